This design comes from an exercise in tuning for small area, a short achievable clock period and few clock cycles on the open sky130 flow, not from production work.
Function was checked by simulation only, so behaviour that the tests miss may differ from the original.
The runs stand in the order in which they began. Some may have run side by side, so a run need not build on the results above it, and the first need not be the original design.
Not every run is shown, and edits may drop behaviour that the tests do not exercise.

`config.mk`:
```
export PLATFORM = sky130hd
export DESIGN_NAME = JAM
export DESIGN_NICKNAME = JAM
export VERILOG_FILES = /design/flow/design.v
export SDC_FILE = /design/flow/constraint.sdc
export NUM_CORES = 4
export LEC_CHECK = 0
export CAP_MARGIN = 20
export CORE_MARGIN = 2
export CORE_UTILIZATION = 40
export SLEW_MARGIN = 20
```
`run.sh`:
```
#!/bin/bash
# synth_recipe.tcl (not shown) runs the flow's synth.tcl, then flattens the netlist and writes it again
# the make line also repeats each setting of config.mk as NAME=value (left out here)
make -C /OpenROAD-flow-scripts/flow DESIGN_CONFIG=/design/flow/config.mk WORK_HOME=/design/flow/orfs CLKGATE_MAP_FILE= SYNTH_SCRIPT=/design/flow/synth_recipe.tcl finish
```
`constraint.sdc`:
```
create_clock -name core_clock -period 8.0 [get_ports {CLK}]
set_input_delay 1.6000 -clock core_clock [delete_from_list [all_inputs] [get_ports {CLK}]]
set_output_delay 1.6000 -clock core_clock [all_outputs]
set_load 0.01 [all_outputs]
```
`design.v`:
```
module JAM (
input CLK,
input RST,
output reg [2:0] W,
output reg [2:0] J,
input [6:0] Cost,
output reg [3:0] MatchCount,
output reg [9:0] MinCost,
output reg Valid );
reg [2:0] array [7:0]; 
reg [2:0] ChangingPoint;  
reg [2:0] minNumPosition;  
reg [9:0] tempMinCost;  
reg [2:0] CostCount;  
wire S2_cmp0 = (array[6] < array[7]);
wire S2_cmp1 = (array[5] < array[6]);
wire S2_cmp2 = (array[4] < array[5]);
wire S2_cmp3 = (array[3] < array[4]);
wire S2_cmp4 = (array[2] < array[3]);
wire S2_cmp5 = (array[1] < array[2]);
wire S2_cmp6 = (array[0] < array[1]);
wire S3_cmp0 = (array[7] > array[ChangingPoint]);
wire S3_cmp1 = (array[6] > array[ChangingPoint]);
wire S3_cmp2 = (array[5] > array[ChangingPoint]);
wire S3_cmp3 = (array[4] > array[ChangingPoint]);
wire S3_cmp4 = (array[3] > array[ChangingPoint]);
wire S3_cmp5 = (array[2] > array[ChangingPoint]);
reg [2:0] state;
parameter S0 = 3'd0,  
          S1 = 3'd1,  
          S2 = 3'd2,  
          S3 = 3'd3,  
          S4 = 3'd4;  
always @(*) begin
    case (state)
        S0: begin
            W = CostCount;
            J = array[CostCount];
        end
        default: begin
            W = 3'd0;
            J = 3'd0;
        end
    endcase
end
always @(posedge CLK or posedge RST) begin
    if (RST) begin
        state <= S0;
        MatchCount <= 0;
        MinCost <= 10'd1023;
        Valid <= 0;
        tempMinCost <= 0;
        CostCount <= 0;
        array[0] <= 3'd0;
        array[1] <= 3'd1;
        array[2] <= 3'd2;
        array[3] <= 3'd3;
        array[4] <= 3'd4;
        array[5] <= 3'd5;
        array[6] <= 3'd6;
        array[7] <= 3'd7;
    end else begin
        case (state)
            S0: begin
                tempMinCost <= tempMinCost + Cost;
                if (CostCount == 3'd7) begin
                    state <= S1;
                    CostCount <= 0;
                end else begin
                    CostCount <= CostCount + 3'd1;
                end
            end 
            S1: begin
                if (tempMinCost < MinCost) begin
                    MinCost <= tempMinCost;
                    MatchCount <= 4'd1;
                end else if (tempMinCost == MinCost) begin
                    MatchCount <= MatchCount + 4'd1;
                end else begin
                    MinCost <= MinCost;
                    MatchCount <= MatchCount;
                end 
                tempMinCost <= 0;
                state <= S2;
            end
            S2: begin  
                if (S2_cmp0) begin
                    ChangingPoint <= 3'd6;
                    state <= S3;
                end else if (S2_cmp1) begin
                    ChangingPoint <= 3'd5;
                    state <= S3;
                end else if (S2_cmp2) begin
                    ChangingPoint <= 3'd4;
                    state <= S3;
                end else if (S2_cmp3) begin
                    ChangingPoint <= 3'd3;
                    state <= S3;
                end else if (S2_cmp4) begin
                    ChangingPoint <= 3'd2;
                    state <= S3;
                end else if (S2_cmp5) begin
                    ChangingPoint <= 3'd1;
                    state <= S3;
                end else if (S2_cmp6) begin
                    ChangingPoint <= 3'd0;
                    state <= S3;
                end else begin
                    Valid <= 1'd1;
                end
            end
            S3: begin
                if (S3_cmp0) begin
                    array[7] <= array[ChangingPoint];
                    array[ChangingPoint] <= array[7];
                end else if (S3_cmp1) begin
                    array[6] <= array[ChangingPoint];
                    array[ChangingPoint] <= array[6];
                end else if (S3_cmp2) begin
                    array[5] <= array[ChangingPoint];
                    array[ChangingPoint] <= array[5];
                end else if (S3_cmp3) begin
                    array[4] <= array[ChangingPoint];
                    array[ChangingPoint] <= array[4];
                end else if (S3_cmp4) begin
                    array[3] <= array[ChangingPoint];
                    array[ChangingPoint] <= array[3];
                end else if (S3_cmp5) begin
                    array[2] <= array[ChangingPoint];
                    array[ChangingPoint] <= array[2];
                end else begin
                    array[1] <= array[ChangingPoint];
                    array[ChangingPoint] <= array[1];
                end
                state <= S4;
            end
            S4: begin
                case (ChangingPoint)
                    3'd0: begin  
                        array[1] <= array[7]; array[7] <= array[1];
                        array[2] <= array[6]; array[6] <= array[2];
                        array[3] <= array[5]; array[5] <= array[3];
                    end
                    3'd1: begin  
                        array[2] <= array[7]; array[7] <= array[2];
                        array[3] <= array[6]; array[6] <= array[3];
                        array[4] <= array[5]; array[5] <= array[4];
                    end
                    3'd2: begin
                        array[3] <= array[7]; array[7] <= array[3];
                        array[4] <= array[6]; array[6] <= array[4];
                    end
                    3'd3: begin
                        array[4] <= array[7]; array[7] <= array[4];
                        array[5] <= array[6]; array[6] <= array[5];
                    end
                    3'd4: begin
                        array[5] <= array[7]; array[7] <= array[5];
                    end
                    3'd5: begin
                        array[6] <= array[7]; array[7] <= array[6];
                    end
                    default: ;
                endcase
                    tempMinCost <= 0;
                    CostCount <= 0;
                    state <= S0;
            end
            default: state <= state;
        endcase
    end
end
endmodule
```
==> results.cfg, run 1 <==
[clock_network]
clk_pin_slew_ns = 0.06
cts_setup_buffers = 0
postCtsHoldBufs = 0
clockBufferDepth = 2
clock-sinks = 58
htree_num_levels = 3
cts_tree = yes
cts_resized = 0
numCtsBuffers = 9
cts_root_buffer = clkbuf_16
worst_skew_pair.late_latency_ns = 0.34

[placement]
routabilityCongestion = 1.005
numPortBuffers = 29
pre_cts_ws_ns = 2.026
dp.final_hpwl_um = 19160

[synth]
synth_area_mm2 = 0.006903
ys.flop_type = dfrtp_1
ys_types = 92
synth-seq-area-share_pct = 21.64
synth-seq-cells = 58
synth_cells = 863
yosysWarnings = 2
synth_top_area_cell = dfrtp_1
ys_async_sr_fraction_pct = 94.83
syn_nets = 927
synth_edf_count = 3
syn_avg_cell_area_um2 = 7.999
netlist_top_cells_area = dfrtp_1 12%, ha_1 9.8%, dfstp_2 8.4%
synth_top_cell_area_share_pct = 11.96

[detailed_routing]
drc = 0
wire_per_inst_um = 25.15
wl_um = 27010
drt_iter0_drc = 1047
drtAntennaViolNets = 0
vias = 7252
first_pass_iters = 9
routed_via_density = 6.752

[outcome]
status = no timing/DRC/antenna violations

[sta]
timing.setup.tns_ns = 0
finalWorstSetupSlack_ns = 1.738
maxSlewHeadroom_pct = 38.80
fin_crit_ns = 6.262
fin_crit_sh_pct = 78.28
setup_viol = 0
rsz0062_at_grt = false
max_freq_mhz = 159.7
fin_skew_ns = 0.01207
slew_viol_final = 0
tightest_slew_ns = 0.9180
final-hold-violation-count = 0

[floorplan]
rows = 48
die_h_um = 135.4
start_util_pct = 40.47
die_w_um = 135.4
core_area_mm2 = 0.01706
io_pins = 30
dieArea_mm2 = 0.01832

[finish]
multi_input_area_mm2 = 0.004907
area_growth_pct = 9.643
register_area_mm2 = 0.001494
n_fill_cell = 1756
drive_gt1_share_pct = 11.78
insertedDiodeCount = 0
nets = 908

[hold_path]
min_from = Valid
hold_path.class = reg2reg

[setup_path]
r2r-end = array[1][1]
cp-end-kind = flip-flop
cp_max_fo = 37
required_ns = 8.21
regToRegStartpoint = ChangingPoint[2]
crit_path_end = array[1][1]
setup.worst_path.start = ChangingPoint[2]
r2r_setup_slack_ns = 1.74
r2r_cells = 16
cp.arrival_ns = 6.48
critical_path_class = reg2reg
crit_path_start_kind = flip-flop

[global_route]
grt_pass1_vias = 6616
grt_use_total_pct = 29.70
grt_pass1_wl_um = 40770
antenna_found_initial = 0
grt-ovfl-total = 0
grt_max_degree = 46

[flow_run]
drv_cap = 0
flip-flops by register name, summed over array words and instances (netlist names):
name	count
ChangingPoint	3
CostCount	3
MatchCount	4
MinCost	10
Valid	1
array	24
state	3
tempMinCost	10
Yosys cell counts (13+ instances only):
cell type  count
a211oi_1      13
a21o_1        19
a21oi_1       50
a221oi_1      16
a22oi_1       13
a31oi_1       14
clkbuf_1      45
dfrtp_1       33
dfstp_2       22
ha_1          54
inv_1         45
mux2_2        17
mux2i_1       28
nand2_1       83
nand2b_1      14
nand3_1       16
nor2_1        60
nor3_1        13
o21ai_0       55
through the flow:
step | hold WS [ns] | util (%) | instance area (µm²) | instances
global route | 0.5103 | 44.37 | 7569 | 1074
floorplan | 0.4915 | - | 6903 | 863
detailed placement | 0.4545 | 42.46 | 7242 | 1058
CTS | 0.4799 | 44.37 | 7567 | 1074
global placement | 0.4646 | 42.46 | 7242 | 1058
finish | 0.4770 | 44.37 | 7569 | 1074
critical path, stage by stage, from the launching register on:
cell and delay (ns):
edfxtp_1 0.32, buf_4 0.34, inv_1 0.32, ha_1 0.38, or3_1 0.36, nor2_1 0.67
a21oi_1 0.07, a21oi_1 0.53, ha_1 0.37, or3b_2 0.22, a211o_1 0.11, o31a_1 0.18
nand4_1 0.61, nor3_2 0.65, nand4_1 0.26, a31oi_2 0.34, mux2_1 0.36
final cells by class:
cell class / instances / share of cell area (%)
inverters: 46 / 2.281
well taps: 225 / 3.720
multi-input cells: 687 / 64.84
repair buffers: 42 / 5.125
flip-flops and latches: 58 / 19.74
clock buffers: 13 / 3.720
clock inverters: 3 / 0.5786
cell families (layout without fill, tap and decap cells):
family	count (synthesis)	count (layout)	synth area share, %
adder cells (fa/ha/maj)	55	55	10.08
AND/OR/NAND/NOR	263	263	19.54
buffers and inverters	118	104	7.286
AO/OA/AOI/OAI	307	307	31.92
flip-flops	58	58	21.64
multiplexers	52	52	8.265
XOR/XNOR	10	10	1.269
placed cells by master, fill, tap and decap left out, types with 22 or more instances in the layout:
cell / netlist / final
nand2_1: 83 / 83
nor2_1: 60 / 60
o21ai_0: 55 / 55
ha_1: 54 / 54
a21oi_1: 50 / 50
inv_1: 45 / 44
dfrtp_1: 33 / 33
clkdlybuf4s50_1: 0 / 29
mux2i_1: 28 / 28
dfstp_2: 22 / 22
layer usage:
metal	share of wire (%)	routed length [µm]	GRT usage, %	vias up
met5	0	0	0	-
li1	-	-	-	3239
met3	13	3475	9.128	116
met2	40	10750	40.30	530
met4	5.3	1419	15.22	0
met1	42	11370	41.99	3367
worst min path at each step:
stage / end / slack, ns / depth (start not counted)
after global routing: Valid / 0.51 / 1
after global placement: Valid / 0.46 / 1
after floorplan: tempMinCost[0] / 0.49 / 1
after detailed placement: Valid / 0.45 / 1
after CTS: Valid / 0.48 / 1
final: Valid / 0.48 / 1
Testbench counts, summed over its fixed seeds: cycles 5,806,056.
Power of run 1 is not shown: the default activity estimate is doubtful for this run.
==> inputs of run 2 (changes only) <==
==> design.v (replaced) <==
module JAM (
input CLK,
input RST,
output reg [2:0] W,
output reg [2:0] J,
input [6:0] Cost,
output reg [3:0] MatchCount,
output reg [9:0] MinCost,
output reg Valid );
localparam P_COL = 2'd0, P_ROW = 2'd1, P_DFS = 2'd2, P_DONE = 2'd3;
reg [1:0] phase;
reg [6:0] colm [0:7];    
reg [6:0] rowm [0:7];    
reg [9:0] LB0;            
reg [9:0] LB [1:7];      
reg [2:0] job [0:6];     
reg [7:0] U;             
reg       adv;           
integer k;
wire [6:0] cm  = colm[J];
wire [6:0] d2  = Cost - cm;
wire [6:0] rm  = rowm[W];
wire [6:0] nc  = (W == 3'd0 || Cost < cm) ? Cost : cm;
wire [6:0] nr  = (J == 3'd0 || d2 < rm) ? d2 : rm;
wire [9:0]  curLB = (W == 3'd0) ? LB0 : LB[W];
wire [7:0]  off   = {1'b0, rm} + {1'b0, cm};
wire [12:0] thr = {3'b000, MinCost} + 13'd1024 - {3'b000, curLB} + {5'b00000, off};
wire [12:0] cs  = {6'b000000, Cost} + 13'd1024;
wire ok   = !adv && (cs <= thr);
wire push = (phase == P_DFS) && ok && (W != 3'd7);
wire less = (cs < thr);
wire [9:0] childLB = curLB + {3'b000, Cost} - {2'b00, off};
wire [7:0] freeU = ~U;
reg  [2:0] nxt; reg has_nxt;
always @(*) begin
    has_nxt = 1'b0; nxt = 3'd0;
    for (k = 7; k >= 0; k = k - 1)
        if (freeU[k] && k > J) begin has_nxt = 1'b1; nxt = k; end
end
wire [7:0] freeP = ~(U | (8'd1 << J));
reg  [2:0] first;
always @(*) begin
    first = 3'd0;
    for (k = 7; k >= 0; k = k - 1)
        if (freeP[k]) first = k;
end
wire [2:0] pj = job[W - 3'd1];
wire [7:0] Up = U & ~(8'd1 << pj);
reg  [2:0] pnxt; reg has_pnxt;
always @(*) begin
    has_pnxt = 1'b0; pnxt = 3'd0;
    for (k = 7; k >= 0; k = k - 1)
        if (!Up[k] && k > pj) begin has_pnxt = 1'b1; pnxt = k; end
end
always @(posedge CLK) begin
    if (phase == P_COL) colm[J] <= nc;
    if (phase == P_ROW) rowm[W] <= nr;
    if (push) begin
        job[W] <= J;
        LB[W + 3'd1] <= childLB;
    end
end
always @(posedge CLK or posedge RST) begin
    if (RST) begin
        phase <= P_COL;
        W <= 3'd0;
        J <= 3'd0;
        U <= 8'd0;
        adv <= 1'b0;
        MinCost <= 10'd1023;
        MatchCount <= 4'd0;
        Valid <= 1'b0;
        LB0 <= 10'd0;
    end else begin
        case (phase)
        P_COL: begin
            if (W == 3'd7) LB0 <= LB0 + {3'b000, nc};
            {J, W} <= {J, W} + 6'd1;
            if (W == 3'd7 && J == 3'd7) phase <= P_ROW;
        end
        P_ROW: begin
            if (J == 3'd7) LB0 <= LB0 + {3'b000, nr};
            {W, J} <= {W, J} + 6'd1;
            if (W == 3'd7 && J == 3'd7) phase <= P_DFS;
        end
        P_DFS: begin
            adv <= 1'b0;
            if (W == 3'd7) begin
                if (ok) begin
                    if (less) begin
                        MinCost <= childLB;
                        MatchCount <= 4'd1;
                    end else
                        MatchCount <= MatchCount + 4'd1;
                end
            end
            if (push) begin
                U <= U | (8'd1 << J);
                W <= W + 3'd1;
                J <= first;
            end else if (has_nxt && W != 3'd7) begin
                J <= nxt;
            end else if (W == 3'd0) begin
                phase <= P_DONE;
                Valid <= 1'b1;
            end else begin
                W <= W - 3'd1;
                U <= Up;
                if (has_pnxt) J <= pnxt;
                else begin
                    J <= pj;
                    adv <= 1'b1;
                end
            end
        end
        default: ;
        endcase
    end
end
endmodule
==> run 2 against run 1 <==
Synthesized cell count increased by 32%. Final area increased by 100%. Fmax decreased by 9.7%. Hold slack improved by 0.0026 ns. Largest cell class is now flip-flops and latches. Highest routed layer unchanged.
==> results.cfg, run 2 <==
[outcome]
status = no timing/DRC/antenna violations

[sta]
tightest_slew_ns = 1.078
final-hold-violation-count = 0
fin_crit_sh_pct = 86.70
slew_viol_final = 0
setup_viol = 0
max_freq_mhz = 144.2
rsz0062_at_grt = false
timing.setup.tns_ns = 0
fin_skew_ns = 0.01250
maxSlewHeadroom_pct = 27.86
fin_crit_ns = 6.936

[clock_network]
cts_resized = 0
htree_num_levels = 1
clock-sinks = 245
clk_pin_slew_ns = 0.06
cts_tree = yes
clockBufferDepth = 3
worst_skew_pair.late_latency_ns = 0.53
numCtsBuffers = 27
cts_setup_buffers = 0
postCtsHoldBufs = 0
cts_root_buffer = clkbuf_16

[global_route]
grt_pass1_vias = 9027
grt_use_total_pct = 19.09
grt_max_degree = 41
grt_pass1_wl_um = 52230
grt-ovfl-total = 0
antenna_found_initial = 0

[finish]
insertedDiodeCount = 0
final_common_cell = edfxtp_1
largest_register_ffs = 70
largestRegisters = LB: 70 flops, colm: 56 flops, rowm: 56 flops
area_growth_pct = 13.55
nets = 1276
final_cell_mix = 203 x edfxtp_1, 92 x inv_1, 77 x nor2_1, 74 x ha_1, 72 x a21oi_1
drive_gt1_share_pct = 13.82
largest_register = LB

[hold_path]
hold_path.class = reg2reg
holdPathStages = 1
min_from = LB0[9]
min_to = LB0[9]

[placement]
dp.final_hpwl_um = 23830
routabilityCongestion = 0.8495
numPortBuffers = 29

[setup_path]
r2r_cells = 23
path_buf_inv = 3
r2r_setup_slack_ns = 1.06
cp.arrival_ns = 7.17
cp_max_fo = 19
crit_chain = clkinv_1, nor2_1, a221o_1, ha_1, a21o_1, a21oi_1, o21bai_1, a21oi_1, o21bai_1, a21oi_1, fa_1, inv_1, ha_1, a211oi_1, nor2_1, a21o_1, o32ai_4, nand2_1, nor3_1, o21a_4, nand2_1, nor3b_1, buf_4
critical_path_class = reg2reg
setup.worst_path.start = W[1]
crit_family = compound AO/OA/AOI/OAI gates
cpMostUsedCell = a21oi_1
regToRegStartpoint = W[1]
max_stage_delay_ns = 0.61
required_ns = 8.24
crit_path_start_kind = flip-flop
slowest_stage = clkinv_1
r2r-end = LB[2][0]
cp-end-kind = flip-flop

[synth]
synth_edf_count = 203
synth_cells = 1137
synth_xor_area_share_pct = 2.288
synth_common_cells = 203 x edfxtp_1, 93 x inv_1, 77 x nor2_1
synthMuxAreaShare_pct = 7.639
syn_nets = 1238
synth-adder-area-share_pct = 9.600
yosysWarnings = 1
ys_types = 64
synth_area_mm2 = 0.01340
synth_top_area_cell = edfxtp_1
synth-seq-cells = 245
synth_compound_gate_area_share_pct = 14.35
synth_simple_gate_area_share_pct = 8.442
yosysMostFrequentCell = edfxtp_1
netlist_top_cells_area = edfxtp_1 45%, ha_1 6.9%, dfrtp_1 6.0%
synth-seq-area-share_pct = 53.44
synth_top_cell_area_share_pct = 45.50
synth_top_family_by_area = compound AO/OA/AOI/OAI gates
ys_async_sr_fraction_pct = 17.14
syn_avg_cell_area_um2 = 11.78
ys.flop_type = edfxtp_1

[detailed_routing]
wl_um = 33540
first_pass_iters = 5
drt_iter0_drc = 834
routed_via_density = 5.608
vias = 9209
wire_per_inst_um = 20.42
drc = 0
drtAntennaViolNets = 0

[floorplan]
die_h_um = 187.0
die_w_um = 187.0
start_util_pct = 40.26
rows = 67
dieArea_mm2 = 0.03497
io_pins = 30
core_area_mm2 = 0.03328

[flow_run]
drv_cap = 0
-- run 2: worst max-delay path by stage --
stage | to | slack, ns | depth (start not counted)
finish | LB[2][0] | 1.06 | 23
global placement | LB0[8] | 0.95 | 26
floorplan | LB[3][0] | 0.70 | 27
global route | W[2] | 0.47 | 26
detailed placement | LB0[8] | 0.87 | 26
CTS | LB[2][0] | 1.04 | 23
-- run 2: cells by family after synthesis --
| family | Yosys count |
|---|---|
| AO/OA/AOI/OAI | 289 |
| flip-flops | 245 |
| buffers and inverters | 149 |
| XOR/XNOR | 35 |
| AND/OR/NAND/NOR | 243 |
| adder cells (fa/ha/maj) | 92 |
| multiplexers | 84 |
-- run 2: cell type report --
| class | instances | area [µm²] |
|---|---|---|
| flip-flops and latches | 245 | 7164 |
| clock inverters | 13 | 156.4 |
| inverters | 95 | 356.6 |
| clock buffers | 35 | 725.7 |
| fillers | 3058 | 18070 |
| repair buffers | 63 | 545.5 |
| multi-input cells | 743 | 5704 |
| well taps | 448 | 560.5 |
-- run 2: metal layers --
metal,share of wire [%],GRT usage [%],vias to the layer above
met1,46,27.15,4563
li1,-,-,4292
met4,3.1,6.502,0
met3,5.5,2.758,59
met5,0,0,-
met2,46,30.04,295
-- run 2: metrics by stage --
| step | hold slack, ns | cells | worst slack, ns | cell area (µm²) | util [%] |
|---|---|---|---|---|---|
| global placement | 0.4539 | 1594 | 0.9540 | 14330 | 43.05 |
| floorplan | 0.4405 | 1137 | 0.6978 | 13400 | - |
| global route | 0.5237 | 1642 | 0.4703 | 15210 | 45.71 |
| finish | 0.4795 | 1642 | 1.064 | 15210 | 45.71 |
| detailed placement | 0.4817 | 1594 | 0.8741 | 14330 | 43.05 |
| CTS | 0.4903 | 1642 | 1.039 | 15210 | 45.70 |
Testbench counts for the RTL of run 2, summed over its fixed seeds: cycles 17,790.
Power of run 2 is not shown: the default activity estimate is doubtful for this run.
==> inputs of run 3 (changes only) <==
--- a/design.v
+++ b/design.v
@@ -11,6 +11,7 @@
 reg [1:0] phase;
 reg [6:0] colm [0:7];    
 reg [6:0] rowm [0:7];    
+reg [2:0] am [0:7];      
 reg [9:0] LB0;            
 reg [9:0] LB [1:7];      
 reg [2:0] job [0:6];     
@@ -21,7 +22,8 @@
 wire [6:0] d2  = Cost - cm;
 wire [6:0] rm  = rowm[W];
 wire [6:0] nc  = (W == 3'd0 || Cost < cm) ? Cost : cm;
-wire [6:0] nr  = (J == 3'd0 || d2 < rm) ? d2 : rm;
+wire       tr  = (J == 3'd0 || d2 <= rm);
+wire [6:0] nr  = tr ? d2 : rm;
 wire [9:0]  curLB = (W == 3'd0) ? LB0 : LB[W];
 wire [7:0]  off   = {1'b0, rm} + {1'b0, cm};
 wire [12:0] thr = {3'b000, MinCost} + 13'd1024 - {3'b000, curLB} + {5'b00000, off};
@@ -30,31 +32,42 @@
 wire push = (phase == P_DFS) && ok && (W != 3'd7);
 wire less = (cs < thr);
 wire [9:0] childLB = curLB + {3'b000, Cost} - {2'b00, off};
-wire [7:0] freeU = ~U;
+wire [2:0] ca   = am[W];
+wire [7:0] freeU = ~U & ~(8'd1 << ca);
+wire [7:0] aboveJ = (J == ca) ? 8'hff : (8'hfe << J);
+wire [7:0] candN = freeU & aboveJ;
 reg  [2:0] nxt; reg has_nxt;
 always @(*) begin
     has_nxt = 1'b0; nxt = 3'd0;
     for (k = 7; k >= 0; k = k - 1)
-        if (freeU[k] && k > J) begin has_nxt = 1'b1; nxt = k; end
+        if (candN[k]) begin has_nxt = 1'b1; nxt = k; end
 end
-wire [7:0] freeP = ~(U | (8'd1 << J));
+wire [7:0] Uc  = U | (8'd1 << J);
+wire [2:0] na  = am[W + 3'd1];
+wire [7:0] freeP = ~Uc;
 reg  [2:0] first;
 always @(*) begin
     first = 3'd0;
     for (k = 7; k >= 0; k = k - 1)
         if (freeP[k]) first = k;
+    if (freeP[na]) first = na;
 end
 wire [2:0] pj = job[W - 3'd1];
+wire [2:0] pa = am[W - 3'd1];
 wire [7:0] Up = U & ~(8'd1 << pj);
+wire [7:0] candP = ~Up & ~(8'd1 << pa) & ((pj == pa) ? 8'hff : (8'hfe << pj));
 reg  [2:0] pnxt; reg has_pnxt;
 always @(*) begin
     has_pnxt = 1'b0; pnxt = 3'd0;
     for (k = 7; k >= 0; k = k - 1)
-        if (!Up[k] && k > pj) begin has_pnxt = 1'b1; pnxt = k; end
+        if (candP[k]) begin has_pnxt = 1'b1; pnxt = k; end
 end
 always @(posedge CLK) begin
     if (phase == P_COL) colm[J] <= nc;
-    if (phase == P_ROW) rowm[W] <= nr;
+    if (phase == P_ROW) begin
+        rowm[W] <= nr;
+        if (tr) am[W] <= J;
+    end
     if (push) begin
         job[W] <= J;
         LB[W + 3'd1] <= childLB;
@@ -81,7 +94,10 @@
         P_ROW: begin
             if (J == 3'd7) LB0 <= LB0 + {3'b000, nr};
             {W, J} <= {W, J} + 6'd1;
-            if (W == 3'd7 && J == 3'd7) phase <= P_DFS;
+            if (W == 3'd7 && J == 3'd7) begin
+                phase <= P_DFS;
+                J <= am[0];
+            end
         end
         P_DFS: begin
             adv <= 1'b0;
==> run 3 against run 2 <==
Global-route usage up 1.3 points. Hold slack better by 0.039 ns. Final cell count up 14%. Count of clock-buffer cells in the layout up 1. Register-to-register slack worse by 0.02 ns. Non-clock buffer count up 2. Area after synthesis up 17%. First-iteration DRC count up 14%. Via count up 16%. Wire length up 23%. Final area up 16%. Critical endpoint is now LB[7][6].
==> results.cfg, run 3 <==
[detailed_routing]
vias = 10724
drc = 0
routed_via_density = 5.723
first_pass_iters = 5
drtAntennaViolNets = 0
drt_iter0_drc = 954
wire_per_inst_um = 22.06
wl_um = 41340

[clock_network]
cts_root_buffer = clkbuf_16
cts_setup_buffers = 0
clockBufferDepth = 3
numCtsBuffers = 30
cts_tree = yes
clock-sinks = 269
worst_skew_pair.late_latency_ns = 0.56
htree_num_levels = 1
clk_pin_slew_ns = 0.06
cts_resized = 0
postCtsHoldBufs = 0

[floorplan]
dieArea_mm2 = 0.04076
die_h_um = 201.9
start_util_pct = 40.53
core_area_mm2 = 0.03865
rows = 72
io_pins = 30
die_w_um = 201.9

[sta]
fin_crit_sh_pct = 86.94
timing.setup.tns_ns = 0
slew_viol_final = 0
maxSlewHeadroom_pct = 27.37
final-hold-violation-count = 0
setup_viol = 0
max_freq_mhz = 143.8
tightest_slew_ns = 1.078
rsz0062_at_grt = false
fin_crit_ns = 6.955
fin_skew_ns = 0.01767

[setup_path]
r2r-end = LB[7][6]
cp.arrival_ns = 7.22
critical_path_class = reg2reg
max_stage_delay_ns = 0.71
r2r_setup_slack_ns = 1.04
cp_max_fo = 25
crit_chain = and2_1, a221oi_1, a21oi_1, a221o_1, ha_1, a21o_1, a21oi_1, o21bai_1, a21oi_1, xnor2_1, fa_1, inv_1, ha_1, o211ai_1, nand2_1, ha_1, nand3_1, o21bai_1, a21oi_1, a2bb2oi_1, o211ai_1, buf_4, nor3_1, buf_4
regToRegStartpoint = W[2]
crit_family = compound AO/OA/AOI/OAI gates
required_ns = 8.26
cpMostUsedCell = a21oi_1
cp-end-kind = flip-flop
path_buf_inv = 3
crit_path_start_kind = flip-flop
slowest_stage = nor3_1
r2r_cells = 24

[synth]
ys.flop_type = edfxtp_1
synth-seq-cells = 269
synth_top_cell_area_share_pct = 43.52
synth_top_area_cell = edfxtp_1
yosysMostFrequentCell = edfxtp_1
synth-seq-area-share_pct = 50.31
synth_common_cells = 227 x edfxtp_1, 88 x inv_1, 88 x nand2_1
synth_cells = 1291
ys_types = 100
netlist_top_cells_area = edfxtp_1 44%, ha_1 6.1%, dfrtp_1 5.1%
syn_nets = 1394
synth_area_mm2 = 0.01566
syn_avg_cell_area_um2 = 12.13
yosysWarnings = 1
ys_async_sr_fraction_pct = 15.61
synth_edf_count = 227

[finish]
final_common_cell = edfxtp_1
design_area_mm2 = 0.01771
drive_gt1_share_pct = 15.78
insertedDiodeCount = 0
largest_register_ffs = 70
area_growth_pct = 13.04
nets = 1436
largestRegisters = LB: 70 flops, colm: 56 flops, rowm: 56 flops
post-route-util_pct = 45.81
n_fill_cell = 3442
largest_register = LB
final_cell_mix = 227 x edfxtp_1, 88 x nand2_1, 87 x inv_1, 76 x ha_1, 73 x nor2_1

[global_route]
grt_pass1_wl_um = 63780
grt-ovfl-total = 0
grt_pass1_vias = 10643
grt_use_total_pct = 20.35
grt_max_degree = 43
antenna_found_initial = 2

[outcome]
status = no timing/DRC/antenna violations

[hold_path]
hold_path.class = reg2reg
min_from = LB0[9]
min_to = LB0[9]
holdPathStages = 1

[placement]
placed_area_mm2 = 0.01662
numPortBuffers = 29
routabilityCongestion = 0.9104
dp.final_hpwl_um = 30150

[flow_run]
drv_cap = 0
==> run 3: cell count changes after synthesis, sizes merged, moves of 7 or more <==
cell	previous run	this run
edfxtp	203	227
mux4	9	30
nand2	71	89
mux2i	29	46
o31ai	2	14
a21oi	72	61
and2	7	17
nand2b	6	16
nor3	20	30
or3	0	10
a22o	11	2
a211o	0	7
nand3	12	19
==> run 3: how the worst max path moves through the flow <==
stage	from	cells after the start	to	slack, ns
after global routing	W[2]	23	LB[7][6]	0.46
after global placement	Cost[0]	28	LB0[9]	0.72
after detailed placement	Cost[0]	28	LB0[9]	0.70
after CTS	W[2]	24	LB[7][0]	1.02
final	W[2]	24	LB[7][6]	1.04
after floorplan	W[2]	27	LB[1][0]	0.52
==> run 3: final cells by class <==
class	instances	area, µm²	share of cell area [%]
sequential	269	7885	44.53
multi-input combinational	874	7182	40.56
clock buffer	36	794.5	4.487
tap	518	648.1	3.661
timing repair buffer	65	560.5	3.166
inverter	93	349.1	1.972
clock inverter	19	286.5	1.618
==> run 3: kinds of logic (layout without fill, tap and decap cells) <==
family                     after synthesis  in the layout  synth area share [%]
AOI/OAI and AO/OA                      314            314                 14.35
buffers and inverters                  148            213                 4.050
DFF                                    269            269                 50.31
and+or+nand+nor                        308            308                 9.793
muxes                                  120            120                 10.62
adders and majority gates               94             94                 8.371
xor gates and xnor gates                38             38                 2.508
==> run 3: routing by layer <==
layer  global-route usage, %  routed length (µm)  vias up  part of all wire [%]
met2                   33.91               19860      330                    48
li1                        -                   -     4972                     -
met3                   2.564                2172       60                   5.3
met5                       0                   8        -                 0.019
met4                   5.751                1004        2                   2.4
met1                   28.01               18290     5360                    44
==> run 3: worst reg2reg max path: cells and delay by family (launching register included) <==
family                   cells  cell delay (ns)
flip-flops                   1             0.64
buffers and inverters        3             0.60
XOR/XNOR                     1             0.15
AND/OR/NAND/NOR              4             1.28
AO/OA/AOI/OAI               12             2.49
adder cells (fa/ha/maj)      4             1.48
==> run 3: metrics by stage <==
stage,setup slack [ns],hold WS [ns],instances
after floorplan,0.5162,0.4448,1291
after global placement,0.7191,0.5207,1819
after detailed placement,0.6989,0.5214,1819
after CTS,1.017,0.5322,1874
after global routing,0.4581,0.5484,1874
final,1.045,0.5181,1874
Testbench counts for the RTL of run 3, summed over its fixed seeds: cycles 8,896.
Power of run 3 is not shown: the default activity estimate is doubtful for this run.
==> inputs of run 4 (changes only) <==
==> design.v (replaced) <==
module JAM (
input CLK,
input RST,
output reg [2:0] W,
output reg [2:0] J,
input [6:0] Cost,
output reg [3:0] MatchCount,
output reg [9:0] MinCost,
output reg Valid );
localparam P_COL = 2'd0, P_ROW = 2'd1, P_INIT = 2'd2, P_DFS = 2'd3;
reg [1:0]  phase;
reg        done;
reg [6:0]  colm [0:7];    
reg [6:0]  rowm [0:7];    
reg [2:0]  am [0:7];      
reg [10:0] P0;            
reg [10:0] P [1:6];       
reg [2:0]  job [0:6];     
reg [7:0]  U;             
reg        adv;           
reg [11:0] thr;           
integer k;
wire [6:0] cm  = colm[J];
wire [6:0] d2  = Cost - cm;
wire [6:0] rm  = rowm[W];
wire [6:0] nc  = (W == 3'd0 || Cost < cm) ? Cost : cm;
wire       tr  = (J == 3'd0 || d2 <= rm);
wire [6:0] nr  = tr ? d2 : rm;
wire thr_neg = thr[11];
wire thr_big = |thr[10:7];
wire ok   = !adv && !thr_neg && (thr_big || Cost <= thr[6:0]);
wire less = !thr_neg && (thr_big || Cost < thr[6:0]);
wire leaf = (W == 3'd7);
wire push = ok && !leaf;
wire better = leaf && ok && less;
wire [2:0] ca     = am[W];
wire [7:0] candN  = ~U & ~(8'd1 << ca) & ((J == ca) ? 8'hff : (8'hfe << J));
reg  [2:0] nxt; reg has_nxt;
always @(*) begin
    has_nxt = 1'b0; nxt = 3'd0;
    for (k = 7; k >= 0; k = k - 1)
        if (candN[k]) begin has_nxt = 1'b1; nxt = k; end
end
wire [2:0] W1    = W + 3'd1;
wire [7:0] freeP = ~(U | (8'd1 << J));
wire [2:0] na    = am[W1];
reg  [2:0] first;
always @(*) begin
    first = 3'd0;
    for (k = 7; k >= 0; k = k - 1)
        if (freeP[k]) first = k;
    if (freeP[na]) first = na;
end
wire [2:0] Wm    = W - 3'd1;
wire [2:0] pj    = job[Wm];
wire [2:0] pa    = am[Wm];
wire [7:0] Up    = U & ~(8'd1 << pj);
wire [7:0] candP = ~Up & ~(8'd1 << pa) & ((pj == pa) ? 8'hff : (8'hfe << pj));
reg  [2:0] pnxt; reg has_pnxt;
always @(*) begin
    has_pnxt = 1'b0; pnxt = 3'd0;
    for (k = 7; k >= 0; k = k - 1)
        if (candP[k]) begin has_pnxt = 1'b1; pnxt = k; end
end
wire [2:0] pc = has_pnxt ? pnxt : pj;
wire [11:0] costx   = {5'd0, Cost};
wire [11:0] rm1     = {5'd0, rowm[W1]};
wire [11:0] a_push  = thr + rm1 + {5'd0, colm[first]};
wire [11:0] thr_push = a_push - costx;
wire [11:0] p_push  = thr + rm1 - {2'd0, MinCost} - costx;
wire [11:0] thr_next = thr - {5'd0, cm} + {5'd0, colm[nxt]};
wire [10:0] Pm      = (Wm == 3'd0) ? P0 : P[Wm];
wire [11:0] b_pop   = {Pm[10], Pm} + {5'd0, colm[pc]};
wire [11:0] thr_pop_same = b_pop + {2'd0, MinCost};
wire [11:0] thr_pop_better = b_pop + {2'd0, MinCost} - thr + costx;
wire [9:0]  leafcost = MinCost - thr[9:0] + {3'd0, Cost};
always @(posedge CLK) begin
    if (phase == P_COL) colm[J] <= nc;
    if (phase == P_ROW) begin
        rowm[W] <= nr;
        if (tr) am[W] <= J;
    end
    if (phase == P_DFS && push) begin
        job[W] <= J;
        if (W1 != 3'd7) P[W1] <= p_push[10:0];
    end
end
always @(posedge CLK or posedge RST) begin
    if (RST) begin
        phase <= P_COL;
        done <= 1'b0;
        W <= 3'd0;
        J <= 3'd0;
        U <= 8'd0;
        adv <= 1'b0;
        thr <= 12'd0;
        P0 <= 11'd0;
        MinCost <= 10'd1023;
        MatchCount <= 4'd0;
        Valid <= 1'b0;
    end else begin
        case (phase)
        P_COL: begin
            if (W == 3'd7) P0 <= P0 - {4'd0, nc};
            {J, W} <= {J, W} + 6'd1;
            if (W == 3'd7 && J == 3'd7) phase <= P_ROW;
        end
        P_ROW: begin
            if (J == 3'd7 && W != 3'd0) P0 <= P0 - {4'd0, nr};
            {W, J} <= {W, J} + 6'd1;
            if (W == 3'd7 && J == 3'd7) phase <= P_INIT;
        end
        P_INIT: begin
            thr <= 12'd1023 + {P0[10], P0} + {5'd0, colm[am[0]]};
            J <= am[0];
            phase <= P_DFS;
        end
        P_DFS: if (!done) begin
            adv <= 1'b0;
            if (better) begin
                MinCost <= leafcost;
                MatchCount <= 4'd1;
            end else if (leaf && ok)
                MatchCount <= MatchCount + 4'd1;
            if (push) begin
                U <= U | (8'd1 << J);
                W <= W1;
                J <= first;
                thr <= thr_push;
            end else if (has_nxt && !leaf) begin
                J <= nxt;
                thr <= thr_next;
            end else if (W == 3'd0) begin
                done <= 1'b1;
                Valid <= 1'b1;
            end else begin
                W <= Wm;
                U <= Up;
                J <= pc;
                adv <= !has_pnxt;
                thr <= better ? thr_pop_better : thr_pop_same;
            end
        end
        endcase
    end
end
endmodule
--- a/config.mk
+++ b/config.mk
@@ -5,7 +5,9 @@
 export SDC_FILE = /design/flow/constraint.sdc
 export NUM_CORES = 4
 export LEC_CHECK = 0
+export ABC_CLOCK_PERIOD_IN_PS = 3500
 export CAP_MARGIN = 20
 export CORE_MARGIN = 2
 export CORE_UTILIZATION = 40
+export SETUP_SLACK_MARGIN = 4.5
 export SLEW_MARGIN = 20
==> run 4 against run 3 <==
Fmax is 10% lower. Critical path depth is 5 higher. Sequential cell count is 10 higher. Non-clock buffer count is 146 higher. Highest routed layer unchanged.
==> results.cfg, run 4 <==
[outcome]
status = no timing/DRC/antenna violations

[setup_path]
cp.arrival_ns = 8.17
crit_path_start_kind = flip-flop
path_buf_inv = 3
r2r_cells = 29
cp_max_fo = 4
critical_path_class = reg2reg
crit_family = compound AO/OA/AOI/OAI gates
cpMostUsedCell = ha_4
cp-end-kind = flip-flop
required_ns = 8.41
slowest_stage = mux4_2
max_stage_delay_ns = 0.61
path_depth = 29

[sta]
finalWorstSetupSlack_ns = 0.2362
maxSlewHeadroom_pct = 22.56
fin_crit_sh_pct = 97.05
slew_viol_final = 0
fin_crit_ns = 7.764
max_freq_mhz = 128.8
final-hold-violation-count = 0
fin_skew_ns = 0.04723
rsz0062_at_grt = true
setup_viol = 0
tightest_slew_ns = 1.157

[global_route]
grt_pass1_vias = 17378
antenna_found_initial = 1
grt_pass1_wl_um = 104800
grt_use_total_pct = 24.47
grt-ovfl-total = 0
grt_max_degree = 66

[detailed_routing]
wl_um = 69260
routed_via_density = 5.939
drtAntennaViolNets = 0
first_pass_iters = 6
drc = 0
wire_per_inst_um = 23.74
vias = 17323
drt_iter0_drc = 1496

[finish]
design_area_mm2 = 0.02637
n_fill_cell = 4841
drive_gt1_share_pct = 24.00
final_cell_mix = 223 x edfxtp_1, 170 x inv_1, 161 x nor2_1, 146 x buf_4, 138 x mux2i_1
largest_register = P
nets = 2409
insertedDiodeCount = 0
area_growth_pct = 22.21
final_cells = 2917
final_common_cell = edfxtp_1
largest_register_ffs = 66
largestRegisters = P: 66 flops, colm: 56 flops, rowm: 56 flops

[synth]
ys_async_sr_fraction_pct = 20.07
ys.flop_type = edfxtp_1
netlist_top_cells_area = edfxtp_1 31%, ha_1 9.1%, mux4_2 6.8%
synth_area_mm2 = 0.02158
synth_top_cell_area_share_pct = 31.04
syn_nets = 2257
ys_types = 92
synth_cells = 2044
yosysMostFrequentCell = edfxtp_1
syn_avg_cell_area_um2 = 10.56
synth-seq-cells = 279
synth-seq-area-share_pct = 37.59
synth_edf_count = 223
synth_top_area_cell = edfxtp_1
yosysWarnings = 1
synth_common_cells = 223 x edfxtp_1, 177 x inv_1, 171 x nor2_1

[floorplan]
rows = 85
die_h_um = 236.3
dieArea_mm2 = 0.05582
io_pins = 30
core_area_mm2 = 0.05360
start_util_pct = 40.25
die_w_um = 236.3

[clock_network]
clk_pin_slew_ns = 0.07
htree_num_levels = 2
clock-sinks = 279
cts_root_buffer = clkbuf_16
numCtsBuffers = 34
worst_skew_pair.late_latency_ns = 0.58
clockBufferDepth = 3
cts_tree = yes

[placement]
pre_cts_ws_ns = 0.008151
routabilityCongestion = 0.9228
place_inst = 2774
dp.final_hpwl_um = 49800
numPortBuffers = 29
placed_area_mm2 = 0.02339

[hold_path]
hold_path.class = reg2reg
holdPathStages = 1

[flow_run]
drv_cap = 0
==> run 4: cell types whose count changed in the layout (fill, tap and decap cells not counted), sizes merged, moves of 20 or more <==
cell / previous run / this run
mux4: 30 / 65
buf: 36 / 176
fa: 18 / 47
xnor2: 26 / 65
inv: 90 / 183
nand2: 89 / 129
mux2i: 46 / 144
nor2: 73 / 172
ha: 76 / 157
xor2: 11 / 31
o21ai: 71 / 122
a21oi: 61 / 125
==> run 4: metrics by stage <==
| step | util (%) | hold slack [ns] | TNS, ns |
|---|---|---|---|
| global route | 49.19 | 0.5631 | -0.07295 |
| CTS | 47.36 | 0.5315 | 0 |
| floorplan | - | 0.4737 | 0 |
| global placement | 43.64 | 0.5014 | 0 |
| finish | 49.19 | 0.5157 | 0 |
| detailed placement | 43.64 | 0.5182 | 0 |
==> run 4: final cells by class <==
type                            count  area, µm²  share of cell area (%)
Timing Repair Buffer              211       2021                   7.663
Tap cell                          696      870.8                   3.302
Sequential cell                   279       8122                   30.80
Inverter                          180      704.4                   2.671
Multi-Input combinational cell   1490      13570                   51.46
Clock buffer                       42      890.9                   3.378
Clock inverter                     19      190.2                  0.7212
==> run 4: final timing paths <==
| check | start | end | slack [ns] |
|---|---|---|---|
| worst max-delay path | W[0] | thr[6] | 0.24 |
| worst min-delay path | MatchCount[2] | MatchCount[2] | 0.52 |
| worst max register to register | W[0] | thr[6] | 0.24 |
| worst min register to register | MatchCount[2] | MatchCount[2] | 0.52 |
| max in group asynchronous | RST | W[0] | 5.67 |
| min in group asynchronous | RST | adv | 1.66 |
==> run 4: routing by layer <==
layer,global-route usage (%),up-vias,routed length (µm)
met5,0,-,11
met4,7.384,2,2279
met3,4.693,138,4887
met2,41.05,696,33080
met1,32.10,8646,29000
li1,-,7841,-
==> run 4: timing repair <==
item | in CTS | in global routing
endpoints found under the setup margin | 348 | 343
pin swaps | 40 | 60
setup buffers | 38 | 37
hold buffers | 0 | 0
resized for setup | 100 | 116
gates cloned | 5 | 2
==> run 4: cell families after synthesis <==
family | synth area share (%)
AOI/OAI and AO/OA | 14.91
xor gates and xnor gates | 4.019
adders and majority gates | 13.46
buffers and inverters | 5.230
DFF | 37.59
muxes | 15.09
and+or+nand+nor | 9.701
Testbench counts for the RTL of run 4, summed over its fixed seeds: cycles 8,908.
Power of run 4 is not shown: the default activity estimate is doubtful for this run.
==> inputs of run 5 (changes only) <==
==> config.mk (replaced) <==
export PLATFORM = sky130hd
export DESIGN_NAME = JAM
export DESIGN_NICKNAME = JAM
export VERILOG_FILES = /design/flow/design.v
export SDC_FILE = /design/flow/constraint.sdc
export NUM_CORES = 4
export LEC_CHECK = 0
export CAP_MARGIN = 20
export CORE_MARGIN = 2
export CORE_UTILIZATION = 40
export SLEW_MARGIN = 20
==> run 5 against run 4 <==
Clock skew down 0.013 ns. Synthesized cell count unchanged. Via count down 1.8%. Critical path type unchanged. Critical endpoint is now thr[11]. Largest cell class unchanged.
==> results.cfg, run 5 <==
[finish]
area_growth_pct = 14.65
design_area_mm2 = 0.02474
drive_gt1_share_pct = 16.99
nets = 2359
largest_register_ffs = 66
largestRegisters = P: 66 flops, colm: 56 flops, rowm: 56 flops
n_fill_cell = 4999
final_common_cell = edfxtp_1
insertedDiodeCount = 0
largest_register = P
final_cell_mix = 223 x edfxtp_1, 174 x inv_1, 167 x nor2_1, 150 x ha_1, 143 x mux2i_1

[synth]
synth_top_area_cell = edfxtp_1
synth-seq-area-share_pct = 37.59
synth_common_cells = 223 x edfxtp_1, 177 x inv_1, 171 x nor2_1
synth_cells = 2044
ys_types = 92
netlist_top_cells_area = edfxtp_1 31%, ha_1 9.1%, mux4_2 6.8%
synth-seq-cells = 279
syn_nets = 2257
synth_area_mm2 = 0.02158
yosysWarnings = 1
synth_top_cell_area_share_pct = 31.04
ys_async_sr_fraction_pct = 20.07
yosysMostFrequentCell = edfxtp_1
synth_edf_count = 223
syn_avg_cell_area_um2 = 10.56
ys.flop_type = edfxtp_1

[global_route]
grt_busiest_layer = met2
grt_use_met3_pct = 4.143
grt-ovfl-total = 0
use_met1_pct = 32.44
grt_pass1_vias = 16893
grt_max_degree = 64
antenna_found_initial = 2
use_met2_pct = 37.95
grt_use_total_pct = 24.05
grt_pass1_wl_um = 102400

[placement]
placed_area_mm2 = 0.02330
numPortBuffers = 29
dp.final_hpwl_um = 50530
routabilityCongestion = 0.9476

[sta]
maxSlewHeadroom_pct = 23.19
fin_crit_ns = 7.690
rsz0062_at_grt = true
slew_viol_final = 0
final-hold-violation-count = 0
max_freq_mhz = 130.0
fin_crit_sh_pct = 96.13
fin_skew_ns = 0.03461
tightest_slew_ns = 1.148
setup_viol = 0

[flow_run]
drv_cap = 0

[setup_path]
slowest_stage = mux4_2
cp_max_fo = 5
max_stage_delay_ns = 0.62
cp-end-kind = flip-flop
cpMostUsedCell = a21oi_2
r2r_setup_slack_ns = 0.31
cp.arrival_ns = 8.11
crit_path_start_kind = flip-flop
required_ns = 8.41
critical_path_class = reg2reg

[detailed_routing]
first_pass_iters = 7
routed_via_density = 5.933
wl_um = 67000
wire_per_inst_um = 23.36
drtAntennaViolNets = 0
drc = 0
drt_iter0_drc = 1543
vias = 17017

[hold_path]
hold_path.class = reg2reg

[floorplan]
die_h_um = 236.3
die_w_um = 236.3
start_util_pct = 40.25
io_pins = 30
core_area_mm2 = 0.05360
rows = 85
dieArea_mm2 = 0.05582

[clock_network]
htree_num_levels = 2
clock-sinks = 279
numCtsBuffers = 34
cts_tree = yes
clk_pin_slew_ns = 0.07
clockBufferDepth = 3
worst_skew_pair.late_latency_ns = 0.56
cts_root_buffer = clkbuf_16

[outcome]
status = no timing/DRC/antenna violations
==> run 5: cell count changes in the layout (fill, tap and decap cells not counted), sizes merged, moves of 2 or more <==
| cell | previous run | this run |
|---|---|---|
| buf | 176 | 132 |
| bufbuf | 4 | 0 |
| clkbuf | 45 | 41 |
| bufinv | 2 | 4 |
| clkdlybuf4s50 | 27 | 29 |
| clkinvlp | 4 | 2 |
==> run 5: metal layers <==
layer / vias up / share of wire, %
li1: 7741 / -
met1: 8364 / 43
met2: 749 / 44
met3: 161 / 7.4
met4: 2 / 5.1
met5: - / 0.018
==> run 5: cell type report <==
class                           instances  area (µm²)  share of cell area (%)
Clock buffer                           41       917.1                   3.707
Clock inverter                         21       236.5                  0.9559
Inverter                              180       675.6                   2.731
Multi-Input combinational cell       1490       12620                   51.03
Sequential cell                       279        8117                   32.81
Tap cell                              696       870.8                   3.520
Timing Repair Buffer                  161        1296                   5.240
==> run 5: stage by stage <==
step / setup TNS (ns) / hold slack (ns) / cells / utilization (%) / setup slack [ns]
2_1_floorplan: 0 / 0.4737 / 2044 / - / 0.03007
3_3_place_gp: -0.2739 / 0.4479 / 2805 / 43.48 / -0.1521
3_5_place_dp: -0.8612 / 0.4670 / 2805 / 43.48 / -0.2739
4_1_cts: 0 / 0.4917 / 2868 / 45.75 / 0.02155
5_1_grt: -0.07498 / 0.5323 / 2868 / 46.15 / -0.06639
6_report: 0 / 0.4933 / 2868 / 46.15 / 0.3096
==> run 5: path summary, 6_finish.rpt <==
check,depth (start not counted),start,to
max in group asynchronous,3,RST,W[0]
max,34,W[0],thr[11]
min,1,Valid,Valid
max reg2reg,34,W[0],thr[11]
min reg2reg,1,Valid,Valid
min in group asynchronous,2,RST,MatchCount[0]
==> run 5: logic make-up (layout without fill, tap and decap cells) <==
kind of cell / Yosys count / after routing / share of synthesized area, %
compound gates: 492 / 492 / 14.91
simple gates: 459 / 459 / 9.701
flops: 279 / 279 / 37.59
buf+inv: 275 / 403 / 5.230
mux: 239 / 239 / 15.09
fa+ha+maj: 204 / 204 / 13.46
xor+xnor: 96 / 96 / 4.019
==> run 5: repair_timing <==
action	in CTS	in global routing
hold buffers	0	0
pin swaps	1	21
endpoints found under the setup margin	6	7
setup buffers	1	0
gates resized for setup	11	51
==> run 5: critical path: cells and delay by family (launching register included) <==
kind	cells	cell delay [ns]
adder cells (fa/ha/maj)	5	1.71
AO/OA/AOI/OAI	13	2.11
XOR/XNOR	5	0.88
buffers and inverters	4	0.45
multiplexers	1	0.62
AND/OR/NAND/NOR	6	1.28
flip-flops	1	0.48
Power of run 5 is not shown: the default activity estimate is doubtful for this run.
==> inputs of run 6 (changes only) <==
==> design.v (replaced) <==
module JAM (
input CLK,
input RST,
output reg [2:0] W,
output reg [2:0] J,
input [6:0] Cost,
output reg [3:0] MatchCount,
output reg [9:0] MinCost,
output reg Valid );
localparam P_COL = 3'd0, P_ROW = 3'd1, P_INS = 3'd2, P_INIT = 3'd3, P_DFS = 3'd4, P_DONE = 3'd5;
reg [2:0]  phase;
reg [6:0]  colm [0:7];    
reg [2:0]  lid  [0:7];    
reg [6:0]  lrm  [0:7];    
reg [2:0]  lam  [0:7];    
reg [2:0]  lkey [0:7];    
reg [6:0]  crm;
reg [2:0]  cam;
reg [2:0]  ckey;
reg [2:0]  L;             
reg [10:0] P0;            
reg [10:0] P [1:6];       
reg [2:0]  job [0:6];     
reg [7:0]  U;             
reg        adv;           
reg [11:0] G;             
reg [6:0]  cmJ;           
integer k;
wire [6:0] cm  = colm[J];
wire [6:0] d2  = Cost - cm;
wire [6:0] nc  = (W == 3'd0 || Cost < cm) ? Cost : cm;
wire       lt2 = (J == 3'd0 || d2 < crm);
wire       eq2 = (d2 == crm);
wire [2:0] ins_id = W - 3'd1;
wire [2:0] ins_n  = W - 3'd1;
reg  [7:0] gt;
always @(*) begin
    for (k = 0; k < 8; k = k + 1)
        gt[k] = (k >= ins_n) || (lkey[k] > ckey);
end
wire do_ins = (phase == P_ROW && J == 3'd0 && W != 3'd0) || (phase == P_INS);
wire [11:0] thr = G + {5'd0, cmJ};
wire thr_neg = thr[11];
wire thr_big = |thr[10:7];
wire ok   = !adv && !thr_neg && (thr_big || Cost <= thr[6:0]);
wire less = !thr_neg && (thr_big || Cost < thr[6:0]);
wire leaf = (L == 3'd7);
wire push = ok && !leaf;
wire better = leaf && ok && less;
wire [2:0] ca     = lam[L];
wire [7:0] candN  = ~U & ~(8'd1 << ca) & ((J == ca) ? 8'hff : (8'hfe << J));
reg  [2:0] nxt; reg has_nxt;
always @(*) begin
    has_nxt = 1'b0; nxt = 3'd0;
    for (k = 7; k >= 0; k = k - 1)
        if (candN[k]) begin has_nxt = 1'b1; nxt = k; end
end
wire [2:0] L1    = L + 3'd1;
wire [7:0] freeP = ~(U | (8'd1 << J));
wire [2:0] na    = lam[L1];
reg  [2:0] first;
always @(*) begin
    first = 3'd0;
    for (k = 7; k >= 0; k = k - 1)
        if (freeP[k]) first = k;
    if (freeP[na]) first = na;
end
wire [2:0] Lm    = L - 3'd1;
wire [2:0] pj    = job[Lm];
wire [2:0] pa    = lam[Lm];
wire [7:0] Up    = U & ~(8'd1 << pj);
wire [7:0] candP = ~Up & ~(8'd1 << pa) & ((pj == pa) ? 8'hff : (8'hfe << pj));
reg  [2:0] pnxt; reg has_pnxt;
always @(*) begin
    has_pnxt = 1'b0; pnxt = 3'd0;
    for (k = 7; k >= 0; k = k - 1)
        if (candP[k]) begin has_pnxt = 1'b1; pnxt = k; end
end
wire [2:0] pc = has_pnxt ? pnxt : pj;
wire [11:0] costx   = {5'd0, Cost};
wire [11:0] rm1     = {5'd0, lrm[L1]};
wire [11:0] a_push  = thr + rm1;
wire [11:0] g_push  = a_push - costx;
wire [11:0] p_push  = a_push - {2'd0, MinCost} - costx;
wire [10:0] Pm      = (Lm == 3'd0) ? P0 : P[Lm];
wire [11:0] g_pop_same = {Pm[10], Pm} + {2'd0, MinCost};
wire [11:0] g_pop_better = {Pm[10], Pm} + {2'd0, MinCost} - thr + costx;
wire [9:0]  leafcost = MinCost - thr[9:0] + {3'd0, Cost};
always @(posedge CLK) begin
    if (phase == P_COL) colm[J] <= nc;
    if (phase == P_ROW) begin
        if (lt2) begin
            crm <= d2;
            cam <= J;
            ckey <= 3'd0;
        end else if (eq2) begin
            cam <= J;
            ckey <= ckey + 3'd1;
        end
    end
    if (do_ins) begin
        for (k = 0; k < 8; k = k + 1)
            if (gt[k]) begin
                if (k > 0 && gt[k - 1]) begin
                    lid[k]  <= lid[k - 1];
                    lrm[k]  <= lrm[k - 1];
                    lam[k]  <= lam[k - 1];
                    lkey[k] <= lkey[k - 1];
                end else begin
                    lid[k]  <= ins_id;
                    lrm[k]  <= crm;
                    lam[k]  <= cam;
                    lkey[k] <= ckey;
                end
            end
    end
    if (phase == P_DFS && push) begin
        job[L] <= J;
        if (L1 != 3'd7) P[L1] <= p_push[10:0];
    end
end
always @(posedge CLK or posedge RST) begin
    if (RST) begin
        phase <= P_COL;
        W <= 3'd0;
        J <= 3'd0;
        L <= 3'd0;
        U <= 8'd0;
        adv <= 1'b0;
        G <= 12'd0;
        cmJ <= 7'd0;
        P0 <= 11'd0;
        MinCost <= 10'd1023;
        MatchCount <= 4'd0;
        Valid <= 1'b0;
    end else begin
        case (phase)
        P_COL: begin
            if (W == 3'd7) P0 <= P0 - {4'd0, nc};
            {J, W} <= {J, W} + 6'd1;
            if (W == 3'd7 && J == 3'd7) phase <= P_ROW;
        end
        P_ROW: begin
            if (J == 3'd0 && W != 3'd0) P0 <= P0 - {4'd0, crm};
            {W, J} <= {W, J} + 6'd1;
            if (W == 3'd7 && J == 3'd7) phase <= P_INS;
        end
        P_INS: begin
            P0 <= P0 - {4'd0, crm};
            phase <= P_INIT;
        end
        P_INIT: begin
            P0 <= P0 + {4'd0, lrm[0]};
            G <= 12'd1023 + {P0[10], P0} + {5'd0, lrm[0]};
            cmJ <= colm[lam[0]];
            W <= lid[0];
            J <= lam[0];
            phase <= P_DFS;
        end
        P_DFS: begin
            adv <= 1'b0;
            if (better) begin
                MinCost <= leafcost;
                MatchCount <= 4'd1;
            end else if (leaf && ok)
                MatchCount <= MatchCount + 4'd1;
            if (push) begin
                U <= U | (8'd1 << J);
                L <= L1;
                W <= lid[L1];
                J <= first;
                G <= g_push;
                cmJ <= colm[first];
            end else if (has_nxt && !leaf) begin
                J <= nxt;
                cmJ <= colm[nxt];
            end else if (L == 3'd0) begin
                phase <= P_DONE;
                Valid <= 1'b1;
            end else begin
                L <= Lm;
                W <= lid[Lm];
                U <= Up;
                J <= pc;
                adv <= !has_pnxt;
                G <= better ? g_pop_better : g_pop_same;
                cmJ <= colm[pc];
            end
        end
        default: ;
        endcase
    end
end
endmodule
==> run 6 against run 5 <==
Synthesized cell count is 21% higher. Sequential cell count is 71 higher. Die area is 16% higher. Final cell count is 17% higher. Worst setup slack better by 0.45 ns. Final area is 13% higher. Via count is 19% higher. Critical path depth is 3 lower. Global-route usage is 0.54 points higher.
==> results.cfg, run 6 <==
[detailed_routing]
first_pass_iters = 9
wl_um = 79680
drt-met1-wl_um = 34350
drt_iter0_drc = 2254
wire_per_inst_um = 23.82
wl_met2_um = 36520
vias = 20227
top_layer = met4
met3_length_um = 5768
routed_via_density = 6.047
drc = 0
drtAntennaViolNets = 0

[synth]
ys.flop_type = edfxtp_1
yosysMostFrequentCell = edfxtp_1
synth-seq-area-share_pct = 40.36
synth-seq-cells = 350
synth_cells = 2464
syn_avg_cell_area_um2 = 10.22
syn_nets = 2667
synth_area_mm2 = 0.02518
synth_edf_count = 281
ys_async_sr_fraction_pct = 18.86
synth_common_cells = 281 x edfxtp_1, 194 x inv_1, 190 x nand2_1
synth_top_area_cell = edfxtp_1
yosysWarnings = 6
netlist_top_cells_area = edfxtp_1 34%, ha_1 8.2%, mux2i_1 6.1%
synth_top_cell_area_share_pct = 33.52
ys_types = 107

[setup_path]
cp_max_fo = 16
cp-end-kind = flip-flop
max_stage_delay_ns = 0.73
r2r_setup_slack_ns = 0.76
slowest_stage = dfrtp_1
cp.arrival_ns = 7.73
crit_family = compound AO/OA/AOI/OAI gates
path_buf_inv = 3
crit_path_start_kind = flip-flop
required_ns = 8.49
cpMostUsedCell = a21oi_1
critical_path_class = reg2reg

[sta]
setup_viol = 0
tightest_slew_ns = 1.181
fin_crit_sh_pct = 90.46
fin_skew_ns = 0.02585
max_freq_mhz = 138.2
final-hold-violation-count = 0
timing.setup.tns_ns = 0
slew_viol_final = 0
fin_crit_ns = 7.237
maxSlewHeadroom_pct = 20.94
rsz0062_at_grt = false

[finish]
largest_register = P
register_area_mm2 = 0.01016
multi_input_area_mm2 = 0.01379
largestRegisters = P: 66 flops, colm: 56 flops, lrm: 56 flops
insertedDiodeCount = 0
design_area_mm2 = 0.02796
area_growth_pct = 11.07
drive_gt1_share_pct = 12.00
final_common_cell = edfxtp_1
post-route-util_pct = 45.15
nets = 2679
n_fill_cell = 5872
final_cell_mix = 281 x edfxtp_1, 193 x inv_1, 190 x nand2_1, 180 x a21oi_1, 169 x nor2_1
largest_register_ffs = 66

[clock_network]
postCtsHoldBufs = 0
cts_tree = yes
numCtsBuffers = 40
clockBufferDepth = 3
worst_skew_pair.late_latency_ns = 0.59
clock-sinks = 350
cts_resized = 0
cts_root_buffer = clkbuf_16
clk_pin_slew_ns = 0.06
htree_num_levels = 2
cts_setup_buffers = 0

[floorplan]
rows = 91
start_util_pct = 40.65
io_pins = 30
dieArea_mm2 = 0.06496
core_area_mm2 = 0.06194
die_w_um = 254.9
die_h_um = 254.9

[hold_path]
hold_path.class = reg2reg

[global_route]
grt_use_total_pct = 24.59
antenna_found_initial = 0
grt_pass1_vias = 19819
grt_pass1_wl_um = 121100
grt-ovfl-total = 0
grt_max_degree = 67

[placement]
routabilityCongestion = 0.9359
placed_area_mm2 = 0.02655
dp.final_hpwl_um = 57630
numPortBuffers = 29

[flow_run]
drv_cap = 0

[outcome]
status = no timing/DRC/antenna violations
## run 6: routing by layer
| layer | track usage, % | vias to the layer above |
|---|---|---|
| met4 | 9.357 | 0 |
| met5 | 0 | - |
| li1 | - | 9155 |
| met3 | 3.865 | 185 |
| met2 | 39.47 | 863 |
| met1 | 33.45 | 10024 |
## run 6: logic make-up (layout without fill, tap and decap cells)
group,count (synthesis),count (layout),share of synthesized area [%]
AND/OR/NAND/NOR,556,556,10.22
multiplexers,260,260,11.76
XOR/XNOR,110,110,4.065
adder cells (fa/ha/maj),194,194,10.48
buffers and inverters,325,369,5.293
flip-flops,350,350,40.36
AO/OA/AOI/OAI,669,669,17.82
## run 6: path summary, 6_finish.rpt
check,startpoint,to,cells past startpoint
max,J[2],P0[10],31
min,Valid,Valid,1
max reg2reg,J[2],P0[10],31
min reg2reg,Valid,Valid,1
max in group asynchronous,RST,L[0],4
min in group asynchronous,RST,MatchCount[2],3
## run 6: stage by stage
stage | hold slack [ns] | setup WS [ns] | std cells
2_1_floorplan | 0.4244 | 1.316 | 2464
3_3_place_gp | 0.4644 | 0.6770 | 3270
3_5_place_dp | 0.4664 | 0.6178 | 3270
4_1_cts | 0.4915 | 0.9513 | 3344
5_1_grt | 0.5182 | 0.0006466 | 3345
6_report | 0.4786 | 0.7634 | 3345
## run 6: final cells by class
| class | count | area share, % |
|---|---|---|
| flip-flops and latches | 350 | 36.35 |
| clock inverters | 19 | 1.025 |
| repair buffers | 99 | 2.989 |
| inverters | 196 | 2.635 |
| clock buffers | 55 | 3.928 |
| well taps | 837 | 3.745 |
| multi-input cells | 1789 | 49.33 |
## run 6: worst register-to-register path: cells and delay by family (launching register included)
family	cells	cell delay (ns)
muxes	1	0.36
adders and majority gates	3	0.93
buffers and inverters	3	0.59
and+or+nand+nor	6	0.85
AOI/OAI and AO/OA	17	3.52
DFF	1	0.73
xor gates and xnor gates	1	0.16
Testbench counts for the RTL of run 6, summed over its fixed seeds: cycles 5,256.
Power of run 6 is not shown: default switching activity piles up to over one toggle a cycle in this logic, so the estimate is an artifact.
==> inputs of run 7 (changes only) <==
--- a/design.v
+++ b/design.v
@@ -17,7 +17,7 @@
 reg [6:0]  crm;
 reg [2:0]  cam;
 reg [2:0]  ckey;
-reg [2:0]  L;             
+reg [7:0]  Lh;            
 reg [10:0] P0;            
 reg [10:0] P [1:6];       
 reg [2:0]  job [0:6];     
@@ -32,22 +32,41 @@
 wire       lt2 = (J == 3'd0 || d2 < crm);
 wire       eq2 = (d2 == crm);
 wire [2:0] ins_id = W - 3'd1;
-wire [2:0] ins_n  = W - 3'd1;
 reg  [7:0] gt;
 always @(*) begin
     for (k = 0; k < 8; k = k + 1)
-        gt[k] = (k >= ins_n) || (lkey[k] > ckey);
+        gt[k] = (k >= ins_id) || (lkey[k] > ckey);
 end
 wire do_ins = (phase == P_ROW && J == 3'd0 && W != 3'd0) || (phase == P_INS);
+wire [7:0] Lup = {Lh[6:0], 1'b0};      
+wire [7:0] Ldn = {1'b0, Lh[7:1]};      
+reg  [6:0] rm1;                        
+reg  [2:0] na, ca, pa, pj, wup, wdn;   
+reg  [10:0] Pm;                        
+always @(*) begin
+    rm1 = 7'd0; na = 3'd0; ca = 3'd0; pa = 3'd0; pj = 3'd0; wup = 3'd0; wdn = 3'd0; Pm = 11'd0;
+    for (k = 0; k < 8; k = k + 1) begin
+        rm1 = rm1 | ({7{Lup[k]}} & lrm[k]);
+        na  = na  | ({3{Lup[k]}} & lam[k]);
+        wup = wup | ({3{Lup[k]}} & lid[k]);
+        ca  = ca  | ({3{Lh[k]}}  & lam[k]);
+        pa  = pa  | ({3{Ldn[k]}} & lam[k]);
+        wdn = wdn | ({3{Ldn[k]}} & lid[k]);
+    end
+    for (k = 0; k < 7; k = k + 1)
+        pj = pj | ({3{Ldn[k]}} & job[k]);
+    Pm = {11{Ldn[0]}} & P0;
+    for (k = 1; k < 7; k = k + 1)
+        Pm = Pm | ({11{Ldn[k]}} & P[k]);
+end
 wire [11:0] thr = G + {5'd0, cmJ};
 wire thr_neg = thr[11];
 wire thr_big = |thr[10:7];
 wire ok   = !adv && !thr_neg && (thr_big || Cost <= thr[6:0]);
 wire less = !thr_neg && (thr_big || Cost < thr[6:0]);
-wire leaf = (L == 3'd7);
+wire leaf = Lh[7];
 wire push = ok && !leaf;
 wire better = leaf && ok && less;
-wire [2:0] ca     = lam[L];
 wire [7:0] candN  = ~U & ~(8'd1 << ca) & ((J == ca) ? 8'hff : (8'hfe << J));
 reg  [2:0] nxt; reg has_nxt;
 always @(*) begin
@@ -55,9 +74,7 @@
     for (k = 7; k >= 0; k = k - 1)
         if (candN[k]) begin has_nxt = 1'b1; nxt = k; end
 end
-wire [2:0] L1    = L + 3'd1;
 wire [7:0] freeP = ~(U | (8'd1 << J));
-wire [2:0] na    = lam[L1];
 reg  [2:0] first;
 always @(*) begin
     first = 3'd0;
@@ -65,9 +82,6 @@
         if (freeP[k]) first = k;
     if (freeP[na]) first = na;
 end
-wire [2:0] Lm    = L - 3'd1;
-wire [2:0] pj    = job[Lm];
-wire [2:0] pa    = lam[Lm];
 wire [7:0] Up    = U & ~(8'd1 << pj);
 wire [7:0] candP = ~Up & ~(8'd1 << pa) & ((pj == pa) ? 8'hff : (8'hfe << pj));
 reg  [2:0] pnxt; reg has_pnxt;
@@ -76,15 +90,10 @@
     for (k = 7; k >= 0; k = k - 1)
         if (candP[k]) begin has_pnxt = 1'b1; pnxt = k; end
 end
-wire [2:0] pc = has_pnxt ? pnxt : pj;
-wire [11:0] costx   = {5'd0, Cost};
-wire [11:0] rm1     = {5'd0, lrm[L1]};
-wire [11:0] a_push  = thr + rm1;
-wire [11:0] g_push  = a_push - costx;
-wire [11:0] p_push  = a_push - {2'd0, MinCost} - costx;
-wire [10:0] Pm      = (Lm == 3'd0) ? P0 : P[Lm];
-wire [11:0] g_pop_same = {Pm[10], Pm} + {2'd0, MinCost};
-wire [11:0] g_pop_better = {Pm[10], Pm} + {2'd0, MinCost} - thr + costx;
+wire [11:0] g_push  = thr + {5'd0, rm1} - {5'd0, Cost};
+wire [11:0] p_push  = thr + {5'd0, rm1} - {2'd0, MinCost} - {5'd0, Cost};
+wire [11:0] g_pop   = {Pm[10], Pm} + {2'd0, MinCost};
+wire [11:0] g_better = {Pm[10], Pm} + {2'd0, MinCost} - thr + {5'd0, Cost};
 wire [9:0]  leafcost = MinCost - thr[9:0] + {3'd0, Cost};
 always @(posedge CLK) begin
     if (phase == P_COL) colm[J] <= nc;
@@ -115,8 +124,10 @@
             end
     end
     if (phase == P_DFS && push) begin
-        job[L] <= J;
-        if (L1 != 3'd7) P[L1] <= p_push[10:0];
+        for (k = 0; k < 7; k = k + 1)
+            if (Lh[k]) job[k] <= J;
+        for (k = 1; k < 7; k = k + 1)
+            if (Lup[k]) P[k] <= p_push[10:0];
     end
 end
 always @(posedge CLK or posedge RST) begin
@@ -124,7 +135,7 @@
         phase <= P_COL;
         W <= 3'd0;
         J <= 3'd0;
-        L <= 3'd0;
+        Lh <= 8'd1;
         U <= 8'd0;
         adv <= 1'b0;
         G <= 12'd0;
@@ -136,12 +147,12 @@
     end else begin
         case (phase)
         P_COL: begin
-            if (W == 3'd7) P0 <= P0 - {4'd0, nc};
             {J, W} <= {J, W} + 6'd1;
             if (W == 3'd7 && J == 3'd7) phase <= P_ROW;
         end
         P_ROW: begin
-            if (J == 3'd0 && W != 3'd0) P0 <= P0 - {4'd0, crm};
+            if (W == 3'd0) P0 <= P0 - {4'd0, cm};
+            else if (J == 3'd0) P0 <= P0 - {4'd0, crm};
             {W, J} <= {W, J} + 6'd1;
             if (W == 3'd7 && J == 3'd7) phase <= P_INS;
         end
@@ -166,25 +177,31 @@
                 MatchCount <= MatchCount + 4'd1;
             if (push) begin
                 U <= U | (8'd1 << J);
-                L <= L1;
-                W <= lid[L1];
+                Lh <= Lup;
+                W <= wup;
                 J <= first;
                 G <= g_push;
                 cmJ <= colm[first];
             end else if (has_nxt && !leaf) begin
                 J <= nxt;
                 cmJ <= colm[nxt];
-            end else if (L == 3'd0) begin
+            end else if (Lh[0]) begin
                 phase <= P_DONE;
                 Valid <= 1'b1;
             end else begin
-                L <= Lm;
-                W <= lid[Lm];
+                Lh <= Ldn;
+                W <= wdn;
                 U <= Up;
-                J <= pc;
-                adv <= !has_pnxt;
-                G <= better ? g_pop_better : g_pop_same;
-                cmJ <= colm[pc];
+                if (better) begin
+                    J <= pj;
+                    adv <= 1'b1;
+                    G <= g_better;
+                end else begin
+                    J <= has_pnxt ? pnxt : pj;
+                    adv <= !has_pnxt;
+                    G <= g_pop;
+                    cmJ <= colm[has_pnxt ? pnxt : pj];
+                end
             end
         end
         default: ;
--- a/config.mk
+++ b/config.mk
@@ -8,4 +8,5 @@
 export CAP_MARGIN = 20
 export CORE_MARGIN = 2
 export CORE_UTILIZATION = 40
+export SETUP_SLACK_MARGIN = 3
 export SLEW_MARGIN = 20
==> run 7 against run 6 <==
Wire length up 2.8%. Fmax increased by 48%. Sequential share of layout area hardly changed. Non-clock buffer count grew 37. Clock skew down 0.0047 ns. First-iteration DRC count increased by 0.18%. Worst setup slack improved by 2.3 ns. Final cell count fell by 4.1%. Global-route usage increased by 0.39 points. Register-to-register slack gained 2.3 ns.
==> results.cfg, run 7 <==
[setup_path]
cp_max_fo = 6
required_ns = 8.50
r2r_cells = 23
cp.arrival_ns = 5.40
crit_path_start_kind = flip-flop
critical_path_class = reg2reg
cp-end-kind = flip-flop
r2r_setup_slack_ns = 3.10

[global_route]
grt_busiest_layer = met2
grt_pass1_wl_um = 120900
use_met2_pct = 40.30
grt_pass1_vias = 19466
grt-ovfl-total = 0
grt_use_total_pct = 24.98
grt_max_degree = 50
grt_use_met3_pct = 3.223
use_met1_pct = 33.98
antenna_found_initial = 0

[sta]
fin_crit_sh_pct = 61.29
timing.setup.tns_ns = 0
max_freq_mhz = 204.0
fin_crit_ns = 4.903
maxSlewHeadroom_pct = 23.22
rsz0062_at_grt = true
setup_viol = 0
finalWorstSetupSlack_ns = 3.097
slew_viol_final = 0
fin_skew_ns = 0.02119
final-hold-violation-count = 0
tightest_slew_ns = 1.145

[floorplan]
start_util_pct = 40.21
die_h_um = 252.4
die_w_um = 252.4
dieArea_mm2 = 0.06369
core_area_mm2 = 0.06137
io_pins = 30
rows = 91

[hold_path]
hold_path.class = reg2reg
holdPathStages = 1

[detailed_routing]
wire_per_inst_um = 25.52
vias = 20068
routed_via_density = 6.256
first_pass_iters = 8
wl_um = 81880
drtAntennaViolNets = 0
drc = 0
drt_iter0_drc = 2258

[synth]
ys_types = 85
synth_top_area_cell = edfxtp_1
ys.flop_type = edfxtp_1
synth_top_cell_area_share_pct = 34.20
synth_cells = 2336
ys_async_sr_fraction_pct = 20.00
syn_avg_cell_area_um2 = 10.56
syn_nets = 2548
netlist_top_cells_area = edfxtp_1 34%, ha_1 8.8%, dfrtp_1 6.1%
synth-seq-area-share_pct = 41.70
synth-seq-cells = 355
synth_common_cells = 281 x edfxtp_1, 195 x inv_1, 173 x ha_1
synth_area_mm2 = 0.02467
synth_edf_count = 281
yosysWarnings = 8
yosysMostFrequentCell = edfxtp_1

[clock_network]
htree_num_levels = 2
worst_skew_pair.late_latency_ns = 0.58
cts_tree = yes
clockBufferDepth = 3
clock-sinks = 355
clk_pin_slew_ns = 0.06
cts_root_buffer = clkbuf_16
postCtsHoldBufs = 0
numCtsBuffers = 39

[placement]
dp.final_hpwl_um = 57020
routabilityCongestion = 0.9088
numPortBuffers = 29
placed_area_mm2 = 0.02576
pre_cts_ws_ns = 2.090

[finish]
register_area_mm2 = 0.01031
n_fill_cell = 5568
largestRegisters = P: 66 flops, colm: 56 flops, lrm: 56 flops
insertedDiodeCount = 0
drive_gt1_share_pct = 19.60
nets = 2601
multi_input_area_mm2 = 0.01377
area_growth_pct = 15.07
largest_register = P
design_area_mm2 = 0.02839
largest_register_ffs = 66
final_common_cell = edfxtp_1
final_cell_mix = 281 x edfxtp_1, 185 x inv_1, 159 x ha_1, 153 x nand2_1, 121 x o21ai_0

[outcome]
status = no timing/DRC/antenna violations

[flow_run]
drv_cap = 0
-- run 7: cell families after synthesis --
logic type	count (synthesis)	share of synthesized area, %
AO/OA/AOI/OAI	647	17.51
AND/OR/NAND/NOR	525	10.21
flip-flops	355	41.70
buffers and inverters	319	5.340
adder cells (fa/ha/maj)	203	11.21
multiplexers	188	10.52
XOR/XNOR	99	3.514
-- run 7: layout make-up --
cell class	instances	area share (%)
Clock buffer	58	4.160
Clock inverter	12	0.2997
Inverter	195	2.609
Multi-Input combinational cell	1662	48.48
Sequential cell	355	36.31
Tap cell	790	3.481
Timing Repair Buffer	136	4.658
-- run 7: what timing repair did --
action / CTS / global route
gates cloned: 0 / 6
endpoints found under the hold margin: 0 / 0
gates resized for setup: 98 / 90
endpoints found under the setup margin: 173 / 145
buffers inserted: 12 / 43
pin swaps: 22 / 57
-- run 7: final timing paths --
path | from | to
min in group asynchronous | RST | P0[0]
max in group asynchronous | RST | J[2]
setup / recovery | Lh[3] | G[11]
setup reg to reg | Lh[3] | G[11]
hold / removal | MatchCount[3] | MatchCount[3]
hold reg to reg | MatchCount[3] | MatchCount[3]
-- run 7: per-layer routing --
metal / share of wire [%] / routed length (µm) / vias to the layer above
met5: 0 / 0 / -
met3: 7.5 / 6119 / 187
met2: 47 / 38220 / 985
li1: - / - / 8880
met4: 4.2 / 3407 / 0
met1: 42 / 34140 / 10016
-- run 7: worst max-delay path, stage by stage (launching register included) --
cell      delay [ns]
dfrtp_2         0.46
buf_12          0.16
buf_4           0.13
buf_4           0.12
a222oi_1        0.36
nand3_1         0.21
ha_1            0.35
inv_1           0.11
o21ai_2         0.07
a21o_1          0.18
a21o_1          0.23
xnor2_2         0.19
fa_2            0.58
inv_2           0.04
ha_4            0.15
and2_4          0.14
o21ai_2         0.15
o21ai_2         0.09
o41ai_2         0.31
xor2_1          0.26
a211oi_2        0.11
nor3b_2         0.19
o31ai_1         0.09
a21oi_1         0.14
-- run 7: metrics by stage --
stage                     cells  util (%)  hold WS (ns)
final                      3208     46.26        0.5363
after global routing       3208     46.26        0.5424
after CTS                  3159     44.81        0.5347
after detailed placement   3077     41.98        0.5261
after global placement     3077     41.97        0.5227
after floorplan            2336         -        0.5015
Testbench counts for the RTL of run 7, summed over its fixed seeds: cycles 5,296.
Power of run 7 is left out for the same reason.
==> inputs of run 8 (changes only) <==
--- a/config.mk
+++ b/config.mk
@@ -8,5 +8,4 @@
 export CAP_MARGIN = 20
 export CORE_MARGIN = 2
 export CORE_UTILIZATION = 40
-export SETUP_SLACK_MARGIN = 3
 export SLEW_MARGIN = 20
==> run 8 against run 7 <==
Still clean on timing, DRC and antenna. Wire length down 4.0%. Fmax down 15%. Worst setup slack worse by 0.85 ns. Register-to-register slack worse by 0.85 ns. Critical path depth down 2. Critical endpoint is now P[3][10].
==> results.cfg, run 8 <==
[outcome]
status = no timing/DRC/antenna violations

[global_route]
grt_max_degree = 43
grt_pass1_vias = 19538
grt_pass1_wl_um = 119600
antenna_found_initial = 1
grt_use_total_pct = 24.61
grt-ovfl-total = 0

[sta]
fin_crit_sh_pct = 71.93
setup_viol = 0
fin_crit_ns = 5.755
max_freq_mhz = 173.8
final-hold-violation-count = 0
rsz0062_at_grt = false
fin_skew_ns = 0.01337
tightest_slew_ns = 1.211
timing.setup.tns_ns = 0
slew_viol_final = 0
maxSlewHeadroom_pct = 16.94

[detailed_routing]
drc = 0
routed_via_density = 6.204
vias = 19554
wire_per_inst_um = 24.93
drt_iter0_drc = 2126
drtAntennaViolNets = 0
wl_um = 78570
first_pass_iters = 6

[synth]
synth_top_family_by_area = compound AO/OA/AOI/OAI gates
yosysWarnings = 8
ys.flop_type = edfxtp_1
synth-seq-area-share_pct = 41.70
synth_cells = 2336
ys_async_sr_fraction_pct = 20.00
synth_compound_gate_area_share_pct = 17.51
syn_nets = 2548
yosysMostFrequentCell = edfxtp_1
synthMuxAreaShare_pct = 10.52
synth_top_cell_area_share_pct = 34.20
netlist_top_cells_area = edfxtp_1 34%, ha_1 8.8%, dfrtp_1 6.1%
synth_area_mm2 = 0.02467
synth_common_cells = 281 x edfxtp_1, 195 x inv_1, 173 x ha_1
synth_xor_area_share_pct = 3.514
synth_top_area_cell = edfxtp_1
synth_edf_count = 281
syn_avg_cell_area_um2 = 10.56
synth-seq-cells = 355
synth-adder-area-share_pct = 11.21
synth_simple_gate_area_share_pct = 10.21
ys_types = 85

[finish]
area_growth_pct = 10.24
multi_input_area_mm2 = 0.01312
insertedDiodeCount = 0
largestRegisters = P: 66 flops, colm: 56 flops, lrm: 56 flops
post-route-util_pct = 44.32
register_area_mm2 = 0.01029
design_area_mm2 = 0.02720
n_fill_cell = 5661
nets = 2541
final_common_cell = edfxtp_1
largest_register = P
drive_gt1_share_pct = 12.40
largest_register_ffs = 66
final_cell_mix = 281 x edfxtp_1, 194 x inv_1, 173 x ha_1, 157 x nand2_1, 137 x o21ai_0

[clock_network]
postCtsHoldBufs = 0
cts_resized = 0
htree_num_levels = 2
clk_pin_slew_ns = 0.06
worst_skew_pair.late_latency_ns = 0.57
cts_root_buffer = clkbuf_16
cts_tree = yes
clockBufferDepth = 3
numCtsBuffers = 41
clock-sinks = 355
cts_setup_buffers = 0

[hold_path]
hold_path.class = reg2reg
min_from = MinCost[7]
holdPathStages = 2
min_to = MinCost[7]

[setup_path]
cp_max_fo = 25
crit_family = compound AO/OA/AOI/OAI gates
r2r-end = P[3][10]
critical_path_class = reg2reg
path_buf_inv = 3
cp-end-kind = flip-flop
cp.arrival_ns = 6.04
regToRegStartpoint = Lh[0]
r2r_cells = 21
crit_chain = a22oi_1, nand3_1, ha_1, inv_1, fa_1, xnor2_1, inv_1, fa_1, inv_1, ha_1, a21o_1, a21oi_1, o21bai_1, a21oi_1, nor2b_1, o21a_1, o21ai_0, nand2b_1, a21oi_1, xnor2_1, xnor2_1
r2r_setup_slack_ns = 2.25
required_ns = 8.29
crit_path_start_kind = flip-flop
path_depth = 21
max_stage_delay_ns = 0.97
slowest_stage = dfstp_2

[flow_run]
drv_cap = 0

[floorplan]
core_area_mm2 = 0.06137
rows = 91
start_util_pct = 40.21
die_h_um = 252.4
die_w_um = 252.4
io_pins = 30
dieArea_mm2 = 0.06369

[placement]
dp.final_hpwl_um = 56920
routabilityCongestion = 0.9253
numPortBuffers = 29
placed_area_mm2 = 0.02575
[run 8: worst max-delay path by stage]
stage                           to     from  slack (ns)
final                     P[3][10]    Lh[0]        2.25
after global routing      P[6][10]   cmJ[0]        1.88
after CTS                   crm[2]     J[2]        2.26
after detailed placement     G[11]  Cost[1]        2.07
after global placement       G[11]  Cost[1]        2.19
after floorplan           P[1][10]    Lh[0]        2.99
[run 8: cells by family after synthesis]
kind of cell,Yosys count
AOI/OAI and AO/OA,647
DFF,355
xor gates and xnor gates,99
and+or+nand+nor,525
adders and majority gates,203
muxes,188
buffers and inverters,319
[run 8: metrics by stage]
stage | setup slack (ns) | instances | hold WS, ns
floorplan | 2.993 | 2336 | 0.5015
global placement | 2.187 | 3075 | 0.5165
detailed placement | 2.074 | 3076 | 0.5149
CTS | 2.261 | 3152 | 0.5249
global route | 1.876 | 3152 | 0.5555
finish | 2.245 | 3152 | 0.5262
[run 8: final cells by class]
cell class / count / share of cell area, %
repair buffers: 74 / 2.300
well taps: 790 / 3.634
multi-input cells: 1662 / 48.22
clock inverters: 22 / 1.164
inverters: 195 / 2.695
flip-flops and latches: 355 / 37.84
clock buffers: 54 / 4.144
[run 8: layer usage]
layer  part of all wire [%]  GRT usage, %  vias to the layer above
met5                      0             0                        -
met4                    4.2         10.16                        0
met3                    7.3         3.409                      184
met2                     47         40.33                      945
met1                     42         32.81                     9658
li1                       -             -                     8767
[run 8: worst reg2reg max path, cell delays in order, from the launching register on]
cell and delay [ns]:
dfstp_2 0.97, a22oi_1 0.22, nand3_1 0.28, ha_1 0.23
inv_1 0.06, fa_1 0.42, xnor2_1 0.31, inv_1 0.09
fa_1 0.48, inv_1 0.04, ha_1 0.32, a21o_1 0.19
a21oi_1 0.22, o21bai_1 0.10, a21oi_1 0.23, nor2b_1 0.08
o21a_1 0.19, o21ai_0 0.15, nand2b_1 0.09, a21oi_1 0.19
xnor2_1 0.10, xnor2_1 0.49
Power of run 8 is left out for the same reason.
==> inputs of run 9 (changes only) <==
--- a/design.v
+++ b/design.v
@@ -22,6 +22,7 @@
 reg [10:0] P [1:6];       
 reg [2:0]  job [0:6];     
 reg [7:0]  U;             
+reg [6:0]  hm;            
 reg        adv;           
 reg [11:0] G;             
 reg [6:0]  cmJ;           
@@ -39,25 +40,16 @@
 end
 wire do_ins = (phase == P_ROW && J == 3'd0 && W != 3'd0) || (phase == P_INS);
 wire [7:0] Lup = {Lh[6:0], 1'b0};      
-wire [7:0] Ldn = {1'b0, Lh[7:1]};      
 reg  [6:0] rm1;                        
-reg  [2:0] na, ca, pa, pj, wup, wdn;   
-reg  [10:0] Pm;                        
-always @(*) begin
-    rm1 = 7'd0; na = 3'd0; ca = 3'd0; pa = 3'd0; pj = 3'd0; wup = 3'd0; wdn = 3'd0; Pm = 11'd0;
+reg  [2:0] na, ca, wup;                
+always @(*) begin
+    rm1 = 7'd0; na = 3'd0; ca = 3'd0; wup = 3'd0;
     for (k = 0; k < 8; k = k + 1) begin
         rm1 = rm1 | ({7{Lup[k]}} & lrm[k]);
         na  = na  | ({3{Lup[k]}} & lam[k]);
         wup = wup | ({3{Lup[k]}} & lid[k]);
         ca  = ca  | ({3{Lh[k]}}  & lam[k]);
-        pa  = pa  | ({3{Ldn[k]}} & lam[k]);
-        wdn = wdn | ({3{Ldn[k]}} & lid[k]);
-    end
-    for (k = 0; k < 7; k = k + 1)
-        pj = pj | ({3{Ldn[k]}} & job[k]);
-    Pm = {11{Ldn[0]}} & P0;
-    for (k = 1; k < 7; k = k + 1)
-        Pm = Pm | ({11{Ldn[k]}} & P[k]);
+    end
 end
 wire [11:0] thr = G + {5'd0, cmJ};
 wire thr_neg = thr[11];
@@ -82,18 +74,47 @@
         if (freeP[k]) first = k;
     if (freeP[na]) first = na;
 end
-wire [7:0] Up    = U & ~(8'd1 << pj);
-wire [7:0] candP = ~Up & ~(8'd1 << pa) & ((pj == pa) ? 8'hff : (8'hfe << pj));
-reg  [2:0] pnxt; reg has_pnxt;
-always @(*) begin
-    has_pnxt = 1'b0; pnxt = 3'd0;
+reg  [7:0] below;      
+reg  [6:0] T;          
+reg  [6:0] lowerT;     
+reg        any;
+always @(*) begin
+    for (k = 0; k < 8; k = k + 1) begin
+        below[k] = 1'b0;
+        if (k < 7) below[k] = |(Lh >> (k + 1));
+    end
+    T = 7'd0; any = 1'b0;
+    for (k = 0; k < 7; k = k + 1)
+        if (hm[k] && below[k]) begin T = 7'd1 << k; any = 1'b1; end
+    for (k = 0; k < 7; k = k + 1)
+        lowerT[k] = (k < 6) ? |(T >> (k + 1)) : 1'b0;
+end
+reg  [2:0] tj, ta, tw;    
+reg  [10:0] Pt;           
+reg  [7:0] Ut;            
+always @(*) begin
+    tj = 3'd0; ta = 3'd0; tw = 3'd0; Ut = 8'd0;
+    for (k = 0; k < 7; k = k + 1) begin
+        tj = tj | ({3{T[k]}} & job[k]);
+        ta = ta | ({3{T[k]}} & lam[k]);
+        tw = tw | ({3{T[k]}} & lid[k]);
+        Ut = Ut | ({8{lowerT[k]}} & (8'd1 << job[k]));
+    end
+    Pt = {11{T[0]}} & P0;
+    for (k = 1; k < 7; k = k + 1)
+        Pt = Pt | ({11{T[k]}} & P[k]);
+end
+wire [7:0] candP = ~Ut & ~(8'd1 << ta) & ((tj == ta) ? 8'hff : (8'hfe << tj));
+reg  [2:0] pnxt;
+always @(*) begin
+    pnxt = 3'd0;
     for (k = 7; k >= 0; k = k - 1)
-        if (candP[k]) begin has_pnxt = 1'b1; pnxt = k; end
+        if (candP[k]) pnxt = k;
 end
 wire [11:0] g_push  = thr + {5'd0, rm1} - {5'd0, Cost};
 wire [11:0] p_push  = thr + {5'd0, rm1} - {2'd0, MinCost} - {5'd0, Cost};
-wire [11:0] g_pop   = {Pm[10], Pm} + {2'd0, MinCost};
-wire [11:0] g_better = {Pm[10], Pm} + {2'd0, MinCost} - thr + {5'd0, Cost};
+wire [11:0] g_pop   = {Pt[10], Pt} + {2'd0, MinCost};
+wire [11:0] g_better = {Pt[10], Pt} + {2'd0, MinCost} - thr + {5'd0, Cost};
 wire [9:0]  leafcost = MinCost - thr[9:0] + {3'd0, Cost};
 always @(posedge CLK) begin
     if (phase == P_COL) colm[J] <= nc;
@@ -125,7 +146,10 @@
     end
     if (phase == P_DFS && push) begin
         for (k = 0; k < 7; k = k + 1)
-            if (Lh[k]) job[k] <= J;
+            if (Lh[k]) begin
+                job[k] <= J;
+                hm[k] <= has_nxt;
+            end
         for (k = 1; k < 7; k = k + 1)
             if (Lup[k]) P[k] <= p_push[10:0];
     end
@@ -185,22 +209,21 @@
             end else if (has_nxt && !leaf) begin
                 J <= nxt;
                 cmJ <= colm[nxt];
-            end else if (Lh[0]) begin
+            end else if (!any) begin
                 phase <= P_DONE;
                 Valid <= 1'b1;
             end else begin
-                Lh <= Ldn;
-                W <= wdn;
-                U <= Up;
+                Lh <= {1'b0, T};
+                W <= tw;
+                U <= Ut;
                 if (better) begin
-                    J <= pj;
+                    J <= tj;
                     adv <= 1'b1;
                     G <= g_better;
                 end else begin
-                    J <= has_pnxt ? pnxt : pj;
-                    adv <= !has_pnxt;
+                    J <= pnxt;
                     G <= g_pop;
-                    cmJ <= colm[has_pnxt ? pnxt : pj];
+                    cmJ <= colm[pnxt];
                 end
             end
         end
--- a/config.mk
+++ b/config.mk
@@ -8,4 +8,5 @@
 export CAP_MARGIN = 20
 export CORE_MARGIN = 2
 export CORE_UTILIZATION = 40
+export SETUP_SLACK_MARGIN = 3.5
 export SLEW_MARGIN = 20
==> run 9 against run 8 <==
Count of clock-buffer cells in the layout is 1 lower. Final area is 17% higher. First-iteration DRC count is 24% higher. Still clean. Fmax is 1.7% higher. Wire length is 18% higher. Sequential share of layout area is 4.8 points lower. Via count is 15% higher. Final cell count is 13% higher. Register-to-register slack better by 0.096 ns. Critical path depth is 1 higher. Worst setup slack better by 0.096 ns.
==> results.cfg, run 9 <==
[outcome]
status = no timing/DRC/antenna violations

[setup_path]
crit_path_start_kind = flip-flop
required_ns = 8.48
slowest_stage = or4_4
critical_path_class = reg2reg
cp.arrival_ns = 6.14
cp-end-kind = flip-flop
crit_chain = or4_4, o21a_4, or4_4, o21ai_2, buf_4, inv_1, fa_2, fa_1, inv_1, ha_1, a21o_1, a21oi_4, o21ai_2, a21o_1, a21oi_2, o21ai_2, o41ai_2, xnor2_1, buf_4, a311oi_2, a211oi_1, o22a_1
cp_max_fo = 5
crit_family = compound AO/OA/AOI/OAI gates
max_stage_delay_ns = 0.59
cpMostUsedCell = o21ai_2
path_buf_inv = 4

[finish]
largestRegisters = P: 66 flops, colm: 56 flops, lrm: 56 flops
largest_register = P
insertedDiodeCount = 0
final_common_cell = edfxtp_1
nets = 2881
area_growth_pct = 23.02
final_cell_mix = 288 x edfxtp_1, 214 x nand2_1, 190 x inv_1, 155 x buf_4, 153 x ha_1
drive_gt1_share_pct = 26.06
largest_register_ffs = 66

[synth]
synth-seq-cells = 362
ys_types = 99
ys_async_sr_fraction_pct = 19.61
synth_edf_count = 288
synth_top_area_cell = edfxtp_1
yosysMostFrequentCell = edfxtp_1
synth-seq-area-share_pct = 40.62
yosysWarnings = 8
synth_area_mm2 = 0.02584
synth_cells = 2499
netlist_top_cells_area = edfxtp_1 33%, ha_1 8.3%, dfrtp_1 5.8%
syn_nets = 2709
synth_common_cells = 288 x edfxtp_1, 221 x nand2_1, 196 x inv_1
syn_avg_cell_area_um2 = 10.34
synth_top_cell_area_share_pct = 33.46
ys.flop_type = edfxtp_1

[clock_network]
cts_root_buffer = clkbuf_16
cts_tree = yes
numCtsBuffers = 43
clock-sinks = 362
worst_skew_pair.late_latency_ns = 0.62
htree_num_levels = 2
clockBufferDepth = 3
clk_pin_slew_ns = 0.06

[global_route]
grt-ovfl-total = 0
grt_max_degree = 60
grt_pass1_vias = 21971
antenna_found_initial = 2
grt_use_met3_pct = 5.477
use_met2_pct = 43.82
grt_busiest_layer = met2
use_met1_pct = 33.66
grt_use_total_pct = 26.65
grt_pass1_wl_um = 135400

[floorplan]
dieArea_mm2 = 0.06666
start_util_pct = 40.31
die_h_um = 258.2
core_area_mm2 = 0.06412
rows = 93
die_w_um = 258.2
io_pins = 30

[detailed_routing]
vias = 22424
wire_per_inst_um = 26.03
drc = 0
first_pass_iters = 7
routed_via_density = 6.299
wl_um = 92680
drtAntennaViolNets = 0
drt_iter0_drc = 2636

[sta]
slew_viol_final = 0
timing.setup.tns_ns = 0
fin_crit_ns = 5.658
holdWs_ns = 0.4834
rsz0062_at_grt = true
max_freq_mhz = 176.7
fin_skew_ns = 0.03819
tightest_slew_ns = 1.144
maxSlewHeadroom_pct = 23.43
fin_crit_sh_pct = 70.73
setup_viol = 0
final-hold-violation-count = 0

[hold_path]
hold_path.class = reg2reg

[flow_run]
drv_cap = 0

[placement]
routabilityCongestion = 0.9356
numPortBuffers = 29
dp.final_hpwl_um = 62370
run 9: cell count changes after synthesis, sizes merged, moves of 12 or more:
cell	change
nand2	+64
a22oi	-33
a221oi	+23
o21ai	+22
o211ai	+21
a31o	+13
a21oi	+12
run 9: worst paths after layout:
| path | startpoint | to | slack (ns) | depth (start not counted) |
|---|---|---|---|---|
| min reg2reg | Valid | Valid | 0.48 | 1 |
| min | Valid | Valid | 0.48 | 1 |
| max in group asynchronous | RST | J[1] | 5.40 | 3 |
| min in group asynchronous | RST | G[9] | 1.26 | 2 |
| max | Lh[7] | G[11] | 2.34 | 22 |
| max reg2reg | Lh[7] | G[11] | 2.34 | 22 |
run 9: repair_timing:
item | 4_1_cts | 5_1_grt
endpoints found under the setup margin | 259 | 256
pin swaps | 73 | 101
buffers inserted | 72 | 85
gates resized for setup | 179 | 168
cloned | 3 | 7
hold buffers | 0 | 0
run 9: per-stage QoR:
step	util, %	setup WS [ns]	area, µm²	std cells
global route	49.59	2.173	31790	3560
floorplan	-	2.359	25960	2499
detailed placement	42.43	1.484	27200	3314
CTS	47.04	2.364	30160	3468
finish	49.59	2.342	31790	3560
global placement	42.43	1.591	27200	3314
run 9: logic make-up (layout without fill, tap and decap cells):
kind of cell / Yosys count / count (layout) / share of synthesized area (%)
AO/OA/AOI/OAI: 730 / 733 / 20.02
multiplexers: 168 / 168 / 8.893
buffers and inverters: 318 / 518 / 4.977
flip-flops: 362 / 362 / 40.62
XOR/XNOR: 96 / 96 / 3.253
adder cells (fa/ha/maj): 201 / 201 / 10.60
AND/OR/NAND/NOR: 624 / 627 / 11.63
run 9: routing by layer:
metal	part of all wire [%]	wire length, µm	up-vias
li1	-	-	9817
met1	38	35300	11005
met2	46	42880	1297
met3	10	9375	303
met4	5.5	5107	2
met5	0.014	13	-
run 9: area by class of cell:
class | count | area, µm²
Fill cell | 5602 | 32320
Clock inverter | 26 | 319.1
Multi-Input combinational cell | 1825 | 15620
Tap cell | 855 | 1070
Timing Repair Buffer | 240 | 2377
Inverter | 199 | 764.5
Clock buffer | 53 | 1134
Sequential cell | 362 | 10520
run 9: worst reg2reg max path: stages, from the launching register on:
cell,delay [ns]
dfrtp_2,0.45
or4_4,0.59
o21a_4,0.26
or4_4,0.59
o21ai_2,0.21
buf_4,0.13
inv_1,0.05
fa_2,0.47
fa_1,0.54
inv_1,0.05
ha_1,0.26
a21o_1,0.20
a21oi_4,0.17
o21ai_2,0.08
a21o_1,0.19
a21oi_2,0.19
o21ai_2,0.09
o41ai_2,0.24
xnor2_1,0.14
buf_4,0.15
a311oi_2,0.22
a211oi_1,0.07
o22a_1,0.19
Testbench counts for the RTL of run 9, summed over its fixed seeds: cycles 4,969.
Power of run 9 is left out for the same reason.
==> inputs of run 10 (changes only) <==
--- a/config.mk
+++ b/config.mk
@@ -8,5 +8,5 @@
 export CAP_MARGIN = 20
 export CORE_MARGIN = 2
 export CORE_UTILIZATION = 40
-export SETUP_SLACK_MARGIN = 3.5
+export SETUP_SLACK_MARGIN = 4.0
 export SLEW_MARGIN = 20
==> run 10 against run 9 <==
Critical path depth increased by 4. Core utilization increased by 0.93 points. Sequential cell count unchanged. Worst setup slack got worse by 0.19 ns. Critical path type unchanged. Largest cell class unchanged.
==> results.cfg, run 10 <==
[outcome]
status = no timing/DRC/antenna violations

[synth]
synth_top_family_by_area = compound AO/OA/AOI/OAI gates
ys_async_sr_fraction_pct = 19.61
ys_types = 99
synthMuxAreaShare_pct = 8.893
synth_common_cells = 288 x edfxtp_1, 221 x nand2_1, 196 x inv_1
syn_nets = 2709
synth_compound_gate_area_share_pct = 20.02
yosysMostFrequentCell = edfxtp_1
ys.flop_type = edfxtp_1
netlist_top_cells_area = edfxtp_1 33%, ha_1 8.3%, dfrtp_1 5.8%
synth-seq-cells = 362
synth_top_cell_area_share_pct = 33.46
synth_area_mm2 = 0.02584
syn_avg_cell_area_um2 = 10.34
synth-adder-area-share_pct = 10.60
synth_edf_count = 288
synth_cells = 2499
synth-seq-area-share_pct = 40.62
yosysWarnings = 8
synth_simple_gate_area_share_pct = 11.63
synth_top_area_cell = edfxtp_1
synth_xor_area_share_pct = 3.253

[sta]
fin_crit_sh_pct = 73.11
slew_viol_final = 0
maxSlewHeadroom_pct = 24.48
timing.setup.tns_ns = 0
fin_skew_ns = 0.03217
tightest_slew_ns = 1.123
final-hold-violation-count = 0
max_freq_mhz = 171.0
setup_viol = 0
fin_crit_ns = 5.849
rsz0062_at_grt = true

[clock_network]
cts_root_buffer = clkbuf_16
postCtsHoldBufs = 0
htree_num_levels = 2
clock-sinks = 362
clockBufferDepth = 3
cts_tree = yes
worst_skew_pair.late_latency_ns = 0.61
numCtsBuffers = 42
clk_pin_slew_ns = 0.06

[floorplan]
core_area_mm2 = 0.06412
dieArea_mm2 = 0.06666
io_pins = 30
die_h_um = 258.2
start_util_pct = 40.31
die_w_um = 258.2
rows = 93

[setup_path]
required_ns = 8.48
path_buf_inv = 3
crit_family = compound AO/OA/AOI/OAI gates
cp.arrival_ns = 6.33
cp-end-kind = flip-flop
critical_path_class = reg2reg
r2r_cells = 26
cp_max_fo = 5
slowest_stage = or4_4
cpMostUsedCell = a21oi_2
max_stage_delay_ns = 0.61
path_depth = 26
r2r_setup_slack_ns = 2.15
crit_path_start_kind = flip-flop

[placement]
numPortBuffers = 29
routabilityCongestion = 0.9605
dp.final_hpwl_um = 62410

[global_route]
grt-ovfl-total = 0
antenna_found_initial = 0
grt_max_degree = 63
grt_use_total_pct = 27.46
grt_pass1_vias = 22583
grt_pass1_wl_um = 139300

[detailed_routing]
wl_um = 93880
drc = 0
first_pass_iters = 8
drt_iter0_drc = 3009
drtAntennaViolNets = 0
vias = 22697
wire_per_inst_um = 26.16
routed_via_density = 6.326

[flow_run]
drv_cap = 0

[finish]
drive_gt1_share_pct = 29.17
largestRegisters = P: 66 flops, colm: 56 flops, lrm: 56 flops
area_growth_pct = 25.33
largest_register = P
largest_register_ffs = 66
final_common_cell = edfxtp_1
nets = 2908
final_cell_mix = 288 x edfxtp_1, 209 x nand2_1, 184 x inv_1, 170 x buf_4, 150 x ha_1

[hold_path]
hold_path.class = reg2reg
holdPathStages = 2
run 10: cell counts after synthesis:
Identical to the previous run, type by type.
run 10: metal layers:
metal / track usage [%] / part of all wire [%] / vias up
met2: 45.06 / 47 / 1348
met1: 35.04 / 39 / 11166
met3: 5.026 / 9.3 / 304
met4: 13.21 / 5.1 / 0
met5: 0 / 0 / -
li1: - / - / 9879
run 10: what timing repair did:
| action | in CTS | in global routing |
|---|---|---|
| buffers inserted | 128 | 52 |
| endpoints found under the setup margin | 284 | 303 |
| cloned | 15 | 2 |
| gates resized for setup | 315 | 123 |
| pin swaps | 122 | 95 |
run 10: path summary, 6_finish.rpt:
check,from,end
max in group asynchronous,RST,J[1]
worst min-delay path,MinCost[7],MinCost[7]
worst max register to register,Lh[7],G[11]
worst max-delay path,Lh[7],G[11]
worst min register to register,MinCost[7],MinCost[7]
min in group asynchronous,RST,MinCost[8]
run 10: area by class of cell:
cell class,instances,area [µm²]
Antenna cell,1,2.502
Tap cell,855,1070
Clock buffer,48,1105
Timing Repair Buffer,261,2489
Multi-Input combinational cell,1832,16090
Sequential cell,362,10520
Inverter,199,774.5
Clock inverter,30,339.1
Fill cell,5575,31720
run 10: through the flow:
step | hold slack, ns | cell area [µm²] | instances | utilization [%] | worst slack [ns]
after detailed placement | 0.5084 | 27290 | 3312 | 42.57 | 1.624
after global placement | 0.4989 | 27290 | 3312 | 42.57 | 1.741
after floorplan | 0.4492 | 26100 | 2499 | - | 2.359
final | 0.5223 | 32390 | 3588 | 50.52 | 2.151
after CTS | 0.5217 | 31400 | 3533 | 48.97 | 2.287
after global routing | 0.5430 | 32390 | 3587 | 50.52 | 1.877
run 10: cells by family (layout without fill, tap and decap cells):
group / count (synthesis) / count (layout)
other cells: 0 / 1
fa+ha+maj: 201 / 201
xor+xnor: 96 / 96
simple gates: 624 / 637
compound gates: 730 / 730
buf+inv: 318 / 538
mux: 168 / 168
flops: 362 / 362
run 10: worst reg2reg max path, stage by stage, from the launching register on:
cell and delay (ns):
dfrtp_1 0.42, or4_4 0.61, o31a_4 0.30, or4_4 0.58, o21ai_2 0.19, ha_2 0.21, inv_2 0.04, fa_2 0.35
inv_2 0.07, a21oi_2 0.05, o21ai_2 0.23, a21oi_2 0.10, o21bai_2 0.22, a21oi_2 0.08, o21bai_1 0.20, a31o_2 0.22
xnor2_2 0.08, ha_1 0.36, ha_4 0.28, nor2_1 0.04, nor2_1 0.17, o41ai_2 0.12, xnor2_1 0.16, buf_4 0.15
a311oi_2 0.24, a211oi_2 0.07, o22a_1 0.17
Power of run 10 is left out for the same reason.
==> inputs of run 11 (changes only) <==
--- a/design.v
+++ b/design.v
@@ -23,6 +23,7 @@
 reg [2:0]  job [0:6];     
 reg [7:0]  U;             
 reg [6:0]  hm;            
+reg [6:0]  T;             
 reg        adv;           
 reg [11:0] G;             
 reg [6:0]  cmJ;           
@@ -74,21 +75,16 @@
         if (freeP[k]) first = k;
     if (freeP[na]) first = na;
 end
-reg  [7:0] below;      
-reg  [6:0] T;          
 reg  [6:0] lowerT;     
-reg        any;
-always @(*) begin
-    for (k = 0; k < 8; k = k + 1) begin
-        below[k] = 1'b0;
-        if (k < 7) below[k] = |(Lh >> (k + 1));
-    end
-    T = 7'd0; any = 1'b0;
-    for (k = 0; k < 7; k = k + 1)
-        if (hm[k] && below[k]) begin T = 7'd1 << k; any = 1'b1; end
+reg  [6:0] Tn;         
+always @(*) begin
     for (k = 0; k < 7; k = k + 1)
         lowerT[k] = (k < 6) ? |(T >> (k + 1)) : 1'b0;
-end
+    Tn = 7'd0;
+    for (k = 0; k < 7; k = k + 1)
+        if (hm[k] && lowerT[k]) Tn = 7'd1 << k;
+end
+wire any = |T;
 reg  [2:0] tj, ta, tw;    
 reg  [10:0] Pt;           
 reg  [7:0] Ut;            
@@ -111,11 +107,34 @@
     for (k = 7; k >= 0; k = k - 1)
         if (candP[k]) pnxt = k;
 end
-wire [11:0] g_push  = thr + {5'd0, rm1} - {5'd0, Cost};
-wire [11:0] p_push  = thr + {5'd0, rm1} - {2'd0, MinCost} - {5'd0, Cost};
+function [23:0] csa;    
+    input [11:0] x, y, z;
+    begin
+        csa[11:0]  = x ^ y ^ z;
+        csa[23:12] = {(x[10:0] & y[10:0]) | (x[10:0] & z[10:0]) | (y[10:0] & z[10:0]), 1'b0};
+    end
+endfunction
+wire [11:0] e_cm   = {5'd0, cmJ};
+wire [11:0] e_rm1  = {5'd0, rm1};
+wire [11:0] n_cost = ~{5'd0, Cost};
+wire [11:0] n_min  = ~{2'd0, MinCost};
+wire [23:0] gp1 = csa(G, e_cm, e_rm1);
+wire [23:0] gp2 = csa(gp1[11:0], gp1[23:12], n_cost);
+wire [11:0] g_push = gp2[11:0] + gp2[23:12] + 12'd1;
+wire [23:0] pp3 = csa(gp2[11:0], gp2[23:12], n_min);
+wire [11:0] p_push = pp3[11:0] + pp3[23:12] + 12'd2;
+wire [23:0] lc1 = csa({2'd0, MinCost}, ~G, ~e_cm);
+wire [23:0] lc2 = csa(lc1[11:0], lc1[23:12], {5'd0, Cost});
+wire [11:0] leafsum = lc2[11:0] + lc2[23:12] + 12'd2;
+wire [9:0]  leafcost = leafsum[9:0];
 wire [11:0] g_pop   = {Pt[10], Pt} + {2'd0, MinCost};
-wire [11:0] g_better = {Pt[10], Pt} + {2'd0, MinCost} - thr + {5'd0, Cost};
-wire [9:0]  leafcost = MinCost - thr[9:0] + {3'd0, Cost};
+reg  [10:0] Pc;
+always @(*) begin
+    Pc = {11{Lh[0]}} & P0;
+    for (k = 1; k < 7; k = k + 1)
+        Pc = Pc | ({11{Lh[k]}} & P[k]);
+end
+wire [11:0] g_adv   = {Pc[10], Pc} + {2'd0, MinCost};
 always @(posedge CLK) begin
     if (phase == P_COL) colm[J] <= nc;
     if (phase == P_ROW) begin
@@ -160,6 +179,7 @@
         W <= 3'd0;
         J <= 3'd0;
         Lh <= 8'd1;
+        T <= 7'd0;
         U <= 8'd0;
         adv <= 1'b0;
         G <= 12'd0;
@@ -202,6 +222,7 @@
             if (push) begin
                 U <= U | (8'd1 << J);
                 Lh <= Lup;
+                if (has_nxt) T <= Lh[6:0];
                 W <= wup;
                 J <= first;
                 G <= g_push;
@@ -209,17 +230,18 @@
             end else if (has_nxt && !leaf) begin
                 J <= nxt;
                 cmJ <= colm[nxt];
+                if (adv) G <= g_adv;
             end else if (!any) begin
                 phase <= P_DONE;
                 Valid <= 1'b1;
             end else begin
                 Lh <= {1'b0, T};
+                T <= Tn;
                 W <= tw;
                 U <= Ut;
                 if (better) begin
                     J <= tj;
                     adv <= 1'b1;
-                    G <= g_better;
                 end else begin
                     J <= pnxt;
                     G <= g_pop;
--- a/config.mk
+++ b/config.mk
@@ -8,5 +8,5 @@
 export CAP_MARGIN = 20
 export CORE_MARGIN = 2
 export CORE_UTILIZATION = 40
-export SETUP_SLACK_MARGIN = 4.0
+export SETUP_SLACK_MARGIN = 3.0
 export SLEW_MARGIN = 20
==> run 11 against run 10 <==
Still clean on timing, DRC and antenna. Die area is 0.60% higher. First-iteration DRC count is 8.0% lower. Sequential share of layout area is 3.0 points higher. Area after synthesis is 0.61% higher. Fmax is 13% higher. Critical path depth is 1 higher. Sequential cell count is 6 higher. Count of clock-buffer cells in the layout is 1 higher. Clock skew is 0.0044 ns higher. Largest cell class unchanged. Highest routed layer unchanged.
==> results.cfg, run 11 <==
[finish]
final_common_cell = edfxtp_1
drive_gt1_share_pct = 18.49
area_growth_pct = 15.64
largest_register = P
nets = 2817
final_cell_mix = 287 x edfxtp_1, 182 x inv_1, 178 x nand2_1, 174 x ha_1, 147 x nor2_1
insertedDiodeCount = 0
largest_register_ffs = 66
largestRegisters = P: 66 flops, colm: 56 flops, lrm: 56 flops
post-route-util_pct = 46.73

[synth]
synthMuxAreaShare_pct = 8.483
syn_avg_cell_area_um2 = 10.33
synth_xor_area_share_pct = 2.627
synth_area_mm2 = 0.02600
synth_simple_gate_area_share_pct = 11.10
synth_edf_count = 287
synth-adder-area-share_pct = 12.13
netlist_top_cells_area = edfxtp_1 33%, ha_1 8.7%, dfrtp_1 6.4%
yosysWarnings = 8
synth_top_cell_area_share_pct = 33.14
synth_cells = 2516
ys_async_sr_fraction_pct = 21.20
synth_top_family_by_area = compound AO/OA/AOI/OAI gates
synth_compound_gate_area_share_pct = 19.69
synth_common_cells = 287 x edfxtp_1, 186 x inv_1, 180 x ha_1
yosysMostFrequentCell = edfxtp_1
syn_nets = 2750
ys_types = 96
synth-seq-cells = 368
synth-seq-area-share_pct = 40.93
synth_top_area_cell = edfxtp_1
ys.flop_type = edfxtp_1

[detailed_routing]
drt_iter0_drc = 2767
routed_via_density = 6.415
wl_um = 91750
wire_per_inst_um = 26.42
first_pass_iters = 10
drc = 0
vias = 22281
drtAntennaViolNets = 0

[clock_network]
cts_tree = yes
cts_root_buffer = clkbuf_16
worst_skew_pair.late_latency_ns = 0.62
numCtsBuffers = 44
postCtsHoldBufs = 0
htree_num_levels = 2
clockBufferDepth = 3
clk_pin_slew_ns = 0.07
clock-sinks = 368

[setup_path]
regToRegStartpoint = Lh[3]
cp.arrival_ns = 5.68
r2r_setup_slack_ns = 2.83
cp_max_fo = 5
r2r-end = G[10]
required_ns = 8.51
r2r_cells = 27
critical_path_class = reg2reg
cp-end-kind = flip-flop
crit_path_start_kind = flip-flop

[global_route]
grt_use_total_pct = 26.76
grt_max_degree = 51
antenna_found_initial = 1
grt_pass1_vias = 21897
grt-ovfl-total = 0
grt_pass1_wl_um = 136300

[sta]
rsz0062_at_grt = true
timing.setup.tns_ns = 0
fin_skew_ns = 0.03655
maxSlewHeadroom_pct = 24.56
slew_viol_final = 0
fin_crit_sh_pct = 64.59
setup_viol = 0
finalWorstSetupSlack_ns = 2.833
max_freq_mhz = 193.5
final-hold-violation-count = 0
fin_crit_ns = 5.167
tightest_slew_ns = 1.126

[floorplan]
dieArea_mm2 = 0.06706
die_h_um = 259.0
die_w_um = 259.0
start_util_pct = 40.41
core_area_mm2 = 0.06435
io_pins = 30
rows = 93

[hold_path]
hold_path.class = reg2reg
min_from = Valid
holdPathStages = 1
min_to = Valid

[placement]
dp.final_hpwl_um = 63080
routabilityCongestion = 0.9311
pre_cts_ws_ns = 1.559
numPortBuffers = 29

[flow_run]
drv_cap = 0

[outcome]
status = no timing/DRC/antenna violations
[run 11: cell count changes after synthesis, sizes merged, moves of 15 or more]
| cell | previous run | this run |
|---|---|---|
| nand2 | 221 | 179 |
| fa | 30 | 45 |
| nor2 | 121 | 159 |
| o211ai | 35 | 17 |
| a31o | 17 | 2 |
| a22oi | 47 | 77 |
| mux4 | 40 | 20 |
| a21oi | 146 | 128 |
| mux2i | 35 | 64 |
| a222oi | 30 | 47 |
[run 11: area by class of cell]
type                            instances  area, µm²
Clock buffer                           49       1140
Clock inverter                         32      397.9
Fill cell                            5853      34280
Inverter                              188      708.2
Multi-Input combinational cell       1820      14620
Sequential cell                       368      10670
Tap cell                              855       1070
Timing Repair Buffer                  161       1464
[run 11: stage by stage]
stage	std cells	hold slack [ns]	instance area, µm²
5_1_grt	3473	0.4960	30070
6_report	3473	0.4768	30070
4_1_cts	3442	0.4861	29470
2_1_floorplan	2516	0.4747	26080
3_3_place_gp	3319	0.4525	27320
3_5_place_dp	3319	0.4755	27320
[run 11: cells by family (layout without fill, tap and decap cells)]
kind of cell             Yosys count  after routing
AO/OA/AOI/OAI                    733            733
XOR/XNOR                          78             78
adder cells (fa/ha/maj)          225            225
buffers and inverters            329            430
flip-flops                       368            368
multiplexers                     183            183
AND/OR/NAND/NOR                  600            601
[run 11: worst max path at each step]
stage | start | to | slack, ns | depth (start not counted)
CTS | Lh[3] | G[11] | 2.95 | 23
global placement | Lh[6] | G[11] | 1.67 | 22
floorplan | Lh[0] | G[11] | 3.01 | 27
global route | Lh[3] | G[10] | 2.67 | 27
finish | Lh[3] | G[10] | 2.83 | 27
detailed placement | Lh[5] | G[11] | 1.56 | 22
[run 11: repair_timing]
| action | in CTS | in global routing |
|---|---|---|
| gates resized for setup | 83 | 67 |
| buffers inserted | 41 | 28 |
| endpoints found under the hold margin | 0 | 0 |
| endpoints found under the setup margin | 209 | 201 |
| cloned | 1 | 2 |
| pin swaps | 22 | 56 |
[run 11: critical path: stages (launching register included)]
cell      delay, ns
dfrtp_2        0.44
buf_6          0.13
a22oi_2        0.20
nand4_1        0.20
buf_4          0.20
buf_6          0.11
mux2i_2        0.15
nand3_2        0.12
a221oi_4       0.07
or3_4          0.42
or2_4          0.29
and2_4         0.19
buf_8          0.12
nor2_4         0.07
a31oi_2        0.05
ha_2           0.22
fa_2           0.40
a21o_1         0.18
a21oi_2        0.16
o21bai_1       0.12
a21oi_2        0.15
o21bai_1       0.11
a21oi_2        0.18
o21bai_1       0.10
a21oi_1        0.17
xor2_1         0.18
a211oi_1       0.09
a211oi_1       0.25
[run 11: routing by layer]
metal | wire [µm] | global-route usage [%] | part of all wire (%)
met1 | 37100 | 35.78 | 40
met2 | 41240 | 41.76 | 45
met3 | 8719 | 4.940 | 9.5
met4 | 4685 | 13.21 | 5.1
met5 | 0 | 0 | 0
Testbench counts for the RTL of run 11, summed over its fixed seeds: cycles 4,969.
Power of run 11 is left out for the same reason.
==> inputs of run 12 (changes only) <==
--- a/config.mk
+++ b/config.mk
@@ -8,5 +8,5 @@
 export CAP_MARGIN = 20
 export CORE_MARGIN = 2
 export CORE_UTILIZATION = 40
-export SETUP_SLACK_MARGIN = 3.0
+export SETUP_SLACK_MARGIN = 3.5
 export SLEW_MARGIN = 20
==> run 12 against run 11 <==
Die area unchanged. Sequential share of layout area decreased by 1.3 points. Critical path depth decreased by 2. Non-clock buffer count grew 58. Worst setup slack better by 0.12 ns. Final cell count increased by 1.7%. Wire length rose by 1.8%. Core utilization increased by 1.8 points. Critical endpoint unchanged. Highest routed layer is now met5.
==> results.cfg, run 12 <==
[flow_run]
drv_cap = 0

[setup_path]
cp.arrival_ns = 5.55
cp-end-kind = flip-flop
r2r_setup_slack_ns = 2.95
critical_path_class = reg2reg
regToRegStartpoint = Lh[1]
r2r_cells = 25
r2r-end = G[10]
setup.worst_path.start = Lh[1]
crit_path_start_kind = flip-flop
required_ns = 8.50
crit_path_end = G[10]
cp_max_fo = 7

[finish]
post-route-util_pct = 48.54
drive_gt1_share_pct = 22.65
nets = 2875
design_area_mm2 = 0.03124
n_fill_cell = 5735
largestRegisters = P: 66 flops, colm: 56 flops, lrm: 56 flops
largest_register_ffs = 66
final_common_cell = edfxtp_1
largest_register = P
final_cell_mix = 287 x edfxtp_1, 178 x inv_1, 178 x nand2_1, 166 x ha_1, 144 x buf_4
area_growth_pct = 20.13

[synth]
synth_edf_count = 287
netlist_top_cells_area = edfxtp_1 33%, ha_1 8.7%, dfrtp_1 6.4%
synthMuxAreaShare_pct = 8.483
synth-seq-cells = 368
synth_xor_area_share_pct = 2.627
yosysMostFrequentCell = edfxtp_1
ys_async_sr_fraction_pct = 21.20
synth_common_cells = 287 x edfxtp_1, 186 x inv_1, 180 x ha_1
synth_cells = 2516
ys.flop_type = edfxtp_1
synth_top_cell_area_share_pct = 33.14
synth_simple_gate_area_share_pct = 11.10
synth_top_area_cell = edfxtp_1
synth-seq-area-share_pct = 40.93
synth_compound_gate_area_share_pct = 19.69
synth_top_family_by_area = compound AO/OA/AOI/OAI gates
ys_types = 96
yosysWarnings = 8
synth_area_mm2 = 0.02600
syn_nets = 2750
syn_avg_cell_area_um2 = 10.33
synth-adder-area-share_pct = 12.13

[sta]
maxSlewHeadroom_pct = 15.69
final-hold-violation-count = 0
setup_viol = 0
fin_skew_ns = 0.04044
holdWs_ns = 0.5298
timing.setup.tns_ns = 0
fin_crit_ns = 5.050
rsz0062_at_grt = true
max_freq_mhz = 198.0
fin_crit_sh_pct = 63.12
tightest_slew_ns = 1.259
slew_viol_final = 0

[clock_network]
postCtsHoldBufs = 0
htree_num_levels = 2
worst_skew_pair.late_latency_ns = 0.61
cts_root_buffer = clkbuf_16
clockBufferDepth = 3
clock-sinks = 368
clk_pin_slew_ns = 0.06
numCtsBuffers = 43
cts_tree = yes

[hold_path]
min_from = MinCost[7]
hold_path.class = reg2reg

[detailed_routing]
wl_um = 93400
first_pass_iters = 8
wire_per_inst_um = 26.45
drc = 0
vias = 22570
drtAntennaViolNets = 0
routed_via_density = 6.392
drt_iter0_drc = 2859

[placement]
dp.final_hpwl_um = 63270
numPortBuffers = 29
placed_area_mm2 = 0.02734
routabilityCongestion = 0.9225

[global_route]
antenna_found_initial = 0
grt-ovfl-total = 0
grt_max_degree = 45
grt_pass1_vias = 22027
grt_pass1_wl_um = 137200
grt_use_total_pct = 26.84

[floorplan]
core_area_mm2 = 0.06435
start_util_pct = 40.41
die_h_um = 259.0
dieArea_mm2 = 0.06706
io_pins = 30
rows = 93
die_w_um = 259.0

[outcome]
status = no timing/DRC/antenna violations
==> run 12: layout make-up <==
| class | count | area (µm²) | share of cell area, % |
|---|---|---|---|
| Antenna cell | 1 | 2.502 | 0.008011 |
| Clock buffer | 47 | 1091 | 3.493 |
| Clock inverter | 32 | 330.3 | 1.057 |
| Inverter | 188 | 714.4 | 2.287 |
| Multi-Input combinational cell | 1821 | 15180 | 48.60 |
| Sequential cell | 368 | 10660 | 34.14 |
| Tap cell | 855 | 1070 | 3.425 |
| Timing Repair Buffer | 219 | 2185 | 6.994 |
==> run 12: worst min path at each step <==
stage	depth (start not counted)	to	slack [ns]
final	2	MinCost[7]	0.53
after global routing	2	MinCost[7]	0.56
after CTS	1	MatchCount[2]	0.54
after detailed placement	1	MatchCount[2]	0.53
after global placement	1	MatchCount[2]	0.52
after floorplan	2	cmJ[2]	0.47
==> run 12: worst max-delay path, stage by stage, from the launching register on <==
cell      delay [ns]
dfrtp_4         0.52
buf_12          0.16
a22oi_2         0.19
nand4_1         0.17
buf_4           0.19
o211ai_1        0.24
a21oi_2         0.11
a21o_1          0.17
or3_4           0.40
or2_4           0.28
and2_4          0.21
nor2_4          0.09
a31oi_2         0.05
ha_2            0.21
fa_2            0.34
a21o_1          0.17
a21oi_2         0.19
o21bai_1        0.11
a21oi_2         0.15
o21bai_1        0.09
a21oi_2         0.14
o21bai_1        0.09
a21oi_1         0.19
xor2_1          0.16
a211oi_1        0.09
a211oi_1        0.22
==> run 12: logic make-up (layout without fill, tap and decap cells) <==
kind of cell,after synthesis,in the layout
other,0,1
multiplexers,183,183
AO/OA/AOI/OAI,733,734
adder cells (fa/ha/maj),225,225
XOR/XNOR,78,78
buffers and inverters,329,486
AND/OR/NAND/NOR,600,601
flip-flops,368,368
==> run 12: layer usage <==
| layer | vias to the layer above | track usage (%) | routed length [µm] |
|---|---|---|---|
| met5 | - | 0 | 99 |
| met3 | 306 | 4.872 | 8700 |
| met4 | 2 | 11.45 | 4776 |
| li1 | 9811 | - | - |
| met2 | 1370 | 42.73 | 42480 |
| met1 | 11081 | 35.92 | 37350 |
==> run 12: stage by stage <==
stage               std cells  worst slack, ns
global route             3530            2.720
finish                   3531            2.950
global placement         3308            2.090
CTS                      3474            3.006
detailed placement       3308            1.973
floorplan                2516            3.189
==> run 12: timing repair <==
action	CTS	global route
gates resized for setup	148	104
gates cloned	4	5
pin swaps	88	52
setup endpoints to repair	278	251
buffers inserted	83	51
Power of run 12 is left out for the same reason.
==> inputs of run 13 (changes only) <==
==> design.v (replaced) <==
module JAM (
input CLK,
input RST,
output reg [2:0] W,
output reg [2:0] J,
input [6:0] Cost,
output reg [3:0] MatchCount,
output reg [9:0] MinCost,
output reg Valid );
localparam P_COL = 3'd0, P_ROW = 3'd1, P_INS = 3'd2, P_INIT = 3'd3, P_DFS = 3'd4, P_DONE = 3'd5, P_INIT2 = 3'd6;
reg [2:0]  phase;
reg [6:0]  colm [0:7];    
reg [2:0]  lid  [0:7];    
reg [6:0]  lrm  [0:7];    
reg [2:0]  lam  [0:7];    
reg [2:0]  lkey [0:7];    
reg [6:0]  crm;
reg [2:0]  cam;
reg [2:0]  ckey;
reg [7:0]  Lh;            
reg [10:0] P0;            
reg [10:0] P [1:6];       
reg [2:0]  job [0:6];     
reg [7:0]  U;             
reg        adv;           
reg [11:0] G;             
reg [6:0]  cmJ;           
integer k;
wire [6:0] cm  = colm[J];
wire [6:0] d2  = Cost - cm;
wire [6:0] nc  = (W == 3'd0 || Cost < cm) ? Cost : cm;
wire       lt2 = (J == 3'd0 || d2 < crm);
wire       eq2 = (d2 == crm);
wire [2:0] ins_id = W - 3'd1;
reg  [7:0] gt;
always @(*) begin
    for (k = 0; k < 8; k = k + 1)
        gt[k] = (k >= ins_id) || (lkey[k] > ckey);
end
wire do_ins = (phase == P_ROW && J == 3'd0 && W != 3'd0) || (phase == P_INS);
wire [7:0] Lup = {Lh[6:0], 1'b0};      
wire [7:0] Ldn = {1'b0, Lh[7:1]};      
reg  [6:0] rm1;                        
reg  [2:0] na, ca, pa, pj, wup, wdn;   
reg  [10:0] Pm;                        
always @(*) begin
    rm1 = 7'd0; na = 3'd0; ca = 3'd0; pa = 3'd0; pj = 3'd0; wup = 3'd0; wdn = 3'd0; Pm = 11'd0;
    for (k = 0; k < 8; k = k + 1) begin
        rm1 = rm1 | ({7{Lup[k]}} & lrm[k]);
        na  = na  | ({3{Lup[k]}} & lam[k]);
        wup = wup | ({3{Lup[k]}} & lid[k]);
        ca  = ca  | ({3{Lh[k]}}  & lam[k]);
        pa  = pa  | ({3{Ldn[k]}} & lam[k]);
        wdn = wdn | ({3{Ldn[k]}} & lid[k]);
    end
    for (k = 0; k < 7; k = k + 1)
        pj = pj | ({3{Ldn[k]}} & job[k]);
    Pm = {11{Ldn[0]}} & P0;
    for (k = 1; k < 7; k = k + 1)
        Pm = Pm | ({11{Ldn[k]}} & P[k]);
end
wire [11:0] thr = G + {5'd0, cmJ};
wire thr_neg = thr[11];
wire thr_big = |thr[10:7];
function [1:0] cmp7;
    input [6:0] a, b;
    reg [7:0] l, e;
    reg [3:0] l1, e1;
    reg [1:0] l2, e2;
    integer i;
    begin
        l = {1'b0, ~a & b};
        e = {1'b1, ~(a ^ b)};
        for (i = 0; i < 4; i = i + 1) begin
            l1[i] = l[2*i+1] | (e[2*i+1] & l[2*i]);
            e1[i] = e[2*i+1] & e[2*i];
        end
        for (i = 0; i < 2; i = i + 1) begin
            l2[i] = l1[2*i+1] | (e1[2*i+1] & l1[2*i]);
            e2[i] = e1[2*i+1] & e1[2*i];
        end
        cmp7 = {l2[1] | (e2[1] & l2[0]), e2[1] & e2[0]};
    end
endfunction
wire [1:0] c7 = cmp7(Cost, thr[6:0]);
wire ok   = !adv && !thr_neg && (thr_big || c7[1] || c7[0]);
wire less = !thr_neg && (thr_big || c7[1]);
wire leaf = Lh[7];
wire push = ok && !leaf;
wire better = leaf && ok && less;
wire [7:0] candN  = ~U & ~(8'd1 << ca) & ((J == ca) ? 8'hff : (8'hfe << J));
reg  [2:0] nxt; reg has_nxt;
always @(*) begin
    has_nxt = 1'b0; nxt = 3'd0;
    for (k = 7; k >= 0; k = k - 1)
        if (candN[k]) begin has_nxt = 1'b1; nxt = k; end
end
wire [7:0] freeP = ~(U | (8'd1 << J));
reg  [2:0] first;
always @(*) begin
    first = 3'd0;
    for (k = 7; k >= 0; k = k - 1)
        if (freeP[k]) first = k;
    if (freeP[na]) first = na;
end
wire [7:0] Up    = U & ~(8'd1 << pj);
wire [7:0] candP = ~Up & ~(8'd1 << pa) & ((pj == pa) ? 8'hff : (8'hfe << pj));
reg  [2:0] pnxt; reg has_pnxt;
always @(*) begin
    has_pnxt = 1'b0; pnxt = 3'd0;
    for (k = 7; k >= 0; k = k - 1)
        if (candP[k]) begin has_pnxt = 1'b1; pnxt = k; end
end
function [23:0] csa;    
    input [11:0] x, y, z;
    begin
        csa[11:0]  = x ^ y ^ z;
        csa[23:12] = {(x[10:0] & y[10:0]) | (x[10:0] & z[10:0]) | (y[10:0] & z[10:0]), 1'b0};
    end
endfunction
wire [11:0] e_cm   = {5'd0, cmJ};
wire [11:0] e_rm1  = {5'd0, rm1};
wire [11:0] n_cost = ~{5'd0, Cost};
wire [11:0] n_min  = ~{2'd0, MinCost};
wire [23:0] gp1 = csa(G, e_cm, e_rm1);
wire [23:0] gp2 = csa(gp1[11:0], gp1[23:12], n_cost);
wire [11:0] g_push = gp2[11:0] + gp2[23:12] + 12'd1;
wire [23:0] pp3 = csa(gp2[11:0], gp2[23:12], n_min);
wire [11:0] p_push = pp3[11:0] + pp3[23:12] + 12'd2;
wire [23:0] lc1 = csa({2'd0, MinCost}, ~G, ~e_cm);
wire [23:0] lc2 = csa(lc1[11:0], lc1[23:12], {5'd0, Cost});
wire [11:0] leafsum = lc2[11:0] + lc2[23:12] + 12'd2;
wire [9:0]  leafcost = leafsum[9:0];
wire [11:0] g_pop   = {Pm[10], Pm} + {2'd0, MinCost};
reg  [10:0] Pc;
always @(*) begin
    Pc = {11{Lh[0]}} & P0;
    for (k = 1; k < 7; k = k + 1)
        Pc = Pc | ({11{Lh[k]}} & P[k]);
end
wire [11:0] g_adv   = {Pc[10], Pc} + {2'd0, MinCost};
always @(posedge CLK) begin
    if (phase == P_COL) colm[J] <= nc;
    if (phase == P_ROW) begin
        if (lt2) begin
            crm <= d2;
            cam <= J;
            ckey <= 3'd0;
        end else if (eq2) begin
            cam <= J;
            ckey <= ckey + 3'd1;
        end
    end
    if (do_ins) begin
        for (k = 0; k < 8; k = k + 1)
            if (gt[k]) begin
                if (k > 0 && gt[k - 1]) begin
                    lid[k]  <= lid[k - 1];
                    lrm[k]  <= lrm[k - 1];
                    lam[k]  <= lam[k - 1];
                    lkey[k] <= lkey[k - 1];
                end else begin
                    lid[k]  <= ins_id;
                    lrm[k]  <= crm;
                    lam[k]  <= cam;
                    lkey[k] <= ckey;
                end
            end
    end
    if (phase == P_DFS) begin
        for (k = 0; k < 7; k = k + 1)
            if (Lh[k]) job[k] <= J;
        for (k = 1; k < 7; k = k + 1)
            if (Lup[k]) P[k] <= p_push[10:0];
    end
end
reg [2:0]  phase_n, W_n, J_n;
reg        Valid_n, adv_n;
reg [7:0]  Lh_n, U_n;
reg [11:0] G_n;
reg [6:0]  cmJ_n;
reg [10:0] P0_n;
reg [9:0]  MinCost_n;
reg [3:0]  MatchCount_n;
always @(*) begin
    phase_n = phase; W_n = W; J_n = J; Valid_n = Valid;
    Lh_n = Lh; U_n = U; adv_n = adv; G_n = G; cmJ_n = cmJ; P0_n = P0;
    MinCost_n = MinCost; MatchCount_n = MatchCount;
    case (phase)
    P_COL: begin
        {J_n, W_n} = {J, W} + 6'd1;
        if (W == 3'd7 && J == 3'd7) phase_n = P_ROW;
    end
    P_ROW: begin
        if (W == 3'd0) P0_n = ((J == 3'd0) ? 11'd0 : P0) - {4'd0, cm};
        else if (J == 3'd0) P0_n = P0 - {4'd0, crm};
        {W_n, J_n} = {W, J} + 6'd1;
        if (W == 3'd7 && J == 3'd7) phase_n = P_INS;
    end
    P_INS: begin
        P0_n = P0 - {4'd0, crm};
        phase_n = P_INIT;
    end
    P_INIT: begin
        P0_n = P0 + {4'd0, lrm[0]};
        G_n = 12'd1023 + {P0[10], P0} + {5'd0, lrm[0]};
        W_n = lid[0];
        J_n = lam[0];
        Lh_n = 8'd1;
        U_n = 8'd0;
        adv_n = 1'b0;
        MinCost_n = 10'd1023;
        MatchCount_n = 4'd0;
        phase_n = P_INIT2;
    end
    P_INIT2: begin
        cmJ_n = cm;
        phase_n = P_DFS;
    end
    P_DFS: begin
        adv_n = 1'b0;
        if (better) begin
            MinCost_n = leafcost;
            MatchCount_n = 4'd1;
        end else if (leaf && ok)
            MatchCount_n = MatchCount + 4'd1;
        if (push) begin
            U_n = U | (8'd1 << J);
            Lh_n = Lup;
            W_n = wup;
            J_n = first;
            G_n = g_push;
            cmJ_n = colm[first];
        end else if (has_nxt && !leaf) begin
            J_n = nxt;
            cmJ_n = colm[nxt];
            if (adv) G_n = g_adv;
        end else if (Lh[0]) begin
            phase_n = P_DONE;
            Valid_n = 1'b1;
        end else begin
            Lh_n = Ldn;
            W_n = wdn;
            U_n = Up;
            J_n = (has_pnxt && !better) ? pnxt : pj;
            adv_n = !has_pnxt || better;
            G_n = g_pop;
            cmJ_n = colm[pnxt];
        end
    end
    default: ;
    endcase
end
always @(posedge CLK or posedge RST) begin
    if (RST) begin
        phase <= P_COL;
        W <= 3'd0;
        J <= 3'd0;
        Valid <= 1'b0;
    end else begin
        phase <= phase_n;
        W <= W_n;
        J <= J_n;
        Valid <= Valid_n;
    end
end
always @(posedge CLK) begin
    Lh <= Lh_n;
    U <= U_n;
    adv <= adv_n;
    G <= G_n;
    cmJ <= cmJ_n;
    P0 <= P0_n;
    MinCost <= MinCost_n;
    MatchCount <= MatchCount_n;
end
endmodule
==> run 13 against run 12 <==
Critical path type unchanged. Non-clock buffer count grew 2. Worst setup slack gained 0.16 ns. Area after synthesis decreased by 5.8%. Final area down 6.2%. First-iteration DRC count decreased by 7.8%. Via count decreased by 11%. Wire length down 12%. Critical path depth decreased by 2. Sequential share of layout area is 1.8 points higher. Clock skew down 0.024 ns.
==> results.cfg, run 13 <==
[synth]
synth-seq-area-share_pct = 42.97
ys_async_sr_fraction_pct = 2.841
yosysWarnings = 8
syn_avg_cell_area_um2 = 10.64
yosysMostFrequentCell = edfxtp_1
synth_simple_gate_area_share_pct = 8.948
synth-adder-area-share_pct = 12.83
ys_types = 81
synth_top_family_by_area = compound AO/OA/AOI/OAI gates
syn_nets = 2533
synth_edf_count = 342
synth_xor_area_share_pct = 3.071
synth_top_area_cell = edfxtp_1
synth_cells = 2300
netlist_top_cells_area = edfxtp_1 42%, ha_1 9.1%, mux2i_1 4.6%
synth_area_mm2 = 0.02448
synth_compound_gate_area_share_pct = 18.21
ys.flop_type = edfxtp_1
synthMuxAreaShare_pct = 8.948
synth-seq-cells = 352
synth_top_cell_area_share_pct = 41.95
synth_common_cells = 342 x edfxtp_1, 186 x inv_1, 179 x ha_1

[sta]
fin_skew_ns = 0.01669
fin_crit_sh_pct = 61.08
rsz0062_at_grt = true
max_freq_mhz = 204.7
slew_viol_final = 0
setup_viol = 0
fin_crit_ns = 4.886
final-hold-violation-count = 0
holdWs_ns = 0.5587
tightest_slew_ns = 1.122
maxSlewHeadroom_pct = 25.23
timing.setup.tns_ns = 0

[detailed_routing]
routed_via_density = 6.178
drtAntennaViolNets = 0
drt_iter0_drc = 2637
drc = 0
first_pass_iters = 9
vias = 20129
wl_um = 82140
wire_per_inst_um = 25.21

[global_route]
grt-ovfl-total = 0
grt_max_degree = 41
grt_pass1_wl_um = 122500
antenna_found_initial = 0
grt_pass1_vias = 19971
grt_use_total_pct = 25.55

[flow_run]
drv_cap = 0

[finish]
nets = 2681
register_area_mm2 = 0.01053
n_fill_cell = 5327
largest_register_ffs = 66
final_common_cell = edfxtp_1
drive_gt1_share_pct = 20.88
insertedDiodeCount = 0
final_cell_mix = 342 x edfxtp_1, 176 x inv_1, 168 x ha_1, 154 x buf_4, 145 x nand2_1
area_growth_pct = 19.73
multi_input_area_mm2 = 0.01361
largest_register = P
largestRegisters = P: 66 flops, colm: 56 flops, lrm: 56 flops

[clock_network]
htree_num_levels = 2
cts_tree = yes
clk_pin_slew_ns = 0.07
worst_skew_pair.late_latency_ns = 0.58
clock-sinks = 352
cts_root_buffer = clkbuf_16
numCtsBuffers = 40
postCtsHoldBufs = 0
clockBufferDepth = 3

[floorplan]
rows = 90
core_area_mm2 = 0.06047
die_w_um = 251.4
io_pins = 30
start_util_pct = 40.49
dieArea_mm2 = 0.06320
die_h_um = 251.4

[setup_path]
crit_path_start_kind = flip-flop
cp_max_fo = 7
cp-end-kind = flip-flop
required_ns = 8.31
critical_path_class = reg2reg
r2r_setup_slack_ns = 3.11
setup.worst_path.start = Lh[3]
regToRegStartpoint = Lh[3]
cp.arrival_ns = 5.19

[placement]
numPortBuffers = 29
dp.final_hpwl_um = 53630
routabilityCongestion = 0.9581

[hold_path]
hold_path.class = reg2reg
min_from = lkey[5][2]

[outcome]
status = no timing/DRC/antenna violations
[run 13: changes by cell type after synthesis, moves of 19 or more]
cell	change
mux2i_1	+48
edfxtp_1	+55
mux2_2	-19
nand2_1	-31
clkbuf_1	-20
dfrtp_1	-57
[run 13: layout make-up]
cell class	count	area share, %
clock inverters	23	0.8579
inverters	189	2.446
multi-input cells	1644	46.44
repair buffers	221	7.295
clock buffers	47	3.718
well taps	782	3.338
flip-flops and latches	352	35.91
[run 13: per-layer routing]
layer / routed length [µm] / part of all wire (%) / up-vias / track usage [%]
met1: 34380 / 42 / 9924 / 34.38
li1: - / - / 8948 / -
met2: 37230 / 45 / 1062 / 40.89
met4: 3581 / 4.4 / 0 / 10.41
met3: 6955 / 8.5 / 195 / 4.421
met5: 0 / 0 / - / 0
[run 13: critical path, stage by stage, from the launching register on]
cell	delay (ns)
edfxtp_1	0.42
buf_6	0.16
buf_6	0.11
a22oi_2	0.23
nand4_4	0.21
xnor2_4	0.24
o211ai_1	0.18
a21oi_1	0.23
and4bb_4	0.24
a31oi_4	0.31
a31oi_1	0.14
ha_2	0.21
fa_2	0.34
a21o_1	0.21
a21oi_2	0.16
o21bai_1	0.11
a21oi_2	0.18
o21bai_1	0.10
a21oi_2	0.18
o21bai_1	0.08
a21oi_1	0.17
xnor2_1	0.10
a211oi_1	0.20
o21ai_1	0.09
[run 13: path summary, 6_finish.rpt]
check / to / cells after the start
worst max-delay path: G[10] / 23
worst min-delay path: lkey[6][2] / 2
worst max register to register: G[10] / 23
worst min register to register: lkey[6][2] / 2
max in group asynchronous: J[2] / 2
min in group asynchronous: W[0] / 2
[run 13: per-stage QoR]
step	cells	utilization [%]	cell area [µm²]	setup WS (ns)
6_report	3258	48.48	29310	3.114
5_1_grt	3258	48.48	29310	2.873
4_1_cts	3205	47.33	28620	3.146
3_5_place_dp	3036	42.65	25790	1.936
3_3_place_gp	3036	42.65	25790	1.980
2_1_floorplan	2300	-	24790	3.143
[run 13: kinds of logic (layout without fill, tap and decap cells)]
| logic type | after synthesis | after routing |
|---|---|---|
| flops | 352 | 352 |
| xor+xnor | 85 | 85 |
| simple gates | 476 | 479 |
| compound gates | 656 | 657 |
| buf+inv | 308 | 480 |
| fa+ha+maj | 224 | 224 |
| mux | 199 | 199 |
[run 13: what timing repair did]
| action | in CTS | in global routing |
|---|---|---|
| buffers inserted | 87 | 52 |
| endpoints found under the setup margin | 240 | 159 |
| resized for setup | 134 | 70 |
| pin swaps | 57 | 68 |
| gates cloned | 12 | 1 |
Testbench counts for the RTL of run 13, summed over its fixed seeds: cycles 5,308.
Power of run 13 is not shown: the default activity estimate is doubtful for this run.
==> inputs of run 14 (changes only) <==
--- a/config.mk
+++ b/config.mk
@@ -8,5 +8,5 @@
 export CAP_MARGIN = 20
 export CORE_MARGIN = 2
 export CORE_UTILIZATION = 40
-export SETUP_SLACK_MARGIN = 3.5
+export SETUP_SLACK_MARGIN = 3.0
 export SLEW_MARGIN = 20
==> run 14 against run 13 <==
Via count down 2.4%. Register-to-register slack worse by 0.25 ns. Critical endpoint is now P[3][10]. Synthesized cell count unchanged. Fmax is 4.9% lower. Largest cell class unchanged. Highest routed layer is now met5.
==> results.cfg, run 14 <==
[finish]
area_growth_pct = 15.18
final_cells = 3181
largestRegisters = P: 66 flops, colm: 56 flops, lrm: 56 flops
post-route-util_pct = 46.63
insertedDiodeCount = 0
final_common_cell = edfxtp_1
largest_register_ffs = 66
largest_register = P
final_cell_mix = 342 x edfxtp_1, 182 x inv_1, 173 x ha_1, 143 x nor2_1, 141 x nand2_1
drive_gt1_share_pct = 16.47
nets = 2600

[global_route]
antenna_found_initial = 1
grt_max_degree = 41
grt_use_total_pct = 24.48
grt_pass1_wl_um = 117600
grt_pass1_vias = 19123
grt-ovfl-total = 0

[sta]
rsz0062_at_grt = true
timing.setup.tns_ns = 0
tightest_slew_ns = 1.124
max_freq_mhz = 194.6
maxSlewHeadroom_pct = 24.82
fin_crit_ns = 5.138
slew_viol_final = 0
fin_crit_sh_pct = 64.22
setup_viol = 0
final-hold-violation-count = 0
fin_skew_ns = 0.03248

[setup_path]
r2r_cells = 19
path_depth = 19
cp.arrival_ns = 5.42
crit_family = adder cells
crit_chain = buf_6, buf_16, a222oi_1, and3_4, fa_1, fa_2, fa_1, inv_2, ha_4, ha_4, fa_2, a21oi_2, nor2_1, nor2_1, o21bai_1, a21oi_2, o21bai_1, a21oi_2, xnor2_2
critical_path_class = reg2reg
path_buf_inv = 3
r2r_setup_slack_ns = 2.86
required_ns = 8.28
max_stage_delay_ns = 0.60
r2r-end = P[3][10]
setup.worst_path.start = Lh[4]
cpMostUsedCell = a21oi_2
cp_max_fo = 6
regToRegStartpoint = Lh[4]
crit_path_start_kind = flip-flop
slowest_stage = fa_2
cp-end-kind = flip-flop
crit_path_end = P[3][10]

[flow_run]
drv_cap = 0

[synth]
synth_area_mm2 = 0.02448
synth-seq-cells = 352
yosysMostFrequentCell = edfxtp_1
yosysWarnings = 8
synth_cells = 2300
ys.flop_type = edfxtp_1
ys_async_sr_fraction_pct = 2.841
syn_avg_cell_area_um2 = 10.64
netlist_top_cells_area = edfxtp_1 42%, ha_1 9.1%, mux2i_1 4.6%
ys_types = 81
synth_edf_count = 342
synth_common_cells = 342 x edfxtp_1, 186 x inv_1, 179 x ha_1
synth_top_cell_area_share_pct = 41.95
synth_top_area_cell = edfxtp_1
syn_nets = 2533
synth-seq-area-share_pct = 42.97

[floorplan]
rows = 90
start_util_pct = 40.49
dieArea_mm2 = 0.06320
core_area_mm2 = 0.06047
io_pins = 30
die_w_um = 251.4
die_h_um = 251.4

[placement]
dp.final_hpwl_um = 53910
place_inst = 3037
routabilityCongestion = 0.9642
numPortBuffers = 29

[clock_network]
numCtsBuffers = 42
clock-sinks = 352
postCtsHoldBufs = 0
cts_root_buffer = clkbuf_16
clockBufferDepth = 3
worst_skew_pair.late_latency_ns = 0.58
cts_tree = yes
htree_num_levels = 2
clk_pin_slew_ns = 0.06

[detailed_routing]
met3_length_um = 6342
drt-met1-wl_um = 33730
wl_um = 79630
drc = 0
routed_via_density = 6.177
drtAntennaViolNets = 0
first_pass_iters = 9
wire_per_inst_um = 25.03
top_layer = met5
vias = 19648
drt_iter0_drc = 2400
wl_met2_um = 37310

[hold_path]
min_from = lkey[5][2]
hold_path.class = reg2reg

[outcome]
status = no timing/DRC/antenna violations
==> run 14: cell counts after synthesis <==
No cell type changed its count.
==> run 14: worst reg2reg max path, cell delays in order (launching register included) <==
cell and delay [ns]:
edfxtp_1 0.50, buf_6 0.18, buf_16 0.13, a222oi_1 0.31, and3_4 0.28, fa_1 0.47, fa_2 0.60, fa_1 0.43
inv_2 0.09, ha_4 0.20, ha_4 0.17, fa_2 0.45, a21oi_2 0.18, nor2_1 0.05, nor2_1 0.16, o21bai_1 0.10
a21oi_2 0.15, o21bai_1 0.09, a21oi_2 0.17, xnor2_2 0.11
==> run 14: what timing repair did <==
action | in CTS | in global routing
setup endpoints to repair | 132 | 117
gates resized for setup | 84 | 70
gates cloned | 3 | 3
buffers inserted | 35 | 27
endpoints found under the hold margin | 0 | 0
pin swaps | 25 | 56
==> run 14: metal layers <==
metal  global-route usage [%]  vias up
met4                    8.350        2
li1                         -     8793
met5                        0        -
met3                    4.162      149
met2                    40.13      933
met1                    32.84     9771
==> run 14: logic make-up (layout without fill, tap and decap cells) <==
logic type | after synthesis | in the layout | synth area share, %
multiplexers | 199 | 199 | 8.948
XOR/XNOR | 85 | 85 | 3.071
AO/OA/AOI/OAI | 656 | 657 | 18.21
buffers and inverters | 308 | 405 | 5.029
flip-flops | 352 | 352 | 42.97
AND/OR/NAND/NOR | 476 | 477 | 8.948
adder cells (fa/ha/maj) | 224 | 224 | 12.83
==> run 14: worst min path at each step <==
| stage | end | slack (ns) | cells past startpoint |
|---|---|---|---|
| after floorplan | Valid | 0.50 | 1 |
| after CTS | Valid | 0.57 | 1 |
| after global placement | lkey[2][1] | 0.54 | 2 |
| final | lkey[6][2] | 0.57 | 2 |
| after detailed placement | lkey[6][2] | 0.55 | 2 |
| after global routing | lrm[6][2] | 0.59 | 2 |
==> run 14: stage by stage <==
| stage | area (µm²) | hold slack, ns | setup slack [ns] |
|---|---|---|---|
| after floorplan | 24560 | 0.5041 | 3.011 |
| after global placement | 25660 | 0.5439 | 1.535 |
| after detailed placement | 25660 | 0.5540 | 1.497 |
| after CTS | 27640 | 0.5670 | 2.863 |
| after global routing | 28200 | 0.5911 | 2.652 |
| final | 28200 | 0.5662 | 2.862 |
==> run 14: cell type report <==
class | count | area (µm²)
Clock buffer | 56 | 1135
Clock inverter | 20 | 165.2
Fill cell | 5474 | 32270
Inverter | 189 | 718.2
Multi-Input combinational cell | 1642 | 13320
Sequential cell | 352 | 10530
Tap cell | 782 | 978.4
Timing Repair Buffer | 140 | 1356
Power of run 14 is not shown: the default activity estimate is doubtful for this run.
==> inputs of run 15 (changes only) <==
--- a/design.v
+++ b/design.v
@@ -18,8 +18,8 @@
 reg [2:0]  cam;
 reg [2:0]  ckey;
 reg [7:0]  Lh;            
-reg [10:0] P0;            
-reg [10:0] P [1:6];       
+reg [9:0]  LB0;           
+reg [9:0]  LB [1:6];      
 reg [2:0]  job [0:6];     
 reg [7:0]  U;             
 reg        adv;           
@@ -42,9 +42,10 @@
 wire [7:0] Ldn = {1'b0, Lh[7:1]};      
 reg  [6:0] rm1;                        
 reg  [2:0] na, ca, pa, pj, wup, wdn;   
-reg  [10:0] Pm;                        
-always @(*) begin
-    rm1 = 7'd0; na = 3'd0; ca = 3'd0; pa = 3'd0; pj = 3'd0; wup = 3'd0; wdn = 3'd0; Pm = 11'd0;
+reg  [9:0] LBm;                        
+reg  [6:0] rmm, rmc;                   
+always @(*) begin
+    rm1 = 7'd0; na = 3'd0; ca = 3'd0; pa = 3'd0; pj = 3'd0; wup = 3'd0; wdn = 3'd0; LBm = 10'd0; rmm = 7'd0; rmc = 7'd0;
     for (k = 0; k < 8; k = k + 1) begin
         rm1 = rm1 | ({7{Lup[k]}} & lrm[k]);
         na  = na  | ({3{Lup[k]}} & lam[k]);
@@ -55,9 +56,13 @@
     end
     for (k = 0; k < 7; k = k + 1)
         pj = pj | ({3{Ldn[k]}} & job[k]);
-    Pm = {11{Ldn[0]}} & P0;
+    LBm = {10{Ldn[0]}} & LB0;
     for (k = 1; k < 7; k = k + 1)
-        Pm = Pm | ({11{Ldn[k]}} & P[k]);
+        LBm = LBm | ({10{Ldn[k]}} & LB[k]);
+    for (k = 0; k < 8; k = k + 1) begin
+        rmm = rmm | ({7{Ldn[k]}} & lrm[k]);
+        rmc = rmc | ({7{Lh[k]}} & lrm[k]);
+    end
 end
 wire [11:0] thr = G + {5'd0, cmJ};
 wire thr_neg = thr[11];
@@ -121,24 +126,23 @@
 wire [11:0] e_cm   = {5'd0, cmJ};
 wire [11:0] e_rm1  = {5'd0, rm1};
 wire [11:0] n_cost = ~{5'd0, Cost};
-wire [11:0] n_min  = ~{2'd0, MinCost};
 wire [23:0] gp1 = csa(G, e_cm, e_rm1);
 wire [23:0] gp2 = csa(gp1[11:0], gp1[23:12], n_cost);
 wire [11:0] g_push = gp2[11:0] + gp2[23:12] + 12'd1;
-wire [23:0] pp3 = csa(gp2[11:0], gp2[23:12], n_min);
-wire [11:0] p_push = pp3[11:0] + pp3[23:12] + 12'd2;
 wire [23:0] lc1 = csa({2'd0, MinCost}, ~G, ~e_cm);
 wire [23:0] lc2 = csa(lc1[11:0], lc1[23:12], {5'd0, Cost});
 wire [11:0] leafsum = lc2[11:0] + lc2[23:12] + 12'd2;
 wire [9:0]  leafcost = leafsum[9:0];
-wire [11:0] g_pop   = {Pm[10], Pm} + {2'd0, MinCost};
-reg  [10:0] Pc;
-always @(*) begin
-    Pc = {11{Lh[0]}} & P0;
+wire [23:0] gb1     = csa({2'd0, MinCost}, ~{2'd0, LBm}, {5'd0, rmm});
+wire [11:0] g_pop   = gb1[11:0] + gb1[23:12] + 12'd1;
+reg  [9:0] LBc;
+always @(*) begin
+    LBc = {10{Lh[0]}} & LB0;
     for (k = 1; k < 7; k = k + 1)
-        Pc = Pc | ({11{Lh[k]}} & P[k]);
-end
-wire [11:0] g_adv   = {Pc[10], Pc} + {2'd0, MinCost};
+        LBc = LBc | ({10{Lh[k]}} & LB[k]);
+end
+wire [23:0] ga1     = csa({2'd0, MinCost}, ~{2'd0, LBc}, {5'd0, rmc});
+wire [11:0] g_adv   = ga1[11:0] + ga1[23:12] + 12'd1;
 always @(posedge CLK) begin
     if (phase == P_COL) colm[J] <= nc;
     if (phase == P_ROW) begin
@@ -171,7 +175,7 @@
         for (k = 0; k < 7; k = k + 1)
             if (Lh[k]) job[k] <= J;
         for (k = 1; k < 7; k = k + 1)
-            if (Lup[k]) P[k] <= p_push[10:0];
+            if (Lup[k]) LB[k] <= leafcost;
     end
 end
 reg [2:0]  phase_n, W_n, J_n;
@@ -179,12 +183,12 @@
 reg [7:0]  Lh_n, U_n;
 reg [11:0] G_n;
 reg [6:0]  cmJ_n;
-reg [10:0] P0_n;
+reg [9:0]  LB0_n;
 reg [9:0]  MinCost_n;
 reg [3:0]  MatchCount_n;
 always @(*) begin
     phase_n = phase; W_n = W; J_n = J; Valid_n = Valid;
-    Lh_n = Lh; U_n = U; adv_n = adv; G_n = G; cmJ_n = cmJ; P0_n = P0;
+    Lh_n = Lh; U_n = U; adv_n = adv; G_n = G; cmJ_n = cmJ; LB0_n = LB0;
     MinCost_n = MinCost; MatchCount_n = MatchCount;
     case (phase)
     P_COL: begin
@@ -192,18 +196,17 @@
         if (W == 3'd7 && J == 3'd7) phase_n = P_ROW;
     end
     P_ROW: begin
-        if (W == 3'd0) P0_n = ((J == 3'd0) ? 11'd0 : P0) - {4'd0, cm};
-        else if (J == 3'd0) P0_n = P0 - {4'd0, crm};
+        if (W == 3'd0) LB0_n = ((J == 3'd0) ? 10'd0 : LB0) + {3'd0, cm};
+        else if (J == 3'd0) LB0_n = LB0 + {3'd0, crm};
         {W_n, J_n} = {W, J} + 6'd1;
         if (W == 3'd7 && J == 3'd7) phase_n = P_INS;
     end
     P_INS: begin
-        P0_n = P0 - {4'd0, crm};
+        LB0_n = LB0 + {3'd0, crm};
         phase_n = P_INIT;
     end
     P_INIT: begin
-        P0_n = P0 + {4'd0, lrm[0]};
-        G_n = 12'd1023 + {P0[10], P0} + {5'd0, lrm[0]};
+        G_n = 12'd1023 - {2'd0, LB0} + {5'd0, lrm[0]};
         W_n = lid[0];
         J_n = lam[0];
         Lh_n = 8'd1;
@@ -270,7 +273,7 @@
     adv <= adv_n;
     G <= G_n;
     cmJ <= cmJ_n;
-    P0 <= P0_n;
+    LB0 <= LB0_n;
     MinCost <= MinCost_n;
     MatchCount <= MatchCount_n;
 end
--- a/config.mk
+++ b/config.mk
@@ -8,5 +8,5 @@
 export CAP_MARGIN = 20
 export CORE_MARGIN = 2
 export CORE_UTILIZATION = 40
-export SETUP_SLACK_MARGIN = 3.0
+export SETUP_SLACK_MARGIN = 4.0
 export SLEW_MARGIN = 20
==> run 15 against run 14 <==
Non-clock buffer count increased by 72. First-iteration DRC count increased by 6.7%. Critical path type unchanged. Final cell count decreased by 0.63%. Highest routed layer unchanged. Count of clock-buffer cells in the layout decreased by 10. Hold slack about the same. Worst setup slack improved by 0.82 ns. Via count increased by 1.8%. Clock skew decreased by 0.0086 ns.
==> results.cfg, run 15 <==
[clock_network]
worst_skew_pair.late_latency_ns = 0.59
postCtsHoldBufs = 0
htree_num_levels = 2
clockBufferDepth = 3
cts_tree = yes
clk_pin_slew_ns = 0.06
cts_root_buffer = clkbuf_16
clock-sinks = 345
numCtsBuffers = 41

[outcome]
status = no timing/DRC/antenna violations

[hold_path]
hold_path.class = reg2reg
min_from = lkey[5][2]

[global_route]
grt_max_degree = 60
grt_pass1_vias = 19647
grt_use_total_pct = 25.46
antenna_found_initial = 1
grt_pass1_wl_um = 121500
grt-ovfl-total = 0

[setup_path]
max_stage_delay_ns = 0.52
regToRegStartpoint = Lh[3]
cp_max_fo = 6
slowest_stage = fa_1
setup.worst_path.start = Lh[3]
crit_chain = buf_4, buf_6, a222oi_1, and3_4, fa_1, fa_1, inv_1, ha_4, nor2b_2, o21ai_2, a21boi_2, o21ai_2, a21boi_2, o21ai_2, a21boi_2, o21a_1, o21ai_0, nand3b_1, o211ai_1
crit_path_start_kind = flip-flop
cp-end-kind = flip-flop
critical_path_class = reg2reg
path_buf_inv = 3
cp.arrival_ns = 4.73
required_ns = 8.42
crit_family = compound AO/OA/AOI/OAI gates

[synth]
synth_cells = 2209
synth-seq-cells = 345
synth-seq-area-share_pct = 42.75
yosysMostFrequentCell = edfxtp_1
synth_top_area_cell = edfxtp_1
synth_edf_count = 335
synth_area_mm2 = 0.02412
syn_avg_cell_area_um2 = 10.92
netlist_top_cells_area = edfxtp_1 42%, ha_1 7.8%, mux2_2 4.3%
ys_async_sr_fraction_pct = 2.899
ys_types = 95
synth_top_cell_area_share_pct = 41.71
synth_common_cells = 335 x edfxtp_1, 174 x inv_1, 151 x ha_1
ys.flop_type = edfxtp_1
yosysWarnings = 8
syn_nets = 2420

[finish]
drive_gt1_share_pct = 24.51
insertedDiodeCount = 0
largest_register_ffs = 60
largest_register = LB
final_common_cell = edfxtp_1
n_fill_cell = 5336
final_cell_mix = 335 x edfxtp_1, 163 x inv_1, 142 x ha_1, 135 x a22oi_1, 128 x buf_4
nets = 2558
area_growth_pct = 20.73
largestRegisters = LB: 60 flops, colm: 56 flops, lrm: 56 flops

[sta]
slew_viol_final = 0
max_freq_mhz = 231.7
fin_crit_ns = 4.316
tightest_slew_ns = 1.191
final-hold-violation-count = 0
rsz0062_at_grt = true
maxSlewHeadroom_pct = 20.62
setup_viol = 0
fin_skew_ns = 0.02392
fin_crit_sh_pct = 53.95
timing.setup.tns_ns = 0

[floorplan]
core_area_mm2 = 0.06002
start_util_pct = 40.18
rows = 90
die_h_um = 249.5
io_pins = 30
die_w_um = 249.5
dieArea_mm2 = 0.06227

[detailed_routing]
drtAntennaViolNets = 0
drt_iter0_drc = 2561
routed_via_density = 6.327
wl_um = 82740
wire_per_inst_um = 26.17
drc = 0
vias = 19999
first_pass_iters = 8

[placement]
dp.final_hpwl_um = 55150
routabilityCongestion = 0.9238
numPortBuffers = 29

[flow_run]
drv_cap = 0
==> run 15: final timing paths <==
| check | end | slack (ns) | cells after the start |
|---|---|---|---|
| setup / recovery | G[10] | 3.68 | 19 |
| hold / removal | lkey[6][2] | 0.57 | 2 |
| setup reg to reg | G[10] | 3.68 | 19 |
| hold reg to reg | lkey[6][2] | 0.57 | 2 |
| max in group asynchronous | J[1] | 6.20 | 2 |
| min in group asynchronous | Valid | 1.44 | 2 |
==> run 15: worst reg2reg max path, stage by stage (launching register included) <==
cell and delay, ns:
edfxtp_1 0.36, buf_4 0.18, buf_6 0.15, a222oi_1 0.31
and3_4 0.29, fa_1 0.44, fa_1 0.52, inv_1 0.08
ha_4 0.23, nor2b_2 0.15, o21ai_2 0.18, a21boi_2 0.10
o21ai_2 0.16, a21boi_2 0.09, o21ai_2 0.15, a21boi_2 0.08
o21a_1 0.20, o21ai_0 0.20, nand3b_1 0.11, o211ai_1 0.19
==> run 15: kinds of logic (layout without fill, tap and decap cells) <==
group	after synthesis	in the layout	share of synthesized area (%)
DFF	345	345	42.75
AOI/OAI and AO/OA	611	611	17.87
buffers and inverters	294	462	5.204
muxes	178	178	9.032
and+or+nand+nor	508	510	10.43
adders and majority gates	202	202	12.07
xor gates and xnor gates	71	71	2.641
==> run 15: what timing repair did <==
item	CTS	global route
gates resized for setup	155	136
gates cloned	8	5
setup buffers	63	62
pin swaps	57	75
setup endpoints to repair	198	141
==> run 15: layer usage <==
metal / vias to the layer above / track usage (%) / share of wire, %
li1: 8707 / - / -
met2: 1150 / 41.34 / 47
met4: 2 / 13.13 / 5.5
met5: - / 0 / 0.0085
met1: 9888 / 32.98 / 39
met3: 252 / 3.963 / 8.5
==> run 15: layout make-up <==
cell class / count / area (µm²) / share of cell area, %
multi-input cells: 1572 / 13600 / 46.71
clock buffers: 46 / 1045 / 3.588
repair buffers: 212 / 2237 / 7.683
clock inverters: 29 / 256.5 / 0.8809
inverters: 175 / 685.7 / 2.355
flip-flops and latches: 345 / 10310 / 35.42
well taps: 782 / 978.4 / 3.360
==> run 15: through the flow <==
stage	std cells	util (%)	worst slack, ns	hold WS (ns)	instance area [µm²]
floorplan	2209	-	3.685	0.5122	24390
global placement	2947	42.31	2.431	0.5480	25390
detailed placement	2948	42.32	2.330	0.5499	25400
CTS	3094	46.70	3.651	0.5679	28030
global route	3161	48.51	3.468	0.6001	29120
finish	3161	48.51	3.684	0.5660	29120
Testbench counts for the RTL of run 15, summed over its fixed seeds: cycles 5,308.
Power of run 15 is not shown: the default activity estimate is doubtful for this run.
==> inputs of run 16 (changes only) <==
--- a/config.mk
+++ b/config.mk
@@ -8,5 +8,5 @@
 export CAP_MARGIN = 20
 export CORE_MARGIN = 2
 export CORE_UTILIZATION = 40
-export SETUP_SLACK_MARGIN = 4.0
+export SETUP_SLACK_MARGIN = 3.5
 export SLEW_MARGIN = 20
==> run 16 against run 15 <==
Still clean on timing, DRC and antenna. Final area fell by 5.3%. First-iteration DRC count fell by 4.8%. Hold slack improved by 0.010 ns. Final cell count fell by 2.8%. Via count fell by 3.5%. Global-route usage fell by 0.74 points. Count of clock-buffer cells in the layout rose by 6. Sequential cell count did not move. Die area did not move. Critical endpoint is now W[1]. Largest cell class unchanged. Highest routed layer is now met4.
==> results.cfg, run 16 <==
[outcome]
status = no timing/DRC/antenna violations

[finish]
largest_register = LB
final_common_cell = edfxtp_1
area_growth_pct = 14.37
design_area_mm2 = 0.02758
largestRegisters = LB: 60 flops, colm: 56 flops, lrm: 56 flops
largest_register_ffs = 60
insertedDiodeCount = 0
final_cell_mix = 335 x edfxtp_1, 170 x inv_1, 150 x ha_1, 135 x a22oi_1, 130 x nand2_1
post-route-util_pct = 45.96
drive_gt1_share_pct = 17.06
nets = 2471

[setup_path]
crit_family = compound AO/OA/AOI/OAI gates
r2r-end = W[1]
crit_path_start_kind = flip-flop
required_ns = 8.45
slowest_stage = edfxtp_1
setup.worst_path.start = cmJ[0]
r2r_cells = 19
crit_path_end = W[1]
crit_chain = ha_2, inv_1, fa_1, nor2b_2, o31a_1, o21a_1, nor2_1, xnor2_2, ha_1, nand2_1, nor3_4, a21oi_1, a311oi_2, buf_4, nand2_1, buf_4, a21oi_1, o211a_1, mux2_2
regToRegStartpoint = cmJ[0]
path_depth = 19
path_buf_inv = 3
max_stage_delay_ns = 0.43
cp_max_fo = 15
cp.arrival_ns = 4.93
cp-end-kind = flip-flop
r2r_setup_slack_ns = 3.53
critical_path_class = reg2reg

[sta]
rsz0062_at_grt = true
max_freq_mhz = 223.6
final-hold-violation-count = 0
fin_crit_ns = 4.473
tightest_slew_ns = 1.156
fin_crit_sh_pct = 55.92
slew_viol_final = 0
timing.setup.tns_ns = 0
setup_viol = 0
maxSlewHeadroom_pct = 22.94
finalWorstSetupSlack_ns = 3.527
fin_skew_ns = 0.03672

[hold_path]
hold_path.class = reg2reg
holdPathStages = 1

[floorplan]
die_h_um = 249.5
rows = 90
io_pins = 30
dieArea_mm2 = 0.06227
core_area_mm2 = 0.06002
start_util_pct = 40.18
die_w_um = 249.5

[global_route]
grt_pass1_wl_um = 117800
grt-ovfl-total = 0
grt_pass1_vias = 18959
grt_max_degree = 62
grt_use_total_pct = 24.71
antenna_found_initial = 0

[synth]
synth-seq-area-share_pct = 42.75
synth-seq-cells = 345
syn_avg_cell_area_um2 = 10.92
ys_types = 95
yosysWarnings = 8
syn_nets = 2420
ys.flop_type = edfxtp_1
synth_edf_count = 335
synth_cells = 2209
synth_common_cells = 335 x edfxtp_1, 174 x inv_1, 151 x ha_1
synth_top_area_cell = edfxtp_1
netlist_top_cells_area = edfxtp_1 42%, ha_1 7.8%, mux2_2 4.3%
synth_top_cell_area_share_pct = 41.71
yosysMostFrequentCell = edfxtp_1
synth_area_mm2 = 0.02412
ys_async_sr_fraction_pct = 2.899

[placement]
dp.final_hpwl_um = 54840
pre_cts_ws_ns = 2.299
numPortBuffers = 29
routabilityCongestion = 0.9146
placed_area_mm2 = 0.02525

[detailed_routing]
routed_via_density = 6.281
drtAntennaViolNets = 0
wl_um = 79240
wire_per_inst_um = 25.78
drc = 0
vias = 19309
drt_iter0_drc = 2437
first_pass_iters = 6

[clock_network]
worst_skew_pair.late_latency_ns = 0.60
clockBufferDepth = 3
clk_pin_slew_ns = 0.06
postCtsHoldBufs = 0
htree_num_levels = 2
cts_root_buffer = clkbuf_16
clock-sinks = 345
cts_tree = yes
numCtsBuffers = 41

[flow_run]
drv_cap = 0
[run 16: cell types whose count changed in the layout (fill, tap and decap cells not counted), sizes merged]
cell           delta
buf              -81
bufbuf            -6
clkinv            -6
dlymetal6s2s      +3
bufinv            +2
clkbuf            +2
inv               -2
clkdlybuf4s15     +1
clkdlybuf4s50     +1
nand2             -1
[run 16: worst min-delay path by stage]
stage	from	to	slack, ns
floorplan	Valid	Valid	0.51
global placement	lid[5][2]	lid[6][2]	0.54
detailed placement	lid[5][2]	lid[6][2]	0.55
CTS	lid[5][2]	lid[6][2]	0.57
global route	lid[5][2]	lid[6][2]	0.60
finish	lid[5][2]	lid[6][2]	0.58
[run 16: stage by stage]
step | cells | hold WS, ns
after floorplan | 2209 | 0.5122
after global placement | 2946 | 0.5447
after detailed placement | 2946 | 0.5550
after CTS | 3044 | 0.5698
after global routing | 3074 | 0.6025
final | 3074 | 0.5761
[run 16: timing repair]
action | in CTS | in global routing
pin swaps | 11 | 38
gates resized for setup | 64 | 66
cloned | 2 | 1
hold endpoints to repair | 0 | 0
endpoints found under the setup margin | 125 | 113
setup buffers | 21 | 28
[run 16: logic make-up after synthesis]
| kind of cell | after synthesis | synth area share (%) |
|---|---|---|
| mux | 178 | 9.032 |
| simple gates | 508 | 10.43 |
| fa+ha+maj | 202 | 12.07 |
| xor+xnor | 71 | 2.641 |
| compound gates | 611 | 17.87 |
| flops | 345 | 42.75 |
| buf+inv | 294 | 5.204 |
[run 16: per-layer routing]
layer / track usage, % / share of wire [%]
met1: 32.05 / 40
met2: 40.79 / 47
met3: 3.066 / 7.7
met4: 12.58 / 5.4
met5: 0 / 0
[run 16: area by class of cell]
class	count	area (µm²)
clock buffer	52	1110
clock inverter	23	255.2
fill	5449	32440
inverter	175	664.4
multi-input combinational	1571	12980
sequential	345	10320
tap	782	978.4
timing repair buffer	126	1274
Power of run 16 is not shown: the default activity estimate is doubtful for this run.
==> inputs of run 17 (changes only) <==
--- a/design.v
+++ b/design.v
@@ -19,7 +19,7 @@
 reg [2:0]  ckey;
 reg [7:0]  Lh;            
 reg [9:0]  LB0;           
-reg [9:0]  LB [1:6];      
+reg [6:0]  dcol [0:6];    
 reg [2:0]  job [0:6];     
 reg [7:0]  U;             
 reg        adv;           
@@ -42,10 +42,9 @@
 wire [7:0] Ldn = {1'b0, Lh[7:1]};      
 reg  [6:0] rm1;                        
 reg  [2:0] na, ca, pa, pj, wup, wdn;   
-reg  [9:0] LBm;                        
-reg  [6:0] rmm, rmc;                   
-always @(*) begin
-    rm1 = 7'd0; na = 3'd0; ca = 3'd0; pa = 3'd0; pj = 3'd0; wup = 3'd0; wdn = 3'd0; LBm = 10'd0; rmm = 7'd0; rmc = 7'd0;
+reg  [6:0] dm, rmc;                    
+always @(*) begin
+    rm1 = 7'd0; na = 3'd0; ca = 3'd0; pa = 3'd0; pj = 3'd0; wup = 3'd0; wdn = 3'd0; dm = 7'd0; rmc = 7'd0;
     for (k = 0; k < 8; k = k + 1) begin
         rm1 = rm1 | ({7{Lup[k]}} & lrm[k]);
         na  = na  | ({3{Lup[k]}} & lam[k]);
@@ -56,13 +55,10 @@
     end
     for (k = 0; k < 7; k = k + 1)
         pj = pj | ({3{Ldn[k]}} & job[k]);
-    LBm = {10{Ldn[0]}} & LB0;
-    for (k = 1; k < 7; k = k + 1)
-        LBm = LBm | ({10{Ldn[k]}} & LB[k]);
-    for (k = 0; k < 8; k = k + 1) begin
-        rmm = rmm | ({7{Ldn[k]}} & lrm[k]);
+    for (k = 0; k < 7; k = k + 1)
+        dm = dm | ({7{Ldn[k]}} & dcol[k]);
+    for (k = 0; k < 8; k = k + 1)
         rmc = rmc | ({7{Lh[k]}} & lrm[k]);
-    end
 end
 wire [11:0] thr = G + {5'd0, cmJ};
 wire thr_neg = thr[11];
@@ -133,16 +129,12 @@
 wire [23:0] lc2 = csa(lc1[11:0], lc1[23:12], {5'd0, Cost});
 wire [11:0] leafsum = lc2[11:0] + lc2[23:12] + 12'd2;
 wire [9:0]  leafcost = leafsum[9:0];
-wire [23:0] gb1     = csa({2'd0, MinCost}, ~{2'd0, LBm}, {5'd0, rmm});
+wire [23:0] gb1     = csa(G, ~{5'd0, rmc}, {5'd0, dm});
 wire [11:0] g_pop   = gb1[11:0] + gb1[23:12] + 12'd1;
-reg  [9:0] LBc;
-always @(*) begin
-    LBc = {10{Lh[0]}} & LB0;
-    for (k = 1; k < 7; k = k + 1)
-        LBc = LBc | ({10{Lh[k]}} & LB[k]);
-end
-wire [23:0] ga1     = csa({2'd0, MinCost}, ~{2'd0, LBc}, {5'd0, rmc});
-wire [11:0] g_adv   = ga1[11:0] + ga1[23:12] + 12'd1;
+wire [23:0] gq1     = csa({5'd0, dm}, ~{5'd0, rmc}, ~e_cm);
+wire [23:0] gq2     = csa(gq1[11:0], gq1[23:12], {5'd0, Cost});
+wire [11:0] g_popb  = gq2[11:0] + gq2[23:12] + 12'd2;
+wire [6:0]  dnow    = Cost - cmJ;
 always @(posedge CLK) begin
     if (phase == P_COL) colm[J] <= nc;
     if (phase == P_ROW) begin
@@ -174,8 +166,8 @@
     if (phase == P_DFS) begin
         for (k = 0; k < 7; k = k + 1)
             if (Lh[k]) job[k] <= J;
-        for (k = 1; k < 7; k = k + 1)
-            if (Lup[k]) LB[k] <= leafcost;
+        for (k = 0; k < 7; k = k + 1)
+            if (Lh[k]) dcol[k] <= dnow;
     end
 end
 reg [2:0]  phase_n, W_n, J_n;
@@ -237,7 +229,6 @@
         end else if (has_nxt && !leaf) begin
             J_n = nxt;
             cmJ_n = colm[nxt];
-            if (adv) G_n = g_adv;
         end else if (Lh[0]) begin
             phase_n = P_DONE;
             Valid_n = 1'b1;
@@ -245,9 +236,9 @@
             Lh_n = Ldn;
             W_n = wdn;
             U_n = Up;
-            J_n = (has_pnxt && !better) ? pnxt : pj;
-            adv_n = !has_pnxt || better;
-            G_n = g_pop;
+            J_n = has_pnxt ? pnxt : pj;
+            adv_n = !has_pnxt;
+            G_n = better ? g_popb : g_pop;
             cmJ_n = colm[pnxt];
         end
     end
--- a/config.mk
+++ b/config.mk
@@ -8,5 +8,5 @@
 export CAP_MARGIN = 20
 export CORE_MARGIN = 2
 export CORE_UTILIZATION = 40
-export SETUP_SLACK_MARGIN = 3.5
+export SETUP_SLACK_MARGIN = 3.0
 export SLEW_MARGIN = 20
==> run 17 against run 16 <==
Sequential share of layout area is 1.2 points higher. Fmax is 7.4% lower. Clock skew is 0.0096 ns lower. Core utilization is 0.99 points lower. Die area is 4.0% lower. First-iteration DRC count is 15% lower. Worst setup slack worse by 0.36 ns. Area after synthesis is 4.1% lower.
==> results.cfg, run 17 <==
[synth]
synth-seq-cells = 334
synthMuxAreaShare_pct = 9.252
synth_top_cell_area_share_pct = 42.07
ys_types = 80
synth_area_mm2 = 0.02312
synth-adder-area-share_pct = 13.38
synth_edf_count = 324
syn_nets = 2324
synth_xor_area_share_pct = 3.171
synth_simple_gate_area_share_pct = 8.895
synth_cells = 2102
synth-seq-area-share_pct = 43.16
syn_avg_cell_area_um2 = 11.00
synth_compound_gate_area_share_pct = 17.15
synth_common_cells = 324 x edfxtp_1, 182 x inv_1, 156 x ha_1
ys_async_sr_fraction_pct = 2.994
yosysMostFrequentCell = edfxtp_1
ys.flop_type = edfxtp_1
synth_top_family_by_area = compound AO/OA/AOI/OAI gates
synth_top_area_cell = edfxtp_1
yosysWarnings = 8
netlist_top_cells_area = edfxtp_1 42%, ha_1 8.4%, fa_1 4.9%

[floorplan]
dieArea_mm2 = 0.05975
io_pins = 30
rows = 88
core_area_mm2 = 0.05748
die_w_um = 244.4
die_h_um = 244.4
start_util_pct = 40.23

[clock_network]
htree_num_levels = 2
numCtsBuffers = 39
cts_tree = yes
clock-sinks = 334
clockBufferDepth = 3
postCtsHoldBufs = 0
cts_root_buffer = clkbuf_16
worst_skew_pair.late_latency_ns = 0.57
clk_pin_slew_ns = 0.06

[finish]
drive_gt1_share_pct = 13.33
n_fill_cell = 5314
final_cell_mix = 324 x edfxtp_1, 181 x inv_1, 156 x ha_1, 129 x a21oi_1, 118 x nor2_1
insertedDiodeCount = 0
nets = 2355
final_common_cell = edfxtp_1
area_growth_pct = 11.75
largestRegisters = colm: 56 flops, lrm: 56 flops, dcol: 49 flops

[outcome]
status = no timing/DRC/antenna violations

[setup_path]
r2r_setup_slack_ns = 3.17
cp-end-kind = flip-flop
cp.arrival_ns = 5.08
r2r_cells = 19
required_ns = 8.25
critical_path_class = reg2reg
crit_path_start_kind = flip-flop
r2r-end = ckey[2]
cp_max_fo = 21
regToRegStartpoint = J[2]

[detailed_routing]
wl_um = 72310
met3_length_um = 5627
first_pass_iters = 6
vias = 17847
wl_met2_um = 34260
drt-met1-wl_um = 29880
drc = 0
routed_via_density = 6.102
wire_per_inst_um = 24.72
drt_iter0_drc = 2074
drtAntennaViolNets = 0
top_layer = met4

[sta]
fin_skew_ns = 0.02713
fin_crit_sh_pct = 60.40
fin_crit_ns = 4.832
tightest_slew_ns = 1.125
setup_viol = 0
slew_viol_final = 0
maxSlewHeadroom_pct = 24.24
rsz0062_at_grt = true
final-hold-violation-count = 0
max_freq_mhz = 207.0
timing.setup.tns_ns = 0

[hold_path]
min_to = lkey[6][2]
hold_path.class = reg2reg
holdPathStages = 2
min_from = lkey[5][2]

[global_route]
grt_pass1_vias = 17856
grt_max_degree = 49
grt_use_total_pct = 23.93
antenna_found_initial = 0
grt-ovfl-total = 0
grt_pass1_wl_um = 109000

[flow_run]
drv_cap = 0

[placement]
dp.final_hpwl_um = 51200
numPortBuffers = 29
routabilityCongestion = 0.9401
run 17: cell count changes in the layout (fill, tap and decap cells not counted), sizes merged, moves of 12 or more:
cell    change
a21oi      +31
nand3      -20
buf        -34
inv        +12
nand2      -19
a222oi     -19
mux2       -13
o21ai      -13
and3       -18
a22oi      -31
run 17: layout make-up:
type                            instances  area [µm²]  area share (%)
Clock buffer                           48        1010           3.907
Multi-Input combinational cell       1485       12150           47.02
Sequential cell                       334        9983           38.63
Inverter                              183       690.7           2.673
Tap cell                              765       957.2           3.704
Clock inverter                         20       207.7          0.8037
Timing Repair Buffer                   90       843.3           3.263
run 17: cell families (layout without fill, tap and decap cells):
family                   Yosys count  in the layout
flip-flops                       334            334
AND/OR/NAND/NOR                  426            426
multiplexers                     176            176
XOR/XNOR                          82             82
adder cells (fa/ha/maj)          213            213
buffers and inverters            284            341
AO/OA/AOI/OAI                    587            588
run 17: through the flow:
| step | instance area, µm² | worst slack (ns) | util (%) | instances | hold slack (ns) |
|---|---|---|---|---|---|
| after floorplan | 23130 | 3.007 | - | 2102 | 0.4932 |
| after global placement | 24300 | 2.327 | 42.27 | 2838 | 0.5560 |
| after detailed placement | 24300 | 2.244 | 42.28 | 2838 | 0.5630 |
| after CTS | 25630 | 2.953 | 44.60 | 2915 | 0.5768 |
| after global routing | 25840 | 2.971 | 44.96 | 2925 | 0.5977 |
| final | 25840 | 3.168 | 44.96 | 2925 | 0.5747 |
run 17: worst max path at each step:
| stage | start | slack, ns | endpoint |
|---|---|---|---|
| 6_report | J[2] | 3.17 | ckey[2] |
| 5_1_grt | Lh[1] | 2.97 | G[8] |
| 4_1_cts | Lh[1] | 2.95 | cmJ[6] |
| 3_5_place_dp | Cost[1] | 2.24 | Lh[3] |
| 3_3_place_gp | Cost[1] | 2.33 | cmJ[2] |
| 2_1_floorplan | J[2] | 3.01 | crm[0] |
run 17: repair_timing:
item	in CTS	in global routing
gates cloned	1	1
pin swaps	2	5
buffers inserted	8	9
setup endpoints to repair	50	91
resized for setup	9	30
run 17: metal layers:
| metal | vias to the layer above | GRT usage [%] |
|---|---|---|
| met4 | 0 | 9.254 |
| met2 | 830 | 39.26 |
| li1 | 7995 | - |
| met3 | 153 | 3.622 |
| met1 | 8869 | 31.92 |
| met5 | - | 0 |
run 17: worst max-delay path, cell delays in order (launching register included):
cell,delay (ns)
dfrtp_4,0.60
buf_6,0.29
mux4_2,0.52
mux2i_1,0.16
buf_4,0.16
inv_1,0.10
ha_1,0.20
inv_1,0.09
fa_1,0.51
ha_1,0.33
nor2b_1,0.13
o21a_1,0.15
o21ai_0,0.15
nand2b_1,0.08
a21oi_1,0.15
nor2b_1,0.06
o21ai_0,0.22
a21oi_2,0.15
o21ai_0,0.11
and3_2,0.31
Testbench counts for the RTL of run 17, summed over its fixed seeds: cycles 5,268.
Power of run 17 is not shown: the default activity estimate is doubtful for this run.
==> inputs of run 18 (changes only) <==
--- a/config.mk
+++ b/config.mk
@@ -8,5 +8,5 @@
 export CAP_MARGIN = 20
 export CORE_MARGIN = 2
 export CORE_UTILIZATION = 40
-export SETUP_SLACK_MARGIN = 3.0
+export SETUP_SLACK_MARGIN = 3.5
 export SLEW_MARGIN = 20
==> run 18 against run 17 <==
Synthesized cell count unchanged. Highest routed layer is now met5. Critical path type unchanged. Global-route usage up 0.78 points. Register-to-register slack better by 0.28 ns. Die area did not move. First-iteration DRC count fell by 0.53%. Sequential share of layout area decreased by 1.9 points. Count of clock-buffer cells in the layout is 2 lower. Largest cell class unchanged. Final area is 5.1% higher. Clock skew shrank 0.011 ns. Hold slack worse by 0.015 ns. Sequential cell count did not move.
==> results.cfg, run 18 <==
[synth]
ys.flop_type = edfxtp_1
syn_nets = 2324
yosysWarnings = 8
synth_area_mm2 = 0.02312
synth_top_area_cell = edfxtp_1
yosysMostFrequentCell = edfxtp_1
ys_types = 80
synth_cells = 2102
synth_edf_count = 324
synth_top_cell_area_share_pct = 42.07
synth-seq-area-share_pct = 43.16
synth_common_cells = 324 x edfxtp_1, 182 x inv_1, 156 x ha_1
netlist_top_cells_area = edfxtp_1 42%, ha_1 8.4%, fa_1 4.9%
ys_async_sr_fraction_pct = 2.994
synth-seq-cells = 334
syn_avg_cell_area_um2 = 11.00

[setup_path]
crit_path_start_kind = flip-flop
r2r-end = G[8]
max_stage_delay_ns = 0.53
r2r_setup_slack_ns = 3.44
r2r_cells = 20
cp_max_fo = 12
crit_chain = buf_4, buf_4, bufbuf_16, a22oi_1, and4_4, inv_1, fa_1, fa_1, inv_1, ha_4, ha_4, a21oi_2, nor2_1, nor2_2, o21bai_1, a21oi_2, xnor2_1, a21oi_1, o211ai_1, o21ai_1
slowest_stage = fa_1
cp.arrival_ns = 4.85
cp-end-kind = flip-flop
critical_path_class = reg2reg
required_ns = 8.29
regToRegStartpoint = Lh[3]

[detailed_routing]
drtAntennaViolNets = 0
drt_iter0_drc = 2063
routed_via_density = 6.168
drc = 0
vias = 18499
wire_per_inst_um = 25.35
first_pass_iters = 6
wl_um = 76020

[clock_network]
worst_skew_pair.late_latency_ns = 0.57
clk_pin_slew_ns = 0.07
htree_num_levels = 2
cts_root_buffer = clkbuf_16
clock-sinks = 334
numCtsBuffers = 39
cts_tree = yes
clockBufferDepth = 3
postCtsHoldBufs = 0

[sta]
fin_crit_ns = 4.555
fin_crit_sh_pct = 56.94
maxSlewHeadroom_pct = 26.11
tightest_slew_ns = 1.108
setup_viol = 0
finalWorstSetupSlack_ns = 3.445
max_freq_mhz = 219.5
rsz0062_at_grt = true
slew_viol_final = 0
fin_skew_ns = 0.01628
final-hold-violation-count = 0
timing.setup.tns_ns = 0

[hold_path]
holdPathStages = 2
hold_path.class = reg2reg
min_from = lkey[5][2]
min_to = lkey[6][2]

[finish]
n_fill_cell = 5211
design_area_mm2 = 0.02717
post-route-util_pct = 47.27
nets = 2426
final_common_cell = edfxtp_1
area_growth_pct = 17.48
final_cell_mix = 324 x edfxtp_1, 167 x inv_1, 147 x ha_1, 118 x a21oi_1, 113 x nor2_1
insertedDiodeCount = 0
largestRegisters = colm: 56 flops, lrm: 56 flops, dcol: 49 flops
drive_gt1_share_pct = 20.10

[flow_run]
drv_cap = 0

[floorplan]
die_w_um = 244.4
rows = 88
dieArea_mm2 = 0.05975
die_h_um = 244.4
core_area_mm2 = 0.05748
io_pins = 30
start_util_pct = 40.23

[global_route]
grt_max_degree = 41
antenna_found_initial = 1
grt-ovfl-total = 0
grt_pass1_vias = 18228
grt_use_total_pct = 24.71
grt_pass1_wl_um = 111700

[placement]
routabilityCongestion = 0.9377
dp.final_hpwl_um = 51420
placed_area_mm2 = 0.02429
numPortBuffers = 29
pre_cts_ws_ns = 1.742

[outcome]
status = no timing/DRC/antenna violations
[run 18: cell counts after synthesis]
No cell type changed its count.
[run 18: cell type report]
cell class	count	area [µm²]	share of cell area [%]
clock inverters	25	362.8	1.336
inverters	183	699.4	2.575
multi-input cells	1488	12590	46.35
flip-flops and latches	334	9988	36.77
well taps	765	957.2	3.523
clock buffers	46	1023	3.767
repair buffers	158	1543	5.679
[run 18: worst max path at each step]
stage	cells after the start	start	slack, ns	end
after floorplan	21	Lh[6]	3.50	G[8]
after global placement	13	Cost[1]	1.92	cmJ[6]
after detailed placement	13	Cost[1]	1.74	cmJ[4]
after CTS	14	Lh[4]	3.34	cmJ[4]
after global routing	19	Lh[1]	3.28	G[9]
final	20	Lh[3]	3.44	G[8]
[run 18: kinds of logic (layout without fill, tap and decap cells)]
family                     after synthesis  after routing  synth area share [%]
AOI/OAI and AO/OA                      587            591                 17.15
and+or+nand+nor                        426            426                 8.895
DFF                                    334            334                 43.16
buffers and inverters                  284            412                 5.005
adders and majority gates              213            213                 13.38
muxes                                  176            176                 9.252
xor gates and xnor gates                82             82                 3.171
[run 18: layer usage]
| layer | part of all wire, % | wire length, µm | vias to the layer above | GRT usage, % |
|---|---|---|---|---|
| met2 | 46 | 34990 | 964 | 39.99 |
| li1 | - | - | 8134 | - |
| met4 | 4.3 | 3278 | 2 | 10.42 |
| met1 | 41 | 31220 | 9234 | 32.85 |
| met5 | 0.016 | 12 | - | 0 |
| met3 | 8.6 | 6507 | 165 | 4.083 |
[run 18: critical path: cells and delay by family, from the launching register on]
kind            cells  cell delay [ns]
fa+ha+maj           4             1.51
compound gates      7             0.94
buf+inv             5             0.75
simple gates        3             0.50
flops               1             0.45
xor+xnor            1             0.14
[run 18: timing repair]
action,in CTS,in global routing
endpoints found under the setup margin,160,135
buffers inserted,46,37
pin swaps,45,45
cloned,5,4
resized for setup,111,66
[run 18: stage by stage]
step	hold WS, ns	cells
4_1_cts	0.5615	2958
2_1_floorplan	0.4932	2102
5_1_grt	0.6050	2999
3_3_place_gp	0.5473	2836
6_report	0.5602	2999
3_5_place_dp	0.5498	2836
Power of run 18 is not shown: the default activity estimate is doubtful for this run.
==> inputs of run 19 (changes only) <==
==> design.v (replaced) <==
module JAM (
input CLK,
input RST,
output reg [2:0] W,
output reg [2:0] J,
input [6:0] Cost,
output reg [3:0] MatchCount,
output reg [9:0] MinCost,
output reg Valid );
localparam P_COL = 3'd0, P_FL = 3'd1, P_FL2 = 3'd2, P_INIT = 3'd3, P_DFS = 3'd4, P_DONE = 3'd5, P_INIT2 = 3'd6, P_INIT3 = 3'd7;
reg [2:0]  phase;
reg [6:0]  colm [0:7];    
reg [6:0]  cmprev;        
reg [6:0]  sr [0:7];      
reg [6:0]  rowm [0:7];
reg [2:0]  am   [0:7];
reg [2:0]  key  [0:7];
reg [2:0]  lid  [0:7];
reg [2:0]  lkey [0:7];
reg [2:0]  W1, Wm;        
reg [7:0]  Lh;            
reg [9:0]  LB0;           
reg [6:0]  dcol [0:6];    
reg [2:0]  job [0:6];     
reg [7:0]  U;             
reg        adv;           
reg [11:0] G;             
reg [6:0]  cmJ;           
integer k;
function [6:0] sel7;
    input [55:0] v;
    input [2:0] i;
    integer n;
    begin
        sel7 = 7'd0;
        for (n = 0; n < 8; n = n + 1)
            sel7 = sel7 | ({7{i == n}} & v[7*n +: 7]);
    end
endfunction
function [2:0] sel3;
    input [23:0] v;
    input [2:0] i;
    integer n;
    begin
        sel3 = 3'd0;
        for (n = 0; n < 8; n = n + 1)
            sel3 = sel3 | ({3{i == n}} & v[3*n +: 3]);
    end
endfunction
wire [55:0] colm_f = {colm[7], colm[6], colm[5], colm[4], colm[3], colm[2], colm[1], colm[0]};
wire [55:0] rowm_f = {rowm[7], rowm[6], rowm[5], rowm[4], rowm[3], rowm[2], rowm[1], rowm[0]};
wire [23:0] am_f   = {am[7], am[6], am[5], am[4], am[3], am[2], am[1], am[0]};
wire [23:0] key_f  = {key[7], key[6], key[5], key[4], key[3], key[2], key[1], key[0]};
wire [6:0] cm  = sel7(colm_f, J);
wire [6:0] nc  = (W == 3'd0 || Cost < cm) ? Cost : cm;
wire       pr  = (phase == P_COL && J != 3'd0) || (phase == P_FL);
wire [2:0] pc  = (phase == P_FL) ? 3'd7 : J - 3'd1;
wire [6:0] d   = sr[7] - cmprev;
wire [6:0] rw  = sel7(rowm_f, W);
wire       lt2 = (pc == 3'd0 || d < rw);
wire       eq2 = (d == rw);
wire       do_ins = (phase == P_FL && W != 3'd0) || (phase == P_FL2);
wire [2:0] ins_id = W - 3'd1;
wire [2:0] ins_key = sel3(key_f, ins_id);
wire [6:0] ins_rm  = sel7(rowm_f, ins_id);
reg  [7:0] gt;
always @(*) begin
    for (k = 0; k < 8; k = k + 1)
        gt[k] = (k >= ins_id) || (lkey[k] > ins_key);
end
wire [7:0] Lup = {Lh[6:0], 1'b0};      
wire [7:0] Ldn = {1'b0, Lh[7:1]};      
wire [6:0] rm1 = sel7(rowm_f, W1);
wire [2:0] na  = sel3(am_f, W1);
wire [6:0] rmc = sel7(rowm_f, W);
wire [2:0] ca  = sel3(am_f, W);
wire [2:0] pa  = sel3(am_f, Wm);
reg  [2:0] pj, lid2u, lid2d;           
reg  [6:0] dm;                         
always @(*) begin
    pj = 3'd0; dm = 7'd0; lid2u = 3'd0; lid2d = 3'd0;
    for (k = 0; k < 7; k = k + 1) begin
        pj = pj | ({3{Ldn[k]}} & job[k]);
        dm = dm | ({7{Ldn[k]}} & dcol[k]);
    end
    for (k = 0; k < 6; k = k + 1) begin
        lid2u = lid2u | ({3{Lh[k]}} & lid[k + 2]);
        lid2d = lid2d | ({3{Lh[k + 2]}} & lid[k]);
    end
end
wire [11:0] thr = G + {5'd0, cmJ};
wire thr_neg = thr[11];
wire thr_big = |thr[10:7];
function [1:0] cmp7;
    input [6:0] a, b;
    reg [7:0] l, e;
    reg [3:0] l1, e1;
    reg [1:0] l2, e2;
    integer i;
    begin
        l = {1'b0, ~a & b};
        e = {1'b1, ~(a ^ b)};
        for (i = 0; i < 4; i = i + 1) begin
            l1[i] = l[2*i+1] | (e[2*i+1] & l[2*i]);
            e1[i] = e[2*i+1] & e[2*i];
        end
        for (i = 0; i < 2; i = i + 1) begin
            l2[i] = l1[2*i+1] | (e1[2*i+1] & l1[2*i]);
            e2[i] = e1[2*i+1] & e1[2*i];
        end
        cmp7 = {l2[1] | (e2[1] & l2[0]), e2[1] & e2[0]};
    end
endfunction
wire [1:0] c7 = cmp7(Cost, thr[6:0]);
wire ok   = !adv && !thr_neg && (thr_big || c7[1] || c7[0]);
wire less = !thr_neg && (thr_big || c7[1]);
wire leaf = Lh[7];
wire push = ok && !leaf;
wire better = leaf && ok && less;
wire [7:0] candN  = ~U & ~(8'd1 << ca) & ((J == ca) ? 8'hff : (8'hfe << J));
reg  [2:0] nxt; reg has_nxt;
always @(*) begin
    has_nxt = 1'b0; nxt = 3'd0;
    for (k = 7; k >= 0; k = k - 1)
        if (candN[k]) begin has_nxt = 1'b1; nxt = k; end
end
wire [7:0] freeP = ~(U | (8'd1 << J));
reg  [2:0] first;
always @(*) begin
    first = 3'd0;
    for (k = 7; k >= 0; k = k - 1)
        if (freeP[k]) first = k;
    if (freeP[na]) first = na;
end
wire [7:0] Up    = U & ~(8'd1 << pj);
wire [7:0] candP = ~Up & ~(8'd1 << pa) & ((pj == pa) ? 8'hff : (8'hfe << pj));
reg  [2:0] pnxt; reg has_pnxt;
always @(*) begin
    has_pnxt = 1'b0; pnxt = 3'd0;
    for (k = 7; k >= 0; k = k - 1)
        if (candP[k]) begin has_pnxt = 1'b1; pnxt = k; end
end
wire [6:0] cm_first = sel7(colm_f, first);
wire [6:0] cm_nxt   = sel7(colm_f, nxt);
wire [6:0] cm_pop   = sel7(colm_f, pnxt);
function [23:0] csa;    
    input [11:0] x, y, z;
    begin
        csa[11:0]  = x ^ y ^ z;
        csa[23:12] = {(x[10:0] & y[10:0]) | (x[10:0] & z[10:0]) | (y[10:0] & z[10:0]), 1'b0};
    end
endfunction
function [11:0] padd;    
    input [11:0] a, b;
    input cin;
    reg [11:0] g, p, gg, pp, g2, p2;
    integer i, lev, blk;
    begin
        g = a & b; p = a ^ b;
        gg = g; pp = p;
        gg[0] = g[0] | (p[0] & cin);
        for (lev = 0; lev < 4; lev = lev + 1) begin
            g2 = gg; p2 = pp;
            for (i = 0; i < 12; i = i + 1)
                if ((i >> lev) & 1) begin
                    blk = ((i >> lev) << lev) - 1;
                    g2[i] = gg[i] | (pp[i] & gg[blk]);
                    p2[i] = pp[i] & pp[blk];
                end
            gg = g2; pp = p2;
        end
        padd = p ^ {gg[10:0], cin};
    end
endfunction
wire [11:0] e_cm   = {5'd0, cmJ};
wire [11:0] e_rm1  = {5'd0, rm1};
wire [11:0] n_cost = ~{5'd0, Cost};
wire [23:0] gp1 = csa(G, e_cm, e_rm1);
wire [23:0] gp2 = csa(gp1[11:0], gp1[23:12], n_cost);
wire [11:0] g_push = padd(gp2[11:0], gp2[23:12], 1'b1);
wire [23:0] lc1 = csa({2'd0, MinCost}, ~G, ~e_cm);
wire [23:0] lc2 = csa(lc1[11:0], lc1[23:12], {5'd0, Cost});
wire [11:0] leafsum = padd(lc2[11:0], {lc2[23:13], 1'b1}, 1'b1);
wire [9:0]  leafcost = leafsum[9:0];
wire [23:0] gb1     = csa(G, ~{5'd0, rmc}, {5'd0, dm});
wire [11:0] g_pop   = padd(gb1[11:0], gb1[23:12], 1'b1);
wire [23:0] gq1     = csa({5'd0, dm}, ~{5'd0, rmc}, ~e_cm);
wire [23:0] gq2     = csa(gq1[11:0], gq1[23:12], {5'd0, Cost});
wire [11:0] g_popb  = padd(gq2[11:0], {gq2[23:13], 1'b1}, 1'b1);
wire [6:0]  dnow    = Cost - cmJ;
always @(posedge CLK) begin
    if (phase == P_COL) begin
        for (k = 0; k < 8; k = k + 1)
            if (J == k) colm[k] <= nc;
        if (W == 3'd7) cmprev <= nc;
    end
    sr[0] <= Cost;
    for (k = 1; k < 8; k = k + 1)
        sr[k] <= sr[k - 1];
    if (pr) begin
        for (k = 0; k < 8; k = k + 1)
            if (W == k) begin
                if (lt2) begin
                    rowm[k] <= d;
                    am[k] <= pc;
                    key[k] <= 3'd0;
                end else if (eq2) begin
                    am[k] <= pc;
                    key[k] <= key[k] + 3'd1;
                end
            end
    end
    if (do_ins) begin
        for (k = 0; k < 8; k = k + 1)
            if (gt[k]) begin
                if (k > 0 && gt[k - 1]) begin
                    lid[k]  <= lid[k - 1];
                    lkey[k] <= lkey[k - 1];
                end else begin
                    lid[k]  <= ins_id;
                    lkey[k] <= ins_key;
                end
            end
    end
    if (phase == P_DFS) begin
        for (k = 0; k < 7; k = k + 1)
            if (Lh[k]) job[k] <= J;
        for (k = 0; k < 7; k = k + 1)
            if (Lh[k]) dcol[k] <= dnow;
    end
end
reg [2:0]  phase_n, W_n, J_n;
reg        Valid_n, adv_n;
reg [2:0]  W1_n, Wm_n;
reg [7:0]  Lh_n, U_n;
reg [11:0] G_n;
reg [6:0]  cmJ_n;
reg [9:0]  LB0_n;
reg [9:0]  MinCost_n;
reg [3:0]  MatchCount_n;
always @(*) begin
    phase_n = phase; W_n = W; J_n = J; Valid_n = Valid;
    W1_n = W1; Wm_n = Wm;
    Lh_n = Lh; U_n = U; adv_n = adv; G_n = G; cmJ_n = cmJ; LB0_n = LB0;
    MinCost_n = MinCost; MatchCount_n = MatchCount;
    case (phase)
    P_COL: begin
        if (W == 3'd0) LB0_n = (J == 3'd0) ? 10'd0 : LB0 + {3'd0, cmprev};
        {J_n, W_n} = {J, W} + 6'd1;
        if (W == 3'd7 && J == 3'd7) phase_n = P_FL;
    end
    P_FL: begin
        LB0_n = LB0 + {3'd0, (W == 3'd0) ? cmprev : ins_rm};
        W_n = W + 3'd1;
        if (W == 3'd7) phase_n = P_FL2;
    end
    P_FL2: begin
        LB0_n = LB0 + {3'd0, ins_rm};
        phase_n = P_INIT;
    end
    P_INIT: begin
        W_n = lid[0];
        W1_n = lid[1];
        Lh_n = 8'd1;
        U_n = 8'd0;
        adv_n = 1'b0;
        MinCost_n = 10'd1023;
        MatchCount_n = 4'd0;
        phase_n = P_INIT2;
    end
    P_INIT2: begin
        G_n = 12'd1023 - {2'd0, LB0} + {5'd0, rmc};
        J_n = ca;
        phase_n = P_INIT3;
    end
    P_INIT3: begin
        cmJ_n = cm;
        phase_n = P_DFS;
    end
    P_DFS: begin
        adv_n = 1'b0;
        if (better) begin
            MinCost_n = leafcost;
            MatchCount_n = 4'd1;
        end else if (leaf && ok)
            MatchCount_n = MatchCount + 4'd1;
        if (push) begin
            U_n = U | (8'd1 << J);
            Lh_n = Lup;
            W_n = W1;
            Wm_n = W;
            W1_n = lid2u;
            J_n = first;
            G_n = g_push;
            cmJ_n = cm_first;
        end else if (has_nxt && !leaf) begin
            J_n = nxt;
            cmJ_n = cm_nxt;
        end else if (Lh[0]) begin
            phase_n = P_DONE;
            Valid_n = 1'b1;
        end else begin
            Lh_n = Ldn;
            W_n = Wm;
            W1_n = W;
            Wm_n = lid2d;
            U_n = Up;
            J_n = has_pnxt ? pnxt : pj;
            adv_n = !has_pnxt;
            G_n = better ? g_popb : g_pop;
            cmJ_n = cm_pop;
        end
    end
    default: ;
    endcase
end
always @(posedge CLK or posedge RST) begin
    if (RST) begin
        phase <= P_COL;
        W <= 3'd0;
        J <= 3'd0;
        Valid <= 1'b0;
    end else begin
        phase <= phase_n;
        W <= W_n;
        J <= J_n;
        Valid <= Valid_n;
    end
end
always @(posedge CLK) begin
    Lh <= Lh_n;
    W1 <= W1_n;
    Wm <= Wm_n;
    U <= U_n;
    adv <= adv_n;
    G <= G_n;
    cmJ <= cmJ_n;
    LB0 <= LB0_n;
    MinCost <= MinCost_n;
    MatchCount <= MatchCount_n;
end
endmodule
==> run 19 against run 18 <==
Sequential share of layout area hardly changed. Hold slack got worse by 0.24 ns. Critical path type unchanged. Core utilization rose by 2.7 points. Still clean on timing, DRC and antenna. Clock skew up 0.012 ns. Worst setup slack worse by 0.57 ns. Synthesized cell count is 16% higher. Critical endpoint is now G[9].
==> results.cfg, run 19 <==
[outcome]
status = no timing/DRC/antenna violations

[clock_network]
clk_pin_slew_ns = 0.06
cts_tree = yes
htree_num_levels = 2
clockBufferDepth = 3
clock-sinks = 414
cts_root_buffer = clkbuf_16
worst_skew_pair.late_latency_ns = 0.61
numCtsBuffers = 49
postCtsHoldBufs = 0

[global_route]
grt_max_degree = 42
grt-ovfl-total = 0
antenna_found_initial = 2
grt_use_total_pct = 27.17
grt_pass1_wl_um = 137600
grt_pass1_vias = 21519

[sta]
holdWs_ns = 0.3220
fin_crit_sh_pct = 64.11
fin_crit_ns = 5.129
tightest_slew_ns = 1.082
maxSlewHeadroom_pct = 27.32
final-hold-violation-count = 0
max_freq_mhz = 195.0
setup_viol = 0
fin_skew_ns = 0.02844
rsz0062_at_grt = true
timing.setup.tns_ns = 0
slew_viol_final = 0

[floorplan]
die_w_um = 259.3
rows = 93
core_area_mm2 = 0.06446
start_util_pct = 40.46
die_h_um = 259.3
io_pins = 30
dieArea_mm2 = 0.06726

[setup_path]
required_ns = 8.45
max_stage_delay_ns = 0.47
slowest_stage = fa_1
path_buf_inv = 7
cp_max_fo = 7
crit_chain = buf_12, clkinvlp_4, buf_6, ha_4, buf_6, buf_6, a222oi_1, mux2i_1, a221o_2, inv_2, fa_1, fa_1, ha_1, a21boi_2, o21a_1, o21a_1, o21a_1, o31ai_4, buf_4, o211ai_1, o21ai_1, nand3_1, o21ai_1
cp-end-kind = flip-flop
crit_path_start_kind = flip-flop
critical_path_class = reg2reg
crit_family = compound AO/OA/AOI/OAI gates
cp.arrival_ns = 5.58

[synth]
synth_common_cells = 348 x edfxtp_1, 194 x nand2_1, 178 x inv_1
synth_edf_count = 348
synth_area_mm2 = 0.02608
yosysWarnings = 11
synth-seq-area-share_pct = 45.33
synth_cells = 2443
synth_top_cell_area_share_pct = 40.07
ys.flop_type = edfxtp_1
netlist_top_cells_area = edfxtp_1 40%, ha_1 7.2%, fa_1 5.0%
syn_avg_cell_area_um2 = 10.68
ys_async_sr_fraction_pct = 2.415
synth-seq-cells = 414
syn_nets = 2668
yosysMostFrequentCell = edfxtp_1
synth_top_area_cell = edfxtp_1
ys_types = 103

[placement]
dp.final_hpwl_um = 63820
routabilityCongestion = 0.9827
numPortBuffers = 29

[detailed_routing]
drc = 0
drtAntennaViolNets = 0
routed_via_density = 6.260
first_pass_iters = 9
drt_iter0_drc = 2662
vias = 22173
wire_per_inst_um = 26.56
wl_um = 94060

[finish]
largestRegisters = colm: 56 flops, rowm: 56 flops, sr: 56 flops
nets = 2873
area_growth_pct = 23.51
final_common_cell = edfxtp_1
drive_gt1_share_pct = 22.75
final_cell_mix = 348 x edfxtp_1, 190 x nand2_1, 187 x buf_4, 160 x inv_1, 137 x nor2_1
n_fill_cell = 5745

[hold_path]
hold_path.class = reg2reg

[flow_run]
drv_cap = 0
-- run 19: metrics by stage --
| stage | std cells | setup slack, ns | cell area [µm²] | util (%) |
|---|---|---|---|---|
| 2_1_floorplan | 2443 | 2.990 | 26210 | - |
| 3_3_place_gp | 3237 | 1.950 | 27300 | 42.34 |
| 3_5_place_dp | 3237 | 2.115 | 27300 | 42.35 |
| 4_1_cts | 3473 | 2.972 | 31050 | 48.17 |
| 5_1_grt | 3541 | 2.678 | 32210 | 49.97 |
| 6_report | 3542 | 2.871 | 32210 | 49.97 |
-- run 19: cell families after synthesis --
kind of cell	Yosys count	share of synthesized area [%]
xor gates and xnor gates	65	2.183
and+or+nand+nor	624	11.30
AOI/OAI and AO/OA	722	20.09
muxes	94	4.227
DFF	414	45.33
adders and majority gates	216	12.23
buffers and inverters	308	4.639
-- run 19: layer usage --
layer	global-route usage, %	up-vias	routed length [µm]
met3	4.589	287	8238
met4	13.83	0	5240
met2	43.49	1221	43080
met5	0	-	0
li1	-	9662	-
met1	35.52	11003	37500
-- run 19: path summary, 6_finish.rpt --
check	slack [ns]	endpoint	start	cells past startpoint
min reg2reg	0.32	sr[7][3]	sr[6][3]	0
max reg2reg	2.87	G[9]	W[0]	23
max in group asynchronous	6.17	J[1]	RST	2
max	2.87	G[9]	W[0]	23
min	0.32	sr[7][3]	sr[6][3]	0
min in group asynchronous	1.37	W[1]	RST	2
-- run 19: what timing repair did --
| item | 4_1_cts | 5_1_grt |
|---|---|---|
| endpoints found under the setup margin | 372 | 257 |
| gates resized for setup | 217 | 124 |
| buffers inserted | 144 | 63 |
| cloned | 3 | 4 |
| pin swaps | 76 | 109 |
-- run 19: final cells by class --
cell class,instances,area [µm²],share of cell area (%)
Multi-Input combinational cell,1722,14340,44.51
Clock inverter,28,205.2,0.6370
Antenna cell,1,2.502,0.007769
Timing Repair inverter,1,7.507,0.02331
Sequential cell,414,11830,36.72
Tap cell,855,1070,3.321
Inverter,178,694.4,2.156
Clock buffer,61,1343,4.168
Timing Repair Buffer,282,2724,8.456
Testbench counts for the RTL of run 19, summed over its fixed seeds: cycles 4,608.
Power of run 19 is not shown: the default activity estimate is doubtful for this run.
==> inputs of run 20 (changes only) <==
--- a/config.mk
+++ b/config.mk
@@ -8,5 +8,5 @@
 export CAP_MARGIN = 20
 export CORE_MARGIN = 2
 export CORE_UTILIZATION = 40
-export SETUP_SLACK_MARGIN = 3.5
+export SETUP_SLACK_MARGIN = 3.0
 export SLEW_MARGIN = 20
==> run 20 against run 19 <==
Still clean on timing, DRC and antenna. Non-clock buffer count down 134. Core utilization down 3.1 points. Final cell count down 3.9%. Critical path depth down 3. Critical path type unchanged. Critical endpoint is now G[10].
==> results.cfg, run 20 <==
[outcome]
status = no timing/DRC/antenna violations

[sta]
fin_crit_sh_pct = 64.68
timing.setup.tns_ns = 0
holdWs_ns = 0.3169
max_freq_mhz = 193.3
rsz0062_at_grt = true
fin_crit_ns = 5.174
slew_viol_final = 0
final-hold-violation-count = 0
maxSlewHeadroom_pct = 28.14
setup_viol = 0
tightest_slew_ns = 1.078
fin_skew_ns = 0.03491
finalWorstSetupSlack_ns = 2.826

[detailed_routing]
routed_via_density = 6.255
drt_iter0_drc = 2787
wl_um = 88930
drc = 0
wire_per_inst_um = 26.12
first_pass_iters = 11
vias = 21298
drtAntennaViolNets = 0

[setup_path]
cp_max_fo = 11
crit_chain = buf_12, clkinvlp_4, buf_6, ha_4, buf_4, buf_6, a222oi_1, mux2i_1, a221o_1, inv_1, fa_1, fa_1, ha_1, o21a_1, o21a_1, o21a_1, o31ai_4, or2_4, o21ai_1, o31ai_1
crit_family = compound AO/OA/AOI/OAI gates
cp.arrival_ns = 5.60
cp-end-kind = flip-flop
cpMostUsedCell = o21a_1
path_buf_inv = 6
max_stage_delay_ns = 0.45
slowest_stage = fa_1
critical_path_class = reg2reg
crit_path_start_kind = flip-flop
required_ns = 8.43

[floorplan]
core_area_mm2 = 0.06446
die_w_um = 259.3
rows = 93
die_h_um = 259.3
io_pins = 30
dieArea_mm2 = 0.06726
start_util_pct = 40.46

[global_route]
grt_pass1_vias = 20583
grt_pass1_wl_um = 131500
grt_max_degree = 38
grt-ovfl-total = 0
antenna_found_initial = 0
grt_use_total_pct = 25.94

[synth]
synth-seq-cells = 414
synth_edf_count = 348
synth_top_cell_area_share_pct = 40.07
yosysMostFrequentCell = edfxtp_1
synth_common_cells = 348 x edfxtp_1, 194 x nand2_1, 178 x inv_1
synth-seq-area-share_pct = 45.33
synth_top_area_cell = edfxtp_1
ys.flop_type = edfxtp_1
ys_async_sr_fraction_pct = 2.415
netlist_top_cells_area = edfxtp_1 40%, ha_1 7.2%, fa_1 5.0%
synth_area_mm2 = 0.02608
synth_cells = 2443
yosysWarnings = 11
ys_types = 103
syn_nets = 2668
syn_avg_cell_area_um2 = 10.68

[finish]
final_cells = 3405
multi_input_area_mm2 = 0.01359
final_cell_mix = 348 x edfxtp_1, 194 x nand2_1, 173 x inv_1, 144 x ha_1, 142 x nor2_1
area_growth_pct = 15.74
insertedDiodeCount = 0
nets = 2736
largestRegisters = colm: 56 flops, rowm: 56 flops, sr: 56 flops
final_common_cell = edfxtp_1
drive_gt1_share_pct = 14.59
n_fill_cell = 5905
register_area_mm2 = 0.01183

[placement]
place_inst = 3240
routabilityCongestion = 0.9549
dp.final_hpwl_um = 62460
numPortBuffers = 29
pre_cts_ws_ns = 2.038

[clock_network]
htree_num_levels = 2
cts_root_buffer = clkbuf_16
clockBufferDepth = 3
numCtsBuffers = 48
cts_tree = yes
worst_skew_pair.late_latency_ns = 0.61
clock-sinks = 414
clk_pin_slew_ns = 0.07
postCtsHoldBufs = 0

[flow_run]
drv_cap = 0

[hold_path]
hold_path.class = reg2reg
run 20: cell counts after synthesis:
No cell type changed its count.
run 20: logic make-up after synthesis:
logic type               count (synthesis)  share of synthesized area [%]
multiplexers                            94                          4.227
adder cells (fa/ha/maj)                216                          12.23
buffers and inverters                  308                          4.639
flip-flops                             414                          45.33
AND/OR/NAND/NOR                        624                          11.30
AO/OA/AOI/OAI                          722                          20.09
XOR/XNOR                                65                          2.183
run 20: what timing repair did:
item / 4_1_cts / 5_1_grt
setup buffers: 38 / 37
pin swaps: 21 / 48
cloned: 0 / 1
endpoints found under the setup margin: 315 / 253
resized for setup: 66 / 82
endpoints found under the hold margin: 0 / 0
run 20: final cells by class:
| class | count | area share, % |
|---|---|---|
| flip-flops and latches | 414 | 39.19 |
| clock buffers | 58 | 4.353 |
| clock inverters | 31 | 0.9824 |
| repair buffers | 148 | 4.684 |
| multi-input cells | 1721 | 45.01 |
| inverters | 178 | 2.238 |
| well taps | 855 | 3.544 |
run 20: through the flow:
step / utilization (%) / cell area, µm²
floorplan: - / 26120
global placement: 42.29 / 27260
detailed placement: 42.30 / 27270
CTS: 45.67 / 29440
global route: 46.82 / 30180
finish: 46.82 / 30180
run 20: final timing paths:
check	depth (start not counted)	slack, ns	to	startpoint
hold / removal	0	0.32	sr[4][5]	sr[3][5]
setup reg to reg	20	2.83	G[10]	W[0]
setup / recovery	20	2.83	G[10]	W[0]
min in group asynchronous	2	1.38	W[2]	RST
hold reg to reg	0	0.32	sr[4][5]	sr[3][5]
max in group asynchronous	2	6.18	J[1]	RST
run 20: per-layer routing:
| metal | part of all wire (%) | track usage, % | routed length, µm |
|---|---|---|---|
| met4 | 5.2 | 11.67 | 4604 |
| met3 | 8.9 | 4.911 | 7875 |
| met2 | 45 | 40.19 | 39730 |
| met5 | 0 | 0 | 0 |
| met1 | 41 | 35.29 | 36720 |
Power of run 20 is not shown: the default activity estimate is doubtful for this run.
==> inputs of run 21 (changes only) <==
==> design.v: back to that of run 17 <==
==> config.mk (replaced) <==
export PLATFORM = sky130hd
export DESIGN_NAME = JAM
export DESIGN_NICKNAME = JAM
export VERILOG_FILES = /design/flow/design.v
export SDC_FILE = /design/flow/constraint.sdc
export NUM_CORES = 4
export LEC_CHECK = 0
export CAP_MARGIN = 10
export CORE_MARGIN = 2
export CORE_UTILIZATION = 40
export SETUP_SLACK_MARGIN = 3.5
export SLEW_MARGIN = 10
==> run 21 against run 20 <==
Still clean on timing, DRC and antenna. Count of clock-buffer cells in the layout fell by 10. Wire length fell by 14%. Final area fell by 10%.
==> results.cfg, run 21 <==
[synth]
ys.flop_type = edfxtp_1
synth_area_mm2 = 0.02312
synth-seq-cells = 334
ys_types = 80
synth-seq-area-share_pct = 43.16
synth_top_area_cell = edfxtp_1
syn_nets = 2324
synth_edf_count = 324
synth_common_cells = 324 x edfxtp_1, 182 x inv_1, 156 x ha_1
yosysMostFrequentCell = edfxtp_1
syn_avg_cell_area_um2 = 11.00
ys_async_sr_fraction_pct = 2.994
synth_top_cell_area_share_pct = 42.07
synth_cells = 2102
yosysWarnings = 8
netlist_top_cells_area = edfxtp_1 42%, ha_1 8.4%, fa_1 4.9%

[sta]
timing.setup.tns_ns = 0
slew_viol_final = 0
tightest_slew_ns = 1.129
fin_crit_ns = 4.615
fin_crit_sh_pct = 57.69
fin_skew_ns = 0.01986
final-hold-violation-count = 0
max_freq_mhz = 216.7
rsz0062_at_grt = true
finalWorstSetupSlack_ns = 3.385
setup_viol = 0
maxSlewHeadroom_pct = 24.72

[floorplan]
io_pins = 30
dieArea_mm2 = 0.05975
die_w_um = 244.4
start_util_pct = 40.23
die_h_um = 244.4
core_area_mm2 = 0.05748
rows = 88

[setup_path]
r2r_cells = 12
cp.arrival_ns = 5.06
setup.worst_path.start = cmJ[3]
crit_path_end = W[1]
cp_max_fo = 9
r2r-end = W[1]
regToRegStartpoint = cmJ[3]
crit_path_start_kind = flip-flop
r2r_setup_slack_ns = 3.38
required_ns = 8.45
critical_path_class = reg2reg
cp-end-kind = flip-flop

[global_route]
grt_use_total_pct = 24.81
grt-ovfl-total = 0
use_met2_pct = 39.99
grt_pass1_vias = 18017
antenna_found_initial = 0
grt_use_met3_pct = 4.104
grt_busiest_layer = met2
use_met1_pct = 33.49
grt_max_degree = 41
grt_pass1_wl_um = 112100

[placement]
numPortBuffers = 29
place_inst = 2836
routabilityCongestion = 0.9377
dp.final_hpwl_um = 51420
placed_area_mm2 = 0.02429
pre_cts_ws_ns = 1.762

[detailed_routing]
drt_iter0_drc = 2357
routed_via_density = 6.175
drtAntennaViolNets = 0
wl_um = 76830
vias = 18531
drc = 0
first_pass_iters = 7
wire_per_inst_um = 25.60

[finish]
drive_gt1_share_pct = 20.18
area_growth_pct = 17.42
final_cells = 3001
largestRegisters = colm: 56 flops, lrm: 56 flops, dcol: 49 flops
final_cell_mix = 324 x edfxtp_1, 165 x inv_1, 148 x ha_1, 121 x a21oi_1, 112 x nor2_1
final_common_cell = edfxtp_1
design_area_mm2 = 0.02715
nets = 2427

[clock_network]
worst_skew_pair.late_latency_ns = 0.57
clockBufferDepth = 3
htree_num_levels = 2
cts_root_buffer = clkbuf_16
postCtsHoldBufs = 0
cts_tree = yes
clk_pin_slew_ns = 0.06
numCtsBuffers = 39
clock-sinks = 334

[hold_path]
hold_path.class = reg2reg

[outcome]
status = no timing/DRC/antenna violations

[flow_run]
drv_cap = 0
run 21: cell types whose count changed in the layout (fill, tap and decap cells not counted), sizes merged, moves of 25 or more:
cell / delta
nand2: -83
mux2: +63
dfxtp: -56
nor2: -47
a22oi: +44
nand3: -25
run 21: what timing repair did:
item	in CTS	in global routing
endpoints found under the setup margin	158	121
pin swaps	49	43
gates resized for setup	118	64
setup buffers	43	40
cloned	6	4
run 21: per-stage QoR:
step | hold slack, ns | util (%)
global route | 0.5993 | 47.24
global placement | 0.5473 | 42.26
CTS | 0.5598 | 46.11
detailed placement | 0.5498 | 42.26
floorplan | 0.4932 | -
finish | 0.5657 | 47.24
run 21: worst max-delay path, stage by stage, from the launching register on:
cell and delay (ns):
edfxtp_1 0.50, inv_1 0.20, ha_1 0.41, and2_1 0.22, a311oi_4 0.38, o211ai_1 0.15, o211ai_1 0.29, nor2b_1 0.88
o21ai_4 0.19, buf_4 0.27, a211o_1 0.30, a21boi_1 0.33, mux2_2 0.39
run 21: final cells by class:
cell class / instances / area, µm²
fill: 5226 / 30320
multi-input combinational: 1488 / 12600
sequential: 334 / 9988
timing repair buffer: 159 / 1572
clock buffer: 48 / 1031
tap: 765 / 957.2
inverter: 183 / 699.4
clock inverter: 23 / 297.8
antenna: 1 / 2.502
run 21: kinds of logic (layout without fill, tap and decap cells):
family,Yosys count,in the layout,share of synthesized area (%)
adders and majority gates,213,213,13.38
DFF,334,334,43.16
buffers and inverters,284,413,5.005
AOI/OAI and AO/OA,587,591,17.15
other,0,1,0
muxes,176,176,9.252
and+or+nand+nor,426,426,8.895
xor gates and xnor gates,82,82,3.171
run 21: how the worst min path moves through the flow:
stage	startpoint	depth (start not counted)	to
floorplan	Valid	1	Valid
global placement	lkey[1][2]	2	lkey[2][2]
detailed placement	lkey[5][2]	2	lkey[6][2]
CTS	lkey[5][2]	2	lkey[6][2]
global route	lrm[1][5]	2	lrm[2][5]
finish	lkey[1][2]	2	lkey[2][2]
run 21: routing by layer:
metal  vias to the layer above  part of all wire, %
li1                       8131                    -
met1                      9213                   41
met2                      1011                   46
met3                       176                  9.2
met4                         0                  3.9
met5                         -                    0
Testbench counts for the RTL of run 21, summed over its fixed seeds: cycles 5,268.
Power of run 21 is not shown: the default activity estimate is doubtful for this run.
==> inputs of run 22 (changes only) <==
==> config.mk (replaced) <==
export PLATFORM = sky130hd
export DESIGN_NAME = JAM
export DESIGN_NICKNAME = JAM
export VERILOG_FILES = /design/flow/design.v
export SDC_FILE = /design/flow/constraint.sdc
export NUM_CORES = 4
export LEC_CHECK = 0
export CAP_MARGIN = 20
export CORE_MARGIN = 2
export CORE_UTILIZATION = 60
export SETUP_SLACK_MARGIN = 3.5
export SLEW_MARGIN = 20
==> run 22 against run 21 <==
Die area down 33%. Highest routed layer unchanged. Worst setup slack gained 0.066 ns. Area after synthesis unchanged.
==> results.cfg, run 22 <==
[finish]
multi_input_area_mm2 = 0.01252
insertedDiodeCount = 0
drive_gt1_share_pct = 18.79
final_cell_mix = 324 x edfxtp_1, 171 x inv_1, 148 x ha_1, 119 x a21oi_1, 115 x nor2_1
largestRegisters = colm: 56 flops, lrm: 56 flops, dcol: 49 flops
n_fill_cell = 2840
nets = 2408
area_growth_pct = 14.49
final_common_cell = edfxtp_1
register_area_mm2 = 0.009982

[detailed_routing]
top_layer = met4
drc = 0
drt_iter0_drc = 2323
met3_length_um = 7972
drt-met1-wl_um = 28620
wl_um = 73530
wire_per_inst_um = 26.98
drtAntennaViolNets = 0
vias = 18458
wl_met2_um = 33200
routed_via_density = 6.774
first_pass_iters = 9

[setup_path]
max_stage_delay_ns = 0.52
r2r_setup_slack_ns = 3.45
critical_path_class = reg2reg
cp-end-kind = flip-flop
crit_chain = buf_12, buf_6, a222oi_1, nand3_1, buf_4, fa_1, ha_1, a21oi_1, o21bai_1, a21oi_1, o21bai_1, a21oi_2, o21ai_0, o41ai_2, xor2_1, o211a_1, a211oi_2
slowest_stage = edfxtp_1
required_ns = 8.39
crit_path_start_kind = flip-flop
regToRegStartpoint = Lh[1]
r2r-end = G[11]
crit_family = compound AO/OA/AOI/OAI gates
cp.arrival_ns = 4.94
path_buf_inv = 3
cp_max_fo = 5
r2r_cells = 17

[clock_network]
cts_root_buffer = clkbuf_16
cts_tree = yes
clockBufferDepth = 3
numCtsBuffers = 38
clock-sinks = 334
postCtsHoldBufs = 0
clk_pin_slew_ns = 0.06
worst_skew_pair.late_latency_ns = 0.58
htree_num_levels = 2

[global_route]
grt_pass1_wl_um = 109500
grt_pass1_vias = 18050
grt_max_degree = 34
antenna_found_initial = 0
grt_use_total_pct = 36.08
grt-ovfl-total = 0

[sta]
slew_viol_final = 0
fin_crit_ns = 4.549
tightest_slew_ns = 1.083
fin_crit_sh_pct = 56.87
rsz0062_at_grt = true
setup_viol = 0
maxSlewHeadroom_pct = 27.01
final-hold-violation-count = 0
timing.setup.tns_ns = 0
max_freq_mhz = 219.8
fin_skew_ns = 0.03203

[synth]
synth_edf_count = 324
synth_cells = 2102
ys_types = 80
ys_async_sr_fraction_pct = 2.994
synth-seq-area-share_pct = 43.16
synth-seq-cells = 334
netlist_top_cells_area = edfxtp_1 42%, ha_1 8.4%, fa_1 4.9%
yosysWarnings = 8
synth_top_area_cell = edfxtp_1
syn_nets = 2324
synth_common_cells = 324 x edfxtp_1, 182 x inv_1, 156 x ha_1
synth_area_mm2 = 0.02312
syn_avg_cell_area_um2 = 11.00
yosysMostFrequentCell = edfxtp_1
synth_top_cell_area_share_pct = 42.07
ys.flop_type = edfxtp_1

[floorplan]
die_w_um = 200.3
core_area_mm2 = 0.03784
io_pins = 30
start_util_pct = 61.11
die_h_um = 200.3
dieArea_mm2 = 0.04013
rows = 71

[hold_path]
hold_path.class = reg2reg
holdPathStages = 1
min_to = Valid
min_from = Valid

[placement]
routabilityCongestion = 0.9501
dp.final_hpwl_um = 50160
numPortBuffers = 29

[outcome]
status = no timing/DRC/antenna violations

[flow_run]
drv_cap = 0
[run 22: cell counts after synthesis]
No cell type changed its count.
[run 22: worst max path at each step]
stage                        from  endpoint  slack (ns)  cells past startpoint
after global routing        Lh[1]     G[11]        3.23                     17
after global placement    Cost[1]    cmJ[0]        2.43                     13
final                       Lh[1]     G[11]        3.45                     17
after detailed placement  Cost[1]    cmJ[0]        2.33                     13
after floorplan             Lh[6]      G[8]        3.50                     21
after CTS                   Lh[1]     G[11]        3.36                     16
[run 22: logic make-up after synthesis]
family                     share of synthesized area (%)
AOI/OAI and AO/OA                                  17.15
xor gates and xnor gates                           3.171
muxes                                              9.252
DFF                                                43.16
buffers and inverters                              5.005
and+or+nand+nor                                    8.895
adders and majority gates                          13.38
[run 22: per-layer routing]
layer  vias to the layer above  track usage, %
li1                       8111               -
met1                      9000           49.86
met2                      1136           55.63
met3                       211           6.378
met4                         0           17.20
met5                         -               0
[run 22: timing repair]
item                       in CTS  in global routing
cloned                          5                  2
gates resized for setup        79                 92
pin swaps                      29                 59
buffers inserted               26                 34
setup endpoints to repair     152                149
[run 22: layout make-up]
class,instances,area share [%]
Clock buffer,49,3.989
Clock inverter,19,0.6144
Inverter,183,2.637
Multi-Input combinational cell,1484,47.30
Sequential cell,334,37.70
Tap cell,511,2.415
Timing Repair Buffer,145,5.340
[run 22: per-stage QoR]
step                area [µm²]  hold WS, ns  cells  utilization, %  worst slack (ns)
floorplan                23200       0.4932   2102               -             3.503
global placement         24010       0.5441   2590           63.45             2.432
detailed placement       24010       0.5430   2590           63.45             2.334
CTS                      25830       0.5626   2689           68.25             3.356
global route             26480       0.5982   2725           69.96             3.232
finish                   26480       0.5683   2725           69.96             3.451
Power of run 22 is not shown: the default activity estimate is doubtful for this run.
==> inputs of run 23 (changes only) <==
--- a/design.v
+++ b/design.v
@@ -25,6 +25,7 @@
 reg        adv;           
 reg [11:0] G;             
 reg [6:0]  cmJ;           
+reg [6:0]  rmc, rm1, dm;  
 integer k;
 wire [6:0] cm  = colm[J];
 wire [6:0] d2  = Cost - cm;
@@ -40,13 +41,13 @@
 wire do_ins = (phase == P_ROW && J == 3'd0 && W != 3'd0) || (phase == P_INS);
 wire [7:0] Lup = {Lh[6:0], 1'b0};      
 wire [7:0] Ldn = {1'b0, Lh[7:1]};      
-reg  [6:0] rm1;                        
+reg  [6:0] rm2u, rm1d;                 
+reg  [6:0] dm2;                        
 reg  [2:0] na, ca, pa, pj, wup, wdn;   
-reg  [6:0] dm, rmc;                    
-always @(*) begin
-    rm1 = 7'd0; na = 3'd0; ca = 3'd0; pa = 3'd0; pj = 3'd0; wup = 3'd0; wdn = 3'd0; dm = 7'd0; rmc = 7'd0;
+always @(*) begin
+    rm2u = 7'd0; rm1d = 7'd0; dm2 = 7'd0; na = 3'd0; ca = 3'd0; pa = 3'd0; pj = 3'd0; wup = 3'd0; wdn = 3'd0;
     for (k = 0; k < 8; k = k + 1) begin
-        rm1 = rm1 | ({7{Lup[k]}} & lrm[k]);
+        rm1d = rm1d | ({7{Ldn[k]}} & lrm[k]);
         na  = na  | ({3{Lup[k]}} & lam[k]);
         wup = wup | ({3{Lup[k]}} & lid[k]);
         ca  = ca  | ({3{Lh[k]}}  & lam[k]);
@@ -55,10 +56,10 @@
     end
     for (k = 0; k < 7; k = k + 1)
         pj = pj | ({3{Ldn[k]}} & job[k]);
-    for (k = 0; k < 7; k = k + 1)
-        dm = dm | ({7{Ldn[k]}} & dcol[k]);
-    for (k = 0; k < 8; k = k + 1)
-        rmc = rmc | ({7{Lh[k]}} & lrm[k]);
+    for (k = 0; k < 6; k = k + 1) begin
+        rm2u = rm2u | ({7{Lh[k]}} & lrm[k + 2]);
+        dm2  = dm2  | ({7{Lh[k + 2]}} & dcol[k]);
+    end
 end
 wire [11:0] thr = G + {5'd0, cmJ};
 wire thr_neg = thr[11];
@@ -174,13 +175,13 @@
 reg        Valid_n, adv_n;
 reg [7:0]  Lh_n, U_n;
 reg [11:0] G_n;
-reg [6:0]  cmJ_n;
+reg [6:0]  cmJ_n, rmc_n, rm1_n, dm_n;
 reg [9:0]  LB0_n;
 reg [9:0]  MinCost_n;
 reg [3:0]  MatchCount_n;
 always @(*) begin
     phase_n = phase; W_n = W; J_n = J; Valid_n = Valid;
-    Lh_n = Lh; U_n = U; adv_n = adv; G_n = G; cmJ_n = cmJ; LB0_n = LB0;
+    Lh_n = Lh; U_n = U; adv_n = adv; G_n = G; cmJ_n = cmJ; rmc_n = rmc; rm1_n = rm1; dm_n = dm; LB0_n = LB0;
     MinCost_n = MinCost; MatchCount_n = MatchCount;
     case (phase)
     P_COL: begin
@@ -199,6 +200,8 @@
     end
     P_INIT: begin
         G_n = 12'd1023 - {2'd0, LB0} + {5'd0, lrm[0]};
+        rmc_n = lrm[0];
+        rm1_n = lrm[1];
         W_n = lid[0];
         J_n = lam[0];
         Lh_n = 8'd1;
@@ -225,6 +228,9 @@
             W_n = wup;
             J_n = first;
             G_n = g_push;
+            rmc_n = rm1;
+            rm1_n = rm2u;
+            dm_n = dnow;
             cmJ_n = colm[first];
         end else if (has_nxt && !leaf) begin
             J_n = nxt;
@@ -239,6 +245,9 @@
             J_n = has_pnxt ? pnxt : pj;
             adv_n = !has_pnxt;
             G_n = better ? g_popb : g_pop;
+            rmc_n = rm1d;
+            rm1_n = rmc;
+            dm_n = dm2;
             cmJ_n = colm[pnxt];
         end
     end
@@ -264,6 +273,9 @@
     adv <= adv_n;
     G <= G_n;
     cmJ <= cmJ_n;
+    rmc <= rmc_n;
+    rm1 <= rm1_n;
+    dm <= dm_n;
     LB0 <= LB0_n;
     MinCost <= MinCost_n;
     MatchCount <= MatchCount_n;
--- a/config.mk
+++ b/config.mk
@@ -7,6 +7,6 @@
 export LEC_CHECK = 0
 export CAP_MARGIN = 20
 export CORE_MARGIN = 2
-export CORE_UTILIZATION = 60
+export CORE_UTILIZATION = 40
 export SETUP_SLACK_MARGIN = 3.5
 export SLEW_MARGIN = 20
==> run 23 against run 22 <==
Non-clock buffer count decreased by 25. Die area increased by 55%. Register-to-register slack improved by 0.09 ns. Sequential share of layout area increased by 0.22 points. Global-route usage decreased by 12 points. Largest cell class unchanged. Highest routed layer unchanged. Still clean on timing, DRC and antenna. Final area increased by 3.7%. Final cell count increased by 13%. Worst setup slack improved by 0.067 ns. First-iteration DRC count decreased by 6.3%. Clock skew decreased by 0.012 ns. Wire length increased by 5.6%. Core utilization decreased by 24 points.
==> results.cfg, run 23 <==
[clock_network]
clock-sinks = 348
worst_skew_pair.late_latency_ns = 0.59
clk_pin_slew_ns = 0.06
cts_tree = yes
numCtsBuffers = 42
htree_num_levels = 2
cts_root_buffer = clkbuf_16
clockBufferDepth = 3

[setup_path]
setup.worst_path.start = Cost[2]
crit_chain = buf_2, fa_1, inv_1, ha_1, nor2b_1, o21ai_1, a21boi_0, o21ai_1, a21boi_0, o21ai_1, a21boi_0, o21a_1, or4_1, a31oi_1, a21oi_1
slowest_stage = fa_1
crit_path_start_kind = primary input
r2r-end = cmJ[2]
crit_path_end = G[10]
crit_family = compound AO/OA/AOI/OAI gates
max_stage_delay_ns = 0.56
path_buf_inv = 2
required_ns = 8.30
regToRegStartpoint = Lh[1]
r2r_setup_slack_ns = 3.54
r2r_cells = 12
cp_max_fo = 7
cp.arrival_ns = 4.79
critical_path_class = in2reg
path_depth = 15
cp-end-kind = flip-flop

[synth]
synth_compound_gate_area_share_pct = 17.55
ys_types = 86
synthMuxAreaShare_pct = 9.588
synth-adder-area-share_pct = 12.87
syn_nets = 2425
synth_top_family_by_area = compound AO/OA/AOI/OAI gates
synth_xor_area_share_pct = 2.943
synth_area_mm2 = 0.02402
yosysMostFrequentCell = edfxtp_1
netlist_top_cells_area = edfxtp_1 42%, ha_1 8.1%, fa_1 4.7%
synth_cells = 2203
synth_simple_gate_area_share_pct = 8.687
ys_async_sr_fraction_pct = 2.874
yosysWarnings = 8
synth_top_cell_area_share_pct = 42.25
synth_top_area_cell = edfxtp_1
synth-seq-cells = 348
synth_common_cells = 338 x edfxtp_1, 188 x inv_1, 156 x ha_1
synth-seq-area-share_pct = 43.29
ys.flop_type = edfxtp_1
syn_avg_cell_area_um2 = 10.91
synth_edf_count = 338

[placement]
pre_cts_ws_ns = 1.761
dp.final_hpwl_um = 53160
routabilityCongestion = 0.9286
placed_area_mm2 = 0.02526
numPortBuffers = 29

[finish]
area_growth_pct = 14.23
final_common_cell = edfxtp_1
design_area_mm2 = 0.02744
final_cell_mix = 338 x edfxtp_1, 183 x inv_1, 154 x ha_1, 137 x a21oi_1
drive_gt1_share_pct = 15.66
nets = 2482
insertedDiodeCount = 0
largestRegisters = colm: 56 flops, lrm: 56 flops, dcol: 42 flops

[sta]
timing.setup.tns_ns = 0
final-hold-violation-count = 0
tightest_slew_ns = 1.159
fin_crit_sh_pct = 56.03
max_freq_mhz = 223.1
fin_skew_ns = 0.01953
fin_crit_ns = 4.483
finalWorstSetupSlack_ns = 3.517
setup_viol = 0
slew_viol_final = 0
maxSlewHeadroom_pct = 22.43
rsz0062_at_grt = true

[global_route]
grt-ovfl-total = 0
grt_use_total_pct = 24.36
grt_pass1_vias = 18422
grt_max_degree = 45
antenna_found_initial = 1
grt_pass1_wl_um = 116000

[floorplan]
start_util_pct = 40.55
die_w_um = 249.1
core_area_mm2 = 0.05924
dieArea_mm2 = 0.06204
io_pins = 30
die_h_um = 249.1
rows = 89

[detailed_routing]
drc = 0
drt_iter0_drc = 2177
drtAntennaViolNets = 0
wl_um = 77630
routed_via_density = 6.119
wire_per_inst_um = 25.32
vias = 18761
first_pass_iters = 6

[outcome]
status = no timing/DRC/antenna violations

[hold_path]
hold_path.class = reg2reg

[flow_run]
drv_cap = 0
## run 23: cell count changes after synthesis, moves of 12 or more
cell      change
a22oi_1      -17
a31oi_1      +32
edfxtp_1     +14
mux2i_1      +37
nand2_1      +22
nor2_1       +12
## run 23: cell type report
class / instances / area, µm²
Clock buffer: 49 / 1129
Clock inverter: 28 / 391.6
Fill cell: 5400 / 31800
Inverter: 189 / 720.7
Multi-Input combinational cell: 1559 / 12700
Sequential cell: 348 / 10410
Tap cell: 773 / 967.2
Timing Repair Buffer: 120 / 1132
## run 23: worst min-delay path by stage
stage          depth (start not counted)    endpoint  startpoint
2_1_floorplan                          1       Valid       Valid
3_3_place_gp                           1   lid[6][2]   lid[5][2]
3_5_place_dp                           2  lkey[2][1]  lkey[1][1]
4_1_cts                                1   lid[6][2]   lid[5][2]
5_1_grt                                1   lid[6][2]   lid[5][2]
6_report                               2  lkey[6][2]  lkey[5][2]
## run 23: logic make-up after synthesis
group | count (synthesis)
AOI/OAI and AO/OA | 623
and+or+nand+nor | 442
DFF | 348
buffers and inverters | 297
adders and majority gates | 213
muxes | 201
xor gates and xnor gates | 79
## run 23: repair_timing
item,4_1_cts,5_1_grt
hold endpoints to repair,0,0
buffers inserted,18,18
gates cloned,1,3
pin swaps,4,18
hold buffers,0,0
resized for setup,45,34
setup endpoints to repair,192,136
## run 23: metrics by stage
stage               hold WS, ns  util, %  std cells
detailed placement       0.5521    42.64       2949
CTS                      0.5674    45.70       3045
finish                   0.5688    46.33       3066
global route             0.5815    46.33       3066
global placement         0.5454    42.64       2949
floorplan                0.5041        -       2203
## run 23: tightest hold or removal path, cell delays in order (launching register included)
cell and delay, ns:
edfxtp_1 0.35, nand2_1 0.05, o21ai_0 0.06
## run 23: routing by layer
metal  vias to the layer above  wire (µm)  global-route usage, %
met3                       150       6182                  3.814
met4                         0       2228                  7.022
met5                         -          0                      0
li1                       8403          -                      -
met1                      9308      33160                  33.85
met2                       900      36050                  39.43
Testbench counts for the RTL of run 23, summed over its fixed seeds: cycles 5,268.
Power of run 23 is not shown: the default activity estimate is doubtful for this run.
==> inputs of run 24 (changes only) <==
==> design.v: back to that of run 17 <==
--- a/config.mk
+++ b/config.mk
@@ -7,6 +7,6 @@
 export LEC_CHECK = 0
 export CAP_MARGIN = 20
 export CORE_MARGIN = 2
-export CORE_UTILIZATION = 40
+export CORE_UTILIZATION = 75
 export SETUP_SLACK_MARGIN = 3.5
 export SLEW_MARGIN = 20
==> run 24 against run 23 <==
Final area shrank 3.5%. Global-route usage increased by 20 points. Non-clock buffer count increased by 34. Sequential share of layout area is 0.22 points lower. Still clean on timing, DRC and antenna. Via count is 7.5% higher. Critical path type is now reg2reg. Clock skew up 0.015 ns. Critical path depth grew 1.
==> results.cfg, run 24 <==
[floorplan]
die_w_um = 179.6
core_area_mm2 = 0.03051
rows = 64
die_h_um = 179.6
start_util_pct = 75.80
dieArea_mm2 = 0.03225
io_pins = 30

[hold_path]
hold_path.class = reg2reg

[detailed_routing]
vias = 20174
wl_um = 80780
first_pass_iters = 10
drc = 0
routed_via_density = 7.700
met3_length_um = 13370
wire_per_inst_um = 30.83
top_layer = met4
drtAntennaViolNets = 0
drt-met1-wl_um = 25400
wl_met2_um = 35130
drt_iter0_drc = 3861

[outcome]
status = no timing/DRC/antenna violations

[synth]
syn_avg_cell_area_um2 = 11.00
syn_nets = 2324
synth_top_area_cell = edfxtp_1
ys_types = 80
synth_top_cell_area_share_pct = 42.07
yosysWarnings = 8
synth-seq-area-share_pct = 43.16
yosysMostFrequentCell = edfxtp_1
netlist_top_cells_area = edfxtp_1 42%, ha_1 8.4%, fa_1 4.9%
synth_cells = 2102
synth_edf_count = 324
synth-seq-cells = 334
synth_area_mm2 = 0.02312
ys.flop_type = edfxtp_1
synth_common_cells = 324 x edfxtp_1, 182 x inv_1, 156 x ha_1
ys_async_sr_fraction_pct = 2.994

[setup_path]
required_ns = 8.26
cp.arrival_ns = 4.96
crit_path_start_kind = flip-flop
critical_path_class = reg2reg
cp_max_fo = 20
cp-end-kind = flip-flop

[sta]
final-hold-violation-count = 0
rsz0062_at_grt = true
slew_viol_final = 0
setup_viol = 0
fin_crit_sh_pct = 58.68
tightest_slew_ns = 1.248
holdWs_ns = 0.5652
max_freq_mhz = 213.0
fin_crit_ns = 4.695
fin_skew_ns = 0.03482
timing.setup.tns_ns = 0
maxSlewHeadroom_pct = 16.81

[finish]
final_common_cell = edfxtp_1
final_cells = 2620
largestRegisters = colm: 56 flops, lrm: 56 flops, dcol: 49 flops
final_cell_mix = 324 x edfxtp_1, 168 x inv_1, 148 x ha_1, 119 x a21oi_1, 116 x nor2_1
drive_gt1_share_pct = 19.72
n_fill_cell = 1466
register_area_mm2 = 0.009982
area_growth_pct = 14.48
nets = 2416
multi_input_area_mm2 = 0.01250

[placement]
place_inst = 2473
numPortBuffers = 29
routabilityCongestion = 0.9789
dp.final_hpwl_um = 48700

[clock_network]
clockBufferDepth = 3
clock-sinks = 334
postCtsHoldBufs = 0
worst_skew_pair.late_latency_ns = 0.57
numCtsBuffers = 37
clk_pin_slew_ns = 0.07
cts_tree = yes
cts_root_buffer = clkbuf_16
htree_num_levels = 2

[global_route]
antenna_found_initial = 0
grt_pass1_wl_um = 110700
grt_pass1_vias = 19199
grt_use_total_pct = 44.63
grt_max_degree = 51
grt-ovfl-total = 0

[flow_run]
drv_cap = 0
==> run 24: cell types whose count changed after synthesis, sizes merged, moves of 11 or more <==
cell / delta
mux2i: -37
a31oi: -34
nand2: -24
a22oi: +18
edfxtp: -14
nor2: -14
and2: +11
o21ai: -11
==> run 24: worst paths after layout <==
path | end | slack [ns] | startpoint | cells after the start
worst min-delay path | lkey[2][2] | 0.57 | lkey[1][2] | 2
worst max-delay path | G[11] | 3.31 | Lh[6] | 16
worst max register to register | G[11] | 3.31 | Lh[6] | 16
min in group asynchronous | phase[2] | 1.44 | RST | 2
max in group asynchronous | J[0] | 6.18 | RST | 2
worst min register to register | lkey[2][2] | 0.57 | lkey[1][2] | 2
==> run 24: repair_timing <==
| action | CTS | global route |
|---|---|---|
| pin swaps | 27 | 68 |
| gates resized for setup | 84 | 104 |
| cloned | 3 | 10 |
| buffers inserted | 26 | 39 |
| endpoints found under the setup margin | 128 | 144 |
==> run 24: final cells by class <==
cell class              count  area share, %
clock buffers              43          3.582
multi-input cells        1484          47.20
well taps                 396          1.872
clock inverters            23         0.8460
diodes                      3        0.02836
flip-flops and latches    334          37.71
repair buffers            154          6.135
inverters                 183          2.628
==> run 24: kinds of logic after synthesis <==
kind of cell | count (synthesis) | synth area share (%)
buffers and inverters | 284 | 5.005
XOR/XNOR | 82 | 3.171
AND/OR/NAND/NOR | 426 | 8.895
adder cells (fa/ha/maj) | 213 | 13.38
flip-flops | 334 | 43.16
AO/OA/AOI/OAI | 587 | 17.15
multiplexers | 176 | 9.252
==> run 24: critical path: stages, from the launching register on <==
cell and delay [ns]:
edfxtp_1 0.49, buf_4 0.22, clkbuf_16 0.21, a222oi_1 0.35
and3_1 0.51, fa_1 0.53, fa_1 0.51, inv_1 0.05
ha_1 0.21, a21oi_1 0.27, o21ai_2 0.14, nand3_1 0.12
nand2_2 0.08, a21o_1 0.21, a21oi_2 0.19, xor2_1 0.21
a211oi_1 0.10
==> run 24: layer usage <==
| metal | vias up | GRT usage [%] |
|---|---|---|
| met5 | - | 0 |
| met4 | 0 | 26.47 |
| met3 | 559 | 12.84 |
| met2 | 2083 | 68.66 |
| met1 | 9446 | 56.69 |
| li1 | 8086 | - |
==> run 24: stage by stage <==
| stage | area, µm² | setup slack, ns | util [%] |
|---|---|---|---|
| final | 26470 | 3.305 | 86.77 |
| after global routing | 26470 | 3.188 | 86.75 |
| after CTS | 25570 | 3.493 | 83.81 |
| after detailed placement | 23860 | 2.333 | 78.20 |
| after global placement | 23850 | 2.238 | 78.16 |
| after floorplan | 23200 | 3.503 | - |
Testbench counts for the RTL of run 24, summed over its fixed seeds: cycles 5,268.
Power of run 24 is not shown: the default activity estimate is doubtful for this run.
==> inputs of run 25 (changes only) <==
--- a/config.mk
+++ b/config.mk
@@ -5,8 +5,9 @@
 export SDC_FILE = /design/flow/constraint.sdc
 export NUM_CORES = 4
 export LEC_CHECK = 0
+export ABC_AREA = 1
 export CAP_MARGIN = 20
 export CORE_MARGIN = 2
-export CORE_UTILIZATION = 75
+export CORE_UTILIZATION = 60
 export SETUP_SLACK_MARGIN = 3.5
 export SLEW_MARGIN = 20
==> run 25 against run 24 <==
Critical path depth increased by 2. Wire length shrank 4.0%. Worst setup slack improved by 0.18 ns. Sequential cell count is the same.
==> results.cfg, run 25 <==
[outcome]
status = no timing/DRC/antenna violations

[detailed_routing]
first_pass_iters = 9
drt_iter0_drc = 2642
drc = 0
routed_via_density = 6.143
drtAntennaViolNets = 0
wire_per_inst_um = 22.46
wl_um = 77590
vias = 21218

[setup_path]
crit_path_start_kind = primary input
cp-end-kind = flip-flop
required_ns = 8.45
critical_path_class = in2reg
cp.arrival_ns = 4.97
cp_max_fo = 6

[sta]
maxSlewHeadroom_pct = 25.26
fin_skew_ns = 0.02648
timing.setup.tns_ns = 0
slew_viol_final = 0
setup_viol = 0
fin_crit_sh_pct = 56.44
rsz0062_at_grt = true
fin_crit_ns = 4.515
final-hold-violation-count = 0
max_freq_mhz = 221.5
tightest_slew_ns = 1.118

[placement]
routabilityCongestion = 0.9718
dp.final_hpwl_um = 53780
numPortBuffers = 29

[synth]
netlist_top_cells_area = edfxtp_1 41%, nand2_1 12%, ha_1 8.2%
yosysMostFrequentCell = nand2_1
syn_nets = 3055
synth-seq-cells = 334
synth-seq-area-share_pct = 41.97
ys_async_sr_fraction_pct = 2.994
synth_top_area_cell = edfxtp_1
synth_cells = 2833
yosysWarnings = 8
syn_avg_cell_area_um2 = 8.394
ys.flop_type = edfxtp_1
ys_types = 57
synth_top_cell_area_share_pct = 40.91
synth_edf_count = 324
synth_common_cells = 776 x nand2_1, 372 x inv_1, 324 x edfxtp_1
synth_area_mm2 = 0.02378

[finish]
nets = 3132
multi_input_area_mm2 = 0.01245
register_area_mm2 = 0.009987
n_fill_cell = 3038
final_common_cell = nand2_1
insertedDiodeCount = 0
area_growth_pct = 14.34
final_cell_mix = 764 x nand2_1, 353 x inv_1, 324 x edfxtp_1, 261 x nand3_1, 169 x o21ai_0
largestRegisters = colm: 56 flops, lrm: 56 flops, dcol: 49 flops
drive_gt1_share_pct = 12.13

[global_route]
grt_pass1_wl_um = 117800
grt_max_degree = 33
grt-ovfl-total = 0
grt_pass1_vias = 20202
grt_use_total_pct = 37.67
antenna_found_initial = 0

[floorplan]
die_w_um = 203.1
dieArea_mm2 = 0.04124
io_pins = 30
core_area_mm2 = 0.03892
rows = 72
start_util_pct = 61.10
die_h_um = 203.1

[clock_network]
cts_root_buffer = clkbuf_16
numCtsBuffers = 38
worst_skew_pair.late_latency_ns = 0.60
htree_num_levels = 2
clock-sinks = 334
clockBufferDepth = 3
clk_pin_slew_ns = 0.06
postCtsHoldBufs = 0
cts_tree = yes

[hold_path]
hold_path.class = reg2reg

[flow_run]
drv_cap = 0
==> run 25: layout make-up <==
| class | count | area share, % |
|---|---|---|
| well taps | 518 | 2.384 |
| repair buffers | 138 | 4.878 |
| multi-input cells | 2007 | 45.79 |
| repair inverters | 1 | 0.02761 |
| clock buffers | 42 | 3.552 |
| clock inverters | 24 | 1.146 |
| inverters | 390 | 5.494 |
| flip-flops and latches | 334 | 36.73 |
==> run 25: path summary, 6_finish.rpt <==
path | startpoint | endpoint | slack [ns] | cells after the start
max in group asynchronous | RST | J[0] | 6.22 | 2
worst min-delay path | cam[2] | lam[0][2] | 0.45 | 0
min in group asynchronous | RST | W[1] | 1.40 | 2
worst min register to register | cam[2] | lam[0][2] | 0.45 | 0
worst max register to register | Lh[6] | G[8] | 3.50 | 24
worst max-delay path | Cost[5] | G[8] | 3.48 | 18
==> run 25: critical path, cell delays in order <==
cell	delay (ns)
clkdlybuf4s50_1	0.75
inv_1	0.16
fa_1	0.56
inv_1	0.05
ha_1	0.33
ha_4	0.28
a21oi_2	0.16
nand2_2	0.10
a21oi_2	0.12
nor2_1	0.06
nor2_1	0.11
inv_1	0.06
or2_4	0.24
nand2_2	0.07
nor2_2	0.04
o22ai_1	0.11
nand2_1	0.06
nand2_1	0.08
==> run 25: cell families (layout without fill, tap and decap cells) <==
group                    count (synthesis)  count (layout)  share of synthesized area, %
AO/OA/AOI/OAI                          460             460                         11.21
AND/OR/NAND/NOR                       1273            1274                         22.85
buffers and inverters                  493             595                         8.755
XOR/XNOR                                59              59                         2.173
multiplexers                             1               1                       0.04209
adder cells (fa/ha/maj)                213             213                         13.01
flip-flops                             334             334                         41.97
==> run 25: metal layers <==
layer | track usage, % | wire length (µm) | vias to the layer above
li1 | - | - | 9706
met1 | 50.54 | 29960 | 9981
met2 | 60.25 | 35450 | 1309
met3 | 7.207 | 8467 | 222
met4 | 15.69 | 3709 | 0
met5 | 0 | 0 | -
==> run 25: what timing repair did <==
item,in CTS,in global routing
pin swaps,25,37
cloned,6,0
resized for setup,126,79
buffers inserted,37,32
endpoints found under the setup margin,167,156
==> run 25: through the flow <==
step	utilization, %	cell area [µm²]	instances	setup WS (ns)	hold slack, ns
2_1_floorplan	-	23800	2833	3.508	0.4264
3_3_place_gp	62.69	24400	3312	1.935	0.4376
3_5_place_dp	62.72	24410	3313	1.768	0.4388
4_1_cts	68.53	26670	3422	3.363	0.4521
5_1_grt	69.87	27190	3454	3.291	0.4704
6_report	69.87	27190	3454	3.485	0.4517
Power of run 25 is not shown: the default activity estimate is doubtful for this run.
==> inputs of run 26 (changes only) <==
--- a/design.v
+++ b/design.v
@@ -125,16 +125,12 @@
 wire [23:0] gp1 = csa(G, e_cm, e_rm1);
 wire [23:0] gp2 = csa(gp1[11:0], gp1[23:12], n_cost);
 wire [11:0] g_push = gp2[11:0] + gp2[23:12] + 12'd1;
-wire [23:0] lc1 = csa({2'd0, MinCost}, ~G, ~e_cm);
-wire [23:0] lc2 = csa(lc1[11:0], lc1[23:12], {5'd0, Cost});
-wire [11:0] leafsum = lc2[11:0] + lc2[23:12] + 12'd2;
-wire [9:0]  leafcost = leafsum[9:0];
-wire [23:0] gb1     = csa(G, ~{5'd0, rmc}, {5'd0, dm});
-wire [11:0] g_pop   = gb1[11:0] + gb1[23:12] + 12'd1;
-wire [23:0] gq1     = csa({5'd0, dm}, ~{5'd0, rmc}, ~e_cm);
-wire [23:0] gq2     = csa(gq1[11:0], gq1[23:12], {5'd0, Cost});
-wire [11:0] g_popb  = gq2[11:0] + gq2[23:12] + 12'd2;
 wire [6:0]  dnow    = Cost - cmJ;
+wire [9:0]  leafcost = MinCost - G[9:0] + {3'd0, dnow};
+wire [7:0]  xpop    = {1'b0, dm} - {1'b0, rmc};
+wire [11:0] g_pop   = G + {{4{xpop[7]}}, xpop};
+wire [8:0]  gpb     = {xpop[7], xpop} + {2'd0, dnow};
+wire [11:0] g_popb  = {{3{gpb[8]}}, gpb};
 always @(posedge CLK) begin
     if (phase == P_COL) colm[J] <= nc;
     if (phase == P_ROW) begin
--- a/config.mk
+++ b/config.mk
@@ -5,7 +5,6 @@
 export SDC_FILE = /design/flow/constraint.sdc
 export NUM_CORES = 4
 export LEC_CHECK = 0
-export ABC_AREA = 1
 export CAP_MARGIN = 20
 export CORE_MARGIN = 2
 export CORE_UTILIZATION = 60
==> run 26 against run 25 <==
Still clean. Sequential cell count unchanged. Critical path depth down 1. Register-to-register slack worse by 0.06 ns. Die area down 3.9%. Hold slack better by 0.023 ns. Via count down 12%.
==> results.cfg, run 26 <==
[outcome]
status = no timing/DRC/antenna violations

[synth]
synth_cells = 2109
syn_avg_cell_area_um2 = 10.83
syn_nets = 2291
ys_types = 95
synth_area_mm2 = 0.02284
synth-seq-cells = 334
netlist_top_cells_area = edfxtp_1 43%, ha_1 7.8%, mux2_2 4.3%
synth-seq-area-share_pct = 43.68
synth_top_cell_area_share_pct = 42.59
synth_edf_count = 324
ys_async_sr_fraction_pct = 2.994
yosysMostFrequentCell = edfxtp_1
ys.flop_type = edfxtp_1
synth_top_area_cell = edfxtp_1
yosysWarnings = 8
synth_common_cells = 324 x edfxtp_1, 150 x inv_1, 143 x ha_1

[finish]
final_common_cell = edfxtp_1
largestRegisters = colm: 56 flops, lrm: 56 flops, dcol: 49 flops
n_fill_cell = 2867
nets = 2364
final_cell_mix = 324 x edfxtp_1, 148 x inv_1, 137 x ha_1, 120 x nand2_1, 114 x a21oi_1
multi_input_area_mm2 = 0.01230
drive_gt1_share_pct = 18.36
register_area_mm2 = 0.009986
area_growth_pct = 13.97
insertedDiodeCount = 0
design_area_mm2 = 0.02604

[clock_network]
clk_pin_slew_ns = 0.06
worst_skew_pair.late_latency_ns = 0.58
cts_tree = yes
postCtsHoldBufs = 0
cts_root_buffer = clkbuf_16
htree_num_levels = 2
clock-sinks = 334
numCtsBuffers = 38
clockBufferDepth = 3

[setup_path]
max_stage_delay_ns = 0.60
cp-end-kind = flip-flop
critical_path_class = reg2reg
regToRegStartpoint = Lh[4]
cpMostUsedCell = a21oi_2
cp.arrival_ns = 4.87
crit_path_start_kind = flip-flop
r2r_cells = 17
cp_max_fo = 3
required_ns = 8.31
r2r_setup_slack_ns = 3.44
slowest_stage = fa_1
crit_chain = a222oi_1, and3_4, fa_2, fa_1, inv_1, ha_1, a21o_1, a21oi_2, o21ai_1, a21oi_2, o21ai_2, a21oi_2, nand2b_4, a21boi_2, or3_1, a21oi_2, o31ai_1
r2r-end = G[9]

[detailed_routing]
vias = 18674
drc = 0
drt_iter0_drc = 2323
first_pass_iters = 9
wire_per_inst_um = 26.55
drtAntennaViolNets = 0
wl_um = 72280
routed_via_density = 6.860

[global_route]
grt_busiest_layer = met2
use_met1_pct = 48.34
grt-ovfl-total = 0
grt_use_total_pct = 36.43
grt_max_degree = 50
grt_use_met3_pct = 6.549
use_met2_pct = 57.74
grt_pass1_vias = 17998
grt_pass1_wl_um = 107600
antenna_found_initial = 0

[sta]
max_freq_mhz = 219.5
slew_viol_final = 0
final-hold-violation-count = 0
finalWorstSetupSlack_ns = 3.444
maxSlewHeadroom_pct = 23.41
fin_crit_sh_pct = 56.95
timing.setup.tns_ns = 0
setup_viol = 0
fin_skew_ns = 0.02679
fin_crit_ns = 4.556
rsz0062_at_grt = true
tightest_slew_ns = 1.149

[hold_path]
min_to = Valid
holdPathStages = 1
hold_path.class = reg2reg
min_from = Valid

[floorplan]
dieArea_mm2 = 0.03965
die_h_um = 199.1
start_util_pct = 60.79
core_area_mm2 = 0.03758
rows = 71
io_pins = 30
die_w_um = 199.1

[placement]
placed_area_mm2 = 0.02378
numPortBuffers = 29
routabilityCongestion = 0.9772
dp.final_hpwl_um = 49970
pre_cts_ws_ns = 1.997

[flow_run]
drv_cap = 0
## run 26: cell types whose count changed after synthesis, moves of 27 or more
cell      before  now
a21o_1         5   39
a22oi_1        4  103
nand3_1      265   59
a221oi_1      33    5
mux2_2         0   88
a222oi_1       0   29
inv_1        372  150
nand2_1      776  121
o21ai_0      190  118
mux2i_1        1   65
fa_1          57   30
## run 26: layout make-up
cell class                 instances  area share [%]
clock inverter                    26          0.9275
tap                              511           2.456
sequential                       334           38.36
clock buffer                      43           3.725
inverter                         152           2.292
multi-input combinational       1518           47.25
timing repair buffer             138           4.998
## run 26: worst max-delay path by stage
stage                     startpoint         end  depth (start not counted)
after floorplan              Cost[0]  MinCost[9]                         17
after global placement       Cost[1]  MinCost[9]                         17
after detailed placement     Cost[1]       G[10]                         14
after CTS                      Lh[4]       G[10]                         16
after global routing           Lh[4]        G[9]                         17
final                          Lh[4]        G[9]                         17
## run 26: cells by family (layout without fill, tap and decap cells)
logic type / Yosys count / in the layout / share of synthesized area (%)
AO/OA/AOI/OAI: 622 / 622 / 18.53
AND/OR/NAND/NOR: 469 / 469 / 10.22
flip-flops: 334 / 334 / 43.68
buffers and inverters: 257 / 359 / 4.710
multiplexers: 179 / 179 / 9.420
adder cells (fa/ha/maj): 173 / 173 / 10.46
XOR/XNOR: 75 / 75 / 2.974
## run 26: stage by stage
step                util, %  cells  hold WS (ns)
floorplan                 -   2109        0.4932
global placement      63.29   2595        0.4641
detailed placement    63.29   2595        0.4682
CTS                   68.07   2700        0.4804
global route          69.28   2722        0.4926
finish                69.28   2722        0.4750
## run 26: timing repair
action,4_1_cts,5_1_grt
gates resized for setup,86,72
gates cloned,2,1
setup endpoints to repair,168,135
buffers inserted,34,21
pin swaps,26,41
endpoints found under the hold margin,0,0
## run 26: layer usage
layer,wire [µm],vias to the layer above,share of wire (%)
met2,33090,1148,46
met4,3886,0,5.4
li1,-,8183,-
met5,0,-,0
met1,28080,9112,39
met3,7222,231,10
## run 26: worst max-delay path, delay by kind of cell, from the launching register on
family	cells	cell delay, ns
AO/OA/AOI/OAI	10	1.60
adder cells (fa/ha/maj)	3	1.34
buffers and inverters	1	0.06
flip-flops	1	0.52
AND/OR/NAND/NOR	3	0.79
Testbench counts for the RTL of run 26, summed over its fixed seeds: cycles 5,268.
Power of run 26 is not shown: the default activity estimate is doubtful for this run.
==> inputs of run 27 (changes only) <==
--- a/config.mk
+++ b/config.mk
@@ -7,6 +7,6 @@
 export LEC_CHECK = 0
 export CAP_MARGIN = 20
 export CORE_MARGIN = 2
-export CORE_UTILIZATION = 60
+export CORE_UTILIZATION = 50
 export SETUP_SLACK_MARGIN = 3.5
 export SLEW_MARGIN = 20
==> run 27 against run 26 <==
Hold slack gained 0.034 ns. Core utilization shrank 11 points. Worst setup slack lost 0.066 ns. Critical endpoint is now G[10]. Fmax shrank 1.4%. Register-to-register slack lost 0.07 ns. Sequential cell count is the same. Area after synthesis is the same. Still clean. Final area grew 1.6%. Global-route usage shrank 5.7 points. Count of clock-buffer cells in the layout grew 7. Final cell count grew 4.2%.
==> results.cfg, run 27 <==
[setup_path]
cp_max_fo = 10
crit_family = adder cells
r2r_cells = 18
required_ns = 8.43
regToRegStartpoint = Lh[6]
cp.arrival_ns = 5.05
slowest_stage = fa_2
max_stage_delay_ns = 0.50
cp-end-kind = flip-flop
critical_path_class = reg2reg
cpMostUsedCell = o21ai_2
crit_chain = buf_12, a222oi_1, and3_4, fa_1, fa_2, buf_4, fa_2, nor2b_4, o21ai_2, a21boi_2, o21ai_2, a21boi_2, o21ai_2, a21boi_2, o21ai_2, and4_1, or3_1, o22ai_1
path_buf_inv = 2
crit_path_start_kind = flip-flop
path_depth = 18
setup.worst_path.start = Lh[6]

[clock_network]
cts_root_buffer = clkbuf_16
numCtsBuffers = 41
clock-sinks = 334
postCtsHoldBufs = 0
cts_tree = yes
worst_skew_pair.late_latency_ns = 0.59
htree_num_levels = 2
clockBufferDepth = 3
clk_pin_slew_ns = 0.06

[outcome]
status = no timing/DRC/antenna violations

[finish]
register_area_mm2 = 0.009986
final_cell_mix = 324 x edfxtp_1, 146 x inv_1, 135 x ha_1, 120 x nand2_1, 109 x a21oi_1
final_common_cell = edfxtp_1
drive_gt1_share_pct = 19.60
nets = 2385
multi_input_area_mm2 = 0.01240
area_growth_pct = 15.79
largestRegisters = colm: 56 flops, lrm: 56 flops, dcol: 49 flops
post-route-util_pct = 58.41
n_fill_cell = 3832
insertedDiodeCount = 0

[floorplan]
io_pins = 30
start_util_pct = 50.45
core_area_mm2 = 0.04528
die_h_um = 217.8
dieArea_mm2 = 0.04742
die_w_um = 217.8
rows = 78

[synth]
synth_top_cell_area_share_pct = 42.59
synth_top_family_by_area = compound AO/OA/AOI/OAI gates
ys.flop_type = edfxtp_1
syn_avg_cell_area_um2 = 10.83
yosysMostFrequentCell = edfxtp_1
synth_xor_area_share_pct = 2.974
synth_cells = 2109
synth_compound_gate_area_share_pct = 18.53
synth-adder-area-share_pct = 10.46
ys_types = 95
synth_top_area_cell = edfxtp_1
yosysWarnings = 8
synth_simple_gate_area_share_pct = 10.22
ys_async_sr_fraction_pct = 2.994
syn_nets = 2291
netlist_top_cells_area = edfxtp_1 43%, ha_1 7.8%, mux2_2 4.3%
synth_common_cells = 324 x edfxtp_1, 150 x inv_1, 143 x ha_1
synth-seq-area-share_pct = 43.68
synth_edf_count = 324
synth-seq-cells = 334
synthMuxAreaShare_pct = 9.421
synth_area_mm2 = 0.02284

[placement]
dp.final_hpwl_um = 50820
pre_cts_ws_ns = 2.041
numPortBuffers = 29
routabilityCongestion = 0.9497

[detailed_routing]
vias = 18396
drc = 0
wire_per_inst_um = 25.95
first_pass_iters = 7
drt_iter0_drc = 2177
routed_via_density = 6.489
wl_um = 73570
drtAntennaViolNets = 0

[sta]
holdWs_ns = 0.5089
tightest_slew_ns = 1.090
finalWorstSetupSlack_ns = 3.378
max_freq_mhz = 216.4
timing.setup.tns_ns = 0
fin_crit_ns = 4.622
slew_viol_final = 0
fin_skew_ns = 0.03479
fin_crit_sh_pct = 57.77
maxSlewHeadroom_pct = 27.31
setup_viol = 0
final-hold-violation-count = 0
rsz0062_at_grt = true

[hold_path]
min_from = Valid
hold_path.class = reg2reg
holdPathStages = 1

[global_route]
grt_use_total_pct = 30.74
grt_max_degree = 50
grt-ovfl-total = 0
antenna_found_initial = 0
use_met2_pct = 50.36
grt_pass1_wl_um = 110000
grt_use_met3_pct = 4.310
grt_busiest_layer = met2
use_met1_pct = 41.22
grt_pass1_vias = 17894

[flow_run]
drv_cap = 0
## run 27: layer usage
metal | vias to the layer above | share of wire, %
li1 | 8236 | -
met1 | 9123 | 41
met2 | 874 | 47
met3 | 163 | 8.3
met4 | 0 | 4.2
met5 | - | 0
## run 27: per-stage QoR
| step | std cells | area [µm²] |
|---|---|---|
| 6_report | 2835 | 26450 |
| 5_1_grt | 2835 | 26450 |
| 4_1_cts | 2796 | 25810 |
| 3_5_place_dp | 2679 | 23880 |
| 3_3_place_gp | 2679 | 23880 |
| 2_1_floorplan | 2109 | 22990 |
## run 27: worst reg2reg max path, delay by kind of cell (launching register included)
family	cells	cell delay (ns)
buffers and inverters	2	0.36
DFF	1	0.47
adders and majority gates	3	1.37
AOI/OAI and AO/OA	9	1.33
and+or+nand+nor	4	0.93
## run 27: worst paths after layout
check / end / slack [ns]
setup / recovery: G[10] / 3.38
hold / removal: Valid / 0.51
setup reg to reg: G[10] / 3.38
hold reg to reg: Valid / 0.51
max in group asynchronous: J[0] / 6.27
min in group asynchronous: J[1] / 1.33
## run 27: repair_timing
action,CTS,global route
cloned,2,1
setup endpoints to repair,166,131
pin swaps,25,52
resized for setup,83,84
buffers inserted,40,38
## run 27: cell type report
class	instances	share of cell area (%)
multi-input combinational	1518	46.89
sequential	334	37.75
timing repair buffer	156	5.468
clock inverter	25	0.7190
inverter	152	2.242
tap	600	2.838
clock buffer	50	4.087
## run 27: cell families after synthesis
| logic type | Yosys count |
|---|---|
| AOI/OAI and AO/OA | 622 |
| xor gates and xnor gates | 75 |
| adders and majority gates | 173 |
| buffers and inverters | 257 |
| DFF | 334 |
| muxes | 179 |
| and+or+nand+nor | 469 |
Power of run 27 is not shown: the default activity estimate is doubtful for this run.
==> inputs of run 28 (changes only) <==
--- a/config.mk
+++ b/config.mk
@@ -7,6 +7,6 @@
 export LEC_CHECK = 0
 export CAP_MARGIN = 20
 export CORE_MARGIN = 2
-export CORE_UTILIZATION = 50
-export SETUP_SLACK_MARGIN = 3.5
+export CORE_UTILIZATION = 60
+export SETUP_SLACK_MARGIN = 3.2
 export SLEW_MARGIN = 20
==> run 28 against run 27 <==
Fmax shrank 1.7%. Sequential cell count is the same. Worst setup slack lost 0.078 ns. Via count is essentially flat. Critical path depth shrank 5. Non-clock buffer count shrank 40. First-iteration DRC count grew 3.0%. Sequential share of layout area grew 1.2 points. Hold slack lost 0.0048 ns. Core utilization grew 9.8 points. Clock skew shrank 0.017 ns. Wire length shrank 3.4%.
==> results.cfg, run 28 <==
[setup_path]
cp-end-kind = flip-flop
r2r-end = G[1]
cp_max_fo = 25
r2r_setup_slack_ns = 3.36
required_ns = 8.30
cp.arrival_ns = 5.00
r2r_cells = 14
crit_path_start_kind = primary input
critical_path_class = in2reg
regToRegStartpoint = Lh[2]

[floorplan]
dieArea_mm2 = 0.03965
rows = 71
die_h_um = 199.1
core_area_mm2 = 0.03758
die_w_um = 199.1
start_util_pct = 60.79
io_pins = 30

[global_route]
grt-ovfl-total = 0
grt_pass1_vias = 17749
grt_pass1_wl_um = 106200
grt_max_degree = 41
grt_use_total_pct = 35.89
antenna_found_initial = 0

[clock_network]
cts_root_buffer = clkbuf_16
clock-sinks = 334
worst_skew_pair.late_latency_ns = 0.57
clk_pin_slew_ns = 0.06
htree_num_levels = 2
numCtsBuffers = 38
clockBufferDepth = 3
cts_tree = yes

[finish]
drive_gt1_share_pct = 15.97
final_cells = 2697
nets = 2342
largestRegisters = colm: 56 flops, lrm: 56 flops, dcol: 49 flops
insertedDiodeCount = 0
area_growth_pct = 12.14
final_common_cell = edfxtp_1
final_cell_mix = 324 x edfxtp_1, 147 x inv_1, 137 x ha_1, 121 x a21oi_1, 120 x nand2_1

[synth]
synth_cells = 2109
syn_avg_cell_area_um2 = 10.83
ys_types = 95
ys.flop_type = edfxtp_1
synth-seq-area-share_pct = 43.68
synth_top_cell_area_share_pct = 42.59
synth_compound_gate_area_share_pct = 18.53
synth_top_area_cell = edfxtp_1
netlist_top_cells_area = edfxtp_1 43%, ha_1 7.8%, mux2_2 4.3%
synthMuxAreaShare_pct = 9.421
synth_simple_gate_area_share_pct = 10.22
syn_nets = 2291
ys_async_sr_fraction_pct = 2.994
synth_common_cells = 324 x edfxtp_1, 150 x inv_1, 143 x ha_1
yosysMostFrequentCell = edfxtp_1
synth-adder-area-share_pct = 10.46
yosysWarnings = 8
synth-seq-cells = 334
synth_top_family_by_area = compound AO/OA/AOI/OAI gates
synth_area_mm2 = 0.02284
synth_edf_count = 324
synth_xor_area_share_pct = 2.974

[detailed_routing]
drc = 0
vias = 18413
wl_um = 71040
wire_per_inst_um = 26.34
drt_iter0_drc = 2243
routed_via_density = 6.827
drtAntennaViolNets = 0
first_pass_iters = 8

[sta]
setup_viol = 0
fin_crit_sh_pct = 58.74
fin_crit_ns = 4.699
final-hold-violation-count = 0
timing.setup.tns_ns = 0
rsz0062_at_grt = true
slew_viol_final = 0
max_freq_mhz = 212.8
maxSlewHeadroom_pct = 21.84
tightest_slew_ns = 1.172
fin_skew_ns = 0.01755

[hold_path]
min_from = Valid
hold_path.class = reg2reg
min_to = Valid
holdPathStages = 1

[placement]
dp.final_hpwl_um = 50090
place_inst = 2598
numPortBuffers = 29
routabilityCongestion = 0.9731

[flow_run]
drv_cap = 0

[outcome]
status = no timing/DRC/antenna violations
[run 28: critical path: stages]
cell and delay, ns:
clkdlybuf4s50_1 0.71, inv_1 0.08, ha_1 0.34, nand2_1 0.07, o211ai_1 0.09, a21o_1 0.18, a221o_1 0.38, o31a_1 0.34
nand2_4 0.27, buf_4 0.35, o31a_1 0.26, a21boi_0 0.19, o22ai_1 0.11
[run 28: what timing repair did]
item                                    in CTS  in global routing
gates cloned                                 0                  0
hold buffers                                 0                  0
setup buffers                               18                 15
resized for setup                           31                 67
pin swaps                                    9                 27
endpoints found under the setup margin     135                126
[run 28: cells by family after synthesis]
logic type	after synthesis
fa+ha+maj	173
simple gates	469
flops	334
xor+xnor	75
compound gates	622
mux	179
buf+inv	257
[run 28: worst max path at each step]
stage / from / endpoint / slack [ns] / cells after the start
2_1_floorplan: Cost[0] / MinCost[9] / 3.21 / 17
3_3_place_gp: Cost[1] / G[10] / 2.11 / 14
3_5_place_dp: Cost[1] / G[10] / 2.00 / 14
4_1_cts: Lh[6] / G[10] / 3.19 / 18
5_1_grt: J[2] / colm[1][2] / 3.09 / 16
6_report: Cost[4] / G[10] / 3.30 / 13
[run 28: metal layers]
metal	wire [µm]	part of all wire (%)	GRT usage [%]	vias to the layer above
li1	-	-	-	8139
met1	28640	40	48.52	9030
met2	32510	46	56.86	1067
met3	6708	9.4	6.515	177
met4	3185	4.5	15.75	0
met5	0	0	0	-
[run 28: area by class of cell]
cell class | count | area, µm²
Inverter | 152 | 571.8
Timing Repair Buffer | 116 | 997.2
Multi-Input combinational cell | 1518 | 12160
Clock inverter | 16 | 242.7
Clock buffer | 50 | 1017
Tap cell | 511 | 639.4
Fill cell | 2914 | 11960
Sequential cell | 334 | 9988
[run 28: through the flow]
step | setup WS [ns] | utilization, % | hold WS, ns | instance area [µm²]
global placement | 2.115 | 63.25 | 0.4923 | 23770
CTS | 3.193 | 67.33 | 0.5135 | 25300
detailed placement | 1.996 | 63.25 | 0.5013 | 23770
finish | 3.301 | 68.17 | 0.5041 | 25620
global route | 3.085 | 68.17 | 0.5091 | 25620
floorplan | 3.207 | - | 0.4932 | 22910
Power of run 28 is not shown: the default activity estimate is doubtful for this run.
==> inputs of run 29 (changes only) <==
--- a/config.mk
+++ b/config.mk
@@ -8,5 +8,5 @@
 export CAP_MARGIN = 20
 export CORE_MARGIN = 2
 export CORE_UTILIZATION = 60
-export SETUP_SLACK_MARGIN = 3.2
+export SETUP_SLACK_MARGIN = 3.8
 export SLEW_MARGIN = 20
==> run 29 against run 28 <==
Worst setup slack gained 0.064 ns. Synthesized cell count is the same. Wire length rose by 4.4%.
==> results.cfg, run 29 <==
[finish]
area_growth_pct = 19.20
register_area_mm2 = 0.009988
post-route-util_pct = 72.46
n_fill_cell = 2714
drive_gt1_share_pct = 23.51
design_area_mm2 = 0.02723
nets = 2433
multi_input_area_mm2 = 0.01273
largestRegisters = colm: 56 flops, lrm: 56 flops, dcol: 49 flops
insertedDiodeCount = 0
final_cell_mix = 324 x edfxtp_1, 146 x inv_1, 134 x buf_4, 131 x ha_1, 120 x nand2_1
final_common_cell = edfxtp_1

[outcome]
status = no timing/DRC/antenna violations

[sta]
fin_crit_ns = 4.635
finalWorstSetupSlack_ns = 3.365
tightest_slew_ns = 1.039
setup_viol = 0
fin_skew_ns = 0.01803
max_freq_mhz = 215.8
fin_crit_sh_pct = 57.94
rsz0062_at_grt = true
timing.setup.tns_ns = 0
maxSlewHeadroom_pct = 30.23
final-hold-violation-count = 0
slew_viol_final = 0

[setup_path]
slowest_stage = fa_2
path_buf_inv = 3
cp_max_fo = 11
cp.arrival_ns = 5.04
crit_path_start_kind = flip-flop
r2r_setup_slack_ns = 3.37
max_stage_delay_ns = 0.50
cp-end-kind = flip-flop
crit_family = adder cells
critical_path_class = reg2reg
required_ns = 8.40
crit_chain = buf_4, buf_6, a22oi_1, and3_4, fa_1, fa_2, buf_6, fa_2, nor2b_4, o21ai_2, a21boi_2, o21ai_2, a21boi_2, o21ai_2, a21boi_2, o21ai_2, and4_1, or3_1, o22ai_1
cpMostUsedCell = o21ai_2

[synth]
synth_top_cell_area_share_pct = 42.59
synth-adder-area-share_pct = 10.46
netlist_top_cells_area = edfxtp_1 43%, ha_1 7.8%, mux2_2 4.3%
yosysMostFrequentCell = edfxtp_1
synth_xor_area_share_pct = 2.974
synth_common_cells = 324 x edfxtp_1, 150 x inv_1, 143 x ha_1
ys_async_sr_fraction_pct = 2.994
synth_area_mm2 = 0.02284
synthMuxAreaShare_pct = 9.421
ys_types = 95
synth_cells = 2109
syn_avg_cell_area_um2 = 10.83
synth-seq-area-share_pct = 43.68
synth_compound_gate_area_share_pct = 18.53
yosysWarnings = 8
syn_nets = 2291
synth_simple_gate_area_share_pct = 10.22
synth-seq-cells = 334
ys.flop_type = edfxtp_1
synth_top_family_by_area = compound AO/OA/AOI/OAI gates
synth_top_area_cell = edfxtp_1
synth_edf_count = 324

[floorplan]
die_w_um = 199.1
start_util_pct = 60.79
core_area_mm2 = 0.03758
die_h_um = 199.1
rows = 71
io_pins = 30
dieArea_mm2 = 0.03965

[detailed_routing]
first_pass_iters = 8
wire_per_inst_um = 26.57
routed_via_density = 6.786
drtAntennaViolNets = 0
drc = 0
drt_iter0_drc = 2268
wl_um = 74150
vias = 18941

[clock_network]
htree_num_levels = 2
clock-sinks = 334
cts_tree = yes
clk_pin_slew_ns = 0.06
clockBufferDepth = 3
worst_skew_pair.late_latency_ns = 0.57
postCtsHoldBufs = 0
cts_root_buffer = clkbuf_16
numCtsBuffers = 38

[placement]
dp.final_hpwl_um = 48670
numPortBuffers = 29
pre_cts_ws_ns = 2.091
placed_area_mm2 = 0.02380
routabilityCongestion = 0.9598

[flow_run]
drv_cap = 0

[global_route]
antenna_found_initial = 0
grt_use_total_pct = 36.34
grt-ovfl-total = 0
grt_pass1_vias = 17645
grt_pass1_wl_um = 107200
grt_max_degree = 45

[hold_path]
hold_path.class = reg2reg
run 29: cell types whose count changed in the layout (fill, tap and decap cells not counted), moves of 6 or more:
cell     delta
a21oi_1    -20
buf_4      +56
o21ai_2     +8
o21ai_0    -14
nor2_1      -7
and2_1      -6
ha_1        -6
a21oi_2    +16
buf_6      +12
nor2_2      +6
buf_12     +13
run 29: kinds of logic (layout without fill, tap and decap cells):
kind of cell / after synthesis / after routing
xor+xnor: 75 / 75
flops: 334 / 334
fa+ha+maj: 173 / 173
buf+inv: 257 / 425
simple gates: 469 / 471
mux: 179 / 179
compound gates: 622 / 623
run 29: path summary, 6_finish.rpt:
kind	startpoint	endpoint	cells after the start
setup / recovery	Lh[2]	G[10]	19
hold reg to reg	Valid	Valid	1
max in group asynchronous	RST	J[2]	2
hold / removal	Valid	Valid	1
setup reg to reg	Lh[2]	G[10]	19
min in group asynchronous	RST	phase[2]	2
run 29: routing by layer:
layer	vias to the layer above	wire, µm	GRT usage, %
met5	-	0	0
met4	0	3180	13.96
met3	204	7389	5.553
met2	1175	34480	58.81
met1	9234	29090	49.57
li1	8328	-	-
run 29: area by class of cell:
cell class              instances  share of cell area, %
repair buffers                204                  7.352
well taps                     511                  2.348
multi-input cells            1521                  46.75
flip-flops and latches        334                  36.68
inverters                     152                  2.173
clock buffers                  50                  3.846
clock inverters                19                 0.8501
run 29: repair_timing:
item,in CTS,in global routing
endpoints found under the hold margin,0,0
setup endpoints to repair,172,159
resized for setup,141,99
buffers inserted,69,55
gates cloned,4,6
pin swaps,35,95
run 29: per-stage QoR:
stage,instances,hold WS [ns]
final,2791,0.4856
after global routing,2791,0.5132
after CTS,2730,0.4977
after detailed placement,2588,0.4844
after global placement,2588,0.4771
after floorplan,2109,0.4932
Power of run 29 is not shown: the default activity estimate is doubtful for this run.
==> inputs of run 30 (changes only) <==
--- a/config.mk
+++ b/config.mk
@@ -8,5 +8,7 @@
 export CAP_MARGIN = 20
 export CORE_MARGIN = 2
 export CORE_UTILIZATION = 60
-export SETUP_SLACK_MARGIN = 3.8
+export CTS_BUF_LIST = sky130_fd_sc_hd__clkbuf_4 sky130_fd_sc_hd__clkbuf_8
+export CTS_CLUSTER_SIZE = 40
+export SETUP_SLACK_MARGIN = 3.5
 export SLEW_MARGIN = 20
==> run 30 against run 29 <==
Still clean. Fmax grew 2.0%. Sequential share of layout area rose by 1.7 points. Sequential cell count stayed put. Clock skew increased by 0.024 ns. First-iteration DRC count decreased by 2.9%. Final cell count decreased by 0.82%. Register-to-register slack better by 0.09 ns. Synthesized cell count unchanged. Hold slack worse by 0.014 ns. Wire length down 2.0%. Critical path type unchanged. Highest routed layer unchanged.
==> results.cfg, run 30 <==
[sta]
rsz0062_at_grt = true
timing.setup.tns_ns = 0
maxSlewHeadroom_pct = 24.43
tightest_slew_ns = 1.134
max_freq_mhz = 220.0
slew_viol_final = 0
setup_viol = 0
final-hold-violation-count = 0
fin_crit_sh_pct = 56.81
fin_skew_ns = 0.04198
fin_crit_ns = 4.545

[floorplan]
start_util_pct = 60.79
io_pins = 30
die_w_um = 199.1
rows = 71
die_h_um = 199.1
dieArea_mm2 = 0.03965
core_area_mm2 = 0.03758

[synth]
syn_nets = 2291
yosysMostFrequentCell = edfxtp_1
synth_top_cell_area_share_pct = 42.59
syn_avg_cell_area_um2 = 10.83
ys_types = 95
synth_area_mm2 = 0.02284
synth_top_area_cell = edfxtp_1
synth_edf_count = 324
ys.flop_type = edfxtp_1
yosysWarnings = 8
synth-seq-area-share_pct = 43.68
synth_cells = 2109
ys_async_sr_fraction_pct = 2.994
netlist_top_cells_area = edfxtp_1 43%, ha_1 7.8%, mux2_2 4.3%
synth-seq-cells = 334
synth_common_cells = 324 x edfxtp_1, 150 x inv_1, 143 x ha_1

[hold_path]
hold_path.class = reg2reg
holdPathStages = 1

[detailed_routing]
vias = 18738
first_pass_iters = 7
drc = 0
routed_via_density = 6.770
drtAntennaViolNets = 0
drt_iter0_drc = 2202
wl_um = 72640
wire_per_inst_um = 26.24

[placement]
dp.final_hpwl_um = 49970
routabilityCongestion = 0.9772
numPortBuffers = 29

[finish]
final_cell_mix = 324 x edfxtp_1, 148 x inv_1, 135 x ha_1, 120 x nand2_1, 113 x a21oi_1
drive_gt1_share_pct = 20.29
insertedDiodeCount = 0
multi_input_area_mm2 = 0.01234
final_common_cell = edfxtp_1
largestRegisters = colm: 56 flops, lrm: 56 flops, dcol: 49 flops
register_area_mm2 = 0.009986
area_growth_pct = 14.03
n_fill_cell = 2877
nets = 2393

[clock_network]
cts_tree = yes
postCtsHoldBufs = 0
cts_root_buffer = clkbuf_8
htree_num_levels = 2
numCtsBuffers = 57
worst_skew_pair.late_latency_ns = 0.67
clock-sinks = 334
clockBufferDepth = 3
clk_pin_slew_ns = 0.07

[setup_path]
crit_path_start_kind = flip-flop
r2r_setup_slack_ns = 3.46
cp-end-kind = flip-flop
cp.arrival_ns = 5.07
r2r_cells = 19
cp_max_fo = 17
critical_path_class = reg2reg
required_ns = 8.52

[global_route]
grt_pass1_wl_um = 107800
grt_use_total_pct = 36.44
grt-ovfl-total = 0
antenna_found_initial = 0
grt_max_degree = 50
grt_pass1_vias = 18217

[outcome]
status = no timing/DRC/antenna violations

[flow_run]
drv_cap = 0
-- run 30: final timing paths --
path,startpoint,end
setup / recovery,Lh[4],G[10]
hold / removal,Valid,Valid
setup reg to reg,Lh[4],G[10]
hold reg to reg,Valid,Valid
max in group asynchronous,RST,J[1]
min in group asynchronous,RST,phase[0]
-- run 30: what timing repair did --
action                                  CTS  global route
pin swaps                                25            32
setup buffers                            34            30
gates cloned                              2             2
resized for setup                        80            81
endpoints found under the setup margin  166           139
-- run 30: stage by stage --
step / cell area (µm²) / worst slack, ns / cells / util, % / hold WS [ns]
3_3_place_gp: 23780 / 2.130 / 2595 / 63.29 / 0.4641
2_1_floorplan: 22990 / 3.257 / 2109 / - / 0.4932
4_1_cts: 25490 / 3.485 / 2736 / 67.83 / 0.4815
3_5_place_dp: 23780 / 1.997 / 2595 / 63.29 / 0.4682
5_1_grt: 26050 / 3.317 / 2768 / 69.32 / 0.4934
6_report: 26050 / 3.455 / 2768 / 69.32 / 0.4715
-- run 30: logic make-up after synthesis --
logic type | Yosys count | share of synthesized area, %
buffers and inverters | 257 | 4.710
XOR/XNOR | 75 | 2.974
AND/OR/NAND/NOR | 469 | 10.22
adder cells (fa/ha/maj) | 173 | 10.46
AO/OA/AOI/OAI | 622 | 18.53
multiplexers | 179 | 9.420
flip-flops | 334 | 43.68
-- run 30: per-layer routing --
layer	wire (µm)	track usage, %	vias up
met5	0	0	-
li1	-	-	8258
met3	7490	6.127	223
met1	27840	48.34	9089
met4	3907	18.30	0
met2	33400	58.08	1168
-- run 30: final cells by class --
cell class	instances	share of cell area, %
inverter	152	2.282
timing repair buffer	147	5.288
tap	511	2.454
clock buffer	70	3.386
sequential	334	38.34
clock inverter	35	0.8838
multi-input combinational	1519	47.37
-- run 30: worst max-delay path, cell delays in order, from the launching register on --
cell and delay (ns):
edfxtp_1 0.51, buf_4 0.19, buf_6 0.14, buf_6 0.17, a22oi_2 0.15, and3_4 0.26
fa_1 0.46, fa_1 0.53, inv_1 0.06, ha_1 0.34, o21ai_2 0.09, a21boi_2 0.18
o21ai_2 0.09, a21boi_2 0.18, o21ai_1 0.12, a21boi_2 0.17, o21ai_1 0.09, and4_1 0.20
or3_1 0.30, o22ai_1 0.15
Power of run 30 is not shown: the default activity estimate is doubtful for this run.
==> inputs of run 31 (changes only) <==
--- a/config.mk
+++ b/config.mk
@@ -8,7 +8,6 @@
 export CAP_MARGIN = 20
 export CORE_MARGIN = 2
 export CORE_UTILIZATION = 60
-export CTS_BUF_LIST = sky130_fd_sc_hd__clkbuf_4 sky130_fd_sc_hd__clkbuf_8
-export CTS_CLUSTER_SIZE = 40
+export CTS_BUF_LIST = sky130_fd_sc_hd__clkbuf_8
 export SETUP_SLACK_MARGIN = 3.5
 export SLEW_MARGIN = 20
==> run 31 against run 30 <==
Critical path depth grew 1. Sequential cell count unchanged. Highest routed layer unchanged. Global-route usage fell by 0.17 points. Final cell count down 0.33%. First-iteration DRC count shrank 0.18%. Via count is 0.54% lower. Still clean. Worst setup slack gained 0.036 ns. Non-clock buffer count down 8. Die area unchanged. Wire length shrank 0.78%.
==> results.cfg, run 31 <==
[outcome]
status = no timing/DRC/antenna violations

[finish]
final_common_cell = edfxtp_1
final_cell_mix = 324 x edfxtp_1, 163 x inv_1, 134 x ha_1, 120 x nand2_1, 114 x a21oi_1
area_growth_pct = 13.30
drive_gt1_share_pct = 19.22
insertedDiodeCount = 0
nets = 2385
largestRegisters = colm: 56 flops, lrm: 56 flops, dcol: 49 flops
post-route-util_pct = 68.88

[placement]
dp.final_hpwl_um = 49970
routabilityCongestion = 0.9772
numPortBuffers = 29

[synth]
yosysWarnings = 8
synth_area_mm2 = 0.02284
syn_avg_cell_area_um2 = 10.83
ys_async_sr_fraction_pct = 2.994
synth_edf_count = 324
ys_types = 95
synth-seq-cells = 334
netlist_top_cells_area = edfxtp_1 43%, ha_1 7.8%, mux2_2 4.3%
synth_top_area_cell = edfxtp_1
synth_top_cell_area_share_pct = 42.59
syn_nets = 2291
synth_cells = 2109
yosysMostFrequentCell = edfxtp_1
ys.flop_type = edfxtp_1
synth_common_cells = 324 x edfxtp_1, 150 x inv_1, 143 x ha_1
synth-seq-area-share_pct = 43.68

[setup_path]
cp-end-kind = flip-flop
crit_path_start_kind = flip-flop
critical_path_class = reg2reg
cp.arrival_ns = 4.94
required_ns = 8.43
cp_max_fo = 3

[global_route]
grt_pass1_wl_um = 107400
grt_pass1_vias = 18187
grt_use_total_pct = 36.27
grt_max_degree = 50
antenna_found_initial = 0
grt-ovfl-total = 0

[sta]
timing.setup.tns_ns = 0
setup_viol = 0
maxSlewHeadroom_pct = 26.47
tightest_slew_ns = 1.103
fin_skew_ns = 0.03629
final-hold-violation-count = 0
slew_viol_final = 0
fin_crit_sh_pct = 56.36
max_freq_mhz = 221.8
fin_crit_ns = 4.509
rsz0062_at_grt = true

[clock_network]
clock-sinks = 334
numCtsBuffers = 57
cts_tree = yes
postCtsHoldBufs = 0
worst_skew_pair.late_latency_ns = 0.68
cts_root_buffer = clkbuf_8
htree_num_levels = 2
clockBufferDepth = 3
clk_pin_slew_ns = 0.07

[detailed_routing]
drt_iter0_drc = 2198
routed_via_density = 6.755
drtAntennaViolNets = 0
wire_per_inst_um = 26.12
wl_um = 72070
drc = 0
vias = 18636
first_pass_iters = 6

[floorplan]
io_pins = 30
rows = 71
dieArea_mm2 = 0.03965
start_util_pct = 60.79
core_area_mm2 = 0.03758
die_h_um = 199.1
die_w_um = 199.1

[hold_path]
hold_path.class = reg2reg

[flow_run]
drv_cap = 0
==> run 31: cell types whose count changed in the layout (fill, tap and decap cells not counted), sizes merged <==
cell / previous run / this run
buf: 115 / 109
bufbuf: 2 / 1
clkbuf: 74 / 60
clkinv: 28 / 27
clkinvlp: 5 / 3
inv: 152 / 167
==> run 31: path summary, 6_finish.rpt <==
kind                       start        to  slack [ns]  cells after the start
hold reg to reg            Valid     Valid        0.47                      1
setup reg to reg           Lh[4]      G[6]        3.49                     20
setup / recovery           Lh[4]      G[6]        3.49                     20
min in group asynchronous    RST  phase[0]        1.28                      2
max in group asynchronous    RST      J[1]        6.28                      2
hold / removal             Valid     Valid        0.47                      1
==> run 31: repair_timing <==
action | in CTS | in global routing
buffers inserted | 33 | 24
pin swaps | 25 | 31
endpoints found under the setup margin | 166 | 139
resized for setup | 80 | 82
cloned | 1 | 2
==> run 31: stage by stage <==
stage / hold WS (ns) / std cells / instance area [µm²] / setup slack, ns
2_1_floorplan: 0.4932 / 2109 / 22990 / 3.257
3_3_place_gp: 0.4641 / 2595 / 23780 / 2.130
3_5_place_dp: 0.4682 / 2595 / 23780 / 1.997
4_1_cts: 0.4813 / 2733 / 25380 / 3.488
5_1_grt: 0.4936 / 2759 / 25880 / 3.309
6_report: 0.4704 / 2759 / 25880 / 3.491
==> run 31: kinds of logic after synthesis <==
group | Yosys count | synth area share [%]
compound gates | 622 | 18.53
xor+xnor | 75 | 2.974
fa+ha+maj | 173 | 10.46
buf+inv | 257 | 4.710
flops | 334 | 43.68
mux | 179 | 9.420
simple gates | 469 | 10.22
==> run 31: worst max-delay path: stages (launching register included) <==
cell and delay, ns:
edfxtp_1 0.51, a222oi_1 0.41, and3_4 0.28, fa_2 0.48
fa_1 0.48, buf_4 0.16, fa_2 0.38, nor2b_4 0.14
o21ai_2 0.07, a21boi_2 0.17, o21ai_2 0.09, a21boi_2 0.20
buf_4 0.14, buf_4 0.09, buf_4 0.10, buf_4 0.10
buf_4 0.09, buf_4 0.09, nor2_1 0.03, o211ai_1 0.16
o21ai_1 0.09
==> run 31: cell type report <==
| cell class | instances | area, µm² |
|---|---|---|
| clock inverters | 47 | 266.5 |
| multi-input cells | 1519 | 12340 |
| flip-flops and latches | 334 | 9986 |
| inverters | 152 | 594.3 |
| fillers | 2898 | 11700 |
| well taps | 511 | 639.4 |
| repair buffers | 139 | 1267 |
| clock buffers | 57 | 784.5 |
==> run 31: layer usage <==
metal | GRT usage, % | wire (µm) | vias to the layer above
li1 | - | - | 8232
met1 | 48.38 | 28140 | 9115
met2 | 57.74 | 33210 | 1086
met3 | 5.755 | 7061 | 203
met4 | 18.27 | 3660 | 0
met5 | 0 | 0 | -
Power of run 31 is not shown: the default activity estimate is doubtful for this run.
==> inputs of run 32 (changes only) <==
--- a/config.mk
+++ b/config.mk
@@ -7,7 +7,7 @@
 export LEC_CHECK = 0
 export CAP_MARGIN = 20
 export CORE_MARGIN = 2
-export CORE_UTILIZATION = 60
+export CORE_UTILIZATION = 68
 export CTS_BUF_LIST = sky130_fd_sc_hd__clkbuf_8
 export SETUP_SLACK_MARGIN = 3.5
 export SLEW_MARGIN = 20
==> run 32 against run 31 <==
Final cell count fell by 2.7%. Hold slack got worse by 0.012 ns. Core utilization rose by 8.3 points. Highest routed layer unchanged. Fmax fell by 5.3%. Sequential share of layout area rose by 0.33 points. Die area fell by 12%. Via count rose by 2.2%. Critical path depth fell by 2. Sequential cell count did not move. Clock skew fell by 0.0048 ns.
==> results.cfg, run 32 <==
[synth]
syn_nets = 2291
ys_types = 95
synth_top_cell_area_share_pct = 42.59
syn_avg_cell_area_um2 = 10.83
synth_area_mm2 = 0.02284
synth_common_cells = 324 x edfxtp_1, 150 x inv_1, 143 x ha_1
synth_cells = 2109
netlist_top_cells_area = edfxtp_1 43%, ha_1 7.8%, mux2_2 4.3%
yosysMostFrequentCell = edfxtp_1
ys_async_sr_fraction_pct = 2.994
synth_top_area_cell = edfxtp_1
synth-seq-area-share_pct = 43.68
ys.flop_type = edfxtp_1
yosysWarnings = 8
synth-seq-cells = 334
synth_edf_count = 324

[placement]
routabilityCongestion = 0.9933
numPortBuffers = 29
dp.final_hpwl_um = 48230
place_inst = 2528

[global_route]
antenna_found_initial = 0
grt_use_total_pct = 40.23
grt-ovfl-total = 0
grt_pass1_wl_um = 107400
grt_max_degree = 50
grt_pass1_vias = 18682

[finish]
final_common_cell = edfxtp_1
area_growth_pct = 12.37
nets = 2371
multi_input_area_mm2 = 0.01237
largestRegisters = colm: 56 flops, lrm: 56 flops, dcol: 49 flops
register_area_mm2 = 0.009988
drive_gt1_share_pct = 18.38
insertedDiodeCount = 0
final_cells = 2684
final_cell_mix = 324 x edfxtp_1, 163 x inv_1, 135 x ha_1, 120 x nand2_1, 111 x a21oi_1
n_fill_cell = 2249

[detailed_routing]
routed_via_density = 7.096
drt_iter0_drc = 2751
drtAntennaViolNets = 0
first_pass_iters = 8
wire_per_inst_um = 26.56
drc = 0
wl_um = 71300
vias = 19045

[sta]
maxSlewHeadroom_pct = 28.68
final-hold-violation-count = 0
fin_crit_ns = 4.760
fin_crit_sh_pct = 59.50
setup_viol = 0
fin_skew_ns = 0.03151
rsz0062_at_grt = true
slew_viol_final = 0
timing.setup.tns_ns = 0
max_freq_mhz = 210.1
tightest_slew_ns = 1.070

[clock_network]
postCtsHoldBufs = 0
cts_root_buffer = clkbuf_8
numCtsBuffers = 58
htree_num_levels = 2
clockBufferDepth = 3
cts_tree = yes
clk_pin_slew_ns = 0.06
clock-sinks = 334
worst_skew_pair.late_latency_ns = 0.68

[setup_path]
required_ns = 8.49
cp.arrival_ns = 5.25
critical_path_class = reg2reg
cp_max_fo = 3
crit_path_start_kind = flip-flop
cp-end-kind = flip-flop

[floorplan]
start_util_pct = 68.64
rows = 67
io_pins = 30
die_h_um = 187.3
dieArea_mm2 = 0.03508
die_w_um = 187.3
core_area_mm2 = 0.03328

[flow_run]
drv_cap = 0

[hold_path]
hold_path.class = reg2reg

[outcome]
status = no timing/DRC/antenna violations
run 32: cell counts after synthesis:
Identical to the previous run, type by type.
run 32: cells by family (layout without fill, tap and decap cells):
logic type / after synthesis / after routing / synth area share (%)
fa+ha+maj: 173 / 173 / 10.46
simple gates: 469 / 469 / 10.22
buf+inv: 257 / 384 / 4.710
compound gates: 622 / 622 / 18.53
flops: 334 / 334 / 43.68
xor+xnor: 75 / 75 / 2.974
mux: 179 / 179 / 9.420
run 32: layout make-up:
type                       count  area share, %
clock inverter                49         0.9651
tap                          448          2.184
inverter                     152          2.301
multi-input combinational   1518          48.21
clock buffer                  58          3.110
timing repair buffer         125          4.323
sequential                   334          38.91
run 32: critical path: stages (launching register included):
cell	delay, ns
edfxtp_1	0.50
buf_8	0.17
a222oi_1	0.34
and3_4	0.28
fa_1	0.47
fa_1	0.53
buf_4	0.16
fa_2	0.40
nor2b_4	0.14
o21ai_2	0.08
a21boi_2	0.19
o21ai_2	0.10
a21boi_2	0.20
o21ai_2	0.09
a21boi_1	0.20
o21ai_1	0.11
and4_1	0.15
or3_1	0.30
o22ai_1	0.17
run 32: timing repair:
item	in CTS	in global routing
gates resized for setup	80	61
pin swaps	18	37
buffers inserted	32	16
cloned	1	0
setup endpoints to repair	189	124
run 32: through the flow:
step / instance area, µm² / hold WS [ns] / util [%] / setup slack [ns]
5_1_grt: 25670 / 0.4846 / 77.13 / 3.106
2_1_floorplan: 22990 / 0.4932 / - / 3.257
3_5_place_dp: 23690 / 0.4535 / 71.17 / 2.037
4_1_cts: 25290 / 0.4671 / 75.99 / 3.388
6_report: 25670 / 0.4584 / 77.13 / 3.240
3_3_place_gp: 23690 / 0.4402 / 71.17 / 2.091
run 32: per-layer routing:
layer  routed length, µm  global-route usage, %  vias up
met2               32400                  62.31     1336
met5                   0                      0        -
met1               25990                  52.75     9205
met4                4408                  22.68        0
met3                8497                  8.987      296
li1                    -                      -     8208
run 32: final timing paths:
kind	startpoint	slack [ns]	depth (start not counted)	endpoint
worst max-delay path	Lh[4]	3.24	18	G[10]
worst min-delay path	Valid	0.46	1	Valid
worst max register to register	Lh[4]	3.24	18	G[10]
worst min register to register	Valid	0.46	1	Valid
max in group asynchronous	RST	6.32	2	J[0]
min in group asynchronous	RST	1.26	2	Valid
Power of run 32 is not shown: the default activity estimate is doubtful for this run.
==> inputs of run 33 (changes only) <==
--- a/config.mk
+++ b/config.mk
@@ -5,9 +5,10 @@
 export SDC_FILE = /design/flow/constraint.sdc
 export NUM_CORES = 4
 export LEC_CHECK = 0
+export ABC_CLOCK_PERIOD_IN_PS = 4500
 export CAP_MARGIN = 20
 export CORE_MARGIN = 2
-export CORE_UTILIZATION = 68
+export CORE_UTILIZATION = 60
 export CTS_BUF_LIST = sky130_fd_sc_hd__clkbuf_8
 export SETUP_SLACK_MARGIN = 3.5
 export SLEW_MARGIN = 20
==> run 33 against run 32 <==
Synthesized cell count unchanged. Core utilization down 8.3 points. Via count down 2.1%. Final area up 0.83%. Fmax up 5.6%. Final cell count up 2.8%. Area after synthesis unchanged. Global-route usage down 4.0 points. Register-to-register slack better by 0.25 ns. Critical endpoint is now G[6]. Highest routed layer unchanged.
==> results.cfg, run 33 <==
[clock_network]
clock-sinks = 334
clk_pin_slew_ns = 0.07
htree_num_levels = 2
numCtsBuffers = 57
cts_root_buffer = clkbuf_8
worst_skew_pair.late_latency_ns = 0.68
clockBufferDepth = 3
cts_tree = yes
postCtsHoldBufs = 0

[global_route]
grt_pass1_wl_um = 107400
grt_max_degree = 50
grt_use_total_pct = 36.27
grt_pass1_vias = 18187
grt-ovfl-total = 0
antenna_found_initial = 0

[setup_path]
cp-end-kind = flip-flop
path_buf_inv = 7
crit_path_start_kind = flip-flop
slowest_stage = edfxtp_1
crit_family = adder cells
required_ns = 8.43
cp_max_fo = 3
critical_path_class = reg2reg
cp.arrival_ns = 4.94
cpMostUsedCell = buf_4
crit_chain = a222oi_1, and3_4, fa_2, fa_1, buf_4, fa_2, nor2b_4, o21ai_2, a21boi_2, o21ai_2, a21boi_2, buf_4, buf_4, buf_4, buf_4, buf_4, buf_4, nor2_1, o211ai_1, o21ai_1
max_stage_delay_ns = 0.51

[finish]
area_growth_pct = 13.30
final_cell_mix = 324 x edfxtp_1, 163 x inv_1, 134 x ha_1, 120 x nand2_1, 114 x a21oi_1
final_common_cell = edfxtp_1
nets = 2385
post-route-util_pct = 68.88
largestRegisters = colm: 56 flops, lrm: 56 flops, dcol: 49 flops
drive_gt1_share_pct = 19.22
final_cells = 2759
insertedDiodeCount = 0

[floorplan]
core_area_mm2 = 0.03758
dieArea_mm2 = 0.03965
die_h_um = 199.1
io_pins = 30
rows = 71
start_util_pct = 60.79
die_w_um = 199.1

[sta]
max_freq_mhz = 221.8
setup_viol = 0
maxSlewHeadroom_pct = 26.47
slew_viol_final = 0
fin_crit_sh_pct = 56.36
rsz0062_at_grt = true
fin_crit_ns = 4.509
final-hold-violation-count = 0
timing.setup.tns_ns = 0
fin_skew_ns = 0.03629
tightest_slew_ns = 1.103
holdWs_ns = 0.4704

[flow_run]
drv_cap = 0

[detailed_routing]
drc = 0
wl_um = 72070
vias = 18636
wire_per_inst_um = 26.12
routed_via_density = 6.755
drt_iter0_drc = 2198
drtAntennaViolNets = 0
first_pass_iters = 6

[synth]
synth_cells = 2109
synth_area_mm2 = 0.02284
ys_async_sr_fraction_pct = 2.994
synth-seq-cells = 334
netlist_top_cells_area = edfxtp_1 43%, ha_1 7.8%, mux2_2 4.3%
synth-seq-area-share_pct = 43.68
ys_types = 95
synth_top_area_cell = edfxtp_1
yosysMostFrequentCell = edfxtp_1
ys.flop_type = edfxtp_1
yosysWarnings = 8
synth_common_cells = 324 x edfxtp_1, 150 x inv_1, 143 x ha_1
synth_top_cell_area_share_pct = 42.59
syn_nets = 2291
syn_avg_cell_area_um2 = 10.83
synth_edf_count = 324

[placement]
numPortBuffers = 29
routabilityCongestion = 0.9772
place_inst = 2595
dp.final_hpwl_um = 49970

[hold_path]
hold_path.class = reg2reg

[outcome]
status = no timing/DRC/antenna violations
run 33: what timing repair did:
item	CTS	global route
setup endpoints to repair	166	139
pin swaps	25	31
buffers inserted	33	24
gates cloned	1	2
resized for setup	80	82
run 33: kinds of logic after synthesis:
group / share of synthesized area [%]
AOI/OAI and AO/OA: 18.53
buffers and inverters: 4.710
adders and majority gates: 10.46
and+or+nand+nor: 10.22
muxes: 9.420
xor gates and xnor gates: 2.974
DFF: 43.68
run 33: metrics by stage:
step | setup WS [ns] | instance area, µm²
after floorplan | 3.257 | 22990
after global placement | 2.130 | 23780
after detailed placement | 1.997 | 23780
after CTS | 3.488 | 25380
after global routing | 3.309 | 25880
final | 3.491 | 25880
run 33: layer usage:
metal	GRT usage, %	wire (µm)	share of wire [%]	vias to the layer above
li1	-	-	-	8232
met5	0	0	0	-
met3	5.755	7061	9.8	203
met2	57.74	33210	46	1086
met4	18.27	3660	5.1	0
met1	48.38	28140	39	9115
run 33: worst paths after layout:
check,startpoint,cells after the start,endpoint,slack [ns]
worst max-delay path,Lh[4],20,G[6],3.49
worst min-delay path,Valid,1,Valid,0.47
worst max register to register,Lh[4],20,G[6],3.49
worst min register to register,Valid,1,Valid,0.47
max in group asynchronous,RST,2,J[1],6.28
min in group asynchronous,RST,2,phase[0],1.28
run 33: layout make-up:
cell class	count	area (µm²)
multi-input cells	1519	12340
fillers	2898	11700
flip-flops and latches	334	9986
repair buffers	139	1267
clock buffers	57	784.5
well taps	511	639.4
inverters	152	594.3
clock inverters	47	266.5
Power of run 33 is not shown: the default activity estimate is doubtful for this run.
==> inputs of run 34 (changes only) <==
--- a/design.v
+++ b/design.v
@@ -25,6 +25,7 @@
 reg        adv;           
 reg [11:0] G;             
 reg [6:0]  cmJ;           
+reg [6:0]  rmc, rm1, dm;  
 integer k;
 wire [6:0] cm  = colm[J];
 wire [6:0] d2  = Cost - cm;
@@ -40,13 +41,13 @@
 wire do_ins = (phase == P_ROW && J == 3'd0 && W != 3'd0) || (phase == P_INS);
 wire [7:0] Lup = {Lh[6:0], 1'b0};      
 wire [7:0] Ldn = {1'b0, Lh[7:1]};      
-reg  [6:0] rm1;                        
+reg  [6:0] rm2u, rm1d;                 
+reg  [6:0] dm2;                        
 reg  [2:0] na, ca, pa, pj, wup, wdn;   
-reg  [6:0] dm, rmc;                    
-always @(*) begin
-    rm1 = 7'd0; na = 3'd0; ca = 3'd0; pa = 3'd0; pj = 3'd0; wup = 3'd0; wdn = 3'd0; dm = 7'd0; rmc = 7'd0;
+always @(*) begin
+    rm2u = 7'd0; rm1d = 7'd0; dm2 = 7'd0; na = 3'd0; ca = 3'd0; pa = 3'd0; pj = 3'd0; wup = 3'd0; wdn = 3'd0;
     for (k = 0; k < 8; k = k + 1) begin
-        rm1 = rm1 | ({7{Lup[k]}} & lrm[k]);
+        rm1d = rm1d | ({7{Ldn[k]}} & lrm[k]);
         na  = na  | ({3{Lup[k]}} & lam[k]);
         wup = wup | ({3{Lup[k]}} & lid[k]);
         ca  = ca  | ({3{Lh[k]}}  & lam[k]);
@@ -55,10 +56,10 @@
     end
     for (k = 0; k < 7; k = k + 1)
         pj = pj | ({3{Ldn[k]}} & job[k]);
-    for (k = 0; k < 7; k = k + 1)
-        dm = dm | ({7{Ldn[k]}} & dcol[k]);
-    for (k = 0; k < 8; k = k + 1)
-        rmc = rmc | ({7{Lh[k]}} & lrm[k]);
+    for (k = 0; k < 6; k = k + 1) begin
+        rm2u = rm2u | ({7{Lh[k]}} & lrm[k + 2]);
+        dm2  = dm2  | ({7{Lh[k + 2]}} & dcol[k]);
+    end
 end
 wire [11:0] thr = G + {5'd0, cmJ};
 wire thr_neg = thr[11];
@@ -170,13 +171,13 @@
 reg        Valid_n, adv_n;
 reg [7:0]  Lh_n, U_n;
 reg [11:0] G_n;
-reg [6:0]  cmJ_n;
+reg [6:0]  cmJ_n, rmc_n, rm1_n, dm_n;
 reg [9:0]  LB0_n;
 reg [9:0]  MinCost_n;
 reg [3:0]  MatchCount_n;
 always @(*) begin
     phase_n = phase; W_n = W; J_n = J; Valid_n = Valid;
-    Lh_n = Lh; U_n = U; adv_n = adv; G_n = G; cmJ_n = cmJ; LB0_n = LB0;
+    Lh_n = Lh; U_n = U; adv_n = adv; G_n = G; cmJ_n = cmJ; rmc_n = rmc; rm1_n = rm1; dm_n = dm; LB0_n = LB0;
     MinCost_n = MinCost; MatchCount_n = MatchCount;
     case (phase)
     P_COL: begin
@@ -195,6 +196,8 @@
     end
     P_INIT: begin
         G_n = 12'd1023 - {2'd0, LB0} + {5'd0, lrm[0]};
+        rmc_n = lrm[0];
+        rm1_n = lrm[1];
         W_n = lid[0];
         J_n = lam[0];
         Lh_n = 8'd1;
@@ -221,6 +224,9 @@
             W_n = wup;
             J_n = first;
             G_n = g_push;
+            rmc_n = rm1;
+            rm1_n = rm2u;
+            dm_n = dnow;
             cmJ_n = colm[first];
         end else if (has_nxt && !leaf) begin
             J_n = nxt;
@@ -235,6 +241,9 @@
             J_n = has_pnxt ? pnxt : pj;
             adv_n = !has_pnxt;
             G_n = better ? g_popb : g_pop;
+            rmc_n = rm1d;
+            rm1_n = rmc;
+            dm_n = dm2;
             cmJ_n = colm[pnxt];
         end
     end
@@ -260,6 +269,9 @@
     adv <= adv_n;
     G <= G_n;
     cmJ <= cmJ_n;
+    rmc <= rmc_n;
+    rm1 <= rm1_n;
+    dm <= dm_n;
     LB0 <= LB0_n;
     MinCost <= MinCost_n;
     MatchCount <= MatchCount_n;
--- a/config.mk
+++ b/config.mk
@@ -5,7 +5,6 @@
 export SDC_FILE = /design/flow/constraint.sdc
 export NUM_CORES = 4
 export LEC_CHECK = 0
-export ABC_CLOCK_PERIOD_IN_PS = 4500
 export CAP_MARGIN = 20
 export CORE_MARGIN = 2
 export CORE_UTILIZATION = 60
==> run 34 against run 33 <==
Still clean. Final area grew 0.90%. Fmax increased by 1.8%. Via count shrank 0.39%. Die area increased by 1.7%. Critical path depth shrank 1. Sequential cell count increased by 14. Critical endpoint is now G[11]. Largest cell class unchanged. Highest routed layer is now met5.
==> results.cfg, run 34 <==
[detailed_routing]
wire_per_inst_um = 25.51
routed_via_density = 6.695
drt_iter0_drc = 2042
vias = 18564
drc = 0
drtAntennaViolNets = 0
first_pass_iters = 8
wl_um = 70750

[sta]
tightest_slew_ns = 1.108
final-hold-violation-count = 0
max_freq_mhz = 225.9
setup_viol = 0
fin_skew_ns = 0.04275
timing.setup.tns_ns = 0
fin_crit_sh_pct = 55.34
slew_viol_final = 0
rsz0062_at_grt = true
fin_crit_ns = 4.428
maxSlewHeadroom_pct = 25.36
holdWs_ns = 0.4698

[setup_path]
r2r_setup_slack_ns = 3.57
regToRegStartpoint = cmJ[0]
crit_path_end = G[11]
setup.worst_path.start = cmJ[0]
cp_max_fo = 16
critical_path_class = reg2reg
cp-end-kind = flip-flop
cp.arrival_ns = 4.86
r2r_cells = 19
r2r-end = G[11]
required_ns = 8.43
crit_path_start_kind = flip-flop

[finish]
final_common_cell = edfxtp_1
insertedDiodeCount = 0
largestRegisters = colm: 56 flops, lrm: 56 flops, dcol: 42 flops
drive_gt1_share_pct = 17.03
design_area_mm2 = 0.02612
area_growth_pct = 12.35
nets = 2388
final_cells = 2773
final_cell_mix = 338 x edfxtp_1, 158 x inv_1, 138 x ha_1, 131 x nand2_1, 127 x a21oi_1

[synth]
synth-seq-cells = 348
ys_types = 85
yosysMostFrequentCell = edfxtp_1
synth_common_cells = 338 x edfxtp_1, 143 x ha_1, 141 x inv_1
synth_top_cell_area_share_pct = 43.66
ys_async_sr_fraction_pct = 2.874
synth_top_area_cell = edfxtp_1
ys.flop_type = edfxtp_1
synth_cells = 2124
syn_nets = 2306
yosysWarnings = 8
synth_edf_count = 338
syn_avg_cell_area_um2 = 10.94
netlist_top_cells_area = edfxtp_1 44%, ha_1 7.7%, mux2_2 4.5%
synth_area_mm2 = 0.02324
synth-seq-area-share_pct = 44.74

[placement]
placed_area_mm2 = 0.02422
place_inst = 2606
numPortBuffers = 29
routabilityCongestion = 0.9612
dp.final_hpwl_um = 48570

[global_route]
grt_use_total_pct = 34.47
grt_max_degree = 55
antenna_found_initial = 1
grt-ovfl-total = 0
grt_pass1_vias = 17985
grt_pass1_wl_um = 106500

[flow_run]
drv_cap = 0

[clock_network]
cts_tree = yes
postCtsHoldBufs = 0
clock-sinks = 348
numCtsBuffers = 60
clk_pin_slew_ns = 0.07
cts_root_buffer = clkbuf_8
htree_num_levels = 2
worst_skew_pair.late_latency_ns = 0.70
clockBufferDepth = 3

[floorplan]
die_w_um = 200.8
io_pins = 30
dieArea_mm2 = 0.04033
core_area_mm2 = 0.03847
die_h_um = 200.8
rows = 72
start_util_pct = 60.43

[outcome]
status = no timing/DRC/antenna violations

[hold_path]
hold_path.class = reg2reg
## run 34: what timing repair did
| item | in CTS | in global routing |
|---|---|---|
| endpoints found under the setup margin | 213 | 171 |
| setup buffers | 21 | 29 |
| pin swaps | 12 | 26 |
| gates cloned | 4 | 2 |
| gates resized for setup | 46 | 48 |
## run 34: critical path: stages (launching register included)
cell	delay (ns)
edfxtp_1	0.46
ha_2	0.25
fa_2	0.35
a21o_1	0.18
a21oi_2	0.15
o21bai_1	0.09
a21oi_2	0.14
xnor2_1	0.08
ha_1	0.29
nand2_1	0.10
nor3_2	0.44
o311ai_4	0.20
buf_4	0.19
a311oi_2	0.25
buf_6	0.23
clkinvlp_4	0.15
buf_4	0.19
nand4_1	0.07
nand2b_1	0.09
o221a_2	0.27
## run 34: final cells by class
type,instances,area [µm²]
Sequential cell,348,10410
Clock buffer,64,880.8
Timing Repair Buffer,123,1076
Multi-Input combinational cell,1530,12250
Inverter,143,573.1
Tap cell,518,648.1
Clock inverter,47,280.3
Fill cell,3025,12350
## run 34: worst min-delay path by stage
stage / from / end / slack [ns] / depth (start not counted)
4_1_cts: Valid / Valid / 0.48 / 1
3_5_place_dp: Valid / Valid / 0.46 / 1
3_3_place_gp: Valid / Valid / 0.45 / 1
5_1_grt: Valid / Valid / 0.50 / 1
6_report: Valid / Valid / 0.47 / 1
2_1_floorplan: Valid / Valid / 0.51 / 1
## run 34: metal layers
layer | vias to the layer above | global-route usage [%] | part of all wire [%]
li1 | 8264 | - | -
met1 | 9075 | 47.17 | 41
met2 | 1026 | 55.49 | 46
met3 | 197 | 5.682 | 9.1
met4 | 2 | 13.31 | 4.1
met5 | - | 0 | 0.016
## run 34: per-stage QoR
step / setup slack (ns) / util [%]
2_1_floorplan: 3.253 / -
3_3_place_gp: 2.099 / 62.96
3_5_place_dp: 1.940 / 62.96
4_1_cts: 3.500 / 66.88
5_1_grt: 3.434 / 67.89
6_report: 3.572 / 67.89
## run 34: cell families after synthesis
group	share of synthesized area, %
compound gates	17.99
buf+inv	4.365
flops	44.74
simple gates	9.102
fa+ha+maj	10.28
mux	10.29
xor+xnor	3.230
Testbench counts for the RTL of run 34, summed over its fixed seeds: cycles 5,268.
Power of run 34 is not shown: the default activity estimate is doubtful for this run.
==> inputs of run 35 (changes only) <==
--- a/config.mk
+++ b/config.mk
@@ -9,5 +9,5 @@
 export CORE_MARGIN = 2
 export CORE_UTILIZATION = 60
 export CTS_BUF_LIST = sky130_fd_sc_hd__clkbuf_8
-export SETUP_SLACK_MARGIN = 3.5
+export SETUP_SLACK_MARGIN = 3.8
 export SLEW_MARGIN = 20
==> run 35 against run 34 <==
Non-clock buffer count is 56 higher. First-iteration DRC count is 12% higher. Final cell count is 2.0% higher. Final area is 5.4% higher. Global-route usage is 1.6 points higher. Worst setup slack worse by 0.0083 ns. Wire length is 6.4% higher. Synthesized cell count stayed put. Die area stayed put. Register-to-register slack hardly changed. Critical path type unchanged.
==> results.cfg, run 35 <==
[outcome]
status = no timing/DRC/antenna violations

[global_route]
grt_pass1_wl_um = 110800
antenna_found_initial = 0
grt_use_total_pct = 36.03
grt_max_degree = 38
grt_pass1_vias = 18476
grt-ovfl-total = 0

[setup_path]
crit_path_end = cmJ[4]
setup.worst_path.start = cmJ[0]
r2r_cells = 18
slowest_stage = or4_4
cp.arrival_ns = 4.87
cp_max_fo = 5
r2r_setup_slack_ns = 3.56
r2r-end = cmJ[4]
crit_chain = ha_2, fa_2, a21o_1, a21oi_2, o21bai_1, a21oi_1, xnor2_1, ha_2, or4_4, a31oi_4, o221ai_4, o311ai_4, buf_6, nor2_4, nor2_4, a21boi_4, a21oi_1, o31a_1
critical_path_class = reg2reg
max_stage_delay_ns = 0.53
crit_path_start_kind = flip-flop
required_ns = 8.43
regToRegStartpoint = cmJ[0]
cp-end-kind = flip-flop

[synth]
synthMuxAreaShare_pct = 10.29
ys.flop_type = edfxtp_1
yosysMostFrequentCell = edfxtp_1
syn_nets = 2306
netlist_top_cells_area = edfxtp_1 44%, ha_1 7.7%, mux2_2 4.5%
synth-adder-area-share_pct = 10.28
synth_area_mm2 = 0.02324
synth-seq-cells = 348
synth-seq-area-share_pct = 44.74
yosysWarnings = 8
syn_avg_cell_area_um2 = 10.94
synth_edf_count = 338
synth_simple_gate_area_share_pct = 9.102
synth_xor_area_share_pct = 3.230
synth_top_cell_area_share_pct = 43.66
ys_async_sr_fraction_pct = 2.874
synth_top_area_cell = edfxtp_1
synth_top_family_by_area = compound AO/OA/AOI/OAI gates
ys_types = 85
synth_compound_gate_area_share_pct = 17.99
synth_cells = 2124
synth_common_cells = 338 x edfxtp_1, 143 x ha_1, 141 x inv_1

[finish]
design_area_mm2 = 0.02752
nets = 2447
register_area_mm2 = 0.01041
insertedDiodeCount = 0
drive_gt1_share_pct = 22.38
area_growth_pct = 18.40
final_cell_mix = 338 x edfxtp_1, 165 x inv_1, 133 x ha_1, 129 x nand2_1, 110 x a21oi_1
n_fill_cell = 2808
final_common_cell = edfxtp_1
largestRegisters = colm: 56 flops, lrm: 56 flops, dcol: 42 flops
multi_input_area_mm2 = 0.01295
post-route-util_pct = 71.55

[sta]
rsz0062_at_grt = true
timing.setup.tns_ns = 0
maxSlewHeadroom_pct = 33.23
slew_viol_final = 0
fin_crit_ns = 4.436
setup_viol = 0
tightest_slew_ns = 0.9984
fin_skew_ns = 0.04609
holdWs_ns = 0.5605
fin_crit_sh_pct = 55.45
max_freq_mhz = 225.4
final-hold-violation-count = 0

[placement]
numPortBuffers = 29
routabilityCongestion = 0.9287
placed_area_mm2 = 0.02429
dp.final_hpwl_um = 48490

[flow_run]
drv_cap = 0

[clock_network]
clockBufferDepth = 3
numCtsBuffers = 59
cts_root_buffer = clkbuf_8
clk_pin_slew_ns = 0.06
htree_num_levels = 2
postCtsHoldBufs = 0
cts_tree = yes
worst_skew_pair.late_latency_ns = 0.69
clock-sinks = 348

[detailed_routing]
drtAntennaViolNets = 0
drt_iter0_drc = 2293
first_pass_iters = 8
wire_per_inst_um = 26.62
drc = 0
vias = 19176
wl_um = 75270
routed_via_density = 6.781

[floorplan]
core_area_mm2 = 0.03847
die_w_um = 200.8
start_util_pct = 60.43
rows = 72
die_h_um = 200.8
io_pins = 30
dieArea_mm2 = 0.04033

[hold_path]
hold_path.class = reg2reg
run 35: metal layers:
metal,track usage (%),part of all wire (%),vias up,wire length (µm)
li1,-,-,8386,-
met1,48.71,39,9380,29220
met2,57.59,46,1183,34690
met3,7.273,11,227,7946
met4,13.99,4.5,0,3414
met5,0,0,-,0
run 35: area by class of cell:
type | count | area share (%)
clock inverter | 47 | 1.259
inverter | 143 | 2.064
timing repair buffer | 179 | 6.487
sequential | 348 | 37.81
clock buffer | 59 | 2.950
tap | 518 | 2.355
multi-input combinational | 1534 | 47.07
run 35: worst min-delay path by stage:
| stage | from | to | slack (ns) | cells past startpoint |
|---|---|---|---|---|
| final | lkey[5][2] | lkey[6][2] | 0.56 | 2 |
| after global routing | Valid | Valid | 0.58 | 1 |
| after CTS | lkey[5][2] | lkey[6][2] | 0.57 | 2 |
| after detailed placement | lkey[5][2] | lkey[6][2] | 0.55 | 2 |
| after global placement | lkey[5][1] | lkey[6][1] | 0.55 | 2 |
| after floorplan | Valid | Valid | 0.51 | 1 |
run 35: timing repair:
| action | 4_1_cts | 5_1_grt |
|---|---|---|
| endpoints found under the hold margin | 0 | 0 |
| resized for setup | 147 | 125 |
| setup endpoints to repair | 221 | 185 |
| pin swaps | 65 | 54 |
| gates cloned | 11 | 6 |
| buffers inserted | 53 | 43 |
run 35: cell families after synthesis:
logic type / after synthesis
and+or+nand+nor: 443
muxes: 201
DFF: 348
adders and majority gates: 173
AOI/OAI and AO/OA: 624
buffers and inverters: 251
xor gates and xnor gates: 84
run 35: worst max-delay path, delay by kind of cell (launching register included):
| kind | cells | cell delay, ns |
|---|---|---|
| AOI/OAI and AO/OA | 10 | 1.92 |
| and+or+nand+nor | 3 | 0.75 |
| adders and majority gates | 3 | 0.75 |
| DFF | 1 | 0.46 |
| buffers and inverters | 1 | 0.16 |
| xor gates and xnor gates | 1 | 0.12 |
run 35: metrics by stage:
stage,cells,setup slack (ns)
after global placement,2609,2.153
after global routing,2828,3.435
after detailed placement,2609,2.096
after floorplan,2124,3.253
after CTS,2779,3.675
final,2828,3.564
Power of run 35 is not shown: the default activity estimate is doubtful for this run.
==> inputs of run 36 (changes only) <==
--- a/config.mk
+++ b/config.mk
@@ -7,7 +7,7 @@
 export LEC_CHECK = 0
 export CAP_MARGIN = 20
 export CORE_MARGIN = 2
-export CORE_UTILIZATION = 60
+export CORE_UTILIZATION = 50
 export CTS_BUF_LIST = sky130_fd_sc_hd__clkbuf_8
-export SETUP_SLACK_MARGIN = 3.8
+export SETUP_SLACK_MARGIN = 3.5
 export SLEW_MARGIN = 20
==> run 36 against run 35 <==
Still clean on timing, DRC and antenna. Die area increased by 20%. Final cell count increased by 2.1%. Final area decreased by 2.3%. Area after synthesis unchanged. First-iteration DRC count increased by 8.2%. Non-clock buffer count decreased by 37. Synthesized cell count unchanged. Sequential cell count unchanged. Register-to-register slack got worse by 0.08 ns. Clock skew increased by 0.0040 ns.
==> results.cfg, run 36 <==
[floorplan]
dieArea_mm2 = 0.04823
die_h_um = 219.6
rows = 79
die_w_um = 219.6
start_util_pct = 50.25
io_pins = 30
core_area_mm2 = 0.04626

[synth]
synth_top_area_cell = edfxtp_1
ys_types = 85
yosysMostFrequentCell = edfxtp_1
netlist_top_cells_area = edfxtp_1 44%, ha_1 7.7%, mux2_2 4.5%
synth_common_cells = 338 x edfxtp_1, 143 x ha_1, 141 x inv_1
ys_async_sr_fraction_pct = 2.874
syn_nets = 2306
synth-seq-area-share_pct = 44.74
synth_cells = 2124
synth_top_cell_area_share_pct = 43.66
synth_area_mm2 = 0.02324
ys.flop_type = edfxtp_1
yosysWarnings = 8
syn_avg_cell_area_um2 = 10.94
synth_edf_count = 338
synth-seq-cells = 348

[clock_network]
clk_pin_slew_ns = 0.07
postCtsHoldBufs = 0
htree_num_levels = 2
worst_skew_pair.late_latency_ns = 0.70
cts_root_buffer = clkbuf_8
numCtsBuffers = 61
clockBufferDepth = 3
cts_tree = yes
clock-sinks = 348

[hold_path]
hold_path.class = reg2reg

[flow_run]
drv_cap = 0

[global_route]
grt_pass1_wl_um = 111900
grt_use_total_pct = 31.06
antenna_found_initial = 1
grt-ovfl-total = 0
grt_max_degree = 47
grt_pass1_vias = 18216

[finish]
area_growth_pct = 15.70
design_area_mm2 = 0.02689
insertedDiodeCount = 0
final_common_cell = edfxtp_1
drive_gt1_share_pct = 19.78
nets = 2410
largestRegisters = colm: 56 flops, lrm: 56 flops, dcol: 42 flops
final_cell_mix = 338 x edfxtp_1, 150 x inv_1, 136 x ha_1, 128 x nand2_1, 120 x a21oi_1

[setup_path]
cp-end-kind = flip-flop
max_stage_delay_ns = 0.51
slowest_stage = edfxtp_1
cp_max_fo = 5
required_ns = 8.42
path_buf_inv = 1
cp.arrival_ns = 4.94
crit_chain = ha_2, fa_2, a21o_1, a21oi_2, o21bai_1, a21oi_1, xnor2_1, ha_2, or4_4, a31oi_4, o221ai_4, o311ai_4, buf_6, nor2_4, nor2_4, a21boi_4, a21oi_1, o31a_1
crit_path_start_kind = flip-flop
crit_family = compound AO/OA/AOI/OAI gates
critical_path_class = reg2reg

[placement]
numPortBuffers = 29
placed_area_mm2 = 0.02434
dp.final_hpwl_um = 50630
routabilityCongestion = 0.9125

[outcome]
status = no timing/DRC/antenna violations

[detailed_routing]
first_pass_iters = 7
drt_iter0_drc = 2482
routed_via_density = 6.457
wl_met2_um = 36180
vias = 18641
drtAntennaViolNets = 0
met3_length_um = 6444
drc = 0
wire_per_inst_um = 26.37
top_layer = met4
drt-met1-wl_um = 31050
wl_um = 76140

[sta]
timing.setup.tns_ns = 0
fin_skew_ns = 0.05013
slew_viol_final = 0
rsz0062_at_grt = true
fin_crit_sh_pct = 56.48
maxSlewHeadroom_pct = 25.35
max_freq_mhz = 221.3
fin_crit_ns = 4.518
tightest_slew_ns = 1.119
setup_viol = 0
final-hold-violation-count = 0
-- run 36: kinds of logic after synthesis --
family	Yosys count	share of synthesized area [%]
AOI/OAI and AO/OA	624	17.99
xor gates and xnor gates	84	3.230
adders and majority gates	173	10.28
buffers and inverters	251	4.365
DFF	348	44.74
muxes	201	10.29
and+or+nand+nor	443	9.102
-- run 36: timing repair --
| item | in CTS | in global routing |
|---|---|---|
| pin swaps | 20 | 32 |
| setup endpoints to repair | 214 | 187 |
| gates resized for setup | 65 | 79 |
| buffers inserted | 32 | 32 |
| gates cloned | 9 | 5 |
-- run 36: per-layer routing --
layer	up-vias	GRT usage, %
li1	8316	-
met1	9207	42.03
met2	957	51.42
met3	161	4.624
met4	0	9.978
met5	-	0
-- run 36: cell type report --
class / count / area (µm²)
fillers: 3823 / 19360
multi-input cells: 1532 / 12510
flip-flops and latches: 348 / 10410
repair buffers: 142 / 1405
clock buffers: 62 / 853.3
well taps: 607 / 759.5
inverters: 143 / 570.5
clock inverters: 53 / 391.6
-- run 36: through the flow --
stage | setup slack (ns) | util, % | hold slack [ns] | std cells
3_5_place_dp | 1.813 | 52.62 | 0.4565 | 2693
6_report | 3.482 | 58.14 | 0.4704 | 2887
2_1_floorplan | 3.253 | - | 0.5122 | 2124
3_3_place_gp | 1.901 | 52.61 | 0.4590 | 2693
4_1_cts | 3.485 | 56.62 | 0.4769 | 2849
5_1_grt | 3.304 | 58.14 | 0.5180 | 2887
-- run 36: path summary, 6_finish.rpt --
path,from,endpoint,slack [ns],cells past startpoint
min in group asynchronous,RST,W[1],1.23,2
min reg2reg,Valid,Valid,0.47,1
max,cmJ[0],cmJ[4],3.48,18
min,Valid,Valid,0.47,1
max reg2reg,cmJ[0],cmJ[4],3.48,18
max in group asynchronous,RST,J[1],6.37,2
Power of run 36 is not shown: the default activity estimate is doubtful for this run.

static timing again, ports no longer ideal:
The results above use ideal ports. As a check the final layouts listed here were re-extracted and re-timed, cells and wires unchanged.
Step 1 assumes that a clkbuf_16 drives the clock port and a buf_2 every other input.
Step 2 moves the port delays by t, midway between the first and last clock arrival at a register: inputs arrive t later, outputs are due t later. That takes back most of the time a late clock gives input paths.
Slacks: ideal ports / drivers / drivers and shift; pairs: ideal ports / drivers.
| run | shift t [ns] | slack for setup (ns) | worst setup path at the end | worst slew at a driven data input, ns |
|---|---|---|---|---|
| run 1 | 0.381 | 1.738 / 1.738 / 1.738 | register to register | 0.03 |
| run 2 | 0.577 | 1.064 / 1.064 / 0.853 | input to register | 0.03 |
| run 3 | 0.599 | 1.045 / 1.045 / 0.694 | input to register | 0.03 |
| run 4 | 0.613 | 0.236 / 0.236 / 0.236 | register to register | 0.03 |
| run 5 | 0.599 | 0.310 / 0.310 / 0.162 | input to register | 0.04 |
| run 6 | 0.637 | 0.763 / 0.763 / 0.441 | input to register | 0.07 |
| run 7 | 0.625 | 3.097 / 3.097 / 2.579 | input to register | 0.04 |
| run 8 | 0.622 | 2.245 / 2.245 / 2.014 | input to register | 0.03 |
| run 9 | 0.657 | 2.342 / 2.342 / 2.342 | register to register | 0.03 |
| run 10 | 0.657 | 2.151 / 2.151 / 2.151 | register to register | 0.03 |
| run 11 | 0.655 | 2.833 / 2.833 / 2.567 | input to register | 0.04 |
| run 12 | 0.647 | 2.950 / 2.950 / 2.649 | input to register | 0.04 |
| run 13 | 0.633 | 3.114 / 3.114 / 2.810 | input to register | 0.03 |
| run 14 | 0.627 | 2.862 / 2.862 / 2.567 | input to register | 0.04 |
| run 15 | 0.629 | 3.684 / 3.684 / 3.380 | input to register | 0.03 |
| run 16 | 0.639 | 3.527 / 3.527 / 2.969 | input to register | 0.03 |
| run 17 | 0.611 | 3.168 / 3.168 / 2.585 | input to register | 0.03 |
| run 18 | 0.617 | 3.445 / 3.445 / 3.057 | input to register | 0.03 |
| run 19 | 0.653 | 2.871 / 2.871 / 2.839 | input to register | 0.07 |
| run 20 | 0.653 | 2.826 / 2.826 / 2.410 | input to register | 0.04 |
| run 21 | 0.621 | 3.385 / 3.385 / 3.070 | input to register | 0.03 |
| run 22 | 0.614 | 3.451 / 3.451 / 2.958 | input to register | 0.03 |
| run 23 | 0.642 | 3.517 / 3.544 / 2.916 | input to register | 0.03 |
| run 24 | 0.607 | 3.305 / 3.305 / 2.961 | input to register | 0.04 |
| run 25 | 0.643 | 3.485 / 3.505 / 2.876 | input to register | 0.03 |
| run 26 | 0.625 | 3.444 / 3.444 / 2.934 | input to register | 0.06 |
| run 27 | 0.633 | 3.378 / 3.378 / 2.958 | input to register | 0.06 |
| run 28 | 0.619 | 3.301 / 3.333 / 2.715 | input to register | 0.03 |
| run 29 | 0.617 | 3.365 / 3.365 / 2.994 | input to register | 0.06 |
| run 30 | 0.704 | 3.455 / 3.455 / 2.857 | input to register | 0.04 |
| run 31 | 0.710 | 3.491 / 3.491 / 2.868 | input to register | 0.04 |
| run 32 | 0.716 | 3.240 / 3.240 / 2.839 | input to register | 0.04 |
| run 33 | 0.710 | 3.491 / 3.491 / 2.868 | input to register | 0.04 |
| run 34 | 0.732 | 3.572 / 3.572 / 2.906 | input to register | 0.06 |
| run 35 | 0.724 | 3.564 / 3.564 / 2.958 | input to register | 0.04 |
| run 36 | 0.734 | 3.482 / 3.482 / 2.861 | input to register | 0.03 |
After both steps setup and hold are still met in every run listed. The setup slack of run 34, which loses most, moves by 0.000 ns with the drivers and by -0.666 ns with both steps.
